This design comes from an exercise in tuning for small area, a short achievable clock period and few clock cycles on the open sky130 flow, not from production work. The RTL was checked by simulation tests, not by an equivalence proof against the original design. The runs stand in the order in which they began. Some may have run side by side, so a run need not build on the results above it, and the first need not be the original design. Not every run is shown, and edits may drop behaviour that the tests do not exercise. Power is estimated from default activity; no workload was simulated.

<file path="flow/constraint.sdc">
create_clock -name core_clock -period 13.0 [get_ports {clk_i}]
set_input_delay 2.6000 -clock core_clock [delete_from_list [all_inputs] [get_ports {clk_i}]]
set_output_delay 2.6000 -clock core_clock [all_outputs]
set_load 0.01 [all_outputs]
</file>
<file path="flow/design.v">
module riscv_alu
(
     input  [  3:0]  alu_op_i
    ,input  [ 31:0]  alu_a_i
    ,input  [ 31:0]  alu_b_i
    ,output [ 31:0]  alu_p_o
);
reg [31:0]      result_r;
reg [31:16]     shift_right_fill_r;
reg [31:0]      shift_right_1_r;
reg [31:0]      shift_right_2_r;
reg [31:0]      shift_right_4_r;
reg [31:0]      shift_right_8_r;
reg [31:0]      shift_left_1_r;
reg [31:0]      shift_left_2_r;
reg [31:0]      shift_left_4_r;
reg [31:0]      shift_left_8_r;
wire [31:0]     sub_res_w = alu_a_i - alu_b_i;
always @ (alu_op_i or alu_a_i or alu_b_i or sub_res_w)
begin
    shift_right_fill_r = 16'b0;
    shift_right_1_r = 32'b0;
    shift_right_2_r = 32'b0;
    shift_right_4_r = 32'b0;
    shift_right_8_r = 32'b0;
    shift_left_1_r = 32'b0;
    shift_left_2_r = 32'b0;
    shift_left_4_r = 32'b0;
    shift_left_8_r = 32'b0;
    case (alu_op_i)
       4'b0001 :
       begin
            if (alu_b_i[0] == 1'b1)
                shift_left_1_r = {alu_a_i[30:0],1'b0};
            else
                shift_left_1_r = alu_a_i;
            if (alu_b_i[1] == 1'b1)
                shift_left_2_r = {shift_left_1_r[29:0],2'b00};
            else
                shift_left_2_r = shift_left_1_r;
            if (alu_b_i[2] == 1'b1)
                shift_left_4_r = {shift_left_2_r[27:0],4'b0000};
            else
                shift_left_4_r = shift_left_2_r;
            if (alu_b_i[3] == 1'b1)
                shift_left_8_r = {shift_left_4_r[23:0],8'b00000000};
            else
                shift_left_8_r = shift_left_4_r;
            if (alu_b_i[4] == 1'b1)
                result_r = {shift_left_8_r[15:0],16'b0000000000000000};
            else
                result_r = shift_left_8_r;
       end
       4'b0010, 4'b0011:
       begin
            if (alu_a_i[31] == 1'b1 && alu_op_i == 4'b0011)
                shift_right_fill_r = 16'b1111111111111111;
            else
                shift_right_fill_r = 16'b0000000000000000;
            if (alu_b_i[0] == 1'b1)
                shift_right_1_r = {shift_right_fill_r[31], alu_a_i[31:1]};
            else
                shift_right_1_r = alu_a_i;
            if (alu_b_i[1] == 1'b1)
                shift_right_2_r = {shift_right_fill_r[31:30], shift_right_1_r[31:2]};
            else
                shift_right_2_r = shift_right_1_r;
            if (alu_b_i[2] == 1'b1)
                shift_right_4_r = {shift_right_fill_r[31:28], shift_right_2_r[31:4]};
            else
                shift_right_4_r = shift_right_2_r;
            if (alu_b_i[3] == 1'b1)
                shift_right_8_r = {shift_right_fill_r[31:24], shift_right_4_r[31:8]};
            else
                shift_right_8_r = shift_right_4_r;
            if (alu_b_i[4] == 1'b1)
                result_r = {shift_right_fill_r[31:16], shift_right_8_r[31:16]};
            else
                result_r = shift_right_8_r;
       end       
       4'b0100 : 
       begin
            result_r      = (alu_a_i + alu_b_i);
       end
       4'b0110 : 
       begin
            result_r      = sub_res_w;
       end
       4'b0111 : 
       begin
            result_r      = (alu_a_i & alu_b_i);
       end
       4'b1000  : 
       begin
            result_r      = (alu_a_i | alu_b_i);
       end
       4'b1001 : 
       begin
            result_r      = (alu_a_i ^ alu_b_i);
       end
       4'b1010 : 
       begin
            result_r      = (alu_a_i < alu_b_i) ? 32'h1 : 32'h0;
       end
       4'b1011 : 
       begin
            if (alu_a_i[31] != alu_b_i[31])
                result_r  = alu_a_i[31] ? 32'h1 : 32'h0;
            else
                result_r  = sub_res_w[31] ? 32'h1 : 32'h0;            
       end       
       default  : 
       begin
            result_r      = alu_a_i;
       end
    endcase
end
assign alu_p_o    = result_r;
endmodule
module riscv_csr_regfile
#(
     parameter SUPPORT_MTIMECMP    = 1,
     parameter SUPPORT_SUPER       = 0
)
(
     input           clk_i
    ,input           rst_i
    ,input           ext_intr_i
    ,input           timer_intr_i
    ,input [31:0]    cpu_id_i
    ,input [31:0]    misa_i
    ,input [5:0]     exception_i
    ,input [31:0]    exception_pc_i
    ,input [31:0]    exception_addr_i
    ,input           csr_ren_i
    ,input  [11:0]   csr_raddr_i
    ,output [31:0]   csr_rdata_o
    ,input  [11:0]   csr_waddr_i
    ,input  [31:0]   csr_wdata_i
    ,output          csr_branch_o
    ,output [31:0]   csr_target_o
    ,output [1:0]    priv_o
    ,output [31:0]   status_o
    ,output [31:0]   satp_o
    ,output [31:0]   interrupt_o
);
reg [31:0]  csr_mepc_q;
reg [31:0]  csr_mcause_q;
reg [31:0]  csr_sr_q;
reg [31:0]  csr_mtvec_q;
reg [31:0]  csr_mip_q;
reg [31:0]  csr_mie_q;
reg [1:0]   csr_mpriv_q;
reg [31:0]  csr_mcycle_q;
reg [31:0]  csr_mcycle_h_q;
reg [31:0]  csr_mscratch_q;
reg [31:0]  csr_mtval_q;
reg [31:0]  csr_mtimecmp_q;
reg         csr_mtime_ie_q;
reg [31:0]  csr_medeleg_q;
reg [31:0]  csr_mideleg_q;
reg [31:0]  csr_sepc_q;
reg [31:0]  csr_stvec_q;
reg [31:0]  csr_scause_q;
reg [31:0]  csr_stval_q;
reg [31:0]  csr_satp_q;
reg [31:0]  csr_sscratch_q;
reg [31:0] irq_pending_r;
reg [31:0] irq_masked_r;
reg [1:0]  irq_priv_r;
reg        m_enabled_r;
reg [31:0] m_interrupts_r;
reg        s_enabled_r;
reg [31:0] s_interrupts_r;
always @ *
begin
    if (SUPPORT_SUPER)
    begin
        irq_pending_r   = (csr_mip_q & csr_mie_q);
        m_enabled_r     = (csr_mpriv_q < 2'd3) || (csr_mpriv_q == 2'd3 && csr_sr_q[3]);
        s_enabled_r     = (csr_mpriv_q < 2'd1)   || (csr_mpriv_q == 2'd1   && csr_sr_q[1]);
        m_interrupts_r  = m_enabled_r    ? (irq_pending_r & ~csr_mideleg_q) : 32'b0;
        s_interrupts_r  = s_enabled_r    ? (irq_pending_r &  csr_mideleg_q) : 32'b0;
        irq_masked_r    = (|m_interrupts_r) ? m_interrupts_r : s_interrupts_r;
        irq_priv_r      = (|m_interrupts_r) ? 2'd3 : 2'd1;
    end
    else
    begin
        irq_pending_r   = (csr_mip_q & csr_mie_q);
        irq_masked_r    = csr_sr_q[3] ? irq_pending_r : 32'b0;
        irq_priv_r      = 2'd3;
    end
end
reg [1:0] irq_priv_q;
always @ (posedge clk_i or posedge rst_i)
if (rst_i)
    irq_priv_q <= 2'd3;
else if (|irq_masked_r)
    irq_priv_q <= irq_priv_r;
assign interrupt_o = irq_masked_r;
reg csr_mip_upd_q;
always @ (posedge clk_i or posedge rst_i)
if (rst_i)
    csr_mip_upd_q <= 1'b0;
else if ((csr_ren_i && csr_raddr_i == 12'h344) || (csr_ren_i && csr_raddr_i == 12'h144))
    csr_mip_upd_q <= 1'b1;
else if (csr_waddr_i == 12'h344 || csr_waddr_i == 12'h144 || (|exception_i))
    csr_mip_upd_q <= 1'b0;
wire buffer_mip_w = (csr_ren_i && csr_raddr_i == 12'h344) | (csr_ren_i && csr_raddr_i == 12'h144) | csr_mip_upd_q;
reg [31:0] rdata_r;
always @ *
begin
    rdata_r = 32'b0;
    case (csr_raddr_i)
    12'h340: rdata_r = csr_mscratch_q & 32'hFFFFFFFF;
    12'h341:     rdata_r = csr_mepc_q & 32'hFFFFFFFF;
    12'h305:    rdata_r = csr_mtvec_q & 32'hFFFFFFFF;
    12'h342:   rdata_r = csr_mcause_q & 32'h8000000F;
    12'h343:    rdata_r = csr_mtval_q & 32'hFFFFFFFF;
    12'h300:  rdata_r = csr_sr_q & 32'hFFFFFFFF;
    12'h344:      rdata_r = csr_mip_q & ((1 << 11)   | (1 << 9)   |                       (1 << 7) | (1 << 5) |                       (1 << 3)  | (1 << 1));
    12'h304:      rdata_r = csr_mie_q & ((1 << 11)   | (1 << 9)   |                       (1 << 7) | (1 << 5) |                       (1 << 3)  | (1 << 1));
    12'hc00,
    12'hc01:    rdata_r = csr_mcycle_q;
    12'hc81:   rdata_r = csr_mcycle_h_q;
    12'hF14:  rdata_r = cpu_id_i;
    12'h301:     rdata_r = misa_i;
    12'h302:  rdata_r = SUPPORT_SUPER ? (csr_medeleg_q & 32'h0000FFFF) : 32'b0;
    12'h303:  rdata_r = SUPPORT_SUPER ? (csr_mideleg_q & 32'h0000FFFF) : 32'b0;
    12'h7c0: rdata_r = SUPPORT_MTIMECMP ? csr_mtimecmp_q : 32'b0;
    12'h100:  rdata_r = SUPPORT_SUPER ? (csr_sr_q       & ((1 << 0) | (1 << 1) | (1 << 4) | (1 << 5) | (1 << 8) | (1 << 18)))  : 32'b0;
    12'h144:      rdata_r = SUPPORT_SUPER ? (csr_mip_q      & ((1 << 9) | (1 << 5) | (1 << 1)))      : 32'b0;
    12'h104:      rdata_r = SUPPORT_SUPER ? (csr_mie_q      & ((1 << 9) | (1 << 5) | (1 << 1)))      : 32'b0;
    12'h141:     rdata_r = SUPPORT_SUPER ? (csr_sepc_q     & 32'hFFFFFFFF)     : 32'b0;
    12'h105:    rdata_r = SUPPORT_SUPER ? (csr_stvec_q    & 32'hFFFFFFFF)    : 32'b0;
    12'h142:   rdata_r = SUPPORT_SUPER ? (csr_scause_q   & 32'h8000000F)   : 32'b0;
    12'h143:    rdata_r = SUPPORT_SUPER ? (csr_stval_q    & 32'hFFFFFFFF)    : 32'b0;
    12'h180:     rdata_r = SUPPORT_SUPER ? (csr_satp_q     & 32'hFFFFFFFF)     : 32'b0;
    12'h140: rdata_r = SUPPORT_SUPER ? (csr_sscratch_q & 32'hFFFFFFFF) : 32'b0;
    default:       rdata_r = 32'b0;
    endcase
end
assign csr_rdata_o = rdata_r;
assign priv_o      = csr_mpriv_q;
assign status_o    = csr_sr_q;
assign satp_o      = csr_satp_q;
reg [31:0]  csr_mepc_r;
reg [31:0]  csr_mcause_r;
reg [31:0]  csr_mtval_r;
reg [31:0]  csr_sr_r;
reg [31:0]  csr_mtvec_r;
reg [31:0]  csr_mip_r;
reg [31:0]  csr_mie_r;
reg [1:0]   csr_mpriv_r;
reg [31:0]  csr_mcycle_r;
reg [31:0]  csr_mscratch_r;
reg [31:0]  csr_mtimecmp_r;
reg         csr_mtime_ie_r;
reg [31:0]  csr_medeleg_r;
reg [31:0]  csr_mideleg_r;
reg [31:0]  csr_mip_next_q;
reg [31:0]  csr_mip_next_r;
reg [31:0]  csr_sepc_r;
reg [31:0]  csr_stvec_r;
reg [31:0]  csr_scause_r;
reg [31:0]  csr_stval_r;
reg [31:0]  csr_satp_r;
reg [31:0]  csr_sscratch_r;
wire is_exception_w = ((exception_i & 6'h30) == 6'h10);
wire exception_s_w  = SUPPORT_SUPER ? ((csr_mpriv_q <= 2'd1) & is_exception_w & csr_medeleg_q[{1'b0, exception_i[3:0]}]) : 1'b0;
always @ *
begin
    csr_mip_next_r  = csr_mip_next_q;
    csr_mepc_r      = csr_mepc_q;
    csr_sr_r        = csr_sr_q;
    csr_mcause_r    = csr_mcause_q;
    csr_mtval_r     = csr_mtval_q;
    csr_mtvec_r     = csr_mtvec_q;
    csr_mip_r       = csr_mip_q;
    csr_mie_r       = csr_mie_q;
    csr_mpriv_r     = csr_mpriv_q;
    csr_mscratch_r  = csr_mscratch_q;
    csr_mcycle_r    = csr_mcycle_q + 32'd1;
    csr_mtimecmp_r  = csr_mtimecmp_q;
    csr_mtime_ie_r  = csr_mtime_ie_q;
    csr_medeleg_r   = csr_medeleg_q;
    csr_mideleg_r   = csr_mideleg_q;
    csr_sepc_r      = csr_sepc_q;
    csr_stvec_r     = csr_stvec_q;
    csr_scause_r    = csr_scause_q;
    csr_stval_r     = csr_stval_q;
    csr_satp_r      = csr_satp_q;
    csr_sscratch_r  = csr_sscratch_q;
    if ((exception_i & 6'h30) == 6'h20)
    begin
        if (irq_priv_q == 2'd3)
        begin
            csr_sr_r[7] = csr_sr_r[3];
            csr_sr_r[12:11]  = csr_mpriv_q;
            csr_sr_r[3]  = 1'b0;
            csr_mpriv_r          = 2'd3;
            csr_mepc_r           = exception_pc_i;
            csr_mtval_r          = 32'b0;
            if (interrupt_o[3])
                csr_mcause_r = (1 << 31) + 32'd3;
            else if (interrupt_o[7])
                csr_mcause_r = (1 << 31) + 32'd7;
            else if (interrupt_o[11])
                csr_mcause_r = (1 << 31) + 32'd11;
        end
        else
        begin
            csr_sr_r[5] = csr_sr_r[1];
            csr_sr_r[8]  = (csr_mpriv_q == 2'd1);
            csr_sr_r[1]  = 1'b0;
            csr_mpriv_r  = 2'd1;
            csr_sepc_r   = exception_pc_i;
            csr_stval_r  = 32'b0;
            if (interrupt_o[1])
                csr_scause_r = (1 << 31) + 32'd1;
            else if (interrupt_o[5])
                csr_scause_r = (1 << 31) + 32'd5;
            else if (interrupt_o[9])
                csr_scause_r = (1 << 31) + 32'd9;
        end
    end
    else if (exception_i >= 6'h30 && exception_i <= 6'h33)
    begin
        if (exception_i[1:0] == 2'd3)
        begin
            csr_mpriv_r          = csr_sr_r[12:11];
            csr_sr_r[3]  = csr_sr_r[7];
            csr_sr_r[7] = 1'b1;
            csr_sr_r[12:11] = 2'd0;
        end
        else
        begin
            csr_mpriv_r          = csr_sr_r[8] ? 2'd1 : 2'd0;
            csr_sr_r[1]  = csr_sr_r[5];
            csr_sr_r[5] = 1'b1;
            csr_sr_r[8] = 1'b0;
        end
    end
    else if (is_exception_w && exception_s_w)
    begin
        csr_sr_r[5] = csr_sr_r[1];
        csr_sr_r[8]  = (csr_mpriv_q == 2'd1);
        csr_sr_r[1]  = 1'b0;
        csr_mpriv_r  = 2'd1;
        csr_sepc_r   = exception_pc_i;
        case (exception_i)
        6'h10,
        6'h11,
        6'h1c:     csr_stval_r = exception_pc_i;
        6'h12,
        6'h14,
        6'h15,
        6'h16,
        6'h17,
        6'h1d,
        6'h1f:    csr_stval_r = exception_addr_i;
        default:                        csr_stval_r = 32'b0;
        endcase
        csr_scause_r = {28'b0, exception_i[3:0]};
    end
    else if (is_exception_w)
    begin
        csr_sr_r[7] = csr_sr_r[3];
        csr_sr_r[12:11]  = csr_mpriv_q;
        csr_sr_r[3]  = 1'b0;
        csr_mpriv_r  = 2'd3;
        csr_mepc_r   = exception_pc_i;
        case (exception_i)
        6'h10,
        6'h11,
        6'h1c:     csr_mtval_r = exception_pc_i;
        6'h12,
        6'h14,
        6'h15,
        6'h16,
        6'h17,
        6'h1d,
        6'h1f:    csr_mtval_r = exception_addr_i;
        default:                        csr_mtval_r = 32'b0;
        endcase        
        csr_mcause_r = {28'b0, exception_i[3:0]};
    end
    else
    begin
        case (csr_waddr_i)
        12'h340: csr_mscratch_r = csr_wdata_i & 32'hFFFFFFFF;
        12'h341:     csr_mepc_r     = csr_wdata_i & 32'hFFFFFFFF;
        12'h305:    csr_mtvec_r    = csr_wdata_i & 32'hFFFFFFFF;
        12'h342:   csr_mcause_r   = csr_wdata_i & 32'h8000000F;
        12'h343:    csr_mtval_r    = csr_wdata_i & 32'hFFFFFFFF;
        12'h300:  csr_sr_r       = csr_wdata_i & 32'hFFFFFFFF;
        12'h344:      csr_mip_r      = csr_wdata_i & ((1 << 11)   | (1 << 9)   |                       (1 << 7) | (1 << 5) |                       (1 << 3)  | (1 << 1));
        12'h304:      csr_mie_r      = csr_wdata_i & ((1 << 11)   | (1 << 9)   |                       (1 << 7) | (1 << 5) |                       (1 << 3)  | (1 << 1));
        12'h302:  csr_medeleg_r  = csr_wdata_i & 32'h0000FFFF;
        12'h303:  csr_mideleg_r  = csr_wdata_i & 32'h0000FFFF;
        12'h7c0:
        begin
            csr_mtimecmp_r = csr_wdata_i & 32'hFFFFFFFF;
            csr_mtime_ie_r = 1'b1;
        end
        12'h141:     csr_sepc_r     = csr_wdata_i & 32'hFFFFFFFF;
        12'h105:    csr_stvec_r    = csr_wdata_i & 32'hFFFFFFFF;
        12'h142:   csr_scause_r   = csr_wdata_i & 32'h8000000F;
        12'h143:    csr_stval_r    = csr_wdata_i & 32'hFFFFFFFF;
        12'h180:     csr_satp_r     = csr_wdata_i & 32'hFFFFFFFF;
        12'h140: csr_sscratch_r = csr_wdata_i & 32'hFFFFFFFF;
        12'h100:  csr_sr_r       = (csr_sr_r & ~((1 << 0) | (1 << 1) | (1 << 4) | (1 << 5) | (1 << 8) | (1 << 18))) | (csr_wdata_i & ((1 << 0) | (1 << 1) | (1 << 4) | (1 << 5) | (1 << 8) | (1 << 18)));
        12'h144:      csr_mip_r      = (csr_mip_r & ~((1 << 9) | (1 << 5) | (1 << 1))) | (csr_wdata_i & ((1 << 9) | (1 << 5) | (1 << 1)));
        12'h104:      csr_mie_r      = (csr_mie_r & ~((1 << 9) | (1 << 5) | (1 << 1))) | (csr_wdata_i & ((1 << 9) | (1 << 5) | (1 << 1)));
        default:
            ;
        endcase
    end
    if (ext_intr_i   &&  csr_mideleg_q[11]) csr_mip_next_r[9] = 1'b1;
    if (ext_intr_i   && ~csr_mideleg_q[11]) csr_mip_next_r[11] = 1'b1;
    if (timer_intr_i &&  csr_mideleg_q[7]) csr_mip_next_r[5] = 1'b1;
    if (timer_intr_i && ~csr_mideleg_q[7]) csr_mip_next_r[7] = 1'b1;
    if (SUPPORT_MTIMECMP && csr_mcycle_q == csr_mtimecmp_q)
    begin
        if (csr_mideleg_q[7])
            csr_mip_next_r[5] = csr_mtime_ie_q;
        else
            csr_mip_next_r[7] = csr_mtime_ie_q;
        csr_mtime_ie_r  = 1'b0;
    end
    csr_mip_r = csr_mip_r | csr_mip_next_r;
end
always @ (posedge clk_i or posedge rst_i)
if (rst_i)
begin
    csr_mepc_q         <= 32'b0;
    csr_sr_q           <= 32'b0;
    csr_mcause_q       <= 32'b0;
    csr_mtval_q        <= 32'b0;
    csr_mtvec_q        <= 32'b0;
    csr_mip_q          <= 32'b0;
    csr_mie_q          <= 32'b0;
    csr_mpriv_q        <= 2'd3;
    csr_mcycle_q       <= 32'b0;
    csr_mcycle_h_q     <= 32'b0;
    csr_mscratch_q     <= 32'b0;
    csr_mtimecmp_q     <= 32'b0;
    csr_mtime_ie_q     <= 1'b0;
    csr_medeleg_q      <= 32'b0;
    csr_mideleg_q      <= 32'b0;
    csr_sepc_q         <= 32'b0;
    csr_stvec_q        <= 32'b0;
    csr_scause_q       <= 32'b0;
    csr_stval_q        <= 32'b0;
    csr_satp_q         <= 32'b0;
    csr_sscratch_q     <= 32'b0;
    csr_mip_next_q     <= 32'b0;
end
else
begin
    csr_mepc_q         <= csr_mepc_r;
    csr_sr_q           <= csr_sr_r;
    csr_mcause_q       <= csr_mcause_r;
    csr_mtval_q        <= csr_mtval_r;
    csr_mtvec_q        <= csr_mtvec_r;
    csr_mip_q          <= csr_mip_r;
    csr_mie_q          <= csr_mie_r;
    csr_mpriv_q        <= SUPPORT_SUPER ? csr_mpriv_r : 2'd3;
    csr_mcycle_q       <= csr_mcycle_r;
    csr_mscratch_q     <= csr_mscratch_r;
    csr_mtimecmp_q     <= SUPPORT_MTIMECMP ? csr_mtimecmp_r : 32'b0;
    csr_mtime_ie_q     <= SUPPORT_MTIMECMP ? csr_mtime_ie_r : 1'b0;
    csr_medeleg_q      <= SUPPORT_SUPER ? (csr_medeleg_r   & 32'h0000FFFF) : 32'b0;
    csr_mideleg_q      <= SUPPORT_SUPER ? (csr_mideleg_r   & 32'h0000FFFF) : 32'b0;
    csr_sepc_q         <= SUPPORT_SUPER ? (csr_sepc_r     & 32'hFFFFFFFF)     : 32'b0;
    csr_stvec_q        <= SUPPORT_SUPER ? (csr_stvec_r    & 32'hFFFFFFFF)    : 32'b0;
    csr_scause_q       <= SUPPORT_SUPER ? (csr_scause_r   & 32'h8000000F)   : 32'b0;
    csr_stval_q        <= SUPPORT_SUPER ? (csr_stval_r    & 32'hFFFFFFFF)    : 32'b0;
    csr_satp_q         <= SUPPORT_SUPER ? (csr_satp_r     & 32'hFFFFFFFF)     : 32'b0;
    csr_sscratch_q     <= SUPPORT_SUPER ? (csr_sscratch_r & 32'hFFFFFFFF) : 32'b0;
    csr_mip_next_q     <= buffer_mip_w ? csr_mip_next_r : 32'b0;
    if (csr_mcycle_q == 32'hFFFFFFFF)
        csr_mcycle_h_q <= csr_mcycle_h_q + 32'd1;
end
reg        branch_r;
reg [31:0] branch_target_r;
always @ *
begin
    branch_r        = 1'b0;
    branch_target_r = 32'b0;
    if (exception_i == 6'h20)
    begin
        branch_r        = 1'b1;
        branch_target_r = (irq_priv_q == 2'd3) ? csr_mtvec_q : csr_stvec_q;
    end
    else if (exception_i >= 6'h30 && exception_i <= 6'h33)
    begin
        if (exception_i[1:0] == 2'd3)
        begin    
            branch_r        = 1'b1;
            branch_target_r = csr_mepc_q;
        end
        else
        begin
            branch_r        = 1'b1;
            branch_target_r = csr_sepc_q;
        end
    end
    else if (is_exception_w && exception_s_w)
    begin
        branch_r        = 1'b1;
        branch_target_r = csr_stvec_q;
    end
    else if (is_exception_w)
    begin
        branch_r        = 1'b1;
        branch_target_r = csr_mtvec_q;
    end
    else if (exception_i == 6'h34)
    begin
        branch_r        = 1'b1;
        branch_target_r = exception_pc_i + 32'd4;
    end
end
assign csr_branch_o = branch_r;
assign csr_target_o = branch_target_r;
endmodule
module riscv_csr
#(
     parameter SUPPORT_MULDIV   = 1
    ,parameter SUPPORT_SUPER    = 1
)
(
     input           clk_i
    ,input           rst_i
    ,input           intr_i
    ,input           opcode_valid_i
    ,input  [ 31:0]  opcode_opcode_i
    ,input  [ 31:0]  opcode_pc_i
    ,input           opcode_invalid_i
    ,input  [  4:0]  opcode_rd_idx_i
    ,input  [  4:0]  opcode_ra_idx_i
    ,input  [  4:0]  opcode_rb_idx_i
    ,input  [ 31:0]  opcode_ra_operand_i
    ,input  [ 31:0]  opcode_rb_operand_i
    ,input           csr_writeback_write_i
    ,input  [ 11:0]  csr_writeback_waddr_i
    ,input  [ 31:0]  csr_writeback_wdata_i
    ,input  [  5:0]  csr_writeback_exception_i
    ,input  [ 31:0]  csr_writeback_exception_pc_i
    ,input  [ 31:0]  csr_writeback_exception_addr_i
    ,input  [ 31:0]  cpu_id_i
    ,input  [ 31:0]  reset_vector_i
    ,input           interrupt_inhibit_i
    ,output [ 31:0]  csr_result_e1_value_o
    ,output          csr_result_e1_write_o
    ,output [ 31:0]  csr_result_e1_wdata_o
    ,output [  5:0]  csr_result_e1_exception_o
    ,output          branch_csr_request_o
    ,output [ 31:0]  branch_csr_pc_o
    ,output [  1:0]  branch_csr_priv_o
    ,output          take_interrupt_o
    ,output          ifence_o
    ,output [  1:0]  mmu_priv_d_o
    ,output          mmu_sum_o
    ,output          mmu_mxr_o
    ,output          mmu_flush_o
    ,output [ 31:0]  mmu_satp_o
);
wire ecall_w             = opcode_valid_i && ((opcode_opcode_i & 32'hffffffff)      == 32'h73);
wire ebreak_w            = opcode_valid_i && ((opcode_opcode_i & 32'hffffffff)     == 32'h100073);
wire eret_w              = opcode_valid_i && ((opcode_opcode_i & 32'hcfffffff)       == 32'h200073);
wire [1:0] eret_priv_w   = opcode_opcode_i[29:28];
wire csrrw_w             = opcode_valid_i && ((opcode_opcode_i & 32'h707f)      == 32'h1073);
wire csrrs_w             = opcode_valid_i && ((opcode_opcode_i & 32'h707f)      == 32'h2073);
wire csrrc_w             = opcode_valid_i && ((opcode_opcode_i & 32'h707f)      == 32'h3073);
wire csrrwi_w            = opcode_valid_i && ((opcode_opcode_i & 32'h707f)     == 32'h5073);
wire csrrsi_w            = opcode_valid_i && ((opcode_opcode_i & 32'h707f)     == 32'h6073);
wire csrrci_w            = opcode_valid_i && ((opcode_opcode_i & 32'h707f)     == 32'h7073);
wire wfi_w               = opcode_valid_i && ((opcode_opcode_i & 32'hffff8fff)        == 32'h10500073);
wire fence_w             = opcode_valid_i && ((opcode_opcode_i & 32'h707f)      == 32'hf);
wire sfence_w            = opcode_valid_i && ((opcode_opcode_i & 32'hfe007fff)     == 32'h12000073);
wire ifence_w            = opcode_valid_i && ((opcode_opcode_i & 32'h707f)     == 32'h100f);
wire [1:0]  current_priv_w;
reg [1:0]   csr_priv_r;
reg         csr_readonly_r;
reg         csr_write_r;
reg         set_r;
reg         clr_r;
reg         csr_fault_r;
reg [31:0]  data_r;
always @ *
begin
    set_r           = csrrw_w | csrrs_w | csrrwi_w | csrrsi_w;
    clr_r           = csrrw_w | csrrc_w | csrrwi_w | csrrci_w;
    csr_priv_r      = opcode_opcode_i[29:28];
    csr_readonly_r  = (opcode_opcode_i[31:30] == 2'd3);
    csr_write_r     = (opcode_ra_idx_i != 5'b0) | csrrw_w | csrrwi_w;
    data_r          = (csrrwi_w | 
                       csrrsi_w | 
                       csrrci_w) ?
                            {27'b0, opcode_ra_idx_i} : opcode_ra_operand_i;
    csr_fault_r     = SUPPORT_SUPER ? (opcode_valid_i && (set_r | clr_r) && ((csr_write_r && csr_readonly_r) || (current_priv_w < csr_priv_r))) : 1'b0;
end
wire satp_update_w = (opcode_valid_i && (set_r || clr_r) && csr_write_r && (opcode_opcode_i[31:20] == 12'h180));
wire timer_irq_w = 1'b0;
wire [31:0] misa_w = SUPPORT_MULDIV ? (32'h40000000 | 32'h00000100 | 32'h00001000): (32'h40000000 | 32'h00000100);
wire [31:0] csr_rdata_w;
wire        csr_branch_w;
wire [31:0] csr_target_w;
wire [31:0] interrupt_w;
wire [31:0] status_reg_w;
wire [31:0] satp_reg_w;
riscv_csr_regfile
#( .SUPPORT_MTIMECMP(1)
  ,.SUPPORT_SUPER(SUPPORT_SUPER) )
u_csrfile
(
     .clk_i(clk_i)
    ,.rst_i(rst_i)
    ,.ext_intr_i(intr_i)
    ,.timer_intr_i(timer_irq_w)
    ,.cpu_id_i(cpu_id_i)
    ,.misa_i(misa_w)
    ,.csr_ren_i(opcode_valid_i)
    ,.csr_raddr_i(opcode_opcode_i[31:20])
    ,.csr_rdata_o(csr_rdata_w)
    ,.exception_i(csr_writeback_exception_i)
    ,.exception_pc_i(csr_writeback_exception_pc_i)
    ,.exception_addr_i(csr_writeback_exception_addr_i)
    ,.csr_waddr_i(csr_writeback_write_i ? csr_writeback_waddr_i : 12'b0)
    ,.csr_wdata_i(csr_writeback_wdata_i)
    ,.csr_branch_o(csr_branch_w)
    ,.csr_target_o(csr_target_w)
    ,.priv_o(current_priv_w)
    ,.status_o(status_reg_w)
    ,.satp_o(satp_reg_w)
    ,.interrupt_o(interrupt_w)
);
reg                     rd_valid_e1_q;
reg [ 31:0]             rd_result_e1_q;
reg [ 31:0]             csr_wdata_e1_q;
reg [6-1:0]  exception_e1_q;
wire                    eret_fault_w = eret_w && (current_priv_w < eret_priv_w);
always @ (posedge clk_i or posedge rst_i)
if (rst_i)
begin
    rd_valid_e1_q   <= 1'b0;
    rd_result_e1_q  <= 32'b0;
    csr_wdata_e1_q  <= 32'b0;
    exception_e1_q  <= 6'b0;
end
else if (opcode_valid_i)
begin
    rd_valid_e1_q   <= (set_r || clr_r) && ~csr_fault_r;
    if (opcode_invalid_i || csr_fault_r || eret_fault_w)
        rd_result_e1_q  <= opcode_opcode_i;
    else    
        rd_result_e1_q  <= csr_rdata_w;
    if ((opcode_opcode_i & 32'hffffffff) == 32'h73)
        exception_e1_q  <= 6'h18 + {4'b0, current_priv_w};
    else if (eret_fault_w)
        exception_e1_q  <= 6'h12;
    else if ((opcode_opcode_i & 32'hcfffffff) == 32'h200073)
        exception_e1_q  <= 6'h30 + {4'b0, eret_priv_w};
    else if ((opcode_opcode_i & 32'hffffffff) == 32'h100073)
        exception_e1_q  <= 6'h13;
    else if (opcode_invalid_i || csr_fault_r)
        exception_e1_q  <= 6'h12;
    else if (satp_update_w || ifence_w || sfence_w)
        exception_e1_q  <= 6'h34;
    else
        exception_e1_q  <= 6'b0;
    if (set_r && clr_r)
        csr_wdata_e1_q <= data_r;
    else if (set_r)
        csr_wdata_e1_q <= csr_rdata_w | data_r;
    else if (clr_r)
        csr_wdata_e1_q <= csr_rdata_w & ~data_r;
end
else
begin
    rd_valid_e1_q   <= 1'b0;
    rd_result_e1_q  <= 32'b0;
    csr_wdata_e1_q  <= 32'b0;
    exception_e1_q  <= 6'b0;
end
assign csr_result_e1_value_o     = rd_result_e1_q;
assign csr_result_e1_write_o     = rd_valid_e1_q;
assign csr_result_e1_wdata_o     = csr_wdata_e1_q;
assign csr_result_e1_exception_o = exception_e1_q;
reg take_interrupt_q;
always @ (posedge clk_i or posedge rst_i)
if (rst_i)
    take_interrupt_q    <= 1'b0;
else
    take_interrupt_q    <= (|interrupt_w) & ~interrupt_inhibit_i;
assign take_interrupt_o = take_interrupt_q;
reg tlb_flush_q;
always @ (posedge clk_i or posedge rst_i)
if (rst_i)
    tlb_flush_q <= 1'b0;
else
    tlb_flush_q <= satp_update_w || sfence_w;
reg ifence_q;
always @ (posedge clk_i or posedge rst_i)
if (rst_i)
    ifence_q    <= 1'b0;
else
    ifence_q    <= ifence_w;
assign ifence_o = ifence_q;
reg        branch_q;
reg [31:0] branch_target_q;
reg        reset_q;
always @ (posedge clk_i or posedge rst_i)
if (rst_i)
begin
    branch_target_q <= 32'b0;
    branch_q        <= 1'b0;
    reset_q         <= 1'b1;
end
else if (reset_q)
begin
    branch_target_q <= reset_vector_i;
    branch_q        <= 1'b1;
    reset_q         <= 1'b0;
end
else
begin
    branch_q        <= csr_branch_w;
    branch_target_q <= csr_target_w;
end
assign branch_csr_request_o = branch_q;
assign branch_csr_pc_o      = branch_target_q;
assign branch_csr_priv_o    = satp_reg_w[31] ? current_priv_w : 2'd3;
assign mmu_priv_d_o     = status_reg_w[17] ? status_reg_w[12:11] : current_priv_w;
assign mmu_satp_o       = satp_reg_w;
assign mmu_flush_o      = tlb_flush_q;
assign mmu_sum_o        = status_reg_w[18];
assign mmu_mxr_o        = status_reg_w[19];
endmodule
module riscv_decoder
(
     input                        valid_i
    ,input                        fetch_fault_i
    ,input                        enable_muldiv_i
    ,input  [31:0]                opcode_i
    ,output                       invalid_o
    ,output                       exec_o
    ,output                       lsu_o
    ,output                       branch_o
    ,output                       mul_o
    ,output                       div_o
    ,output                       csr_o
    ,output                       rd_valid_o
);
wire invalid_w =    valid_i && 
                   ~(((opcode_i & 32'h707f) == 32'h7013)             ||
                    ((opcode_i & 32'h707f) == 32'h13)              ||
                    ((opcode_i & 32'h707f) == 32'h2013)              ||
                    ((opcode_i & 32'h707f) == 32'h3013)            ||
                    ((opcode_i & 32'h707f) == 32'h6013)                ||
                    ((opcode_i & 32'h707f) == 32'h4013)              ||
                    ((opcode_i & 32'hfc00707f) == 32'h1013)              ||
                    ((opcode_i & 32'hfc00707f) == 32'h5013)              ||
                    ((opcode_i & 32'hfc00707f) == 32'h40005013)              ||
                    ((opcode_i & 32'h7f) == 32'h37)                ||
                    ((opcode_i & 32'h7f) == 32'h17)            ||
                    ((opcode_i & 32'hfe00707f) == 32'h33)                ||
                    ((opcode_i & 32'hfe00707f) == 32'h40000033)                ||
                    ((opcode_i & 32'hfe00707f) == 32'h2033)                ||
                    ((opcode_i & 32'hfe00707f) == 32'h3033)              ||
                    ((opcode_i & 32'hfe00707f) == 32'h4033)                ||
                    ((opcode_i & 32'hfe00707f) == 32'h6033)                  ||
                    ((opcode_i & 32'hfe00707f) == 32'h7033)                ||
                    ((opcode_i & 32'hfe00707f) == 32'h1033)                ||
                    ((opcode_i & 32'hfe00707f) == 32'h5033)                ||
                    ((opcode_i & 32'hfe00707f) == 32'h40005033)                ||
                    ((opcode_i & 32'h7f) == 32'h6f)                ||
                    ((opcode_i & 32'h707f) == 32'h67)              ||
                    ((opcode_i & 32'h707f) == 32'h63)                ||
                    ((opcode_i & 32'h707f) == 32'h1063)                ||
                    ((opcode_i & 32'h707f) == 32'h4063)                ||
                    ((opcode_i & 32'h707f) == 32'h5063)                ||
                    ((opcode_i & 32'h707f) == 32'h6063)              ||
                    ((opcode_i & 32'h707f) == 32'h7063)              ||
                    ((opcode_i & 32'h707f) == 32'h3)                  ||
                    ((opcode_i & 32'h707f) == 32'h1003)                  ||
                    ((opcode_i & 32'h707f) == 32'h2003)                  ||
                    ((opcode_i & 32'h707f) == 32'h4003)                ||
                    ((opcode_i & 32'h707f) == 32'h5003)                ||
                    ((opcode_i & 32'h707f) == 32'h6003)                ||
                    ((opcode_i & 32'h707f) == 32'h23)                  ||
                    ((opcode_i & 32'h707f) == 32'h1023)                  ||
                    ((opcode_i & 32'h707f) == 32'h2023)                  ||
                    ((opcode_i & 32'hffffffff) == 32'h73)            ||
                    ((opcode_i & 32'hffffffff) == 32'h100073)          ||
                    ((opcode_i & 32'hcfffffff) == 32'h200073)              ||
                    ((opcode_i & 32'h707f) == 32'h1073)            ||
                    ((opcode_i & 32'h707f) == 32'h2073)            ||
                    ((opcode_i & 32'h707f) == 32'h3073)            ||
                    ((opcode_i & 32'h707f) == 32'h5073)          ||
                    ((opcode_i & 32'h707f) == 32'h6073)          ||
                    ((opcode_i & 32'h707f) == 32'h7073)          ||
                    ((opcode_i & 32'hffff8fff) == 32'h10500073)                ||
                    ((opcode_i & 32'h707f) == 32'hf)            ||
                    ((opcode_i & 32'h707f) == 32'h100f)          ||
                    ((opcode_i & 32'hfe007fff) == 32'h12000073)          ||
                    (enable_muldiv_i && (opcode_i & 32'hfe00707f) == 32'h2000033)       ||
                    (enable_muldiv_i && (opcode_i & 32'hfe00707f) == 32'h2001033)     ||
                    (enable_muldiv_i && (opcode_i & 32'hfe00707f) == 32'h2002033) ||
                    (enable_muldiv_i && (opcode_i & 32'hfe00707f) == 32'h2003033)   ||
                    (enable_muldiv_i && (opcode_i & 32'hfe00707f) == 32'h2004033)       ||
                    (enable_muldiv_i && (opcode_i & 32'hfe00707f) == 32'h2005033)     ||
                    (enable_muldiv_i && (opcode_i & 32'hfe00707f) == 32'h2006033)       ||
                    (enable_muldiv_i && (opcode_i & 32'hfe00707f) == 32'h2007033));
assign invalid_o = invalid_w;
assign rd_valid_o = ((opcode_i & 32'h707f) == 32'h67)     ||
                    ((opcode_i & 32'h7f) == 32'h6f)       ||
                    ((opcode_i & 32'h7f) == 32'h37)       ||
                    ((opcode_i & 32'h7f) == 32'h17)   ||
                    ((opcode_i & 32'h707f) == 32'h13)     ||
                    ((opcode_i & 32'hfc00707f) == 32'h1013)     ||
                    ((opcode_i & 32'h707f) == 32'h2013)     ||
                    ((opcode_i & 32'h707f) == 32'h3013)   ||
                    ((opcode_i & 32'h707f) == 32'h4013)     ||
                    ((opcode_i & 32'hfc00707f) == 32'h5013)     ||
                    ((opcode_i & 32'hfc00707f) == 32'h40005013)     ||
                    ((opcode_i & 32'h707f) == 32'h6013)       ||
                    ((opcode_i & 32'h707f) == 32'h7013)     ||
                    ((opcode_i & 32'hfe00707f) == 32'h33)       ||
                    ((opcode_i & 32'hfe00707f) == 32'h40000033)       ||
                    ((opcode_i & 32'hfe00707f) == 32'h1033)       ||
                    ((opcode_i & 32'hfe00707f) == 32'h2033)       ||
                    ((opcode_i & 32'hfe00707f) == 32'h3033)     ||
                    ((opcode_i & 32'hfe00707f) == 32'h4033)       ||
                    ((opcode_i & 32'hfe00707f) == 32'h5033)       ||
                    ((opcode_i & 32'hfe00707f) == 32'h40005033)       ||
                    ((opcode_i & 32'hfe00707f) == 32'h6033)         ||
                    ((opcode_i & 32'hfe00707f) == 32'h7033)       ||
                    ((opcode_i & 32'h707f) == 32'h3)         ||
                    ((opcode_i & 32'h707f) == 32'h1003)         ||
                    ((opcode_i & 32'h707f) == 32'h2003)         ||
                    ((opcode_i & 32'h707f) == 32'h4003)       ||
                    ((opcode_i & 32'h707f) == 32'h5003)       ||
                    ((opcode_i & 32'h707f) == 32'h6003)       ||
                    ((opcode_i & 32'hfe00707f) == 32'h2000033)       ||
                    ((opcode_i & 32'hfe00707f) == 32'h2001033)     ||
                    ((opcode_i & 32'hfe00707f) == 32'h2002033) ||
                    ((opcode_i & 32'hfe00707f) == 32'h2003033)   ||
                    ((opcode_i & 32'hfe00707f) == 32'h2004033)       ||
                    ((opcode_i & 32'hfe00707f) == 32'h2005033)     ||
                    ((opcode_i & 32'hfe00707f) == 32'h2006033)       ||
                    ((opcode_i & 32'hfe00707f) == 32'h2007033)     ||
                    ((opcode_i & 32'h707f) == 32'h1073)   ||
                    ((opcode_i & 32'h707f) == 32'h2073)   ||
                    ((opcode_i & 32'h707f) == 32'h3073)   ||
                    ((opcode_i & 32'h707f) == 32'h5073) ||
                    ((opcode_i & 32'h707f) == 32'h6073) ||
                    ((opcode_i & 32'h707f) == 32'h7073);
assign exec_o =     ((opcode_i & 32'h707f) == 32'h7013)  ||
                    ((opcode_i & 32'h707f) == 32'h13)  ||
                    ((opcode_i & 32'h707f) == 32'h2013)  ||
                    ((opcode_i & 32'h707f) == 32'h3013)||
                    ((opcode_i & 32'h707f) == 32'h6013)    ||
                    ((opcode_i & 32'h707f) == 32'h4013)  ||
                    ((opcode_i & 32'hfc00707f) == 32'h1013)  ||
                    ((opcode_i & 32'hfc00707f) == 32'h5013)  ||
                    ((opcode_i & 32'hfc00707f) == 32'h40005013)  ||
                    ((opcode_i & 32'h7f) == 32'h37)    ||
                    ((opcode_i & 32'h7f) == 32'h17)||
                    ((opcode_i & 32'hfe00707f) == 32'h33)    ||
                    ((opcode_i & 32'hfe00707f) == 32'h40000033)    ||
                    ((opcode_i & 32'hfe00707f) == 32'h2033)    ||
                    ((opcode_i & 32'hfe00707f) == 32'h3033)  ||
                    ((opcode_i & 32'hfe00707f) == 32'h4033)    ||
                    ((opcode_i & 32'hfe00707f) == 32'h6033)      ||
                    ((opcode_i & 32'hfe00707f) == 32'h7033)    ||
                    ((opcode_i & 32'hfe00707f) == 32'h1033)    ||
                    ((opcode_i & 32'hfe00707f) == 32'h5033)    ||
                    ((opcode_i & 32'hfe00707f) == 32'h40005033);
assign lsu_o =      ((opcode_i & 32'h707f) == 32'h3)   ||
                    ((opcode_i & 32'h707f) == 32'h1003)   ||
                    ((opcode_i & 32'h707f) == 32'h2003)   ||
                    ((opcode_i & 32'h707f) == 32'h4003) ||
                    ((opcode_i & 32'h707f) == 32'h5003) ||
                    ((opcode_i & 32'h707f) == 32'h6003) ||
                    ((opcode_i & 32'h707f) == 32'h23)   ||
                    ((opcode_i & 32'h707f) == 32'h1023)   ||
                    ((opcode_i & 32'h707f) == 32'h2023);
assign branch_o =   ((opcode_i & 32'h7f) == 32'h6f)   ||
                    ((opcode_i & 32'h707f) == 32'h67) ||
                    ((opcode_i & 32'h707f) == 32'h63)   ||
                    ((opcode_i & 32'h707f) == 32'h1063)   ||
                    ((opcode_i & 32'h707f) == 32'h4063)   ||
                    ((opcode_i & 32'h707f) == 32'h5063)   ||
                    ((opcode_i & 32'h707f) == 32'h6063) ||
                    ((opcode_i & 32'h707f) == 32'h7063);
assign mul_o =      enable_muldiv_i &&
                    (((opcode_i & 32'hfe00707f) == 32'h2000033)    ||
                    ((opcode_i & 32'hfe00707f) == 32'h2001033)   ||
                    ((opcode_i & 32'hfe00707f) == 32'h2002033) ||
                    ((opcode_i & 32'hfe00707f) == 32'h2003033));
assign div_o =      enable_muldiv_i &&
                    (((opcode_i & 32'hfe00707f) == 32'h2004033) ||
                    ((opcode_i & 32'hfe00707f) == 32'h2005033) ||
                    ((opcode_i & 32'hfe00707f) == 32'h2006033) ||
                    ((opcode_i & 32'hfe00707f) == 32'h2007033));
assign csr_o =      ((opcode_i & 32'hffffffff) == 32'h73)            ||
                    ((opcode_i & 32'hffffffff) == 32'h100073)          ||
                    ((opcode_i & 32'hcfffffff) == 32'h200073)              ||
                    ((opcode_i & 32'h707f) == 32'h1073)            ||
                    ((opcode_i & 32'h707f) == 32'h2073)            ||
                    ((opcode_i & 32'h707f) == 32'h3073)            ||
                    ((opcode_i & 32'h707f) == 32'h5073)          ||
                    ((opcode_i & 32'h707f) == 32'h6073)          ||
                    ((opcode_i & 32'h707f) == 32'h7073)          ||
                    ((opcode_i & 32'hffff8fff) == 32'h10500073)                ||
                    ((opcode_i & 32'h707f) == 32'hf)            ||
                    ((opcode_i & 32'h707f) == 32'h100f)          ||
                    ((opcode_i & 32'hfe007fff) == 32'h12000073)          ||
                    invalid_w || fetch_fault_i;
endmodule
module riscv_decode
#(
     parameter SUPPORT_MULDIV   = 1
    ,parameter EXTRA_DECODE_STAGE = 0
)
(
     input           clk_i
    ,input           rst_i
    ,input           fetch_in_valid_i
    ,input  [ 31:0]  fetch_in_instr_i
    ,input  [ 31:0]  fetch_in_pc_i
    ,input           fetch_in_fault_fetch_i
    ,input           fetch_in_fault_page_i
    ,input           fetch_out_accept_i
    ,input           squash_decode_i
    ,output          fetch_in_accept_o
    ,output          fetch_out_valid_o
    ,output [ 31:0]  fetch_out_instr_o
    ,output [ 31:0]  fetch_out_pc_o
    ,output          fetch_out_fault_fetch_o
    ,output          fetch_out_fault_page_o
    ,output          fetch_out_instr_exec_o
    ,output          fetch_out_instr_lsu_o
    ,output          fetch_out_instr_branch_o
    ,output          fetch_out_instr_mul_o
    ,output          fetch_out_instr_div_o
    ,output          fetch_out_instr_csr_o
    ,output          fetch_out_instr_rd_valid_o
    ,output          fetch_out_instr_invalid_o
);
wire        enable_muldiv_w     = SUPPORT_MULDIV;
generate
if (EXTRA_DECODE_STAGE)
begin
    wire [31:0] fetch_in_instr_w = (fetch_in_fault_page_i | fetch_in_fault_fetch_i) ? 32'b0 : fetch_in_instr_i;
    reg [66:0]  buffer_q;
    always @(posedge clk_i or posedge rst_i)
    if (rst_i)
        buffer_q <= 67'b0;
    else if (squash_decode_i)
        buffer_q <= 67'b0;
    else if (fetch_out_accept_i || !fetch_out_valid_o)
        buffer_q <= {fetch_in_valid_i, fetch_in_fault_page_i, fetch_in_fault_fetch_i, fetch_in_instr_w, fetch_in_pc_i};
    assign {fetch_out_valid_o,
            fetch_out_fault_page_o,
            fetch_out_fault_fetch_o,
            fetch_out_instr_o,
            fetch_out_pc_o} = buffer_q;
    riscv_decoder
    u_dec
    (
         .valid_i(fetch_out_valid_o)
        ,.fetch_fault_i(fetch_out_fault_page_o | fetch_out_fault_fetch_o)
        ,.enable_muldiv_i(enable_muldiv_w)
        ,.opcode_i(fetch_out_instr_o)
        ,.invalid_o(fetch_out_instr_invalid_o)
        ,.exec_o(fetch_out_instr_exec_o)
        ,.lsu_o(fetch_out_instr_lsu_o)
        ,.branch_o(fetch_out_instr_branch_o)
        ,.mul_o(fetch_out_instr_mul_o)
        ,.div_o(fetch_out_instr_div_o)
        ,.csr_o(fetch_out_instr_csr_o)
        ,.rd_valid_o(fetch_out_instr_rd_valid_o)
    );
    assign fetch_in_accept_o        = fetch_out_accept_i;
end
else
begin
    wire [31:0] fetch_in_instr_w = (fetch_in_fault_page_i | fetch_in_fault_fetch_i) ? 32'b0 : fetch_in_instr_i;
    riscv_decoder
    u_dec
    (
         .valid_i(fetch_in_valid_i)
        ,.fetch_fault_i(fetch_in_fault_fetch_i | fetch_in_fault_page_i)
        ,.enable_muldiv_i(enable_muldiv_w)
        ,.opcode_i(fetch_out_instr_o)
        ,.invalid_o(fetch_out_instr_invalid_o)
        ,.exec_o(fetch_out_instr_exec_o)
        ,.lsu_o(fetch_out_instr_lsu_o)
        ,.branch_o(fetch_out_instr_branch_o)
        ,.mul_o(fetch_out_instr_mul_o)
        ,.div_o(fetch_out_instr_div_o)
        ,.csr_o(fetch_out_instr_csr_o)
        ,.rd_valid_o(fetch_out_instr_rd_valid_o)
    );
    assign fetch_out_valid_o        = fetch_in_valid_i;
    assign fetch_out_pc_o           = fetch_in_pc_i;
    assign fetch_out_instr_o        = fetch_in_instr_w;
    assign fetch_out_fault_page_o   = fetch_in_fault_page_i;
    assign fetch_out_fault_fetch_o  = fetch_in_fault_fetch_i;
    assign fetch_in_accept_o        = fetch_out_accept_i;
end
endgenerate
endmodule
module riscv_divider
(
     input           clk_i
    ,input           rst_i
    ,input           opcode_valid_i
    ,input  [ 31:0]  opcode_opcode_i
    ,input  [ 31:0]  opcode_pc_i
    ,input           opcode_invalid_i
    ,input  [  4:0]  opcode_rd_idx_i
    ,input  [  4:0]  opcode_ra_idx_i
    ,input  [  4:0]  opcode_rb_idx_i
    ,input  [ 31:0]  opcode_ra_operand_i
    ,input  [ 31:0]  opcode_rb_operand_i
    ,output          writeback_valid_o
    ,output [ 31:0]  writeback_value_o
);
reg          valid_q;
reg  [31:0]  wb_result_q;
wire inst_div_w         = (opcode_opcode_i & 32'hfe00707f) == 32'h2004033;
wire inst_divu_w        = (opcode_opcode_i & 32'hfe00707f) == 32'h2005033;
wire inst_rem_w         = (opcode_opcode_i & 32'hfe00707f) == 32'h2006033;
wire inst_remu_w        = (opcode_opcode_i & 32'hfe00707f) == 32'h2007033;
wire div_rem_inst_w     = ((opcode_opcode_i & 32'hfe00707f) == 32'h2004033)  || 
                          ((opcode_opcode_i & 32'hfe00707f) == 32'h2005033) ||
                          ((opcode_opcode_i & 32'hfe00707f) == 32'h2006033)  ||
                          ((opcode_opcode_i & 32'hfe00707f) == 32'h2007033);
wire signed_operation_w = ((opcode_opcode_i & 32'hfe00707f) == 32'h2004033) || ((opcode_opcode_i & 32'hfe00707f) == 32'h2006033);
wire div_operation_w    = ((opcode_opcode_i & 32'hfe00707f) == 32'h2004033) || ((opcode_opcode_i & 32'hfe00707f) == 32'h2005033);
reg [31:0] dividend_q;
reg [62:0] divisor_q;
reg [31:0] quotient_q;
reg [31:0] q_mask_q;
reg        div_inst_q;
reg        div_busy_q;
reg        invert_res_q;
wire div_start_w    = opcode_valid_i & div_rem_inst_w;
wire div_complete_w = !(|q_mask_q) & div_busy_q;
always @(posedge clk_i or posedge rst_i)
if (rst_i)
begin
    div_busy_q     <= 1'b0;
    dividend_q     <= 32'b0;
    divisor_q      <= 63'b0;
    invert_res_q   <= 1'b0;
    quotient_q     <= 32'b0;
    q_mask_q       <= 32'b0;
    div_inst_q     <= 1'b0;
end
else if (div_start_w)
begin
    div_busy_q     <= 1'b1;
    div_inst_q     <= div_operation_w;
    if (signed_operation_w && opcode_ra_operand_i[31])
        dividend_q <= -opcode_ra_operand_i;
    else
        dividend_q <= opcode_ra_operand_i;
    if (signed_operation_w && opcode_rb_operand_i[31])
        divisor_q <= {-opcode_rb_operand_i, 31'b0};
    else
        divisor_q <= {opcode_rb_operand_i, 31'b0};
    invert_res_q  <= (((opcode_opcode_i & 32'hfe00707f) == 32'h2004033) && (opcode_ra_operand_i[31] != opcode_rb_operand_i[31]) && |opcode_rb_operand_i) || 
                     (((opcode_opcode_i & 32'hfe00707f) == 32'h2006033) && opcode_ra_operand_i[31]);
    quotient_q     <= 32'b0;
    q_mask_q       <= 32'h80000000;
end
else if (div_complete_w)
begin
    div_busy_q <= 1'b0;
end
else if (div_busy_q)
begin
    if (divisor_q <= {31'b0, dividend_q})
    begin
        dividend_q <= dividend_q - divisor_q[31:0];
        quotient_q <= quotient_q | q_mask_q;
    end
    divisor_q <= {1'b0, divisor_q[62:1]};
    q_mask_q  <= {1'b0, q_mask_q[31:1]};
end
reg [31:0] div_result_r;
always @ *
begin
    div_result_r = 32'b0;
    if (div_inst_q)
        div_result_r = invert_res_q ? -quotient_q : quotient_q;
    else
        div_result_r = invert_res_q ? -dividend_q : dividend_q;
end
always @(posedge clk_i or posedge rst_i)
if (rst_i)
    valid_q <= 1'b0;
else
    valid_q <= div_complete_w;
always @(posedge clk_i or posedge rst_i)
if (rst_i)
    wb_result_q <= 32'b0;
else if (div_complete_w)
    wb_result_q <= div_result_r;
assign writeback_valid_o = valid_q;
assign writeback_value_o  = wb_result_q;
endmodule
module riscv_exec
(
     input           clk_i
    ,input           rst_i
    ,input           opcode_valid_i
    ,input  [ 31:0]  opcode_opcode_i
    ,input  [ 31:0]  opcode_pc_i
    ,input           opcode_invalid_i
    ,input  [  4:0]  opcode_rd_idx_i
    ,input  [  4:0]  opcode_ra_idx_i
    ,input  [  4:0]  opcode_rb_idx_i
    ,input  [ 31:0]  opcode_ra_operand_i
    ,input  [ 31:0]  opcode_rb_operand_i
    ,input           hold_i
    ,output          branch_request_o
    ,output          branch_is_taken_o
    ,output          branch_is_not_taken_o
    ,output [ 31:0]  branch_source_o
    ,output          branch_is_call_o
    ,output          branch_is_ret_o
    ,output          branch_is_jmp_o
    ,output [ 31:0]  branch_pc_o
    ,output          branch_d_request_o
    ,output [ 31:0]  branch_d_pc_o
    ,output [  1:0]  branch_d_priv_o
    ,output [ 31:0]  writeback_value_o
);
reg [31:0]  imm20_r;
reg [31:0]  imm12_r;
reg [31:0]  bimm_r;
reg [31:0]  jimm20_r;
reg [4:0]   shamt_r;
always @ *
begin
    imm20_r     = {opcode_opcode_i[31:12], 12'b0};
    imm12_r     = {{20{opcode_opcode_i[31]}}, opcode_opcode_i[31:20]};
    bimm_r      = {{19{opcode_opcode_i[31]}}, opcode_opcode_i[31], opcode_opcode_i[7], opcode_opcode_i[30:25], opcode_opcode_i[11:8], 1'b0};
    jimm20_r    = {{12{opcode_opcode_i[31]}}, opcode_opcode_i[19:12], opcode_opcode_i[20], opcode_opcode_i[30:25], opcode_opcode_i[24:21], 1'b0};
    shamt_r     = opcode_opcode_i[24:20];
end
reg [3:0]  alu_func_r;
reg [31:0] alu_input_a_r;
reg [31:0] alu_input_b_r;
always @ *
begin
    alu_func_r     = 4'b0000;
    alu_input_a_r  = 32'b0;
    alu_input_b_r  = 32'b0;
    if ((opcode_opcode_i & 32'hfe00707f) == 32'h33)  
    begin
        alu_func_r     = 4'b0100;
        alu_input_a_r  = opcode_ra_operand_i;
        alu_input_b_r  = opcode_rb_operand_i;
    end
    else if ((opcode_opcode_i & 32'hfe00707f) == 32'h7033)  
    begin
        alu_func_r     = 4'b0111;
        alu_input_a_r  = opcode_ra_operand_i;
        alu_input_b_r  = opcode_rb_operand_i;
    end
    else if ((opcode_opcode_i & 32'hfe00707f) == 32'h6033)  
    begin
        alu_func_r     = 4'b1000;
        alu_input_a_r  = opcode_ra_operand_i;
        alu_input_b_r  = opcode_rb_operand_i;
    end
    else if ((opcode_opcode_i & 32'hfe00707f) == 32'h1033)  
    begin
        alu_func_r     = 4'b0001;
        alu_input_a_r  = opcode_ra_operand_i;
        alu_input_b_r  = opcode_rb_operand_i;
    end
    else if ((opcode_opcode_i & 32'hfe00707f) == 32'h40005033)  
    begin
        alu_func_r     = 4'b0011;
        alu_input_a_r  = opcode_ra_operand_i;
        alu_input_b_r  = opcode_rb_operand_i;
    end
    else if ((opcode_opcode_i & 32'hfe00707f) == 32'h5033)  
    begin
        alu_func_r     = 4'b0010;
        alu_input_a_r  = opcode_ra_operand_i;
        alu_input_b_r  = opcode_rb_operand_i;
    end
    else if ((opcode_opcode_i & 32'hfe00707f) == 32'h40000033)  
    begin
        alu_func_r     = 4'b0110;
        alu_input_a_r  = opcode_ra_operand_i;
        alu_input_b_r  = opcode_rb_operand_i;
    end
    else if ((opcode_opcode_i & 32'hfe00707f) == 32'h4033)  
    begin
        alu_func_r     = 4'b1001;
        alu_input_a_r  = opcode_ra_operand_i;
        alu_input_b_r  = opcode_rb_operand_i;
    end
    else if ((opcode_opcode_i & 32'hfe00707f) == 32'h2033)  
    begin
        alu_func_r     = 4'b1011;
        alu_input_a_r  = opcode_ra_operand_i;
        alu_input_b_r  = opcode_rb_operand_i;
    end
    else if ((opcode_opcode_i & 32'hfe00707f) == 32'h3033)  
    begin
        alu_func_r     = 4'b1010;
        alu_input_a_r  = opcode_ra_operand_i;
        alu_input_b_r  = opcode_rb_operand_i;
    end
    else if ((opcode_opcode_i & 32'h707f) == 32'h13)  
    begin
        alu_func_r     = 4'b0100;
        alu_input_a_r  = opcode_ra_operand_i;
        alu_input_b_r  = imm12_r;
    end
    else if ((opcode_opcode_i & 32'h707f) == 32'h7013)  
    begin
        alu_func_r     = 4'b0111;
        alu_input_a_r  = opcode_ra_operand_i;
        alu_input_b_r  = imm12_r;
    end
    else if ((opcode_opcode_i & 32'h707f) == 32'h2013)  
    begin
        alu_func_r     = 4'b1011;
        alu_input_a_r  = opcode_ra_operand_i;
        alu_input_b_r  = imm12_r;
    end
    else if ((opcode_opcode_i & 32'h707f) == 32'h3013)  
    begin
        alu_func_r     = 4'b1010;
        alu_input_a_r  = opcode_ra_operand_i;
        alu_input_b_r  = imm12_r;
    end
    else if ((opcode_opcode_i & 32'h707f) == 32'h6013)  
    begin
        alu_func_r     = 4'b1000;
        alu_input_a_r  = opcode_ra_operand_i;
        alu_input_b_r  = imm12_r;
    end
    else if ((opcode_opcode_i & 32'h707f) == 32'h4013)  
    begin
        alu_func_r     = 4'b1001;
        alu_input_a_r  = opcode_ra_operand_i;
        alu_input_b_r  = imm12_r;
    end
    else if ((opcode_opcode_i & 32'hfc00707f) == 32'h1013)  
    begin
        alu_func_r     = 4'b0001;
        alu_input_a_r  = opcode_ra_operand_i;
        alu_input_b_r  = {27'b0, shamt_r};
    end
    else if ((opcode_opcode_i & 32'hfc00707f) == 32'h5013)  
    begin
        alu_func_r     = 4'b0010;
        alu_input_a_r  = opcode_ra_operand_i;
        alu_input_b_r  = {27'b0, shamt_r};
    end
    else if ((opcode_opcode_i & 32'hfc00707f) == 32'h40005013)  
    begin
        alu_func_r     = 4'b0011;
        alu_input_a_r  = opcode_ra_operand_i;
        alu_input_b_r  = {27'b0, shamt_r};
    end
    else if ((opcode_opcode_i & 32'h7f) == 32'h37)  
    begin
        alu_input_a_r  = imm20_r;
    end
    else if ((opcode_opcode_i & 32'h7f) == 32'h17)  
    begin
        alu_func_r     = 4'b0100;
        alu_input_a_r  = opcode_pc_i;
        alu_input_b_r  = imm20_r;
    end     
    else if (((opcode_opcode_i & 32'h7f) == 32'h6f) || ((opcode_opcode_i & 32'h707f) == 32'h67))  
    begin
        alu_func_r     = 4'b0100;
        alu_input_a_r  = opcode_pc_i;
        alu_input_b_r  = 32'd4;
    end
end
wire [31:0]  alu_p_w;
riscv_alu
u_alu
(
    .alu_op_i(alu_func_r),
    .alu_a_i(alu_input_a_r),
    .alu_b_i(alu_input_b_r),
    .alu_p_o(alu_p_w)
);
reg [31:0] result_q;
always @ (posedge clk_i or posedge rst_i)
if (rst_i)
    result_q  <= 32'b0;
else if (~hold_i)
    result_q <= alu_p_w;
assign writeback_value_o  = result_q;
function [0:0] less_than_signed;
    input  [31:0] x;
    input  [31:0] y;
    reg [31:0] v;
begin
    v = (x - y);
    if (x[31] != y[31])
        less_than_signed = x[31];
    else
        less_than_signed = v[31];
end
endfunction
function [0:0] greater_than_signed;
    input  [31:0] x;
    input  [31:0] y;
    reg [31:0] v;
begin
    v = (y - x);
    if (x[31] != y[31])
        greater_than_signed = y[31];
    else
        greater_than_signed = v[31];
end
endfunction
reg        branch_r;
reg        branch_taken_r;
reg [31:0] branch_target_r;
reg        branch_call_r;
reg        branch_ret_r;
reg        branch_jmp_r;
always @ *
begin
    branch_r        = 1'b0;
    branch_taken_r  = 1'b0;
    branch_call_r   = 1'b0;
    branch_ret_r    = 1'b0;
    branch_jmp_r    = 1'b0;
    branch_target_r = opcode_pc_i + bimm_r;
    if ((opcode_opcode_i & 32'h7f) == 32'h6f)  
    begin
        branch_r        = 1'b1;
        branch_taken_r  = 1'b1;
        branch_target_r = opcode_pc_i + jimm20_r;
        branch_call_r   = (opcode_rd_idx_i == 5'd1);  
        branch_jmp_r    = 1'b1;
    end
    else if ((opcode_opcode_i & 32'h707f) == 32'h67)  
    begin
        branch_r            = 1'b1;
        branch_taken_r      = 1'b1;
        branch_target_r     = opcode_ra_operand_i + imm12_r;
        branch_target_r[0]  = 1'b0;
        branch_ret_r        = (opcode_ra_idx_i == 5'd1 && imm12_r[11:0] == 12'b0);  
        branch_call_r       = ~branch_ret_r && (opcode_rd_idx_i == 5'd1);  
        branch_jmp_r        = ~(branch_call_r | branch_ret_r);
    end
    else if ((opcode_opcode_i & 32'h707f) == 32'h63)  
    begin
        branch_r      = 1'b1;
        branch_taken_r= (opcode_ra_operand_i == opcode_rb_operand_i);
    end
    else if ((opcode_opcode_i & 32'h707f) == 32'h1063)  
    begin
        branch_r      = 1'b1;    
        branch_taken_r= (opcode_ra_operand_i != opcode_rb_operand_i);
    end
    else if ((opcode_opcode_i & 32'h707f) == 32'h4063)  
    begin
        branch_r      = 1'b1;
        branch_taken_r= less_than_signed(opcode_ra_operand_i, opcode_rb_operand_i);
    end
    else if ((opcode_opcode_i & 32'h707f) == 32'h5063)  
    begin
        branch_r      = 1'b1;    
        branch_taken_r= greater_than_signed(opcode_ra_operand_i,opcode_rb_operand_i) | (opcode_ra_operand_i == opcode_rb_operand_i);
    end
    else if ((opcode_opcode_i & 32'h707f) == 32'h6063)  
    begin
        branch_r      = 1'b1;    
        branch_taken_r= (opcode_ra_operand_i < opcode_rb_operand_i);
    end
    else if ((opcode_opcode_i & 32'h707f) == 32'h7063)  
    begin
        branch_r      = 1'b1;
        branch_taken_r= (opcode_ra_operand_i >= opcode_rb_operand_i);
    end
end
reg        branch_taken_q;
reg        branch_ntaken_q;
reg [31:0] pc_x_q;
reg [31:0] pc_m_q;
reg        branch_call_q;
reg        branch_ret_q;
reg        branch_jmp_q;
always @ (posedge clk_i or posedge rst_i)
if (rst_i)
begin
    branch_taken_q   <= 1'b0;
    branch_ntaken_q  <= 1'b0;
    pc_x_q           <= 32'b0;
    pc_m_q           <= 32'b0;
    branch_call_q    <= 1'b0;
    branch_ret_q     <= 1'b0;
    branch_jmp_q     <= 1'b0;
end
else if (opcode_valid_i)
begin
    branch_taken_q   <= branch_r && opcode_valid_i & branch_taken_r;
    branch_ntaken_q  <= branch_r && opcode_valid_i & ~branch_taken_r;
    pc_x_q           <= branch_taken_r ? branch_target_r : opcode_pc_i + 32'd4;
    branch_call_q    <= branch_r && opcode_valid_i && branch_call_r;
    branch_ret_q     <= branch_r && opcode_valid_i && branch_ret_r;
    branch_jmp_q     <= branch_r && opcode_valid_i && branch_jmp_r;
    pc_m_q           <= opcode_pc_i;
end
assign branch_request_o   = branch_taken_q | branch_ntaken_q;
assign branch_is_taken_o  = branch_taken_q;
assign branch_is_not_taken_o = branch_ntaken_q;
assign branch_source_o    = pc_m_q;
assign branch_pc_o        = pc_x_q;
assign branch_is_call_o   = branch_call_q;
assign branch_is_ret_o    = branch_ret_q;
assign branch_is_jmp_o    = branch_jmp_q;
assign branch_d_request_o = (branch_r && opcode_valid_i && branch_taken_r);
assign branch_d_pc_o      = branch_target_r;
assign branch_d_priv_o    = 2'b0;  
endmodule
module riscv_fetch
#(
     parameter SUPPORT_MMU      = 1
)
(
     input           clk_i
    ,input           rst_i
    ,input           fetch_accept_i
    ,input           icache_accept_i
    ,input           icache_valid_i
    ,input           icache_error_i
    ,input  [ 31:0]  icache_inst_i
    ,input           icache_page_fault_i
    ,input           fetch_invalidate_i
    ,input           branch_request_i
    ,input  [ 31:0]  branch_pc_i
    ,input  [  1:0]  branch_priv_i
    ,output          fetch_valid_o
    ,output [ 31:0]  fetch_instr_o
    ,output [ 31:0]  fetch_pc_o
    ,output          fetch_fault_fetch_o
    ,output          fetch_fault_page_o
    ,output          icache_rd_o
    ,output          icache_flush_o
    ,output          icache_invalidate_o
    ,output [ 31:0]  icache_pc_o
    ,output [  1:0]  icache_priv_o
    ,output          squash_decode_o
);
reg         active_q;
wire        icache_busy_w;
wire        stall_w       = !fetch_accept_i || icache_busy_w || !icache_accept_i;
reg         branch_q;
reg [31:0]  branch_pc_q;
reg [1:0]   branch_priv_q;
always @ (posedge clk_i or posedge rst_i)
if (rst_i)
begin
    branch_q       <= 1'b0;
    branch_pc_q    <= 32'b0;
    branch_priv_q  <= 2'd3;
end
else if (branch_request_i)
begin
    branch_q       <= 1'b1;
    branch_pc_q    <= branch_pc_i;
    branch_priv_q  <= branch_priv_i;
end
else if (icache_rd_o && icache_accept_i)
begin
    branch_q       <= 1'b0;
    branch_pc_q    <= 32'b0;
end
wire        branch_w      = branch_q;
wire [31:0] branch_pc_w   = branch_pc_q;
wire [1:0]  branch_priv_w = branch_priv_q;
assign squash_decode_o    = branch_request_i;
always @ (posedge clk_i or posedge rst_i)
if (rst_i)
    active_q    <= 1'b0;
else if (branch_w && ~stall_w)
    active_q    <= 1'b1;
reg stall_q;
always @ (posedge clk_i or posedge rst_i)
if (rst_i)
    stall_q    <= 1'b0;
else
    stall_q    <= stall_w;
reg icache_fetch_q;
reg icache_invalidate_q;
always @ (posedge clk_i or posedge rst_i)
if (rst_i)
    icache_fetch_q <= 1'b0;
else if (icache_rd_o && icache_accept_i)
    icache_fetch_q <= 1'b1;
else if (icache_valid_i)
    icache_fetch_q <= 1'b0;
always @ (posedge clk_i or posedge rst_i)
if (rst_i)
    icache_invalidate_q <= 1'b0;
else if (icache_invalidate_o && !icache_accept_i)
    icache_invalidate_q <= 1'b1;
else
    icache_invalidate_q <= 1'b0;
reg [31:0]  pc_f_q;
reg [31:0]  pc_d_q;
wire [31:0] icache_pc_w;
wire [1:0]  icache_priv_w;
wire        fetch_resp_drop_w;
always @ (posedge clk_i or posedge rst_i)
if (rst_i)
    pc_f_q  <= 32'b0;
else if (branch_w && ~stall_w)
    pc_f_q  <= branch_pc_w;
else if (!stall_w)
    pc_f_q  <= {icache_pc_w[31:2],2'b0} + 32'd4;
reg [1:0] priv_f_q;
reg       branch_d_q;
always @ (posedge clk_i or posedge rst_i)
if (rst_i)
    priv_f_q  <= 2'd3;
else if (branch_w && ~stall_w)
    priv_f_q  <= branch_priv_w;
always @ (posedge clk_i or posedge rst_i)
if (rst_i)
    branch_d_q  <= 1'b0;
else if (branch_w && ~stall_w)
    branch_d_q  <= 1'b1;
else if (!stall_w)
    branch_d_q  <= 1'b0;
assign icache_pc_w       = pc_f_q;
assign icache_priv_w     = priv_f_q;
assign fetch_resp_drop_w = branch_w | branch_d_q;
always @ (posedge clk_i or posedge rst_i)
if (rst_i)
    pc_d_q <= 32'b0;
else if (icache_rd_o && icache_accept_i)
    pc_d_q <= icache_pc_w;
assign icache_rd_o         = active_q & fetch_accept_i & !icache_busy_w;
assign icache_pc_o         = {icache_pc_w[31:2],2'b0};
assign icache_priv_o       = icache_priv_w;
assign icache_flush_o      = fetch_invalidate_i | icache_invalidate_q;
assign icache_invalidate_o = 1'b0;
assign icache_busy_w       =  icache_fetch_q && !icache_valid_i;
reg [65:0]  skid_buffer_q;
reg         skid_valid_q;
always @ (posedge clk_i or posedge rst_i)
if (rst_i)
begin
    skid_buffer_q  <= 66'b0;
    skid_valid_q   <= 1'b0;
end 
else if (fetch_valid_o && !fetch_accept_i)
begin
    skid_valid_q  <= 1'b1;
    skid_buffer_q <= {fetch_fault_page_o, fetch_fault_fetch_o, fetch_pc_o, fetch_instr_o};
end
else
begin
    skid_valid_q  <= 1'b0;
    skid_buffer_q <= 66'b0;
end
assign fetch_valid_o       = (icache_valid_i || skid_valid_q) & !fetch_resp_drop_w;
assign fetch_pc_o          = skid_valid_q ? skid_buffer_q[63:32] : {pc_d_q[31:2],2'b0};
assign fetch_instr_o       = skid_valid_q ? skid_buffer_q[31:0]  : icache_inst_i;
assign fetch_fault_fetch_o = skid_valid_q ? skid_buffer_q[64] : icache_error_i;
assign fetch_fault_page_o  = skid_valid_q ? skid_buffer_q[65] : icache_page_fault_i;
endmodule
module riscv_lsu
#(
     parameter MEM_CACHE_ADDR_MIN = 32'h80000000
    ,parameter MEM_CACHE_ADDR_MAX = 32'h8fffffff
)
(
     input           clk_i
    ,input           rst_i
    ,input           opcode_valid_i
    ,input  [ 31:0]  opcode_opcode_i
    ,input  [ 31:0]  opcode_pc_i
    ,input           opcode_invalid_i
    ,input  [  4:0]  opcode_rd_idx_i
    ,input  [  4:0]  opcode_ra_idx_i
    ,input  [  4:0]  opcode_rb_idx_i
    ,input  [ 31:0]  opcode_ra_operand_i
    ,input  [ 31:0]  opcode_rb_operand_i
    ,input  [ 31:0]  mem_data_rd_i
    ,input           mem_accept_i
    ,input           mem_ack_i
    ,input           mem_error_i
    ,input  [ 10:0]  mem_resp_tag_i
    ,input           mem_load_fault_i
    ,input           mem_store_fault_i
    ,output [ 31:0]  mem_addr_o
    ,output [ 31:0]  mem_data_wr_o
    ,output          mem_rd_o
    ,output [  3:0]  mem_wr_o
    ,output          mem_cacheable_o
    ,output [ 10:0]  mem_req_tag_o
    ,output          mem_invalidate_o
    ,output          mem_writeback_o
    ,output          mem_flush_o
    ,output          writeback_valid_o
    ,output [ 31:0]  writeback_value_o
    ,output [  5:0]  writeback_exception_o
    ,output          stall_o
);
reg [ 31:0]  mem_addr_q;
reg [ 31:0]  mem_data_wr_q;
reg          mem_rd_q;
reg [  3:0]  mem_wr_q;
reg          mem_cacheable_q;
reg          mem_invalidate_q;
reg          mem_writeback_q;
reg          mem_flush_q;
reg          mem_unaligned_e1_q;
reg          mem_unaligned_e2_q;
reg          mem_load_q;
reg          mem_xb_q;
reg          mem_xh_q;
reg          mem_ls_q;
reg pending_lsu_e2_q;
wire issue_lsu_e1_w    = (mem_rd_o || (|mem_wr_o) || mem_writeback_o || mem_invalidate_o || mem_flush_o) && mem_accept_i;
wire complete_ok_e2_w  = mem_ack_i & ~mem_error_i;
wire complete_err_e2_w = mem_ack_i & mem_error_i;
always @ (posedge clk_i or posedge rst_i)
if (rst_i)
    pending_lsu_e2_q <= 1'b0;
else if (issue_lsu_e1_w)
    pending_lsu_e2_q <= 1'b1;
else if (complete_ok_e2_w || complete_err_e2_w)
    pending_lsu_e2_q <= 1'b0;
wire delay_lsu_e2_w = pending_lsu_e2_q && !complete_ok_e2_w;
always @ (posedge clk_i or posedge rst_i)
if (rst_i)
    mem_unaligned_e2_q <= 1'b0;
else
    mem_unaligned_e2_q <= mem_unaligned_e1_q & ~delay_lsu_e2_w;
wire load_inst_w = (((opcode_opcode_i & 32'h707f) == 32'h3)  || 
                    ((opcode_opcode_i & 32'h707f) == 32'h1003)  || 
                    ((opcode_opcode_i & 32'h707f) == 32'h2003)  || 
                    ((opcode_opcode_i & 32'h707f) == 32'h4003) || 
                    ((opcode_opcode_i & 32'h707f) == 32'h5003) || 
                    ((opcode_opcode_i & 32'h707f) == 32'h6003));
wire load_signed_inst_w = (((opcode_opcode_i & 32'h707f) == 32'h3)  || 
                           ((opcode_opcode_i & 32'h707f) == 32'h1003)  || 
                           ((opcode_opcode_i & 32'h707f) == 32'h2003));
wire store_inst_w = (((opcode_opcode_i & 32'h707f) == 32'h23)  || 
                     ((opcode_opcode_i & 32'h707f) == 32'h1023)  || 
                     ((opcode_opcode_i & 32'h707f) == 32'h2023));
wire req_lb_w = ((opcode_opcode_i & 32'h707f) == 32'h3) || ((opcode_opcode_i & 32'h707f) == 32'h4003);
wire req_lh_w = ((opcode_opcode_i & 32'h707f) == 32'h1003) || ((opcode_opcode_i & 32'h707f) == 32'h5003);
wire req_lw_w = ((opcode_opcode_i & 32'h707f) == 32'h2003) || ((opcode_opcode_i & 32'h707f) == 32'h6003);
wire req_sb_w = ((opcode_opcode_i & 32'h707f) == 32'h23);
wire req_sh_w = ((opcode_opcode_i & 32'h707f) == 32'h1023);
wire req_sw_w = ((opcode_opcode_i & 32'h707f) == 32'h2023);
wire req_sw_lw_w = ((opcode_opcode_i & 32'h707f) == 32'h2023) || ((opcode_opcode_i & 32'h707f) == 32'h2003) || ((opcode_opcode_i & 32'h707f) == 32'h6003);
wire req_sh_lh_w = ((opcode_opcode_i & 32'h707f) == 32'h1023) || ((opcode_opcode_i & 32'h707f) == 32'h1003) || ((opcode_opcode_i & 32'h707f) == 32'h5003);
reg [31:0]  mem_addr_r;
reg         mem_unaligned_r;
reg [31:0]  mem_data_r;
reg         mem_rd_r;
reg [3:0]   mem_wr_r;
always @ *
begin
    mem_addr_r      = 32'b0;
    mem_data_r      = 32'b0;
    mem_unaligned_r = 1'b0;
    mem_wr_r        = 4'b0;
    mem_rd_r        = 1'b0;
    if (opcode_valid_i && ((opcode_opcode_i & 32'h707f) == 32'h1073))
        mem_addr_r = opcode_ra_operand_i;
    else if (opcode_valid_i && load_inst_w)
        mem_addr_r = opcode_ra_operand_i + {{20{opcode_opcode_i[31]}}, opcode_opcode_i[31:20]};
    else
        mem_addr_r = opcode_ra_operand_i + {{20{opcode_opcode_i[31]}}, opcode_opcode_i[31:25], opcode_opcode_i[11:7]};
    if (opcode_valid_i && req_sw_lw_w)
        mem_unaligned_r = (mem_addr_r[1:0] != 2'b0);
    else if (opcode_valid_i && req_sh_lh_w)
        mem_unaligned_r = mem_addr_r[0];
    mem_rd_r = (opcode_valid_i && load_inst_w && !mem_unaligned_r);
    if (opcode_valid_i && ((opcode_opcode_i & 32'h707f) == 32'h2023) && !mem_unaligned_r)
    begin
        mem_data_r  = opcode_rb_operand_i;
        mem_wr_r    = 4'hF;
    end
    else if (opcode_valid_i && ((opcode_opcode_i & 32'h707f) == 32'h1023) && !mem_unaligned_r)
    begin
        case (mem_addr_r[1:0])
        2'h2 :
        begin
            mem_data_r  = {opcode_rb_operand_i[15:0],16'h0000};
            mem_wr_r    = 4'b1100;
        end
        default :
        begin
            mem_data_r  = {16'h0000,opcode_rb_operand_i[15:0]};
            mem_wr_r    = 4'b0011;
        end
        endcase
    end
    else if (opcode_valid_i && ((opcode_opcode_i & 32'h707f) == 32'h23))
    begin
        case (mem_addr_r[1:0])
        2'h3 :
        begin
            mem_data_r  = {opcode_rb_operand_i[7:0],24'h000000};
            mem_wr_r    = 4'b1000;
        end
        2'h2 :
        begin
            mem_data_r  = {{8'h00,opcode_rb_operand_i[7:0]},16'h0000};
            mem_wr_r    = 4'b0100;
        end
        2'h1 :
        begin
            mem_data_r  = {{16'h0000,opcode_rb_operand_i[7:0]},8'h00};
            mem_wr_r    = 4'b0010;
        end
        2'h0 :
        begin
            mem_data_r  = {24'h000000,opcode_rb_operand_i[7:0]};
            mem_wr_r    = 4'b0001;
        end
        default :
        ;
        endcase
    end
    else
        mem_wr_r    = 4'b0;
end
wire dcache_flush_w      = ((opcode_opcode_i & 32'h707f) == 32'h1073) && (opcode_opcode_i[31:20] == 12'h3a0);
wire dcache_writeback_w  = ((opcode_opcode_i & 32'h707f) == 32'h1073) && (opcode_opcode_i[31:20] == 12'h3a1);
wire dcache_invalidate_w = ((opcode_opcode_i & 32'h707f) == 32'h1073) && (opcode_opcode_i[31:20] == 12'h3a2);
always @ (posedge clk_i or posedge rst_i)
if (rst_i)
begin
    mem_addr_q         <= 32'b0;
    mem_data_wr_q      <= 32'b0;
    mem_rd_q           <= 1'b0;
    mem_wr_q           <= 4'b0;
    mem_cacheable_q    <= 1'b0;
    mem_invalidate_q   <= 1'b0;
    mem_writeback_q    <= 1'b0;
    mem_flush_q        <= 1'b0;
    mem_unaligned_e1_q <= 1'b0;
    mem_load_q         <= 1'b0;
    mem_xb_q           <= 1'b0;
    mem_xh_q           <= 1'b0;
    mem_ls_q           <= 1'b0;
end
else if (complete_err_e2_w || mem_unaligned_e2_q)
begin
    mem_addr_q         <= 32'b0;
    mem_data_wr_q      <= 32'b0;
    mem_rd_q           <= 1'b0;
    mem_wr_q           <= 4'b0;
    mem_cacheable_q    <= 1'b0;
    mem_invalidate_q   <= 1'b0;
    mem_writeback_q    <= 1'b0;
    mem_flush_q        <= 1'b0;
    mem_unaligned_e1_q <= 1'b0;
    mem_load_q         <= 1'b0;
    mem_xb_q           <= 1'b0;
    mem_xh_q           <= 1'b0;
    mem_ls_q           <= 1'b0;
end
else if ((mem_rd_q || (|mem_wr_q) || mem_unaligned_e1_q) && delay_lsu_e2_w)
    ;
else if (!((mem_writeback_o || mem_invalidate_o || mem_flush_o || mem_rd_o || mem_wr_o != 4'b0) && !mem_accept_i))
begin
    mem_addr_q         <= 32'b0;
    mem_data_wr_q      <= mem_data_r;
    mem_rd_q           <= mem_rd_r;
    mem_wr_q           <= mem_wr_r;
    mem_cacheable_q    <= 1'b0;
    mem_invalidate_q   <= 1'b0;
    mem_writeback_q    <= 1'b0;
    mem_flush_q        <= 1'b0;
    mem_unaligned_e1_q <= mem_unaligned_r;
    mem_load_q         <= opcode_valid_i && load_inst_w;
    mem_xb_q           <= req_lb_w | req_sb_w;
    mem_xh_q           <= req_lh_w | req_sh_w;
    mem_ls_q           <= load_signed_inst_w;
/*verilator lint_off UNSIGNED*/
/*verilator lint_off CMPCONST*/
    mem_cacheable_q  <= (mem_addr_r >= MEM_CACHE_ADDR_MIN && mem_addr_r <= MEM_CACHE_ADDR_MAX) ||
                        (opcode_valid_i && (dcache_invalidate_w || dcache_writeback_w || dcache_flush_w));
/*verilator lint_on CMPCONST*/
/*verilator lint_on UNSIGNED*/
    mem_invalidate_q <= opcode_valid_i & dcache_invalidate_w;
    mem_writeback_q  <= opcode_valid_i & dcache_writeback_w;
    mem_flush_q      <= opcode_valid_i & dcache_flush_w;
    mem_addr_q       <= mem_addr_r;
end
assign mem_addr_o       = {mem_addr_q[31:2], 2'b0};
assign mem_data_wr_o    = mem_data_wr_q;
assign mem_rd_o         = mem_rd_q & ~delay_lsu_e2_w;
assign mem_wr_o         = mem_wr_q & ~{4{delay_lsu_e2_w}};
assign mem_cacheable_o  = mem_cacheable_q;
assign mem_req_tag_o    = 11'b0;
assign mem_invalidate_o = mem_invalidate_q;
assign mem_writeback_o  = mem_writeback_q;
assign mem_flush_o      = mem_flush_q;
assign stall_o          = ((mem_writeback_o || mem_invalidate_o || mem_flush_o || mem_rd_o || mem_wr_o != 4'b0) && !mem_accept_i) || delay_lsu_e2_w || mem_unaligned_e1_q;
wire        resp_load_w;
wire [31:0] resp_addr_w;
wire        resp_byte_w;
wire        resp_half_w;
wire        resp_signed_w;
riscv_lsu_fifo
#(
     .WIDTH(36)
    ,.DEPTH(2)
    ,.ADDR_W(1)
)
u_lsu_request
(
     .clk_i(clk_i)
    ,.rst_i(rst_i)
    ,.push_i(((mem_rd_o || (|mem_wr_o) || mem_writeback_o || mem_invalidate_o || mem_flush_o) && mem_accept_i) || (mem_unaligned_e1_q && ~delay_lsu_e2_w))
    ,.data_in_i({mem_addr_q, mem_ls_q, mem_xh_q, mem_xb_q, mem_load_q})
    ,.accept_o()
    ,.valid_o()
    ,.data_out_o({resp_addr_w, resp_signed_w, resp_half_w, resp_byte_w, resp_load_w})
    ,.pop_i(mem_ack_i || mem_unaligned_e2_q)
);
reg [1:0]  addr_lsb_r;
reg        load_byte_r;
reg        load_half_r;
reg        load_signed_r;
reg [31:0] wb_result_r;
always @ *
begin
    wb_result_r   = 32'b0;
    addr_lsb_r    = resp_addr_w[1:0];
    load_byte_r   = resp_byte_w;
    load_half_r   = resp_half_w;
    load_signed_r = resp_signed_w;
    if ((mem_ack_i && mem_error_i) || mem_unaligned_e2_q)
        wb_result_r = resp_addr_w;
    else if (mem_ack_i && resp_load_w)
    begin
        if (load_byte_r)
        begin
            case (addr_lsb_r[1:0])
            2'h3: wb_result_r = {24'b0, mem_data_rd_i[31:24]};
            2'h2: wb_result_r = {24'b0, mem_data_rd_i[23:16]};
            2'h1: wb_result_r = {24'b0, mem_data_rd_i[15:8]};
            2'h0: wb_result_r = {24'b0, mem_data_rd_i[7:0]};
            endcase
            if (load_signed_r && wb_result_r[7])
                wb_result_r = {24'hFFFFFF, wb_result_r[7:0]};
        end
        else if (load_half_r)
        begin
            if (addr_lsb_r[1])
                wb_result_r = {16'b0, mem_data_rd_i[31:16]};
            else
                wb_result_r = {16'b0, mem_data_rd_i[15:0]};
            if (load_signed_r && wb_result_r[15])
                wb_result_r = {16'hFFFF, wb_result_r[15:0]};
        end
        else
            wb_result_r = mem_data_rd_i;
    end
end
assign writeback_valid_o    = mem_ack_i | mem_unaligned_e2_q;
assign writeback_value_o    = wb_result_r;
wire fault_load_align_w     = mem_unaligned_e2_q & resp_load_w;
wire fault_store_align_w    = mem_unaligned_e2_q & ~resp_load_w;
wire fault_load_bus_w       = mem_error_i &&  resp_load_w;
wire fault_store_bus_w      = mem_error_i && ~resp_load_w;
wire fault_load_page_w      = mem_error_i && mem_load_fault_i;
wire fault_store_page_w     = mem_error_i && mem_store_fault_i;
assign writeback_exception_o         = fault_load_align_w  ? 6'h14:
                                       fault_store_align_w ? 6'h16:
                                       fault_load_page_w   ? 6'h1d:
                                       fault_store_page_w  ? 6'h1f:
                                       fault_load_bus_w    ? 6'h15:
                                       fault_store_bus_w   ? 6'h17:
                                       6'b0;
endmodule 
module riscv_lsu_fifo
#(
    parameter WIDTH   = 8,
    parameter DEPTH   = 4,
    parameter ADDR_W  = 2
)
(
     input               clk_i
    ,input               rst_i
    ,input  [WIDTH-1:0]  data_in_i
    ,input               push_i
    ,input               pop_i
    ,output [WIDTH-1:0]  data_out_o
    ,output              accept_o
    ,output              valid_o
);
localparam COUNT_W = ADDR_W + 1;
reg [WIDTH-1:0]   ram_q[DEPTH-1:0];
reg [ADDR_W-1:0]  rd_ptr_q;
reg [ADDR_W-1:0]  wr_ptr_q;
reg [COUNT_W-1:0] count_q;
integer i;
always @ (posedge clk_i or posedge rst_i)
if (rst_i)
begin
    count_q   <= {(COUNT_W) {1'b0}};
    rd_ptr_q  <= {(ADDR_W) {1'b0}};
    wr_ptr_q  <= {(ADDR_W) {1'b0}};
    for (i=0;i<DEPTH;i=i+1)
    begin
        ram_q[i] <= {(WIDTH) {1'b0}};
    end
end
else
begin
    if (push_i & accept_o)
    begin
        ram_q[wr_ptr_q] <= data_in_i;
        wr_ptr_q        <= wr_ptr_q + 1;
    end
    if (pop_i & valid_o)
        rd_ptr_q      <= rd_ptr_q + 1;
    if ((push_i & accept_o) & ~(pop_i & valid_o))
        count_q <= count_q + 1;
    else if (~(push_i & accept_o) & (pop_i & valid_o))
        count_q <= count_q - 1;
end
/*verilator lint_off WIDTH*/
assign valid_o       = (count_q != 0);
assign accept_o      = (count_q != DEPTH);
/*verilator lint_on WIDTH*/
assign data_out_o    = ram_q[rd_ptr_q];
endmodule
module riscv_mmu
#(
     parameter MEM_CACHE_ADDR_MIN = 32'h80000000
    ,parameter MEM_CACHE_ADDR_MAX = 32'h8fffffff
    ,parameter SUPPORT_MMU      = 1
)
(
     input           clk_i
    ,input           rst_i
    ,input  [  1:0]  priv_d_i
    ,input           sum_i
    ,input           mxr_i
    ,input           flush_i
    ,input  [ 31:0]  satp_i
    ,input           fetch_in_rd_i
    ,input           fetch_in_flush_i
    ,input           fetch_in_invalidate_i
    ,input  [ 31:0]  fetch_in_pc_i
    ,input  [  1:0]  fetch_in_priv_i
    ,input           fetch_out_accept_i
    ,input           fetch_out_valid_i
    ,input           fetch_out_error_i
    ,input  [ 31:0]  fetch_out_inst_i
    ,input  [ 31:0]  lsu_in_addr_i
    ,input  [ 31:0]  lsu_in_data_wr_i
    ,input           lsu_in_rd_i
    ,input  [  3:0]  lsu_in_wr_i
    ,input           lsu_in_cacheable_i
    ,input  [ 10:0]  lsu_in_req_tag_i
    ,input           lsu_in_invalidate_i
    ,input           lsu_in_writeback_i
    ,input           lsu_in_flush_i
    ,input  [ 31:0]  lsu_out_data_rd_i
    ,input           lsu_out_accept_i
    ,input           lsu_out_ack_i
    ,input           lsu_out_error_i
    ,input  [ 10:0]  lsu_out_resp_tag_i
    ,output          fetch_in_accept_o
    ,output          fetch_in_valid_o
    ,output          fetch_in_error_o
    ,output [ 31:0]  fetch_in_inst_o
    ,output          fetch_out_rd_o
    ,output          fetch_out_flush_o
    ,output          fetch_out_invalidate_o
    ,output [ 31:0]  fetch_out_pc_o
    ,output          fetch_in_fault_o
    ,output [ 31:0]  lsu_in_data_rd_o
    ,output          lsu_in_accept_o
    ,output          lsu_in_ack_o
    ,output          lsu_in_error_o
    ,output [ 10:0]  lsu_in_resp_tag_o
    ,output [ 31:0]  lsu_out_addr_o
    ,output [ 31:0]  lsu_out_data_wr_o
    ,output          lsu_out_rd_o
    ,output [  3:0]  lsu_out_wr_o
    ,output          lsu_out_cacheable_o
    ,output [ 10:0]  lsu_out_req_tag_o
    ,output          lsu_out_invalidate_o
    ,output          lsu_out_writeback_o
    ,output          lsu_out_flush_o
    ,output          lsu_in_load_fault_o
    ,output          lsu_in_store_fault_o
);
localparam  STATE_W            = 2;
localparam  STATE_IDLE         = 0;
localparam  STATE_LEVEL_FIRST  = 1;
localparam  STATE_LEVEL_SECOND = 2;
localparam  STATE_UPDATE       = 3;
generate
if (SUPPORT_MMU)
begin
    reg [STATE_W-1:0] state_q;
    wire              idle_w = (state_q == STATE_IDLE);
    wire        resp_mmu_w   = (lsu_out_resp_tag_i[9:7] == 3'b111);
    wire        resp_valid_w = resp_mmu_w & lsu_out_ack_i;
    wire        resp_error_w = resp_mmu_w & lsu_out_error_i;
    wire [31:0] resp_data_w  = lsu_out_data_rd_i;
    wire        cpu_accept_w;
    reg       load_q;
    reg [3:0] store_q;
    always @ (posedge clk_i or posedge rst_i)
    if (rst_i)
        load_q <= 1'b0;
    else if (lsu_in_rd_i)
        load_q <= ~lsu_in_accept_o;
    always @ (posedge clk_i or posedge rst_i)
    if (rst_i)
        store_q <= 4'b0;
    else if (|lsu_in_wr_i)
        store_q <= lsu_in_accept_o ? 4'b0 : lsu_in_wr_i;
    wire       load_w  = lsu_in_rd_i | load_q;
    wire [3:0] store_w = lsu_in_wr_i | store_q;
    reg [31:0] lsu_in_addr_q;
    always @ (posedge clk_i or posedge rst_i)
    if (rst_i)
        lsu_in_addr_q <= 32'b0;
    else if (load_w || (|store_w))
        lsu_in_addr_q <= lsu_in_addr_i;
    wire [31:0] lsu_addr_w = (load_w || (|store_w)) ? lsu_in_addr_i : lsu_in_addr_q;
    wire        itlb_hit_w;
    wire        dtlb_hit_w;
    reg         dtlb_req_q;
    wire        vm_enable_w = satp_i[31];
    wire [31:0] ptbr_w      = {satp_i[19:0], 12'b0};
    wire        ifetch_vm_w = (fetch_in_priv_i != 2'd3);
    wire        dfetch_vm_w = (priv_d_i != 2'd3);
    wire        supervisor_i_w = (fetch_in_priv_i == 2'd1);
    wire        supervisor_d_w = (priv_d_i == 2'd1);
    wire        vm_i_enable_w = (ifetch_vm_w);
    wire        vm_d_enable_w = (vm_enable_w & dfetch_vm_w);
    wire        itlb_miss_w = fetch_in_rd_i & vm_i_enable_w & ~itlb_hit_w;
    wire        dtlb_miss_w = (load_w || (|store_w)) & vm_d_enable_w & ~dtlb_hit_w;
    wire [31:0] request_addr_w = idle_w ? 
                                (dtlb_miss_w ? lsu_addr_w : fetch_in_pc_i) :
                                 dtlb_req_q ? lsu_addr_w : fetch_in_pc_i;
    reg [31:0]  pte_addr_q;
    reg [31:0]  pte_entry_q;
    reg [31:0]  virt_addr_q;
    wire [31:0] pte_ppn_w   = {10'b0, resp_data_w[31:10]};
    wire [9:0]  pte_flags_w = resp_data_w[9:0];
    always @ (posedge clk_i or posedge rst_i)
    if (rst_i)
    begin
        pte_addr_q  <= 32'b0;
        pte_entry_q <= 32'b0;
        virt_addr_q <= 32'b0;
        dtlb_req_q  <= 1'b0;
        state_q     <= STATE_IDLE;
    end
    else
    begin
        if (state_q == STATE_IDLE && (itlb_miss_w || dtlb_miss_w))
        begin
            pte_addr_q  <= ptbr_w + {20'b0, request_addr_w[31:22], 2'b0};
            virt_addr_q <= request_addr_w;
            dtlb_req_q  <= dtlb_miss_w;
            state_q     <= STATE_LEVEL_FIRST;
        end
        else if (state_q == STATE_LEVEL_FIRST && resp_valid_w)
        begin
            if (resp_error_w || !resp_data_w[0])
            begin
                pte_entry_q <= 32'b0;
                state_q     <= STATE_UPDATE;
            end
            else if (!(resp_data_w[1] || resp_data_w[2] || resp_data_w[3]))
            begin
                pte_addr_q  <= {resp_data_w[29:10], 12'b0} + {20'b0, request_addr_w[21:12], 2'b0};
                state_q     <= STATE_LEVEL_SECOND;
            end
            else
            begin
                pte_entry_q <= ((pte_ppn_w | {22'b0, request_addr_w[21:12]}) << (10 + 2)) | {22'b0, pte_flags_w};
                state_q     <= STATE_UPDATE;
            end
        end
        else if (state_q == STATE_LEVEL_SECOND && resp_valid_w)
        begin
            if (resp_data_w[0])
            begin
                pte_entry_q <= (pte_ppn_w << (10 + 2)) | {22'b0, pte_flags_w};
                state_q     <= STATE_UPDATE;
            end
            else
            begin
                pte_entry_q <= 32'b0;
                state_q     <= STATE_UPDATE;
            end
        end
        else if (state_q == STATE_UPDATE)
        begin
            state_q    <= STATE_IDLE;
        end
    end
    reg         itlb_valid_q;
    reg [31:12] itlb_va_addr_q;
    reg [31:0]  itlb_entry_q;
    always @ (posedge clk_i or posedge rst_i)
    if (rst_i)
        itlb_valid_q <= 1'b0;
    else if (flush_i)
        itlb_valid_q <= 1'b0;
    else if (state_q == STATE_UPDATE && !dtlb_req_q)
        itlb_valid_q <= (itlb_va_addr_q == fetch_in_pc_i[31:12]);  
    else if (state_q != STATE_IDLE && !dtlb_req_q)
        itlb_valid_q <= 1'b0;
    always @ (posedge clk_i or posedge rst_i)
    if (rst_i)
    begin
        itlb_va_addr_q <= 20'b0;
        itlb_entry_q   <= 32'b0;
    end
    else if (state_q == STATE_UPDATE && !dtlb_req_q)
    begin
        itlb_va_addr_q <= virt_addr_q[31:12];
        itlb_entry_q   <= pte_entry_q;
    end
    assign itlb_hit_w   = fetch_in_rd_i & itlb_valid_q & (itlb_va_addr_q == fetch_in_pc_i[31:12]);
    reg pc_fault_r;
    always @ *
    begin
        pc_fault_r = 1'b0;
        if (vm_i_enable_w && itlb_hit_w)
        begin
            if (supervisor_i_w)
            begin
                if (itlb_entry_q[4])
                    pc_fault_r = 1'b1;
                else
                    pc_fault_r = ~itlb_entry_q[3];
            end
            else
                pc_fault_r = (~itlb_entry_q[3]) | (~itlb_entry_q[4]);
        end
    end
    reg pc_fault_q;
    always @ (posedge clk_i or posedge rst_i)
    if (rst_i)
        pc_fault_q <= 1'b0;
    else
        pc_fault_q <= pc_fault_r;
    assign fetch_out_rd_o         = (~vm_i_enable_w & fetch_in_rd_i) || (itlb_hit_w & ~pc_fault_r);
    assign fetch_out_pc_o         = vm_i_enable_w ? {itlb_entry_q[31:12], fetch_in_pc_i[11:0]} : fetch_in_pc_i;
    assign fetch_out_flush_o      = fetch_in_flush_i;
    assign fetch_out_invalidate_o = fetch_in_invalidate_i;  
    assign fetch_in_accept_o      = (~vm_i_enable_w & fetch_out_accept_i) | (vm_i_enable_w & itlb_hit_w & fetch_out_accept_i) | pc_fault_r;
    assign fetch_in_valid_o       = fetch_out_valid_i | pc_fault_q;
    assign fetch_in_error_o       = fetch_out_valid_i & fetch_out_error_i;
    assign fetch_in_fault_o       = pc_fault_q;
    assign fetch_in_inst_o        = fetch_out_inst_i;
    reg         dtlb_valid_q;
    reg [31:12] dtlb_va_addr_q;
    reg [31:0]  dtlb_entry_q;
    always @ (posedge clk_i or posedge rst_i)
    if (rst_i)
        dtlb_valid_q <= 1'b0;
    else if (flush_i)
        dtlb_valid_q <= 1'b0;
    else if (state_q == STATE_UPDATE && dtlb_req_q)
        dtlb_valid_q <= 1'b1;
    always @ (posedge clk_i or posedge rst_i)
    if (rst_i)
    begin
        dtlb_va_addr_q <= 20'b0;
        dtlb_entry_q   <= 32'b0;
    end
    else if (state_q == STATE_UPDATE && dtlb_req_q)
    begin
        dtlb_va_addr_q <= virt_addr_q[31:12];
        dtlb_entry_q   <= pte_entry_q;
    end
    assign dtlb_hit_w   = dtlb_valid_q & (dtlb_va_addr_q == lsu_addr_w[31:12]);
    reg load_fault_r;
    always @ *
    begin
        load_fault_r = 1'b0;
        if (vm_d_enable_w && load_w && dtlb_hit_w)
        begin
            if (supervisor_d_w)
            begin
                if (dtlb_entry_q[4] && !sum_i)
                    load_fault_r = 1'b1;
                else
                    load_fault_r = ~(dtlb_entry_q[1] | (mxr_i & dtlb_entry_q[3]));
            end
            else
                load_fault_r = (~dtlb_entry_q[1]) | (~dtlb_entry_q[4]);
        end
    end
    reg store_fault_r;
    always @ *
    begin
        store_fault_r = 1'b0;
        if (vm_d_enable_w && (|store_w) && dtlb_hit_w)
        begin
            if (supervisor_d_w)
            begin
                if (dtlb_entry_q[4] && !sum_i)
                    store_fault_r = 1'b1;
                else
                    store_fault_r = (~dtlb_entry_q[1]) | (~dtlb_entry_q[2]);
            end
            else
                store_fault_r = (~dtlb_entry_q[1]) | (~dtlb_entry_q[2]) | (~dtlb_entry_q[4]);
        end
    end
    reg store_fault_q;
    reg load_fault_q;
    always @ (posedge clk_i or posedge rst_i)
    if (rst_i)
        store_fault_q <= 1'b0;
    else
        store_fault_q <= store_fault_r;
    always @ (posedge clk_i or posedge rst_i)
    if (rst_i)
        load_fault_q <= 1'b0;
    else
        load_fault_q <= load_fault_r;   
    wire        lsu_out_rd_w         = vm_d_enable_w ? (load_w  & dtlb_hit_w & ~load_fault_r)       : lsu_in_rd_i;
    wire [3:0]  lsu_out_wr_w         = vm_d_enable_w ? (store_w & {4{dtlb_hit_w & ~store_fault_r}}) : lsu_in_wr_i;
    wire [31:0] lsu_out_addr_w       = vm_d_enable_w ? {dtlb_entry_q[31:12], lsu_addr_w[11:0]}      : lsu_addr_w;
    wire [31:0] lsu_out_data_wr_w    = lsu_in_data_wr_i;
    wire        lsu_out_invalidate_w = lsu_in_invalidate_i;
    wire        lsu_out_writeback_w  = lsu_in_writeback_i;
    reg         lsu_out_cacheable_r;
    always @ *
    begin
/*verilator lint_off UNSIGNED*/
/*verilator lint_off CMPCONST*/
        if (lsu_in_invalidate_i || lsu_in_writeback_i || lsu_in_flush_i)
            lsu_out_cacheable_r = 1'b1;
        else
            lsu_out_cacheable_r = (lsu_out_addr_w >= MEM_CACHE_ADDR_MIN && lsu_out_addr_w <= MEM_CACHE_ADDR_MAX);
/*verilator lint_on CMPCONST*/
/*verilator lint_on UNSIGNED*/
    end
    wire [10:0] lsu_out_req_tag_w    = lsu_in_req_tag_i;
    wire        lsu_out_flush_w      = lsu_in_flush_i;
    assign lsu_in_ack_o         = (lsu_out_ack_i & ~resp_mmu_w) | store_fault_q | load_fault_q;
    assign lsu_in_resp_tag_o    = lsu_out_resp_tag_i;
    assign lsu_in_error_o       = (lsu_out_error_i & ~resp_mmu_w) | store_fault_q | load_fault_q;
    assign lsu_in_data_rd_o     = lsu_out_data_rd_i;
    assign lsu_in_store_fault_o = store_fault_q;
    assign lsu_in_load_fault_o  = load_fault_q;
    assign lsu_in_accept_o      = (~vm_d_enable_w & cpu_accept_w) | (vm_d_enable_w & dtlb_hit_w & cpu_accept_w) | store_fault_r | load_fault_r;
    reg mem_req_q;
    wire mmu_accept_w;
    always @ (posedge clk_i or posedge rst_i)
    if (rst_i)
        mem_req_q <= 1'b0;
    else if (state_q == STATE_IDLE && (itlb_miss_w || dtlb_miss_w))
        mem_req_q <= 1'b1;
    else if (state_q == STATE_LEVEL_FIRST && resp_valid_w && !resp_error_w && resp_data_w[0] && (!(resp_data_w[1] || resp_data_w[2] || resp_data_w[3])))
        mem_req_q <= 1'b1;    
    else if (mmu_accept_w)
        mem_req_q <= 1'b0;
    reg  read_hold_q;
    reg  src_mmu_q;
    wire src_mmu_w = read_hold_q ? src_mmu_q : mem_req_q;
    always @ (posedge clk_i or posedge rst_i)
    if (rst_i)
    begin
        read_hold_q  <= 1'b0;
        src_mmu_q    <= 1'b0;
    end
    else if ((lsu_out_rd_o || (|lsu_out_wr_o)) && !lsu_out_accept_i)
    begin
        read_hold_q  <= 1'b1;
        src_mmu_q    <= src_mmu_w;
    end
    else if (lsu_out_accept_i)
        read_hold_q  <= 1'b0;
    assign mmu_accept_w         = src_mmu_w  & lsu_out_accept_i;
    assign cpu_accept_w         = ~src_mmu_w & lsu_out_accept_i;
    assign lsu_out_rd_o         = src_mmu_w ? mem_req_q  : lsu_out_rd_w;
    assign lsu_out_wr_o         = src_mmu_w ? 4'b0       : lsu_out_wr_w;
    assign lsu_out_addr_o       = src_mmu_w ? pte_addr_q : lsu_out_addr_w;
    assign lsu_out_data_wr_o    = lsu_out_data_wr_w;
    assign lsu_out_invalidate_o = src_mmu_w ? 1'b0 : lsu_out_invalidate_w;
    assign lsu_out_writeback_o  = src_mmu_w ? 1'b0 : lsu_out_writeback_w;
    assign lsu_out_cacheable_o  = src_mmu_w ? 1'b1 : lsu_out_cacheable_r;
    assign lsu_out_req_tag_o    = src_mmu_w ? {1'b0, 3'b111, 7'b0} : lsu_out_req_tag_w;
    assign lsu_out_flush_o      = src_mmu_w ? 1'b0 : lsu_out_flush_w;
end
else
begin
    assign fetch_out_rd_o         = fetch_in_rd_i;
    assign fetch_out_pc_o         = fetch_in_pc_i;
    assign fetch_out_flush_o      = fetch_in_flush_i;
    assign fetch_out_invalidate_o = fetch_in_invalidate_i;
    assign fetch_in_accept_o      = fetch_out_accept_i;
    assign fetch_in_valid_o       = fetch_out_valid_i;
    assign fetch_in_error_o       = fetch_out_error_i;
    assign fetch_in_fault_o       = 1'b0;
    assign fetch_in_inst_o        = fetch_out_inst_i;
    assign lsu_out_rd_o           = lsu_in_rd_i;
    assign lsu_out_wr_o           = lsu_in_wr_i;
    assign lsu_out_addr_o         = lsu_in_addr_i;
    assign lsu_out_data_wr_o      = lsu_in_data_wr_i;
    assign lsu_out_invalidate_o   = lsu_in_invalidate_i;
    assign lsu_out_writeback_o    = lsu_in_writeback_i;
    assign lsu_out_cacheable_o    = lsu_in_cacheable_i;
    assign lsu_out_req_tag_o      = lsu_in_req_tag_i;
    assign lsu_out_flush_o        = lsu_in_flush_i;
    assign lsu_in_ack_o           = lsu_out_ack_i;
    assign lsu_in_resp_tag_o      = lsu_out_resp_tag_i;
    assign lsu_in_error_o         = lsu_out_error_i;
    assign lsu_in_data_rd_o       = lsu_out_data_rd_i;
    assign lsu_in_store_fault_o   = 1'b0;
    assign lsu_in_load_fault_o    = 1'b0;
    assign lsu_in_accept_o        = lsu_out_accept_i;
end
endgenerate
endmodule
module riscv_multiplier
(
     input           clk_i
    ,input           rst_i
    ,input           opcode_valid_i
    ,input  [ 31:0]  opcode_opcode_i
    ,input  [ 31:0]  opcode_pc_i
    ,input           opcode_invalid_i
    ,input  [  4:0]  opcode_rd_idx_i
    ,input  [  4:0]  opcode_ra_idx_i
    ,input  [  4:0]  opcode_rb_idx_i
    ,input  [ 31:0]  opcode_ra_operand_i
    ,input  [ 31:0]  opcode_rb_operand_i
    ,input           hold_i
    ,output [ 31:0]  writeback_value_o
);
localparam MULT_STAGES = 2;  
reg  [31:0]  result_e2_q;
reg  [31:0]  result_e3_q;
reg [32:0]   operand_a_e1_q;
reg [32:0]   operand_b_e1_q;
reg          mulhi_sel_e1_q;
wire [64:0]  mult_result_w;
reg  [32:0]  operand_b_r;
reg  [32:0]  operand_a_r;
reg  [31:0]  result_r;
wire mult_inst_w    = ((opcode_opcode_i & 32'hfe00707f) == 32'h2000033)        || 
                      ((opcode_opcode_i & 32'hfe00707f) == 32'h2001033)      ||
                      ((opcode_opcode_i & 32'hfe00707f) == 32'h2002033)  ||
                      ((opcode_opcode_i & 32'hfe00707f) == 32'h2003033);
always @ *
begin
    if ((opcode_opcode_i & 32'hfe00707f) == 32'h2002033)
        operand_a_r = {opcode_ra_operand_i[31], opcode_ra_operand_i[31:0]};
    else if ((opcode_opcode_i & 32'hfe00707f) == 32'h2001033)
        operand_a_r = {opcode_ra_operand_i[31], opcode_ra_operand_i[31:0]};
    else  
        operand_a_r = {1'b0, opcode_ra_operand_i[31:0]};
end
always @ *
begin
    if ((opcode_opcode_i & 32'hfe00707f) == 32'h2002033)
        operand_b_r = {1'b0, opcode_rb_operand_i[31:0]};
    else if ((opcode_opcode_i & 32'hfe00707f) == 32'h2001033)
        operand_b_r = {opcode_rb_operand_i[31], opcode_rb_operand_i[31:0]};
    else  
        operand_b_r = {1'b0, opcode_rb_operand_i[31:0]};
end
always @(posedge clk_i or posedge rst_i)
if (rst_i)
begin
    operand_a_e1_q <= 33'b0;
    operand_b_e1_q <= 33'b0;
    mulhi_sel_e1_q <= 1'b0;
end
else if (hold_i)
    ;
else if (opcode_valid_i && mult_inst_w)
begin
    operand_a_e1_q <= operand_a_r;
    operand_b_e1_q <= operand_b_r;
    mulhi_sel_e1_q <= ~((opcode_opcode_i & 32'hfe00707f) == 32'h2000033);
end
else
begin
    operand_a_e1_q <= 33'b0;
    operand_b_e1_q <= 33'b0;
    mulhi_sel_e1_q <= 1'b0;
end
assign mult_result_w = {{ 32 {operand_a_e1_q[32]}}, operand_a_e1_q}*{{ 32 {operand_b_e1_q[32]}}, operand_b_e1_q};
always @ *
begin
    result_r = mulhi_sel_e1_q ? mult_result_w[63:32] : mult_result_w[31:0];
end
always @(posedge clk_i or posedge rst_i)
if (rst_i)
    result_e2_q <= 32'b0;
else if (~hold_i)
    result_e2_q <= result_r;
always @(posedge clk_i or posedge rst_i)
if (rst_i)
    result_e3_q <= 32'b0;
else if (~hold_i)
    result_e3_q <= result_e2_q;
assign writeback_value_o  = (MULT_STAGES == 3) ? result_e3_q : result_e2_q;
endmodule
module riscv_pipe_ctrl
#(
     parameter SUPPORT_LOAD_BYPASS = 1
    ,parameter SUPPORT_MUL_BYPASS  = 1
)
(
     input           clk_i
    ,input           rst_i
    ,input           issue_valid_i
    ,input           issue_accept_i
    ,input           issue_stall_i
    ,input           issue_lsu_i
    ,input           issue_csr_i
    ,input           issue_div_i
    ,input           issue_mul_i
    ,input           issue_branch_i
    ,input           issue_rd_valid_i
    ,input  [4:0]    issue_rd_i
    ,input  [5:0]    issue_exception_i
    ,input           take_interrupt_i
    ,input           issue_branch_taken_i
    ,input [31:0]    issue_branch_target_i
    ,input [31:0]    issue_pc_i
    ,input [31:0]    issue_opcode_i
    ,input [31:0]    issue_operand_ra_i
    ,input [31:0]    issue_operand_rb_i
    ,input [31:0]    alu_result_e1_i
    ,input [ 31:0]   csr_result_value_e1_i
    ,input           csr_result_write_e1_i
    ,input [ 31:0]   csr_result_wdata_e1_i
    ,input [  5:0]   csr_result_exception_e1_i
    ,output          load_e1_o
    ,output          store_e1_o
    ,output          mul_e1_o
    ,output          branch_e1_o
    ,output [  4:0]  rd_e1_o
    ,output [31:0]   pc_e1_o
    ,output [31:0]   opcode_e1_o
    ,output [31:0]   operand_ra_e1_o
    ,output [31:0]   operand_rb_e1_o
    ,input           mem_complete_i
    ,input [31:0]    mem_result_e2_i
    ,input  [5:0]    mem_exception_e2_i
    ,input [31:0]    mul_result_e2_i
    ,output          load_e2_o
    ,output          mul_e2_o
    ,output [  4:0]  rd_e2_o
    ,output [31:0]   result_e2_o
    ,input           div_complete_i
    ,input  [31:0]   div_result_i
    ,output          valid_wb_o
    ,output          csr_wb_o
    ,output [  4:0]  rd_wb_o
    ,output [31:0]   result_wb_o
    ,output [31:0]   pc_wb_o
    ,output [31:0]   opcode_wb_o
    ,output [31:0]   operand_ra_wb_o
    ,output [31:0]   operand_rb_wb_o
    ,output [5:0]    exception_wb_o
    ,output          csr_write_wb_o
    ,output [11:0]   csr_waddr_wb_o
    ,output [31:0]   csr_wdata_wb_o
    ,output          stall_o
    ,output          squash_e1_e2_o
    ,input           squash_e1_e2_i
    ,input           squash_wb_i
);
wire squash_e1_e2_w;
wire branch_misaligned_w = (issue_branch_taken_i && issue_branch_target_i[1:0] != 2'b0);
reg                     valid_e1_q;
reg [10-1:0]     ctrl_e1_q;
reg [31:0]              pc_e1_q;
reg [31:0]              npc_e1_q;
reg [31:0]              opcode_e1_q;
reg [31:0]              operand_ra_e1_q;
reg [31:0]              operand_rb_e1_q;
reg [6-1:0]  exception_e1_q;
always @ (posedge clk_i or posedge rst_i)
if (rst_i)
begin
    valid_e1_q      <= 1'b0;
    ctrl_e1_q       <= 10'b0;
    pc_e1_q         <= 32'b0;
    npc_e1_q        <= 32'b0;
    opcode_e1_q     <= 32'b0;
    operand_ra_e1_q <= 32'b0;
    operand_rb_e1_q <= 32'b0;
    exception_e1_q  <= 6'b0;
end
else if (issue_stall_i)
    ;
else if ((issue_valid_i && issue_accept_i) && ~(squash_e1_e2_o || squash_e1_e2_i))
begin
    valid_e1_q                  <= 1'b1;
    ctrl_e1_q[0]      <= ~(issue_lsu_i | issue_csr_i | issue_div_i | issue_mul_i);
    ctrl_e1_q[1]     <= issue_lsu_i &  issue_rd_valid_i & ~take_interrupt_i;  
    ctrl_e1_q[2]    <= issue_lsu_i & ~issue_rd_valid_i & ~take_interrupt_i;
    ctrl_e1_q[3]      <= issue_csr_i & ~take_interrupt_i;
    ctrl_e1_q[4]      <= issue_div_i & ~take_interrupt_i;
    ctrl_e1_q[5]      <= issue_mul_i & ~take_interrupt_i;
    ctrl_e1_q[6]   <= issue_branch_i & ~take_interrupt_i;
    ctrl_e1_q[7] <= issue_rd_valid_i & ~take_interrupt_i;
    ctrl_e1_q[8]     <= take_interrupt_i;
    ctrl_e1_q[9] <= 1'b1;
    pc_e1_q         <= issue_pc_i;
    npc_e1_q        <= issue_branch_taken_i ? issue_branch_target_i : issue_pc_i + 32'd4;
    opcode_e1_q     <= issue_opcode_i;
    operand_ra_e1_q <= issue_operand_ra_i;
    operand_rb_e1_q <= issue_operand_rb_i;
    exception_e1_q  <= (|issue_exception_i) ? issue_exception_i : 
                       branch_misaligned_w  ? 6'h10 : 6'b0;
end
else
begin
    valid_e1_q      <= 1'b0;
    ctrl_e1_q       <= 10'b0;
    pc_e1_q         <= 32'b0;
    npc_e1_q        <= 32'b0;
    opcode_e1_q     <= 32'b0;
    operand_ra_e1_q <= 32'b0;
    operand_rb_e1_q <= 32'b0;
    exception_e1_q  <= 6'b0;
end
wire   alu_e1_w        = ctrl_e1_q[0];
assign load_e1_o       = ctrl_e1_q[1];
assign store_e1_o      = ctrl_e1_q[2];
wire   csr_e1_w        = ctrl_e1_q[3];
wire   div_e1_w        = ctrl_e1_q[4];
assign mul_e1_o        = ctrl_e1_q[5];
assign branch_e1_o     = ctrl_e1_q[6];
assign rd_e1_o         = {5{ctrl_e1_q[7]}} & opcode_e1_q[11:7];
assign pc_e1_o         = pc_e1_q;
assign opcode_e1_o     = opcode_e1_q;
assign operand_ra_e1_o = operand_ra_e1_q;
assign operand_rb_e1_o = operand_rb_e1_q;
reg                     valid_e2_q;
reg [10-1:0]     ctrl_e2_q;
reg                     csr_wr_e2_q;
reg [31:0]              csr_wdata_e2_q;
reg [31:0]              result_e2_q;
reg [31:0]              pc_e2_q;
reg [31:0]              npc_e2_q;
reg [31:0]              opcode_e2_q;
reg [31:0]              operand_ra_e2_q;
reg [31:0]              operand_rb_e2_q;
reg [6-1:0]  exception_e2_q;
always @ (posedge clk_i or posedge rst_i)
if (rst_i)
begin
    valid_e2_q      <= 1'b0;
    ctrl_e2_q       <= 10'b0;
    csr_wr_e2_q     <= 1'b0;
    csr_wdata_e2_q  <= 32'b0;
    pc_e2_q         <= 32'b0;
    npc_e2_q        <= 32'b0;
    opcode_e2_q     <= 32'b0;
    operand_ra_e2_q <= 32'b0;
    operand_rb_e2_q <= 32'b0;
    result_e2_q     <= 32'b0;
    exception_e2_q  <= 6'b0;
end
else if (issue_stall_i)
    ;
else if (squash_e1_e2_o || squash_e1_e2_i)
begin
    valid_e2_q      <= 1'b0;
    ctrl_e2_q       <= 10'b0;
    csr_wr_e2_q     <= 1'b0;
    csr_wdata_e2_q  <= 32'b0;
    pc_e2_q         <= 32'b0;
    npc_e2_q        <= 32'b0;
    opcode_e2_q     <= 32'b0;
    operand_ra_e2_q <= 32'b0;
    operand_rb_e2_q <= 32'b0;
    result_e2_q     <= 32'b0;
    exception_e2_q  <= 6'b0;
end
else
begin
    valid_e2_q      <= valid_e1_q;
    ctrl_e2_q       <= ctrl_e1_q;
    csr_wr_e2_q     <= csr_result_write_e1_i;
    csr_wdata_e2_q  <= csr_result_wdata_e1_i;
    pc_e2_q         <= pc_e1_q;
    npc_e2_q        <= npc_e1_q;
    opcode_e2_q     <= opcode_e1_q;
    operand_ra_e2_q <= operand_ra_e1_q;
    operand_rb_e2_q <= operand_rb_e1_q;
    if (ctrl_e1_q[8])
        exception_e2_q  <= 6'h20;
    else if (|exception_e1_q)
    begin
        valid_e2_q      <= 1'b0;
        exception_e2_q  <= exception_e1_q;
    end
    else
        exception_e2_q  <= csr_result_exception_e1_i;
    if (ctrl_e1_q[4])
        result_e2_q <= div_result_i; 
    else if (ctrl_e1_q[3])
        result_e2_q <= csr_result_value_e1_i;
    else
        result_e2_q <= alu_result_e1_i;
end
reg [31:0] result_e2_r;
wire valid_e2_w      = valid_e2_q & ~issue_stall_i;
always @ *
begin
    result_e2_r = result_e2_q;
    if (SUPPORT_LOAD_BYPASS && valid_e2_w && (ctrl_e2_q[1] || ctrl_e2_q[2]))
        result_e2_r = mem_result_e2_i;
    else if (SUPPORT_MUL_BYPASS && valid_e2_w && ctrl_e2_q[5])
        result_e2_r = mul_result_e2_i;
end
wire   load_store_e2_w = ctrl_e2_q[1] | ctrl_e2_q[2];
assign load_e2_o       = ctrl_e2_q[1];
assign mul_e2_o        = ctrl_e2_q[5];
assign rd_e2_o         = {5{(valid_e2_w && ctrl_e2_q[7] && ~stall_o)}} & opcode_e2_q[11:7];
assign result_e2_o     = result_e2_r;
assign stall_o         = (ctrl_e1_q[4] && ~div_complete_i) || ((ctrl_e2_q[1] | ctrl_e2_q[2]) & ~mem_complete_i);
reg [6-1:0] exception_e2_r;
always @ *
begin
    if (valid_e2_q && (ctrl_e2_q[1] || ctrl_e2_q[2]) && mem_complete_i)
        exception_e2_r = mem_exception_e2_i;
    else
        exception_e2_r = exception_e2_q;
end
assign squash_e1_e2_w = |exception_e2_r;
reg squash_e1_e2_q;
always @ (posedge clk_i or posedge rst_i)
if (rst_i)
    squash_e1_e2_q <= 1'b0;
else if (~issue_stall_i)
    squash_e1_e2_q <= squash_e1_e2_w;
assign squash_e1_e2_o = squash_e1_e2_w | squash_e1_e2_q;
reg                     valid_wb_q;
reg [10-1:0]     ctrl_wb_q;
reg                     csr_wr_wb_q;
reg [31:0]              csr_wdata_wb_q;
reg [31:0]              result_wb_q;
reg [31:0]              pc_wb_q;
reg [31:0]              npc_wb_q;
reg [31:0]              opcode_wb_q;
reg [31:0]              operand_ra_wb_q;
reg [31:0]              operand_rb_wb_q;
reg [6-1:0]  exception_wb_q;
always @ (posedge clk_i or posedge rst_i)
if (rst_i)
begin
    valid_wb_q      <= 1'b0;
    ctrl_wb_q       <= 10'b0;
    csr_wr_wb_q     <= 1'b0;
    csr_wdata_wb_q  <= 32'b0;
    pc_wb_q         <= 32'b0;
    npc_wb_q        <= 32'b0;
    opcode_wb_q     <= 32'b0;
    operand_ra_wb_q <= 32'b0;
    operand_rb_wb_q <= 32'b0;
    result_wb_q     <= 32'b0;
    exception_wb_q  <= 6'b0;
end
else if (issue_stall_i)
    ;
else if (squash_wb_i)
begin
    valid_wb_q      <= 1'b0;
    ctrl_wb_q       <= 10'b0;
    csr_wr_wb_q     <= 1'b0;
    csr_wdata_wb_q  <= 32'b0;
    pc_wb_q         <= 32'b0;
    npc_wb_q        <= 32'b0;
    opcode_wb_q     <= 32'b0;
    operand_ra_wb_q <= 32'b0;
    operand_rb_wb_q <= 32'b0;
    result_wb_q     <= 32'b0;
    exception_wb_q  <= 6'b0;
end
else
begin
    case (exception_e2_r)
    6'h14,
    6'h15,
    6'h16,
    6'h17,
    6'h1d,
    6'h1f:
        valid_wb_q      <= 1'b0;
    default:
        valid_wb_q      <= valid_e2_q;
    endcase
    csr_wr_wb_q     <= csr_wr_e2_q;   
    csr_wdata_wb_q  <= csr_wdata_e2_q;
    if (|exception_e2_r)
        ctrl_wb_q       <= ctrl_e2_q & ~(1 << 7);
    else
        ctrl_wb_q       <= ctrl_e2_q;
    pc_wb_q         <= pc_e2_q;
    npc_wb_q        <= npc_e2_q;
    opcode_wb_q     <= opcode_e2_q;
    operand_ra_wb_q <= operand_ra_e2_q;
    operand_rb_wb_q <= operand_rb_e2_q;
    exception_wb_q  <= exception_e2_r;
    if (valid_e2_w && (ctrl_e2_q[1] || ctrl_e2_q[2]))
        result_wb_q <= mem_result_e2_i;
    else if (valid_e2_w && ctrl_e2_q[5])
        result_wb_q <= mul_result_e2_i;
    else
        result_wb_q <= result_e2_q;
end
wire complete_wb_w     = ctrl_wb_q[9] & ~issue_stall_i;
assign valid_wb_o      = valid_wb_q & ~issue_stall_i;
assign csr_wb_o        = ctrl_wb_q[3] & ~issue_stall_i;  
assign rd_wb_o         = {5{(valid_wb_o && ctrl_wb_q[7] && ~stall_o)}} & opcode_wb_q[11:7];
assign result_wb_o     = result_wb_q;
assign pc_wb_o         = pc_wb_q;
assign opcode_wb_o     = opcode_wb_q;
assign operand_ra_wb_o = operand_ra_wb_q;
assign operand_rb_wb_o = operand_rb_wb_q;
assign exception_wb_o  = exception_wb_q;
assign csr_write_wb_o  = csr_wr_wb_q;
assign csr_waddr_wb_o  = opcode_wb_q[31:20];
assign csr_wdata_wb_o  = csr_wdata_wb_q;
endmodule
module riscv_regfile
#(
     parameter SUPPORT_REGFILE_XILINX = 0
)
(
     input           clk_i
    ,input           rst_i
    ,input  [  4:0]  rd0_i
    ,input  [ 31:0]  rd0_value_i
    ,input  [  4:0]  ra0_i
    ,input  [  4:0]  rb0_i
    ,output [ 31:0]  ra0_value_o
    ,output [ 31:0]  rb0_value_o
);
generate
if (SUPPORT_REGFILE_XILINX)
begin: REGFILE_XILINX_SINGLE
    riscv_xilinx_2r1w
    u_reg
    (
         .clk_i(clk_i)
        ,.rst_i(rst_i)
        ,.rd0_i(rd0_i)
        ,.rd0_value_i(rd0_value_i)
        ,.ra_i(ra0_i)
        ,.rb_i(rb0_i)
        ,.ra_value_o(ra0_value_o)
        ,.rb_value_o(rb0_value_o)
    );
end
else
begin: REGFILE
    reg [31:0] reg_r1_q;
    reg [31:0] reg_r2_q;
    reg [31:0] reg_r3_q;
    reg [31:0] reg_r4_q;
    reg [31:0] reg_r5_q;
    reg [31:0] reg_r6_q;
    reg [31:0] reg_r7_q;
    reg [31:0] reg_r8_q;
    reg [31:0] reg_r9_q;
    reg [31:0] reg_r10_q;
    reg [31:0] reg_r11_q;
    reg [31:0] reg_r12_q;
    reg [31:0] reg_r13_q;
    reg [31:0] reg_r14_q;
    reg [31:0] reg_r15_q;
    reg [31:0] reg_r16_q;
    reg [31:0] reg_r17_q;
    reg [31:0] reg_r18_q;
    reg [31:0] reg_r19_q;
    reg [31:0] reg_r20_q;
    reg [31:0] reg_r21_q;
    reg [31:0] reg_r22_q;
    reg [31:0] reg_r23_q;
    reg [31:0] reg_r24_q;
    reg [31:0] reg_r25_q;
    reg [31:0] reg_r26_q;
    reg [31:0] reg_r27_q;
    reg [31:0] reg_r28_q;
    reg [31:0] reg_r29_q;
    reg [31:0] reg_r30_q;
    reg [31:0] reg_r31_q;
    wire [31:0] x0_zero_w = 32'b0;
    wire [31:0] x1_ra_w   = reg_r1_q;
    wire [31:0] x2_sp_w   = reg_r2_q;
    wire [31:0] x3_gp_w   = reg_r3_q;
    wire [31:0] x4_tp_w   = reg_r4_q;
    wire [31:0] x5_t0_w   = reg_r5_q;
    wire [31:0] x6_t1_w   = reg_r6_q;
    wire [31:0] x7_t2_w   = reg_r7_q;
    wire [31:0] x8_s0_w   = reg_r8_q;
    wire [31:0] x9_s1_w   = reg_r9_q;
    wire [31:0] x10_a0_w  = reg_r10_q;
    wire [31:0] x11_a1_w  = reg_r11_q;
    wire [31:0] x12_a2_w  = reg_r12_q;
    wire [31:0] x13_a3_w  = reg_r13_q;
    wire [31:0] x14_a4_w  = reg_r14_q;
    wire [31:0] x15_a5_w  = reg_r15_q;
    wire [31:0] x16_a6_w  = reg_r16_q;
    wire [31:0] x17_a7_w  = reg_r17_q;
    wire [31:0] x18_s2_w  = reg_r18_q;
    wire [31:0] x19_s3_w  = reg_r19_q;
    wire [31:0] x20_s4_w  = reg_r20_q;
    wire [31:0] x21_s5_w  = reg_r21_q;
    wire [31:0] x22_s6_w  = reg_r22_q;
    wire [31:0] x23_s7_w  = reg_r23_q;
    wire [31:0] x24_s8_w  = reg_r24_q;
    wire [31:0] x25_s9_w  = reg_r25_q;
    wire [31:0] x26_s10_w = reg_r26_q;
    wire [31:0] x27_s11_w = reg_r27_q;
    wire [31:0] x28_t3_w  = reg_r28_q;
    wire [31:0] x29_t4_w  = reg_r29_q;
    wire [31:0] x30_t5_w  = reg_r30_q;
    wire [31:0] x31_t6_w  = reg_r31_q;
    always @ (posedge clk_i )
    if (rst_i)
    begin
        reg_r1_q       <= 32'h00000000;
        reg_r2_q       <= 32'h00000000;
        reg_r3_q       <= 32'h00000000;
        reg_r4_q       <= 32'h00000000;
        reg_r5_q       <= 32'h00000000;
        reg_r6_q       <= 32'h00000000;
        reg_r7_q       <= 32'h00000000;
        reg_r8_q       <= 32'h00000000;
        reg_r9_q       <= 32'h00000000;
        reg_r10_q      <= 32'h00000000;
        reg_r11_q      <= 32'h00000000;
        reg_r12_q      <= 32'h00000000;
        reg_r13_q      <= 32'h00000000;
        reg_r14_q      <= 32'h00000000;
        reg_r15_q      <= 32'h00000000;
        reg_r16_q      <= 32'h00000000;
        reg_r17_q      <= 32'h00000000;
        reg_r18_q      <= 32'h00000000;
        reg_r19_q      <= 32'h00000000;
        reg_r20_q      <= 32'h00000000;
        reg_r21_q      <= 32'h00000000;
        reg_r22_q      <= 32'h00000000;
        reg_r23_q      <= 32'h00000000;
        reg_r24_q      <= 32'h00000000;
        reg_r25_q      <= 32'h00000000;
        reg_r26_q      <= 32'h00000000;
        reg_r27_q      <= 32'h00000000;
        reg_r28_q      <= 32'h00000000;
        reg_r29_q      <= 32'h00000000;
        reg_r30_q      <= 32'h00000000;
        reg_r31_q      <= 32'h00000000;
    end
    else
    begin
        if      (rd0_i == 5'd1) reg_r1_q <= rd0_value_i;
        if      (rd0_i == 5'd2) reg_r2_q <= rd0_value_i;
        if      (rd0_i == 5'd3) reg_r3_q <= rd0_value_i;
        if      (rd0_i == 5'd4) reg_r4_q <= rd0_value_i;
        if      (rd0_i == 5'd5) reg_r5_q <= rd0_value_i;
        if      (rd0_i == 5'd6) reg_r6_q <= rd0_value_i;
        if      (rd0_i == 5'd7) reg_r7_q <= rd0_value_i;
        if      (rd0_i == 5'd8) reg_r8_q <= rd0_value_i;
        if      (rd0_i == 5'd9) reg_r9_q <= rd0_value_i;
        if      (rd0_i == 5'd10) reg_r10_q <= rd0_value_i;
        if      (rd0_i == 5'd11) reg_r11_q <= rd0_value_i;
        if      (rd0_i == 5'd12) reg_r12_q <= rd0_value_i;
        if      (rd0_i == 5'd13) reg_r13_q <= rd0_value_i;
        if      (rd0_i == 5'd14) reg_r14_q <= rd0_value_i;
        if      (rd0_i == 5'd15) reg_r15_q <= rd0_value_i;
        if      (rd0_i == 5'd16) reg_r16_q <= rd0_value_i;
        if      (rd0_i == 5'd17) reg_r17_q <= rd0_value_i;
        if      (rd0_i == 5'd18) reg_r18_q <= rd0_value_i;
        if      (rd0_i == 5'd19) reg_r19_q <= rd0_value_i;
        if      (rd0_i == 5'd20) reg_r20_q <= rd0_value_i;
        if      (rd0_i == 5'd21) reg_r21_q <= rd0_value_i;
        if      (rd0_i == 5'd22) reg_r22_q <= rd0_value_i;
        if      (rd0_i == 5'd23) reg_r23_q <= rd0_value_i;
        if      (rd0_i == 5'd24) reg_r24_q <= rd0_value_i;
        if      (rd0_i == 5'd25) reg_r25_q <= rd0_value_i;
        if      (rd0_i == 5'd26) reg_r26_q <= rd0_value_i;
        if      (rd0_i == 5'd27) reg_r27_q <= rd0_value_i;
        if      (rd0_i == 5'd28) reg_r28_q <= rd0_value_i;
        if      (rd0_i == 5'd29) reg_r29_q <= rd0_value_i;
        if      (rd0_i == 5'd30) reg_r30_q <= rd0_value_i;
        if      (rd0_i == 5'd31) reg_r31_q <= rd0_value_i;
    end
    reg [31:0] ra0_value_r;
    reg [31:0] rb0_value_r;
    always @ *
    begin
        case (ra0_i)
        5'd1: ra0_value_r = reg_r1_q;
        5'd2: ra0_value_r = reg_r2_q;
        5'd3: ra0_value_r = reg_r3_q;
        5'd4: ra0_value_r = reg_r4_q;
        5'd5: ra0_value_r = reg_r5_q;
        5'd6: ra0_value_r = reg_r6_q;
        5'd7: ra0_value_r = reg_r7_q;
        5'd8: ra0_value_r = reg_r8_q;
        5'd9: ra0_value_r = reg_r9_q;
        5'd10: ra0_value_r = reg_r10_q;
        5'd11: ra0_value_r = reg_r11_q;
        5'd12: ra0_value_r = reg_r12_q;
        5'd13: ra0_value_r = reg_r13_q;
        5'd14: ra0_value_r = reg_r14_q;
        5'd15: ra0_value_r = reg_r15_q;
        5'd16: ra0_value_r = reg_r16_q;
        5'd17: ra0_value_r = reg_r17_q;
        5'd18: ra0_value_r = reg_r18_q;
        5'd19: ra0_value_r = reg_r19_q;
        5'd20: ra0_value_r = reg_r20_q;
        5'd21: ra0_value_r = reg_r21_q;
        5'd22: ra0_value_r = reg_r22_q;
        5'd23: ra0_value_r = reg_r23_q;
        5'd24: ra0_value_r = reg_r24_q;
        5'd25: ra0_value_r = reg_r25_q;
        5'd26: ra0_value_r = reg_r26_q;
        5'd27: ra0_value_r = reg_r27_q;
        5'd28: ra0_value_r = reg_r28_q;
        5'd29: ra0_value_r = reg_r29_q;
        5'd30: ra0_value_r = reg_r30_q;
        5'd31: ra0_value_r = reg_r31_q;
        default : ra0_value_r = 32'h00000000;
        endcase
        case (rb0_i)
        5'd1: rb0_value_r = reg_r1_q;
        5'd2: rb0_value_r = reg_r2_q;
        5'd3: rb0_value_r = reg_r3_q;
        5'd4: rb0_value_r = reg_r4_q;
        5'd5: rb0_value_r = reg_r5_q;
        5'd6: rb0_value_r = reg_r6_q;
        5'd7: rb0_value_r = reg_r7_q;
        5'd8: rb0_value_r = reg_r8_q;
        5'd9: rb0_value_r = reg_r9_q;
        5'd10: rb0_value_r = reg_r10_q;
        5'd11: rb0_value_r = reg_r11_q;
        5'd12: rb0_value_r = reg_r12_q;
        5'd13: rb0_value_r = reg_r13_q;
        5'd14: rb0_value_r = reg_r14_q;
        5'd15: rb0_value_r = reg_r15_q;
        5'd16: rb0_value_r = reg_r16_q;
        5'd17: rb0_value_r = reg_r17_q;
        5'd18: rb0_value_r = reg_r18_q;
        5'd19: rb0_value_r = reg_r19_q;
        5'd20: rb0_value_r = reg_r20_q;
        5'd21: rb0_value_r = reg_r21_q;
        5'd22: rb0_value_r = reg_r22_q;
        5'd23: rb0_value_r = reg_r23_q;
        5'd24: rb0_value_r = reg_r24_q;
        5'd25: rb0_value_r = reg_r25_q;
        5'd26: rb0_value_r = reg_r26_q;
        5'd27: rb0_value_r = reg_r27_q;
        5'd28: rb0_value_r = reg_r28_q;
        5'd29: rb0_value_r = reg_r29_q;
        5'd30: rb0_value_r = reg_r30_q;
        5'd31: rb0_value_r = reg_r31_q;
        default : rb0_value_r = 32'h00000000;
        endcase
    end
    assign ra0_value_o = ra0_value_r;
    assign rb0_value_o = rb0_value_r;
end
endgenerate
endmodule
module riscv_issue
#(
     parameter SUPPORT_MULDIV   = 1
    ,parameter SUPPORT_DUAL_ISSUE = 1
    ,parameter SUPPORT_LOAD_BYPASS = 1
    ,parameter SUPPORT_MUL_BYPASS = 1
    ,parameter SUPPORT_REGFILE_XILINX = 0
)
(
     input           clk_i
    ,input           rst_i
    ,input           fetch_valid_i
    ,input  [ 31:0]  fetch_instr_i
    ,input  [ 31:0]  fetch_pc_i
    ,input           fetch_fault_fetch_i
    ,input           fetch_fault_page_i
    ,input           fetch_instr_exec_i
    ,input           fetch_instr_lsu_i
    ,input           fetch_instr_branch_i
    ,input           fetch_instr_mul_i
    ,input           fetch_instr_div_i
    ,input           fetch_instr_csr_i
    ,input           fetch_instr_rd_valid_i
    ,input           fetch_instr_invalid_i
    ,input           branch_exec_request_i
    ,input           branch_exec_is_taken_i
    ,input           branch_exec_is_not_taken_i
    ,input  [ 31:0]  branch_exec_source_i
    ,input           branch_exec_is_call_i
    ,input           branch_exec_is_ret_i
    ,input           branch_exec_is_jmp_i
    ,input  [ 31:0]  branch_exec_pc_i
    ,input           branch_d_exec_request_i
    ,input  [ 31:0]  branch_d_exec_pc_i
    ,input  [  1:0]  branch_d_exec_priv_i
    ,input           branch_csr_request_i
    ,input  [ 31:0]  branch_csr_pc_i
    ,input  [  1:0]  branch_csr_priv_i
    ,input  [ 31:0]  writeback_exec_value_i
    ,input           writeback_mem_valid_i
    ,input  [ 31:0]  writeback_mem_value_i
    ,input  [  5:0]  writeback_mem_exception_i
    ,input  [ 31:0]  writeback_mul_value_i
    ,input           writeback_div_valid_i
    ,input  [ 31:0]  writeback_div_value_i
    ,input  [ 31:0]  csr_result_e1_value_i
    ,input           csr_result_e1_write_i
    ,input  [ 31:0]  csr_result_e1_wdata_i
    ,input  [  5:0]  csr_result_e1_exception_i
    ,input           lsu_stall_i
    ,input           take_interrupt_i
    ,output          fetch_accept_o
    ,output          branch_request_o
    ,output [ 31:0]  branch_pc_o
    ,output [  1:0]  branch_priv_o
    ,output          exec_opcode_valid_o
    ,output          lsu_opcode_valid_o
    ,output          csr_opcode_valid_o
    ,output          mul_opcode_valid_o
    ,output          div_opcode_valid_o
    ,output [ 31:0]  opcode_opcode_o
    ,output [ 31:0]  opcode_pc_o
    ,output          opcode_invalid_o
    ,output [  4:0]  opcode_rd_idx_o
    ,output [  4:0]  opcode_ra_idx_o
    ,output [  4:0]  opcode_rb_idx_o
    ,output [ 31:0]  opcode_ra_operand_o
    ,output [ 31:0]  opcode_rb_operand_o
    ,output [ 31:0]  lsu_opcode_opcode_o
    ,output [ 31:0]  lsu_opcode_pc_o
    ,output          lsu_opcode_invalid_o
    ,output [  4:0]  lsu_opcode_rd_idx_o
    ,output [  4:0]  lsu_opcode_ra_idx_o
    ,output [  4:0]  lsu_opcode_rb_idx_o
    ,output [ 31:0]  lsu_opcode_ra_operand_o
    ,output [ 31:0]  lsu_opcode_rb_operand_o
    ,output [ 31:0]  mul_opcode_opcode_o
    ,output [ 31:0]  mul_opcode_pc_o
    ,output          mul_opcode_invalid_o
    ,output [  4:0]  mul_opcode_rd_idx_o
    ,output [  4:0]  mul_opcode_ra_idx_o
    ,output [  4:0]  mul_opcode_rb_idx_o
    ,output [ 31:0]  mul_opcode_ra_operand_o
    ,output [ 31:0]  mul_opcode_rb_operand_o
    ,output [ 31:0]  csr_opcode_opcode_o
    ,output [ 31:0]  csr_opcode_pc_o
    ,output          csr_opcode_invalid_o
    ,output [  4:0]  csr_opcode_rd_idx_o
    ,output [  4:0]  csr_opcode_ra_idx_o
    ,output [  4:0]  csr_opcode_rb_idx_o
    ,output [ 31:0]  csr_opcode_ra_operand_o
    ,output [ 31:0]  csr_opcode_rb_operand_o
    ,output          csr_writeback_write_o
    ,output [ 11:0]  csr_writeback_waddr_o
    ,output [ 31:0]  csr_writeback_wdata_o
    ,output [  5:0]  csr_writeback_exception_o
    ,output [ 31:0]  csr_writeback_exception_pc_o
    ,output [ 31:0]  csr_writeback_exception_addr_o
    ,output          exec_hold_o
    ,output          mul_hold_o
    ,output          interrupt_inhibit_o
);
wire enable_muldiv_w     = SUPPORT_MULDIV;
wire enable_mul_bypass_w = SUPPORT_MUL_BYPASS;
wire stall_w;
wire squash_w;
reg [1:0] priv_x_q;
always @ (posedge clk_i or posedge rst_i)
if (rst_i)
    priv_x_q <= 2'd3;
else if (branch_csr_request_i)
    priv_x_q <= branch_csr_priv_i;
wire opcode_valid_w = fetch_valid_i & ~squash_w & ~branch_csr_request_i;
assign branch_request_o     = branch_csr_request_i | branch_d_exec_request_i;
assign branch_pc_o          = branch_csr_request_i ? branch_csr_pc_i   : branch_d_exec_pc_i;
assign branch_priv_o        = branch_csr_request_i ? branch_csr_priv_i : priv_x_q;
wire [4:0] issue_ra_idx_w   = fetch_instr_i[19:15];
wire [4:0] issue_rb_idx_w   = fetch_instr_i[24:20];
wire [4:0] issue_rd_idx_w   = fetch_instr_i[11:7];
wire       issue_sb_alloc_w = fetch_instr_rd_valid_i;
wire       issue_exec_w     = fetch_instr_exec_i;
wire       issue_lsu_w      = fetch_instr_lsu_i;
wire       issue_branch_w   = fetch_instr_branch_i;
wire       issue_mul_w      = fetch_instr_mul_i;
wire       issue_div_w      = fetch_instr_div_i;
wire       issue_csr_w      = fetch_instr_csr_i;
wire       issue_invalid_w  = fetch_instr_invalid_i;
wire        pipe_squash_e1_e2_w;
reg         opcode_issue_r;
reg         opcode_accept_r;
wire        pipe_stall_raw_w;
wire        pipe_load_e1_w;
wire        pipe_store_e1_w;
wire        pipe_mul_e1_w;
wire        pipe_branch_e1_w;
wire [4:0]  pipe_rd_e1_w;
wire [31:0] pipe_pc_e1_w;
wire [31:0] pipe_opcode_e1_w;
wire [31:0] pipe_operand_ra_e1_w;
wire [31:0] pipe_operand_rb_e1_w;
wire        pipe_load_e2_w;
wire        pipe_mul_e2_w;
wire [4:0]  pipe_rd_e2_w;
wire [31:0] pipe_result_e2_w;
wire        pipe_valid_wb_w;
wire        pipe_csr_wb_w;
wire [4:0]  pipe_rd_wb_w;
wire [31:0] pipe_result_wb_w;
wire [31:0] pipe_pc_wb_w;
wire [31:0] pipe_opc_wb_w;
wire [31:0] pipe_ra_val_wb_w;
wire [31:0] pipe_rb_val_wb_w;
wire [6-1:0] pipe_exception_wb_w;
wire [6-1:0] issue_fault_w = fetch_fault_fetch_i ? 6'h11:
                                        fetch_fault_page_i  ? 6'h1c: 6'b0;
riscv_pipe_ctrl
#( 
     .SUPPORT_LOAD_BYPASS(SUPPORT_LOAD_BYPASS)
    ,.SUPPORT_MUL_BYPASS(SUPPORT_MUL_BYPASS)
)
u_pipe_ctrl
(
     .clk_i(clk_i)
    ,.rst_i(rst_i)    
    ,.issue_valid_i(opcode_issue_r)
    ,.issue_accept_i(opcode_accept_r)
    ,.issue_stall_i(stall_w)
    ,.issue_lsu_i(issue_lsu_w)
    ,.issue_csr_i(issue_csr_w)
    ,.issue_div_i(issue_div_w)
    ,.issue_mul_i(issue_mul_w)
    ,.issue_branch_i(issue_branch_w)
    ,.issue_rd_valid_i(issue_sb_alloc_w)
    ,.issue_rd_i(issue_rd_idx_w)
    ,.issue_exception_i(issue_fault_w)
    ,.issue_pc_i(opcode_pc_o)
    ,.issue_opcode_i(opcode_opcode_o)
    ,.issue_operand_ra_i(opcode_ra_operand_o)
    ,.issue_operand_rb_i(opcode_rb_operand_o)
    ,.issue_branch_taken_i(branch_d_exec_request_i)
    ,.issue_branch_target_i(branch_d_exec_pc_i)
    ,.take_interrupt_i(take_interrupt_i)
    ,.alu_result_e1_i(writeback_exec_value_i)
    ,.csr_result_value_e1_i(csr_result_e1_value_i)
    ,.csr_result_write_e1_i(csr_result_e1_write_i)
    ,.csr_result_wdata_e1_i(csr_result_e1_wdata_i)
    ,.csr_result_exception_e1_i(csr_result_e1_exception_i)
    ,.load_e1_o(pipe_load_e1_w)
    ,.store_e1_o(pipe_store_e1_w)
    ,.mul_e1_o(pipe_mul_e1_w)
    ,.branch_e1_o(pipe_branch_e1_w)
    ,.rd_e1_o(pipe_rd_e1_w)
    ,.pc_e1_o(pipe_pc_e1_w)
    ,.opcode_e1_o(pipe_opcode_e1_w)
    ,.operand_ra_e1_o(pipe_operand_ra_e1_w)
    ,.operand_rb_e1_o(pipe_operand_rb_e1_w)
    ,.mem_complete_i(writeback_mem_valid_i)
    ,.mem_result_e2_i(writeback_mem_value_i)
    ,.mem_exception_e2_i(writeback_mem_exception_i)
    ,.mul_result_e2_i(writeback_mul_value_i)
    ,.load_e2_o(pipe_load_e2_w)
    ,.mul_e2_o(pipe_mul_e2_w)
    ,.rd_e2_o(pipe_rd_e2_w)
    ,.result_e2_o(pipe_result_e2_w)
    ,.stall_o(pipe_stall_raw_w)
    ,.squash_e1_e2_o(pipe_squash_e1_e2_w)
    ,.squash_e1_e2_i(1'b0)
    ,.squash_wb_i(1'b0)
    ,.div_complete_i(writeback_div_valid_i)
    ,.div_result_i(writeback_div_value_i)
    ,.valid_wb_o(pipe_valid_wb_w)
    ,.csr_wb_o(pipe_csr_wb_w)
    ,.rd_wb_o(pipe_rd_wb_w)
    ,.result_wb_o(pipe_result_wb_w)
    ,.pc_wb_o(pipe_pc_wb_w)
    ,.opcode_wb_o(pipe_opc_wb_w)
    ,.operand_ra_wb_o(pipe_ra_val_wb_w)
    ,.operand_rb_wb_o(pipe_rb_val_wb_w)
    ,.exception_wb_o(pipe_exception_wb_w)
    ,.csr_write_wb_o(csr_writeback_write_o)
    ,.csr_waddr_wb_o(csr_writeback_waddr_o)
    ,.csr_wdata_wb_o(csr_writeback_wdata_o)   
);
assign exec_hold_o = stall_w;
assign mul_hold_o  = stall_w;
assign csr_writeback_exception_o      = pipe_exception_wb_w;
assign csr_writeback_exception_pc_o   = pipe_pc_wb_w;
assign csr_writeback_exception_addr_o = pipe_result_wb_w;
reg div_pending_q;
reg csr_pending_q;
always @ (posedge clk_i or posedge rst_i)
if (rst_i)
    div_pending_q <= 1'b0;
else if (pipe_squash_e1_e2_w)
    div_pending_q <= 1'b0;
else if (div_opcode_valid_o && issue_div_w)
    div_pending_q <= 1'b1;
else if (writeback_div_valid_i)
    div_pending_q <= 1'b0;
always @ (posedge clk_i or posedge rst_i)
if (rst_i)
    csr_pending_q <= 1'b0;
else if (pipe_squash_e1_e2_w)
    csr_pending_q <= 1'b0;
else if (csr_opcode_valid_o && issue_csr_w)
    csr_pending_q <= 1'b1;
else if (pipe_csr_wb_w)
    csr_pending_q <= 1'b0;
assign squash_w = pipe_squash_e1_e2_w;
reg [31:0] scoreboard_r;
always @ *
begin
    opcode_issue_r     = 1'b0;
    opcode_accept_r    = 1'b0;
    scoreboard_r       = 32'b0;
    if (SUPPORT_LOAD_BYPASS == 0)
    begin
        if (pipe_load_e2_w)
            scoreboard_r[pipe_rd_e2_w] = 1'b1;
    end
    if (SUPPORT_MUL_BYPASS == 0)
    begin
        if (pipe_mul_e2_w)
            scoreboard_r[pipe_rd_e2_w] = 1'b1;
    end
    if (pipe_load_e1_w || pipe_mul_e1_w)
        scoreboard_r[pipe_rd_e1_w] = 1'b1;
    if ((pipe_load_e1_w || pipe_store_e1_w) && (issue_mul_w || issue_div_w || issue_csr_w))
        scoreboard_r = 32'hFFFFFFFF;
    if (lsu_stall_i || stall_w || div_pending_q || csr_pending_q)
        ;
    else if (opcode_valid_w &&
        !(scoreboard_r[issue_ra_idx_w] || 
          scoreboard_r[issue_rb_idx_w] ||
          scoreboard_r[issue_rd_idx_w]))
    begin
        opcode_issue_r  = 1'b1;
        opcode_accept_r = 1'b1;
        if (opcode_accept_r && issue_sb_alloc_w && (|issue_rd_idx_w))
            scoreboard_r[issue_rd_idx_w] = 1'b1;
    end 
end
assign lsu_opcode_valid_o   = opcode_issue_r & ~take_interrupt_i;
assign exec_opcode_valid_o  = opcode_issue_r;
assign mul_opcode_valid_o   = enable_muldiv_w & opcode_issue_r;
assign div_opcode_valid_o   = enable_muldiv_w & opcode_issue_r;
assign interrupt_inhibit_o  = csr_pending_q || issue_csr_w;
assign fetch_accept_o       = opcode_valid_w ? (opcode_accept_r & ~take_interrupt_i) : 1'b1;
assign stall_w              = pipe_stall_raw_w;
wire [31:0] issue_ra_value_w;
wire [31:0] issue_rb_value_w;
wire [31:0] issue_b_ra_value_w;
wire [31:0] issue_b_rb_value_w;
riscv_regfile
#(
     .SUPPORT_REGFILE_XILINX(SUPPORT_REGFILE_XILINX)
)
u_regfile
(
    .clk_i(clk_i),
    .rst_i(rst_i),
    .rd0_i(pipe_rd_wb_w),
    .rd0_value_i(pipe_result_wb_w),
    .ra0_i(issue_ra_idx_w),
    .rb0_i(issue_rb_idx_w),
    .ra0_value_o(issue_ra_value_w),
    .rb0_value_o(issue_rb_value_w)
);
assign opcode_opcode_o = fetch_instr_i;
assign opcode_pc_o     = fetch_pc_i;
assign opcode_rd_idx_o = issue_rd_idx_w;
assign opcode_ra_idx_o = issue_ra_idx_w;
assign opcode_rb_idx_o = issue_rb_idx_w;
assign opcode_invalid_o= 1'b0; 
reg [31:0] issue_ra_value_r;
reg [31:0] issue_rb_value_r;
always @ *
begin
    issue_ra_value_r = issue_ra_value_w;
    issue_rb_value_r = issue_rb_value_w;
    if (pipe_rd_wb_w == issue_ra_idx_w)
        issue_ra_value_r = pipe_result_wb_w;
    if (pipe_rd_wb_w == issue_rb_idx_w)
        issue_rb_value_r = pipe_result_wb_w;
    if (pipe_rd_e2_w == issue_ra_idx_w)
        issue_ra_value_r = pipe_result_e2_w;
    if (pipe_rd_e2_w == issue_rb_idx_w)
        issue_rb_value_r = pipe_result_e2_w;
    if (pipe_rd_e1_w == issue_ra_idx_w)
        issue_ra_value_r = writeback_exec_value_i;
    if (pipe_rd_e1_w == issue_rb_idx_w)
        issue_rb_value_r = writeback_exec_value_i;
    if (issue_ra_idx_w == 5'b0)
        issue_ra_value_r = 32'b0;
    if (issue_rb_idx_w == 5'b0)
        issue_rb_value_r = 32'b0;
end
assign opcode_ra_operand_o = issue_ra_value_r;
assign opcode_rb_operand_o = issue_rb_value_r;
assign lsu_opcode_opcode_o      = opcode_opcode_o;
assign lsu_opcode_pc_o          = opcode_pc_o;
assign lsu_opcode_rd_idx_o      = opcode_rd_idx_o;
assign lsu_opcode_ra_idx_o      = opcode_ra_idx_o;
assign lsu_opcode_rb_idx_o      = opcode_rb_idx_o;
assign lsu_opcode_ra_operand_o  = opcode_ra_operand_o;
assign lsu_opcode_rb_operand_o  = opcode_rb_operand_o;
assign lsu_opcode_invalid_o     = 1'b0;
assign mul_opcode_opcode_o      = opcode_opcode_o;
assign mul_opcode_pc_o          = opcode_pc_o;
assign mul_opcode_rd_idx_o      = opcode_rd_idx_o;
assign mul_opcode_ra_idx_o      = opcode_ra_idx_o;
assign mul_opcode_rb_idx_o      = opcode_rb_idx_o;
assign mul_opcode_ra_operand_o  = opcode_ra_operand_o;
assign mul_opcode_rb_operand_o  = opcode_rb_operand_o;
assign mul_opcode_invalid_o     = 1'b0;
assign csr_opcode_valid_o       = opcode_issue_r & ~take_interrupt_i;
assign csr_opcode_opcode_o      = opcode_opcode_o;
assign csr_opcode_pc_o          = opcode_pc_o;
assign csr_opcode_rd_idx_o      = opcode_rd_idx_o;
assign csr_opcode_ra_idx_o      = opcode_ra_idx_o;
assign csr_opcode_rb_idx_o      = opcode_rb_idx_o;
assign csr_opcode_ra_operand_o  = opcode_ra_operand_o;
assign csr_opcode_rb_operand_o  = opcode_rb_operand_o;
assign csr_opcode_invalid_o     = opcode_issue_r && issue_invalid_w;
endmodule
module riscv_core
#(
     parameter SUPPORT_MULDIV   = 1
    ,parameter SUPPORT_SUPER    = 0
    ,parameter SUPPORT_MMU      = 0
    ,parameter SUPPORT_LOAD_BYPASS = 1
    ,parameter SUPPORT_MUL_BYPASS = 1
    ,parameter SUPPORT_REGFILE_XILINX = 0
    ,parameter EXTRA_DECODE_STAGE = 0
    ,parameter MEM_CACHE_ADDR_MIN = 32'h80000000
    ,parameter MEM_CACHE_ADDR_MAX = 32'h8fffffff
)
(
     input           clk_i
    ,input           rst_i
    ,input  [ 31:0]  mem_d_data_rd_i
    ,input           mem_d_accept_i
    ,input           mem_d_ack_i
    ,input           mem_d_error_i
    ,input  [ 10:0]  mem_d_resp_tag_i
    ,input           mem_i_accept_i
    ,input           mem_i_valid_i
    ,input           mem_i_error_i
    ,input  [ 31:0]  mem_i_inst_i
    ,input           intr_i
    ,input  [ 31:0]  reset_vector_i
    ,input  [ 31:0]  cpu_id_i
    ,output [ 31:0]  mem_d_addr_o
    ,output [ 31:0]  mem_d_data_wr_o
    ,output          mem_d_rd_o
    ,output [  3:0]  mem_d_wr_o
    ,output          mem_d_cacheable_o
    ,output [ 10:0]  mem_d_req_tag_o
    ,output          mem_d_invalidate_o
    ,output          mem_d_writeback_o
    ,output          mem_d_flush_o
    ,output          mem_i_rd_o
    ,output          mem_i_flush_o
    ,output          mem_i_invalidate_o
    ,output [ 31:0]  mem_i_pc_o
);
wire           mmu_lsu_writeback_w;
wire  [  1:0]  fetch_in_priv_w;
wire  [  4:0]  mul_opcode_rd_idx_w;
wire           mmu_flush_w;
wire  [ 31:0]  lsu_opcode_pc_w;
wire           fetch_accept_w;
wire  [  4:0]  csr_opcode_rd_idx_w;
wire  [ 31:0]  branch_exec_source_w;
wire  [ 31:0]  csr_opcode_rb_operand_w;
wire  [ 31:0]  writeback_div_value_w;
wire           csr_opcode_valid_w;
wire           branch_csr_request_w;
wire  [ 31:0]  mmu_ifetch_inst_w;
wire  [ 31:0]  opcode_pc_w;
wire  [  4:0]  opcode_rb_idx_w;
wire           mmu_lsu_error_w;
wire           mul_opcode_valid_w;
wire           mmu_mxr_w;
wire  [  1:0]  branch_d_exec_priv_w;
wire           mmu_ifetch_valid_w;
wire           csr_opcode_invalid_w;
wire  [  5:0]  csr_writeback_exception_w;
wire           fetch_instr_mul_w;
wire           branch_exec_is_ret_w;
wire  [ 31:0]  csr_writeback_exception_addr_w;
wire  [  3:0]  mmu_lsu_wr_w;
wire           fetch_in_fault_w;
wire           branch_request_w;
wire  [ 31:0]  csr_opcode_pc_w;
wire           writeback_mem_valid_w;
wire  [  5:0]  csr_result_e1_exception_w;
wire  [ 31:0]  branch_csr_pc_w;
wire  [ 31:0]  mmu_lsu_data_wr_w;
wire           fetch_fault_page_w;
wire  [ 10:0]  mmu_lsu_resp_tag_w;
wire  [ 10:0]  mmu_lsu_req_tag_w;
wire  [ 31:0]  opcode_ra_operand_w;
wire           squash_decode_w;
wire           fetch_dec_fault_page_w;
wire  [ 31:0]  mul_opcode_opcode_w;
wire           exec_hold_w;
wire           fetch_instr_invalid_w;
wire  [ 31:0]  branch_pc_w;
wire  [  4:0]  mul_opcode_ra_idx_w;
wire  [  4:0]  csr_opcode_rb_idx_w;
wire           lsu_stall_w;
wire           branch_exec_is_not_taken_w;
wire  [ 31:0]  branch_exec_pc_w;
wire  [ 31:0]  opcode_opcode_w;
wire  [ 31:0]  mul_opcode_pc_w;
wire           branch_d_exec_request_w;
wire  [ 31:0]  mul_opcode_ra_operand_w;
wire           branch_exec_is_taken_w;
wire           fetch_dec_fault_fetch_w;
wire           fetch_dec_valid_w;
wire           fetch_fault_fetch_w;
wire           lsu_opcode_invalid_w;
wire  [ 31:0]  mmu_lsu_addr_w;
wire           mul_hold_w;
wire           mmu_ifetch_accept_w;
wire           mmu_lsu_ack_w;
wire  [ 31:0]  fetch_pc_w;
wire           mmu_ifetch_invalidate_w;
wire  [ 31:0]  mul_opcode_rb_operand_w;
wire  [  1:0]  branch_csr_priv_w;
wire           branch_exec_request_w;
wire  [ 31:0]  lsu_opcode_ra_operand_w;
wire           div_opcode_valid_w;
wire  [  1:0]  branch_priv_w;
wire           mmu_lsu_rd_w;
wire  [ 31:0]  fetch_dec_pc_w;
wire           interrupt_inhibit_w;
wire           mmu_ifetch_error_w;
wire  [  5:0]  writeback_mem_exception_w;
wire           fetch_instr_lsu_w;
wire  [  1:0]  mmu_priv_d_w;
wire  [  4:0]  opcode_ra_idx_w;
wire  [ 31:0]  csr_opcode_ra_operand_w;
wire  [ 31:0]  writeback_mem_value_w;
wire           writeback_div_valid_w;
wire  [  4:0]  mul_opcode_rb_idx_w;
wire           opcode_invalid_w;
wire           fetch_instr_branch_w;
wire  [ 31:0]  mmu_ifetch_pc_w;
wire           mmu_ifetch_rd_w;
wire           mmu_ifetch_flush_w;
wire  [  4:0]  lsu_opcode_rd_idx_w;
wire  [ 31:0]  lsu_opcode_opcode_w;
wire           mmu_load_fault_w;
wire  [ 31:0]  mmu_satp_w;
wire  [ 31:0]  csr_result_e1_wdata_w;
wire  [ 31:0]  opcode_rb_operand_w;
wire           mmu_lsu_invalidate_w;
wire           fetch_dec_accept_w;
wire  [  4:0]  csr_opcode_ra_idx_w;
wire           ifence_w;
wire           fetch_instr_exec_w;
wire  [  4:0]  opcode_rd_idx_w;
wire  [ 31:0]  csr_writeback_wdata_w;
wire           csr_writeback_write_w;
wire           take_interrupt_w;
wire  [ 31:0]  csr_result_e1_value_w;
wire  [ 31:0]  branch_d_exec_pc_w;
wire           fetch_valid_w;
wire  [ 11:0]  csr_writeback_waddr_w;
wire           branch_exec_is_jmp_w;
wire           mmu_lsu_cacheable_w;
wire           fetch_instr_csr_w;
wire           lsu_opcode_valid_w;
wire  [ 31:0]  fetch_dec_instr_w;
wire           csr_result_e1_write_w;
wire  [ 31:0]  csr_opcode_opcode_w;
wire           fetch_instr_div_w;
wire  [ 31:0]  fetch_instr_w;
wire           mul_opcode_invalid_w;
wire           fetch_instr_rd_valid_w;
wire  [ 31:0]  mmu_lsu_data_rd_w;
wire           exec_opcode_valid_w;
wire  [ 31:0]  writeback_mul_value_w;
wire           mmu_lsu_flush_w;
wire  [  4:0]  lsu_opcode_rb_idx_w;
wire           mmu_lsu_accept_w;
wire  [ 31:0]  lsu_opcode_rb_operand_w;
wire           mmu_sum_w;
wire  [ 31:0]  writeback_exec_value_w;
wire  [  4:0]  lsu_opcode_ra_idx_w;
wire  [ 31:0]  csr_writeback_exception_pc_w;
wire           mmu_store_fault_w;
wire           branch_exec_is_call_w;
riscv_exec
u_exec
(
     .clk_i(clk_i)
    ,.rst_i(rst_i)
    ,.opcode_valid_i(exec_opcode_valid_w)
    ,.opcode_opcode_i(opcode_opcode_w)
    ,.opcode_pc_i(opcode_pc_w)
    ,.opcode_invalid_i(opcode_invalid_w)
    ,.opcode_rd_idx_i(opcode_rd_idx_w)
    ,.opcode_ra_idx_i(opcode_ra_idx_w)
    ,.opcode_rb_idx_i(opcode_rb_idx_w)
    ,.opcode_ra_operand_i(opcode_ra_operand_w)
    ,.opcode_rb_operand_i(opcode_rb_operand_w)
    ,.hold_i(exec_hold_w)
    ,.branch_request_o(branch_exec_request_w)
    ,.branch_is_taken_o(branch_exec_is_taken_w)
    ,.branch_is_not_taken_o(branch_exec_is_not_taken_w)
    ,.branch_source_o(branch_exec_source_w)
    ,.branch_is_call_o(branch_exec_is_call_w)
    ,.branch_is_ret_o(branch_exec_is_ret_w)
    ,.branch_is_jmp_o(branch_exec_is_jmp_w)
    ,.branch_pc_o(branch_exec_pc_w)
    ,.branch_d_request_o(branch_d_exec_request_w)
    ,.branch_d_pc_o(branch_d_exec_pc_w)
    ,.branch_d_priv_o(branch_d_exec_priv_w)
    ,.writeback_value_o(writeback_exec_value_w)
);
riscv_decode
#(
     .EXTRA_DECODE_STAGE(EXTRA_DECODE_STAGE)
    ,.SUPPORT_MULDIV(SUPPORT_MULDIV)
)
u_decode
(
     .clk_i(clk_i)
    ,.rst_i(rst_i)
    ,.fetch_in_valid_i(fetch_dec_valid_w)
    ,.fetch_in_instr_i(fetch_dec_instr_w)
    ,.fetch_in_pc_i(fetch_dec_pc_w)
    ,.fetch_in_fault_fetch_i(fetch_dec_fault_fetch_w)
    ,.fetch_in_fault_page_i(fetch_dec_fault_page_w)
    ,.fetch_out_accept_i(fetch_accept_w)
    ,.squash_decode_i(squash_decode_w)
    ,.fetch_in_accept_o(fetch_dec_accept_w)
    ,.fetch_out_valid_o(fetch_valid_w)
    ,.fetch_out_instr_o(fetch_instr_w)
    ,.fetch_out_pc_o(fetch_pc_w)
    ,.fetch_out_fault_fetch_o(fetch_fault_fetch_w)
    ,.fetch_out_fault_page_o(fetch_fault_page_w)
    ,.fetch_out_instr_exec_o(fetch_instr_exec_w)
    ,.fetch_out_instr_lsu_o(fetch_instr_lsu_w)
    ,.fetch_out_instr_branch_o(fetch_instr_branch_w)
    ,.fetch_out_instr_mul_o(fetch_instr_mul_w)
    ,.fetch_out_instr_div_o(fetch_instr_div_w)
    ,.fetch_out_instr_csr_o(fetch_instr_csr_w)
    ,.fetch_out_instr_rd_valid_o(fetch_instr_rd_valid_w)
    ,.fetch_out_instr_invalid_o(fetch_instr_invalid_w)
);
riscv_mmu
#(
     .MEM_CACHE_ADDR_MAX(MEM_CACHE_ADDR_MAX)
    ,.SUPPORT_MMU(SUPPORT_MMU)
    ,.MEM_CACHE_ADDR_MIN(MEM_CACHE_ADDR_MIN)
)
u_mmu
(
     .clk_i(clk_i)
    ,.rst_i(rst_i)
    ,.priv_d_i(mmu_priv_d_w)
    ,.sum_i(mmu_sum_w)
    ,.mxr_i(mmu_mxr_w)
    ,.flush_i(mmu_flush_w)
    ,.satp_i(mmu_satp_w)
    ,.fetch_in_rd_i(mmu_ifetch_rd_w)
    ,.fetch_in_flush_i(mmu_ifetch_flush_w)
    ,.fetch_in_invalidate_i(mmu_ifetch_invalidate_w)
    ,.fetch_in_pc_i(mmu_ifetch_pc_w)
    ,.fetch_in_priv_i(fetch_in_priv_w)
    ,.fetch_out_accept_i(mem_i_accept_i)
    ,.fetch_out_valid_i(mem_i_valid_i)
    ,.fetch_out_error_i(mem_i_error_i)
    ,.fetch_out_inst_i(mem_i_inst_i)
    ,.lsu_in_addr_i(mmu_lsu_addr_w)
    ,.lsu_in_data_wr_i(mmu_lsu_data_wr_w)
    ,.lsu_in_rd_i(mmu_lsu_rd_w)
    ,.lsu_in_wr_i(mmu_lsu_wr_w)
    ,.lsu_in_cacheable_i(mmu_lsu_cacheable_w)
    ,.lsu_in_req_tag_i(mmu_lsu_req_tag_w)
    ,.lsu_in_invalidate_i(mmu_lsu_invalidate_w)
    ,.lsu_in_writeback_i(mmu_lsu_writeback_w)
    ,.lsu_in_flush_i(mmu_lsu_flush_w)
    ,.lsu_out_data_rd_i(mem_d_data_rd_i)
    ,.lsu_out_accept_i(mem_d_accept_i)
    ,.lsu_out_ack_i(mem_d_ack_i)
    ,.lsu_out_error_i(mem_d_error_i)
    ,.lsu_out_resp_tag_i(mem_d_resp_tag_i)
    ,.fetch_in_accept_o(mmu_ifetch_accept_w)
    ,.fetch_in_valid_o(mmu_ifetch_valid_w)
    ,.fetch_in_error_o(mmu_ifetch_error_w)
    ,.fetch_in_inst_o(mmu_ifetch_inst_w)
    ,.fetch_out_rd_o(mem_i_rd_o)
    ,.fetch_out_flush_o(mem_i_flush_o)
    ,.fetch_out_invalidate_o(mem_i_invalidate_o)
    ,.fetch_out_pc_o(mem_i_pc_o)
    ,.fetch_in_fault_o(fetch_in_fault_w)
    ,.lsu_in_data_rd_o(mmu_lsu_data_rd_w)
    ,.lsu_in_accept_o(mmu_lsu_accept_w)
    ,.lsu_in_ack_o(mmu_lsu_ack_w)
    ,.lsu_in_error_o(mmu_lsu_error_w)
    ,.lsu_in_resp_tag_o(mmu_lsu_resp_tag_w)
    ,.lsu_out_addr_o(mem_d_addr_o)
    ,.lsu_out_data_wr_o(mem_d_data_wr_o)
    ,.lsu_out_rd_o(mem_d_rd_o)
    ,.lsu_out_wr_o(mem_d_wr_o)
    ,.lsu_out_cacheable_o(mem_d_cacheable_o)
    ,.lsu_out_req_tag_o(mem_d_req_tag_o)
    ,.lsu_out_invalidate_o(mem_d_invalidate_o)
    ,.lsu_out_writeback_o(mem_d_writeback_o)
    ,.lsu_out_flush_o(mem_d_flush_o)
    ,.lsu_in_load_fault_o(mmu_load_fault_w)
    ,.lsu_in_store_fault_o(mmu_store_fault_w)
);
riscv_lsu
#(
     .MEM_CACHE_ADDR_MAX(MEM_CACHE_ADDR_MAX)
    ,.MEM_CACHE_ADDR_MIN(MEM_CACHE_ADDR_MIN)
)
u_lsu
(
     .clk_i(clk_i)
    ,.rst_i(rst_i)
    ,.opcode_valid_i(lsu_opcode_valid_w)
    ,.opcode_opcode_i(lsu_opcode_opcode_w)
    ,.opcode_pc_i(lsu_opcode_pc_w)
    ,.opcode_invalid_i(lsu_opcode_invalid_w)
    ,.opcode_rd_idx_i(lsu_opcode_rd_idx_w)
    ,.opcode_ra_idx_i(lsu_opcode_ra_idx_w)
    ,.opcode_rb_idx_i(lsu_opcode_rb_idx_w)
    ,.opcode_ra_operand_i(lsu_opcode_ra_operand_w)
    ,.opcode_rb_operand_i(lsu_opcode_rb_operand_w)
    ,.mem_data_rd_i(mmu_lsu_data_rd_w)
    ,.mem_accept_i(mmu_lsu_accept_w)
    ,.mem_ack_i(mmu_lsu_ack_w)
    ,.mem_error_i(mmu_lsu_error_w)
    ,.mem_resp_tag_i(mmu_lsu_resp_tag_w)
    ,.mem_load_fault_i(mmu_load_fault_w)
    ,.mem_store_fault_i(mmu_store_fault_w)
    ,.mem_addr_o(mmu_lsu_addr_w)
    ,.mem_data_wr_o(mmu_lsu_data_wr_w)
    ,.mem_rd_o(mmu_lsu_rd_w)
    ,.mem_wr_o(mmu_lsu_wr_w)
    ,.mem_cacheable_o(mmu_lsu_cacheable_w)
    ,.mem_req_tag_o(mmu_lsu_req_tag_w)
    ,.mem_invalidate_o(mmu_lsu_invalidate_w)
    ,.mem_writeback_o(mmu_lsu_writeback_w)
    ,.mem_flush_o(mmu_lsu_flush_w)
    ,.writeback_valid_o(writeback_mem_valid_w)
    ,.writeback_value_o(writeback_mem_value_w)
    ,.writeback_exception_o(writeback_mem_exception_w)
    ,.stall_o(lsu_stall_w)
);
riscv_csr
#(
     .SUPPORT_SUPER(SUPPORT_SUPER)
    ,.SUPPORT_MULDIV(SUPPORT_MULDIV)
)
u_csr
(
     .clk_i(clk_i)
    ,.rst_i(rst_i)
    ,.intr_i(intr_i)
    ,.opcode_valid_i(csr_opcode_valid_w)
    ,.opcode_opcode_i(csr_opcode_opcode_w)
    ,.opcode_pc_i(csr_opcode_pc_w)
    ,.opcode_invalid_i(csr_opcode_invalid_w)
    ,.opcode_rd_idx_i(csr_opcode_rd_idx_w)
    ,.opcode_ra_idx_i(csr_opcode_ra_idx_w)
    ,.opcode_rb_idx_i(csr_opcode_rb_idx_w)
    ,.opcode_ra_operand_i(csr_opcode_ra_operand_w)
    ,.opcode_rb_operand_i(csr_opcode_rb_operand_w)
    ,.csr_writeback_write_i(csr_writeback_write_w)
    ,.csr_writeback_waddr_i(csr_writeback_waddr_w)
    ,.csr_writeback_wdata_i(csr_writeback_wdata_w)
    ,.csr_writeback_exception_i(csr_writeback_exception_w)
    ,.csr_writeback_exception_pc_i(csr_writeback_exception_pc_w)
    ,.csr_writeback_exception_addr_i(csr_writeback_exception_addr_w)
    ,.cpu_id_i(cpu_id_i)
    ,.reset_vector_i(reset_vector_i)
    ,.interrupt_inhibit_i(interrupt_inhibit_w)
    ,.csr_result_e1_value_o(csr_result_e1_value_w)
    ,.csr_result_e1_write_o(csr_result_e1_write_w)
    ,.csr_result_e1_wdata_o(csr_result_e1_wdata_w)
    ,.csr_result_e1_exception_o(csr_result_e1_exception_w)
    ,.branch_csr_request_o(branch_csr_request_w)
    ,.branch_csr_pc_o(branch_csr_pc_w)
    ,.branch_csr_priv_o(branch_csr_priv_w)
    ,.take_interrupt_o(take_interrupt_w)
    ,.ifence_o(ifence_w)
    ,.mmu_priv_d_o(mmu_priv_d_w)
    ,.mmu_sum_o(mmu_sum_w)
    ,.mmu_mxr_o(mmu_mxr_w)
    ,.mmu_flush_o(mmu_flush_w)
    ,.mmu_satp_o(mmu_satp_w)
);
riscv_multiplier
u_mul
(
     .clk_i(clk_i)
    ,.rst_i(rst_i)
    ,.opcode_valid_i(mul_opcode_valid_w)
    ,.opcode_opcode_i(mul_opcode_opcode_w)
    ,.opcode_pc_i(mul_opcode_pc_w)
    ,.opcode_invalid_i(mul_opcode_invalid_w)
    ,.opcode_rd_idx_i(mul_opcode_rd_idx_w)
    ,.opcode_ra_idx_i(mul_opcode_ra_idx_w)
    ,.opcode_rb_idx_i(mul_opcode_rb_idx_w)
    ,.opcode_ra_operand_i(mul_opcode_ra_operand_w)
    ,.opcode_rb_operand_i(mul_opcode_rb_operand_w)
    ,.hold_i(mul_hold_w)
    ,.writeback_value_o(writeback_mul_value_w)
);
riscv_divider
u_div
(
     .clk_i(clk_i)
    ,.rst_i(rst_i)
    ,.opcode_valid_i(div_opcode_valid_w)
    ,.opcode_opcode_i(opcode_opcode_w)
    ,.opcode_pc_i(opcode_pc_w)
    ,.opcode_invalid_i(opcode_invalid_w)
    ,.opcode_rd_idx_i(opcode_rd_idx_w)
    ,.opcode_ra_idx_i(opcode_ra_idx_w)
    ,.opcode_rb_idx_i(opcode_rb_idx_w)
    ,.opcode_ra_operand_i(opcode_ra_operand_w)
    ,.opcode_rb_operand_i(opcode_rb_operand_w)
    ,.writeback_valid_o(writeback_div_valid_w)
    ,.writeback_value_o(writeback_div_value_w)
);
riscv_issue
#(
     .SUPPORT_REGFILE_XILINX(SUPPORT_REGFILE_XILINX)
    ,.SUPPORT_LOAD_BYPASS(SUPPORT_LOAD_BYPASS)
    ,.SUPPORT_MULDIV(SUPPORT_MULDIV)
    ,.SUPPORT_MUL_BYPASS(SUPPORT_MUL_BYPASS)
    ,.SUPPORT_DUAL_ISSUE(1)
)
u_issue
(
     .clk_i(clk_i)
    ,.rst_i(rst_i)
    ,.fetch_valid_i(fetch_valid_w)
    ,.fetch_instr_i(fetch_instr_w)
    ,.fetch_pc_i(fetch_pc_w)
    ,.fetch_fault_fetch_i(fetch_fault_fetch_w)
    ,.fetch_fault_page_i(fetch_fault_page_w)
    ,.fetch_instr_exec_i(fetch_instr_exec_w)
    ,.fetch_instr_lsu_i(fetch_instr_lsu_w)
    ,.fetch_instr_branch_i(fetch_instr_branch_w)
    ,.fetch_instr_mul_i(fetch_instr_mul_w)
    ,.fetch_instr_div_i(fetch_instr_div_w)
    ,.fetch_instr_csr_i(fetch_instr_csr_w)
    ,.fetch_instr_rd_valid_i(fetch_instr_rd_valid_w)
    ,.fetch_instr_invalid_i(fetch_instr_invalid_w)
    ,.branch_exec_request_i(branch_exec_request_w)
    ,.branch_exec_is_taken_i(branch_exec_is_taken_w)
    ,.branch_exec_is_not_taken_i(branch_exec_is_not_taken_w)
    ,.branch_exec_source_i(branch_exec_source_w)
    ,.branch_exec_is_call_i(branch_exec_is_call_w)
    ,.branch_exec_is_ret_i(branch_exec_is_ret_w)
    ,.branch_exec_is_jmp_i(branch_exec_is_jmp_w)
    ,.branch_exec_pc_i(branch_exec_pc_w)
    ,.branch_d_exec_request_i(branch_d_exec_request_w)
    ,.branch_d_exec_pc_i(branch_d_exec_pc_w)
    ,.branch_d_exec_priv_i(branch_d_exec_priv_w)
    ,.branch_csr_request_i(branch_csr_request_w)
    ,.branch_csr_pc_i(branch_csr_pc_w)
    ,.branch_csr_priv_i(branch_csr_priv_w)
    ,.writeback_exec_value_i(writeback_exec_value_w)
    ,.writeback_mem_valid_i(writeback_mem_valid_w)
    ,.writeback_mem_value_i(writeback_mem_value_w)
    ,.writeback_mem_exception_i(writeback_mem_exception_w)
    ,.writeback_mul_value_i(writeback_mul_value_w)
    ,.writeback_div_valid_i(writeback_div_valid_w)
    ,.writeback_div_value_i(writeback_div_value_w)
    ,.csr_result_e1_value_i(csr_result_e1_value_w)
    ,.csr_result_e1_write_i(csr_result_e1_write_w)
    ,.csr_result_e1_wdata_i(csr_result_e1_wdata_w)
    ,.csr_result_e1_exception_i(csr_result_e1_exception_w)
    ,.lsu_stall_i(lsu_stall_w)
    ,.take_interrupt_i(take_interrupt_w)
    ,.fetch_accept_o(fetch_accept_w)
    ,.branch_request_o(branch_request_w)
    ,.branch_pc_o(branch_pc_w)
    ,.branch_priv_o(branch_priv_w)
    ,.exec_opcode_valid_o(exec_opcode_valid_w)
    ,.lsu_opcode_valid_o(lsu_opcode_valid_w)
    ,.csr_opcode_valid_o(csr_opcode_valid_w)
    ,.mul_opcode_valid_o(mul_opcode_valid_w)
    ,.div_opcode_valid_o(div_opcode_valid_w)
    ,.opcode_opcode_o(opcode_opcode_w)
    ,.opcode_pc_o(opcode_pc_w)
    ,.opcode_invalid_o(opcode_invalid_w)
    ,.opcode_rd_idx_o(opcode_rd_idx_w)
    ,.opcode_ra_idx_o(opcode_ra_idx_w)
    ,.opcode_rb_idx_o(opcode_rb_idx_w)
    ,.opcode_ra_operand_o(opcode_ra_operand_w)
    ,.opcode_rb_operand_o(opcode_rb_operand_w)
    ,.lsu_opcode_opcode_o(lsu_opcode_opcode_w)
    ,.lsu_opcode_pc_o(lsu_opcode_pc_w)
    ,.lsu_opcode_invalid_o(lsu_opcode_invalid_w)
    ,.lsu_opcode_rd_idx_o(lsu_opcode_rd_idx_w)
    ,.lsu_opcode_ra_idx_o(lsu_opcode_ra_idx_w)
    ,.lsu_opcode_rb_idx_o(lsu_opcode_rb_idx_w)
    ,.lsu_opcode_ra_operand_o(lsu_opcode_ra_operand_w)
    ,.lsu_opcode_rb_operand_o(lsu_opcode_rb_operand_w)
    ,.mul_opcode_opcode_o(mul_opcode_opcode_w)
    ,.mul_opcode_pc_o(mul_opcode_pc_w)
    ,.mul_opcode_invalid_o(mul_opcode_invalid_w)
    ,.mul_opcode_rd_idx_o(mul_opcode_rd_idx_w)
    ,.mul_opcode_ra_idx_o(mul_opcode_ra_idx_w)
    ,.mul_opcode_rb_idx_o(mul_opcode_rb_idx_w)
    ,.mul_opcode_ra_operand_o(mul_opcode_ra_operand_w)
    ,.mul_opcode_rb_operand_o(mul_opcode_rb_operand_w)
    ,.csr_opcode_opcode_o(csr_opcode_opcode_w)
    ,.csr_opcode_pc_o(csr_opcode_pc_w)
    ,.csr_opcode_invalid_o(csr_opcode_invalid_w)
    ,.csr_opcode_rd_idx_o(csr_opcode_rd_idx_w)
    ,.csr_opcode_ra_idx_o(csr_opcode_ra_idx_w)
    ,.csr_opcode_rb_idx_o(csr_opcode_rb_idx_w)
    ,.csr_opcode_ra_operand_o(csr_opcode_ra_operand_w)
    ,.csr_opcode_rb_operand_o(csr_opcode_rb_operand_w)
    ,.csr_writeback_write_o(csr_writeback_write_w)
    ,.csr_writeback_waddr_o(csr_writeback_waddr_w)
    ,.csr_writeback_wdata_o(csr_writeback_wdata_w)
    ,.csr_writeback_exception_o(csr_writeback_exception_w)
    ,.csr_writeback_exception_pc_o(csr_writeback_exception_pc_w)
    ,.csr_writeback_exception_addr_o(csr_writeback_exception_addr_w)
    ,.exec_hold_o(exec_hold_w)
    ,.mul_hold_o(mul_hold_w)
    ,.interrupt_inhibit_o(interrupt_inhibit_w)
);
riscv_fetch
#(
     .SUPPORT_MMU(SUPPORT_MMU)
)
u_fetch
(
     .clk_i(clk_i)
    ,.rst_i(rst_i)
    ,.fetch_accept_i(fetch_dec_accept_w)
    ,.icache_accept_i(mmu_ifetch_accept_w)
    ,.icache_valid_i(mmu_ifetch_valid_w)
    ,.icache_error_i(mmu_ifetch_error_w)
    ,.icache_inst_i(mmu_ifetch_inst_w)
    ,.icache_page_fault_i(fetch_in_fault_w)
    ,.fetch_invalidate_i(ifence_w)
    ,.branch_request_i(branch_request_w)
    ,.branch_pc_i(branch_pc_w)
    ,.branch_priv_i(branch_priv_w)
    ,.fetch_valid_o(fetch_dec_valid_w)
    ,.fetch_instr_o(fetch_dec_instr_w)
    ,.fetch_pc_o(fetch_dec_pc_w)
    ,.fetch_fault_fetch_o(fetch_dec_fault_fetch_w)
    ,.fetch_fault_page_o(fetch_dec_fault_page_w)
    ,.icache_rd_o(mmu_ifetch_rd_w)
    ,.icache_flush_o(mmu_ifetch_flush_w)
    ,.icache_invalidate_o(mmu_ifetch_invalidate_w)
    ,.icache_pc_o(mmu_ifetch_pc_w)
    ,.icache_priv_o(fetch_in_priv_w)
    ,.squash_decode_o(squash_decode_w)
);
endmodule
</file>
<file path="flow/run.sh">
#!/bin/bash
# synth_recipe.tcl (not shown) runs the flow's synth.tcl, then flattens the netlist and writes it again
# the make line also repeats each setting of config.mk as NAME=value (left out here)
make -C /OpenROAD-flow-scripts/flow DESIGN_CONFIG=/design/flow/config.mk WORK_HOME=/design/flow/orfs CLKGATE_MAP_FILE= SYNTH_SCRIPT=/design/flow/synth_recipe.tcl finish
</file>
<file path="flow/config.mk">
export PLATFORM = sky130hd
export DESIGN_NAME = riscv_core
export DESIGN_NICKNAME = riscv_core
export VERILOG_FILES = /design/flow/design.v
export SDC_FILE = /design/flow/constraint.sdc
export NUM_CORES = 8
export LEC_CHECK = 0
export CAP_MARGIN = 20
export CORE_MARGIN = 2
export CORE_UTILIZATION = 30
export GPL_ROUTABILITY_DRIVEN = 1
export SLEW_MARGIN = 20
</file>
==> qor.csv, run 1 <==
stage,metric,value,unit
status,status,finished clean,
clocking,holdBufCountCts,0,
detailed_routing,antenna_left,0,
floorplan,ios,267,
grt,grt_max_degree,191,
floorplan,die-height,762.5,um
power_and_ir_drop,power_frac_clock,41.3,%
yosys,synth.avg_cell_area,8.329,um2
timing,fin_setup_tns,0,ns
cells_and_area,n_fill_cell,59550,
yosys,synth_cell_type_count,146,
placement,place.gp.congestion,1.182,
clocking,post_cts_buffers,0,
floorplan,core.rowCount,278,
timing,hold_violations,0,
yosys,syn_inst,20720,
detailed_routing,routedWlPerCell,33.95,um
clocking,clkTransAtPathRegs,0.06,ns
power_and_ir_drop,power_frac_comb,19.6,%
timing,finalSetupViolations,0,
grt,grt_pass1_vias,162500,
floorplan,core_area,573200,um2
timing,drv_slew,0,
yosys,yosysMostFrequentCell,nand2_1,
timing,fin_crit_sh,92.87,%
detailed_routing,routed-via-count,175500,
cells_and_area,multiInputGateArea,108700,um2
clocking,cts_buffer_depth,4,
timing,max_freq,0.08283,GHz
floorplan,fp.dieW,762.5,um
floorplan,start_util,30.11,%
yosys,synth-edff-count,0,
setup_path,cpMostUsedCell,a21oi_1,
cells_and_area,nets,22470,
yosys,synth_common_cells,"4394 x nand2_1, 1907 x a21oi_1, 1370 x inv_1",
yosys,yosysWarnings,13,
grt,grt_pass1_wl,1324000,um
floorplan,dieArea,581400,um2
yosys,synth.area.top_cells,"dfrtp_1 19%, fa_1 13%, dfxtp_1 12%, nand2_1 9.6%, a21oi_1 5.5%",
clocking,cts_tree,done,
setup_path,cp_slowest_cell,nor4_2,
yosys,seq_area_frac_synth,30.89,%
detailed_routing,drc,0,
clocking,cts_sinks,2329,
clocking,cts_resized,0,
grt,antenna_found_initial,138,
setup_path,path_max_fanout,13,
placement,hpwlAfterDp,696200,um
yosys,netlist_area,172600,um2
setup_path,slowest_delay,0.73,ns
timing,worstMarginPinSlew,1.373,ns
yosys,synth-seq-cells,2329,
placement,portBuffers,237,
flow_run,maxCapViolations,0,
setup_path,critPathLaunchType,input pin,
power_and_ir_drop,seqPwrFrac,39.0,%
cells_and_area,syn2layout_area_growth,14.12,%
power_and_ir_drop,ir_worst_vdd,0.0001004,V
clocking,h-tree-depth,5,
detailed_routing,avgViaCountPerCell,6.150,
grt,track_usage,32.01,%
power_and_ir_drop,p_int,0.01332,W
detailed_routing,drt-initial-drc-count,30840,
yosys,netlist.area_leader.share,19.37,%
yosys,synth_top_area_cell,dfrtp_1,
yosys,synth_flop_cell,dfrtp_1,
setup_path,crit_required,13.84,ns
power_and_ir_drop,p_leak,80.39,nW
timing,grt_setup_unrepaired,no,
clocking,clock_latency,1.03,ns
power_and_ir_drop,p_switching,0.006595,W
setup_path,critPathKind,in -> reg,
setup_path,cp-end-kind,register,
detailed_routing,firstDrtPassIters,13,
cells_and_area,seq_area,53340,um2
cells_and_area,layout-drive-gt1-share,11.08,%
yosys,async_flop_share,57.41,%
power_and_ir_drop,power.density,101.1,nW/um2
clocking,cts_buffers,271,
grt,grt_overflow,0,
clocking,cts_root_buffer,clkbuf_16,
timing,max_slew_margin,8.470,%
setup_path,arrival,12.91,ns
worst_hold_path,hold_path.class,reg -> reg,
timing,fin_crit,12.07,ns
power_and_ir_drop,p_sw_share,33.12,%
power_and_ir_drop,p_total,0.01991,W
timing,skew,0.04730,ns
detailed_routing,routed_wl,968800,um
critical path, delay by kind of cell:
family	cells	cell delay, ns
compound gates	23	5.16
fa+ha+maj	2	0.44
buf+inv	7	2.09
simple gates	12	2.54
cell families after synthesis:
logic type	count (synthesis)	share of synthesized area, %
AO/OA/AOI/OAI	5263	19.86
XOR/XNOR	407	2.065
adder cells (fa/ha/maj)	1666	17.01
buffers and inverters	3029	7.041
flip-flops	2329	30.89
multiplexers	686	4.266
other	1	0.002173
AND/OR/NAND/NOR	7340	18.86
per-layer routing:
| layer | track usage [%] | wire length [um] |
|---|---|---|
| met5 | 2.163 | 2194 |
| met4 | 22.13 | 85740 |
| met3 | 12.66 | 132500 |
| met2 | 44.21 | 381800 |
| met1 | 40.44 | 366500 |
worst paths after layout:
check                                                    from                             endpoint  slack (ns)  depth (start not counted)
max in group asynchronous                               rst_i                 u_lsu.mem_addr_q[11]        8.56                          5
hold reg to reg            u_csr.u_csrfile.csr_mip_next_q[11]        u_csr.u_csrfile.csr_mip_q[11]        0.44                          2
hold / removal             u_csr.u_csrfile.csr_mip_next_q[11]        u_csr.u_csrfile.csr_mip_q[11]        0.44                          2
setup reg to reg                    u_fetch.skid_buffer_q[64]                  u_exec.result_q[31]        1.92                         42
setup / recovery                             mem_i_inst_i[21]                  u_exec.result_q[31]        0.93                         44
min in group asynchronous                               rst_i  u_issue.u_pipe_ctrl.result_wb_q[15]        2.02                          2
state kept, by name, indices dropped and copies added, names as in the netlist, 33 cells and up:
signal                     count
u_mul.operand_b_e1_q          33
u_mul.operand_a_e1_q          33
u_div.divisor_q               63
u_fetch.skid_buffer_q         66
u_lsu.u_lsu_request.ram_q     72
through the flow:
step                setup WS, ns  instances  hold WS [ns]  cell area [um2]  util (%)
global placement          0.2136      27940        0.4281           187400     32.68
detailed placement        0.2971      27940        0.4455           187400     32.69
global route              0.5895      28450        0.4836           196800     34.32
finish                    0.9274      28530        0.4393           197000     34.36
floorplan                 -8.576      20740        0.4161           172700         -
CTS                        1.303      28420        0.4451           196600     34.29
power by group through the flow:
stage,logic [W],registers (W),clock network (W)
after floorplan,0.00198,0.00776,0
after global placement,0.00366,0.00789,0
after detailed placement,0.00368,0.00790,0
after CTS,0.00370,0.00776,0.00820
after global routing,0.00400,0.00779,0.00848
final,0.00391,0.00777,0.00823
area by class of cell:
class	instances	area share (%)
diodes	105	0.1334
clock buffers	390	4.024
clock inverters	91	0.6410
inverters	1396	2.664
multi-input cells	15380	55.17
flip-flops and latches	2329	27.08
well taps	7560	4.803
repair buffers	1284	5.485
cells in the final DEF, fill, tap and decap left out, types with 115 or more instances in the layout:
cell / instances
clkbuf_16: 277
dfrtp_1: 1322
o21ai_0: 785
mux2i_1: 293
a21o_1: 160
and3_1: 209
a222oi_1: 174
clkdlybuf4s50_1: 235
a221oi_1: 172
and2_1: 338
buf_4: 999
inv_1: 1369
o211ai_1: 115
nand4_1: 202
nor3_1: 176
ha_1: 530
a211oi_1: 179
nor2_1: 998
nand2_1: 4363
nand3_1: 287
mux2_2: 339
dfxtp_1: 992
xnor2_1: 300
a22o_1: 136
fa_1: 1135
a22oi_1: 651
a21oi_1: 1901
Testbench counts, summed over its fixed seeds: cycles 592,794.
==> run 2, diff against run 1 <==
--- a/flow/design.v
+++ b/flow/design.v
@@ -612,7 +612,7 @@
 wire [31:0] status_reg_w;
 wire [31:0] satp_reg_w;
 riscv_csr_regfile
-#( .SUPPORT_MTIMECMP(1)
+#( .SUPPORT_MTIMECMP(0)
   ,.SUPPORT_SUPER(SUPPORT_SUPER) )
 u_csrfile
 (
@@ -1031,90 +1031,81 @@
     ,output          writeback_valid_o
     ,output [ 31:0]  writeback_value_o
 );
-reg          valid_q;
-reg  [31:0]  wb_result_q;
-wire inst_div_w         = (opcode_opcode_i & 32'hfe00707f) == 32'h2004033;
-wire inst_divu_w        = (opcode_opcode_i & 32'hfe00707f) == 32'h2005033;
-wire inst_rem_w         = (opcode_opcode_i & 32'hfe00707f) == 32'h2006033;
-wire inst_remu_w        = (opcode_opcode_i & 32'hfe00707f) == 32'h2007033;
-wire div_rem_inst_w     = ((opcode_opcode_i & 32'hfe00707f) == 32'h2004033)  || 
+wire div_rem_inst_w     = ((opcode_opcode_i & 32'hfe00707f) == 32'h2004033)  ||
                           ((opcode_opcode_i & 32'hfe00707f) == 32'h2005033) ||
                           ((opcode_opcode_i & 32'hfe00707f) == 32'h2006033)  ||
                           ((opcode_opcode_i & 32'hfe00707f) == 32'h2007033);
 wire signed_operation_w = ((opcode_opcode_i & 32'hfe00707f) == 32'h2004033) || ((opcode_opcode_i & 32'hfe00707f) == 32'h2006033);
 wire div_operation_w    = ((opcode_opcode_i & 32'hfe00707f) == 32'h2004033) || ((opcode_opcode_i & 32'hfe00707f) == 32'h2005033);
-reg [31:0] dividend_q;
-reg [62:0] divisor_q;
-reg [31:0] quotient_q;
-reg [31:0] q_mask_q;
-reg        div_inst_q;
-reg        div_busy_q;
-reg        invert_res_q;
-wire div_start_w    = opcode_valid_i & div_rem_inst_w;
-wire div_complete_w = !(|q_mask_q) & div_busy_q;
-always @(posedge clk_i or posedge rst_i)
+wire div_start_w        = opcode_valid_i & div_rem_inst_w;
+reg         busy_q;
+reg         first_q;      
+reg  [5:0]  cnt_q;        
+reg         div_inst_q;
+reg         signed_q;
+reg         invert_res_q;
+reg  [31:0] rem_q;        
+reg  [31:0] nq_q;         
+reg  [31:0] den_q;        
+reg         valid_q;
+reg  [31:0] wb_result_q;
+wire div_complete_w = busy_q & (cnt_q == 6'd32);
+wire [31:0] n_w   = (first_q && signed_q && nq_q[31])  ? (32'b0 - nq_q)  : nq_q;
+wire [31:0] d_w   = (first_q && signed_q && den_q[31]) ? (32'b0 - den_q) : den_q;
+wire [31:0] r_w   = first_q ? 32'b0 : rem_q;
+wire [32:0] shl_w = {r_w, n_w[31]};
+wire [33:0] sub_w = {1'b0, shl_w} - {2'b0, d_w};
+wire        ge_w  = ~sub_w[33];
+always @ (posedge clk_i or posedge rst_i)
 if (rst_i)
 begin
-    div_busy_q     <= 1'b0;
-    dividend_q     <= 32'b0;
-    divisor_q      <= 63'b0;
-    invert_res_q   <= 1'b0;
-    quotient_q     <= 32'b0;
-    q_mask_q       <= 32'b0;
-    div_inst_q     <= 1'b0;
+    busy_q       <= 1'b0;
+    first_q      <= 1'b0;
+    cnt_q        <= 6'd0;
+    div_inst_q   <= 1'b0;
+    signed_q     <= 1'b0;
+    invert_res_q <= 1'b0;
 end
 else if (div_start_w)
 begin
-    div_busy_q     <= 1'b1;
-    div_inst_q     <= div_operation_w;
-    if (signed_operation_w && opcode_ra_operand_i[31])
-        dividend_q <= -opcode_ra_operand_i;
-    else
-        dividend_q <= opcode_ra_operand_i;
-    if (signed_operation_w && opcode_rb_operand_i[31])
-        divisor_q <= {-opcode_rb_operand_i, 31'b0};
-    else
-        divisor_q <= {opcode_rb_operand_i, 31'b0};
-    invert_res_q  <= (((opcode_opcode_i & 32'hfe00707f) == 32'h2004033) && (opcode_ra_operand_i[31] != opcode_rb_operand_i[31]) && |opcode_rb_operand_i) || 
-                     (((opcode_opcode_i & 32'hfe00707f) == 32'h2006033) && opcode_ra_operand_i[31]);
-    quotient_q     <= 32'b0;
-    q_mask_q       <= 32'h80000000;
+    busy_q       <= 1'b1;
+    first_q      <= 1'b1;
+    cnt_q        <= 6'd0;
+    div_inst_q   <= div_operation_w;
+    signed_q     <= signed_operation_w;
+    invert_res_q <= (((opcode_opcode_i & 32'hfe00707f) == 32'h2004033) && (opcode_ra_operand_i[31] != opcode_rb_operand_i[31]) && |opcode_rb_operand_i) ||
+                    (((opcode_opcode_i & 32'hfe00707f) == 32'h2006033) && opcode_ra_operand_i[31]);
 end
 else if (div_complete_w)
+    busy_q       <= 1'b0;
+else if (busy_q)
 begin
-    div_busy_q <= 1'b0;
+    first_q      <= 1'b0;
+    cnt_q        <= cnt_q + 6'd1;
 end
-else if (div_busy_q)
+always @ (posedge clk_i)
+if (div_start_w)
 begin
-    if (divisor_q <= {31'b0, dividend_q})
-    begin
-        dividend_q <= dividend_q - divisor_q[31:0];
-        quotient_q <= quotient_q | q_mask_q;
-    end
-    divisor_q <= {1'b0, divisor_q[62:1]};
-    q_mask_q  <= {1'b0, q_mask_q[31:1]};
+    nq_q  <= opcode_ra_operand_i;
+    den_q <= opcode_rb_operand_i;
 end
-reg [31:0] div_result_r;
-always @ *
+else if (busy_q && !div_complete_w)
 begin
-    div_result_r = 32'b0;
-    if (div_inst_q)
-        div_result_r = invert_res_q ? -quotient_q : quotient_q;
-    else
-        div_result_r = invert_res_q ? -dividend_q : dividend_q;
+    rem_q <= ge_w ? sub_w[31:0] : shl_w[31:0];
+    nq_q  <= {n_w[30:0], ge_w};
+    den_q <= d_w;
 end
-always @(posedge clk_i or posedge rst_i)
+wire [31:0] res_w = div_inst_q ? nq_q : rem_q;
+always @ (posedge clk_i or posedge rst_i)
 if (rst_i)
     valid_q <= 1'b0;
 else
     valid_q <= div_complete_w;
-always @(posedge clk_i or posedge rst_i)
-if (rst_i)
-    wb_result_q <= 32'b0;
-else if (div_complete_w)
-    wb_result_q <= div_result_r;
+always @ (posedge clk_i)
+if (div_complete_w)
+    wb_result_q <= invert_res_q ? (32'b0 - res_w) : res_w;
 assign writeback_valid_o = valid_q;
-assign writeback_value_o  = wb_result_q;
+assign writeback_value_o = wb_result_q;
 endmodule
 module riscv_exec
 (
@@ -1130,17 +1121,9 @@
     ,input  [ 31:0]  opcode_ra_operand_i
     ,input  [ 31:0]  opcode_rb_operand_i
     ,input           hold_i
-    ,output          branch_request_o
-    ,output          branch_is_taken_o
-    ,output          branch_is_not_taken_o
-    ,output [ 31:0]  branch_source_o
-    ,output          branch_is_call_o
-    ,output          branch_is_ret_o
-    ,output          branch_is_jmp_o
-    ,output [ 31:0]  branch_pc_o
-    ,output          branch_d_request_o
-    ,output [ 31:0]  branch_d_pc_o
-    ,output [  1:0]  branch_d_priv_o
+    ,output          branch_e1_fire_o       
+    ,output          branch_e1_taken_o      
+    ,output [ 31:0]  branch_e1_pc_o
     ,output [ 31:0]  writeback_value_o
 );
 reg [31:0]  imm20_r;
@@ -1156,6 +1139,14 @@
     jimm20_r    = {{12{opcode_opcode_i[31]}}, opcode_opcode_i[19:12], opcode_opcode_i[20], opcode_opcode_i[30:25], opcode_opcode_i[24:21], 1'b0};
     shamt_r     = opcode_opcode_i[24:20];
 end
+wire inst_jal_w  = ((opcode_opcode_i & 32'h7f) == 32'h6f);
+wire inst_jalr_w = ((opcode_opcode_i & 32'h707f) == 32'h67);
+wire inst_bxx_w  = ((opcode_opcode_i & 32'h707f) == 32'h63) ||
+                   ((opcode_opcode_i & 32'h707f) == 32'h1063) ||
+                   ((opcode_opcode_i & 32'h707f) == 32'h4063) ||
+                   ((opcode_opcode_i & 32'h707f) == 32'h5063) ||
+                   ((opcode_opcode_i & 32'h707f) == 32'h6063) ||
+                   ((opcode_opcode_i & 32'h707f) == 32'h7063);
 reg [3:0]  alu_func_r;
 reg [31:0] alu_input_a_r;
 reg [31:0] alu_input_b_r;
@@ -1287,156 +1278,88 @@
         alu_func_r     = 4'b0100;
         alu_input_a_r  = opcode_pc_i;
         alu_input_b_r  = imm20_r;
-    end     
-    else if (((opcode_opcode_i & 32'h7f) == 32'h6f) || ((opcode_opcode_i & 32'h707f) == 32'h67))  
+    end
+    else if (inst_jal_w || inst_jalr_w)  
     begin
         alu_func_r     = 4'b0100;
         alu_input_a_r  = opcode_pc_i;
         alu_input_b_r  = 32'd4;
     end
+    else if (inst_bxx_w)  
+    begin
+        alu_input_a_r  = opcode_ra_operand_i;
+        alu_input_b_r  = opcode_rb_operand_i;
+    end
+end
+reg [3:0]  alu_func_q;
+reg [31:0] alu_a_q;
+reg [31:0] alu_b_q;
+reg        br_jal_q;
+reg        br_jalr_q;
+reg        br_bxx_q;
+reg [2:0]  br_f3_q;
+reg [31:0] br_base_q;      
+reg [11:0] br_imm_q;       
+reg        fresh_q;
+always @ (posedge clk_i)
+if (~hold_i)
+begin
+    alu_func_q <= alu_func_r;
+    alu_a_q    <= alu_input_a_r;
+    alu_b_q    <= alu_input_b_r;
+    br_f3_q    <= opcode_opcode_i[14:12];
+    br_base_q  <= inst_jalr_w ? opcode_ra_operand_i : (opcode_pc_i + (inst_jal_w ? jimm20_r : bimm_r));
+    br_imm_q   <= opcode_opcode_i[31:20];
 end
-wire [31:0]  alu_p_w;
-riscv_alu
-u_alu
-(
-    .alu_op_i(alu_func_r),
-    .alu_a_i(alu_input_a_r),
-    .alu_b_i(alu_input_b_r),
-    .alu_p_o(alu_p_w)
-);
-reg [31:0] result_q;
 always @ (posedge clk_i or posedge rst_i)
 if (rst_i)
-    result_q  <= 32'b0;
-else if (~hold_i)
-    result_q <= alu_p_w;
-assign writeback_value_o  = result_q;
-function [0:0] less_than_signed;
-    input  [31:0] x;
-    input  [31:0] y;
-    reg [31:0] v;
-begin
-    v = (x - y);
-    if (x[31] != y[31])
-        less_than_signed = x[31];
-    else
-        less_than_signed = v[31];
-end
-endfunction
-function [0:0] greater_than_signed;
-    input  [31:0] x;
-    input  [31:0] y;
-    reg [31:0] v;
-begin
-    v = (y - x);
-    if (x[31] != y[31])
-        greater_than_signed = y[31];
-    else
-        greater_than_signed = v[31];
+begin
+    br_jal_q  <= 1'b0;
+    br_jalr_q <= 1'b0;
+    br_bxx_q  <= 1'b0;
+    fresh_q   <= 1'b0;
 end
-endfunction
-reg        branch_r;
-reg        branch_taken_r;
-reg [31:0] branch_target_r;
-reg        branch_call_r;
-reg        branch_ret_r;
-reg        branch_jmp_r;
-always @ *
+else
 begin
-    branch_r        = 1'b0;
-    branch_taken_r  = 1'b0;
-    branch_call_r   = 1'b0;
-    branch_ret_r    = 1'b0;
-    branch_jmp_r    = 1'b0;
-    branch_target_r = opcode_pc_i + bimm_r;
-    if ((opcode_opcode_i & 32'h7f) == 32'h6f)  
-    begin
-        branch_r        = 1'b1;
-        branch_taken_r  = 1'b1;
-        branch_target_r = opcode_pc_i + jimm20_r;
-        branch_call_r   = (opcode_rd_idx_i == 5'd1);  
-        branch_jmp_r    = 1'b1;
-    end
-    else if ((opcode_opcode_i & 32'h707f) == 32'h67)  
-    begin
-        branch_r            = 1'b1;
-        branch_taken_r      = 1'b1;
-        branch_target_r     = opcode_ra_operand_i + imm12_r;
-        branch_target_r[0]  = 1'b0;
-        branch_ret_r        = (opcode_ra_idx_i == 5'd1 && imm12_r[11:0] == 12'b0);  
-        branch_call_r       = ~branch_ret_r && (opcode_rd_idx_i == 5'd1);  
-        branch_jmp_r        = ~(branch_call_r | branch_ret_r);
-    end
-    else if ((opcode_opcode_i & 32'h707f) == 32'h63)  
-    begin
-        branch_r      = 1'b1;
-        branch_taken_r= (opcode_ra_operand_i == opcode_rb_operand_i);
-    end
-    else if ((opcode_opcode_i & 32'h707f) == 32'h1063)  
-    begin
-        branch_r      = 1'b1;    
-        branch_taken_r= (opcode_ra_operand_i != opcode_rb_operand_i);
-    end
-    else if ((opcode_opcode_i & 32'h707f) == 32'h4063)  
-    begin
-        branch_r      = 1'b1;
-        branch_taken_r= less_than_signed(opcode_ra_operand_i, opcode_rb_operand_i);
-    end
-    else if ((opcode_opcode_i & 32'h707f) == 32'h5063)  
+    if (~hold_i)
     begin
-        branch_r      = 1'b1;    
-        branch_taken_r= greater_than_signed(opcode_ra_operand_i,opcode_rb_operand_i) | (opcode_ra_operand_i == opcode_rb_operand_i);
-    end
-    else if ((opcode_opcode_i & 32'h707f) == 32'h6063)  
-    begin
-        branch_r      = 1'b1;    
-        branch_taken_r= (opcode_ra_operand_i < opcode_rb_operand_i);
-    end
-    else if ((opcode_opcode_i & 32'h707f) == 32'h7063)  
-    begin
-        branch_r      = 1'b1;
-        branch_taken_r= (opcode_ra_operand_i >= opcode_rb_operand_i);
+        br_jal_q  <= opcode_valid_i & inst_jal_w;
+        br_jalr_q <= opcode_valid_i & inst_jalr_w;
+        br_bxx_q  <= opcode_valid_i & inst_bxx_w;
     end
+    fresh_q <= opcode_valid_i;
 end
-reg        branch_taken_q;
-reg        branch_ntaken_q;
-reg [31:0] pc_x_q;
-reg [31:0] pc_m_q;
-reg        branch_call_q;
-reg        branch_ret_q;
-reg        branch_jmp_q;
-always @ (posedge clk_i or posedge rst_i)
-if (rst_i)
+wire [31:0]  alu_p_w;
+riscv_alu
+u_alu
+(
+    .alu_op_i(alu_func_q),
+    .alu_a_i(alu_a_q),
+    .alu_b_i(alu_b_q),
+    .alu_p_o(alu_p_w)
+);
+assign writeback_value_o = alu_p_w;
+wire [32:0] cmp_sub_w = {1'b0, alu_a_q} - {1'b0, alu_b_q};
+wire        cmp_eq_w  = (alu_a_q == alu_b_q);
+wire        cmp_ltu_w = cmp_sub_w[32];
+wire        cmp_lt_w  = (alu_a_q[31] != alu_b_q[31]) ? alu_a_q[31] : cmp_sub_w[31];
+reg cond_r;
+always @ *
 begin
-    branch_taken_q   <= 1'b0;
-    branch_ntaken_q  <= 1'b0;
-    pc_x_q           <= 32'b0;
-    pc_m_q           <= 32'b0;
-    branch_call_q    <= 1'b0;
-    branch_ret_q     <= 1'b0;
-    branch_jmp_q     <= 1'b0;
+    case (br_f3_q)
+    3'b000:  cond_r = cmp_eq_w;
+    3'b001:  cond_r = ~cmp_eq_w;
+    3'b100:  cond_r = cmp_lt_w;
+    3'b101:  cond_r = ~cmp_lt_w;
+    3'b110:  cond_r = cmp_ltu_w;
+    default: cond_r = ~cmp_ltu_w;
+    endcase
 end
-else if (opcode_valid_i)
-begin
-    branch_taken_q   <= branch_r && opcode_valid_i & branch_taken_r;
-    branch_ntaken_q  <= branch_r && opcode_valid_i & ~branch_taken_r;
-    pc_x_q           <= branch_taken_r ? branch_target_r : opcode_pc_i + 32'd4;
-    branch_call_q    <= branch_r && opcode_valid_i && branch_call_r;
-    branch_ret_q     <= branch_r && opcode_valid_i && branch_ret_r;
-    branch_jmp_q     <= branch_r && opcode_valid_i && branch_jmp_r;
-    pc_m_q           <= opcode_pc_i;
-end
-assign branch_request_o   = branch_taken_q | branch_ntaken_q;
-assign branch_is_taken_o  = branch_taken_q;
-assign branch_is_not_taken_o = branch_ntaken_q;
-assign branch_source_o    = pc_m_q;
-assign branch_pc_o        = pc_x_q;
-assign branch_is_call_o   = branch_call_q;
-assign branch_is_ret_o    = branch_ret_q;
-assign branch_is_jmp_o    = branch_jmp_q;
-assign branch_d_request_o = (branch_r && opcode_valid_i && branch_taken_r);
-assign branch_d_pc_o      = branch_target_r;
-assign branch_d_priv_o    = 2'b0;  
+wire [31:0] jalr_target_w = br_base_q + {{20{br_imm_q[11]}}, br_imm_q};
+wire        taken_w       = br_jal_q | br_jalr_q | (br_bxx_q & cond_r);
+assign branch_e1_taken_o = taken_w;
+assign branch_e1_fire_o  = fresh_q & taken_w;
+assign branch_e1_pc_o    = br_jalr_q ? {jalr_target_w[31:1], 1'b0} : br_base_q;
 endmodule
 module riscv_fetch
 #(
@@ -1452,9 +1375,11 @@
     ,input  [ 31:0]  icache_inst_i
     ,input           icache_page_fault_i
     ,input           fetch_invalidate_i
-    ,input           branch_request_i
+    ,input           branch_request_i        
     ,input  [ 31:0]  branch_pc_i
     ,input  [  1:0]  branch_priv_i
+    ,input           branch_e1_i             
+    ,input  [ 31:0]  branch_e1_pc_i
     ,output          fetch_valid_o
     ,output [ 31:0]  fetch_instr_o
     ,output [ 31:0]  fetch_pc_o
@@ -1473,6 +1398,9 @@
 reg         branch_q;
 reg [31:0]  branch_pc_q;
 reg [1:0]   branch_priv_q;
+wire        branch_w      = branch_e1_i | branch_q;
+wire [31:0] branch_pc_w   = branch_e1_i ? branch_e1_pc_i : branch_pc_q;
+wire [1:0]  branch_priv_w = branch_priv_q;
 always @ (posedge clk_i or posedge rst_i)
 if (rst_i)
 begin
@@ -1491,9 +1419,11 @@
     branch_q       <= 1'b0;
     branch_pc_q    <= 32'b0;
 end
-wire        branch_w      = branch_q;
-wire [31:0] branch_pc_w   = branch_pc_q;
-wire [1:0]  branch_priv_w = branch_priv_q;
+else if (branch_e1_i)
+begin
+    branch_q       <= 1'b1;
+    branch_pc_q    <= branch_e1_pc_i;
+end
 assign squash_decode_o    = branch_request_i;
 always @ (posedge clk_i or posedge rst_i)
 if (rst_i)
@@ -1624,15 +1554,15 @@
     ,output [  5:0]  writeback_exception_o
     ,output          stall_o
 );
-reg [ 31:0]  mem_addr_q;
-reg [ 31:0]  mem_data_wr_q;
-reg          mem_rd_q;
-reg [  3:0]  mem_wr_q;
-reg          mem_cacheable_q;
-reg          mem_invalidate_q;
-reg          mem_writeback_q;
-reg          mem_flush_q;
-reg          mem_unaligned_e1_q;
+wire [ 31:0] mem_addr_q;
+wire [ 31:0] mem_data_wr_q;
+wire         mem_rd_q;
+wire [  3:0] mem_wr_q;
+wire         mem_cacheable_q;
+wire         mem_invalidate_q;
+wire         mem_writeback_q;
+wire         mem_flush_q;
+wire         mem_unaligned_e1_w;
 reg          mem_unaligned_e2_q;
 reg          mem_load_q;
 reg          mem_xb_q;
@@ -1654,7 +1584,7 @@
 if (rst_i)
     mem_unaligned_e2_q <= 1'b0;
 else
-    mem_unaligned_e2_q <= mem_unaligned_e1_q & ~delay_lsu_e2_w;
+    mem_unaligned_e2_q <= mem_unaligned_e1_w & ~delay_lsu_e2_w;
 wire load_inst_w = (((opcode_opcode_i & 32'h707f) == 32'h3)  || 
                     ((opcode_opcode_i & 32'h707f) == 32'h1003)  || 
                     ((opcode_opcode_i & 32'h707f) == 32'h2003)  || 
@@ -1675,142 +1605,144 @@
 wire req_sw_w = ((opcode_opcode_i & 32'h707f) == 32'h2023);
 wire req_sw_lw_w = ((opcode_opcode_i & 32'h707f) == 32'h2023) || ((opcode_opcode_i & 32'h707f) == 32'h2003) || ((opcode_opcode_i & 32'h707f) == 32'h6003);
 wire req_sh_lh_w = ((opcode_opcode_i & 32'h707f) == 32'h1023) || ((opcode_opcode_i & 32'h707f) == 32'h1003) || ((opcode_opcode_i & 32'h707f) == 32'h5003);
-reg [31:0]  mem_addr_r;
-reg         mem_unaligned_r;
+reg [31:0]  ra_q;
+reg [11:0]  imm_q;
+reg [31:0]  rb_q;
+reg         valid_q;
+reg         sw_lw_q;
+reg         sh_lh_q;
+reg         ld_q;
+reg         st_w_q;
+reg         st_h_q;
+reg         st_b_q;
+reg [2:0]   cop_q;       
+wire        csrrw_w = ((opcode_opcode_i & 32'h707f) == 32'h1073);
+wire dcache_flush_w      = csrrw_w && (opcode_opcode_i[31:20] == 12'h3a0);
+wire dcache_writeback_w  = csrrw_w && (opcode_opcode_i[31:20] == 12'h3a1);
+wire dcache_invalidate_w = csrrw_w && (opcode_opcode_i[31:20] == 12'h3a2);
+wire [31:0] mem_addr_w = ra_q + {{20{imm_q[11]}}, imm_q};
+assign mem_unaligned_e1_w = (sw_lw_q && (mem_addr_w[1:0] != 2'b0)) || (sh_lh_q && mem_addr_w[0]);
+assign mem_rd_q = ld_q && !mem_unaligned_e1_w;
 reg [31:0]  mem_data_r;
-reg         mem_rd_r;
 reg [3:0]   mem_wr_r;
 always @ *
 begin
-    mem_addr_r      = 32'b0;
-    mem_data_r      = 32'b0;
-    mem_unaligned_r = 1'b0;
-    mem_wr_r        = 4'b0;
-    mem_rd_r        = 1'b0;
-    if (opcode_valid_i && ((opcode_opcode_i & 32'h707f) == 32'h1073))
-        mem_addr_r = opcode_ra_operand_i;
-    else if (opcode_valid_i && load_inst_w)
-        mem_addr_r = opcode_ra_operand_i + {{20{opcode_opcode_i[31]}}, opcode_opcode_i[31:20]};
-    else
-        mem_addr_r = opcode_ra_operand_i + {{20{opcode_opcode_i[31]}}, opcode_opcode_i[31:25], opcode_opcode_i[11:7]};
-    if (opcode_valid_i && req_sw_lw_w)
-        mem_unaligned_r = (mem_addr_r[1:0] != 2'b0);
-    else if (opcode_valid_i && req_sh_lh_w)
-        mem_unaligned_r = mem_addr_r[0];
-    mem_rd_r = (opcode_valid_i && load_inst_w && !mem_unaligned_r);
-    if (opcode_valid_i && ((opcode_opcode_i & 32'h707f) == 32'h2023) && !mem_unaligned_r)
+    mem_data_r = 32'b0;
+    mem_wr_r   = 4'b0;
+    if (st_w_q && !mem_unaligned_e1_w)
     begin
-        mem_data_r  = opcode_rb_operand_i;
+        mem_data_r  = rb_q;
         mem_wr_r    = 4'hF;
     end
-    else if (opcode_valid_i && ((opcode_opcode_i & 32'h707f) == 32'h1023) && !mem_unaligned_r)
+    else if (st_h_q && !mem_unaligned_e1_w)
     begin
-        case (mem_addr_r[1:0])
+        case (mem_addr_w[1:0])
         2'h2 :
         begin
-            mem_data_r  = {opcode_rb_operand_i[15:0],16'h0000};
+            mem_data_r  = {rb_q[15:0],16'h0000};
             mem_wr_r    = 4'b1100;
         end
         default :
         begin
-            mem_data_r  = {16'h0000,opcode_rb_operand_i[15:0]};
+            mem_data_r  = {16'h0000,rb_q[15:0]};
             mem_wr_r    = 4'b0011;
         end
         endcase
     end
-    else if (opcode_valid_i && ((opcode_opcode_i & 32'h707f) == 32'h23))
+    else if (st_b_q)
     begin
-        case (mem_addr_r[1:0])
+        case (mem_addr_w[1:0])
         2'h3 :
         begin
-            mem_data_r  = {opcode_rb_operand_i[7:0],24'h000000};
+            mem_data_r  = {rb_q[7:0],24'h000000};
             mem_wr_r    = 4'b1000;
         end
         2'h2 :
         begin
-            mem_data_r  = {{8'h00,opcode_rb_operand_i[7:0]},16'h0000};
+            mem_data_r  = {{8'h00,rb_q[7:0]},16'h0000};
             mem_wr_r    = 4'b0100;
         end
         2'h1 :
         begin
-            mem_data_r  = {{16'h0000,opcode_rb_operand_i[7:0]},8'h00};
+            mem_data_r  = {{16'h0000,rb_q[7:0]},8'h00};
             mem_wr_r    = 4'b0010;
         end
-        2'h0 :
+        default :
         begin
-            mem_data_r  = {24'h000000,opcode_rb_operand_i[7:0]};
+            mem_data_r  = {24'h000000,rb_q[7:0]};
             mem_wr_r    = 4'b0001;
         end
-        default :
-        ;
         endcase
     end
-    else
-        mem_wr_r    = 4'b0;
 end
-wire dcache_flush_w      = ((opcode_opcode_i & 32'h707f) == 32'h1073) && (opcode_opcode_i[31:20] == 12'h3a0);
-wire dcache_writeback_w  = ((opcode_opcode_i & 32'h707f) == 32'h1073) && (opcode_opcode_i[31:20] == 12'h3a1);
-wire dcache_invalidate_w = ((opcode_opcode_i & 32'h707f) == 32'h1073) && (opcode_opcode_i[31:20] == 12'h3a2);
+assign mem_addr_q       = mem_addr_w;
+assign mem_data_wr_q    = mem_data_r;
+assign mem_wr_q         = mem_wr_r;
+assign mem_flush_q      = cop_q[0];
+assign mem_writeback_q  = cop_q[1];
+assign mem_invalidate_q = cop_q[2];
+/*verilator lint_off UNSIGNED*/
+/*verilator lint_off CMPCONST*/
+assign mem_cacheable_q  = (mem_addr_w >= MEM_CACHE_ADDR_MIN && mem_addr_w <= MEM_CACHE_ADDR_MAX) || (|cop_q);
+/*verilator lint_on CMPCONST*/
+/*verilator lint_on UNSIGNED*/
+wire lsu_clear_w = complete_err_e2_w || mem_unaligned_e2_q;
+wire lsu_hold_w  = ((mem_rd_q || (|mem_wr_q) || mem_unaligned_e1_w) && delay_lsu_e2_w) ||
+                   ((mem_writeback_o || mem_invalidate_o || mem_flush_o || mem_rd_o || mem_wr_o != 4'b0) && !mem_accept_i);
 always @ (posedge clk_i or posedge rst_i)
 if (rst_i)
 begin
-    mem_addr_q         <= 32'b0;
-    mem_data_wr_q      <= 32'b0;
-    mem_rd_q           <= 1'b0;
-    mem_wr_q           <= 4'b0;
-    mem_cacheable_q    <= 1'b0;
-    mem_invalidate_q   <= 1'b0;
-    mem_writeback_q    <= 1'b0;
-    mem_flush_q        <= 1'b0;
-    mem_unaligned_e1_q <= 1'b0;
+    valid_q            <= 1'b0;
+    sw_lw_q            <= 1'b0;
+    sh_lh_q            <= 1'b0;
+    ld_q               <= 1'b0;
+    st_w_q             <= 1'b0;
+    st_h_q             <= 1'b0;
+    st_b_q             <= 1'b0;
+    cop_q              <= 3'b0;
     mem_load_q         <= 1'b0;
     mem_xb_q           <= 1'b0;
     mem_xh_q           <= 1'b0;
     mem_ls_q           <= 1'b0;
 end
-else if (complete_err_e2_w || mem_unaligned_e2_q)
+else if (lsu_clear_w)
 begin
-    mem_addr_q         <= 32'b0;
-    mem_data_wr_q      <= 32'b0;
-    mem_rd_q           <= 1'b0;
-    mem_wr_q           <= 4'b0;
-    mem_cacheable_q    <= 1'b0;
-    mem_invalidate_q   <= 1'b0;
-    mem_writeback_q    <= 1'b0;
-    mem_flush_q        <= 1'b0;
-    mem_unaligned_e1_q <= 1'b0;
+    valid_q            <= 1'b0;
+    sw_lw_q            <= 1'b0;
+    sh_lh_q            <= 1'b0;
+    ld_q               <= 1'b0;
+    st_w_q             <= 1'b0;
+    st_h_q             <= 1'b0;
+    st_b_q             <= 1'b0;
+    cop_q              <= 3'b0;
     mem_load_q         <= 1'b0;
     mem_xb_q           <= 1'b0;
     mem_xh_q           <= 1'b0;
     mem_ls_q           <= 1'b0;
 end
-else if ((mem_rd_q || (|mem_wr_q) || mem_unaligned_e1_q) && delay_lsu_e2_w)
-    ;
-else if (!((mem_writeback_o || mem_invalidate_o || mem_flush_o || mem_rd_o || mem_wr_o != 4'b0) && !mem_accept_i))
+else if (!lsu_hold_w)
 begin
-    mem_addr_q         <= 32'b0;
-    mem_data_wr_q      <= mem_data_r;
-    mem_rd_q           <= mem_rd_r;
-    mem_wr_q           <= mem_wr_r;
-    mem_cacheable_q    <= 1'b0;
-    mem_invalidate_q   <= 1'b0;
-    mem_writeback_q    <= 1'b0;
-    mem_flush_q        <= 1'b0;
-    mem_unaligned_e1_q <= mem_unaligned_r;
+    valid_q            <= opcode_valid_i;
+    sw_lw_q            <= opcode_valid_i && req_sw_lw_w;
+    sh_lh_q            <= opcode_valid_i && req_sh_lh_w && !req_sw_lw_w;
+    ld_q               <= opcode_valid_i && load_inst_w;
+    st_w_q             <= opcode_valid_i && ((opcode_opcode_i & 32'h707f) == 32'h2023);
+    st_h_q             <= opcode_valid_i && ((opcode_opcode_i & 32'h707f) == 32'h1023);
+    st_b_q             <= opcode_valid_i && ((opcode_opcode_i & 32'h707f) == 32'h23);
+    cop_q              <= {opcode_valid_i & dcache_invalidate_w, opcode_valid_i & dcache_writeback_w, opcode_valid_i & dcache_flush_w};
     mem_load_q         <= opcode_valid_i && load_inst_w;
     mem_xb_q           <= req_lb_w | req_sb_w;
     mem_xh_q           <= req_lh_w | req_sh_w;
     mem_ls_q           <= load_signed_inst_w;
-/*verilator lint_off UNSIGNED*/
-/*verilator lint_off CMPCONST*/
-    mem_cacheable_q  <= (mem_addr_r >= MEM_CACHE_ADDR_MIN && mem_addr_r <= MEM_CACHE_ADDR_MAX) ||
-                        (opcode_valid_i && (dcache_invalidate_w || dcache_writeback_w || dcache_flush_w));
-/*verilator lint_on CMPCONST*/
-/*verilator lint_on UNSIGNED*/
-    mem_invalidate_q <= opcode_valid_i & dcache_invalidate_w;
-    mem_writeback_q  <= opcode_valid_i & dcache_writeback_w;
-    mem_flush_q      <= opcode_valid_i & dcache_flush_w;
-    mem_addr_q       <= mem_addr_r;
+end
+always @ (posedge clk_i)
+if (!lsu_clear_w && !lsu_hold_w)
+begin
+    ra_q  <= opcode_ra_operand_i;
+    rb_q  <= opcode_rb_operand_i;
+    imm_q <= (opcode_valid_i && csrrw_w)     ? 12'b0 :
+             (opcode_valid_i && load_inst_w) ? opcode_opcode_i[31:20] :
+                                               {opcode_opcode_i[31:25], opcode_opcode_i[11:7]};
 end
 assign mem_addr_o       = {mem_addr_q[31:2], 2'b0};
 assign mem_data_wr_o    = mem_data_wr_q;
@@ -1821,7 +1753,7 @@
 assign mem_invalidate_o = mem_invalidate_q;
 assign mem_writeback_o  = mem_writeback_q;
 assign mem_flush_o      = mem_flush_q;
-assign stall_o          = ((mem_writeback_o || mem_invalidate_o || mem_flush_o || mem_rd_o || mem_wr_o != 4'b0) && !mem_accept_i) || delay_lsu_e2_w || mem_unaligned_e1_q;
+assign stall_o          = ((mem_writeback_o || mem_invalidate_o || mem_flush_o || mem_rd_o || mem_wr_o != 4'b0) && !mem_accept_i) || delay_lsu_e2_w || mem_unaligned_e1_w;
 wire        resp_load_w;
 wire [31:0] resp_addr_w;
 wire        resp_byte_w;
@@ -1837,7 +1769,7 @@
 (
      .clk_i(clk_i)
     ,.rst_i(rst_i)
-    ,.push_i(((mem_rd_o || (|mem_wr_o) || mem_writeback_o || mem_invalidate_o || mem_flush_o) && mem_accept_i) || (mem_unaligned_e1_q && ~delay_lsu_e2_w))
+    ,.push_i(((mem_rd_o || (|mem_wr_o) || mem_writeback_o || mem_invalidate_o || mem_flush_o) && mem_accept_i) || (mem_unaligned_e1_w && ~delay_lsu_e2_w))
     ,.data_in_i({mem_addr_q, mem_ls_q, mem_xh_q, mem_xb_q, mem_load_q})
     ,.accept_o()
     ,.valid_o()
@@ -2453,8 +2385,8 @@
     ,input  [4:0]    issue_rd_i
     ,input  [5:0]    issue_exception_i
     ,input           take_interrupt_i
-    ,input           issue_branch_taken_i
-    ,input [31:0]    issue_branch_target_i
+    ,input           branch_e1_taken_i       
+    ,input [31:0]    branch_e1_target_i
     ,input [31:0]    issue_pc_i
     ,input [31:0]    issue_opcode_i
     ,input [31:0]    issue_operand_ra_i
@@ -2501,11 +2433,9 @@
     ,input           squash_wb_i
 );
 wire squash_e1_e2_w;
-wire branch_misaligned_w = (issue_branch_taken_i && issue_branch_target_i[1:0] != 2'b0);
 reg                     valid_e1_q;
 reg [10-1:0]     ctrl_e1_q;
 reg [31:0]              pc_e1_q;
-reg [31:0]              npc_e1_q;
 reg [31:0]              opcode_e1_q;
 reg [31:0]              operand_ra_e1_q;
 reg [31:0]              operand_rb_e1_q;
@@ -2516,7 +2446,6 @@
     valid_e1_q      <= 1'b0;
     ctrl_e1_q       <= 10'b0;
     pc_e1_q         <= 32'b0;
-    npc_e1_q        <= 32'b0;
     opcode_e1_q     <= 32'b0;
     operand_ra_e1_q <= 32'b0;
     operand_rb_e1_q <= 32'b0;
@@ -2538,24 +2467,24 @@
     ctrl_e1_q[8]     <= take_interrupt_i;
     ctrl_e1_q[9] <= 1'b1;
     pc_e1_q         <= issue_pc_i;
-    npc_e1_q        <= issue_branch_taken_i ? issue_branch_target_i : issue_pc_i + 32'd4;
     opcode_e1_q     <= issue_opcode_i;
     operand_ra_e1_q <= issue_operand_ra_i;
     operand_rb_e1_q <= issue_operand_rb_i;
-    exception_e1_q  <= (|issue_exception_i) ? issue_exception_i : 
-                       branch_misaligned_w  ? 6'h10 : 6'b0;
+    exception_e1_q  <= issue_exception_i;
 end
 else
 begin
     valid_e1_q      <= 1'b0;
     ctrl_e1_q       <= 10'b0;
     pc_e1_q         <= 32'b0;
-    npc_e1_q        <= 32'b0;
     opcode_e1_q     <= 32'b0;
     operand_ra_e1_q <= 32'b0;
     operand_rb_e1_q <= 32'b0;
     exception_e1_q  <= 6'b0;
 end
+wire                    branch_misaligned_e1_w = valid_e1_q && branch_e1_taken_i && (branch_e1_target_i[1:0] != 2'b0);
+wire [6-1:0] exception_e1_w = (|exception_e1_q)      ? exception_e1_q :
+                                         branch_misaligned_e1_w ? 6'h10 : 6'b0;
 wire   alu_e1_w        = ctrl_e1_q[0];
 assign load_e1_o       = ctrl_e1_q[1];
 assign store_e1_o      = ctrl_e1_q[2];
@@ -2574,7 +2503,6 @@
 reg [31:0]              csr_wdata_e2_q;
 reg [31:0]              result_e2_q;
 reg [31:0]              pc_e2_q;
-reg [31:0]              npc_e2_q;
 reg [31:0]              opcode_e2_q;
 reg [31:0]              operand_ra_e2_q;
 reg [31:0]              operand_rb_e2_q;
@@ -2587,7 +2515,6 @@
     csr_wr_e2_q     <= 1'b0;
     csr_wdata_e2_q  <= 32'b0;
     pc_e2_q         <= 32'b0;
-    npc_e2_q        <= 32'b0;
     opcode_e2_q     <= 32'b0;
     operand_ra_e2_q <= 32'b0;
     operand_rb_e2_q <= 32'b0;
@@ -2603,7 +2530,6 @@
     csr_wr_e2_q     <= 1'b0;
     csr_wdata_e2_q  <= 32'b0;
     pc_e2_q         <= 32'b0;
-    npc_e2_q        <= 32'b0;
     opcode_e2_q     <= 32'b0;
     operand_ra_e2_q <= 32'b0;
     operand_rb_e2_q <= 32'b0;
@@ -2617,16 +2543,15 @@
     csr_wr_e2_q     <= csr_result_write_e1_i;
     csr_wdata_e2_q  <= csr_result_wdata_e1_i;
     pc_e2_q         <= pc_e1_q;
-    npc_e2_q        <= npc_e1_q;
     opcode_e2_q     <= opcode_e1_q;
     operand_ra_e2_q <= operand_ra_e1_q;
     operand_rb_e2_q <= operand_rb_e1_q;
     if (ctrl_e1_q[8])
         exception_e2_q  <= 6'h20;
-    else if (|exception_e1_q)
+    else if (|exception_e1_w)
     begin
         valid_e2_q      <= 1'b0;
-        exception_e2_q  <= exception_e1_q;
+        exception_e2_q  <= exception_e1_w;
     end
     else
         exception_e2_q  <= csr_result_exception_e1_i;
@@ -2675,7 +2600,6 @@
 reg [31:0]              csr_wdata_wb_q;
 reg [31:0]              result_wb_q;
 reg [31:0]              pc_wb_q;
-reg [31:0]              npc_wb_q;
 reg [31:0]              opcode_wb_q;
 reg [31:0]              operand_ra_wb_q;
 reg [31:0]              operand_rb_wb_q;
@@ -2688,7 +2612,6 @@
     csr_wr_wb_q     <= 1'b0;
     csr_wdata_wb_q  <= 32'b0;
     pc_wb_q         <= 32'b0;
-    npc_wb_q        <= 32'b0;
     opcode_wb_q     <= 32'b0;
     operand_ra_wb_q <= 32'b0;
     operand_rb_wb_q <= 32'b0;
@@ -2704,7 +2627,6 @@
     csr_wr_wb_q     <= 1'b0;
     csr_wdata_wb_q  <= 32'b0;
     pc_wb_q         <= 32'b0;
-    npc_wb_q        <= 32'b0;
     opcode_wb_q     <= 32'b0;
     operand_ra_wb_q <= 32'b0;
     operand_rb_wb_q <= 32'b0;
@@ -2731,7 +2653,6 @@
     else
         ctrl_wb_q       <= ctrl_e2_q;
     pc_wb_q         <= pc_e2_q;
-    npc_wb_q        <= npc_e2_q;
     opcode_wb_q     <= opcode_e2_q;
     operand_ra_wb_q <= operand_ra_e2_q;
     operand_rb_wb_q <= operand_rb_e2_q;
@@ -2852,42 +2773,13 @@
     wire [31:0] x29_t4_w  = reg_r29_q;
     wire [31:0] x30_t5_w  = reg_r30_q;
     wire [31:0] x31_t6_w  = reg_r31_q;
-    always @ (posedge clk_i )
+    reg [31:1] written_q;
+    always @ (posedge clk_i or posedge rst_i)
     if (rst_i)
-    begin
-        reg_r1_q       <= 32'h00000000;
-        reg_r2_q       <= 32'h00000000;
-        reg_r3_q       <= 32'h00000000;
-        reg_r4_q       <= 32'h00000000;
-        reg_r5_q       <= 32'h00000000;
-        reg_r6_q       <= 32'h00000000;
-        reg_r7_q       <= 32'h00000000;
-        reg_r8_q       <= 32'h00000000;
-        reg_r9_q       <= 32'h00000000;
-        reg_r10_q      <= 32'h00000000;
-        reg_r11_q      <= 32'h00000000;
-        reg_r12_q      <= 32'h00000000;
-        reg_r13_q      <= 32'h00000000;
-        reg_r14_q      <= 32'h00000000;
-        reg_r15_q      <= 32'h00000000;
-        reg_r16_q      <= 32'h00000000;
-        reg_r17_q      <= 32'h00000000;
-        reg_r18_q      <= 32'h00000000;
-        reg_r19_q      <= 32'h00000000;
-        reg_r20_q      <= 32'h00000000;
-        reg_r21_q      <= 32'h00000000;
-        reg_r22_q      <= 32'h00000000;
-        reg_r23_q      <= 32'h00000000;
-        reg_r24_q      <= 32'h00000000;
-        reg_r25_q      <= 32'h00000000;
-        reg_r26_q      <= 32'h00000000;
-        reg_r27_q      <= 32'h00000000;
-        reg_r28_q      <= 32'h00000000;
-        reg_r29_q      <= 32'h00000000;
-        reg_r30_q      <= 32'h00000000;
-        reg_r31_q      <= 32'h00000000;
-    end
-    else
+        written_q <= 31'b0;
+    else if (rd0_i != 5'd0)
+        written_q[rd0_i] <= 1'b1;
+    always @ (posedge clk_i )
     begin
         if      (rd0_i == 5'd1) reg_r1_q <= rd0_value_i;
         if      (rd0_i == 5'd2) reg_r2_q <= rd0_value_i;
@@ -2994,8 +2886,9 @@
         default : rb0_value_r = 32'h00000000;
         endcase
     end
-    assign ra0_value_o = ra0_value_r;
-    assign rb0_value_o = rb0_value_r;
+    wire [31:0] written_w = {written_q, 1'b0};
+    assign ra0_value_o = written_w[ra0_i] ? ra0_value_r : 32'b0;
+    assign rb0_value_o = written_w[rb0_i] ? rb0_value_r : 32'b0;
 end
 endgenerate
 endmodule
@@ -3023,17 +2916,8 @@
     ,input           fetch_instr_csr_i
     ,input           fetch_instr_rd_valid_i
     ,input           fetch_instr_invalid_i
-    ,input           branch_exec_request_i
-    ,input           branch_exec_is_taken_i
-    ,input           branch_exec_is_not_taken_i
-    ,input  [ 31:0]  branch_exec_source_i
-    ,input           branch_exec_is_call_i
-    ,input           branch_exec_is_ret_i
-    ,input           branch_exec_is_jmp_i
-    ,input  [ 31:0]  branch_exec_pc_i
-    ,input           branch_d_exec_request_i
-    ,input  [ 31:0]  branch_d_exec_pc_i
-    ,input  [  1:0]  branch_d_exec_priv_i
+    ,input           branch_e1_taken_i
+    ,input  [ 31:0]  branch_e1_pc_i
     ,input           branch_csr_request_i
     ,input  [ 31:0]  branch_csr_pc_i
     ,input  [  1:0]  branch_csr_priv_i
@@ -3112,8 +2996,8 @@
 else if (branch_csr_request_i)
     priv_x_q <= branch_csr_priv_i;
 wire opcode_valid_w = fetch_valid_i & ~squash_w & ~branch_csr_request_i;
-assign branch_request_o     = branch_csr_request_i | branch_d_exec_request_i;
-assign branch_pc_o          = branch_csr_request_i ? branch_csr_pc_i   : branch_d_exec_pc_i;
+assign branch_request_o     = branch_csr_request_i;
+assign branch_pc_o          = branch_csr_pc_i;
 assign branch_priv_o        = branch_csr_request_i ? branch_csr_priv_i : priv_x_q;
 wire [4:0] issue_ra_idx_w   = fetch_instr_i[19:15];
 wire [4:0] issue_rb_idx_w   = fetch_instr_i[24:20];
@@ -3178,8 +3062,8 @@
     ,.issue_opcode_i(opcode_opcode_o)
     ,.issue_operand_ra_i(opcode_ra_operand_o)
     ,.issue_operand_rb_i(opcode_rb_operand_o)
-    ,.issue_branch_taken_i(branch_d_exec_request_i)
-    ,.issue_branch_target_i(branch_d_exec_pc_i)
+    ,.branch_e1_taken_i(branch_e1_taken_i)
+    ,.branch_e1_target_i(branch_e1_pc_i)
     ,.take_interrupt_i(take_interrupt_i)
     ,.alu_result_e1_i(writeback_exec_value_i)
     ,.csr_result_value_e1_i(csr_result_e1_value_i)
@@ -3534,6 +3418,9 @@
 wire  [ 31:0]  csr_writeback_exception_pc_w;
 wire           mmu_store_fault_w;
 wire           branch_exec_is_call_w;
+wire           branch_e1_fire_w;
+wire           branch_e1_taken_w;
+wire  [ 31:0]  branch_e1_pc_w;
 riscv_exec
 u_exec
 (
@@ -3549,17 +3436,9 @@
     ,.opcode_ra_operand_i(opcode_ra_operand_w)
     ,.opcode_rb_operand_i(opcode_rb_operand_w)
     ,.hold_i(exec_hold_w)
-    ,.branch_request_o(branch_exec_request_w)
-    ,.branch_is_taken_o(branch_exec_is_taken_w)
-    ,.branch_is_not_taken_o(branch_exec_is_not_taken_w)
-    ,.branch_source_o(branch_exec_source_w)
-    ,.branch_is_call_o(branch_exec_is_call_w)
-    ,.branch_is_ret_o(branch_exec_is_ret_w)
-    ,.branch_is_jmp_o(branch_exec_is_jmp_w)
-    ,.branch_pc_o(branch_exec_pc_w)
-    ,.branch_d_request_o(branch_d_exec_request_w)
-    ,.branch_d_pc_o(branch_d_exec_pc_w)
-    ,.branch_d_priv_o(branch_d_exec_priv_w)
+    ,.branch_e1_fire_o(branch_e1_fire_w)
+    ,.branch_e1_taken_o(branch_e1_taken_w)
+    ,.branch_e1_pc_o(branch_e1_pc_w)
     ,.writeback_value_o(writeback_exec_value_w)
 );
 riscv_decode
@@ -3798,17 +3677,8 @@
     ,.fetch_instr_csr_i(fetch_instr_csr_w)
     ,.fetch_instr_rd_valid_i(fetch_instr_rd_valid_w)
     ,.fetch_instr_invalid_i(fetch_instr_invalid_w)
-    ,.branch_exec_request_i(branch_exec_request_w)
-    ,.branch_exec_is_taken_i(branch_exec_is_taken_w)
-    ,.branch_exec_is_not_taken_i(branch_exec_is_not_taken_w)
-    ,.branch_exec_source_i(branch_exec_source_w)
-    ,.branch_exec_is_call_i(branch_exec_is_call_w)
-    ,.branch_exec_is_ret_i(branch_exec_is_ret_w)
-    ,.branch_exec_is_jmp_i(branch_exec_is_jmp_w)
-    ,.branch_exec_pc_i(branch_exec_pc_w)
-    ,.branch_d_exec_request_i(branch_d_exec_request_w)
-    ,.branch_d_exec_pc_i(branch_d_exec_pc_w)
-    ,.branch_d_exec_priv_i(branch_d_exec_priv_w)
+    ,.branch_e1_taken_i(branch_e1_taken_w)
+    ,.branch_e1_pc_i(branch_e1_pc_w)
     ,.branch_csr_request_i(branch_csr_request_w)
     ,.branch_csr_pc_i(branch_csr_pc_w)
     ,.branch_csr_priv_i(branch_csr_priv_w)
@@ -3894,6 +3764,8 @@
     ,.branch_request_i(branch_request_w)
     ,.branch_pc_i(branch_pc_w)
     ,.branch_priv_i(branch_priv_w)
+    ,.branch_e1_i(branch_e1_fire_w)
+    ,.branch_e1_pc_i(branch_e1_pc_w)
     ,.fetch_valid_o(fetch_dec_valid_w)
     ,.fetch_instr_o(fetch_dec_instr_w)
     ,.fetch_pc_o(fetch_dec_pc_w)
==> run 2 against run 1 <==
Effect of this change:
- flip-flop and latch count rose by 39
- sequential share of layout area rose by 8.7 points
- sequential power rose by 8.6%
- largest cell class unchanged
- total power fell by 3.7%
==> qor.csv, run 2 <==
stage,metric,value,unit
yosys,yosysWarnings,13,
setup_path,path_delay_family,compound AO/OA/AOI/OAI gates,
grt,grt_pass1_wl,1051000,um
floorplan,core.rowCount,270,
setup_path,slowest_delay,0.56,ns
detailed_routing,routed-via-count,140900,
setup_path,cp-end-kind,primary output,
yosys,async_flop_share,44.64,%
floorplan,dieArea,549500,um2
setup_path,cpMostUsedCell,buf_4,
yosys,seq_area_frac_synth,40.36,%
clocking,cts_resized,0,
setup_path,arrival,9.77,ns
flow_run,maxCapViolations,0,
setup_path,critPathKind,reg -> out,
grt,grt_overflow,0,
power_and_ir_drop,p_switching,0.005713,W
cells_and_area,regMostFlops,u_lsu.u_lsu_request.ram_q,
yosys,synth-edff-count,1311,
timing,fin_setup_tns,0,ns
clocking,cts_buffer_depth,4,
power_and_ir_drop,p_leak,72.54,nW
clocking,cts_root_buffer,clkbuf_16,
detailed_routing,routedWlPerCell,32.59,um
timing,drv_slew,0,
detailed_routing,avgViaCountPerCell,6.034,
grt,grt_max_degree,197,
placement,place.gp.congestion,1.007,
yosys,netlist.area_leader.share,24.14,%
power_and_ir_drop,ir_worst_vdd,0.00009815,V
placement,pre_cts_slack,1.797,ns
cells_and_area,syn2layout_area_growth,12.99,%
setup_path,path_buf_inv,5,
clocking,post_cts_buffers,0,
floorplan,die-height,741.3,um
timing,fin_ws,0.6325,ns
timing,skew,0.06016,ns
setup_path,cp_slowest_cell,clkdlybuf4s50_1,
yosys,netlist_area,163100,um2
clocking,cts_sinks,2368,
cells_and_area,final_util,34.05,%
power_and_ir_drop,p_sw_share,29.78,%
yosys,synth-seq-cells,2368,
yosys,syn_inst,15900,
clocking,cts_tree,done,
placement,hpwlAfterDp,527500,um
power_and_ir_drop,p_int,0.01347,W
setup_path,crit_required,10.40,ns
clocking,cts_buffers,264,
cells_and_area,largest_reg_flops,72,
grt,antenna_found_initial,127,
detailed_routing,antenna_left,0,
clocking,clkTransAtPathRegs,0.07,ns
cells_and_area,reg_top3,"u_lsu.u_lsu_request.ram_q: 72 flops, u_fetch.skid_buffer_q: 66 flops",
cells_and_area,layout_common_cells,"2155 x nand2_1, 1311 x edfxtp_1, 1293 x inv_1",
cells_and_area,nets,17630,
cells_and_area,final_common_cell,nand2_1,
setup_path,critPathLaunchType,register,
power_and_ir_drop,seqPwrFrac,44.0,%
clocking,clock_latency,0.96,ns
timing,fin_crit,12.37,ns
setup_path,path_max_fanout,25,
timing,grt_setup_unrepaired,no,
timing,max_freq,0.08086,GHz
cells_and_area,n_fill_cell,54550,
power_and_ir_drop,power_frac_clock,40.8,%
power_and_ir_drop,power_frac_comb,15.2,%
status,status,finished clean,
yosys,synth_common_cells,"2159 x nand2_1, 1311 x edfxtp_1, 1295 x inv_1",
timing,worstMarginPinSlew,1.331,ns
grt,track_usage,26.77,%
timing,fin_crit_sh,95.13,%
timing,hold_violations,0,
timing,max_slew_margin,10.96,%
timing,finalSetupViolations,0,
clocking,holdBufCountCts,0,
yosys,yosysMostFrequentCell,nand2_1,
detailed_routing,firstDrtPassIters,14,
floorplan,start_util,30.13,%
cells_and_area,layout-drive-gt1-share,10.20,%
grt,grt_pass1_vias,133500,
yosys,synth_cell_type_count,122,
floorplan,core_area,541200,um2
power_and_ir_drop,power.density,104.1,nW/um2
worst_hold_path,hold_path.class,reg -> reg,
floorplan,ios,267,
placement,portBuffers,237,
timing,hold-worst-slack,0.4635,ns
yosys,synth.avg_cell_area,10.25,um2
yosys,synth_top_area_cell,edfxtp_1,
detailed_routing,routed_wl,761400,um
detailed_routing,drt-initial-drc-count,23390,
clocking,h-tree-depth,5,
yosys,synth_flop_cell,edfxtp_1,
power_and_ir_drop,p_total,0.01918,W
yosys,synth.area.top_cells,"edfxtp_1 24%, dfrtp_1 16%, fa_1 14%, nand2_1 5.0%, ha_1 3.5%",
detailed_routing,drc,0,
floorplan,fp.dieW,741.3,um
## run 2: changes by cell type after synthesis, moves of 79 or more
cell	before	now
a21oi_1	1907	700
a221oi_1	173	295
a22o_1	136	309
a22oi_1	651	441
and3_1	217	117
clkbuf_1	1284	806
dfrtp_1	1336	1056
dfxtp_1	992	0
edfxtp_1	0	1311
mux2_2	339	254
mux4_2	1	80
nand2_1	4394	2159
nor2_1	1042	877
## run 2: metrics by stage
stage,std cells,area [um2]
floorplan,15920,163100
global placement,22820,175200
detailed placement,22820,175300
CTS,23300,184000
global route,23310,184100
finish,23360,184300
## run 2: path summary, 6_finish.rpt
path                                                       from                          endpoint  slack (ns)  depth (start not counted)
worst max-delay path                          u_exec.alu_b_q[2]                        mem_i_rd_o        0.63                         32
worst min-delay path            u_issue.u_pipe_ctrl.pc_e2_q[14]   u_issue.u_pipe_ctrl.pc_wb_q[14]        0.46                          2
worst max register to register         u_mul.operand_b_e1_q[11]             u_mul.result_e2_q[22]        2.29                         32
worst min register to register  u_issue.u_pipe_ctrl.pc_e2_q[14]   u_issue.u_pipe_ctrl.pc_wb_q[14]        0.46                          2
max in group asynchronous                                 rst_i   u_issue.u_pipe_ctrl.pc_e1_q[16]        8.06                          5
min in group asynchronous                                 rst_i  u_lsu.u_lsu_request.ram_q[0][33]        2.14                          2
## run 2: tightest hold or removal path: cells and delay by family, from the launching register on
kind | cells | cell delay (ns)
flops | 1 | 0.34
simple gates | 2 | 0.09
## run 2: power by group through the flow
stage / combinational, W / sequential (W) / clock, W
after floorplan: 0.00138 / 0.00850 / 0
after global placement: 0.00275 / 0.00857 / 0
after detailed placement: 0.00277 / 0.00858 / 0
after CTS: 0.00278 / 0.00843 / 0.00783
after global routing: 0.00299 / 0.00846 / 0.00812
final: 0.00292 / 0.00844 / 0.00782
## run 2: metal layers
layer / vias up / wire [um] / track usage, %
li1: 56570 / - / -
met1: 70460 / 276600 / 33.73
met2: 11150 / 318200 / 39.11
met3: 2709 / 106900 / 9.679
met4: 56 / 59120 / 16.28
met5: - / 550 / 0.06115
## run 2: layout make-up
class	count	area [um2]	share of cell area [%]
diodes	62	155.1	0.08420
clock buffers	336	7227	3.922
clock inverters	138	1531	0.8312
inverters	1304	4906	2.663
multi-input cells	11150	88890	48.24
flip-flops and latches	2368	65840	35.73
well taps	7208	9019	4.895
repair buffers	796	6688	3.630
## run 2: logic make-up (layout without fill, tap and decap cells)
| kind of cell | Yosys count | count (layout) | share of synthesized area (%) |
|---|---|---|---|
| other cells | 1 | 79 | 0.002300 |
| mux | 651 | 651 | 4.832 |
| simple gates | 4771 | 4771 | 13.55 |
| flops | 2368 | 2368 | 40.36 |
| xor+xnor | 416 | 416 | 2.234 |
| fa+ha+maj | 1594 | 1594 | 17.44 |
| buf+inv | 2403 | 2574 | 5.828 |
| compound gates | 3700 | 3700 | 15.75 |
Testbench counts for the RTL of run 2, summed over its fixed seeds: cycles 592,794.
==> run 3, diff against run 2 <==
--- a/flow/design.v
+++ b/flow/design.v
@@ -642,21 +642,22 @@
 reg [ 31:0]             csr_wdata_e1_q;
 reg [6-1:0]  exception_e1_q;
 wire                    eret_fault_w = eret_w && (current_priv_w < eret_priv_w);
+wire set_u_w = ((opcode_opcode_i & 32'h707f)  == 32'h1073)  | ((opcode_opcode_i & 32'h707f)  == 32'h2073) |
+               ((opcode_opcode_i & 32'h707f) == 32'h5073) | ((opcode_opcode_i & 32'h707f) == 32'h6073);
+wire clr_u_w = ((opcode_opcode_i & 32'h707f)  == 32'h1073)  | ((opcode_opcode_i & 32'h707f)  == 32'h3073) |
+               ((opcode_opcode_i & 32'h707f) == 32'h5073) | ((opcode_opcode_i & 32'h707f) == 32'h7073);
+wire [31:0] data_u_w = (((opcode_opcode_i & 32'h707f) == 32'h5073) |
+                        ((opcode_opcode_i & 32'h707f) == 32'h6073) |
+                        ((opcode_opcode_i & 32'h707f) == 32'h7073)) ? {27'b0, opcode_ra_idx_i} : opcode_ra_operand_i;
 always @ (posedge clk_i or posedge rst_i)
 if (rst_i)
 begin
     rd_valid_e1_q   <= 1'b0;
-    rd_result_e1_q  <= 32'b0;
-    csr_wdata_e1_q  <= 32'b0;
     exception_e1_q  <= 6'b0;
 end
 else if (opcode_valid_i)
 begin
     rd_valid_e1_q   <= (set_r || clr_r) && ~csr_fault_r;
-    if (opcode_invalid_i || csr_fault_r || eret_fault_w)
-        rd_result_e1_q  <= opcode_opcode_i;
-    else    
-        rd_result_e1_q  <= csr_rdata_w;
     if ((opcode_opcode_i & 32'hffffffff) == 32'h73)
         exception_e1_q  <= 6'h18 + {4'b0, current_priv_w};
     else if (eret_fault_w)
@@ -671,20 +672,25 @@
         exception_e1_q  <= 6'h34;
     else
         exception_e1_q  <= 6'b0;
-    if (set_r && clr_r)
-        csr_wdata_e1_q <= data_r;
-    else if (set_r)
-        csr_wdata_e1_q <= csr_rdata_w | data_r;
-    else if (clr_r)
-        csr_wdata_e1_q <= csr_rdata_w & ~data_r;
 end
 else
 begin
     rd_valid_e1_q   <= 1'b0;
-    rd_result_e1_q  <= 32'b0;
-    csr_wdata_e1_q  <= 32'b0;
     exception_e1_q  <= 6'b0;
 end
+always @ (posedge clk_i)
+begin
+    if (opcode_invalid_i || csr_fault_r)
+        rd_result_e1_q  <= opcode_opcode_i;
+    else
+        rd_result_e1_q  <= csr_rdata_w;
+    if (set_u_w && clr_u_w)
+        csr_wdata_e1_q <= data_u_w;
+    else if (set_u_w)
+        csr_wdata_e1_q <= csr_rdata_w | data_u_w;
+    else
+        csr_wdata_e1_q <= csr_rdata_w & ~data_u_w;
+end
 assign csr_result_e1_value_o     = rd_result_e1_q;
 assign csr_result_e1_write_o     = rd_valid_e1_q;
 assign csr_result_e1_wdata_o     = csr_wdata_e1_q;
@@ -950,6 +956,7 @@
     ,output          fetch_out_instr_csr_o
     ,output          fetch_out_instr_rd_valid_o
     ,output          fetch_out_instr_invalid_o
+    ,output [ 31:0]  fetch_out_instr_raw_o       
 );
 wire        enable_muldiv_w     = SUPPORT_MULDIV;
 generate
@@ -1011,6 +1018,7 @@
     assign fetch_out_instr_o        = fetch_in_instr_w;
     assign fetch_out_fault_page_o   = fetch_in_fault_page_i;
     assign fetch_out_fault_fetch_o  = fetch_in_fault_fetch_i;
+    assign fetch_out_instr_raw_o    = fetch_in_instr_i;
     assign fetch_in_accept_o        = fetch_out_accept_i;
 end
 endgenerate
@@ -1028,6 +1036,8 @@
     ,input  [  4:0]  opcode_rb_idx_i
     ,input  [ 31:0]  opcode_ra_operand_i
     ,input  [ 31:0]  opcode_rb_operand_i
+    ,input  [ 31:0]  operand_a_e1_i         
+    ,input  [ 31:0]  operand_b_e1_i
     ,output          writeback_valid_o
     ,output [ 31:0]  writeback_value_o
 );
@@ -1050,8 +1060,8 @@
 reg         valid_q;
 reg  [31:0] wb_result_q;
 wire div_complete_w = busy_q & (cnt_q == 6'd32);
-wire [31:0] n_w   = (first_q && signed_q && nq_q[31])  ? (32'b0 - nq_q)  : nq_q;
-wire [31:0] d_w   = (first_q && signed_q && den_q[31]) ? (32'b0 - den_q) : den_q;
+wire [31:0] n_w   = ~first_q ? nq_q  : (signed_q && operand_a_e1_i[31]) ? (32'b0 - operand_a_e1_i) : operand_a_e1_i;
+wire [31:0] d_w   = ~first_q ? den_q : (signed_q && operand_b_e1_i[31]) ? (32'b0 - operand_b_e1_i) : operand_b_e1_i;
 wire [31:0] r_w   = first_q ? 32'b0 : rem_q;
 wire [32:0] shl_w = {r_w, n_w[31]};
 wire [33:0] sub_w = {1'b0, shl_w} - {2'b0, d_w};
@@ -1073,23 +1083,19 @@
     cnt_q        <= 6'd0;
     div_inst_q   <= div_operation_w;
     signed_q     <= signed_operation_w;
-    invert_res_q <= (((opcode_opcode_i & 32'hfe00707f) == 32'h2004033) && (opcode_ra_operand_i[31] != opcode_rb_operand_i[31]) && |opcode_rb_operand_i) ||
-                    (((opcode_opcode_i & 32'hfe00707f) == 32'h2006033) && opcode_ra_operand_i[31]);
 end
 else if (div_complete_w)
     busy_q       <= 1'b0;
 else if (busy_q)
 begin
+    if (first_q)
+        invert_res_q <= signed_q && (div_inst_q ? ((operand_a_e1_i[31] != operand_b_e1_i[31]) && |operand_b_e1_i)
+                                                : operand_a_e1_i[31]);
     first_q      <= 1'b0;
     cnt_q        <= cnt_q + 6'd1;
 end
 always @ (posedge clk_i)
-if (div_start_w)
-begin
-    nq_q  <= opcode_ra_operand_i;
-    den_q <= opcode_rb_operand_i;
-end
-else if (busy_q && !div_complete_w)
+if (busy_q && !div_complete_w)
 begin
     rem_q <= ge_w ? sub_w[31:0] : shl_w[31:0];
     nq_q  <= {n_w[30:0], ge_w};
@@ -1121,10 +1127,13 @@
     ,input  [ 31:0]  opcode_ra_operand_i
     ,input  [ 31:0]  opcode_rb_operand_i
     ,input           hold_i
+    ,input           opcode_fault_i         
     ,output          branch_e1_fire_o       
     ,output          branch_e1_taken_o      
     ,output [ 31:0]  branch_e1_pc_o
     ,output [ 31:0]  writeback_value_o
+    ,output [ 31:0]  operand_a_e1_o         
+    ,output [ 31:0]  operand_b_e1_o
 );
 reg [31:0]  imm20_r;
 reg [31:0]  imm12_r;
@@ -1141,6 +1150,7 @@
 end
 wire inst_jal_w  = ((opcode_opcode_i & 32'h7f) == 32'h6f);
 wire inst_jalr_w = ((opcode_opcode_i & 32'h707f) == 32'h67);
+wire inst_muldiv_w = (opcode_opcode_i[6:0] == 7'b0110011) && (opcode_opcode_i[31:25] == 7'b0000001);
 wire inst_bxx_w  = ((opcode_opcode_i & 32'h707f) == 32'h63) ||
                    ((opcode_opcode_i & 32'h707f) == 32'h1063) ||
                    ((opcode_opcode_i & 32'h707f) == 32'h4063) ||
@@ -1285,8 +1295,8 @@
         alu_input_a_r  = opcode_pc_i;
         alu_input_b_r  = 32'd4;
     end
-    else if (inst_bxx_w)  
-    begin
+    else if (inst_bxx_w || inst_muldiv_w)  
+    begin                                  
         alu_input_a_r  = opcode_ra_operand_i;
         alu_input_b_r  = opcode_rb_operand_i;
     end
@@ -1323,9 +1333,9 @@
 begin
     if (~hold_i)
     begin
-        br_jal_q  <= opcode_valid_i & inst_jal_w;
-        br_jalr_q <= opcode_valid_i & inst_jalr_w;
-        br_bxx_q  <= opcode_valid_i & inst_bxx_w;
+        br_jal_q  <= opcode_valid_i & ~opcode_fault_i & inst_jal_w;
+        br_jalr_q <= opcode_valid_i & ~opcode_fault_i & inst_jalr_w;
+        br_bxx_q  <= opcode_valid_i & ~opcode_fault_i & inst_bxx_w;
     end
     fresh_q <= opcode_valid_i;
 end
@@ -1339,10 +1349,32 @@
     .alu_p_o(alu_p_w)
 );
 assign writeback_value_o = alu_p_w;
-wire [32:0] cmp_sub_w = {1'b0, alu_a_q} - {1'b0, alu_b_q};
-wire        cmp_eq_w  = (alu_a_q == alu_b_q);
-wire        cmp_ltu_w = cmp_sub_w[32];
-wire        cmp_lt_w  = (alu_a_q[31] != alu_b_q[31]) ? alu_a_q[31] : cmp_sub_w[31];
+assign operand_a_e1_o    = alu_a_q;
+assign operand_b_e1_o    = alu_b_q;
+function [1:0] cmp_lt_eq;    
+    input [31:0] a;
+    input [31:0] b;
+    reg [31:0] lt0, eq0;
+    reg [15:0] lt1, eq1;
+    reg [7:0]  lt2, eq2;
+    reg [3:0]  lt3, eq3;
+    reg [1:0]  lt4, eq4;
+    integer k;
+begin
+    lt0 = ~a & b;
+    eq0 = ~(a ^ b);
+    for (k = 0; k < 16; k = k + 1) begin lt1[k] = lt0[2*k+1] | (eq0[2*k+1] & lt0[2*k]); eq1[k] = eq0[2*k+1] & eq0[2*k]; end
+    for (k = 0; k < 8;  k = k + 1) begin lt2[k] = lt1[2*k+1] | (eq1[2*k+1] & lt1[2*k]); eq2[k] = eq1[2*k+1] & eq1[2*k]; end
+    for (k = 0; k < 4;  k = k + 1) begin lt3[k] = lt2[2*k+1] | (eq2[2*k+1] & lt2[2*k]); eq3[k] = eq2[2*k+1] & eq2[2*k]; end
+    for (k = 0; k < 2;  k = k + 1) begin lt4[k] = lt3[2*k+1] | (eq3[2*k+1] & lt3[2*k]); eq4[k] = eq3[2*k+1] & eq3[2*k]; end
+    cmp_lt_eq = {lt4[1] | (eq4[1] & lt4[0]), eq4[1] & eq4[0]};
+end
+endfunction
+wire [1:0] cmp_u_w   = cmp_lt_eq(alu_a_q, alu_b_q);
+wire [1:0] cmp_s_w   = cmp_lt_eq({~alu_a_q[31], alu_a_q[30:0]}, {~alu_b_q[31], alu_b_q[30:0]});
+wire       cmp_eq_w  = cmp_u_w[0];
+wire       cmp_ltu_w = cmp_u_w[1];
+wire       cmp_lt_w  = cmp_s_w[1];
 reg cond_r;
 always @ *
 begin
@@ -1496,20 +1528,13 @@
 reg         skid_valid_q;
 always @ (posedge clk_i or posedge rst_i)
 if (rst_i)
-begin
-    skid_buffer_q  <= 66'b0;
-    skid_valid_q   <= 1'b0;
-end 
+    skid_valid_q  <= 1'b0;
 else if (fetch_valid_o && !fetch_accept_i)
-begin
     skid_valid_q  <= 1'b1;
-    skid_buffer_q <= {fetch_fault_page_o, fetch_fault_fetch_o, fetch_pc_o, fetch_instr_o};
-end
 else
-begin
     skid_valid_q  <= 1'b0;
-    skid_buffer_q <= 66'b0;
-end
+always @ (posedge clk_i)
+    skid_buffer_q <= {fetch_fault_page_o, fetch_fault_fetch_o, fetch_pc_o, fetch_instr_o};
 assign fetch_valid_o       = (icache_valid_i || skid_valid_q) & !fetch_resp_drop_w;
 assign fetch_pc_o          = skid_valid_q ? skid_buffer_q[63:32] : {pc_d_q[31:2],2'b0};
 assign fetch_instr_o       = skid_valid_q ? skid_buffer_q[31:0]  : icache_inst_i;
@@ -2296,12 +2321,9 @@
     ,output [ 31:0]  writeback_value_o
 );
 localparam MULT_STAGES = 2;  
-reg  [31:0]  result_e2_q;
-reg  [31:0]  result_e3_q;
 reg [32:0]   operand_a_e1_q;
 reg [32:0]   operand_b_e1_q;
 reg          mulhi_sel_e1_q;
-wire [64:0]  mult_result_w;
 reg  [32:0]  operand_b_r;
 reg  [32:0]  operand_a_r;
 reg  [31:0]  result_r;
@@ -2327,43 +2349,107 @@
     else  
         operand_b_r = {1'b0, opcode_rb_operand_i[31:0]};
 end
-always @(posedge clk_i or posedge rst_i)
-if (rst_i)
-begin
-    operand_a_e1_q <= 33'b0;
-    operand_b_e1_q <= 33'b0;
-    mulhi_sel_e1_q <= 1'b0;
-end
-else if (hold_i)
-    ;
-else if (opcode_valid_i && mult_inst_w)
+always @(posedge clk_i)
+if (~hold_i)
 begin
     operand_a_e1_q <= operand_a_r;
     operand_b_e1_q <= operand_b_r;
     mulhi_sel_e1_q <= ~((opcode_opcode_i & 32'hfe00707f) == 32'h2000033);
 end
-else
+wire [63:0] csa_sum_w;
+wire [63:0] csa_carry_w;
+riscv_mul_csa
+u_csa
+(
+     .a_i(operand_a_e1_q)
+    ,.b_i(operand_b_e1_q)
+    ,.sum_o(csa_sum_w)
+    ,.carry_o(csa_carry_w)
+);
+reg  [63:0] sum_q;
+reg  [63:0] carry_q;
+reg         mulhi_sel_e2_q;
+always @(posedge clk_i)
+if (~hold_i)
 begin
-    operand_a_e1_q <= 33'b0;
-    operand_b_e1_q <= 33'b0;
-    mulhi_sel_e1_q <= 1'b0;
+    sum_q          <= csa_sum_w;
+    carry_q        <= csa_carry_w;
+    mulhi_sel_e2_q <= mulhi_sel_e1_q;
 end
-assign mult_result_w = {{ 32 {operand_a_e1_q[32]}}, operand_a_e1_q}*{{ 32 {operand_b_e1_q[32]}}, operand_b_e1_q};
+wire [63:0] prod_w = sum_q + carry_q;
 always @ *
 begin
-    result_r = mulhi_sel_e1_q ? mult_result_w[63:32] : mult_result_w[31:0];
+    result_r = mulhi_sel_e2_q ? prod_w[63:32] : prod_w[31:0];
 end
-always @(posedge clk_i or posedge rst_i)
-if (rst_i)
-    result_e2_q <= 32'b0;
-else if (~hold_i)
-    result_e2_q <= result_r;
-always @(posedge clk_i or posedge rst_i)
-if (rst_i)
-    result_e3_q <= 32'b0;
-else if (~hold_i)
-    result_e3_q <= result_e2_q;
-assign writeback_value_o  = (MULT_STAGES == 3) ? result_e3_q : result_e2_q;
+assign writeback_value_o  = result_r;
+endmodule
+module riscv_mul_csa
+(
+     input  [32:0]  a_i        
+    ,input  [32:0]  b_i        
+    ,output [63:0]  sum_o
+    ,output [63:0]  carry_o
+);
+wire [33:0] b_w = {b_i[32], b_i};           
+wire [33:0] a1_w = {a_i[32], a_i};          
+wire [33:0] a2_w = {a_i, 1'b0};             
+reg [63:0] row_r [0:17];
+integer i;
+reg [2:0]  trip;
+reg [33:0] m;
+reg        neg;
+reg [63:0] k;
+always @ *
+begin
+    for (i = 0; i < 18; i = i + 1)
+        row_r[i] = 64'b0;
+    for (i = 0; i < 17; i = i + 1)
+    begin
+        trip = {b_w[2*i+1], b_w[2*i], (i == 0) ? 1'b0 : b_w[2*i-1]};
+        case (trip)
+        3'b001, 3'b010: begin m = a1_w;  neg = 1'b0; end
+        3'b011:         begin m = a2_w;  neg = 1'b0; end
+        3'b100:         begin m = a2_w;  neg = 1'b1; end
+        3'b101, 3'b110: begin m = a1_w;  neg = 1'b1; end
+        default:        begin m = 34'b0; neg = 1'b0; end
+        endcase
+        if (neg)
+            m = ~m;
+        row_r[i] = row_r[i] | ({30'b0, ~m[33], m[32:0]} << (2*i));
+        if (i < 16)
+            row_r[i+1] = row_r[i+1] | ({63'b0, neg} << (2*i));
+        else
+            row_r[17] = row_r[17] | ({63'b0, neg} << (2*i));
+    end
+    k = 64'b0;
+    for (i = 0; i < 17; i = i + 1)
+        k = k - (64'd1 << (33 + 2*i));
+    row_r[17] = row_r[17] | k;
+end
+function [127:0] csa;
+    input [63:0] x, y, z;
+begin
+    csa = {((x & y) | (x & z) | (y & z)) << 1, x ^ y ^ z};
+end
+endfunction
+wire [127:0] l1_0 = csa(row_r[0],  row_r[1],  row_r[2]);
+wire [127:0] l1_1 = csa(row_r[3],  row_r[4],  row_r[5]);
+wire [127:0] l1_2 = csa(row_r[6],  row_r[7],  row_r[8]);
+wire [127:0] l1_3 = csa(row_r[9],  row_r[10], row_r[11]);
+wire [127:0] l1_4 = csa(row_r[12], row_r[13], row_r[14]);
+wire [127:0] l1_5 = csa(row_r[15], row_r[16], row_r[17]);
+wire [127:0] l2_0 = csa(l1_0[63:0], l1_0[127:64], l1_1[63:0]);
+wire [127:0] l2_1 = csa(l1_1[127:64], l1_2[63:0], l1_2[127:64]);
+wire [127:0] l2_2 = csa(l1_3[63:0], l1_3[127:64], l1_4[63:0]);
+wire [127:0] l2_3 = csa(l1_4[127:64], l1_5[63:0], l1_5[127:64]);
+wire [127:0] l3_0 = csa(l2_0[63:0], l2_0[127:64], l2_1[63:0]);
+wire [127:0] l3_1 = csa(l2_1[127:64], l2_2[63:0], l2_2[127:64]);
+wire [127:0] l4_0 = csa(l3_0[63:0], l3_0[127:64], l3_1[63:0]);
+wire [127:0] l4_1 = csa(l3_1[127:64], l2_3[63:0], l2_3[127:64]);
+wire [127:0] l5_0 = csa(l4_0[63:0], l4_0[127:64], l4_1[63:0]);
+wire [127:0] l6_0 = csa(l5_0[63:0], l5_0[127:64], l4_1[127:64]);
+assign sum_o   = l6_0[63:0];
+assign carry_o = l6_0[127:64];
 endmodule
 module riscv_pipe_ctrl
 #(
@@ -2445,10 +2531,6 @@
 begin
     valid_e1_q      <= 1'b0;
     ctrl_e1_q       <= 10'b0;
-    pc_e1_q         <= 32'b0;
-    opcode_e1_q     <= 32'b0;
-    operand_ra_e1_q <= 32'b0;
-    operand_rb_e1_q <= 32'b0;
     exception_e1_q  <= 6'b0;
 end
 else if (issue_stall_i)
@@ -2466,22 +2548,22 @@
     ctrl_e1_q[7] <= issue_rd_valid_i & ~take_interrupt_i;
     ctrl_e1_q[8]     <= take_interrupt_i;
     ctrl_e1_q[9] <= 1'b1;
-    pc_e1_q         <= issue_pc_i;
-    opcode_e1_q     <= issue_opcode_i;
-    operand_ra_e1_q <= issue_operand_ra_i;
-    operand_rb_e1_q <= issue_operand_rb_i;
     exception_e1_q  <= issue_exception_i;
 end
 else
 begin
     valid_e1_q      <= 1'b0;
     ctrl_e1_q       <= 10'b0;
-    pc_e1_q         <= 32'b0;
-    opcode_e1_q     <= 32'b0;
-    operand_ra_e1_q <= 32'b0;
-    operand_rb_e1_q <= 32'b0;
     exception_e1_q  <= 6'b0;
 end
+always @ (posedge clk_i)
+if (!issue_stall_i)
+begin
+    pc_e1_q         <= issue_pc_i;
+    opcode_e1_q     <= issue_opcode_i;
+    operand_ra_e1_q <= issue_operand_ra_i;
+    operand_rb_e1_q <= issue_operand_rb_i;
+end
 wire                    branch_misaligned_e1_w = valid_e1_q && branch_e1_taken_i && (branch_e1_target_i[1:0] != 2'b0);
 wire [6-1:0] exception_e1_w = (|exception_e1_q)      ? exception_e1_q :
                                          branch_misaligned_e1_w ? 6'h10 : 6'b0;
@@ -2513,12 +2595,6 @@
     valid_e2_q      <= 1'b0;
     ctrl_e2_q       <= 10'b0;
     csr_wr_e2_q     <= 1'b0;
-    csr_wdata_e2_q  <= 32'b0;
-    pc_e2_q         <= 32'b0;
-    opcode_e2_q     <= 32'b0;
-    operand_ra_e2_q <= 32'b0;
-    operand_rb_e2_q <= 32'b0;
-    result_e2_q     <= 32'b0;
     exception_e2_q  <= 6'b0;
 end
 else if (issue_stall_i)
@@ -2528,12 +2604,6 @@
     valid_e2_q      <= 1'b0;
     ctrl_e2_q       <= 10'b0;
     csr_wr_e2_q     <= 1'b0;
-    csr_wdata_e2_q  <= 32'b0;
-    pc_e2_q         <= 32'b0;
-    opcode_e2_q     <= 32'b0;
-    operand_ra_e2_q <= 32'b0;
-    operand_rb_e2_q <= 32'b0;
-    result_e2_q     <= 32'b0;
     exception_e2_q  <= 6'b0;
 end
 else
@@ -2541,11 +2611,6 @@
     valid_e2_q      <= valid_e1_q;
     ctrl_e2_q       <= ctrl_e1_q;
     csr_wr_e2_q     <= csr_result_write_e1_i;
-    csr_wdata_e2_q  <= csr_result_wdata_e1_i;
-    pc_e2_q         <= pc_e1_q;
-    opcode_e2_q     <= opcode_e1_q;
-    operand_ra_e2_q <= operand_ra_e1_q;
-    operand_rb_e2_q <= operand_rb_e1_q;
     if (ctrl_e1_q[8])
         exception_e2_q  <= 6'h20;
     else if (|exception_e1_w)
@@ -2555,8 +2620,17 @@
     end
     else
         exception_e2_q  <= csr_result_exception_e1_i;
+end
+always @ (posedge clk_i)
+if (!issue_stall_i)
+begin
+    csr_wdata_e2_q  <= csr_result_wdata_e1_i;
+    pc_e2_q         <= pc_e1_q;
+    opcode_e2_q     <= opcode_e1_q;
+    operand_ra_e2_q <= operand_ra_e1_q;
+    operand_rb_e2_q <= operand_rb_e1_q;
     if (ctrl_e1_q[4])
-        result_e2_q <= div_result_i; 
+        result_e2_q <= div_result_i;
     else if (ctrl_e1_q[3])
         result_e2_q <= csr_result_value_e1_i;
     else
@@ -2610,12 +2684,6 @@
     valid_wb_q      <= 1'b0;
     ctrl_wb_q       <= 10'b0;
     csr_wr_wb_q     <= 1'b0;
-    csr_wdata_wb_q  <= 32'b0;
-    pc_wb_q         <= 32'b0;
-    opcode_wb_q     <= 32'b0;
-    operand_ra_wb_q <= 32'b0;
-    operand_rb_wb_q <= 32'b0;
-    result_wb_q     <= 32'b0;
     exception_wb_q  <= 6'b0;
 end
 else if (issue_stall_i)
@@ -2625,12 +2693,6 @@
     valid_wb_q      <= 1'b0;
     ctrl_wb_q       <= 10'b0;
     csr_wr_wb_q     <= 1'b0;
-    csr_wdata_wb_q  <= 32'b0;
-    pc_wb_q         <= 32'b0;
-    opcode_wb_q     <= 32'b0;
-    operand_ra_wb_q <= 32'b0;
-    operand_rb_wb_q <= 32'b0;
-    result_wb_q     <= 32'b0;
     exception_wb_q  <= 6'b0;
 end
 else
@@ -2647,16 +2709,20 @@
         valid_wb_q      <= valid_e2_q;
     endcase
     csr_wr_wb_q     <= csr_wr_e2_q;   
-    csr_wdata_wb_q  <= csr_wdata_e2_q;
     if (|exception_e2_r)
         ctrl_wb_q       <= ctrl_e2_q & ~(1 << 7);
     else
         ctrl_wb_q       <= ctrl_e2_q;
+    exception_wb_q  <= exception_e2_r;
+end
+always @ (posedge clk_i)
+if (!issue_stall_i)
+begin
+    csr_wdata_wb_q  <= csr_wdata_e2_q;
     pc_wb_q         <= pc_e2_q;
     opcode_wb_q     <= opcode_e2_q;
     operand_ra_wb_q <= operand_ra_e2_q;
     operand_rb_wb_q <= operand_rb_e2_q;
-    exception_wb_q  <= exception_e2_r;
     if (valid_e2_w && (ctrl_e2_q[1] || ctrl_e2_q[2]))
         result_wb_q <= mem_result_e2_i;
     else if (valid_e2_w && ctrl_e2_q[5])
@@ -2916,6 +2982,7 @@
     ,input           fetch_instr_csr_i
     ,input           fetch_instr_rd_valid_i
     ,input           fetch_instr_invalid_i
+    ,input  [ 31:0]  fetch_instr_raw_i
     ,input           branch_e1_taken_i
     ,input  [ 31:0]  branch_e1_pc_i
     ,input           branch_csr_request_i
@@ -2944,6 +3011,7 @@
     ,output          mul_opcode_valid_o
     ,output          div_opcode_valid_o
     ,output [ 31:0]  opcode_opcode_o
+    ,output          opcode_fault_o
     ,output [ 31:0]  opcode_pc_o
     ,output          opcode_invalid_o
     ,output [  4:0]  opcode_rd_idx_o
@@ -2999,9 +3067,9 @@
 assign branch_request_o     = branch_csr_request_i;
 assign branch_pc_o          = branch_csr_pc_i;
 assign branch_priv_o        = branch_csr_request_i ? branch_csr_priv_i : priv_x_q;
-wire [4:0] issue_ra_idx_w   = fetch_instr_i[19:15];
-wire [4:0] issue_rb_idx_w   = fetch_instr_i[24:20];
-wire [4:0] issue_rd_idx_w   = fetch_instr_i[11:7];
+wire [4:0] issue_ra_idx_w   = fetch_instr_raw_i[19:15];
+wire [4:0] issue_rb_idx_w   = fetch_instr_raw_i[24:20];
+wire [4:0] issue_rd_idx_w   = fetch_instr_raw_i[11:7];
 wire       issue_sb_alloc_w = fetch_instr_rd_valid_i;
 wire       issue_exec_w     = fetch_instr_exec_i;
 wire       issue_lsu_w      = fetch_instr_lsu_i;
@@ -3132,38 +3200,34 @@
 else if (pipe_csr_wb_w)
     csr_pending_q <= 1'b0;
 assign squash_w = pipe_squash_e1_e2_w;
-reg [31:0] scoreboard_r;
+wire       issue_fault_any_w = fetch_fault_fetch_i | fetch_fault_page_i;
+wire [6:0] raw_opc_w = fetch_instr_raw_i[6:0];
+wire [2:0] raw_f3_w  = fetch_instr_raw_i[14:12];
+wire [6:0] raw_f7_w  = fetch_instr_raw_i[31:25];
+wire       raw_elb_w = (raw_opc_w == 7'b0110111) ||                                        
+                       (raw_opc_w == 7'b0010111) ||                                        
+                       (raw_opc_w == 7'b1101111) ||                                        
+                       ((raw_opc_w == 7'b1100111) && (raw_f3_w == 3'b000)) ||              
+                       ((raw_opc_w == 7'b1100011) && (raw_f3_w[2:1] != 2'b01)) ||          
+                       ((raw_opc_w == 7'b0000011) && (raw_f3_w[1:0] != 2'b11)) ||          
+                       ((raw_opc_w == 7'b0100011) && !raw_f3_w[2] && (raw_f3_w[1:0] != 2'b11)) ||  
+                       ((raw_opc_w == 7'b0010011) && ((raw_f3_w[1:0] != 2'b01) ||
+                                                      (raw_f7_w[6:1] == 6'b000000) ||
+                                                      ((raw_f3_w == 3'b101) && (raw_f7_w[6:1] == 6'b010000)))) ||  
+                       ((raw_opc_w == 7'b0110011) && ((raw_f7_w == 7'b0000000) ||
+                                                      ((raw_f7_w == 7'b0100000) && ((raw_f3_w == 3'b000) || (raw_f3_w == 3'b101)))));  
+wire       issue_mdc_w = issue_fault_any_w | ~raw_elb_w;
+wire [4:0] hz_ra_w = fetch_instr_raw_i[19:15] & {5{~issue_fault_any_w}};
+wire [4:0] hz_rb_w = fetch_instr_raw_i[24:20] & {5{~issue_fault_any_w}};
+wire [4:0] hz_rd_w = fetch_instr_raw_i[11:7]  & {5{~issue_fault_any_w}};
+wire       hz_sb_w = (pipe_load_e1_w | pipe_mul_e1_w) &
+                     ((hz_ra_w == pipe_rd_e1_w) | (hz_rb_w == pipe_rd_e1_w) | (hz_rd_w == pipe_rd_e1_w));
+wire       hz_cls_w = (pipe_load_e1_w | pipe_store_e1_w) & issue_mdc_w;
+wire       issue_blocked_w = lsu_stall_i | stall_w | div_pending_q | csr_pending_q;
 always @ *
 begin
-    opcode_issue_r     = 1'b0;
-    opcode_accept_r    = 1'b0;
-    scoreboard_r       = 32'b0;
-    if (SUPPORT_LOAD_BYPASS == 0)
-    begin
-        if (pipe_load_e2_w)
-            scoreboard_r[pipe_rd_e2_w] = 1'b1;
-    end
-    if (SUPPORT_MUL_BYPASS == 0)
-    begin
-        if (pipe_mul_e2_w)
-            scoreboard_r[pipe_rd_e2_w] = 1'b1;
-    end
-    if (pipe_load_e1_w || pipe_mul_e1_w)
-        scoreboard_r[pipe_rd_e1_w] = 1'b1;
-    if ((pipe_load_e1_w || pipe_store_e1_w) && (issue_mul_w || issue_div_w || issue_csr_w))
-        scoreboard_r = 32'hFFFFFFFF;
-    if (lsu_stall_i || stall_w || div_pending_q || csr_pending_q)
-        ;
-    else if (opcode_valid_w &&
-        !(scoreboard_r[issue_ra_idx_w] || 
-          scoreboard_r[issue_rb_idx_w] ||
-          scoreboard_r[issue_rd_idx_w]))
-    begin
-        opcode_issue_r  = 1'b1;
-        opcode_accept_r = 1'b1;
-        if (opcode_accept_r && issue_sb_alloc_w && (|issue_rd_idx_w))
-            scoreboard_r[issue_rd_idx_w] = 1'b1;
-    end 
+    opcode_issue_r  = opcode_valid_w & ~issue_blocked_w & ~hz_sb_w & ~hz_cls_w;
+    opcode_accept_r = opcode_issue_r;
 end
 assign lsu_opcode_valid_o   = opcode_issue_r & ~take_interrupt_i;
 assign exec_opcode_valid_o  = opcode_issue_r;
@@ -3191,7 +3255,8 @@
     .ra0_value_o(issue_ra_value_w),
     .rb0_value_o(issue_rb_value_w)
 );
-assign opcode_opcode_o = fetch_instr_i;
+assign opcode_opcode_o = fetch_instr_raw_i;
+assign opcode_fault_o  = issue_fault_any_w;
 assign opcode_pc_o     = fetch_pc_i;
 assign opcode_rd_idx_o = issue_rd_idx_w;
 assign opcode_ra_idx_o = issue_ra_idx_w;
@@ -3222,7 +3287,7 @@
 end
 assign opcode_ra_operand_o = issue_ra_value_r;
 assign opcode_rb_operand_o = issue_rb_value_r;
-assign lsu_opcode_opcode_o      = opcode_opcode_o;
+assign lsu_opcode_opcode_o      = fetch_instr_i;
 assign lsu_opcode_pc_o          = opcode_pc_o;
 assign lsu_opcode_rd_idx_o      = opcode_rd_idx_o;
 assign lsu_opcode_ra_idx_o      = opcode_ra_idx_o;
@@ -3239,14 +3304,14 @@
 assign mul_opcode_rb_operand_o  = opcode_rb_operand_o;
 assign mul_opcode_invalid_o     = 1'b0;
 assign csr_opcode_valid_o       = opcode_issue_r & ~take_interrupt_i;
-assign csr_opcode_opcode_o      = opcode_opcode_o;
+assign csr_opcode_opcode_o      = fetch_instr_i;
 assign csr_opcode_pc_o          = opcode_pc_o;
 assign csr_opcode_rd_idx_o      = opcode_rd_idx_o;
 assign csr_opcode_ra_idx_o      = opcode_ra_idx_o;
 assign csr_opcode_rb_idx_o      = opcode_rb_idx_o;
 assign csr_opcode_ra_operand_o  = opcode_ra_operand_o;
 assign csr_opcode_rb_operand_o  = opcode_rb_operand_o;
-assign csr_opcode_invalid_o     = opcode_issue_r && issue_invalid_w;
+assign csr_opcode_invalid_o     = issue_invalid_w;    
 endmodule
 module riscv_core
 #(
@@ -3421,6 +3486,10 @@
 wire           branch_e1_fire_w;
 wire           branch_e1_taken_w;
 wire  [ 31:0]  branch_e1_pc_w;
+wire  [ 31:0]  exec_operand_a_e1_w;
+wire  [ 31:0]  fetch_instr_raw_w;
+wire           opcode_fault_w;
+wire  [ 31:0]  exec_operand_b_e1_w;
 riscv_exec
 u_exec
 (
@@ -3436,9 +3505,12 @@
     ,.opcode_ra_operand_i(opcode_ra_operand_w)
     ,.opcode_rb_operand_i(opcode_rb_operand_w)
     ,.hold_i(exec_hold_w)
+    ,.opcode_fault_i(opcode_fault_w)
     ,.branch_e1_fire_o(branch_e1_fire_w)
     ,.branch_e1_taken_o(branch_e1_taken_w)
     ,.branch_e1_pc_o(branch_e1_pc_w)
+    ,.operand_a_e1_o(exec_operand_a_e1_w)
+    ,.operand_b_e1_o(exec_operand_b_e1_w)
     ,.writeback_value_o(writeback_exec_value_w)
 );
 riscv_decode
@@ -3471,6 +3543,7 @@
     ,.fetch_out_instr_csr_o(fetch_instr_csr_w)
     ,.fetch_out_instr_rd_valid_o(fetch_instr_rd_valid_w)
     ,.fetch_out_instr_invalid_o(fetch_instr_invalid_w)
+    ,.fetch_out_instr_raw_o(fetch_instr_raw_w)
 );
 riscv_mmu
 #(
@@ -3641,7 +3714,7 @@
      .clk_i(clk_i)
     ,.rst_i(rst_i)
     ,.opcode_valid_i(div_opcode_valid_w)
-    ,.opcode_opcode_i(opcode_opcode_w)
+    ,.opcode_opcode_i(csr_opcode_opcode_w)
     ,.opcode_pc_i(opcode_pc_w)
     ,.opcode_invalid_i(opcode_invalid_w)
     ,.opcode_rd_idx_i(opcode_rd_idx_w)
@@ -3649,6 +3722,8 @@
     ,.opcode_rb_idx_i(opcode_rb_idx_w)
     ,.opcode_ra_operand_i(opcode_ra_operand_w)
     ,.opcode_rb_operand_i(opcode_rb_operand_w)
+    ,.operand_a_e1_i(exec_operand_a_e1_w)
+    ,.operand_b_e1_i(exec_operand_b_e1_w)
     ,.writeback_valid_o(writeback_div_valid_w)
     ,.writeback_value_o(writeback_div_value_w)
 );
@@ -3677,6 +3752,7 @@
     ,.fetch_instr_csr_i(fetch_instr_csr_w)
     ,.fetch_instr_rd_valid_i(fetch_instr_rd_valid_w)
     ,.fetch_instr_invalid_i(fetch_instr_invalid_w)
+    ,.fetch_instr_raw_i(fetch_instr_raw_w)
     ,.branch_e1_taken_i(branch_e1_taken_w)
     ,.branch_e1_pc_i(branch_e1_pc_w)
     ,.branch_csr_request_i(branch_csr_request_w)
@@ -3705,6 +3781,7 @@
     ,.mul_opcode_valid_o(mul_opcode_valid_w)
     ,.div_opcode_valid_o(div_opcode_valid_w)
     ,.opcode_opcode_o(opcode_opcode_w)
+    ,.opcode_fault_o(opcode_fault_w)
     ,.opcode_pc_o(opcode_pc_w)
     ,.opcode_invalid_o(opcode_invalid_w)
     ,.opcode_rd_idx_o(opcode_rd_idx_w)
--- a/flow/config.mk
+++ b/flow/config.mk
@@ -5,8 +5,9 @@
 export SDC_FILE = /design/flow/constraint.sdc
 export NUM_CORES = 8
 export LEC_CHECK = 0
-export CAP_MARGIN = 20
+export CAP_MARGIN = 30
 export CORE_MARGIN = 2
 export CORE_UTILIZATION = 30
 export GPL_ROUTABILITY_DRIVEN = 1
-export SLEW_MARGIN = 20
+export SETUP_SLACK_MARGIN = 5
+export SLEW_MARGIN = 30
==> run 3 against run 2 <==
Effect of this change:
- die area fell by 3.9%
- synthesized area decreased by 4.0%
- critical path depth is 21 lower
- count of clock-buffer cells in the layout grew 29
- via count is essentially flat
- total power grew 36%
- first-iteration DRC count increased by 20%
- critical path type is now in -> out
- cell area shrank 2.7%
- flip-flop and latch count up 78
- utilization rose by 0.41 points
- synthesized cell count fell by 5.8%
==> qor.csv, run 3 <==
stage,metric,value,unit
power_and_ir_drop,power_frac_comb,32.1,%
timing,skew,0.1677,ns
cells_and_area,layout_common_cells,"1763 x edfxtp_1, 1225 x nor2_1, 1000 x nand2_1",
yosys,synthAdderAreaFrac,9.933,%
power_and_ir_drop,p_leak,68.41,nW
grt,grt_pass1_vias,129200,
grt,grt_pass1_wl,1042000,um
detailed_routing,drc,0,
grt,track_usage,27.65,%
setup_path,path_buf_inv,2,
detailed_routing,drt-initial-drc-count,28130,
flow_run,maxCapViolations,0,
floorplan,dieArea,527900,um2
clocking,cts_tree,done,
clocking,clkTransAtPathRegs,0.07,ns
yosys,yosys.area_share.simple,11.21,%
yosys,synth_top_family_by_area,compound AO/OA/AOI/OAI gates,
setup_path,reg2reg_to,u_exec.br_base_q[0],
detailed_routing,routed_wl,766600,um
setup_path,worstPathCellList,dlygate4sd2_1 > and3b_2 > o221a_4 > and2_2 > nand2_4 > a41o_4 > o41ai_4 > a31oi_4 > and2_4 > nor2_1 > clkbuf_2,
cells_and_area,nets,16010,
yosys,syn_inst,14970,
yosys,synth-seq-cells,2446,
floorplan,core.rowCount,265,
status,status,finished clean,
cells_and_area,syn2layout_area_growth,14.52,%
timing,hold_violations,0,
cells_and_area,layout-drive-gt1-share,11.85,%
cells_and_area,largest_reg_flops,72,
timing,drv_slew,0,
yosys,async_flop_share,22.61,%
setup_path,ff2ff_path_depth,22,
clocking,cts_buffers,274,
worst_hold_path,hold_end,u_issue.u_pipe_ctrl.csr_wdata_e2_q[0],
worst_hold_path,min_from,u_csr.csr_wdata_e1_q[0],
worst_hold_path,hold_path.class,reg -> reg,
power_and_ir_drop,seqPwrFrac,36.8,%
clocking,cts_sinks,2446,
detailed_routing,routedWlPerCell,34.56,um
setup_path,cp-end-kind,primary output,
clocking,h-tree-depth,5,
setup_path,arrival,5.50,ns
clocking,holdBufCountCts,0,
power_and_ir_drop,power.density,145.7,nW/um2
detailed_routing,routed-via-count,141100,
clocking,cts_buffer_depth,4,
placement,hpwlAfterDp,520900,um
power_and_ir_drop,p_int,0.01686,W
timing,grt_setup_unrepaired,yes,
grt,grt_max_degree,153,
timing,worstMarginPinSlew,1.221,ns
yosys,synth.area.top_cells,"edfxtp_1 34%, dfrtp_1 8.8%, fa_1 6.0%, ha_1 3.9%, a22oi_1 3.7%",
setup_path,slowest_delay,0.42,ns
yosys,synth-edff-count,1763,
setup_path,path_max_fanout,7,
yosys,netlist_area,156600,um2
cells_and_area,final_common_cell,edfxtp_1,
floorplan,ios,267,
cells_and_area,regMostFlops,u_lsu.u_lsu_request.ram_q,
yosys,synth_compound_area_share,19.15,%
timing,fin_setup_tns,0,ns
detailed_routing,firstDrtPassIters,13,
clocking,clock_latency,1.04,ns
floorplan,die-height,726.6,um
grt,grt_overflow,0,
floorplan,fp.dieW,726.6,um
floorplan,core_area,520600,um2
setup_path,path_delay_family,compound AO/OA/AOI/OAI gates,
timing,fin_crit,8.100,ns
power_and_ir_drop,ir_worst_vdd,0.0001660,V
yosys,yosysWarnings,15,
worst_hold_path,hold_depth,0,
timing,finalSetupViolations,0,
power_and_ir_drop,power_frac_clock,31.1,%
clocking,cts_root_buffer,clkbuf_16,
setup_path,crit_required,10.40,ns
yosys,yosysMostFrequentCell,edfxtp_1,
yosys,synth_xor_area_share,5.256,%
setup_path,critPathLaunchType,input pin,
timing,max_freq,0.1235,GHz
setup_path,critPathKind,in -> out,
placement,place.gp.congestion,1.060,
yosys,synth.avg_cell_area,10.46,um2
yosys,synthMuxAreaShare,5.248,%
yosys,synth_cell_type_count,110,
timing,max_slew_margin,17.30,%
power_and_ir_drop,p_sw_share,35.48,%
yosys,synth_common_cells,"1763 x edfxtp_1, 1301 x nor2_1, 1011 x nand2_1",
detailed_routing,avgViaCountPerCell,6.361,
placement,portBuffers,237,
setup_path,cp_slowest_cell,o41ai_4,
power_and_ir_drop,p_switching,0.009271,W
floorplan,start_util,30.09,%
yosys,netlist.area_leader.share,33.80,%
yosys,synth_top_area_cell,edfxtp_1,
grt,antenna_found_initial,89,
setup_path,reg2reg_slack,5.03,ns
timing,hold-worst-slack,0.3880,ns
cells_and_area,reg_top3,"u_lsu.u_lsu_request.ram_q: 72 flops, u_fetch.skid_buffer_q: 66 flops, u_mul.sum_q: 64 flops",
timing,fin_crit_sh,62.30,%
detailed_routing,antenna_left,0,
setup_path,r2r-start,u_exec.alu_b_q[1],
yosys,seq_area_frac_synth,44.30,%
yosys,synth_flop_cell,edfxtp_1,
[run 3: changes by cell type after synthesis, sizes merged, moves of 138 or more]
cell	delta
and2	-239
xor2	+362
nand2	-1148
edfxtp	+452
nor2	+419
dfrtp	-504
inv	-544
a221oi	+143
o21ai	-138
xnor2	+162
fa	-663
a22oi	+335
[run 3: worst max path at each step]
stage / start / to / slack (ns) / cells after the start
floorplan: rst_i / async pin / 2.88 / 1
detailed placement: mem_i_inst_i[29] / mem_i_rd_o / 3.16 / 11
global route: mem_i_inst_i[21] / mem_i_rd_o / 4.85 / 12
finish: mem_i_inst_i[1] / mem_i_rd_o / 4.90 / 11
global placement: mem_i_inst_i[29] / mem_i_rd_o / 3.15 / 11
CTS: mem_i_inst_i[16] / mem_i_rd_o / 4.78 / 10
[run 3: cell families after synthesis]
logic type | count (synthesis)
mux | 680
other cells | 1
simple gates | 3781
fa+ha+maj | 962
xor+xnor | 940
compound gates | 4213
buf+inv | 1951
flops | 2446
[run 3: power groups by stage]
stage	Combinational, W	Sequential (W)	Clock [W]
final	0.00840	0.00961	0.00813
after global routing	0.00896	0.00964	0.00840
after CTS	0.00820	0.00959	0.00810
after detailed placement	0.00813	0.00974	0
after global placement	0.00804	0.00974	0
after floorplan	0.00489	0.00956	0
[run 3: per-layer routing]
| metal | wire [um] | vias to the layer above | global-route usage, % | share of wire [%] |
|---|---|---|---|---|
| met3 | 119500 | 3071 | 11.33 | 16 |
| met4 | 63470 | 46 | 17.85 | 8.3 |
| li1 | - | 55970 | - | - |
| met2 | 308300 | 12250 | 39.01 | 40 |
| met5 | 1060 | - | 0.4173 | 0.14 |
| met1 | 274300 | 69740 | 34.67 | 36 |
[run 3: final cells by class]
class,count,area (um2)
fillers,52150,341200
repair buffers,817,7193
multi-input cells,10590,81710
clock buffers,365,7636
well taps,6942,8686
clock inverters,136,1538
inverters,768,2917
diodes,113,282.8
flip-flops and latches,2446,69400
[run 3: worst reg2reg max path: stages (launching register included)]
cell and delay (ns):
edfxtp_1 0.34, buf_4 0.47, inv_1 0.36, ha_1 0.48, nor2_1 0.10, o311ai_1 0.52
nand3_1 0.24, a21oi_1 0.32, nor3_1 0.09, buf_4 0.18, o311a_1 0.38, o32a_1 0.40
a21oi_1 0.27, o21bai_1 0.12, fa_1 0.39, o21ai_0 0.57, a21oi_1 0.16, nand4_1 0.36
nor4_1 0.15, a211o_1 0.50, o22a_1 0.45, nor2_1 0.69, mux2_2 0.28
[run 3: stage by stage]
step	cell area [um2]	power, W	utilization (%)	cells	worst slack [ns]
after global routing	179100	0.02700	34.41	22080	4.851
after global placement	168300	0.01778	32.32	21500	3.146
final	179400	0.02613	34.46	22180	4.900
after detailed placement	168400	0.01787	32.36	21510	3.159
after CTS	178500	0.02590	34.28	22040	4.777
after floorplan	156700	0.01444	-	14990	2.875
[run 3: repair_timing]
item                                    4_1_cts  5_1_grt
pin swaps                                    15        7
gates resized for setup                     135       43
endpoints found under the hold margin         0        0
gates cloned                                  4        0
buffers inserted                             33       11
endpoints found under the setup margin        8       21
Testbench counts for the RTL of run 3, summed over its fixed seeds: cycles 592,794.
==> run 4, diff against run 3 <==
--- a/flow/design.v
+++ b/flow/design.v
@@ -1056,12 +1056,11 @@
 reg         invert_res_q;
 reg  [31:0] rem_q;        
 reg  [31:0] nq_q;         
-reg  [31:0] den_q;        
 reg         valid_q;
 reg  [31:0] wb_result_q;
 wire div_complete_w = busy_q & (cnt_q == 6'd32);
 wire [31:0] n_w   = ~first_q ? nq_q  : (signed_q && operand_a_e1_i[31]) ? (32'b0 - operand_a_e1_i) : operand_a_e1_i;
-wire [31:0] d_w   = ~first_q ? den_q : (signed_q && operand_b_e1_i[31]) ? (32'b0 - operand_b_e1_i) : operand_b_e1_i;
+wire [31:0] d_w   = (signed_q && operand_b_e1_i[31]) ? (32'b0 - operand_b_e1_i) : operand_b_e1_i;
 wire [31:0] r_w   = first_q ? 32'b0 : rem_q;
 wire [32:0] shl_w = {r_w, n_w[31]};
 wire [33:0] sub_w = {1'b0, shl_w} - {2'b0, d_w};
@@ -1099,7 +1098,6 @@
 begin
     rem_q <= ge_w ? sub_w[31:0] : shl_w[31:0];
     nq_q  <= {n_w[30:0], ge_w};
-    den_q <= d_w;
 end
 wire [31:0] res_w = div_inst_q ? nq_q : rem_q;
 always @ (posedge clk_i or posedge rst_i)
@@ -2318,6 +2316,8 @@
     ,input  [ 31:0]  opcode_ra_operand_i
     ,input  [ 31:0]  opcode_rb_operand_i
     ,input           hold_i
+    ,input  [ 31:0]  operand_a_e1_i         
+    ,input  [ 31:0]  operand_b_e1_i
     ,output [ 31:0]  writeback_value_o
 );
 localparam MULT_STAGES = 2;  
@@ -2331,31 +2331,20 @@
                       ((opcode_opcode_i & 32'hfe00707f) == 32'h2001033)      ||
                       ((opcode_opcode_i & 32'hfe00707f) == 32'h2002033)  ||
                       ((opcode_opcode_i & 32'hfe00707f) == 32'h2003033);
-always @ *
-begin
-    if ((opcode_opcode_i & 32'hfe00707f) == 32'h2002033)
-        operand_a_r = {opcode_ra_operand_i[31], opcode_ra_operand_i[31:0]};
-    else if ((opcode_opcode_i & 32'hfe00707f) == 32'h2001033)
-        operand_a_r = {opcode_ra_operand_i[31], opcode_ra_operand_i[31:0]};
-    else  
-        operand_a_r = {1'b0, opcode_ra_operand_i[31:0]};
-end
-always @ *
-begin
-    if ((opcode_opcode_i & 32'hfe00707f) == 32'h2002033)
-        operand_b_r = {1'b0, opcode_rb_operand_i[31:0]};
-    else if ((opcode_opcode_i & 32'hfe00707f) == 32'h2001033)
-        operand_b_r = {opcode_rb_operand_i[31], opcode_rb_operand_i[31:0]};
-    else  
-        operand_b_r = {1'b0, opcode_rb_operand_i[31:0]};
-end
+reg a_signed_e1_q;
+reg b_signed_e1_q;
 always @(posedge clk_i)
 if (~hold_i)
 begin
-    operand_a_e1_q <= operand_a_r;
-    operand_b_e1_q <= operand_b_r;
+    a_signed_e1_q  <= ((opcode_opcode_i & 32'hfe00707f) == 32'h2002033) || ((opcode_opcode_i & 32'hfe00707f) == 32'h2001033);
+    b_signed_e1_q  <= ((opcode_opcode_i & 32'hfe00707f) == 32'h2001033);
     mulhi_sel_e1_q <= ~((opcode_opcode_i & 32'hfe00707f) == 32'h2000033);
 end
+always @ *
+begin
+    operand_a_e1_q = {a_signed_e1_q & operand_a_e1_i[31], operand_a_e1_i};
+    operand_b_e1_q = {b_signed_e1_q & operand_b_e1_i[31], operand_b_e1_i};
+end
 wire [63:0] csa_sum_w;
 wire [63:0] csa_carry_w;
 riscv_mul_csa
@@ -2641,15 +2630,15 @@
 always @ *
 begin
     result_e2_r = result_e2_q;
-    if (SUPPORT_LOAD_BYPASS && valid_e2_w && (ctrl_e2_q[1] || ctrl_e2_q[2]))
+    if (SUPPORT_LOAD_BYPASS && valid_e2_q && (ctrl_e2_q[1] || ctrl_e2_q[2]))
         result_e2_r = mem_result_e2_i;
-    else if (SUPPORT_MUL_BYPASS && valid_e2_w && ctrl_e2_q[5])
+    else if (SUPPORT_MUL_BYPASS && valid_e2_q && ctrl_e2_q[5])
         result_e2_r = mul_result_e2_i;
 end
 wire   load_store_e2_w = ctrl_e2_q[1] | ctrl_e2_q[2];
 assign load_e2_o       = ctrl_e2_q[1];
 assign mul_e2_o        = ctrl_e2_q[5];
-assign rd_e2_o         = {5{(valid_e2_w && ctrl_e2_q[7] && ~stall_o)}} & opcode_e2_q[11:7];
+assign rd_e2_o         = {5{(valid_e2_q && ctrl_e2_q[7])}} & opcode_e2_q[11:7];
 assign result_e2_o     = result_e2_r;
 assign stall_o         = (ctrl_e1_q[4] && ~div_complete_i) || ((ctrl_e2_q[1] | ctrl_e2_q[2]) & ~mem_complete_i);
 reg [6-1:0] exception_e2_r;
@@ -2733,7 +2722,7 @@
 wire complete_wb_w     = ctrl_wb_q[9] & ~issue_stall_i;
 assign valid_wb_o      = valid_wb_q & ~issue_stall_i;
 assign csr_wb_o        = ctrl_wb_q[3] & ~issue_stall_i;  
-assign rd_wb_o         = {5{(valid_wb_o && ctrl_wb_q[7] && ~stall_o)}} & opcode_wb_q[11:7];
+assign rd_wb_o         = {5{(valid_wb_q && ctrl_wb_q[7])}} & opcode_wb_q[11:7];
 assign result_wb_o     = result_wb_q;
 assign pc_wb_o         = pc_wb_q;
 assign opcode_wb_o     = opcode_wb_q;
@@ -3706,6 +3695,8 @@
     ,.opcode_ra_operand_i(mul_opcode_ra_operand_w)
     ,.opcode_rb_operand_i(mul_opcode_rb_operand_w)
     ,.hold_i(mul_hold_w)
+    ,.operand_a_e1_i(exec_operand_a_e1_w)
+    ,.operand_b_e1_i(exec_operand_b_e1_w)
     ,.writeback_value_o(writeback_mul_value_w)
 );
 riscv_divider
==> flow/flow/run.sh (new file) <==
#!/bin/bash
# Layout flow: the standard flow, with the input/output port buffers
# made from sky130_fd_sc_hd__buf_4 (the standard flow's buffer_ports
# picks a delay cell, clkdlybuf4s50_1, which is slow on the port paths).
# The tools' output goes to standard.log in this folder.
set -euo pipefail
export BUFFER_PORTS_ARGS="-buffer_cell sky130_fd_sc_hd__buf_4"
bash standard.sh finish > standard.log 2>&1
==> flow/standard.sh (new file) <==
#!/bin/bash
# synth_recipe.tcl (not shown) runs the flow's synth.tcl, then flattens the netlist and writes it again
# the make line also repeats each setting of config.mk as NAME=value (left out here)
make -C /OpenROAD-flow-scripts/flow DESIGN_CONFIG=/design/flow/config.mk WORK_HOME=/design/flow/orfs CLKGATE_MAP_FILE= SYNTH_SCRIPT=/design/flow/synth_recipe.tcl "${@:-finish}"
--- a/flow/config.mk
+++ b/flow/config.mk
@@ -7,7 +7,7 @@
 export LEC_CHECK = 0
 export CAP_MARGIN = 30
 export CORE_MARGIN = 2
-export CORE_UTILIZATION = 30
+export CORE_UTILIZATION = 55
 export GPL_ROUTABILITY_DRIVEN = 1
 export SETUP_SLACK_MARGIN = 5
 export SLEW_MARGIN = 30
removed: flow/run.sh
==> run 4 against run 3 <==
Effect of this change:
- still clean
- worst hold slack got worse by 0.0075 ns
- maximum frequency increased by 0.34%
- utilization increased by 27 points
- count of clock-buffer cells in the layout decreased by 63
- total power decreased by 24%
- via count increased by 3.4%
- die area decreased by 46%
- cell area decreased by 5.3%
- clock power decreased by 8.1%
- critical path type is now reg -> out
==> qor.csv, run 4 <==
stage,metric,value,unit
setup_path,cp-end-kind,primary output,
floorplan,fp.dieW,531.8,um
detailed_routing,routed-via-count,145900,
cells_and_area,reg_top3,"u_lsu.u_lsu_request.ram_q: 72 flops, u_fetch.skid_buffer_q: 66 flops, u_mul.sum_q: 64 flops",
worst_hold_path,hold_depth,0,
clocking,h-tree-depth,4,
floorplan,core_area,276700,um2
cells_and_area,regMostFlops,u_lsu.u_lsu_request.ram_q,
timing,hold_violations,0,
yosys,synth_common_cells,"1667 x edfxtp_1, 1102 x nor2_1, 1044 x nand2_1",
grt,grt_pass1_wl,1061000,um
yosys,yosysWarnings,15,
cells_and_area,syn2layout_area_growth,10.90,%
yosys,synth_flop_cell,edfxtp_1,
cells_and_area,final_util,61.39,%
placement,portBuffers,237,
detailed_routing,drc,0,
clocking,cts_buffers,244,
yosys,synth_cell_type_count,108,
timing,finalSetupViolations,0,
timing,max_slew_margin,16.81,%
clocking,cts_root_buffer,clkbuf_16,
setup_path,reg2reg_to,u_lsu.rb_q[26],
yosys,async_flop_share,23.53,%
timing,fin_crit_sh,62.09,%
timing,skew,0.1554,ns
timing,worstMarginPinSlew,1.242,ns
clocking,cts_tree,done,
setup_path,path_max_fanout,12,
clocking,clock_latency,1.03,ns
placement,pre_cts_slack,4.183,ns
yosys,synth.avg_cell_area,10.29,um2
status,status,finished clean,
setup_path,ff2ff_path_depth,17,
detailed_routing,antenna_left,0,
floorplan,start_util,55.36,%
grt,antenna_found_initial,99,
setup_path,slowest_delay,0.83,ns
worst_hold_path,min_from,u_issue.u_pipe_ctrl.csr_wdata_e2_q[14],
placement,place.gp.congestion,1.102,
cells_and_area,finalNonFillerCells,18760,
setup_path,r2r-start,u_fetch.skid_valid_q,
clocking,cts_sinks,2350,
setup_path,critPathKind,reg -> out,
yosys,netlist.area_leader.share,32.68,%
detailed_routing,drt-initial-drc-count,31520,
cells_and_area,nets,15890,
timing,drv_slew,0,
timing,grt_setup_unrepaired,no,
setup_path,critPathLaunchType,register,
flow_run,maxCapViolations,0,
detailed_routing,routed_wl,780100,um
yosys,yosysMostFrequentCell,edfxtp_1,
timing,fin_ws,4.928,ns
setup_path,reg2reg_slack,5.17,ns
yosys,synth.area.top_cells,"edfxtp_1 33%, dfrtp_1 9.0%, fa_1 6.1%, ha_1 4.2%, a22oi_1 4.2%",
cells_and_area,largest_reg_flops,72,
grt,grt_max_degree,177,
yosys,netlist_area,153200,um2
yosys,seq_area_frac_synth,43.41,%
detailed_routing,firstDrtPassIters,15,
yosys,synth-edff-count,1667,
grt,track_usage,53.19,%
placement,dp_cells,18160,
yosys,synth_top_area_cell,edfxtp_1,
grt,grt_pass1_vias,133300,
setup_path,path_delay_family,buffers and inverters,
floorplan,die-height,531.8,um
yosys,syn_inst,14890,
power_and_ir_drop,power.density,117.2,nW/um2
setup_path,worstPathCellList,inv_1 > ha_1 > inv_1 > a21o_1 > nand2_1 > o2111ai_1 > a211oi_2 > buf_4 > mux2_2 > a21o_2 > and4_4 > nor2_1 > buf_4,
power_and_ir_drop,p_leak,64.44,nW
floorplan,ios,267,
detailed_routing,routedWlPerCell,41.59,um
placement,hpwlAfterDp,523800,um
setup_path,arrival,5.47,ns
floorplan,dieArea,282800,um2
cells_and_area,layout-drive-gt1-share,12.56,%
timing,fin_setup_tns,0,ns
yosys,synth-seq-cells,2350,
setup_path,crit_required,10.40,ns
timing,fin_crit,8.072,ns
floorplan,core.rowCount,193,
setup_path,cp_slowest_cell,edfxtp_1,
timing,hold-worst-slack,0.3805,ns
worst_hold_path,hold_path.class,reg -> reg,
clocking,cts_buffer_depth,4,
setup_path,path_buf_inv,4,
cells_and_area,layout_common_cells,"1667 x edfxtp_1, 1073 x nor2_1, 1031 x nand2_1",
worst_hold_path,hold_end,u_issue.u_pipe_ctrl.csr_wdata_wb_q[14],
cells_and_area,final_common_cell,edfxtp_1,
power_and_ir_drop,ir_worst_vdd,0.0001360,V
grt,grt_overflow,0,
clocking,clkTransAtPathRegs,0.06,ns
timing,max_freq,0.1239,GHz
detailed_routing,avgViaCountPerCell,7.781,
## run 4: changes by cell type after synthesis, sizes merged, moves of 36 or more
cell | before | now
nor3 | 231 | 267
mux2 | 304 | 245
nand3 | 330 | 389
nor2 | 1301 | 1104
xnor2 | 437 | 610
o22ai | 84 | 155
a22oi | 776 | 851
a222oi | 151 | 111
o21ai | 681 | 779
edfxtp | 1763 | 1667
a221o | 33 | 110
a21oi | 684 | 799
xor2 | 503 | 263
a221oi | 440 | 243
## run 4: worst max-delay path by stage
| stage | cells past startpoint | slack [ns] | startpoint | to |
|---|---|---|---|---|
| finish | 13 | 4.93 | u_exec.alu_b_q[15] | mem_i_rd_o |
| global route | 14 | 5.00 | u_exec.alu_a_q[23] | mem_i_rd_o |
| CTS | 14 | 4.96 | u_exec.alu_a_q[19] | mem_i_rd_o |
| detailed placement | 12 | 4.18 | mem_i_inst_i[13] | mem_i_rd_o |
| global placement | 15 | 4.12 | mem_i_inst_i[20] | mem_i_rd_o |
| floorplan | 1 | 2.88 | rst_i | async pin |
## run 4: logic make-up (layout without fill, tap and decap cells)
| family | count (synthesis) | count (layout) | synth area share [%] |
|---|---|---|---|
| adder cells (fa/ha/maj) | 984 | 984 | 10.34 |
| AO/OA/AOI/OAI | 4462 | 4462 | 20.31 |
| XOR/XNOR | 873 | 873 | 4.991 |
| buffers and inverters | 1939 | 1996 | 5.013 |
| AND/OR/NAND/NOR | 3699 | 3700 | 11.34 |
| other | 1 | 108 | 0.002448 |
| flip-flops | 2350 | 2350 | 43.41 |
| multiplexers | 578 | 578 | 4.602 |
## run 4: repair_timing
action                     CTS  global route
hold buffers                 0             0
buffers inserted            14            19
gates resized for setup     47            52
pin swaps                    2             4
setup endpoints to repair    2             3
cloned                       0             2
## run 4: layout make-up
type	instances	area, um2
Clock buffer	302	6574
Sequential cell	2350	66510
Clock inverter	146	1733
Timing Repair Buffer	796	6528
Antenna cell	91	227.7
Tap cell	3705	4636
Inverter	752	2873
Multi-Input combinational cell	10610	80810
Fill cell	22560	106900
## run 4: routing by layer
layer	up-vias	part of all wire, %	global-route usage (%)
li1	55590	-	-
met1	70580	33	65.42
met2	15440	39	70.79
met3	4264	18	27.12
met4	60	9.9	38.78
met5	-	0.16	2.581
## run 4: where the power goes
part | switching [W] | internal, W | leakage (nW)
clock | 0.00319 | 0.00428 | 4.04
sequential | 0.000357 | 0.00844 | 24.6
combinational | 0.00244 | 0.00121 | 35.8
total | 0.00599 | 0.0139 | 64.4
## run 4: through the flow
| step | power, W | cell area, um2 |
|---|---|---|
| CTS | 0.01957 | 168800 |
| floorplan | 0.01086 | 153300 |
| global placement | 0.01221 | 159900 |
| global route | 0.02024 | 169700 |
| detailed placement | 0.01230 | 160200 |
| finish | 0.01991 | 169900 |
Testbench counts for the RTL of run 4, summed over its fixed seeds: cycles 592,794.
==> run 5, diff against run 4 <==
--- a/flow/design.v
+++ b/flow/design.v
@@ -1059,12 +1059,16 @@
 reg         valid_q;
 reg  [31:0] wb_result_q;
 wire div_complete_w = busy_q & (cnt_q == 6'd32);
-wire [31:0] n_w   = ~first_q ? nq_q  : (signed_q && operand_a_e1_i[31]) ? (32'b0 - operand_a_e1_i) : operand_a_e1_i;
-wire [31:0] d_w   = (signed_q && operand_b_e1_i[31]) ? (32'b0 - operand_b_e1_i) : operand_b_e1_i;
-wire [31:0] r_w   = first_q ? 32'b0 : rem_q;
-wire [32:0] shl_w = {r_w, n_w[31]};
-wire [33:0] sub_w = {1'b0, shl_w} - {2'b0, d_w};
-wire        ge_w  = ~sub_w[33];
+wire        a_neg_w = first_q & signed_q & operand_a_e1_i[31];
+wire [31:0] a_abs_w = a_neg_w ? (32'b0 - operand_a_e1_i) : operand_a_e1_i;
+wire        a_top_w = a_neg_w ? (operand_a_e1_i[30:0] == 31'b0) : operand_a_e1_i[31];
+wire [31:0] n_w     = first_q ? a_abs_w : nq_q;
+wire        n_top_w = first_q ? a_top_w : nq_q[31];
+wire [31:0] r_w     = first_q ? 32'b0 : rem_q;
+wire        d_neg_w = signed_q & operand_b_e1_i[31];
+wire [32:0] shl_w   = {r_w, n_top_w};
+wire [33:0] sub_w   = {1'b0, shl_w} + (d_neg_w ? {{2{1'b1}}, operand_b_e1_i} : {2'b11, ~operand_b_e1_i}) + {33'b0, ~d_neg_w};
+wire        ge_w    = ~sub_w[33];
 always @ (posedge clk_i or posedge rst_i)
 if (rst_i)
 begin
@@ -1097,7 +1101,7 @@
 if (busy_q && !div_complete_w)
 begin
     rem_q <= ge_w ? sub_w[31:0] : shl_w[31:0];
-    nq_q  <= {n_w[30:0], ge_w};
+    nq_q  <= {n_w[30:0], ge_w};    
 end
 wire [31:0] res_w = div_inst_q ? nq_q : rem_q;
 always @ (posedge clk_i or posedge rst_i)
@@ -1306,6 +1310,9 @@
 reg        br_jalr_q;
 reg        br_bxx_q;
 reg [2:0]  br_f3_q;
+reg [31:0] cmp_a_q;        
+reg [31:0] cmp_b_q;
+reg [5:0]  br_kind_q;      
 reg [31:0] br_base_q;      
 reg [11:0] br_imm_q;       
 reg        fresh_q;
@@ -1316,6 +1323,8 @@
     alu_a_q    <= alu_input_a_r;
     alu_b_q    <= alu_input_b_r;
     br_f3_q    <= opcode_opcode_i[14:12];
+    cmp_a_q    <= opcode_ra_operand_i;
+    cmp_b_q    <= opcode_rb_operand_i;
     br_base_q  <= inst_jalr_w ? opcode_ra_operand_i : (opcode_pc_i + (inst_jal_w ? jimm20_r : bimm_r));
     br_imm_q   <= opcode_opcode_i[31:20];
 end
@@ -1325,6 +1334,7 @@
     br_jal_q  <= 1'b0;
     br_jalr_q <= 1'b0;
     br_bxx_q  <= 1'b0;
+    br_kind_q <= 6'b0;
     fresh_q   <= 1'b0;
 end
 else
@@ -1334,6 +1344,10 @@
         br_jal_q  <= opcode_valid_i & ~opcode_fault_i & inst_jal_w;
         br_jalr_q <= opcode_valid_i & ~opcode_fault_i & inst_jalr_w;
         br_bxx_q  <= opcode_valid_i & ~opcode_fault_i & inst_bxx_w;
+        br_kind_q <= {6{opcode_valid_i & ~opcode_fault_i & inst_bxx_w}} &
+                     {opcode_opcode_i[14:12] == 3'b111, opcode_opcode_i[14:12] == 3'b110,
+                      opcode_opcode_i[14:12] == 3'b101, opcode_opcode_i[14:12] == 3'b100,
+                      opcode_opcode_i[14:12] == 3'b001, opcode_opcode_i[14:12] == 3'b000};
     end
     fresh_q <= opcode_valid_i;
 end
@@ -1368,25 +1382,16 @@
     cmp_lt_eq = {lt4[1] | (eq4[1] & lt4[0]), eq4[1] & eq4[0]};
 end
 endfunction
-wire [1:0] cmp_u_w   = cmp_lt_eq(alu_a_q, alu_b_q);
-wire [1:0] cmp_s_w   = cmp_lt_eq({~alu_a_q[31], alu_a_q[30:0]}, {~alu_b_q[31], alu_b_q[30:0]});
+wire [1:0] cmp_u_w   = cmp_lt_eq(cmp_a_q, cmp_b_q);
+wire [1:0] cmp_s_w   = cmp_lt_eq({~cmp_a_q[31], cmp_a_q[30:0]}, {~cmp_b_q[31], cmp_b_q[30:0]});
 wire       cmp_eq_w  = cmp_u_w[0];
 wire       cmp_ltu_w = cmp_u_w[1];
 wire       cmp_lt_w  = cmp_s_w[1];
-reg cond_r;
-always @ *
-begin
-    case (br_f3_q)
-    3'b000:  cond_r = cmp_eq_w;
-    3'b001:  cond_r = ~cmp_eq_w;
-    3'b100:  cond_r = cmp_lt_w;
-    3'b101:  cond_r = ~cmp_lt_w;
-    3'b110:  cond_r = cmp_ltu_w;
-    default: cond_r = ~cmp_ltu_w;
-    endcase
-end
+wire cond_w = (br_kind_q[0] &  cmp_eq_w)  | (br_kind_q[1] & ~cmp_eq_w) |
+              (br_kind_q[2] &  cmp_lt_w)  | (br_kind_q[3] & ~cmp_lt_w) |
+              (br_kind_q[4] &  cmp_ltu_w) | (br_kind_q[5] & ~cmp_ltu_w);
 wire [31:0] jalr_target_w = br_base_q + {{20{br_imm_q[11]}}, br_imm_q};
-wire        taken_w       = br_jal_q | br_jalr_q | (br_bxx_q & cond_r);
+wire        taken_w       = br_jal_q | br_jalr_q | cond_w;
 assign branch_e1_taken_o = taken_w;
 assign branch_e1_fire_o  = fresh_q & taken_w;
 assign branch_e1_pc_o    = br_jalr_q ? {jalr_target_w[31:1], 1'b0} : br_base_q;
@@ -1411,6 +1416,11 @@
     ,input           branch_e1_i             
     ,input  [ 31:0]  branch_e1_pc_i
     ,output          fetch_valid_o
+    ,output          fetch_valid_nb_o        
+    ,output          skid_valid_o            
+    ,output [ 31:0]  skid_instr_o
+    ,output          skid_fault_o
+    ,input           fetch_accept_nb_i       
     ,output [ 31:0]  fetch_instr_o
     ,output [ 31:0]  fetch_pc_o
     ,output          fetch_fault_fetch_o
@@ -1516,7 +1526,7 @@
     pc_d_q <= 32'b0;
 else if (icache_rd_o && icache_accept_i)
     pc_d_q <= icache_pc_w;
-assign icache_rd_o         = active_q & fetch_accept_i & !icache_busy_w;
+assign icache_rd_o         = active_q & (branch_e1_i | fetch_accept_nb_i) & !icache_busy_w;
 assign icache_pc_o         = {icache_pc_w[31:2],2'b0};
 assign icache_priv_o       = icache_priv_w;
 assign icache_flush_o      = fetch_invalidate_i | icache_invalidate_q;
@@ -1534,6 +1544,10 @@
 always @ (posedge clk_i)
     skid_buffer_q <= {fetch_fault_page_o, fetch_fault_fetch_o, fetch_pc_o, fetch_instr_o};
 assign fetch_valid_o       = (icache_valid_i || skid_valid_q) & !fetch_resp_drop_w;
+assign fetch_valid_nb_o    = (icache_valid_i || skid_valid_q) & !(branch_q | branch_d_q);
+assign skid_valid_o        = skid_valid_q;
+assign skid_instr_o        = skid_buffer_q[31:0];
+assign skid_fault_o        = skid_buffer_q[64] | skid_buffer_q[65];
 assign fetch_pc_o          = skid_valid_q ? skid_buffer_q[63:32] : {pc_d_q[31:2],2'b0};
 assign fetch_instr_o       = skid_valid_q ? skid_buffer_q[31:0]  : icache_inst_i;
 assign fetch_fault_fetch_o = skid_valid_q ? skid_buffer_q[64] : icache_error_i;
@@ -1643,7 +1657,13 @@
 wire dcache_flush_w      = csrrw_w && (opcode_opcode_i[31:20] == 12'h3a0);
 wire dcache_writeback_w  = csrrw_w && (opcode_opcode_i[31:20] == 12'h3a1);
 wire dcache_invalidate_w = csrrw_w && (opcode_opcode_i[31:20] == 12'h3a2);
-wire [31:0] mem_addr_w = ra_q + {{20{imm_q[11]}}, imm_q};
+wire [12:0] addr_lo_w  = {1'b0, ra_q[11:0]} + {1'b0, imm_q};
+wire [19:0] addr_hp1_w = ra_q[31:12] + 20'd1;
+wire [19:0] addr_hm1_w = ra_q[31:12] - 20'd1;
+wire [1:0]  addr_hsel_w = {imm_q[11], addr_lo_w[12]};    
+wire [19:0] addr_hi_w  = (addr_hsel_w == 2'b01) ? addr_hp1_w :
+                         (addr_hsel_w == 2'b10) ? addr_hm1_w : ra_q[31:12];
+wire [31:0] mem_addr_w = {addr_hi_w, addr_lo_w[11:0]};
 assign mem_unaligned_e1_w = (sw_lw_q && (mem_addr_w[1:0] != 2'b0)) || (sh_lh_q && mem_addr_w[0]);
 assign mem_rd_q = ld_q && !mem_unaligned_e1_w;
 reg [31:0]  mem_data_r;
@@ -1704,11 +1724,10 @@
 assign mem_flush_q      = cop_q[0];
 assign mem_writeback_q  = cop_q[1];
 assign mem_invalidate_q = cop_q[2];
-/*verilator lint_off UNSIGNED*/
-/*verilator lint_off CMPCONST*/
-assign mem_cacheable_q  = (mem_addr_w >= MEM_CACHE_ADDR_MIN && mem_addr_w <= MEM_CACHE_ADDR_MAX) || (|cop_q);
-/*verilator lint_on CMPCONST*/
-/*verilator lint_on UNSIGNED*/
+wire        in_range_w = (addr_hsel_w == 2'b01) ? (addr_hp1_w[19:16] == MEM_CACHE_ADDR_MIN[31:28]) :
+                         (addr_hsel_w == 2'b10) ? (addr_hm1_w[19:16] == MEM_CACHE_ADDR_MIN[31:28]) :
+                                                  (ra_q[31:28]       == MEM_CACHE_ADDR_MIN[31:28]);
+assign mem_cacheable_q  = in_range_w || (|cop_q);
 wire lsu_clear_w = complete_err_e2_w || mem_unaligned_e2_q;
 wire lsu_hold_w  = ((mem_rd_q || (|mem_wr_q) || mem_unaligned_e1_w) && delay_lsu_e2_w) ||
                    ((mem_writeback_o || mem_invalidate_o || mem_flush_o || mem_rd_o || mem_wr_o != 4'b0) && !mem_accept_i);
@@ -2972,6 +2991,11 @@
     ,input           fetch_instr_rd_valid_i
     ,input           fetch_instr_invalid_i
     ,input  [ 31:0]  fetch_instr_raw_i
+    ,input           fetch_skid_valid_i      
+    ,input  [ 31:0]  fetch_skid_instr_i
+    ,input           fetch_skid_fault_i
+    ,input  [ 31:0]  fetch_port_instr_i
+    ,input           fetch_port_fault_i
     ,input           branch_e1_taken_i
     ,input  [ 31:0]  branch_e1_pc_i
     ,input           branch_csr_request_i
@@ -2991,6 +3015,8 @@
     ,input           lsu_stall_i
     ,input           take_interrupt_i
     ,output          fetch_accept_o
+    ,input           fetch_valid_nb_i        
+    ,output          fetch_accept_nb_o       
     ,output          branch_request_o
     ,output [ 31:0]  branch_pc_o
     ,output [  1:0]  branch_priv_o
@@ -3190,28 +3216,45 @@
     csr_pending_q <= 1'b0;
 assign squash_w = pipe_squash_e1_e2_w;
 wire       issue_fault_any_w = fetch_fault_fetch_i | fetch_fault_page_i;
-wire [6:0] raw_opc_w = fetch_instr_raw_i[6:0];
-wire [2:0] raw_f3_w  = fetch_instr_raw_i[14:12];
-wire [6:0] raw_f7_w  = fetch_instr_raw_i[31:25];
-wire       raw_elb_w = (raw_opc_w == 7'b0110111) ||                                        
-                       (raw_opc_w == 7'b0010111) ||                                        
-                       (raw_opc_w == 7'b1101111) ||                                        
-                       ((raw_opc_w == 7'b1100111) && (raw_f3_w == 3'b000)) ||              
-                       ((raw_opc_w == 7'b1100011) && (raw_f3_w[2:1] != 2'b01)) ||          
-                       ((raw_opc_w == 7'b0000011) && (raw_f3_w[1:0] != 2'b11)) ||          
-                       ((raw_opc_w == 7'b0100011) && !raw_f3_w[2] && (raw_f3_w[1:0] != 2'b11)) ||  
-                       ((raw_opc_w == 7'b0010011) && ((raw_f3_w[1:0] != 2'b01) ||
-                                                      (raw_f7_w[6:1] == 6'b000000) ||
-                                                      ((raw_f3_w == 3'b101) && (raw_f7_w[6:1] == 6'b010000)))) ||  
-                       ((raw_opc_w == 7'b0110011) && ((raw_f7_w == 7'b0000000) ||
-                                                      ((raw_f7_w == 7'b0100000) && ((raw_f3_w == 3'b000) || (raw_f3_w == 3'b101)))));  
-wire       issue_mdc_w = issue_fault_any_w | ~raw_elb_w;
-wire [4:0] hz_ra_w = fetch_instr_raw_i[19:15] & {5{~issue_fault_any_w}};
-wire [4:0] hz_rb_w = fetch_instr_raw_i[24:20] & {5{~issue_fault_any_w}};
-wire [4:0] hz_rd_w = fetch_instr_raw_i[11:7]  & {5{~issue_fault_any_w}};
-wire       hz_sb_w = (pipe_load_e1_w | pipe_mul_e1_w) &
-                     ((hz_ra_w == pipe_rd_e1_w) | (hz_rb_w == pipe_rd_e1_w) | (hz_rd_w == pipe_rd_e1_w));
-wire       hz_cls_w = (pipe_load_e1_w | pipe_store_e1_w) & issue_mdc_w;
+function hazard;
+    input [31:0] raw;
+    input        fault;
+    input        sb_e1;         
+    input        ls_e1;         
+    input [4:0]  rd_e1;
+    reg [6:0] opc;
+    reg [2:0] f3;
+    reg [6:0] f7;
+    reg       elb;
+    reg [4:0] ra, rb, rd;
+begin
+    opc = raw[6:0]; f3 = raw[14:12]; f7 = raw[31:25];
+    elb = (opc == 7'b0110111) ||                                        
+          (opc == 7'b0010111) ||                                        
+          (opc == 7'b1101111) ||                                        
+          ((opc == 7'b1100111) && (f3 == 3'b000)) ||                    
+          ((opc == 7'b1100011) && (f3[2:1] != 2'b01)) ||                
+          ((opc == 7'b0000011) && (f3[1:0] != 2'b11)) ||                
+          ((opc == 7'b0100011) && !f3[2] && (f3[1:0] != 2'b11)) ||      
+          ((opc == 7'b0010011) && ((f3[1:0] != 2'b01) ||
+                                   (f7[6:1] == 6'b000000) ||
+                                   ((f3 == 3'b101) && (f7[6:1] == 6'b010000)))) ||  
+          ((opc == 7'b0110011) && ((f7 == 7'b0000000) ||
+                                   ((f7 == 7'b0100000) && ((f3 == 3'b000) || (f3 == 3'b101)))));  
+    ra = raw[19:15] & {5{~fault}};
+    rb = raw[24:20] & {5{~fault}};
+    rd = raw[11:7]  & {5{~fault}};
+    hazard = (sb_e1 & ((ra == rd_e1) | (rb == rd_e1) | (rd == rd_e1))) |
+             (ls_e1 & (fault | ~elb));
+end
+endfunction
+wire hz_skid_w = hazard(fetch_skid_instr_i, fetch_skid_fault_i, pipe_load_e1_w | pipe_mul_e1_w,
+                        pipe_load_e1_w | pipe_store_e1_w, pipe_rd_e1_w);
+wire hz_port_w = hazard(fetch_port_instr_i, fetch_port_fault_i, pipe_load_e1_w | pipe_mul_e1_w,
+                        pipe_load_e1_w | pipe_store_e1_w, pipe_rd_e1_w);
+wire hz_any_w  = fetch_skid_valid_i ? hz_skid_w : hz_port_w;
+wire hz_sb_w   = hz_any_w;
+wire hz_cls_w  = 1'b0;
 wire       issue_blocked_w = lsu_stall_i | stall_w | div_pending_q | csr_pending_q;
 always @ *
 begin
@@ -3224,6 +3267,8 @@
 assign div_opcode_valid_o   = enable_muldiv_w & opcode_issue_r;
 assign interrupt_inhibit_o  = csr_pending_q || issue_csr_w;
 assign fetch_accept_o       = opcode_valid_w ? (opcode_accept_r & ~take_interrupt_i) : 1'b1;
+wire opcode_valid_nb_w      = fetch_valid_nb_i & ~squash_w & ~branch_csr_request_i;
+assign fetch_accept_nb_o    = ~opcode_valid_nb_w | (~issue_blocked_w & ~hz_sb_w & ~hz_cls_w & ~take_interrupt_i);
 assign stall_w              = pipe_stall_raw_w;
 wire [31:0] issue_ra_value_w;
 wire [31:0] issue_rb_value_w;
@@ -3478,6 +3523,11 @@
 wire  [ 31:0]  exec_operand_a_e1_w;
 wire  [ 31:0]  fetch_instr_raw_w;
 wire           opcode_fault_w;
+wire           fetch_valid_nb_w;
+wire           fetch_skid_valid_w;
+wire  [ 31:0]  fetch_skid_instr_w;
+wire           fetch_skid_fault_w;
+wire           fetch_accept_nb_w;
 wire  [ 31:0]  exec_operand_b_e1_w;
 riscv_exec
 u_exec
@@ -3744,6 +3794,11 @@
     ,.fetch_instr_rd_valid_i(fetch_instr_rd_valid_w)
     ,.fetch_instr_invalid_i(fetch_instr_invalid_w)
     ,.fetch_instr_raw_i(fetch_instr_raw_w)
+    ,.fetch_skid_valid_i(fetch_skid_valid_w)
+    ,.fetch_skid_instr_i(fetch_skid_instr_w)
+    ,.fetch_skid_fault_i(fetch_skid_fault_w)
+    ,.fetch_port_instr_i(mem_i_inst_i)
+    ,.fetch_port_fault_i(mem_i_error_i)
     ,.branch_e1_taken_i(branch_e1_taken_w)
     ,.branch_e1_pc_i(branch_e1_pc_w)
     ,.branch_csr_request_i(branch_csr_request_w)
@@ -3763,6 +3818,8 @@
     ,.lsu_stall_i(lsu_stall_w)
     ,.take_interrupt_i(take_interrupt_w)
     ,.fetch_accept_o(fetch_accept_w)
+    ,.fetch_valid_nb_i(fetch_valid_nb_w)
+    ,.fetch_accept_nb_o(fetch_accept_nb_w)
     ,.branch_request_o(branch_request_w)
     ,.branch_pc_o(branch_pc_w)
     ,.branch_priv_o(branch_priv_w)
@@ -3835,6 +3892,11 @@
     ,.branch_e1_i(branch_e1_fire_w)
     ,.branch_e1_pc_i(branch_e1_pc_w)
     ,.fetch_valid_o(fetch_dec_valid_w)
+    ,.fetch_valid_nb_o(fetch_valid_nb_w)
+    ,.skid_valid_o(fetch_skid_valid_w)
+    ,.skid_instr_o(fetch_skid_instr_w)
+    ,.skid_fault_o(fetch_skid_fault_w)
+    ,.fetch_accept_nb_i(fetch_accept_nb_w)
     ,.fetch_instr_o(fetch_dec_instr_w)
     ,.fetch_pc_o(fetch_dec_pc_w)
     ,.fetch_fault_fetch_o(fetch_dec_fault_fetch_w)
==> flow/flow/run.sh (replaced) <==
#!/bin/bash
set -euo pipefail
export BUFFER_PORTS_ARGS="-buffer_cell sky130_fd_sc_hd__buf_4"
bash standard.sh SETUP_SLACK_MARGIN=6 finish > standard.log 2>&1
==> run 5 against run 4 <==
Effect of this change:
- routed wire length fell by 0.21%
- largest power group unchanged
- utilization rose by 0.058 points
- maximum frequency rose by 7.6%
==> qor.csv, run 5 <==
stage,metric,value,unit
cells_and_area,multiInputGateArea,81050,um2
yosys,synth_flop_cell,edfxtp_1,
clocking,cts_buffer_depth,4,
floorplan,die-height,535.5,um
detailed_routing,drc,0,
clocking,cts_buffers,272,
detailed_routing,antenna_left,0,
floorplan,fp.dieW,535.5,um
setup_path,critPathLaunchType,input pin,
yosys,synth_cell_type_count,127,
setup_path,cpMostUsedCell,buf_4,
setup_path,r2r-start,u_fetch.skid_valid_q,
power_and_ir_drop,ir_worst_vdd,0.0001358,V
detailed_routing,drt-initial-drc-count,30410,
placement,hpwlAfterDp,528300,um
yosys,synth-edff-count,1728,
cells_and_area,n_fill_cell,22930,
grt,grt_overflow,0,
placement,place.gp.congestion,1.102,
setup_path,critPathLaunch,mem_i_inst_i[20],
yosys,syn_inst,15170,
setup_path,critPathKind,in -> reg,
timing,worstMarginPinSlew,1.265,ns
flow_run,maxCapViolations,0,
timing,finalSetupViolations,0,
cells_and_area,final_common_cell,edfxtp_1,
yosys,netlist_area,155400,um2
timing,skew,0.06701,ns
clocking,clock_latency,0.96,ns
placement,place_area,162600,um2
detailed_routing,routedWlPerCell,40.63,um
grt,grt_pass1_wl,1055000,um
clocking,cts_sinks,2416,
timing,fin_crit,7.500,ns
setup_path,path_buf_inv,5,
timing,drv_slew,0,
cells_and_area,syn2layout_area_growth,11.35,%
setup_path,path_delay_family,compound AO/OA/AOI/OAI gates,
setup_path,worstPathCellList,buf_12 > buf_4 > mux2i_4 > buf_4 > nand2_2 > nor3_4 > buf_4 > a22oi_1 > nand3_1 > nor2_1 > a21oi_1 > a21oi_1 > a21oi_1 > nor2_1 > a211oi_1 > buf_4,
timing,grt_setup_unrepaired,yes,
yosys,seq_area_frac_synth,44.06,%
clocking,cts_tree,done,
placement,portBuffers,237,
floorplan,dieArea,286800,um2
yosys,synth_common_cells,"1728 x edfxtp_1, 1227 x nand2_1, 1108 x nor2_1",
yosys,async_flop_share,23.10,%
timing,fin_crit_sh,57.69,%
yosys,synth-seq-cells,2416,
worst_hold_path,min_from,u_csr.csr_wdata_e1_q[6],
floorplan,core.rowCount,195,
setup_path,crit_required,13.76,ns
cells_and_area,layout-drive-gt1-share,12.88,%
yosys,synth_top_area_cell,edfxtp_1,
cells_and_area,seq_area,68470,um2
timing,hold_violations,0,
detailed_routing,routed-via-count,146500,
yosys,yosysMostFrequentCell,edfxtp_1,
power_and_ir_drop,p_leak,66.31,nW
clocking,cts_root_buffer,clkbuf_16,
grt,antenna_found_initial,86,
cells_and_area,largest_reg_flops,72,
timing,max_slew_margin,15.65,%
setup_path,cp-end-kind,register,
setup_path,path_max_fanout,24,
yosys,synth.area.top_cells,"edfxtp_1 33%, dfrtp_1 9.0%, fa_1 6.0%, a22oi_1 4.1%, ha_1 4.0%",
detailed_routing,routed_wl,778400,um
cells_and_area,regMostFlops,u_lsu.u_lsu_request.ram_q,
timing,max_freq,0.1333,GHz
cells_and_area,fin_area,173000,um2
setup_path,cp_slowest_cell,a21oi_1,
timing,fin_setup_tns,0,ns
grt,grt_pass1_vias,133600,
power_and_ir_drop,power.density,120.8,nW/um2
floorplan,start_util,55.18,%
yosys,synth.avg_cell_area,10.24,um2
cells_and_area,final_util,61.45,%
grt,grt_max_degree,156,
grt,track_usage,52.58,%
floorplan,core_area,281600,um2
cells_and_area,reg_top3,"u_lsu.u_lsu_request.ram_q: 72 flops, u_fetch.skid_buffer_q: 66 flops, u_mul.sum_q: 64 flops",
worst_hold_path,hold_path.class,reg -> reg,
status,status,finished clean,
detailed_routing,avgViaCountPerCell,7.645,
cells_and_area,nets,16230,
clocking,clkTransAtPathRegs,0.07,ns
detailed_routing,firstDrtPassIters,14,
setup_path,slowest_delay,0.86,ns
cells_and_area,layout_common_cells,"1728 x edfxtp_1, 1218 x nand2_1, 1023 x nor2_1",
clocking,h-tree-depth,5,
floorplan,ios,267,
yosys,yosysWarnings,15,
yosys,netlist.area_leader.share,33.40,%
setup_path,arrival,8.26,ns
[run 5: cell types whose count changed in the layout (fill, tap and decap cells not counted), sizes merged, moves of 43 or more]
cell,before,now
clkbuf,305,359
nand2,1044,1229
a21oi,799,879
edfxtp,1667,1728
and2,120,77
inv,745,801
[run 5: worst register-to-register path, stage by stage (launching register included)]
cell and delay [ns]:
dfrtp_4 0.81, buf_6 0.65, mux2i_4 0.61, buf_4 0.43, nand2_2 0.69, nor3_4 0.74
buf_4 0.68, a22oi_1 0.31, nand3_1 0.12, nor2_1 0.07, a21oi_1 0.86, a21oi_1 0.14
a21oi_1 0.34, nor2_1 0.08, a211oi_1 0.29, buf_4 0.26
[run 5: through the flow]
stage	instances	setup WS, ns	hold WS, ns	total power (W)
floorplan	15190	2.805	0.3855	0.01115
global placement	18510	4.882	0.3881	0.01276
detailed placement	18520	4.976	0.3896	0.01288
CTS	19040	5.883	0.3943	0.02053
global route	19090	5.714	0.3881	0.02125
finish	19160	5.500	0.3922	0.02090
[run 5: area by class of cell]
type,instances,share of cell area [%]
multi-input cells,10790,46.85
flip-flops and latches,2416,39.58
clock buffers,356,4.309
repair buffers,837,3.894
well taps,3743,2.707
inverters,799,1.752
clock inverters,131,0.7912
diodes,86,0.1244
[run 5: repair_timing]
action	4_1_cts	5_1_grt
setup endpoints to repair	47	38
resized for setup	65	72
pin swaps	27	28
hold buffers	0	0
setup buffers	29	22
[run 5: cells by family (layout without fill, tap and decap cells)]
| family | after synthesis | count (layout) | synth area share, % |
|---|---|---|---|
| fa+ha+maj | 963 | 963 | 10.02 |
| xor+xnor | 912 | 912 | 5.141 |
| simple gates | 3858 | 3858 | 11.51 |
| buf+inv | 1977 | 2123 | 5.028 |
| other cells | 1 | 103 | 0.002414 |
| mux | 551 | 551 | 4.247 |
| compound gates | 4491 | 4491 | 19.99 |
| flops | 2416 | 2416 | 44.06 |
[run 5: power by group]
group          switching (W)  leakage (nW)  internal, W
logic                0.00277          35.8      0.00130
registers           0.000358          26.2      0.00865
clock network        0.00344          4.29      0.00437
[run 5: per-layer routing]
metal  share of wire, %  vias up  global-route usage, %
li1                   -    56450                      -
met1                 33    70890                  64.48
met2                 39    15010                  70.17
met3                 18     4065                  25.83
met4                 10       77                  40.26
met5               0.15        -                  1.516
[run 5: final timing paths]
kind | to | slack (ns) | cells past startpoint
max in group asynchronous | u_lsu.u_lsu_request.ram_q[0][0] | 8.98 | 5
max | u_lsu.rb_q[21] | 5.50 | 16
max reg2reg | u_lsu.rb_q[21] | 5.78 | 15
min in group asynchronous | u_csr.u_csrfile.csr_mcycle_q[17] | 1.86 | 3
min | u_issue.u_pipe_ctrl.csr_wdata_e2_q[6] | 0.39 | 0
min reg2reg | u_issue.u_pipe_ctrl.csr_wdata_e2_q[6] | 0.39 | 0
Testbench counts for the RTL of run 5, summed over its fixed seeds: cycles 592,794.
==> run 6, diff against run 5 <==
--- a/flow/design.v
+++ b/flow/design.v
@@ -1098,7 +1098,6 @@
     cnt_q        <= cnt_q + 6'd1;
 end
 always @ (posedge clk_i)
-if (busy_q && !div_complete_w)
 begin
     rem_q <= ge_w ? sub_w[31:0] : shl_w[31:0];
     nq_q  <= {n_w[30:0], ge_w};    
@@ -1445,25 +1444,22 @@
 if (rst_i)
 begin
     branch_q       <= 1'b0;
-    branch_pc_q    <= 32'b0;
     branch_priv_q  <= 2'd3;
 end
 else if (branch_request_i)
 begin
     branch_q       <= 1'b1;
-    branch_pc_q    <= branch_pc_i;
     branch_priv_q  <= branch_priv_i;
 end
 else if (icache_rd_o && icache_accept_i)
-begin
     branch_q       <= 1'b0;
-    branch_pc_q    <= 32'b0;
-end
 else if (branch_e1_i)
-begin
     branch_q       <= 1'b1;
+always @ (posedge clk_i)
+if (branch_request_i)
+    branch_pc_q    <= branch_pc_i;
+else if (!(icache_rd_o && icache_accept_i) && branch_e1_i)
     branch_pc_q    <= branch_e1_pc_i;
-end
 assign squash_decode_o    = branch_request_i;
 always @ (posedge clk_i or posedge rst_i)
 if (rst_i)
@@ -1497,10 +1493,8 @@
 wire [31:0] icache_pc_w;
 wire [1:0]  icache_priv_w;
 wire        fetch_resp_drop_w;
-always @ (posedge clk_i or posedge rst_i)
-if (rst_i)
-    pc_f_q  <= 32'b0;
-else if (branch_w && ~stall_w)
+always @ (posedge clk_i)
+if (branch_w && ~stall_w)
     pc_f_q  <= branch_pc_w;
 else if (!stall_w)
     pc_f_q  <= {icache_pc_w[31:2],2'b0} + 32'd4;
@@ -1521,10 +1515,8 @@
 assign icache_pc_w       = pc_f_q;
 assign icache_priv_w     = priv_f_q;
 assign fetch_resp_drop_w = branch_w | branch_d_q;
-always @ (posedge clk_i or posedge rst_i)
-if (rst_i)
-    pc_d_q <= 32'b0;
-else if (icache_rd_o && icache_accept_i)
+always @ (posedge clk_i)
+if (icache_rd_o && icache_accept_i)
     pc_d_q <= icache_pc_w;
 assign icache_rd_o         = active_q & (branch_e1_i | fetch_accept_nb_i) & !icache_busy_w;
 assign icache_pc_o         = {icache_pc_w[31:2],2'b0};
@@ -1657,7 +1649,22 @@
 wire dcache_flush_w      = csrrw_w && (opcode_opcode_i[31:20] == 12'h3a0);
 wire dcache_writeback_w  = csrrw_w && (opcode_opcode_i[31:20] == 12'h3a1);
 wire dcache_invalidate_w = csrrw_w && (opcode_opcode_i[31:20] == 12'h3a2);
-wire [12:0] addr_lo_w  = {1'b0, ra_q[11:0]} + {1'b0, imm_q};
+function [12:0] add12;
+    input [11:0] a;
+    input [11:0] b;
+    reg [11:0] g, p, g1, p1, g2, p2, g3, p3, g4;
+    integer k;
+begin
+    g = a & b;
+    p = a ^ b;
+    for (k = 0; k < 12; k = k + 1) begin g1[k] = (k >= 1) ? (g[k]  | (p[k]  & g[k-1]))  : g[k];  p1[k] = (k >= 1) ? (p[k]  & p[k-1])  : p[k];  end
+    for (k = 0; k < 12; k = k + 1) begin g2[k] = (k >= 2) ? (g1[k] | (p1[k] & g1[k-2])) : g1[k]; p2[k] = (k >= 2) ? (p1[k] & p1[k-2]) : p1[k]; end
+    for (k = 0; k < 12; k = k + 1) begin g3[k] = (k >= 4) ? (g2[k] | (p2[k] & g2[k-4])) : g2[k]; p3[k] = (k >= 4) ? (p2[k] & p2[k-4]) : p2[k]; end
+    for (k = 0; k < 12; k = k + 1) begin g4[k] = (k >= 8) ? (g3[k] | (p3[k] & g3[k-8])) : g3[k]; end
+    add12 = {g4[11], p ^ {g4[10:0], 1'b0}};
+end
+endfunction
+wire [12:0] addr_lo_w  = add12(ra_q[11:0], imm_q);
 wire [19:0] addr_hp1_w = ra_q[31:12] + 20'd1;
 wire [19:0] addr_hm1_w = ra_q[31:12] - 20'd1;
 wire [1:0]  addr_hsel_w = {imm_q[11], addr_lo_w[12]};    
@@ -1902,18 +1909,11 @@
     count_q   <= {(COUNT_W) {1'b0}};
     rd_ptr_q  <= {(ADDR_W) {1'b0}};
     wr_ptr_q  <= {(ADDR_W) {1'b0}};
-    for (i=0;i<DEPTH;i=i+1)
-    begin
-        ram_q[i] <= {(WIDTH) {1'b0}};
-    end
 end
 else
 begin
     if (push_i & accept_o)
-    begin
-        ram_q[wr_ptr_q] <= data_in_i;
         wr_ptr_q        <= wr_ptr_q + 1;
-    end
     if (pop_i & valid_o)
         rd_ptr_q      <= rd_ptr_q + 1;
     if ((push_i & accept_o) & ~(pop_i & valid_o))
@@ -1926,6 +1926,9 @@
 assign accept_o      = (count_q != DEPTH);
 /*verilator lint_on WIDTH*/
 assign data_out_o    = ram_q[rd_ptr_q];
+always @ (posedge clk_i)
+if (push_i & accept_o)
+    ram_q[wr_ptr_q] <= data_in_i;
 endmodule
 module riscv_mmu
 #(
--- a/flow/config.mk
+++ b/flow/config.mk
@@ -7,7 +7,9 @@
 export LEC_CHECK = 0
 export CAP_MARGIN = 30
 export CORE_MARGIN = 2
-export CORE_UTILIZATION = 55
+export CORE_UTILIZATION = 50
+export CTS_CLUSTER_DIAMETER = 80
+export CTS_CLUSTER_SIZE = 24
 export GPL_ROUTABILITY_DRIVEN = 1
 export SETUP_SLACK_MARGIN = 5
 export SLEW_MARGIN = 30
==> run 6 against run 5 <==
Effect of this change:
- register-to-register slack better by 0.20 ns
- largest power group unchanged
- routed wire length is 4.5% higher
- first-iteration DRC count is 0.89% higher
- total power is 26% lower
- cell area is 2.0% lower
- combinational power is 57% lower
- critical path depth is 1 lower
- worst hold slack worse by 0.036 ns
- synthesized cell count is 2.6% lower
- still clean
- critical endpoint is now u_lsu.rb_q[11]
- non-clock buffer count is 19 higher
- cell count is 0.89% lower
==> qor.csv, run 6 <==
stage,metric,value,unit
setup_path,critPathLaunch,mem_i_inst_i[23],
grt,grt_max_degree,187,
setup_path,cp-end-kind,register,
floorplan,die-height,560.1,um
cells_and_area,n_fill_cell,26640,
timing,max_slew_margin,17.74,%
yosys,synth_flop_cell,edfxtp_1,
grt,met1_usage,62.59,%
clocking,cts_tree,done,
clocking,h-tree-depth,4,
power_and_ir_drop,power_frac_comb,11.1,%
power_and_ir_drop,p_leak,61.10,nW
timing,fin_crit,7.393,ns
cells_and_area,regMostFlops,u_lsu.u_lsu_request.ram_q,
yosys,synth-seq-cells,2416,
cells_and_area,nets,15780,
yosys,netlist.area_leader.share,35.46,%
yosys,syn_inst,14770,
placement,portBuffers,237,
setup_path,reg2reg_to,u_exec.alu_a_q[31],
placement,place.gp.congestion,1.095,
cells_and_area,reg_top3,"u_lsu.u_lsu_request.ram_q: 72 flops, u_fetch.skid_buffer_q: 66 flops, u_mul.sum_q: 64 flops",
yosys,synthAdderAreaFrac,10.06,%
setup_path,r2r-start,u_exec.alu_a_q[10],
power_and_ir_drop,p_switching,0.004278,W
yosys,synth_cell_type_count,112,
setup_path,critPathKind,in -> reg,
worst_hold_path,hold_path.class,reg -> reg,
clocking,cts_buffer_depth,4,
floorplan,core_area,308300,um2
clocking,clock_latency,0.97,ns
clocking,cts_root_buffer,clkbuf_16,
yosys,async_flop_share,16.39,%
grt,antenna_found_initial,120,
detailed_routing,drc,0,
yosys,synth_common_cells,"1826 x edfxtp_1, 1147 x nor2_1, 1019 x nand2_1",
detailed_routing,routed_wl,813200,um
timing,fin_setup_tns,0,ns
yosys,synth_xor_area_share,5.330,%
setup_path,worstPathCellList,buf_12 > mux2i_4 > buf_4 > nand2_1 > buf_4 > nor2_4 > buf_4 > a22oi_1 > nand2_1 > nor4_1 > nand4_1 > o21ai_2 > a21oi_1 > a22oi_2 > nor2_1,
timing,worstMarginPinSlew,1.226,ns
yosys,yosysWarnings,14,
clocking,cts_sinks,2416,
cells_and_area,largest_reg_flops,72,
setup_path,ff2ff_path_depth,24,
clocking,clkTransAtPathRegs,0.09,ns
setup_path,path_max_fanout,20,
power_and_ir_drop,power_frac_clock,34.7,%
yosys,seq_area_frac_synth,44.38,%
cells_and_area,layout-drive-gt1-share,12.48,%
timing,max_freq,0.1353,GHz
setup_path,reg2reg_slack,5.98,ns
grt,grt_pass1_wl,1091000,um
yosys,yosysMostFrequentCell,edfxtp_1,
clocking,holdBufCountCts,0,
setup_path,crit_required,13.63,ns
yosys,synthMuxAreaShare,4.777,%
cells_and_area,syn2layout_area_growth,9.645,%
placement,hpwlAfterDp,559700,um
yosys,synth_top_family_by_area,compound AO/OA/AOI/OAI gates,
cells_and_area,final_common_cell,edfxtp_1,
cells_and_area,layout_common_cells,"1826 x edfxtp_1, 1061 x nor2_1, 1014 x nand2_1",
detailed_routing,routed-via-count,142800,
timing,drv_slew,0,
timing,fin_ws,5.607,ns
yosys,synth_compound_area_share,19.24,%
timing,fin_crit_sh,56.87,%
floorplan,ios,267,
grt,busiest_layer,met2,
setup_path,slowest_delay,0.67,ns
floorplan,fp.dieW,560.1,um
timing,skew,0.1486,ns
setup_path,cp.depth,15,
detailed_routing,firstDrtPassIters,14,
yosys,yosys.area_share.simple,11.41,%
yosys,synth.avg_cell_area,10.47,um2
timing,finalSetupViolations,0,
yosys,synth-edff-count,1826,
placement,pre_cts_slack,4.622,ns
grt,grt_overflow,0,
clocking,cts_buffers,151,
setup_path,path_delay_family,simple AND/OR/NAND/NOR gates,
detailed_routing,drt-initial-drc-count,30680,
grt,grt_util_met2,67.42,%
setup_path,path_buf_inv,4,
flow_run,maxCapViolations,0,
timing,hold_violations,0,
setup_path,critPathLaunchType,input pin,
setup_path,cp_slowest_cell,a21oi_1,
setup_path,cpMostUsedCell,buf_4,
grt,grt_util_met3,24.40,%
grt,grt_pass1_vias,130100,
status,status,finished clean,
detailed_routing,routedWlPerCell,42.82,um
power_and_ir_drop,p_sw_share,27.55,%
grt,track_usage,50.06,%
power_and_ir_drop,seqPwrFrac,54.1,%
floorplan,dieArea,313700,um2
floorplan,start_util,50.15,%
yosys,netlist_area,154600,um2
setup_path,endpoint,u_lsu.rb_q[11],
power_and_ir_drop,power.density,91.59,nW/um2
floorplan,core.rowCount,204,
setup_path,arrival,8.02,ns
yosys,synth_top_area_cell,edfxtp_1,
power_and_ir_drop,p_int,0.01125,W
yosys,synth.area.top_cells,"edfxtp_1 35%, dfrtp_1 6.4%, fa_1 6.1%, a22oi_1 4.6%, ha_1 4.0%",
detailed_routing,avgViaCountPerCell,7.518,
timing,grt_setup_unrepaired,yes,
detailed_routing,antenna_left,0,
power_and_ir_drop,ir_worst_vdd,0.0001340,V
## run 6: power groups by stage
stage                     registers [W]  logic (W)  clock network [W]
after CTS                       0.00840    0.00159            0.00535
after detailed placement        0.00857    0.00156                  0
after global placement          0.00857    0.00153                  0
after global routing            0.00841    0.00172            0.00563
final                           0.00840    0.00173            0.00540
after floorplan                 0.00854   0.000761                  0
## run 6: layout make-up
class / count / area (um2) / area share (%)
Clock inverter: 67 / 890.9 / 0.5254
Inverter: 745 / 2818 / 1.662
Multi-Input combinational cell: 10500 / 80840 / 47.68
Sequential cell: 2416 / 68650 / 40.49
Clock buffer: 190 / 4101 / 2.419
Timing Repair Buffer: 856 / 6842 / 4.035
Antenna cell: 100 / 250.2 / 0.1476
Tap cell: 4120 / 5155 / 3.040
## run 6: layer usage
metal	share of wire, %	up-vias
met5	0.22	-
met4	9.0	72
met3	17	3413
met2	39	13950
met1	35	70260
li1	-	55060
## run 6: stage by stage
| stage | instance area, um2 | total power [W] | hold slack, ns | utilization, % | instances |
|---|---|---|---|---|---|
| finish | 169500 | 0.01553 | 0.3558 | 54.99 | 18990 |
| global route | 169300 | 0.01576 | 0.3963 | 54.92 | 18900 |
| CTS | 168700 | 0.01534 | 0.3800 | 54.71 | 18870 |
| detailed placement | 163000 | 0.01013 | 0.3954 | 52.87 | 18580 |
| global placement | 162700 | 0.01010 | 0.3913 | 52.75 | 18570 |
| floorplan | 154700 | 0.009297 | 0.3855 | - | 14790 |
## run 6: worst min-delay path by stage
stage | endpoint | cells past startpoint | from
6_report | u_div.nq_q[28] | 2 | u_div.nq_q[27]
4_1_cts | u_div.nq_q[28] | 2 | u_div.nq_q[27]
3_3_place_gp | u_issue.u_pipe_ctrl.csr_wdata_e2_q[7] | 0 | u_csr.csr_wdata_e1_q[7]
3_5_place_dp | u_issue.u_pipe_ctrl.csr_wdata_e2_q[6] | 0 | u_csr.csr_wdata_e1_q[6]
5_1_grt | u_div.nq_q[28] | 2 | u_div.nq_q[27]
2_1_floorplan | u_issue.u_pipe_ctrl.csr_wdata_e2_q[0] | 0 | u_csr.csr_wdata_e1_q[0]
## run 6: kinds of logic (layout without fill, tap and decap cells)
| family | Yosys count | in the layout |
|---|---|---|
| multiplexers | 605 | 605 |
| adder cells (fa/ha/maj) | 962 | 962 |
| other | 1 | 117 |
| buffers and inverters | 1878 | 1858 |
| flip-flops | 2416 | 2416 |
| XOR/XNOR | 941 | 941 |
| AO/OA/AOI/OAI | 4245 | 4245 |
| AND/OR/NAND/NOR | 3726 | 3726 |
## run 6: worst reg2reg max path, delay by kind of cell (launching register included)
kind | cells | cell delay (ns)
compound gates | 14 | 3.36
buf+inv | 4 | 1.32
fa+ha+maj | 2 | 0.89
simple gates | 4 | 0.83
flops | 1 | 0.34
## run 6: repair_timing
item,CTS,global route
endpoints found under the hold margin,0,0
cloned,1,0
buffers inserted,33,13
pin swaps,38,10
endpoints found under the setup margin,68,58
resized for setup,91,42
Testbench counts for the RTL of run 6, summed over its fixed seeds: cycles 592,794.
==> run 7, diff against run 6 <==
--- a/flow/design.v
+++ b/flow/design.v
@@ -1417,6 +1417,7 @@
     ,output          fetch_valid_o
     ,output          fetch_valid_nb_o        
     ,output          skid_valid_o            
+    ,output          drop_nb_o               
     ,output [ 31:0]  skid_instr_o
     ,output          skid_fault_o
     ,input           fetch_accept_nb_i       
@@ -1538,6 +1539,7 @@
 assign fetch_valid_o       = (icache_valid_i || skid_valid_q) & !fetch_resp_drop_w;
 assign fetch_valid_nb_o    = (icache_valid_i || skid_valid_q) & !(branch_q | branch_d_q);
 assign skid_valid_o        = skid_valid_q;
+assign drop_nb_o           = branch_q | branch_d_q;
 assign skid_instr_o        = skid_buffer_q[31:0];
 assign skid_fault_o        = skid_buffer_q[64] | skid_buffer_q[65];
 assign fetch_pc_o          = skid_valid_q ? skid_buffer_q[63:32] : {pc_d_q[31:2],2'b0};
@@ -2995,6 +2997,8 @@
     ,input           fetch_instr_invalid_i
     ,input  [ 31:0]  fetch_instr_raw_i
     ,input           fetch_skid_valid_i      
+    ,input           fetch_drop_nb_i
+    ,input           fetch_port_valid_i
     ,input  [ 31:0]  fetch_skid_instr_i
     ,input           fetch_skid_fault_i
     ,input  [ 31:0]  fetch_port_instr_i
@@ -3270,8 +3274,11 @@
 assign div_opcode_valid_o   = enable_muldiv_w & opcode_issue_r;
 assign interrupt_inhibit_o  = csr_pending_q || issue_csr_w;
 assign fetch_accept_o       = opcode_valid_w ? (opcode_accept_r & ~take_interrupt_i) : 1'b1;
-wire opcode_valid_nb_w      = fetch_valid_nb_i & ~squash_w & ~branch_csr_request_i;
-assign fetch_accept_nb_o    = ~opcode_valid_nb_w | (~issue_blocked_w & ~hz_sb_w & ~hz_cls_w & ~take_interrupt_i);
+wire accept_k_w             = ~fetch_drop_nb_i & ~squash_w & ~branch_csr_request_i;
+wire accept_q_w             = ~issue_blocked_w & ~take_interrupt_i;
+wire accept_skid_w          = ~accept_k_w | (accept_q_w & ~hz_skid_w);
+wire accept_port_w          = ~(fetch_port_valid_i & accept_k_w) | (accept_q_w & ~hz_port_w);
+assign fetch_accept_nb_o    = fetch_skid_valid_i ? accept_skid_w : accept_port_w;
 assign stall_w              = pipe_stall_raw_w;
 wire [31:0] issue_ra_value_w;
 wire [31:0] issue_rb_value_w;
@@ -3528,6 +3535,7 @@
 wire           opcode_fault_w;
 wire           fetch_valid_nb_w;
 wire           fetch_skid_valid_w;
+wire           fetch_drop_nb_w;
 wire  [ 31:0]  fetch_skid_instr_w;
 wire           fetch_skid_fault_w;
 wire           fetch_accept_nb_w;
@@ -3798,6 +3806,8 @@
     ,.fetch_instr_invalid_i(fetch_instr_invalid_w)
     ,.fetch_instr_raw_i(fetch_instr_raw_w)
     ,.fetch_skid_valid_i(fetch_skid_valid_w)
+    ,.fetch_drop_nb_i(fetch_drop_nb_w)
+    ,.fetch_port_valid_i(mem_i_valid_i)
     ,.fetch_skid_instr_i(fetch_skid_instr_w)
     ,.fetch_skid_fault_i(fetch_skid_fault_w)
     ,.fetch_port_instr_i(mem_i_inst_i)
@@ -3897,6 +3907,7 @@
     ,.fetch_valid_o(fetch_dec_valid_w)
     ,.fetch_valid_nb_o(fetch_valid_nb_w)
     ,.skid_valid_o(fetch_skid_valid_w)
+    ,.drop_nb_o(fetch_drop_nb_w)
     ,.skid_instr_o(fetch_skid_instr_w)
     ,.skid_fault_o(fetch_skid_fault_w)
     ,.fetch_accept_nb_i(fetch_accept_nb_w)
--- a/flow/config.mk
+++ b/flow/config.mk
@@ -11,5 +11,6 @@
 export CTS_CLUSTER_DIAMETER = 80
 export CTS_CLUSTER_SIZE = 24
 export GPL_ROUTABILITY_DRIVEN = 1
+export PLACE_DENSITY = 0.75
 export SETUP_SLACK_MARGIN = 5
 export SLEW_MARGIN = 30
==> run 7 against run 6 <==
Effect of this change:
- maximum frequency fell by 1.2%
- largest cell class unchanged
- still clean
- total power rose by 18%
- combinational power rose by 140%
- critical endpoint is now u_exec.cmp_b_q[13]
- clock power fell by 7.6%
- critical path type unchanged
- clock skew fell by 0.072 ns
- sequential share of layout area rose by 0.71 points
- register-to-register slack got worse by 0.15 ns
- synthesized cell count fell by 1.8%
==> qor.csv, run 7 <==
stage,metric,value,unit
setup_path,critPathLaunchType,input pin,
clocking,cts_sinks,2416,
yosys,synth_cell_type_count,121,
detailed_routing,avgViaCountPerCell,7.489,
placement,hpwlAfterDp,484300,um
worst_hold_path,hold_path.class,reg -> reg,
timing,hold-worst-slack,0.4100,ns
clocking,cts_tree,done,
placement,pre_cts_slack,4.819,ns
timing,skew,0.07682,ns
yosys,netlist_area,153000,um2
cells_and_area,regMostFlops,u_lsu.u_lsu_request.ram_q,
timing,fin_crit,7.484,ns
setup_path,critPathKind,in -> reg,
grt,grt_pass1_vias,125300,
floorplan,die-height,557.3,um
floorplan,start_util,50.13,%
power_and_ir_drop,power.density,110.0,nW/um2
detailed_routing,routedWlPerCell,38.48,um
cells_and_area,multiInputGateArea,79090,um2
yosys,synth-seq-cells,2416,
cells_and_area,largest_reg_flops,72,
detailed_routing,firstDrtPassIters,17,
yosys,async_flop_share,16.39,%
yosys,syn_inst,14510,
yosys,yosysMostFrequentCell,edfxtp_1,
clocking,cts_root_buffer,clkbuf_16,
cells_and_area,final_common_cell,edfxtp_1,
detailed_routing,routed-via-count,139200,
cells_and_area,layout-drive-gt1-share,12.27,%
yosys,synth-edff-count,1826,
power_and_ir_drop,ir_worst_vdd,0.0001515,V
yosys,synth_common_cells,"1826 x edfxtp_1, 1041 x nor2_1, 942 x nand2_1",
placement,place.gp.congestion,1.068,
clocking,cts_buffers,143,
floorplan,ios,267,
cells_and_area,nets,15460,
timing,fin_ws,5.516,ns
grt,grt_overflow,0,
detailed_routing,routed_wl,715500,um
setup_path,arrival,7.96,ns
setup_path,cp_slowest_cell,o31ai_1,
yosys,seq_area_frac_synth,44.84,%
timing,fin_crit_sh,57.57,%
timing,drv_slew,0,
floorplan,fp.dieW,557.3,um
power_and_ir_drop,p_leak,62.35,nW
clocking,h-tree-depth,4,
setup_path,r2r-start,u_fetch.skid_valid_q,
timing,fin_setup_tns,0,ns
timing,max_slew_margin,10.72,%
setup_path,cpMostUsedCell,buf_4,
yosys,synth_flop_cell,edfxtp_1,
setup_path,reg2reg_slack,5.83,ns
grt,grt_max_degree,162,
grt,antenna_found_initial,84,
setup_path,path_buf_inv,4,
floorplan,core.rowCount,203,
setup_path,worstPathCellList,buf_4 > mux2i_2 > buf_4 > inv_2 > nand3_4 > nor2_4 > buf_4 > a22oi_1 > nand4_1 > or4_1 > a221oi_2 > o31ai_1,
yosys,synth.area.top_cells,"edfxtp_1 36%, dfrtp_1 6.5%, fa_1 6.1%, a22oi_1 4.1%, ha_1 4.0%",
timing,hold_violations,0,
floorplan,dieArea,310500,um2
detailed_routing,antenna_left,0,
grt,track_usage,44.34,%
status,status,finished clean,
clocking,clkTransAtPathRegs,0.10,ns
timing,max_freq,0.1336,GHz
yosys,yosysWarnings,14,
detailed_routing,drc,0,
yosys,synth_top_area_cell,edfxtp_1,
clocking,holdBufCountCts,0,
cells_and_area,reg_top3,"u_lsu.u_lsu_request.ram_q: 72 flops, u_fetch.skid_buffer_q: 66 flops, u_mul.sum_q: 64 flops",
setup_path,crit_required,13.48,ns
cells_and_area,layout_common_cells,"1826 x edfxtp_1, 954 x nor2_1, 936 x nand2_1",
grt,grt_pass1_wl,971700,um
setup_path,path_max_fanout,26,
setup_path,cp-end-kind,register,
placement,portBuffers,237,
setup_path,slowest_delay,1.12,ns
detailed_routing,drt-initial-drc-count,31770,
timing,worstMarginPinSlew,1.328,ns
worst_hold_path,min_from,u_issue.u_pipe_ctrl.pc_e1_q[0],
yosys,synth.avg_cell_area,10.55,um2
setup_path,path_delay_family,simple AND/OR/NAND/NOR gates,
floorplan,core_area,305300,um2
clocking,cts_buffer_depth,4,
setup_path,critPathLaunch,mem_i_inst_i[22],
clocking,clock_latency,0.91,ns
cells_and_area,syn2layout_area_growth,8.855,%
timing,grt_setup_unrepaired,yes,
flow_run,maxCapViolations,0,
cells_and_area,seq_area,68640,um2
timing,finalSetupViolations,0,
yosys,netlist.area_leader.share,35.83,%
cells_and_area,n_fill_cell,26430,
-- run 7: cell type report --
class | instances | share of cell area (%)
diodes | 66 | 0.09914
clock buffers | 176 | 2.273
clock inverters | 48 | 0.3402
inverters | 747 | 1.690
multi-input cells | 10230 | 47.48
flip-flops and latches | 2416 | 41.20
well taps | 4100 | 3.079
repair buffers | 804 | 3.841
-- run 7: power by group --
part           switching (W)  total [W]  internal (W)
registers           0.000360    0.00909       0.00873
clock network        0.00281    0.00499       0.00218
logic                0.00277    0.00423       0.00147
total                0.00594     0.0183        0.0124
-- run 7: stage by stage --
step	instance area, um2	std cells	utilization [%]	total power, W
detailed placement	160600	18260	52.62	0.01314
finish	166600	18590	54.57	0.01832
global placement	160400	18250	52.55	0.01307
CTS	165700	18500	54.28	0.01796
global route	166500	18540	54.52	0.01870
floorplan	153100	14530	-	0.01156
-- run 7: cells by family (layout without fill, tap and decap cells) --
group	count (synthesis)	in the layout	share of synthesized area, %
simple gates	3445	3445	10.69
buf+inv	1876	1775	4.864
mux	600	600	4.701
compound gates	4250	4250	19.24
other cells	1	83	0.002450
xor+xnor	960	960	5.494
fa+ha+maj	962	962	10.17
flops	2416	2416	44.84
-- run 7: final timing paths --
kind,end,cells past startpoint
min in group asynchronous,u_csr.branch_target_q[20],3
worst max-delay path,u_exec.cmp_b_q[13],12
worst min-delay path,u_issue.u_pipe_ctrl.pc_e2_q[0],0
max in group asynchronous,u_issue.u_regfile.REGFILE.written_q[3],7
worst max register to register,u_exec.cmp_b_q[13],12
worst min register to register,u_issue.u_pipe_ctrl.pc_e2_q[0],0
-- run 7: what timing repair did --
item / in CTS / in global routing
resized for setup: 100 / 66
cloned: 2 / 0
endpoints found under the setup margin: 38 / 62
pin swaps: 36 / 19
buffers inserted: 23 / 18
-- run 7: layer usage --
layer	track usage [%]	vias to the layer above	wire length (um)
li1	-	54020	-
met1	55.32	67360	243200
met2	59.17	13790	274900
met3	22.26	3962	128400
met4	30.12	101	66900
met5	3.165	-	2038
Testbench counts for the RTL of run 7, summed over its fixed seeds: cycles 592,794.
==> run 8, diff against run 7 <==
--- a/flow/design.v
+++ b/flow/design.v
@@ -721,21 +721,21 @@
 always @ (posedge clk_i or posedge rst_i)
 if (rst_i)
 begin
-    branch_target_q <= 32'b0;
     branch_q        <= 1'b0;
     reset_q         <= 1'b1;
 end
 else if (reset_q)
 begin
-    branch_target_q <= reset_vector_i;
     branch_q        <= 1'b1;
     reset_q         <= 1'b0;
 end
 else
-begin
     branch_q        <= csr_branch_w;
+always @ (posedge clk_i)
+if (reset_q)
+    branch_target_q <= reset_vector_i;
+else
     branch_target_q <= csr_target_w;
-end
 assign branch_csr_request_o = branch_q;
 assign branch_csr_pc_o      = branch_target_q;
 assign branch_csr_priv_o    = satp_reg_w[31] ? current_priv_w : 2'd3;
@@ -1136,18 +1136,12 @@
     ,output [ 31:0]  operand_a_e1_o         
     ,output [ 31:0]  operand_b_e1_o
 );
-reg [31:0]  imm20_r;
-reg [31:0]  imm12_r;
 reg [31:0]  bimm_r;
 reg [31:0]  jimm20_r;
-reg [4:0]   shamt_r;
 always @ *
 begin
-    imm20_r     = {opcode_opcode_i[31:12], 12'b0};
-    imm12_r     = {{20{opcode_opcode_i[31]}}, opcode_opcode_i[31:20]};
     bimm_r      = {{19{opcode_opcode_i[31]}}, opcode_opcode_i[31], opcode_opcode_i[7], opcode_opcode_i[30:25], opcode_opcode_i[11:8], 1'b0};
     jimm20_r    = {{12{opcode_opcode_i[31]}}, opcode_opcode_i[19:12], opcode_opcode_i[20], opcode_opcode_i[30:25], opcode_opcode_i[24:21], 1'b0};
-    shamt_r     = opcode_opcode_i[24:20];
 end
 wire inst_jal_w  = ((opcode_opcode_i & 32'h7f) == 32'h6f);
 wire inst_jalr_w = ((opcode_opcode_i & 32'h707f) == 32'h67);
@@ -1159,173 +1153,193 @@
                    ((opcode_opcode_i & 32'h707f) == 32'h6063) ||
                    ((opcode_opcode_i & 32'h707f) == 32'h7063);
 reg [3:0]  alu_func_r;
-reg [31:0] alu_input_a_r;
-reg [31:0] alu_input_b_r;
+reg        a_pc_r;         
+reg        a_imm_r;        
+reg        b_i_r;          
+reg        b_u_r;          
+reg        b_four_r;       
+reg        sel_a_r;        
+reg        sel_b_r;        
 always @ *
 begin
     alu_func_r     = 4'b0000;
-    alu_input_a_r  = 32'b0;
-    alu_input_b_r  = 32'b0;
+    a_pc_r         = 1'b0;
+    a_imm_r        = 1'b0;
+    b_i_r          = 1'b0;
+    b_u_r          = 1'b0;
+    b_four_r       = 1'b0;
+    sel_a_r        = 1'b0;
+    sel_b_r        = 1'b0;
     if ((opcode_opcode_i & 32'hfe00707f) == 32'h33)  
     begin
         alu_func_r     = 4'b0100;
-        alu_input_a_r  = opcode_ra_operand_i;
-        alu_input_b_r  = opcode_rb_operand_i;
+        sel_a_r        = 1'b1;
+        sel_b_r        = 1'b1;
     end
     else if ((opcode_opcode_i & 32'hfe00707f) == 32'h7033)  
     begin
         alu_func_r     = 4'b0111;
-        alu_input_a_r  = opcode_ra_operand_i;
-        alu_input_b_r  = opcode_rb_operand_i;
+        sel_a_r        = 1'b1;
+        sel_b_r        = 1'b1;
     end
     else if ((opcode_opcode_i & 32'hfe00707f) == 32'h6033)  
     begin
         alu_func_r     = 4'b1000;
-        alu_input_a_r  = opcode_ra_operand_i;
-        alu_input_b_r  = opcode_rb_operand_i;
+        sel_a_r        = 1'b1;
+        sel_b_r        = 1'b1;
     end
     else if ((opcode_opcode_i & 32'hfe00707f) == 32'h1033)  
     begin
         alu_func_r     = 4'b0001;
-        alu_input_a_r  = opcode_ra_operand_i;
-        alu_input_b_r  = opcode_rb_operand_i;
+        sel_a_r        = 1'b1;
+        sel_b_r        = 1'b1;
     end
     else if ((opcode_opcode_i & 32'hfe00707f) == 32'h40005033)  
     begin
         alu_func_r     = 4'b0011;
-        alu_input_a_r  = opcode_ra_operand_i;
-        alu_input_b_r  = opcode_rb_operand_i;
+        sel_a_r        = 1'b1;
+        sel_b_r        = 1'b1;
     end
     else if ((opcode_opcode_i & 32'hfe00707f) == 32'h5033)  
     begin
         alu_func_r     = 4'b0010;
-        alu_input_a_r  = opcode_ra_operand_i;
-        alu_input_b_r  = opcode_rb_operand_i;
+        sel_a_r        = 1'b1;
+        sel_b_r        = 1'b1;
     end
     else if ((opcode_opcode_i & 32'hfe00707f) == 32'h40000033)  
     begin
         alu_func_r     = 4'b0110;
-        alu_input_a_r  = opcode_ra_operand_i;
-        alu_input_b_r  = opcode_rb_operand_i;
+        sel_a_r        = 1'b1;
+        sel_b_r        = 1'b1;
     end
     else if ((opcode_opcode_i & 32'hfe00707f) == 32'h4033)  
     begin
         alu_func_r     = 4'b1001;
-        alu_input_a_r  = opcode_ra_operand_i;
-        alu_input_b_r  = opcode_rb_operand_i;
+        sel_a_r        = 1'b1;
+        sel_b_r        = 1'b1;
     end
     else if ((opcode_opcode_i & 32'hfe00707f) == 32'h2033)  
     begin
         alu_func_r     = 4'b1011;
-        alu_input_a_r  = opcode_ra_operand_i;
-        alu_input_b_r  = opcode_rb_operand_i;
+        sel_a_r        = 1'b1;
+        sel_b_r        = 1'b1;
     end
     else if ((opcode_opcode_i & 32'hfe00707f) == 32'h3033)  
     begin
         alu_func_r     = 4'b1010;
-        alu_input_a_r  = opcode_ra_operand_i;
-        alu_input_b_r  = opcode_rb_operand_i;
+        sel_a_r        = 1'b1;
+        sel_b_r        = 1'b1;
     end
     else if ((opcode_opcode_i & 32'h707f) == 32'h13)  
     begin
         alu_func_r     = 4'b0100;
-        alu_input_a_r  = opcode_ra_operand_i;
-        alu_input_b_r  = imm12_r;
+        sel_a_r        = 1'b1;
+        b_i_r          = 1'b1;
     end
     else if ((opcode_opcode_i & 32'h707f) == 32'h7013)  
     begin
         alu_func_r     = 4'b0111;
-        alu_input_a_r  = opcode_ra_operand_i;
-        alu_input_b_r  = imm12_r;
+        sel_a_r        = 1'b1;
+        b_i_r          = 1'b1;
     end
     else if ((opcode_opcode_i & 32'h707f) == 32'h2013)  
     begin
         alu_func_r     = 4'b1011;
-        alu_input_a_r  = opcode_ra_operand_i;
-        alu_input_b_r  = imm12_r;
+        sel_a_r        = 1'b1;
+        b_i_r          = 1'b1;
     end
     else if ((opcode_opcode_i & 32'h707f) == 32'h3013)  
     begin
         alu_func_r     = 4'b1010;
-        alu_input_a_r  = opcode_ra_operand_i;
-        alu_input_b_r  = imm12_r;
+        sel_a_r        = 1'b1;
+        b_i_r          = 1'b1;
     end
     else if ((opcode_opcode_i & 32'h707f) == 32'h6013)  
     begin
         alu_func_r     = 4'b1000;
-        alu_input_a_r  = opcode_ra_operand_i;
-        alu_input_b_r  = imm12_r;
+        sel_a_r        = 1'b1;
+        b_i_r          = 1'b1;
     end
     else if ((opcode_opcode_i & 32'h707f) == 32'h4013)  
     begin
         alu_func_r     = 4'b1001;
-        alu_input_a_r  = opcode_ra_operand_i;
-        alu_input_b_r  = imm12_r;
+        sel_a_r        = 1'b1;
+        b_i_r          = 1'b1;
     end
     else if ((opcode_opcode_i & 32'hfc00707f) == 32'h1013)  
     begin
         alu_func_r     = 4'b0001;
-        alu_input_a_r  = opcode_ra_operand_i;
-        alu_input_b_r  = {27'b0, shamt_r};
+        sel_a_r        = 1'b1;
+        b_i_r          = 1'b1;    
     end
     else if ((opcode_opcode_i & 32'hfc00707f) == 32'h5013)  
     begin
         alu_func_r     = 4'b0010;
-        alu_input_a_r  = opcode_ra_operand_i;
-        alu_input_b_r  = {27'b0, shamt_r};
+        sel_a_r        = 1'b1;
+        b_i_r          = 1'b1;    
     end
     else if ((opcode_opcode_i & 32'hfc00707f) == 32'h40005013)  
     begin
         alu_func_r     = 4'b0011;
-        alu_input_a_r  = opcode_ra_operand_i;
-        alu_input_b_r  = {27'b0, shamt_r};
+        sel_a_r        = 1'b1;
+        b_i_r          = 1'b1;    
     end
     else if ((opcode_opcode_i & 32'h7f) == 32'h37)  
     begin
-        alu_input_a_r  = imm20_r;
+        a_imm_r  = 1'b1;
     end
     else if ((opcode_opcode_i & 32'h7f) == 32'h17)  
     begin
         alu_func_r     = 4'b0100;
-        alu_input_a_r  = opcode_pc_i;
-        alu_input_b_r  = imm20_r;
+        a_pc_r   = 1'b1;
+        b_u_r    = 1'b1;
     end
     else if (inst_jal_w || inst_jalr_w)  
     begin
         alu_func_r     = 4'b0100;
-        alu_input_a_r  = opcode_pc_i;
-        alu_input_b_r  = 32'd4;
+        a_pc_r   = 1'b1;
+        b_four_r = 1'b1;
     end
     else if (inst_bxx_w || inst_muldiv_w)  
     begin                                  
-        alu_input_a_r  = opcode_ra_operand_i;
-        alu_input_b_r  = opcode_rb_operand_i;
+        sel_a_r        = 1'b1;
+        sel_b_r        = 1'b1;
     end
 end
 reg [3:0]  alu_func_q;
-reg [31:0] alu_a_q;
-reg [31:0] alu_b_q;
+reg        a_pc_q;
+reg        a_imm_q;
+reg        b_i_q;
+reg        b_u_q;
+reg        b_four_q;
+reg [31:12] imm_hi_q;      
+reg [31:0] pc_q;
+reg        sel_a_q;
+reg        sel_b_q;
 reg        br_jal_q;
 reg        br_jalr_q;
 reg        br_bxx_q;
-reg [2:0]  br_f3_q;
-reg [31:0] cmp_a_q;        
-reg [31:0] cmp_b_q;
+reg [31:0] ra_q;           
+reg [31:0] rb_q;
 reg [5:0]  br_kind_q;      
-reg [31:0] br_base_q;      
-reg [11:0] br_imm_q;       
+reg [31:0] br_target_q;    
 reg        fresh_q;
 always @ (posedge clk_i)
 if (~hold_i)
 begin
     alu_func_q <= alu_func_r;
-    alu_a_q    <= alu_input_a_r;
-    alu_b_q    <= alu_input_b_r;
-    br_f3_q    <= opcode_opcode_i[14:12];
-    cmp_a_q    <= opcode_ra_operand_i;
-    cmp_b_q    <= opcode_rb_operand_i;
-    br_base_q  <= inst_jalr_w ? opcode_ra_operand_i : (opcode_pc_i + (inst_jal_w ? jimm20_r : bimm_r));
-    br_imm_q   <= opcode_opcode_i[31:20];
+    a_pc_q     <= a_pc_r;
+    a_imm_q    <= a_imm_r;
+    b_i_q      <= b_i_r;
+    b_u_q      <= b_u_r;
+    b_four_q   <= b_four_r;
+    imm_hi_q   <= opcode_opcode_i[31:12];
+    pc_q       <= opcode_pc_i;
+    sel_a_q    <= sel_a_r;
+    sel_b_q    <= sel_b_r;
+    ra_q       <= opcode_ra_operand_i;
+    rb_q       <= opcode_rb_operand_i;
+    br_target_q <= opcode_pc_i + (inst_jal_w ? jimm20_r : bimm_r);
 end
 always @ (posedge clk_i or posedge rst_i)
 if (rst_i)
@@ -1350,18 +1364,24 @@
     end
     fresh_q <= opcode_valid_i;
 end
+wire [31:0]  alu_a_w = sel_a_q ? ra_q :
+                       ({32{a_pc_q}} & pc_q) | ({32{a_imm_q}} & {imm_hi_q, 12'b0});
+wire [31:0]  alu_b_w = sel_b_q ? rb_q :
+                       ({32{b_i_q}} & {{20{imm_hi_q[31]}}, imm_hi_q[31:20]}) |
+                       ({32{b_u_q}} & {imm_hi_q, 12'b0}) |
+                       {29'b0, b_four_q, 2'b0};
 wire [31:0]  alu_p_w;
 riscv_alu
 u_alu
 (
     .alu_op_i(alu_func_q),
-    .alu_a_i(alu_a_q),
-    .alu_b_i(alu_b_q),
+    .alu_a_i(alu_a_w),
+    .alu_b_i(alu_b_w),
     .alu_p_o(alu_p_w)
 );
 assign writeback_value_o = alu_p_w;
-assign operand_a_e1_o    = alu_a_q;
-assign operand_b_e1_o    = alu_b_q;
+assign operand_a_e1_o    = ra_q;
+assign operand_b_e1_o    = rb_q;
 function [1:0] cmp_lt_eq;    
     input [31:0] a;
     input [31:0] b;
@@ -1381,19 +1401,19 @@
     cmp_lt_eq = {lt4[1] | (eq4[1] & lt4[0]), eq4[1] & eq4[0]};
 end
 endfunction
-wire [1:0] cmp_u_w   = cmp_lt_eq(cmp_a_q, cmp_b_q);
-wire [1:0] cmp_s_w   = cmp_lt_eq({~cmp_a_q[31], cmp_a_q[30:0]}, {~cmp_b_q[31], cmp_b_q[30:0]});
+wire [1:0] cmp_u_w   = cmp_lt_eq(ra_q, rb_q);
+wire [1:0] cmp_s_w   = cmp_lt_eq({~ra_q[31], ra_q[30:0]}, {~rb_q[31], rb_q[30:0]});
 wire       cmp_eq_w  = cmp_u_w[0];
 wire       cmp_ltu_w = cmp_u_w[1];
 wire       cmp_lt_w  = cmp_s_w[1];
 wire cond_w = (br_kind_q[0] &  cmp_eq_w)  | (br_kind_q[1] & ~cmp_eq_w) |
               (br_kind_q[2] &  cmp_lt_w)  | (br_kind_q[3] & ~cmp_lt_w) |
               (br_kind_q[4] &  cmp_ltu_w) | (br_kind_q[5] & ~cmp_ltu_w);
-wire [31:0] jalr_target_w = br_base_q + {{20{br_imm_q[11]}}, br_imm_q};
+wire [31:0] jalr_target_w = ra_q + {{20{imm_hi_q[31]}}, imm_hi_q[31:20]};
 wire        taken_w       = br_jal_q | br_jalr_q | cond_w;
 assign branch_e1_taken_o = taken_w;
 assign branch_e1_fire_o  = fresh_q & taken_w;
-assign branch_e1_pc_o    = br_jalr_q ? {jalr_target_w[31:1], 1'b0} : br_base_q;
+assign branch_e1_pc_o    = br_jalr_q ? {jalr_target_w[31:1], 1'b0} : br_target_q;
 endmodule
 module riscv_fetch
 #(
@@ -1733,9 +1753,14 @@
 assign mem_flush_q      = cop_q[0];
 assign mem_writeback_q  = cop_q[1];
 assign mem_invalidate_q = cop_q[2];
-wire        in_range_w = (addr_hsel_w == 2'b01) ? (addr_hp1_w[19:16] == MEM_CACHE_ADDR_MIN[31:28]) :
-                         (addr_hsel_w == 2'b10) ? (addr_hm1_w[19:16] == MEM_CACHE_ADDR_MIN[31:28]) :
-                                                  (ra_q[31:28]       == MEM_CACHE_ADDR_MIN[31:28]);
+wire [3:0]  cache_top_w  = MEM_CACHE_ADDR_MIN[31:28];
+wire        top_eq_w     = (ra_q[31:28] == cache_top_w);
+wire        top_eq_m1_w  = (ra_q[31:28] == cache_top_w - 4'd1);
+wire        top_eq_p1_w  = (ra_q[31:28] == cache_top_w + 4'd1);
+wire        in_range_p1_w = (&ra_q[27:12]) ? top_eq_m1_w : top_eq_w;    
+wire        in_range_m1_w = (~|ra_q[27:12]) ? top_eq_p1_w : top_eq_w;   
+wire        in_range_w = (addr_hsel_w == 2'b01) ? in_range_p1_w :
+                         (addr_hsel_w == 2'b10) ? in_range_m1_w : top_eq_w;
 assign mem_cacheable_q  = in_range_w || (|cop_q);
 wire lsu_clear_w = complete_err_e2_w || mem_unaligned_e2_q;
 wire lsu_hold_w  = ((mem_rd_q || (|mem_wr_q) || mem_unaligned_e1_w) && delay_lsu_e2_w) ||
@@ -2635,9 +2660,13 @@
         exception_e2_q  <= csr_result_exception_e1_i;
 end
 always @ (posedge clk_i)
-if (!issue_stall_i)
 begin
     csr_wdata_e2_q  <= csr_result_wdata_e1_i;
+    csr_wdata_wb_q  <= csr_wdata_e2_q;
+end
+always @ (posedge clk_i)
+if (!issue_stall_i)
+begin
     pc_e2_q         <= pc_e1_q;
     opcode_e2_q     <= opcode_e1_q;
     operand_ra_e2_q <= operand_ra_e1_q;
@@ -2731,7 +2760,6 @@
 always @ (posedge clk_i)
 if (!issue_stall_i)
 begin
-    csr_wdata_wb_q  <= csr_wdata_e2_q;
     pc_wb_q         <= pc_e2_q;
     opcode_wb_q     <= opcode_e2_q;
     operand_ra_wb_q <= operand_ra_e2_q;
--- a/flow/config.mk
+++ b/flow/config.mk
@@ -11,6 +11,5 @@
 export CTS_CLUSTER_DIAMETER = 80
 export CTS_CLUSTER_SIZE = 24
 export GPL_ROUTABILITY_DRIVEN = 1
-export PLACE_DENSITY = 0.75
 export SETUP_SLACK_MARGIN = 5
 export SLEW_MARGIN = 30
==> run 8 against run 7 <==
Effect of this change:
- clock skew grew 0.0019 ns
- register-to-register slack better by 0.17 ns
- non-clock buffer count is 115 higher
- largest cell class unchanged
- highest routed layer unchanged
==> qor.csv, run 8 <==
stage,metric,value,unit
cells_and_area,reg_top3,"u_lsu.u_lsu_request.ram_q: 72 flops, u_fetch.skid_buffer_q: 66 flops, u_mul.sum_q: 64 flops",
cells_and_area,largest_reg_flops,72,
yosys,synthMuxAreaShare,4.181,%
yosys,async_flop_share,15.47,%
yosys,syn_inst,14940,
cells_and_area,final_common_cell,edfxtp_1,
yosys,synth_top_area_cell,edfxtp_1,
placement,pre_cts_slack,4.590,ns
setup_path,reg2reg_slack,6.00,ns
yosys,synth_compound_area_share,20.47,%
power_and_ir_drop,ir_worst_vdd,0.0002427,V
timing,drv_slew,0,
worst_hold_path,min_from,u_issue.u_pipe_ctrl.csr_wdata_e2_q[0],
placement,place.gp.congestion,1.161,
setup_path,ff2ff_path_depth,27,
clocking,cts_buffer_depth,4,
timing,fin_setup_tns,0,ns
cells_and_area,layout-drive-gt1-share,12.72,%
timing,finalSetupViolations,0,
detailed_routing,routed-via-count,146200,
detailed_routing,avgViaCountPerCell,7.657,
floorplan,core_area,303000,um2
clocking,cts_root_buffer,clkbuf_16,
setup_path,path_max_fanout,6,
yosys,synth_common_cells,"1712 x edfxtp_1, 1269 x nor2_1, 962 x nand2_1",
power_and_ir_drop,power_frac_clock,19.5,%
clocking,clock_latency,0.93,ns
power_and_ir_drop,power_frac_comb,44.2,%
timing,worstMarginPinSlew,1.304,ns
floorplan,core.rowCount,202,
yosys,netlist_area,152500,um2
placement,hpwlAfterDp,590000,um
cells_and_area,fin_area,167700,um2
yosys,netlist.area_leader.share,33.71,%
placement,place_area,160600,um2
clocking,holdBufCountCts,0,
yosys,synthAdderAreaFrac,10.09,%
setup_path,arrival,4.97,ns
yosys,synth_xor_area_share,5.184,%
power_and_ir_drop,p_sw_share,41.16,%
grt,grt_pass1_wl,1119000,um
setup_path,critPathKind,reg -> out,
yosys,synth_cell_type_count,120,
setup_path,crit_required,10.40,ns
placement,portBuffers,237,
detailed_routing,routedWlPerCell,44.25,um
clocking,cts_buffers,140,
grt,antenna_found_initial,163,
floorplan,die-height,556.2,um
detailed_routing,antenna_left,0,
worst_hold_path,hold_end,u_issue.u_pipe_ctrl.csr_wdata_wb_q[0],
floorplan,start_util,50.32,%
status,status,finished clean,
setup_path,slowest_delay,0.61,ns
yosys,synth-edff-count,1712,
grt,grt_pass1_vias,131700,
clocking,cts_sinks,2366,
detailed_routing,drc,0,
clocking,h-tree-depth,4,
timing,max_freq,0.1320,GHz
setup_path,reg2reg_to,u_csr.csr_wdata_e1_q[0],
floorplan,fp.dieW,556.2,um
setup_path,critPathLaunchType,register,
timing,max_slew_margin,12.58,%
floorplan,ios,267,
grt,grt_max_degree,135,
setup_path,cp-end-kind,primary output,
detailed_routing,routed_wl,845100,um
power_and_ir_drop,p_int,0.01552,W
detailed_routing,drt-initial-drc-count,32600,
power_and_ir_drop,p_switching,0.01086,W
setup_path,worstPathCellList,buf_4 > inv_1 > ha_1 > nand4_1 > or4_4 > nor3_4 > mux2i_1 > o311ai_2 > a2111oi_4 > nand2b_4 > and3_4 > buf_6,
power_and_ir_drop,p_leak,62.88,nW
yosys,yosysWarnings,14,
timing,fin_crit_sh,58.26,%
flow_run,maxCapViolations,0,
setup_path,r2r-start,u_exec.sel_b_q,
setup_path,path_delay_family,simple AND/OR/NAND/NOR gates,
setup_path,path_buf_inv,3,
worst_hold_path,hold_depth,0,
timing,grt_setup_unrepaired,yes,
detailed_routing,firstDrtPassIters,17,
cells_and_area,syn2layout_area_growth,9.983,%
yosys,synth_flop_cell,edfxtp_1,
yosys,synth-seq-cells,2366,
floorplan,dieArea,309400,um2
grt,grt_overflow,0,
yosys,synth.avg_cell_area,10.21,um2
cells_and_area,layout_common_cells,"1712 x edfxtp_1, 1167 x nor2_1, 952 x nand2_1",
power_and_ir_drop,power.density,157.3,nW/um2
worst_hold_path,hold_path.class,reg -> reg,
power_and_ir_drop,seqPwrFrac,36.3,%
yosys,seq_area_frac_synth,43.50,%
yosys,synth_top_family_by_area,compound AO/OA/AOI/OAI gates,
timing,skew,0.07874,ns
timing,fin_ws,5.426,ns
yosys,yosysMostFrequentCell,edfxtp_1,
timing,fin_crit,7.574,ns
cells_and_area,regMostFlops,u_lsu.u_lsu_request.ram_q,
yosys,synth.area.top_cells,"edfxtp_1 34%, fa_1 6.2%, dfrtp_1 6.0%, a22oi_1 4.0%, ha_1 3.9%",
clocking,cts_tree,done,
timing,hold_violations,0,
yosys,yosys.area_share.simple,11.53,%
cells_and_area,nets,15940,
grt,track_usage,52.81,%
setup_path,cp_slowest_cell,or4_4,
clocking,clkTransAtPathRegs,0.10,ns
run 8: cell count changes after synthesis, sizes merged, moves of 71 or more:
cell	before	now
nor2	1049	1270
edfxtp	1826	1712
a221oi	219	322
a211oi	133	312
a222oi	170	70
o22ai	198	119
nand3	341	412
o211ai	83	158
dfxtp	194	288
run 8: cell families (layout without fill, tap and decap cells):
group | after synthesis | count (layout)
multiplexers | 569 | 569
buffers and inverters | 1928 | 1907
XOR/XNOR | 901 | 901
AND/OR/NAND/NOR | 3755 | 3755
other | 1 | 204
adder cells (fa/ha/maj) | 948 | 948
flip-flops | 2366 | 2366
AO/OA/AOI/OAI | 4472 | 4472
run 8: stage by stage:
step | hold WS, ns | instances | power [W] | utilization (%)
CTS | 0.2982 | 18880 | 0.02581 | 54.90
global route | 0.3146 | 18960 | 0.02724 | 55.22
finish | 0.2950 | 19100 | 0.02639 | 55.34
detailed placement | 0.3121 | 18580 | 0.02078 | 52.99
floorplan | 0.3096 | 14960 | 0.01610 | -
global placement | 0.3159 | 18570 | 0.02068 | 52.88
run 8: final cells by class:
cell class,instances,area (um2)
sequential,2366,66350
timing repair buffer,919,7559
clock inverter,52,711.9
fill,26230,135300
clock buffer,186,3889
antenna,187,467.9
multi-input combinational,10660,80850
tap,3978,4977
inverter,750,2904
run 8: power groups by stage:
stage / sequential [W] / combinational [W] / clock, W
after global routing: 0.00960 / 0.0123 / 0.00534
final: 0.00959 / 0.0117 / 0.00514
after detailed placement: 0.00970 / 0.0111 / 0
after global placement: 0.00969 / 0.0110 / 0
after floorplan: 0.00946 / 0.00664 / 0
after CTS: 0.00954 / 0.0112 / 0.00508
run 8: what timing repair did:
item,4_1_cts,5_1_grt
setup endpoints to repair,67,67
cloned,7,1
resized for setup,105,98
buffers inserted,56,24
pin swaps,27,17
run 8: worst max path at each step:
stage,from,slack [ns],to,depth (start not counted)
finish,u_exec.ra_q[11],5.43,mem_i_rd_o,12
global route,mem_i_inst_i[26],5.49,mem_i_rd_o,12
CTS,mem_i_inst_i[26],5.60,mem_i_rd_o,12
detailed placement,u_exec.sel_b_q,4.59,u_csr.csr_wdata_e1_q[0],25
global placement,mem_i_inst_i[15],4.68,u_csr.csr_wdata_e1_q[16],15
floorplan,rst_i,5.49,async pin,1
run 8: per-layer routing:
layer	global-route usage (%)	part of all wire, %	vias up
met2	66.12	36	15250
met3	32.99	20	3901
li1	-	-	55630
met4	37.34	9.4	132
met1	64.81	34	71340
met5	2.297	0.28	-
Testbench counts for the RTL of run 8, summed over its fixed seeds: cycles 592,794.
==> run 9, diff against run 8 <==
--- a/flow/design.v
+++ b/flow/design.v
@@ -542,6 +542,7 @@
     ,input  [  4:0]  opcode_ra_idx_i
     ,input  [  4:0]  opcode_rb_idx_i
     ,input  [ 31:0]  opcode_ra_operand_i
+    ,input  [ 31:0]  operand_ra_e1_i        
     ,input  [ 31:0]  opcode_rb_operand_i
     ,input           csr_writeback_write_i
     ,input  [ 11:0]  csr_writeback_waddr_i
@@ -646,9 +647,9 @@
                ((opcode_opcode_i & 32'h707f) == 32'h5073) | ((opcode_opcode_i & 32'h707f) == 32'h6073);
 wire clr_u_w = ((opcode_opcode_i & 32'h707f)  == 32'h1073)  | ((opcode_opcode_i & 32'h707f)  == 32'h3073) |
                ((opcode_opcode_i & 32'h707f) == 32'h5073) | ((opcode_opcode_i & 32'h707f) == 32'h7073);
-wire [31:0] data_u_w = (((opcode_opcode_i & 32'h707f) == 32'h5073) |
-                        ((opcode_opcode_i & 32'h707f) == 32'h6073) |
-                        ((opcode_opcode_i & 32'h707f) == 32'h7073)) ? {27'b0, opcode_ra_idx_i} : opcode_ra_operand_i;
+wire imm_u_w = ((opcode_opcode_i & 32'h707f) == 32'h5073) |
+               ((opcode_opcode_i & 32'h707f) == 32'h6073) |
+               ((opcode_opcode_i & 32'h707f) == 32'h7073);
 always @ (posedge clk_i or posedge rst_i)
 if (rst_i)
 begin
@@ -678,18 +679,30 @@
     rd_valid_e1_q   <= 1'b0;
     exception_e1_q  <= 6'b0;
 end
+reg        wr_set_e1_q;
+reg        wr_clr_e1_q;
+reg        wr_imm_e1_q;
+reg [4:0]  wr_idx_e1_q;
 always @ (posedge clk_i)
 begin
     if (opcode_invalid_i || csr_fault_r)
         rd_result_e1_q  <= opcode_opcode_i;
     else
         rd_result_e1_q  <= csr_rdata_w;
-    if (set_u_w && clr_u_w)
-        csr_wdata_e1_q <= data_u_w;
-    else if (set_u_w)
-        csr_wdata_e1_q <= csr_rdata_w | data_u_w;
+    wr_set_e1_q <= set_u_w;
+    wr_clr_e1_q <= clr_u_w;
+    wr_imm_e1_q <= imm_u_w;
+    wr_idx_e1_q <= opcode_ra_idx_i;
+end
+wire [31:0] data_e1_w = wr_imm_e1_q ? {27'b0, wr_idx_e1_q} : operand_ra_e1_i;
+always @ *
+begin
+    if (wr_set_e1_q && wr_clr_e1_q)
+        csr_wdata_e1_q = data_e1_w;
+    else if (wr_set_e1_q)
+        csr_wdata_e1_q = rd_result_e1_q | data_e1_w;
     else
-        csr_wdata_e1_q <= csr_rdata_w & ~data_u_w;
+        csr_wdata_e1_q = rd_result_e1_q & ~data_e1_w;
 end
 assign csr_result_e1_value_o     = rd_result_e1_q;
 assign csr_result_e1_write_o     = rd_valid_e1_q;
@@ -1136,13 +1149,6 @@
     ,output [ 31:0]  operand_a_e1_o         
     ,output [ 31:0]  operand_b_e1_o
 );
-reg [31:0]  bimm_r;
-reg [31:0]  jimm20_r;
-always @ *
-begin
-    bimm_r      = {{19{opcode_opcode_i[31]}}, opcode_opcode_i[31], opcode_opcode_i[7], opcode_opcode_i[30:25], opcode_opcode_i[11:8], 1'b0};
-    jimm20_r    = {{12{opcode_opcode_i[31]}}, opcode_opcode_i[19:12], opcode_opcode_i[20], opcode_opcode_i[30:25], opcode_opcode_i[24:21], 1'b0};
-end
 wire inst_jal_w  = ((opcode_opcode_i & 32'h7f) == 32'h6f);
 wire inst_jalr_w = ((opcode_opcode_i & 32'h707f) == 32'h67);
 wire inst_muldiv_w = (opcode_opcode_i[6:0] == 7'b0110011) && (opcode_opcode_i[31:25] == 7'b0000001);
@@ -1322,7 +1328,7 @@
 reg [31:0] ra_q;           
 reg [31:0] rb_q;
 reg [5:0]  br_kind_q;      
-reg [31:0] br_target_q;    
+reg [11:7]  imm_lo_q;      
 reg        fresh_q;
 always @ (posedge clk_i)
 if (~hold_i)
@@ -1339,7 +1345,7 @@
     sel_b_q    <= sel_b_r;
     ra_q       <= opcode_ra_operand_i;
     rb_q       <= opcode_rb_operand_i;
-    br_target_q <= opcode_pc_i + (inst_jal_w ? jimm20_r : bimm_r);
+    imm_lo_q   <= opcode_opcode_i[11:7];
 end
 always @ (posedge clk_i or posedge rst_i)
 if (rst_i)
@@ -1413,7 +1419,10 @@
 wire        taken_w       = br_jal_q | br_jalr_q | cond_w;
 assign branch_e1_taken_o = taken_w;
 assign branch_e1_fire_o  = fresh_q & taken_w;
-assign branch_e1_pc_o    = br_jalr_q ? {jalr_target_w[31:1], 1'b0} : br_target_q;
+wire [31:0] bimm_e1_w     = {{19{imm_hi_q[31]}}, imm_hi_q[31], imm_lo_q[7], imm_hi_q[30:25], imm_lo_q[11:8], 1'b0};
+wire [31:0] jimm_e1_w     = {{12{imm_hi_q[31]}}, imm_hi_q[19:12], imm_hi_q[20], imm_hi_q[30:25], imm_hi_q[24:21], 1'b0};
+wire [31:0] pc_target_w   = pc_q + (br_jal_q ? jimm_e1_w : bimm_e1_w);
+assign branch_e1_pc_o    = br_jalr_q ? {jalr_target_w[31:1], 1'b0} : pc_target_w;
 endmodule
 module riscv_fetch
 #(
@@ -3744,6 +3753,7 @@
     ,.opcode_ra_idx_i(csr_opcode_ra_idx_w)
     ,.opcode_rb_idx_i(csr_opcode_rb_idx_w)
     ,.opcode_ra_operand_i(csr_opcode_ra_operand_w)
+    ,.operand_ra_e1_i(exec_operand_a_e1_w)
     ,.opcode_rb_operand_i(csr_opcode_rb_operand_w)
     ,.csr_writeback_write_i(csr_writeback_write_w)
     ,.csr_writeback_waddr_i(csr_writeback_waddr_w)
--- a/flow/config.mk
+++ b/flow/config.mk
@@ -11,5 +11,6 @@
 export CTS_CLUSTER_DIAMETER = 80
 export CTS_CLUSTER_SIZE = 24
 export GPL_ROUTABILITY_DRIVEN = 1
+export PLACE_DENSITY = 0.75
 export SETUP_SLACK_MARGIN = 5
 export SLEW_MARGIN = 30
==> run 9 against run 8 <==
Effect of this change:
- routed wire length decreased by 19%
- die area decreased by 3.2%
- highest routed layer unchanged
- combinational power down 9%
- clock skew grew 0.017 ns
- critical path type unchanged
- count of clock-buffer cells in the layout down 22
- largest cell class unchanged
- critical endpoint is now mem_d_cacheable_o
- total power fell by 7.7%
- cell count down 3.9%
==> qor.csv, run 9 <==
stage,metric,value,unit
status,status,finished clean,
detailed_routing,firstDrtPassIters,31,
worst_hold_path,hold_end,u_issue.u_pipe_ctrl.csr_wdata_wb_q[30],
yosys,yosysMostFrequentCell,edfxtp_1,
detailed_routing,routedWlPerCell,37.34,um
grt,antenna_found_initial,73,
yosys,netlist.area_leader.share,34.22,%
detailed_routing,routed-via-count,135600,
clocking,clkTransAtPathRegs,0.10,ns
floorplan,dieArea,299400,um2
yosys,synth_common_cells,"1681 x edfxtp_1, 1270 x nor2_1, 970 x nand2_1",
worst_hold_path,hold_depth,0,
timing,max_slew_margin,16.22,%
setup_path,critPathLaunchType,register,
clocking,holdBufCountCts,0,
cells_and_area,final_util,54.75,%
detailed_routing,top_layer_used,met5,
timing,hold_violations,0,
yosys,synth.area.top_cells,"edfxtp_1 34%, fa_1 6.4%, dfrtp_1 6.2%, a22oi_1 4.5%, ha_1 4.1%",
detailed_routing,antenna_left,0,
timing,fin_ws,5.533,ns
timing,skew,0.09551,ns
placement,place.gp.congestion,1.088,
timing,finalSetupViolations,0,
power_and_ir_drop,ir_worst_vdd,0.0001987,V
floorplan,start_util,50.21,%
power_and_ir_drop,p_total,0.02436,W
cells_and_area,regMostFlops,u_lsu.u_lsu_request.ram_q,
yosys,async_flop_share,15.87,%
setup_path,reg2reg_to,u_issue.u_pipe_ctrl.result_e2_q[19],
floorplan,core.rowCount,199,
clocking,h-tree-depth,3,
setup_path,cp-end-kind,primary output,
yosys,yosysWarnings,14,
setup_path,path_max_fanout,4,
setup_path,critPathKind,reg -> out,
yosys,syn_inst,14450,
power_and_ir_drop,p_switching,0.009893,W
floorplan,fp.dieW,547.2,um
timing,drv_slew,0,
setup_path,reg2reg_slack,6.16,ns
yosys,synth-edff-count,1681,
detailed_routing,drc,0,
cells_and_area,final_common_cell,edfxtp_1,
grt,grt_pass1_wl,940000,um
timing,fin_setup_tns,0,ns
cells_and_area,layout-drive-gt1-share,11.77,%
placement,pre_cts_slack,4.965,ns
placement,hpwlAfterDp,457900,um
power_and_ir_drop,power_frac_comb,43.8,%
detailed_routing,wl_met1,229700,um
timing,worstMarginPinSlew,1.245,ns
timing,grt_setup_unrepaired,yes,
yosys,synth_flop_cell,edfxtp_1,
timing,hold-worst-slack,0.3260,ns
yosys,seq_area_frac_synth,43.94,%
power_and_ir_drop,power_frac_clock,18.7,%
cells_and_area,syn2layout_area_growth,9.037,%
setup_path,crit_required,10.40,ns
clocking,cts_root_buffer,clkbuf_16,
power_and_ir_drop,p_sw_share,40.62,%
grt,grt_overflow,0,
worst_hold_path,hold_path.class,reg -> reg,
power_and_ir_drop,seqPwrFrac,37.5,%
detailed_routing,routed_wl,685300,um
grt,track_usage,44.04,%
floorplan,core_area,293800,um2
power_and_ir_drop,p_int,0.01446,W
clocking,cts_buffers,121,
yosys,synth.avg_cell_area,10.21,um2
detailed_routing,drt-initial-drc-count,30590,
timing,fin_crit,7.467,ns
clocking,cts_buffer_depth,3,
power_and_ir_drop,power.density,151.4,nW/um2
grt,grt_max_degree,158,
detailed_routing,wl_met2,261300,um
power_and_ir_drop,p_leak,60.83,nW
clocking,clock_latency,0.92,ns
cells_and_area,n_fill_cell,25480,
clocking,cts_tree,done,
cells_and_area,nets,15380,
yosys,synth_cell_type_count,99,
floorplan,die-height,547.2,um
cells_and_area,largest_reg_flops,72,
timing,fin_crit_sh,57.44,%
flow_run,maxCapViolations,0,
placement,portBuffers,237,
detailed_routing,dr_wl_met3,123000,um
cells_and_area,reg_top3,"u_lsu.u_lsu_request.ram_q: 72 flops, u_fetch.skid_buffer_q: 66 flops, u_mul.sum_q: 64 flops",
setup_path,ff2ff_path_depth,14,
yosys,synth_top_area_cell,edfxtp_1,
setup_path,r2r-start,u_exec.ra_q[9],
cells_and_area,layout_common_cells,"1681 x edfxtp_1, 1184 x nor2_1, 967 x nand2_1",
detailed_routing,avgViaCountPerCell,7.391,
setup_path,arrival,4.87,ns
timing,max_freq,0.1339,GHz
clocking,cts_sinks,2306,
grt,grt_pass1_vias,123200,
worst_hold_path,min_from,u_issue.u_pipe_ctrl.csr_wdata_e2_q[30],
yosys,netlist_area,147500,um2
yosys,synth-seq-cells,2306,
floorplan,ios,267,
## run 9: cell count changes in the layout (fill, tap and decap cells not counted), sizes merged, moves of 29 or more
cell	previous run	this run
a21oi	788	593
diode	187	58
a221oi	322	246
o21ai	736	810
a22oi	819	890
buf	909	840
o211ai	158	97
a222oi	70	128
nor4	73	117
a22o	245	203
o22ai	119	78
nor2b	113	81
edfxtp	1712	1681
dfxtp	288	259
## run 9: metal layers
layer,vias up,GRT usage [%]
li1,53260,-
met3,3497,20.41
met1,64950,55.00
met5,-,0.7756
met4,70,33.90
met2,13870,58.46
## run 9: worst max path at each step
stage	from	end	slack, ns	cells past startpoint
final	u_lsu.ra_q[18]	mem_d_cacheable_o	5.53	11
after global routing	u_lsu.ra_q[15]	mem_d_cacheable_o	5.58	11
after CTS	mem_i_inst_i[14]	mem_i_rd_o	5.56	12
after detailed placement	u_exec.a_pc_q	u_lsu.rb_q[31]	4.96	22
after global placement	u_exec.a_pc_q	u_lsu.rb_q[31]	5.02	22
after floorplan	rst_i	async pin	5.49	1
## run 9: metrics by stage
| stage | cells | cell area [um2] |
|---|---|---|
| floorplan | 14470 | 147600 |
| global placement | 17980 | 154700 |
| detailed placement | 17980 | 154900 |
| CTS | 18250 | 159800 |
| global route | 18310 | 160700 |
| finish | 18350 | 160900 |
## run 9: final cells by class
type                    count  area, um2  share of cell area (%)
inverters                 736       2814                   1.749
multi-input cells       10280      77450                   48.15
diodes                     58      145.1                 0.09023
flip-flops and latches   2306      64830                   40.30
well taps                3919       4903                   3.048
clock buffers             164       3283                   2.041
clock inverters            46      659.4                  0.4099
repair buffers            846       6768                   4.207
## run 9: worst max-delay path, cell delays in order (launching register included)
cell	delay (ns)
edfxtp_1	0.58
or4_4	0.60
or3_4	0.39
or3_4	0.38
or3_4	0.38
or2_4	0.28
nor4_4	0.19
nand3_1	0.11
o21ai_1	0.13
a21oi_1	0.12
o211ai_1	0.59
buf_4	0.24
## run 9: what timing repair did
| item | CTS | global route |
|---|---|---|
| endpoints found under the setup margin | 55 | 37 |
| pin swaps | 34 | 32 |
| gates resized for setup | 105 | 85 |
| buffers inserted | 54 | 40 |
| hold endpoints to repair | 0 | 0 |
| cloned | 2 | 2 |
## run 9: cells by family (layout without fill, tap and decap cells)
family	Yosys count	in the layout	share of synthesized area, %
xor gates and xnor gates	909	909	5.397
adders and majority gates	948	948	10.43
other	1	75	0.002542
buffers and inverters	1883	1792	4.902
muxes	591	591	4.320
DFF	2306	2306	43.94
and+or+nand+nor	3668	3668	11.41
AOI/OAI and AO/OA	4144	4144	19.60
## run 9: power by group through the flow
stage	registers (W)	logic, W	clock network, W
3_5_place_dp	0.00927	0.0101	0
2_1_floorplan	0.00909	0.00635	0
4_1_cts	0.00910	0.0102	0.00448
6_report	0.00914	0.0107	0.00455
3_3_place_gp	0.00926	0.00989	0
5_1_grt	0.00915	0.0114	0.00472
Testbench counts for the RTL of run 9, summed over its fixed seeds: cycles 592,794.
==> run 10, diff against run 9 <==
--- a/flow/config.mk
+++ b/flow/config.mk
@@ -11,6 +11,5 @@
 export CTS_CLUSTER_DIAMETER = 80
 export CTS_CLUSTER_SIZE = 24
 export GPL_ROUTABILITY_DRIVEN = 1
-export PLACE_DENSITY = 0.75
 export SETUP_SLACK_MARGIN = 5
 export SLEW_MARGIN = 30
==> run 10 against run 9 <==
Effect of this change:
- clock power is 11% higher
- count of clock-buffer cells in the layout is 1 higher
- synthesized cell count stayed put
- sequential share of layout area is 0.26 points lower
- cell area is 0.65% higher
- global-route usage is 3.3 points higher
- worst setup slack worse by 0.012 ns
- synthesized area stayed put
- sequential power hardly changed
- utilization is 0.35 points higher
- non-clock buffer count is 35 higher
- critical endpoint is now mem_i_rd_o
==> qor.csv, run 10 <==
stage,metric,value,unit
status,status,finished clean,
power_and_ir_drop,p_leak,61.37,nW
cells_and_area,fin_area,161900,um2
timing,fin_crit,7.479,ns
flow_run,maxCapViolations,0,
setup_path,slowest_delay,0.93,ns
detailed_routing,routed-via-count,134400,
placement,portBuffers,237,
setup_path,path_buf_inv,2,
yosys,async_flop_share,15.87,%
yosys,synth_cell_type_count,99,
power_and_ir_drop,power_frac_comb,44.1,%
setup_path,worstPathCellList,ha_1 > nand2_1 > nor4_2 > o21ai_0 > nand2_1 > o311a_1 > or4b_4 > mux2_4 > o31ai_1 > buf_4 > and4_4 > nor2_4 > buf_6,
setup_path,cp-end-kind,primary output,
timing,fin_crit_sh,57.53,%
floorplan,fp.dieW,547.2,um
yosys,syn_inst,14450,
timing,hold-worst-slack,0.3346,ns
setup_path,path_max_fanout,4,
clocking,cts_sinks,2306,
setup_path,arrival,4.88,ns
yosys,synth_flop_cell,edfxtp_1,
power_and_ir_drop,ir_worst_vdd,0.0002662,V
floorplan,die-height,547.2,um
yosys,synth_common_cells,"1681 x edfxtp_1, 1270 x nor2_1, 970 x nand2_1",
cells_and_area,reg_top3,"u_lsu.u_lsu_request.ram_q: 72 flops, u_fetch.skid_buffer_q: 66 flops, u_mul.sum_q: 64 flops",
yosys,yosysWarnings,14,
power_and_ir_drop,p_int,0.01485,W
floorplan,ios,267,
timing,hold_violations,0,
detailed_routing,drt-initial-drc-count,25410,
clocking,cts_buffers,141,
timing,skew,0.1106,ns
setup_path,critPathLaunch,u_exec.rb_q[13],
setup_path,crit_required,10.40,ns
power_and_ir_drop,p_switching,0.01052,W
detailed_routing,avgViaCountPerCell,7.310,
floorplan,start_util,50.21,%
grt,grt_overflow,0,
yosys,synth-edff-count,1681,
grt,grt_max_degree,164,
clocking,cts_root_buffer,clkbuf_16,
power_and_ir_drop,p_sw_share,41.47,%
placement,place_area,155400,um2
detailed_routing,routed_wl,736300,um
setup_path,r2r-start,u_exec.rb_q[13],
power_and_ir_drop,power_frac_clock,19.9,%
yosys,synth.area.top_cells,"edfxtp_1 34%, fa_1 6.4%, dfrtp_1 6.2%, a22oi_1 4.5%, ha_1 4.1%",
worst_hold_path,min_from,u_issue.u_pipe_ctrl.csr_wdata_e2_q[21],
grt,grt_pass1_vias,124200,
grt,grt_pass1_wl,997700,um
cells_and_area,layout-drive-gt1-share,12.19,%
yosys,netlist_area,147500,um2
timing,drv_slew,0,
yosys,synth_top_area_cell,edfxtp_1,
setup_path,critPathKind,reg -> out,
clocking,clkTransAtPathRegs,0.10,ns
placement,dp_cells,18030,
worst_hold_path,hold_path.class,reg -> reg,
floorplan,dieArea,299400,um2
setup_path,cpMostUsedCell,nand2_1,
setup_path,path_delay_family,simple AND/OR/NAND/NOR gates,
yosys,yosys.area_share.simple,11.41,%
power_and_ir_drop,power.density,156.7,nW/um2
cells_and_area,layout_common_cells,"1681 x edfxtp_1, 1184 x nor2_1, 968 x nand2_1",
yosys,synthMuxAreaShare,4.320,%
timing,worstMarginPinSlew,1.229,ns
grt,track_usage,47.37,%
clocking,clock_latency,0.95,ns
yosys,synth_top_family_by_area,compound AO/OA/AOI/OAI gates,
placement,hpwlAfterDp,502800,um
setup_path,cp_slowest_cell,edfxtp_1,
cells_and_area,regMostFlops,u_lsu.u_lsu_request.ram_q,
cells_and_area,n_fill_cell,25500,
cells_and_area,final_util,55.10,%
cells_and_area,largest_reg_flops,72,
yosys,synth-seq-cells,2306,
floorplan,core_area,293800,um2
detailed_routing,routedWlPerCell,40.05,um
power_and_ir_drop,seqPwrFrac,36.1,%
yosys,synth_xor_area_share,5.397,%
timing,finalSetupViolations,0,
cells_and_area,nets,15440,
cells_and_area,seq_area,64840,um2
clocking,h-tree-depth,4,
clocking,holdBufCountCts,0,
floorplan,core.rowCount,199,
clocking,cts_buffer_depth,4,
cells_and_area,multiInputGateArea,77500,um2
setup_path,critPathLaunchType,register,
detailed_routing,antenna_left,0,
cells_and_area,finalNonFillerCells,18390,
timing,fin_setup_tns,0,ns
detailed_routing,firstDrtPassIters,30,
clocking,cts_tree,done,
yosys,seq_area_frac_synth,43.94,%
timing,max_freq,0.1337,GHz
yosys,netlist.area_leader.share,34.22,%
grt,antenna_found_initial,74,
cells_and_area,syn2layout_area_growth,9.742,%
yosys,synth.avg_cell_area,10.21,um2
placement,place.gp.congestion,1.061,
detailed_routing,drc,0,
yosys,synth_compound_area_share,19.60,%
yosys,synthAdderAreaFrac,10.43,%
yosys,yosysMostFrequentCell,edfxtp_1,
timing,grt_setup_unrepaired,yes,
cells_and_area,final_common_cell,edfxtp_1,
timing,max_slew_margin,15.70,%
[run 10: changes by cell type in the layout (fill, tap and decap cells not counted), moves of 5 or more]
cell,previous run,this run
nor3_1,182,189
nor3_2,57,50
clkbuf_16,126,148
clkinv_8,5,13
buf_8,3,9
diode_2,58,39
nor4_2,19,28
nor4_1,91,80
clkinv_1,14,9
inv_16,2,10
xnor2_2,24,18
buf_4,789,810
mux2i_2,6,1
clkbuf_1,37,20
[run 10: cell type report]
type,instances,share of cell area (%)
sequential,2306,40.05
inverter,736,1.736
clock inverter,63,0.5294
multi-input combinational,10280,47.87
timing repair buffer,881,4.455
clock buffer,165,2.274
antenna,39,0.06028
tap,3919,3.029
[run 10: routing by layer]
metal	vias up	share of wire (%)	track usage [%]
li1	53370	-	-
met1	65850	35	60.13
met2	12100	41	67.23
met3	3035	15	16.86
met4	52	8.9	33.10
met5	-	0.069	0.09497
[run 10: cell families after synthesis]
kind of cell	after synthesis
adders and majority gates	948
buffers and inverters	1883
muxes	591
DFF	2306
and+or+nand+nor	3668
AOI/OAI and AO/OA	4144
xor gates and xnor gates	909
other	1
[run 10: power groups by stage]
stage | sequential, W | clock (W) | combinational (W)
floorplan | 0.00909 | 0 | 0.00635
global placement | 0.00928 | 0 | 0.0104
detailed placement | 0.00928 | 0 | 0.0105
CTS | 0.00912 | 0.00502 | 0.0107
global route | 0.00916 | 0.00526 | 0.0120
finish | 0.00915 | 0.00504 | 0.0112
[run 10: path summary, 6_finish.rpt]
| kind | cells past startpoint | endpoint | slack (ns) |
|---|---|---|---|
| max | 13 | mem_i_rd_o | 5.52 |
| max reg2reg | 13 | u_mul.sum_q[29] | 6.10 |
| min | 0 | u_issue.u_pipe_ctrl.csr_wdata_wb_q[21] | 0.33 |
| min reg2reg | 0 | u_issue.u_pipe_ctrl.csr_wdata_wb_q[21] | 0.33 |
| max in group asynchronous | 4 | u_lsu.u_lsu_request.rd_ptr_q | 9.47 |
| min in group asynchronous | 2 | u_csr.u_csrfile.csr_mcycle_h_q[17] | 1.73 |
[run 10: stage by stage]
step	setup slack, ns	total power (W)
3_5_place_dp	4.966	0.01975
4_1_cts	5.505	0.02487
3_3_place_gp	4.974	0.01973
5_1_grt	5.557	0.02638
6_report	5.521	0.02538
2_1_floorplan	5.491	0.01544
[run 10: repair_timing]
action                                  CTS  global route
hold endpoints to repair                  0             0
gates resized for setup                 116            73
pin swaps                                35            31
setup buffers                            49            32
cloned                                    2             4
endpoints found under the setup margin   39            38
==> run 11, diff against run 10 <==
--- a/flow/config.mk
+++ b/flow/config.mk
@@ -7,7 +7,7 @@
 export LEC_CHECK = 0
 export CAP_MARGIN = 30
 export CORE_MARGIN = 2
-export CORE_UTILIZATION = 50
+export CORE_UTILIZATION = 55
 export CTS_CLUSTER_DIAMETER = 80
 export CTS_CLUSTER_SIZE = 24
 export GPL_ROUTABILITY_DRIVEN = 1
==> run 11 against run 10 <==
Effect of this change:
- total power rose by 0.70%
- first-iteration DRC count rose by 5.4%
- highest routed layer unchanged
- sequential share of layout area rose by 0.12 points
- non-clock buffer count fell by 23
- critical path depth rose by 2
- critical endpoint unchanged
==> qor.csv, run 11 <==
stage,metric,value,unit
detailed_routing,drt-initial-drc-count,26770,
yosys,synth-edff-count,1681,
clocking,cts_buffers,142,
detailed_routing,routedWlPerCell,39.79,um
yosys,synth_flop_cell,edfxtp_1,
timing,drv_slew,0,
floorplan,start_util,55.16,%
grt,track_usage,50.98,%
setup_path,cp_slowest_cell,or4b_4,
cells_and_area,syn2layout_area_growth,9.431,%
setup_path,slowest_delay,0.59,ns
clocking,clock_latency,0.92,ns
yosys,syn_inst,14450,
floorplan,core.rowCount,190,
placement,portBuffers,237,
detailed_routing,firstDrtPassIters,10,
timing,hold_violations,0,
detailed_routing,routed-via-count,135500,
setup_path,cp-end-kind,primary output,
floorplan,fp.dieW,521.9,um
floorplan,core_area,267400,um2
timing,grt_setup_unrepaired,yes,
clocking,h-tree-depth,4,
power_and_ir_drop,ir_worst_vdd,0.0003548,V
cells_and_area,layout-drive-gt1-share,12.19,%
clocking,cts_root_buffer,clkbuf_16,
power_and_ir_drop,seqPwrFrac,35.9,%
status,status,finished clean,
cells_and_area,layout_common_cells,"1681 x edfxtp_1, 1184 x nor2_1, 967 x nand2_1",
yosys,async_flop_share,15.87,%
power_and_ir_drop,power_frac_clock,20.0,%
cells_and_area,nets,15420,
setup_path,path_max_fanout,6,
power_and_ir_drop,p_leak,61.30,nW
grt,grt_pass1_vias,124400,
yosys,synth_top_area_cell,edfxtp_1,
yosys,synth-seq-cells,2306,
yosys,synth.area.top_cells,"edfxtp_1 34%, fa_1 6.4%, dfrtp_1 6.2%, a22oi_1 4.5%, ha_1 4.1%",
setup_path,reg2reg_slack,6.01,ns
timing,max_slew_margin,21.14,%
power_and_ir_drop,power_frac_comb,44.1,%
setup_path,worstPathCellList,buf_12 > inv_1 > buf_8 > ha_1 > a21o_1 > a21o_1 > a221oi_2 > a21oi_2 > or4b_4 > mux2_4 > o31ai_2 > buf_4 > and4_4 > nor2_4 > buf_6,
power_and_ir_drop,p_switching,0.01054,W
yosys,synth_common_cells,"1681 x edfxtp_1, 1270 x nor2_1, 970 x nand2_1",
yosys,netlist_area,147500,um2
cells_and_area,regMostFlops,u_lsu.u_lsu_request.ram_q,
timing,finalSetupViolations,0,
grt,grt_max_degree,154,
yosys,yosysMostFrequentCell,edfxtp_1,
timing,worstMarginPinSlew,1.183,ns
yosys,synth.avg_cell_area,10.21,um2
setup_path,ff2ff_path_depth,25,
grt,antenna_found_initial,71,
power_and_ir_drop,p_total,0.02555,W
timing,fin_crit_sh,57.26,%
timing,skew,0.1034,ns
clocking,cts_tree,done,
setup_path,cpMostUsedCell,a21o_1,
detailed_routing,antenna_left,0,
timing,max_freq,0.1343,GHz
detailed_routing,routed_wl,716600,um
setup_path,r2r-start,u_exec.sel_a_q,
setup_path,critPathLaunchType,register,
power_and_ir_drop,p_int,0.01501,W
worst_hold_path,hold_end,u_issue.u_pipe_ctrl.csr_wdata_wb_q[18],
yosys,netlist.area_leader.share,34.22,%
yosys,synth_cell_type_count,99,
detailed_routing,dr_wl_met3,114000,um
setup_path,path_delay_family,compound AO/OA/AOI/OAI gates,
floorplan,ios,267,
clocking,cts_buffer_depth,4,
detailed_routing,wl_met1,245200,um
placement,place.gp.congestion,1.096,
detailed_routing,wl_met2,288000,um
detailed_routing,drc,0,
timing,fin_setup_tns,0,ns
setup_path,crit_required,10.40,ns
worst_hold_path,min_from,u_issue.u_pipe_ctrl.csr_wdata_e2_q[18],
setup_path,arrival,4.84,ns
yosys,seq_area_frac_synth,43.94,%
cells_and_area,largest_reg_flops,72,
setup_path,reg2reg_to,u_exec.ra_q[0],
power_and_ir_drop,power.density,158.3,nW/um2
timing,fin_crit,7.444,ns
cells_and_area,final_common_cell,edfxtp_1,
grt,grt_pass1_wl,976800,um
placement,hpwlAfterDp,487700,um
detailed_routing,top_layer_used,met5,
power_and_ir_drop,p_sw_share,41.25,%
grt,grt_overflow,0,
floorplan,dieArea,272400,um2
worst_hold_path,hold_path.class,reg -> reg,
cells_and_area,reg_top3,"u_lsu.u_lsu_request.ram_q: 72 flops, u_fetch.skid_buffer_q: 66 flops, u_mul.sum_q: 64 flops",
setup_path,path_buf_inv,5,
timing,hold-worst-slack,0.3349,ns
flow_run,maxCapViolations,0,
clocking,clkTransAtPathRegs,0.09,ns
setup_path,critPathKind,reg -> out,
detailed_routing,avgViaCountPerCell,7.522,
worst_hold_path,hold_depth,0,
clocking,holdBufCountCts,0,
clocking,cts_sinks,2306,
yosys,yosysWarnings,14,
setup_path,critPathLaunch,u_exec.ra_q[25],
floorplan,die-height,521.9,um
[run 11: changes by cell type in the layout (fill, tap and decap cells not counted), moves of 6 or more]
cell / previous run / this run
buf_4: 810 / 783
buf_6: 27 / 34
clkbuf_8: 3 / 9
diode_2: 39 / 51
inv_16: 10 / 1
o21ai_0: 786 / 776
o21ai_1: 17 / 26
[run 11: power by group through the flow]
stage / Sequential, W / Clock (W) / Combinational, W
3_5_place_dp: 0.00929 / 0 / 0.0103
5_1_grt: 0.00918 / 0.00530 / 0.0120
2_1_floorplan: 0.00909 / 0 / 0.00635
6_report: 0.00918 / 0.00510 / 0.0113
4_1_cts: 0.00914 / 0.00505 / 0.0106
3_3_place_gp: 0.00929 / 0 / 0.0103
[run 11: metal layers]
metal / global-route usage (%) / up-vias
li1: - / 53340
met1: 64.33 / 65830
met2: 70.58 / 12820
met3: 19.80 / 3442
met4: 37.79 / 42
met5: 0.3861 / -
[run 11: timing repair]
action | 4_1_cts | 5_1_grt
setup endpoints to repair | 46 | 53
resized for setup | 109 | 95
pin swaps | 31 | 34
buffers inserted | 47 | 52
cloned | 2 | 3
[run 11: layout make-up]
cell class | count | area [um2]
clock buffer | 169 | 3737
tap | 3552 | 4444
multi-input combinational | 10280 | 77580
timing repair buffer | 858 | 6990
inverter | 736 | 2824
clock inverter | 62 | 892.1
antenna | 51 | 127.6
sequential | 2306 | 64840
fill | 22060 | 106000
[run 11: kinds of logic after synthesis]
logic type      count (synthesis)  synth area share, %
compound gates               4144                19.60
simple gates                 3668                11.41
flops                        2306                43.94
buf+inv                      1883                4.902
fa+ha+maj                     948                10.43
xor+xnor                      909                5.397
mux                           591                4.320
other cells                     1             0.002542
[run 11: worst reg2reg max path: stages, from the launching register on]
cell and delay (ns):
edfxtp_1 0.35, buf_6 0.37, nor2b_4 0.17, a22oi_2 0.48, inv_1 0.34, ha_1 0.52, nor2b_1 0.20, o21bai_1 0.12
a21oi_1 0.11, o211ai_1 0.27, o21ai_2 0.17, o21ai_1 0.49, o211a_1 0.31, nor2_1 0.06, nor2_1 0.13, o211ai_1 0.11
nand2_1 0.14, fa_1 0.19, nor2_1 0.05, nor2_1 0.08, o221ai_1 0.28, a21oi_1 0.21, o21ai_0 0.11, o22ai_1 0.53
nand2_1 0.50, a32o_1 0.45
[run 11: metrics by stage]
stage	worst slack, ns	util [%]	instance area (um2)	std cells
finish	5.556	60.36	161400	18010
global route	5.565	60.32	161300	17960
CTS	5.552	59.92	160300	17900
detailed placement	4.912	57.83	154700	17620
global placement	4.725	57.73	154400	17610
floorplan	5.491	-	147600	14470
[run 11: worst max path at each step]
| stage | to | slack [ns] | cells after the start |
|---|---|---|---|
| floorplan | async pin | 5.49 | 1 |
| global placement | u_exec.rb_q[31] | 4.72 | 22 |
| detailed placement | u_exec.rb_q[31] | 4.91 | 22 |
| CTS | mem_i_rd_o | 5.55 | 12 |
| global route | mem_i_rd_o | 5.56 | 15 |
| finish | mem_i_rd_o | 5.56 | 15 |
==> run 12, diff against run 11 <==
--- a/flow/design.v
+++ b/flow/design.v
@@ -2398,9 +2398,13 @@
     b_signed_e1_q  <= ((opcode_opcode_i & 32'hfe00707f) == 32'h2001033);
     mulhi_sel_e1_q <= ~((opcode_opcode_i & 32'hfe00707f) == 32'h2000033);
 end
+reg [31:0] mul_a_e1_q;
+always @(posedge clk_i)
+if (~hold_i && mult_inst_w)
+    mul_a_e1_q <= opcode_ra_operand_i;
 always @ *
 begin
-    operand_a_e1_q = {a_signed_e1_q & operand_a_e1_i[31], operand_a_e1_i};
+    operand_a_e1_q = {a_signed_e1_q & mul_a_e1_q[31], mul_a_e1_q};
     operand_b_e1_q = {b_signed_e1_q & operand_b_e1_i[31], operand_b_e1_i};
 end
 wire [63:0] csa_sum_w;
--- a/flow/config.mk
+++ b/flow/config.mk
@@ -7,7 +7,7 @@
 export LEC_CHECK = 0
 export CAP_MARGIN = 30
 export CORE_MARGIN = 2
-export CORE_UTILIZATION = 55
+export CORE_UTILIZATION = 50
 export CTS_CLUSTER_DIAMETER = 80
 export CTS_CLUSTER_SIZE = 24
 export GPL_ROUTABILITY_DRIVEN = 1
==> run 12 against run 11 <==
Effect of this change:
- still clean
- sequential share of layout area hardly changed
- total power is 2.7% higher
- flip-flop and latch count is 32 higher
- die area is 11% higher
- largest power group unchanged
==> qor.csv, run 12 <==
stage,metric,value,unit
grt,grt_overflow,0,
yosys,yosysMostFrequentCell,edfxtp_1,
timing,grt_setup_unrepaired,yes,
yosys,synth-seq-cells,2338,
yosys,synth.area.top_cells,"edfxtp_1 35%, fa_1 6.3%, dfrtp_1 6.1%, a22oi_1 4.2%, ha_1 4.0%",
clocking,clkTransAtPathRegs,0.10,ns
cells_and_area,reg_top3,"u_lsu.u_lsu_request.ram_q: 72 flops, u_fetch.skid_buffer_q: 66 flops, u_mul.sum_q: 64 flops",
floorplan,ios,267,
cells_and_area,multiInputGateArea,78290,um2
yosys,synth_cell_type_count,103,
setup_path,path_max_fanout,4,
flow_run,maxCapViolations,0,
floorplan,core.rowCount,200,
timing,worstMarginPinSlew,1.226,ns
cells_and_area,finalNonFillerCells,18490,
setup_path,critPathKind,reg -> out,
grt,grt_max_degree,161,
detailed_routing,avgViaCountPerCell,7.406,
placement,hpwlAfterDp,535100,um
status,status,finished clean,
cells_and_area,regMostFlops,u_lsu.u_lsu_request.ram_q,
clocking,cts_tree,done,
setup_path,cp-end-kind,primary output,
cells_and_area,seq_area,65800,um2
detailed_routing,routed_wl,763600,um
yosys,netlist.area_leader.share,34.52,%
grt,antenna_found_initial,97,
power_and_ir_drop,ir_worst_vdd,0.0002064,V
yosys,synth_top_area_cell,edfxtp_1,
detailed_routing,routedWlPerCell,41.29,um
clocking,clock_latency,0.97,ns
clocking,cts_root_buffer,clkbuf_16,
yosys,netlist_area,149000,um2
timing,max_slew_margin,18.28,%
detailed_routing,drt-initial-drc-count,28550,
cells_and_area,n_fill_cell,25670,
grt,grt_pass1_vias,125900,
timing,max_freq,0.1361,GHz
yosys,async_flop_share,15.65,%
yosys,yosysWarnings,14,
clocking,cts_buffer_depth,4,
floorplan,die-height,549.9,um
yosys,synth_common_cells,"1713 x edfxtp_1, 1274 x nor2_1, 959 x nand2_1",
detailed_routing,routed-via-count,137000,
timing,fin_crit_sh,56.51,%
detailed_routing,antenna_left,0,
yosys,syn_inst,14530,
detailed_routing,drc,0,
yosys,synth_flop_cell,edfxtp_1,
setup_path,arrival,4.75,ns
yosys,seq_area_frac_synth,44.14,%
yosys,synth-edff-count,1713,
clocking,h-tree-depth,4,
placement,dp_cells,18120,
clocking,cts_buffers,149,
setup_path,critPathLaunch,u_exec.ra_q[1],
cells_and_area,layout-drive-gt1-share,12.23,%
floorplan,core_area,296800,um2
timing,fin_crit,7.347,ns
floorplan,fp.dieW,549.9,um
grt,grt_pass1_wl,1030000,um
cells_and_area,nets,15510,
clocking,cts_sinks,2338,
power_and_ir_drop,power.density,160.2,nW/um2
cells_and_area,largest_reg_flops,72,
timing,fin_ws,5.653,ns
floorplan,dieArea,302400,um2
timing,fin_setup_tns,0,ns
cells_and_area,syn2layout_area_growth,9.905,%
placement,pre_cts_slack,4.757,ns
cells_and_area,final_common_cell,edfxtp_1,
timing,hold_violations,0,
worst_hold_path,min_from,u_issue.u_pipe_ctrl.csr_wdata_e2_q[8],
setup_path,critPathLaunchType,register,
timing,finalSetupViolations,0,
yosys,synth.avg_cell_area,10.26,um2
placement,place.gp.congestion,1.059,
floorplan,start_util,50.21,%
timing,skew,0.1105,ns
detailed_routing,firstDrtPassIters,14,
worst_hold_path,hold_path.class,reg -> reg,
placement,portBuffers,237,
setup_path,crit_required,10.40,ns
timing,drv_slew,0,
grt,track_usage,48.89,%
clocking,holdBufCountCts,0,
setup_path,r2r-start,u_fetch.skid_valid_q,
power_and_ir_drop,p_leak,62.00,nW
cells_and_area,layout_common_cells,"1713 x edfxtp_1, 1221 x nor2_1, 953 x nand2_1",
run 12: changes by cell type in the layout (fill, tap and decap cells not counted), moves of 37 or more:
cell      previous run  this run
nor2_4              60        17
nor2_1            1184      1221
a21oi_1            577       644
o21ai_0            776       706
a22oi_1            888       823
a221oi_1           241       305
run 12: critical path, stage by stage, from the launching register on:
cell and delay [ns]:
edfxtp_1 0.47, clkinvlp_4 0.29, ha_4 0.32, a21oi_2 0.14, o221ai_2 0.11, nand2_1 0.08
o211ai_1 0.25, a211oi_4 0.58, mux2_4 0.39, o31a_4 0.36, buf_12 0.13, nor4_4 0.40
nor2_1 0.09, buf_4 0.17
run 12: where the power goes:
| part | internal (W) | total, W | switching (W) | leakage (nW) |
|---|---|---|---|---|
| combinational | 0.00431 | 0.0115 | 0.00720 | 35.7 |
| clock | 0.00234 | 0.00532 | 0.00298 | 2.39 |
| sequential | 0.00900 | 0.00941 | 0.000404 | 23.9 |
| total | 0.0157 | 0.0262 | 0.0106 | 62.0 |
run 12: logic make-up after synthesis:
logic type	share of synthesized area, %
compound gates	19.83
fa+ha+maj	10.32
other cells	0.002516
mux	3.907
simple gates	11.46
flops	44.14
buf+inv	4.989
xor+xnor	5.342
run 12: cell type report:
type                            count  share of cell area, %
Antenna cell                       45                0.06875
Clock buffer                      167                  2.369
Clock inverter                     76                 0.6593
Inverter                          759                  1.751
Multi-Input combinational cell  10320                  47.80
Sequential cell                  2338                  40.17
Tap cell                         3939                  3.009
Timing Repair Buffer              844                  4.168
run 12: repair_timing:
action | 4_1_cts | 5_1_grt
setup endpoints to repair | 66 | 69
pin swaps | 48 | 18
hold endpoints to repair | 0 | 0
resized for setup | 136 | 42
setup buffers | 62 | 15
gates cloned | 6 | 0
run 12: final timing paths:
check | end | slack (ns) | cells after the start
setup reg to reg | u_lsu.rb_q[27] | 5.94 | 13
max in group asynchronous | u_fetch.skid_valid_q | 9.01 | 5
setup / recovery | mem_i_rd_o | 5.65 | 13
hold reg to reg | u_issue.u_pipe_ctrl.csr_wdata_wb_q[8] | 0.32 | 0
hold / removal | u_issue.u_pipe_ctrl.csr_wdata_wb_q[8] | 0.32 | 0
min in group asynchronous | u_csr.u_csrfile.csr_mepc_q[16] | 1.70 | 2
run 12: per-stage QoR:
stage / hold WS [ns] / total power (W) / instance area (um2) / utilization [%]
after global placement: 0.3134 / 0.02042 / 156400 / 52.69
after detailed placement: 0.3121 / 0.02059 / 156800 / 52.82
after floorplan: 0.3096 / 0.01649 / 149100 / -
after CTS: 0.3135 / 0.02588 / 163100 / 54.94
after global routing: 0.3203 / 0.02750 / 163700 / 55.15
final: 0.3185 / 0.02624 / 163800 / 55.19
run 12: per-layer routing:
layer / up-vias / track usage [%] / share of wire (%)
li1: 53750 / - / -
met1: 67020 / 63.61 / 36
met2: 12950 / 67.50 / 40
met3: 3159 / 19.74 / 16
met4: 86 / 30.51 / 8.0
met5: - / 0.06254 / 0.077
Testbench counts for the RTL of run 12, summed over its fixed seeds: cycles 592,794.
==> run 13, diff against run 12 <==
--- a/flow/config.mk
+++ b/flow/config.mk
@@ -11,5 +11,6 @@
 export CTS_CLUSTER_DIAMETER = 80
 export CTS_CLUSTER_SIZE = 24
 export GPL_ROUTABILITY_DRIVEN = 1
+export PLACE_DENSITY = 0.75
 export SETUP_SLACK_MARGIN = 5
 export SLEW_MARGIN = 30
==> run 13 against run 12 <==
Effect of this change:
- the layout now fails its checks (max-capacitance violations)
- sequential power rose by 0.5%
- count of clock-buffer cells in the layout decreased by 3
- worst hold slack improved by 0.010 ns
- cell count shrank 0.54%
- die area is the same
- cell area shrank 1.3%
- non-clock buffer count decreased by 81
- utilization down 0.71 points
- synthesized area stayed put
- critical endpoint unchanged
==> qor.csv, run 13 <==
stage,metric,value,unit
yosys,netlist_area,149000,um2
yosys,yosysMostFrequentCell,edfxtp_1,
placement,place.gp.congestion,1.061,
yosys,synth_top_area_cell,edfxtp_1,
yosys,synth_flop_cell,edfxtp_1,
status,so_faults,max-capacitance violations,
grt,grt_overflow,0,
timing,fin_crit,7.482,ns
setup_path,critPathLaunchType,input pin,
grt,track_usage,43.86,%
grt,grt_pass1_vias,123400,
clocking,cts_buffer_depth,3,
timing,fin_crit_sh,57.55,%
cells_and_area,layout_common_cells,"1713 x edfxtp_1, 1226 x nor2_1, 955 x nand2_1",
detailed_routing,firstDrtPassIters,12,
clocking,clock_latency,0.90,ns
cells_and_area,syn2layout_area_growth,8.489,%
timing,max_freq,0.1337,GHz
setup_path,crit_required,10.40,ns
cells_and_area,reg_top3,"u_lsu.u_lsu_request.ram_q: 72 flops, u_fetch.skid_buffer_q: 66 flops, u_mul.sum_q: 64 flops",
grt,grt_max_degree,181,
placement,portBuffers,237,
cells_and_area,layout-drive-gt1-share,11.00,%
yosys,yosys.area_share.simple,11.46,%
cells_and_area,final_common_cell,edfxtp_1,
worst_hold_path,hold_path.class,reg -> reg,
placement,place_area,156200,um2
cells_and_area,nets,15410,
cells_and_area,fin_area,161700,um2
yosys,async_flop_share,15.65,%
setup_path,path_max_fanout,7,
floorplan,core_area,296800,um2
power_and_ir_drop,ir_worst_vdd,0.0004553,V
detailed_routing,drt-initial-drc-count,28740,
floorplan,fp.dieW,549.9,um
yosys,synth_xor_area_share,5.342,%
detailed_routing,routed-via-count,135100,
setup_path,critPathKind,in -> out,
yosys,syn_inst,14530,
timing,skew,0.06318,ns
yosys,synthMuxAreaShare,3.907,%
yosys,synth-edff-count,1713,
setup_path,critPathLaunch,mem_i_inst_i[5],
placement,hpwlAfterDp,458200,um
floorplan,dieArea,302400,um2
power_and_ir_drop,power.density,162.6,nW/um2
clocking,clkTransAtPathRegs,0.09,ns
timing,grt_setup_unrepaired,yes,
timing,drv_slew,2,
yosys,synth_common_cells,"1713 x edfxtp_1, 1274 x nor2_1, 959 x nand2_1",
clocking,cts_tree,done,
yosys,synth_top_family_by_area,compound AO/OA/AOI/OAI gates,
clocking,cts_root_buffer,clkbuf_16,
timing,worstMarginPinSlew,1.546,ns
worst_hold_path,min_from,u_issue.u_pipe_ctrl.csr_wdata_e2_q[16],
yosys,netlist.area_leader.share,34.52,%
flow_run,maxCapViolations,1,
clocking,cts_sinks,2338,
floorplan,die-height,549.9,um
timing,fin_setup_tns,0,ns
yosys,seq_area_frac_synth,44.14,%
yosys,synth-seq-cells,2338,
power_and_ir_drop,p_leak,61.00,nW
timing,finalSetupViolations,0,
clocking,cts_buffers,130,
yosys,yosysWarnings,14,
yosys,synth_cell_type_count,103,
yosys,synth.area.top_cells,"edfxtp_1 35%, fa_1 6.3%, dfrtp_1 6.1%, a22oi_1 4.2%, ha_1 4.0%",
floorplan,core.rowCount,200,
detailed_routing,routedWlPerCell,37.12,um
timing,hold_violations,0,
yosys,synthAdderAreaFrac,10.32,%
grt,grt_pass1_wl,942600,um
cells_and_area,regMostFlops,u_lsu.u_lsu_request.ram_q,
setup_path,r2r-start,u_exec.rb_q[10],
clocking,h-tree-depth,4,
floorplan,ios,267,
detailed_routing,antenna_left,0,
detailed_routing,drc,0,
setup_path,arrival,4.88,ns
floorplan,start_util,50.21,%
detailed_routing,routed_wl,682800,um
yosys,synth.avg_cell_area,10.26,um2
cells_and_area,largest_reg_flops,72,
yosys,synth_compound_area_share,19.83,%
timing,max_slew_margin,-4.134,%
setup_path,cp-end-kind,primary output,
detailed_routing,avgViaCountPerCell,7.346,
status,status,finished with violations,
grt,antenna_found_initial,58,
==> run 13: changes by cell type in the layout (fill, tap and decap cells not counted), sizes merged <==
cell      before  now
diode         45   52
bufbuf         6    2
clkbuf       169  164
clkinv        46   28
inv          781  778
or2           23   24
clkinvlp       6    3
buf          836  761
==> run 13: cell type report <==
| type | count | area [um2] |
|---|---|---|
| Clock inverter | 52 | 686.9 |
| Fill cell | 26080 | 135100 |
| Sequential cell | 2338 | 65800 |
| Inverter | 759 | 2864 |
| Antenna cell | 52 | 130.1 |
| Clock buffer | 164 | 3452 |
| Multi-Input combinational cell | 10330 | 77760 |
| Timing Repair Buffer | 763 | 6067 |
| Tap cell | 3939 | 4928 |
==> run 13: stage by stage <==
| step | hold WS [ns] | worst slack, ns | util [%] | power [W] | std cells |
|---|---|---|---|---|---|
| 2_1_floorplan | 0.3096 | 5.491 | - | 0.01649 | 14540 |
| 3_3_place_gp | 0.3115 | 4.872 | 52.55 | 0.02106 | 18060 |
| 3_5_place_dp | 0.3121 | 4.838 | 52.62 | 0.02114 | 18070 |
| 4_1_cts | 0.3179 | 5.590 | 54.23 | 0.02586 | 18320 |
| 5_1_grt | 0.3351 | 5.472 | 54.44 | 0.02743 | 18350 |
| 6_report | 0.3287 | 5.518 | 54.48 | 0.02629 | 18390 |
==> run 13: timing repair <==
action                     CTS  global route
pin swaps                   24            17
gates resized for setup     66            45
setup endpoints to repair   46            43
gates cloned                 2             1
hold buffers                 0             0
buffers inserted            34            12
==> run 13: kinds of logic (layout without fill, tap and decap cells) <==
kind of cell,after synthesis,after routing
buffers and inverters,1882,1738
flip-flops,2338,2338
other,1,69
adder cells (fa/ha/maj),948,948
AND/OR/NAND/NOR,3703,3704
multiplexers,536,536
XOR/XNOR,909,909
AO/OA/AOI/OAI,4211,4211
==> run 13: path summary, 6_finish.rpt <==
check | to | cells past startpoint | slack (ns)
setup reg to reg | u_exec.ra_q[31] | 22 | 6.11
setup / recovery | mem_i_rd_o | 12 | 5.52
hold reg to reg | u_issue.u_pipe_ctrl.csr_wdata_wb_q[16] | 0 | 0.33
hold / removal | u_issue.u_pipe_ctrl.csr_wdata_wb_q[16] | 0 | 0.33
max in group asynchronous | u_fetch.skid_valid_q | 7 | 8.37
min in group asynchronous | u_issue.u_regfile.REGFILE.written_q[19] | 3 | 1.82
==> run 13: critical path: stages <==
cell and delay [ns]:
buf_4 0.17, nor3b_2 0.17, o21ai_0 0.10, a211o_1 0.30, a311o_1 0.30, a211oi_2 0.29
o2111ai_2 0.25, a21oi_2 0.20, nor4_2 0.06, buf_4 0.21, nor2_2 0.09, buf_4 0.12
==> run 13: power breakdown <==
| part | internal, W | switching [W] |
|---|---|---|
| clock | 0.00202 | 0.00272 |
| sequential | 0.00901 | 0.000454 |
| combinational | 0.00451 | 0.00757 |
==> run 13: metal layers <==
metal / routed length [um] / share of wire (%) / track usage (%)
met2: 269200 / 39 / 60.06
met5: 453 / 0.066 / 0.7348
met3: 112700 / 17 / 17.93
met4: 65430 / 9.6 / 31.37
met1: 235000 / 34 / 55.75
==> run 14, diff against run 13 <==
--- a/flow/config.mk
+++ b/flow/config.mk
@@ -7,10 +7,9 @@
 export LEC_CHECK = 0
 export CAP_MARGIN = 30
 export CORE_MARGIN = 2
-export CORE_UTILIZATION = 50
+export CORE_UTILIZATION = 55
 export CTS_CLUSTER_DIAMETER = 80
 export CTS_CLUSTER_SIZE = 24
 export GPL_ROUTABILITY_DRIVEN = 1
-export PLACE_DENSITY = 0.75
 export SETUP_SLACK_MARGIN = 5
 export SLEW_MARGIN = 30
==> run 14 against run 13 <==
Effect of this change:
- now clean on timing, DRC and antenna
- largest cell class unchanged
- synthesized cell count unchanged
- highest routed layer unchanged
- critical endpoint unchanged
- flip-flop and latch count stayed put
- first-iteration DRC count is 5.1% higher
- routed wire length up 7.3%
- clock power increased by 8.0%
- non-clock buffer count is 80 higher
- maximum frequency shrank 1.2%
- cell area rose by 0.54%
- global-route usage is 7.6 points higher
==> qor.csv, run 14 <==
stage,metric,value,unit
setup_path,critPathLaunchType,register,
detailed_routing,routed-via-count,138300,
timing,fin_ws,5.430,ns
power_and_ir_drop,power_frac_comb,44.1,%
yosys,synth_common_cells,"1713 x edfxtp_1, 1274 x nor2_1, 959 x nand2_1",
cells_and_area,layout-drive-gt1-share,11.97,%
yosys,netlist_area,149000,um2
yosys,seq_area_frac_synth,44.14,%
cells_and_area,syn2layout_area_growth,9.080,%
yosys,yosysWarnings,14,
grt,grt_overflow,0,
clocking,clkTransAtPathRegs,0.09,ns
timing,fin_crit,7.570,ns
cells_and_area,regMostFlops,u_lsu.u_lsu_request.ram_q,
setup_path,crit_required,10.40,ns
setup_path,path_buf_inv,3,
grt,grt_pass1_wl,1002000,um
setup_path,critPathLaunch,u_exec.rb_q[29],
clocking,holdBufCountCts,0,
yosys,async_flop_share,15.65,%
timing,max_slew_margin,14.44,%
floorplan,start_util,55.19,%
timing,hold_violations,0,
timing,worstMarginPinSlew,1.267,ns
yosys,synth_top_area_cell,edfxtp_1,
detailed_routing,antenna_left,0,
placement,hpwlAfterDp,505800,um
floorplan,core_area,270000,um2
clocking,h-tree-depth,4,
flow_run,maxCapViolations,0,
yosys,synth.avg_cell_area,10.26,um2
cells_and_area,reg_top3,"u_lsu.u_lsu_request.ram_q: 72 flops, u_fetch.skid_buffer_q: 66 flops, u_mul.sum_q: 64 flops",
setup_path,arrival,4.97,ns
cells_and_area,final_common_cell,edfxtp_1,
clocking,cts_tree,done,
setup_path,slowest_delay,0.60,ns
yosys,synth-edff-count,1713,
clocking,cts_buffers,144,
timing,finalSetupViolations,0,
timing,max_freq,0.1321,GHz
yosys,synth.area.top_cells,"edfxtp_1 35%, fa_1 6.3%, dfrtp_1 6.1%, a22oi_1 4.2%, ha_1 4.0%",
yosys,synth_xor_area_share,5.342,%
setup_path,path_max_fanout,30,
power_and_ir_drop,power.density,160.0,nW/um2
cells_and_area,layout_common_cells,"1713 x edfxtp_1, 1227 x nor2_1, 953 x nand2_1",
yosys,synthAdderAreaFrac,10.32,%
yosys,yosys.area_share.simple,11.46,%
timing,grt_setup_unrepaired,yes,
placement,place.gp.congestion,1.125,
clocking,cts_buffer_depth,4,
floorplan,ios,267,
power_and_ir_drop,p_leak,61.74,nW
detailed_routing,avgViaCountPerCell,7.626,
power_and_ir_drop,power_frac_clock,19.7,%
power_and_ir_drop,seqPwrFrac,36.1,%
setup_path,cp_slowest_cell,edfxtp_1,
detailed_routing,drt-initial-drc-count,30200,
status,status,finished clean,
power_and_ir_drop,p_sw_share,40.00,%
detailed_routing,firstDrtPassIters,17,
yosys,syn_inst,14530,
yosys,yosysMostFrequentCell,edfxtp_1,
placement,pre_cts_slack,4.728,ns
yosys,synthMuxAreaShare,3.907,%
setup_path,critPathKind,reg -> out,
cells_and_area,fin_area,162600,um2
setup_path,cp-end-kind,primary output,
floorplan,die-height,524.5,um
setup_path,path_delay_family,simple AND/OR/NAND/NOR gates,
grt,grt_max_degree,172,
clocking,clock_latency,0.92,ns
detailed_routing,drc,0,
cells_and_area,nets,15510,
grt,track_usage,51.50,%
timing,fin_crit_sh,58.23,%
cells_and_area,n_fill_cell,22190,
setup_path,r2r-start,u_exec.sel_b_q,
timing,fin_setup_tns,0,ns
timing,skew,0.07203,ns
worst_hold_path,hold_path.class,reg -> reg,
yosys,synth_flop_cell,edfxtp_1,
yosys,synth-seq-cells,2338,
power_and_ir_drop,p_total,0.02601,W
setup_path,cpMostUsedCell,buf_6,
power_and_ir_drop,ir_worst_vdd,0.0002235,V
setup_path,worstPathCellList,ha_1 > nand4_1 > nor2_1 > or4b_4 > nor3_4 > mux2i_2 > nand2_1 > o31a_1 > buf_6 > nor4_4 > buf_4 > nor2_4 > buf_6,
clocking,cts_sinks,2338,
floorplan,fp.dieW,524.5,um
yosys,synth_cell_type_count,103,
grt,antenna_found_initial,92,
yosys,synth_compound_area_share,19.83,%
detailed_routing,routed_wl,732700,um
grt,grt_pass1_vias,126700,
clocking,cts_root_buffer,clkbuf_16,
power_and_ir_drop,p_int,0.01561,W
floorplan,dieArea,275100,um2
power_and_ir_drop,p_switching,0.01040,W
worst_hold_path,min_from,u_issue.u_pipe_ctrl.csr_wdata_e2_q[4],
placement,place_area,156100,um2
yosys,synth_top_family_by_area,compound AO/OA/AOI/OAI gates,
yosys,netlist.area_leader.share,34.52,%
floorplan,core.rowCount,191,
placement,portBuffers,237,
cells_and_area,largest_reg_flops,72,
timing,drv_slew,0,
detailed_routing,routedWlPerCell,40.42,um
-- run 14: metrics by stage --
step / hold WS, ns / utilization, % / instances
after floorplan: 0.3096 / - / 14540
after global placement: 0.3149 / 57.71 / 17740
after detailed placement: 0.3128 / 57.81 / 17750
after CTS: 0.3295 / 59.89 / 18040
after global routing: 0.3383 / 60.15 / 18080
final: 0.3312 / 60.20 / 18130
-- run 14: cells by family after synthesis --
| family | count (synthesis) |
|---|---|
| AO/OA/AOI/OAI | 4211 |
| multiplexers | 536 |
| adder cells (fa/ha/maj) | 948 |
| other | 1 |
| AND/OR/NAND/NOR | 3703 |
| XOR/XNOR | 909 |
| flip-flops | 2338 |
| buffers and inverters | 1882 |
-- run 14: area by class of cell --
type	count	area, um2	area share, %
Inverter	759	2872	1.766
Antenna cell	58	145.1	0.08928
Clock inverter	65	858.3	0.5280
Timing Repair Buffer	843	6590	4.054
Tap cell	3570	4467	2.748
Clock buffer	171	3789	2.331
Sequential cell	2338	65800	40.47
Multi-Input combinational cell	10320	78040	48.01
-- run 14: path summary, 6_finish.rpt --
| kind | endpoint | slack, ns | cells after the start |
|---|---|---|---|
| worst max-delay path | mem_i_rd_o | 5.43 | 13 |
| worst min-delay path | u_issue.u_pipe_ctrl.csr_wdata_wb_q[4] | 0.33 | 0 |
| worst max register to register | u_lsu.ra_q[23] | 6.05 | 17 |
| worst min register to register | u_issue.u_pipe_ctrl.csr_wdata_wb_q[4] | 0.33 | 0 |
| max in group asynchronous | u_fetch.skid_valid_q | 9.72 | 5 |
| min in group asynchronous | u_csr.u_csrfile.csr_sr_q[18] | 1.71 | 3 |
-- run 14: timing repair --
action / 4_1_cts / 5_1_grt
setup buffers: 51 / 21
pin swaps: 44 / 33
endpoints found under the setup margin: 56 / 46
gates resized for setup: 116 / 45
cloned: 1 / 0
-- run 14: power by group through the flow --
stage / sequential, W / clock, W / combinational, W
after global routing: 0.00941 / 0.00534 / 0.0125
after global placement: 0.00954 / 0 / 0.0108
after floorplan: 0.00935 / 0 / 0.00714
final: 0.00940 / 0.00513 / 0.0115
after detailed placement: 0.00954 / 0 / 0.0110
after CTS: 0.00936 / 0.00509 / 0.0111
-- run 14: layer usage --
layer | vias to the layer above | GRT usage, % | share of wire [%]
li1 | 53760 | - | -
met1 | 66600 | 64.54 | 34
met2 | 13970 | 69.62 | 39
met3 | 3862 | 23.15 | 17
met4 | 54 | 37.36 | 9.6
met5 | - | 2.320 | 0.13
==> run 15, diff against run 14 <==
--- a/flow/design.v
+++ b/flow/design.v
@@ -2398,13 +2398,9 @@
     b_signed_e1_q  <= ((opcode_opcode_i & 32'hfe00707f) == 32'h2001033);
     mulhi_sel_e1_q <= ~((opcode_opcode_i & 32'hfe00707f) == 32'h2000033);
 end
-reg [31:0] mul_a_e1_q;
-always @(posedge clk_i)
-if (~hold_i && mult_inst_w)
-    mul_a_e1_q <= opcode_ra_operand_i;
 always @ *
 begin
-    operand_a_e1_q = {a_signed_e1_q & mul_a_e1_q[31], mul_a_e1_q};
+    operand_a_e1_q = {a_signed_e1_q & operand_a_e1_i[31], operand_a_e1_i};
     operand_b_e1_q = {b_signed_e1_q & operand_b_e1_i[31], operand_b_e1_i};
 end
 wire [63:0] csa_sum_w;
--- a/flow/config.mk
+++ b/flow/config.mk
@@ -11,5 +11,6 @@
 export CTS_CLUSTER_DIAMETER = 80
 export CTS_CLUSTER_SIZE = 24
 export GPL_ROUTABILITY_DRIVEN = 1
+export PLACE_DENSITY = 0.75
 export SETUP_SLACK_MARGIN = 5
 export SLEW_MARGIN = 30
==> run 15 against run 14 <==
Effect of this change:
- maximum frequency down 1.1%
- worst setup slack got worse by 0.083 ns
- synthesized cell count decreased by 0.54%
- still clean
- critical endpoint unchanged
- clock power shrank 3%
- largest cell class unchanged
- flip-flop and latch count shrank 32
- count of clock-buffer cells in the layout decreased by 11
==> qor.csv, run 15 <==
stage,metric,value,unit
status,status,finished clean,
setup_path,ff2ff_path_depth,14,
yosys,synth-edff-count,1681,
yosys,netlist_area,147500,um2
power_and_ir_drop,p_leak,61.36,nW
setup_path,cp_slowest_cell,edfxtp_1,
floorplan,start_util,55.16,%
flow_run,maxCapViolations,0,
timing,fin_crit_sh,58.88,%
clocking,cts_buffer_depth,3,
power_and_ir_drop,power.density,154.3,nW/um2
grt,grt_pass1_vias,123400,
cells_and_area,regMostFlops,u_lsu.u_lsu_request.ram_q,
timing,finalSetupViolations,0,
timing,skew,0.09056,ns
clocking,holdBufCountCts,0,
placement,pre_cts_slack,5.143,ns
power_and_ir_drop,ir_worst_vdd,0.0001934,V
setup_path,reg2reg_slack,5.69,ns
cells_and_area,final_common_cell,edfxtp_1,
yosys,netlist.area_leader.share,34.22,%
yosys,yosysWarnings,14,
detailed_routing,avgViaCountPerCell,7.558,
floorplan,core_area,267400,um2
timing,max_freq,0.1307,GHz
clocking,cts_sinks,2306,
timing,hold-worst-slack,0.3275,ns
setup_path,critPathKind,reg -> out,
placement,portBuffers,237,
yosys,syn_inst,14450,
timing,fin_setup_tns,0,ns
yosys,yosysMostFrequentCell,edfxtp_1,
cells_and_area,layout_common_cells,"1681 x edfxtp_1, 1189 x nor2_1, 961 x nand2_1",
floorplan,dieArea,272400,um2
cells_and_area,layout-drive-gt1-share,12.29,%
grt,grt_pass1_wl,950900,um
yosys,seq_area_frac_synth,43.94,%
cells_and_area,final_util,60.45,%
timing,fin_crit,7.654,ns
timing,fin_ws,5.346,ns
floorplan,core.rowCount,190,
setup_path,cp.depth,14,
cells_and_area,n_fill_cell,21970,
yosys,synth-seq-cells,2306,
clocking,cts_buffers,134,
timing,max_slew_margin,16.37,%
setup_path,cp-end-kind,primary output,
power_and_ir_drop,p_total,0.02494,W
yosys,synth_flop_cell,edfxtp_1,
worst_hold_path,hold_path.class,reg -> reg,
floorplan,ios,267,
timing,grt_setup_unrepaired,yes,
yosys,async_flop_share,15.87,%
detailed_routing,routed_wl,697000,um
timing,drv_slew,0,
cells_and_area,largest_reg_flops,72,
grt,grt_overflow,0,
setup_path,path_max_fanout,5,
clocking,h-tree-depth,4,
grt,track_usage,49.40,%
yosys,synth_top_area_cell,edfxtp_1,
placement,place.gp.congestion,1.122,
yosys,synth.avg_cell_area,10.21,um2
clocking,clkTransAtPathRegs,0.10,ns
setup_path,path_delay_family,compound AO/OA/AOI/OAI gates,
placement,hpwlAfterDp,463200,um
setup_path,critPathLaunchType,register,
detailed_routing,routed-via-count,136300,
detailed_routing,antenna_left,0,
yosys,synth_cell_type_count,99,
setup_path,worstPathCellList,ha_1 > a21o_1 > a21o_1 > a21oi_1 > nor4_1 > o311a_1 > or4b_4 > mux2_4 > o31ai_1 > buf_4 > and4_1 > buf_6 > nor2_4 > buf_6,
clocking,clock_latency,0.93,ns
setup_path,path_buf_inv,3,
setup_path,slowest_delay,0.83,ns
setup_path,crit_required,10.40,ns
yosys,synth.area.top_cells,"edfxtp_1 34%, fa_1 6.4%, dfrtp_1 6.2%, a22oi_1 4.5%, ha_1 4.1%",
timing,worstMarginPinSlew,1.243,ns
clocking,cts_tree,done,
detailed_routing,firstDrtPassIters,14,
clocking,cts_root_buffer,clkbuf_16,
cells_and_area,syn2layout_area_growth,9.587,%
detailed_routing,drt-initial-drc-count,30090,
setup_path,arrival,5.05,ns
cells_and_area,reg_top3,"u_lsu.u_lsu_request.ram_q: 72 flops, u_fetch.skid_buffer_q: 66 flops, u_mul.sum_q: 64 flops",
yosys,synth_common_cells,"1681 x edfxtp_1, 1270 x nor2_1, 970 x nand2_1",
cells_and_area,nets,15440,
grt,antenna_found_initial,61,
detailed_routing,drc,0,
detailed_routing,routedWlPerCell,38.65,um
floorplan,fp.dieW,521.9,um
worst_hold_path,hold_depth,0,
grt,grt_max_degree,153,
timing,hold_violations,0,
floorplan,die-height,521.9,um
[run 15: area by class of cell]
class	instances	area (um2)	share of cell area, %
multi-input combinational	10280	77620	48.01
sequential	2306	64840	40.10
timing repair buffer	885	7204	4.456
tap	3552	4444	2.749
clock buffer	160	3503	2.167
inverter	736	2826	1.748
clock inverter	65	1109	0.6857
antenna	50	125.1	0.07739
[run 15: cell families (layout without fill, tap and decap cells)]
logic type | count (synthesis) | in the layout | share of synthesized area [%]
and+or+nand+nor | 3668 | 3668 | 11.41
buffers and inverters | 1883 | 1846 | 4.902
xor gates and xnor gates | 909 | 909 | 5.397
AOI/OAI and AO/OA | 4144 | 4144 | 19.60
adders and majority gates | 948 | 948 | 10.43
muxes | 591 | 591 | 4.320
other | 1 | 67 | 0.002542
DFF | 2306 | 2306 | 43.94
[run 15: through the flow]
| step | std cells | area (um2) |
|---|---|---|
| 6_report | 18030 | 161700 |
| 3_3_place_gp | 17590 | 154200 |
| 5_1_grt | 17990 | 161600 |
| 3_5_place_dp | 17600 | 154400 |
| 4_1_cts | 17930 | 160300 |
| 2_1_floorplan | 14470 | 147600 |
[run 15: final timing paths]
kind	endpoint	start
max in group asynchronous	u_issue.u_pipe_ctrl.ctrl_e1_q[4]	rst_i
min reg2reg	u_issue.u_pipe_ctrl.csr_wdata_wb_q[5]	u_issue.u_pipe_ctrl.csr_wdata_e2_q[5]
min	u_issue.u_pipe_ctrl.csr_wdata_wb_q[5]	u_issue.u_pipe_ctrl.csr_wdata_e2_q[5]
max reg2reg	u_issue.u_pipe_ctrl.result_e2_q[21]	u_exec.imm_hi_q[22]
max	mem_i_rd_o	u_exec.rb_q[5]
min in group asynchronous	u_csr.u_csrfile.csr_mcycle_h_q[7]	rst_i
[run 15: report_power, final]
group / total (W) / switching, W / internal [W]
Sequential: 0.00915 / 0.000410 / 0.00874
Clock: 0.00499 / 0.00281 / 0.00218
Combinational: 0.0108 / 0.00694 / 0.00386
[run 15: repair_timing]
action                                  in CTS  in global routing
buffers inserted                            99                 44
resized for setup                          106                122
endpoints found under the setup margin      40                 79
pin swaps                                   43                 51
gates cloned                                 3                  5
[run 15: metal layers]
metal	vias up	GRT usage, %	share of wire (%)
li1	53350	-	-
met5	-	2.036	0.18
met1	65170	59.80	32
met3	3837	21.18	17
met2	13870	67.40	39
met4	52	41.54	11
Testbench counts for the RTL of run 15, summed over its fixed seeds: cycles 592,794.
==> run 16, diff against run 15 <==
--- a/flow/design.v
+++ b/flow/design.v
@@ -2398,9 +2398,13 @@
     b_signed_e1_q  <= ((opcode_opcode_i & 32'hfe00707f) == 32'h2001033);
     mulhi_sel_e1_q <= ~((opcode_opcode_i & 32'hfe00707f) == 32'h2000033);
 end
+reg [31:0] mul_a_e1_q;
+always @(posedge clk_i)
+if (~hold_i && mult_inst_w)
+    mul_a_e1_q <= opcode_ra_operand_i;
 always @ *
 begin
-    operand_a_e1_q = {a_signed_e1_q & operand_a_e1_i[31], operand_a_e1_i};
+    operand_a_e1_q = {a_signed_e1_q & mul_a_e1_q[31], mul_a_e1_q};
     operand_b_e1_q = {b_signed_e1_q & operand_b_e1_i[31], operand_b_e1_i};
 end
 wire [63:0] csa_sum_w;
==> flow/config.mk (replaced) <==
export PLATFORM = sky130hd
export DESIGN_NAME = riscv_core
export DESIGN_NICKNAME = riscv_core
export VERILOG_FILES = /design/flow/design.v
export SDC_FILE = /design/flow/constraint.sdc
export NUM_CORES = 8
export LEC_CHECK = 0
export CAP_MARGIN = 35
export CORE_MARGIN = 2
export CORE_UTILIZATION = 50
export CTS_CLUSTER_DIAMETER = 80
export CTS_CLUSTER_SIZE = 24
export GPL_ROUTABILITY_DRIVEN = 1
export PLACE_DENSITY = 0.75
export SETUP_SLACK_MARGIN = 5
export SLEW_MARGIN = 35
==> run 16 against run 15 <==
Effect of this change:
- utilization down 5.9 points
- critical path type is now in -> out
- register-to-register slack better by 0.56 ns
- synthesized area rose by 1.0%
- flip-flop and latch count increased by 32
- sequential power is 3.3% higher
- critical path depth decreased by 2
- die area up 11%
- highest routed layer unchanged
- non-clock buffer count down 100
==> qor.csv, run 16 <==
stage,metric,value,unit
status,status,finished clean,
cells_and_area,layout_common_cells,"1713 x edfxtp_1, 1229 x nor2_1, 954 x nand2_1",
setup_path,cp_slowest_cell,a211o_1,
yosys,synth_common_cells,"1713 x edfxtp_1, 1274 x nor2_1, 959 x nand2_1",
clocking,cts_tree,done,
setup_path,worstPathCellList,buf_4 > nor3b_2 > o21ai_0 > a211o_1 > a311o_1 > a211oi_2 > o2111ai_2 > a21oi_2 > nor4_2 > buf_4 > nor2_4 > buf_6,
grt,grt_pass1_vias,123500,
detailed_routing,firstDrtPassIters,17,
worst_hold_path,hold_end,u_issue.u_pipe_ctrl.csr_wdata_wb_q[29],
setup_path,cpMostUsedCell,buf_4,
cells_and_area,regMostFlops,u_lsu.u_lsu_request.ram_q,
yosys,synthAdderAreaFrac,10.32,%
placement,hpwlAfterDp,459500,um
cells_and_area,layout-drive-gt1-share,11.10,%
floorplan,start_util,50.21,%
detailed_routing,antenna_left,0,
setup_path,crit_required,10.40,ns
floorplan,core_area,296800,um2
placement,portBuffers,237,
grt,antenna_found_initial,57,
setup_path,reg2reg_to,u_mul.mul_a_e1_q[31],
floorplan,dieArea,302400,um2
yosys,async_flop_share,15.65,%
setup_path,path_buf_inv,3,
floorplan,fp.dieW,549.9,um
clocking,cts_sinks,2338,
yosys,synth_compound_area_share,19.83,%
clocking,cts_root_buffer,clkbuf_16,
clocking,cts_buffer_depth,3,
floorplan,ios,267,
detailed_routing,routed-via-count,134500,
grt,grt_pass1_wl,943000,um
setup_path,r2r-start,u_exec.imm_hi_q[22],
timing,max_slew_margin,22.70,%
cells_and_area,n_fill_cell,25980,
timing,max_freq,0.1338,GHz
flow_run,maxCapViolations,0,
yosys,synth_top_area_cell,edfxtp_1,
yosys,synthMuxAreaShare,3.907,%
cells_and_area,final_common_cell,edfxtp_1,
detailed_routing,routed_wl,682900,um
timing,hold_violations,0,
timing,fin_crit,7.475,ns
power_and_ir_drop,power.density,161.4,nW/um2
cells_and_area,syn2layout_area_growth,8.622,%
grt,grt_max_degree,105,
cells_and_area,reg_top3,"u_lsu.u_lsu_request.ram_q: 72 flops, u_fetch.skid_buffer_q: 66 flops, u_mul.sum_q: 64 flops",
yosys,netlist.area_leader.share,34.52,%
setup_path,arrival,4.88,ns
placement,place.gp.congestion,1.061,
timing,drv_slew,0,
clocking,clock_latency,0.92,ns
floorplan,die-height,549.9,um
worst_hold_path,hold_depth,0,
detailed_routing,drc,0,
yosys,yosys.area_share.simple,11.46,%
grt,track_usage,43.85,%
grt,grt_overflow,0,
clocking,clkTransAtPathRegs,0.09,ns
setup_path,critPathLaunchType,input pin,
yosys,netlist_area,149000,um2
cells_and_area,largest_reg_flops,72,
yosys,synth.area.top_cells,"edfxtp_1 35%, fa_1 6.3%, dfrtp_1 6.1%, a22oi_1 4.2%, ha_1 4.0%",
clocking,h-tree-depth,3,
worst_hold_path,min_from,u_issue.u_pipe_ctrl.csr_wdata_e2_q[29],
setup_path,path_delay_family,compound AO/OA/AOI/OAI gates,
setup_path,slowest_delay,0.31,ns
timing,worstMarginPinSlew,1.147,ns
timing,fin_setup_tns,0,ns
power_and_ir_drop,ir_worst_vdd,0.0004653,V
setup_path,ff2ff_path_depth,23,
setup_path,critPathKind,in -> out,
yosys,synth-edff-count,1713,
yosys,synth-seq-cells,2338,
floorplan,core.rowCount,200,
yosys,synth.avg_cell_area,10.26,um2
power_and_ir_drop,p_leak,61.08,nW
detailed_routing,avgViaCountPerCell,7.312,
worst_hold_path,hold_path.class,reg -> reg,
setup_path,path_max_fanout,7,
yosys,yosysWarnings,14,
detailed_routing,routedWlPerCell,37.12,um
yosys,yosysMostFrequentCell,edfxtp_1,
yosys,synth_cell_type_count,103,
yosys,synth_xor_area_share,5.342,%
cells_and_area,nets,15430,
timing,hold-worst-slack,0.3195,ns
timing,grt_setup_unrepaired,yes,
timing,fin_crit_sh,57.50,%
power_and_ir_drop,p_total,0.02613,W
clocking,cts_buffers,121,
timing,finalSetupViolations,0,
yosys,synth_top_family_by_area,compound AO/OA/AOI/OAI gates,
setup_path,cp-end-kind,primary output,
detailed_routing,drt-initial-drc-count,28530,
yosys,syn_inst,14530,
yosys,synth_flop_cell,edfxtp_1,
timing,skew,0.1333,ns
yosys,seq_area_frac_synth,44.14,%
setup_path,reg2reg_slack,6.25,ns
run 16: cell type report:
class / instances / area, um2 / area share (%)
well taps: 3939 / 4928 / 3.045
inverters: 759 / 2864 / 1.769
flip-flops and latches: 2338 / 65800 / 40.65
clock buffers: 165 / 3297 / 2.037
clock inverters: 41 / 664.4 / 0.4104
diodes: 44 / 110.1 / 0.06802
repair buffers: 785 / 6399 / 3.953
multi-input cells: 10320 / 77810 / 48.07
run 16: repair_timing:
action                                  4_1_cts  5_1_grt
endpoints found under the setup margin       41       34
hold buffers                                  0        0
pin swaps                                    22       16
gates resized for setup                      68       37
setup buffers                                36       10
cloned                                        3        0
run 16: metrics by stage:
| step | setup WS [ns] | utilization, % | cells | area, um2 |
|---|---|---|---|---|
| finish | 5.525 | 54.54 | 18400 | 161900 |
| floorplan | 5.491 | - | 14540 | 149100 |
| global placement | 4.872 | 52.55 | 18060 | 156000 |
| CTS | 5.598 | 54.27 | 18320 | 161100 |
| global route | 5.480 | 54.51 | 18360 | 161800 |
| detailed placement | 4.874 | 52.72 | 18080 | 156500 |
run 16: logic make-up (layout without fill, tap and decap cells):
logic type      count (synthesis)  in the layout
fa+ha+maj                     948            948
mux                           536            536
simple gates                 3703           3703
buf+inv                      1882           1750
compound gates               4211           4211
flops                        2338           2338
xor+xnor                      909            909
other cells                     1             61
run 16: metal layers:
| layer | global-route usage (%) | vias up | share of wire [%] | wire, um |
|---|---|---|---|---|
| met4 | 31.31 | 36 | 9.6 | 65820 |
| met5 | 0.2345 | - | 0.072 | 494 |
| li1 | - | 53620 | - | - |
| met3 | 18.89 | 3336 | 17 | 114800 |
| met1 | 55.26 | 64490 | 34 | 233200 |
| met2 | 59.93 | 13030 | 39 | 268600 |
run 16: worst max path at each step:
stage | startpoint | to | cells past startpoint
2_1_floorplan | rst_i | async pin | 1
3_3_place_gp | mem_d_ack_i | mem_i_rd_o | 13
5_1_grt | mem_d_ack_i | mem_i_rd_o | 14
4_1_cts | mem_i_inst_i[26] | mem_i_rd_o | 12
6_report | mem_i_inst_i[5] | mem_i_rd_o | 12
3_5_place_dp | mem_d_ack_i | mem_i_rd_o | 13
run 16: power breakdown:
group / internal [W] / switching, W / total, W
Sequential: 0.00900 / 0.000447 / 0.00945
Clock: 0.00192 / 0.00266 / 0.00459
Combinational: 0.00451 / 0.00758 / 0.0121
Testbench counts for the RTL of run 16, summed over its fixed seeds: cycles 592,794.

[afterwards: timing with drivers on the ports]
The results above use ideal ports. As a check the final layouts listed here were re-extracted and re-timed, cells and wires unchanged. Step 1, drivers: a clkbuf_16 drives clk_i and a buf_2 each remaining input, both assumed. Step 2 times the ports against the registers' clock, not the clock port: input delays grow and output delays shrink by t, the midpoint of the rising clock arrivals with the driver on. a / b / c = ideal ports / drivers / drivers and shift; a / b = the first two.
run	shift t [ns]	slack for setup (ns)	worst setup path at the end	slew at the worst register clock pin (ns)
run 1	1.126	0.927 / 0.829 / -0.172	input to register	0.07 / 0.07
run 2	1.054	0.632 / 0.513 / 1.567	register to output	0.08 / 0.08
run 3	1.097	4.900 / 4.744 / 3.965	input to register	0.07 / 0.07
run 4	1.065	4.928 / 4.812 / 4.035	input to register	0.08 / 0.08
run 5	1.030	5.500 / 5.565 / 4.534	input to register	0.08 / 0.08
run 6	1.017	5.607 / 5.556 / 4.620	input to register	0.11 / 0.11
run 7	0.997	5.516 / 5.488 / 4.490	input to register	0.11 / 0.11
run 8	0.993	5.426 / 5.316 / 4.602	input to register	0.11 / 0.11
run 9	0.985	5.533 / 5.415 / 4.918	input to register	0.11 / 0.11
run 10	1.011	5.521 / 5.409 / 4.859	input to register	0.11 / 0.11
run 11	0.990	5.556 / 5.442 / 5.000	input to register	0.11 / 0.11
run 12	1.019	5.653 / 5.511 / 4.916	input to register	0.11 / 0.11
run 13	0.983	5.518 / 5.338 / 4.956	input to register	0.11 / 0.11
run 14	0.996	5.430 / 5.319 / 5.054	input to register	0.10 / 0.10
run 15	0.996	5.346 / 5.232 / 4.982	input to register	0.10 / 0.10
run 16	0.965	5.525 / 5.296 / 4.748	input to register	0.11 / 0.11
Met with ideal ports but missed after step 2: setup timing in run 1. The setup slack of run 1, which loses most, moves by -0.098 ns with the drivers and by -1.099 ns with both steps.
